Source: an optimization exercise on an open RTL-to-GDS flow (aim: small area, a short achievable clock period and few clock cycles). Production flows keep margins and buffers that such runs may drop.
At most, simulation tests tie the RTL to the original design; equivalence was not proved.
The runs stand in the order in which they began. Some may have run side by side, so a run need not build on the results above it, and the first need not be the original design.
Not every run is shown, and edits may drop behaviour that the tests do not exercise.
For runs 2 to 10, 12, 14, 15, 17, 18, 24 to 26, 34, 38 to 40, 44 and 46, only the layout was checked, not whether the RTL still works.

## flow/config.mk

```make
export PLATFORM = sky130hd
export DESIGN_NAME = top_module
export DESIGN_NICKNAME = top_module
export VERILOG_FILES = /design/flow/design.v
export SDC_FILE = /design/flow/constraint.sdc
export NUM_CORES = 4
export LEC_CHECK = 0
export CAP_MARGIN = 20
export CORE_MARGIN = 2
export CORE_UTILIZATION = 40
export PLACE_DENSITY = 0.6
export SLEW_MARGIN = 20
```

## flow/constraint.sdc

```tcl
create_clock -name core_clock -period 5.0 [get_ports {clk}]
set_input_delay 1.0000 -clock core_clock [delete_from_list [all_inputs] [get_ports {clk}]]
set_output_delay 1.0000 -clock core_clock [all_outputs]
set_load 0.01 [all_outputs]
```

## flow/design.v

```verilog
module halfadder(S,C,x,y);
    input x,y;
    output S,C;
    xor(S,x,y);
    and(C,x,y);
endmodule
module fulladder(S,C,x,y,z);
   input x,y,z;
   output S,C;
   wire S1,D1,D2;
   halfadder HA1(S1,D1,x,y),
            HA2(S,D2,S1,z);
   or(C,D1,D2);
endmodule
`timescale 1ns / 1ps
module EightBitAdder(s,x,y,c,ov);
    input [7:0] x,y;
    input c;
    output ov;
    output [8:0] s;
    wire c1,c2,c3,c4,c5,c6;
    fulladder   FA1 (s[0],c1,x[0],y[0],c),
                FA2 (s[1],c2,x[1],y[1],c1),
                FA3 (s[2],c3,x[2],y[2],c2),
                FA4 (s[3],c4,x[3],y[3],c3),
                FA5 (s[4],c5,x[4],y[4],c4),
                FA6 (s[5],c6,x[5],y[5],c5),
                FA7 (s[6],ov,x[6],y[6],c6),
                FA8 (s[7],s[8],x[7],y[7],ov);
endmodule
`timescale 1ns / 1ps
module index_adder(next_index,index);
    input [3:0] index;
    output [3:0] next_index;
    wire c0,c1,c2,c3;
    halfadder IA1 (next_index[0],c0,index[0],1'b1),
                IA2 (next_index[1],c1,index[1],c0),
                IA3 (next_index[2],c2,index[2],c1),
                IA4 (next_index[3],c3,index[3],c2);
endmodule
`timescale 1ns / 1ps
module signchanger(nega,a);
    input [7:0] a;
    output [7:0] nega;
    wire [7:0] b,c;
    not(b[0],a[0]);
    not(b[1],a[1]);
    not(b[2],a[2]);
    not(b[3],a[3]);
    not(b[4],a[4]);
    not(b[5],a[5]);
    not(b[6],a[6]);
    not(b[7],a[7]);
    halfadder IA1 (nega[0],c[0],b[0],1'b1),
                IA2 (nega[1],c[1],b[1],c[0]),
                IA3 (nega[2],c[2],b[2],c[1]),
                IA4 (nega[3],c[3],b[3],c[2]),
                IA5 (nega[4],c[4],b[4],c[3]),
                IA6 (nega[5],c[5],b[5],c[4]),
                IA7 (nega[6],c[6],b[6],c[5]),
                IA8 (nega[7],c[7],b[7],c[6]);
endmodule
`timescale 1ns / 1ps
module EightBitAND(r,a,b);
    input [7:0]a,b;
    output [7:0]r;
    and(r[0],a[0],b[0]);
    and(r[1],a[1],b[1]);
    and(r[2],a[2],b[2]);
    and(r[3],a[3],b[3]);
    and(r[4],a[4],b[4]);
    and(r[5],a[5],b[5]);
    and(r[6],a[6],b[6]);
    and(r[7],a[7],b[7]);
endmodule
`timescale 1ns / 1ps
module EightBitOR(r,a,b);
    input [7:0]a,b;
    output [7:0]r;
    or(r[0],a[0],b[0]);
    or(r[1],a[1],b[1]);
    or(r[2],a[2],b[2]);
    or(r[3],a[3],b[3]);
    or(r[4],a[4],b[4]);
    or(r[5],a[5],b[5]);
    or(r[6],a[6],b[6]);
    or(r[7],a[7],b[7]);
endmodule
`timescale 1ns / 1ps
module EightBitXOR(r,a,b);
    input [7:0]a,b;
    output [7:0]r;
    xor(r[0],a[0],b[0]);
    xor(r[1],a[1],b[1]);
    xor(r[2],a[2],b[2]);
    xor(r[3],a[3],b[3]);
    xor(r[4],a[4],b[4]);
    xor(r[5],a[5],b[5]);
    xor(r[6],a[6],b[6]);
    xor(r[7],a[7],b[7]);
endmodule
`timescale 1ns / 1ps
module EightBitNOT(b,a);
    input [7:0] a;
    output [7:0]b;
    not(b[0],a[0]);
    not(b[1],a[1]);
    not(b[2],a[2]);
    not(b[3],a[3]);
    not(b[4],a[4]);
    not(b[5],a[5]);
    not(b[6],a[6]);
    not(b[7],a[7]);
endmodule
`timescale 1ns / 1ps
module EightBitMultiplier(mu_res,comp,x,y,not_y,clk,en,res);
    input [7:0] x,y,not_y;
    input clk,en,res;
    output [15:0] mu_res;
    output reg comp;
    reg signed [16:0] pro;
    reg [3:0] index;
    reg [7:0] add_b;
    wire [8:0] sum;
    wire [3:0] next_index;
    wire cont2,interm,interm2;
    reg clk_con,carry,isaneg;
    reg signed [16:0] pro_w;
    reg [3:0] index_w;
    reg [7:0] add_b_w;
    reg comp_w,clk_con_w,carry_w,isaneg_w;
    assign mu_res = pro[16:1];
    EightBitAdder mult_adder (sum,pro[16:9],add_b,carry,);
    index_adder MIA (next_index,index);
    or(interm2,index[1],index[0]);
    or(interm,index[2],interm2);
    or(cont2,index[3],interm);
    always @(posedge clk)
    begin
        pro_w = pro;
        index_w = index;
        add_b_w = add_b;
        comp_w = comp;
        clk_con_w = clk_con;
        carry_w = carry;
        isaneg_w = isaneg;
        if(!res)
        begin
            if(en)
            begin
                if(!cont2)
                begin
                    pro_w[8:1] = x;
                    isaneg_w = x[7];
                end
                if(!index[3])
                begin
                    if(!clk_con)
                    begin
                        if(isaneg_w)
                        begin
                            if(pro_w[0])
                            begin
                                if(pro_w[1])
                                begin
                                    add_b_w = 8'b0;
                                    carry_w = 1'b0;
                                end
                                else
                                begin
                                    add_b_w = y;
                                    carry_w = 1'b0;
                                end
                            end
                            else
                            begin
                                if(pro_w[1])
                                begin
                                    add_b_w = not_y;
                                    carry_w = 1'b1;
                                end
                                else
                                begin
                                    add_b_w = 8'b0;
                                    carry_w = 1'b0;
                                end
                            end
                        end
                        else
                        begin
                            if(pro_w[1])
                            begin
                                add_b_w = y;
                                carry_w = 1'b0;
                            end
                            else
                            begin
                                add_b_w = 8'b0;
                                carry_w = 1'b0;
                            end
                        end
                        clk_con_w = ~clk_con;
                    end
                    else
                    begin
                        pro_w[16:9] = sum[7:0];
                        pro_w = pro_w >>> 1;
                        pro_w[16] = sum[8] ^ pro[16] ^ add_b[7];
                        index_w = next_index;
                        clk_con_w = ~clk_con_w;
                    end
                end
                else
                    comp_w = 1'b1;
            end
        end
        else
        begin 
            pro_w = 17'b0;
            index_w = 4'b0;
            comp_w = 1'b0;
            clk_con_w = 1'b0;
        end
        pro <= pro_w;
        index <= index_w;
        add_b <= add_b_w;
        comp <= comp_w;
        clk_con <= clk_con_w;
        carry <= carry_w;
        isaneg <= isaneg_w;
    end
endmodule
`timescale 1ns / 1ps
module EightBitDivisor(sol,comp,x,y,noty,clk,en,res);
    input [7:0] x,y,noty;
    input clk,en,res;
    output [15:0] sol;
    output reg comp;
    reg signed [15:0] sol;
    reg [3:0] index;
    reg [7:0] add_b;
    wire [8:0] sum;
    wire [3:0] next_index;
    wire cont2,interm,interm2,interm3,end_indi;
    reg clk_con,carry,sign,in_store;
    reg signed [15:0] sol_w;
    reg [3:0] index_w;
    reg [7:0] add_b_w;
    reg comp_w,clk_con_w,carry_w,sign_w,in_store_w;
    EightBitAdder div_adder (sum,sol[15:8],add_b,carry,);
    index_adder DIA (next_index,index);
    and(interm3,index[1],index[0]);
    and(end_indi,index[2],interm3);
    or(interm2,index[1],index[0]);
    or(interm,index[2],interm2);
    or(cont2,index[3],interm);
    always @(posedge clk)
    begin
        sol_w = sol;
        index_w = index;
        add_b_w = add_b;
        comp_w = comp;
        clk_con_w = clk_con;
        carry_w = carry;
        sign_w = sign;
        in_store_w = in_store;
        if(!res)
        begin
            if(en)
            begin
                if(!in_store)
                begin
                    sol_w[7:0] = x;
                    in_store_w = 1'b1;
                end
                if(!index[3])
                begin
                    if(!clk_con)
                    begin
                        sol_w = sol_w <<< 1;
                        if(!sign)
                        begin
                            add_b_w = noty;
                            carry_w = 1'b1;
                        end
                        else
                        begin
                            add_b_w = y;
                            carry_w = 1'b0;
                        end
                        clk_con_w = ~clk_con;
                    end
                    else
                    begin
                        if(!end_indi)
                        begin
                            sol_w[15:8] = sum[7:0];
                            sol_w[0] = ~sol_w[15];
                        end
                        else
                        begin
                            sol_w[15:8] = sum[7:0];
                            sol_w[0] = ~sum[7];
                        end
                        sign_w = sol_w[15];
                        index_w = next_index;
                        clk_con_w = ~clk_con;
                    end
                end
                else
                    comp_w = 1'b1;
            end
        end
        else
        begin
            sol_w = 16'b0;
            index_w = 4'b0;
            comp_w = 1'b0;
            clk_con_w = 1'b0;
            carry_w = 1'b0;
            sign_w = 1'b0;
            in_store_w = 1'b0;
        end
        sol <= sol_w;
        index <= index_w;
        add_b <= add_b_w;
        comp <= comp_w;
        clk_con <= clk_con_w;
        carry <= carry_w;
        sign <= sign_w;
        in_store <= in_store_w;
    end
endmodule
`timescale 1ns / 1ps
module top_module(ans,sign,overflow,car,done,a,b,con,start,clk,rst);
    input [7:0] a;
    input [7:0] b;
    input [2:0] con;
    input start;
    input clk;
    input rst;
    output reg sign,car,overflow,done;
    output [15:0] ans;
    wire [15:0] mult_res,div_res;
    wire [8:0] sum;
    wire [7:0] rfix,negr,rem,notb,not_negb,and_ans,or_ans,xor_ans,nega,negb,negqo,div_a,div_b,div_notb,y;
    wire [8:0] rsum;
    wire mult_com,div_com,ov,carry,mult_enab,mult_reset,div_enab,div_reset;
    reg [7:0] ra,rb;
    reg [2:0] op;
    reg [15:0] sol;
    reg [1:0] state;
    assign ans = sol;
    parameter ADD = 3'b000;
    parameter SUB = 3'b001;
    parameter MUL = 3'b010;
    parameter DIV = 3'b011;
    parameter AND = 3'b100;
    parameter OR = 3'b101;
    parameter NOT = 3'b110;
    parameter XOR = 3'b111;
    localparam IDLE = 2'd0;
    localparam RUN = 2'd1;
    localparam DIVFIX = 2'd2;
    assign y = (op == SUB) ? notb : rb;
    assign carry = (op == SUB);
    assign mult_enab = (state == RUN) && (op == MUL);
    assign mult_reset = !mult_enab;
    assign div_enab = (state == RUN) && (op == DIV);
    assign div_reset = !div_enab;
    EightBitAdder adder (sum,ra,y,carry,ov);
    EightBitMultiplier mult (mult_res,mult_com,ra,rb,notb,clk,mult_enab,mult_reset);
    EightBitDivisor div (div_res,div_com,div_a,div_b,div_notb,clk,div_enab,div_reset);
    EightBitAND and_gate (and_ans,ra,rb);
    EightBitOR or_gate (or_ans,ra,rb);
    EightBitNOT not_gate (notb,rb);
    EightBitXOR xor_gate (xor_ans,ra,rb);
    signchanger s1 (nega,ra);
    signchanger s2 (negb,rb);
    signchanger s3 (negqo,sol[7:0]);
    EightBitNOT not_gate2 (not_negb,negb);
    assign div_a = ra[7]?nega:ra;
    assign div_b = rb[7]?negb:rb;
    assign div_notb = rb[7]?not_negb:notb;
    EightBitAdder rem_adder (rsum,sol[15:8],div_b,1'b0,);
    assign rfix = sol[15]?rsum[7:0]:sol[15:8];
    signchanger s4 (negr,rfix);
    assign rem = ra[7]?negr:rfix;
    always @(posedge clk)
    begin
        done <= 1'b0;
        if(rst)
        begin
            state <= IDLE;
            sol <= 16'b0;
            sign <= 1'b0;
            car <= 1'b0;
            overflow <= 1'b0;
        end
        else
        begin
            case(state)
                IDLE :
                begin
                    if(start)
                    begin
                        ra <= a;
                        rb <= b;
                        op <= con;
                        state <= RUN;
                    end
                end
                RUN :
                begin
                    case(op)
                        ADD, SUB :
                        begin
                            sol <= {8'b00000000, sum[7:0]};
                            car <= sum[8];
                            sign <= sum[7];
                            overflow <= sum[8] ^ ov;
                            done <= 1'b1;
                            state <= IDLE;
                        end
                        MUL :
                        begin
                            if(mult_com)
                            begin
                                sol <= mult_res;
                                sign <= mult_res[15];
                                car <= 1'b0;
                                overflow <= 1'b0;
                                done <= 1'b1;
                                state <= IDLE;
                            end
                        end
                        DIV :
                        begin
                            if(div_com)
                            begin
                                sol <= div_res;
                                state <= DIVFIX;
                            end
                        end
                        AND :
                        begin
                            sol <= {8'b00000000, and_ans};
                            sign <= and_ans[7];
                            car <= 1'b0;
                            overflow <= 1'b0;
                            done <= 1'b1;
                            state <= IDLE;
                        end
                        OR :
                        begin
                            sol <= {8'b00000000, or_ans};
                            sign <= or_ans[7];
                            car <= 1'b0;
                            overflow <= 1'b0;
                            done <= 1'b1;
                            state <= IDLE;
                        end
                        NOT :
                        begin
                            sol <= {8'b00000000, notb};
                            sign <= notb[7];
                            car <= 1'b0;
                            overflow <= 1'b0;
                            done <= 1'b1;
                            state <= IDLE;
                        end
                        default :
                        begin
                            sol <= {8'b00000000, xor_ans};
                            sign <= xor_ans[7];
                            car <= 1'b0;
                            overflow <= 1'b0;
                            done <= 1'b1;
                            state <= IDLE;
                        end
                    endcase
                end
                default :
                begin
                    if(ra[7] ^ rb[7])
                    begin
                        sol[7:0] <= negqo;
                        sign <= negqo[7];
                    end
                    else
                        sign <= sol[7];
                    sol[15:8] <= rem;
                    car <= 1'b0;
                    overflow <= 1'b0;
                    done <= 1'b1;
                    state <= IDLE;
                end
            endcase
        end
    end
endmodule
```

## flow/run.sh

```bash
#!/bin/bash
# synth_recipe.tcl (not shown) runs the flow's synth.tcl, then flattens the netlist and writes it again
# the make line also repeats each setting of config.mk as NAME=value (left out here)
make -C /OpenROAD-flow-scripts/flow DESIGN_CONFIG=/design/flow/config.mk WORK_HOME=/design/flow/orfs CLKGATE_MAP_FILE= SYNTH_SCRIPT=/design/flow/synth_recipe.tcl finish
```

==> results of run 1 <==
## stage by stage
step / util / cells / area, um^2
6_report: 0.458 / 913 / 7510
5_1_grt: 0.458 / 913 / 7510
4_1_cts: 0.457 / 913 / 7500
3_5_place_dp: 0.441 / 897 / 7230
3_3_place_gp: 0.441 / 897 / 7230
2_1_floorplan: - / 670 / 6670
## cell type report
cell class / count / area, um^2
Multi-Input combinational cell: 470 / 3770
Timing Repair Buffer: 55 / 515
Inverter: 45 / 169
Tap cell: 220 / 275
Fill cell: 1571 / 8900
Clock inverter: 3 / 25.0
Sequential cell: 107 / 2510
Clock buffer: 13 / 244
## flip-flops by register name (all words and copies together) (netlist names), 2 cells and up
signal / cells
rb: 8
mult.pro: 17
mult.index: 4
op: 3
mult.add_b: 8
div.add_b: 8
ra: 8
div.index: 4
div.sol: 16
state: 2
sol: 16
## worst max-delay path: stages, from the launching register on
cell       delay, ps
edfxtp_1         430
nor3_4           250
xnor2_1          130
fa_1             420
fa_1             400
fa_1             420
fa_1             390
fa_1             410
fa_1             440
fa_1             530
a2bb2oi_1         60
o22ai_1          250
o221ai_1         190
a221oi_1         290
## kinds of logic after synthesis
group	after synthesis
mux	65
compound gates	119
simple gates	189
xor+xnor	22
buf+inv	93
flops	107
fa+ha+maj	75
## routing by layer
metal / vias up / routed length, um
li1: 2353 / -
met1: 2420 / 8160
met2: 108 / 7900
met3: 23 / 677
met4: 0 / 373
met5: - / 0
## worst max-delay path by stage
stage | from | to
floorplan | op[1] | sol[7]
detailed placement | rb[0] | sol[14]
global route | op[0] | sign
CTS | rb[0] | sol[7]
finish | op[1] | sign
global placement | rb[0] | sol[14]
## cells in the final DEF (no fill, tap or decap), types with 14 or more instances in the layout
| cell | Yosys | layout |
|---|---|---|
| nor2_1 | 79 | 79 |
| edfxtp_1 | 37 | 37 |
| a21oi_1 | 40 | 40 |
| o21ai_0 | 25 | 25 |
| clkdlybuf4s50_1 | 0 | 41 |
| mux2i_1 | 52 | 52 |
| nand2_1 | 55 | 55 |
| dfxtp_1 | 70 | 70 |
| inv_1 | 45 | 44 |
| xnor2_1 | 19 | 19 |
| fa_1 | 29 | 29 |
| buf_4 | 9 | 14 |
| ha_1 | 46 | 46 |
## repair_timing
action	in CTS	in global routing
gates resized for setup	0	2
hold buffers	0	0
setup endpoints to repair	0	2
==> impl_metrics.tcl, run 1 <==
set metrics [dict create \
    outcome "finished clean" \
    gp_congestion 0.895 \
    clock_path_buffers 2 \
    fin_tns_setup_ps 0 \
    synth_top_family_by_area "adder cells" \
    drt_iter0_markers 281 \
    grt_usage 0.206 \
    ys.warnings.count 3 \
    drtAntennaViolNets 0 \
    vias 4904 \
    synth-seq-cells 107 \
    cp-end-kind "register" \
    dp_slack_ps 323 \
    io_pins 42 \
    hpwlAfterDp_um 12900 \
    wl_um 17100 \
    cts.sink_count 107 \
    syn2layout_area_growth_pct 12.7 \
    grt_max_degree 30 \
    cp.arrival_ps 4980 \
    gr-usage-met3 0.0251 \
    yosysTopAreaCell "dfxtp_1" \
    yosys.area.top_type_share 0.210 \
    finalNetCount 785 \
    io_buffers 41 \
    grt_overflow 0 \
    syn-num-nets 767 \
    busiest_layer "met2" \
    vias_per_cell 5.37 \
    holdWs_ps 475 \
    crit_type "reg -> reg" \
    netlist_area_mm2 0.00667 \
    grt_pass1_vias 4973 \
    clk_pin_slew_ps 70 \
    initial_utilization 0.406 \
    synth_cells 670 \
    htree_levels 3 \
    synth-simple-area-share 0.132 \
    synth_adder_area_share 0.173 \
    rows 47 \
    drt_pass1_iterations 4 \
    yosysUniqueCellTypes 57 \
    fmax_mhz 212 \
    yosysMostFrequentCell "nor2_1" \
    fin_ws_ps 284 \
    finalMaxSlewViolations 0 \
    setup_violations 0 \
    hold_viol 0 \
    r2r-start "op[1]" \
    synth_xor_area_frac 0.0289 \
    cts_setup_buffers 0 \
    gr-usage-met1 0.292 \
    drive_gt1_frac 0.0779 \
    synth.avg_cell_area_um2 9.95 \
    cts_tree "yes" \
    cp_max_fo 3 \
    period_needed_ps 4720 \
    detail_route.wl_per_cell_um 18.7 \
    r2r_setup_slack_ps 280 \
    cap_violations 0 \
    post-route-period-util 0.943 \
    synth-seq-area-share 0.377 \
    min_path_cells 2 \
    die-area_mm2 0.0177 \
    reg2reg_depth 13 \
    fp.dieW_um 133 \
    coreArea_mm2 0.0164 \
    synth-compound-area-share 0.119 \
    synth.area.mux_share 0.110 \
    synth-async-reset-ratio 0 \
    antenna_found_initial 0 \
    n_antenna_cell 0 \
    min-delay-start "sol[5]" \
    clock_latency_ps 360 \
    synthTopCellsByCount "nor2_1 (79), dfxtp_1 (70), nand2_1 (55), mux2i_1 (52), ha_1 (46)" \
    start_kind "register" \
    cts_root_buf "clkbuf_16" \
    worst_slew_pin_slew_ps 775 \
    numCtsBuffers 9 \
    hold_path.class "reg -> reg" \
    fin_skew_ps 8.77 \
    rsz0062_at_grt "no" \
    grt_pass1_wl_um 28100 \
    maxSlewHeadroom 0.483 \
    whs_endpoint "sol[5]" \
    r2r_end "sign" \
    required_ps 5270 \
    drc 0 \
    ys.flop_type "dfxtp_1" \
    grtUsageMet2 0.326 \
    die_h_um 133 \
    synth_edf_count 37 \
    netlist_top_cells_area "dfxtp_1 (21%), edfxtp_1 (17%), fa_1 (8.7%)" \
]
Testbench counts, summed over its fixed seeds: cycles 20,044.
Power of run 1 is not shown: the default activity estimate is doubtful for this run.
==> run 2, diff against run 1 <==
==> flow/design.v (replaced) <==
`timescale 1ns / 1ps
module top_module(ans,sign,overflow,car,done,a,b,con,start,clk,rst);
    input [7:0] a;
    input [7:0] b;
    input [2:0] con;
    input start;
    input clk;
    input rst;
    output reg sign,car,overflow,done;
    output [15:0] ans;
    localparam S_IDLE = 3'd0;
    localparam S_M1   = 3'd1;
    localparam S_M2   = 3'd2;
    localparam S_DA   = 3'd3;
    localparam S_DS   = 3'd4;
    localparam S_DF   = 3'd5;
    reg [15:0] R;       
    reg [7:0] A, B;     
    reg [2:0] st;
    reg [2:0] cnt;
    reg qneg;
    assign ans = R;
    wire        sub = (con == 3'b001);
    wire [7:0]  bx  = sub ? ~b : b;
    wire [8:0]  sum = {1'b0, a} + {1'b0, bx} + {8'd0, sub};
    wire        ov  = (a[7] == bx[7]) && (sum[7] != a[7]);
    reg  [7:0]  lres;
    always @* begin
        case (con)
            3'b000, 3'b001: lres = sum[7:0];
            3'b100: lres = a & b;
            3'b101: lres = a | b;
            3'b110: lres = ~b;
            default: lres = a ^ b;
        endcase
    end
    wire arith = (con[2:1] == 2'b00);
    function [9:0] booth_pp;      
        input [7:0] x;
        input [2:0] bits;         
        reg one, two, neg;
        reg [9:0] m;
        begin
            one = bits[1] ^ bits[0];
            two = (bits[2] & ~bits[1] & ~bits[0]) | (~bits[2] & bits[1] & bits[0]);
            neg = bits[2];
            m = one ? {{2{x[7]}}, x} : (two ? {x[7], x, 1'b0} : 10'd0);
            booth_pp = neg ? ~m : m;
        end
    endfunction
    wire [9:0] pp0 = booth_pp(A, {B[1:0], 1'b0});
    wire [9:0] pp1 = booth_pp(A, B[3:1]);
    wire [9:0] pp2 = booth_pp(A, B[5:3]);
    wire [9:0] pp3 = booth_pp(A, B[7:5]);
    wire [15:0] m1 = {{6{pp0[9]}}, pp0} + {{4{pp1[9]}}, pp1, 2'b00}
                   + {13'd0, B[3], 1'b0, B[1]};
    wire [15:0] m2 = R + {{2{pp2[9]}}, pp2, 4'b0000} + {pp3, 6'b000000}
                   + {9'd0, B[7], 1'b0, B[5], 4'b0000};
    wire [7:0] aa = A[7] ? (~A + 8'd1) : A;
    wire [7:0] bb = B[7] ? (~B + 8'd1) : B;
    function [3:0] blen;
        input [7:0] x;
        begin
            casez (x)
                8'b1???????: blen = 4'd8;
                8'b01??????: blen = 4'd7;
                8'b001?????: blen = 4'd6;
                8'b0001????: blen = 4'd5;
                8'b00001???: blen = 4'd4;
                8'b000001??: blen = 4'd3;
                8'b0000001?: blen = 4'd2;
                8'b00000001: blen = 4'd1;
                default:     blen = 4'd0;
            endcase
        end
    endfunction
    wire [3:0] la = blen(aa);
    wire [3:0] lb = blen(bb);
    wire [3:0] sh = la - lb;
    wire       qzero = (la < lb);
    wire       bzero = (B == 8'd0);
    wire [7:0] dal = bb << sh[2:0];
    wire [8:0] dt  = {1'b0, R[15:8]} - {1'b0, B};
    wire       qb  = ~dt[8];
    wire [7:0] qf  = qneg ? (~R[7:0] + 8'd1) : R[7:0];
    wire [7:0] rf  = A[7] ? (~R[15:8] + 8'd1) : R[15:8];
    always @(posedge clk) begin
        done <= 1'b0;
        if (rst) begin
            st <= S_IDLE;
        end else begin
            case (st)
                S_M1: begin
                    R <= m1;
                    st <= S_M2;
                end
                S_M2: begin
                    R <= m2;
                    sign <= m2[15];
                    car <= 1'b0;
                    overflow <= 1'b0;
                    done <= 1'b1;
                    st <= S_IDLE;
                end
                S_DA: begin
                    qneg <= A[7] ^ B[7];
                    car <= 1'b0;
                    overflow <= 1'b0;
                    if (bzero) begin
                        R <= {A, A[7] ? ((A == 8'h80) ? 8'h02 : 8'h01) : 8'hff};
                        sign <= ~A[7];
                        done <= 1'b1;
                        st <= S_IDLE;
                    end else if (qzero) begin
                        R <= {A, 8'h00};
                        sign <= 1'b0;
                        done <= 1'b1;
                        st <= S_IDLE;
                    end else begin
                        R <= {aa, 8'h00};
                        B <= dal;
                        cnt <= sh[2:0];
                        st <= S_DS;
                    end
                end
                S_DS: begin
                    R <= {qb ? dt[7:0] : R[15:8], R[6:0], qb};
                    B <= {1'b0, B[7:1]};
                    cnt <= cnt - 3'd1;
                    if (cnt == 3'd0)
                        st <= S_DF;
                end
                S_DF: begin
                    R <= {rf, qf};
                    sign <= qf[7];
                    done <= 1'b1;
                    st <= S_IDLE;
                end
                default: begin
                    if (start) begin
                        A <= a;
                        B <= b;
                        R <= {8'h00, lres};
                        sign <= lres[7];
                        car <= arith & sum[8];
                        overflow <= arith & ov;
                        if (con == 3'b010)
                            st <= S_M1;
                        else if (con == 3'b011)
                            st <= S_DA;
                        else
                            done <= 1'b1;
                    end
                end
            endcase
        end
    end
endmodule
==> impl_metrics.tcl, run 2 <==
set metrics [dict create \
    yosysUniqueCellTypes 82 \
    r2r_end "R[12]" \
    period_needed_ps 4550 \
    final_core_util 0.456 \
    netlist_area_mm2 0.00733 \
    initial_utilization 0.408 \
    vias 7146 \
    crit_type "reg -> reg" \
    cp.arrival_ps 4550 \
    critPathLaunch "A[2]" \
    clock_latency_ps 310 \
    coreArea_mm2 0.0180 \
    syn2layout_area_growth_pct 11.8 \
    fin_ws_ps 452 \
    yosys.area.top_type_share 0.160 \
    clk_pin_slew_ps 70 \
    r2r_setup_slack_ps 450 \
    detail_route.wl_per_cell_um 20.1 \
    die-area_mm2 0.0194 \
    worstPathCellList "xor2_1 -> nand2_1 -> o31ai_1 -> fa_1 -> inv_1 -> fa_1 -> inv_1 -> ha_1 -> fa_1 -> a211o_1 -> a21o_1 -> a21oi_1 -> xnor2_1 -> a211oi_1 -> o32ai_1" \
    synth.avg_cell_area_um2 7.78 \
    yosysTopAreaCell "edfxtp_1" \
    crit_buf_inv 2 \
    vias_per_cell 6.01 \
    fin_tns_setup_ps 0 \
    hpwlAfterDp_um 18700 \
    grt_overflow 0 \
    final_cells 1190 \
    layout_common_cells "a21oi_1 (124), ha_1 (85), nor2_1 (83), nand2_1 (76), inv_1 (63)" \
    ctsHoldBuffers 0 \
    cts.sink_count 43 \
    maxSlewHeadroom 0.300 \
    synth-seq-cells 43 \
    drtAntennaViolNets 0 \
    finalNetCount 1081 \
    hold_viol 0 \
    gp_congestion 0.911 \
    rows 49 \
    post-route-period-util 0.910 \
    grt_pass1_wl_um 37000 \
    largest_register_ff_count 16 \
    ys.flop_type "edfxtp_1" \
    setup_violations 0 \
    numCtsBuffers 5 \
    start_kind "register" \
    cts_root_buf "clkbuf_16" \
    yosysMostFrequentCell "a21oi_1" \
    io_buffers 41 \
    reg2reg_depth 15 \
    grt_usage 0.241 \
    drc 0 \
    cp-endpoint "R[12]" \
    dpl.cell_count 1182 \
    crit_family "adder cells" \
    grt_pass1_vias 6686 \
    fp.dieW_um 139 \
    drt_pass1_iterations 5 \
    met3WireLength_um 1490 \
    met1_length_um 10400 \
    top_register "R" \
    final_common_cell "a21oi_1" \
    path_common_cell "fa_1" \
    dp_slack_ps 476 \
    hold_path.class "reg -> reg" \
    die_h_um 139 \
    finalMaxSlewViolations 0 \
    ys.warnings.count 1 \
    cts_setup_buffers 0 \
    netlist_top_cells_area "edfxtp_1 (16%), ha_1 (15%), a21oi_1 (8.5%)" \
    cp_num_cells 15 \
    min-delay-start "cnt[0]" \
    synth_edf_count 39 \
    required_ps 5000 \
    fmax_mhz 220 \
    ctsResizeCount 0 \
    outcome "finished clean" \
    r2r-start "A[2]" \
    grt_max_degree 31 \
    htree_levels 2 \
    clock_path_buffers 2 \
    antenna_found_initial 0 \
    synthTopCellsByCount "a21oi_1 (124), ha_1 (85), nor2_1 (83), nand2_1 (76), inv_1 (63)" \
    fin_skew_ps 7.59 \
    rsz0062_at_grt "no" \
    cpPeakStageDelay_ps 890 \
    io_pins 42 \
    slowest_stage "edfxtp_1" \
    cp-end-kind "register" \
    drive_gt1_frac 0.0739 \
    synth_cells 943 \
    synth-async-reset-ratio 0 \
    wl_um 24000 \
    reg.largest.list "R: 16 flops, A: 8 flops, B: 8 flops" \
    worst_slew_pin_slew_ps 1050 \
    syn-num-nets 1064 \
    highest_layer "met4" \
    cts_tree "yes" \
    n_antenna_cell 0 \
    cap_violations 0 \
    cp_max_fo 21 \
    route.met2.wl_um 11400 \
    drt_iter0_markers 695 \
    synth-seq-area-share 0.171 \
    min_path_cells 1 \
]
-- run 2: cell families (layout without fill, tap and decap cells) --
| kind of cell | after synthesis | count (layout) | share of synthesized area |
|---|---|---|---|
| AOI/OAI and AO/OA | 304 | 304 | 0.263 |
| xor gates and xnor gates | 97 | 97 | 0.118 |
| adders and majority gates | 99 | 99 | 0.183 |
| buffers and inverters | 126 | 144 | 0.0667 |
| DFF | 43 | 43 | 0.171 |
| muxes | 14 | 14 | 0.0230 |
| and+or+nand+nor | 260 | 260 | 0.176 |
-- run 2: worst min path at each step --
stage / to / slack (ps)
after floorplan: cnt[0] / 550
after global placement: cnt[0] / 570
after detailed placement: cnt[0] / 600
after CTS: cnt[0] / 610
after global routing: cnt[0] / 620
final: cnt[0] / 620
-- run 2: through the flow --
stage | hold slack, ps | area (um^2)
4_1_cts | 609 | 8200
5_1_grt | 621 | 8200
3_5_place_dp | 598 | 8020
2_1_floorplan | 549 | 7340
6_report | 623 | 8200
3_3_place_gp | 572 | 8020
-- run 2: cell type report --
type / instances / area, um^2
clock inverter: 2 / 38.8
clock buffer: 6 / 139
fill: 1791 / 9760
multi-input combinational: 774 / 5600
sequential: 43 / 1250
inverter: 65 / 244
timing repair buffer: 71 / 636
tap: 229 / 287
-- run 2: per-layer routing --
layer,GRT usage,up-vias
met1,0.328,3416
li1,-,3426
met3,0.0317,45
met5,0,-
met4,0.0824,0
met2,0.393,259
Power of run 2 is not shown: the default activity estimate is doubtful for this run.
==> run 3, diff against run 2 <==
--- a/flow/config.mk
+++ b/flow/config.mk
@@ -7,6 +7,7 @@
 export LEC_CHECK = 0
+export ABC_AREA = 1
 export CAP_MARGIN = 20
 export CORE_MARGIN = 2
-export CORE_UTILIZATION = 40
-export PLACE_DENSITY = 0.6
+export CORE_UTILIZATION = 65
+export PLACE_DENSITY = 0.75
 export SLEW_MARGIN = 20
==> impl_metrics.tcl, run 3 <==
set metrics [dict create \
    cts_setup_buffers 0 \
    path_common_cell "nand2_1" \
    fp.dieW_um 110 \
    worst_slew_pin_slew_ps 792 \
    hpwlAfterDp_um 17600 \
    required_ps 5050 \
    yosys.area.top_type_share 0.160 \
    ctsResizeCount 0 \
    clk_pin_slew_ps 70 \
    wl_um 22200 \
    synth-seq-cells 43 \
    reg2reg_depth 22 \
    fin_ws_ps 426 \
    clock_path_buffers 2 \
    coreArea_mm2 0.0109 \
    netlist_area_mm2 0.00733 \
    min-delay-start "st[0]" \
    nFillCells 958 \
    cp_max_fo 16 \
    cts_root_buf "clkbuf_16" \
    numCtsBuffers 5 \
    crit_family "adder cells" \
    syn-num-nets 1225 \
    vias 7651 \
    cap_violations 0 \
    drtAntennaViolNets 0 \
    hold_path.class "reg -> reg" \
    finalMaxSlewViolations 0 \
    synth_cells 1104 \
    yosysTopAreaCell "edfxtp_1" \
    synthTopCellsByCount "nand2_1 (277), inv_1 (171), ha_1 (85), o21ai_0 (82), nand3_1 (76)" \
    met3WireLength_um 1950 \
    io_pins 42 \
    setup_violations 0 \
    synth_edf_count 39 \
    ctsHoldBuffers 0 \
    final_common_cell "nand2_1" \
    grt_overflow 0 \
    ys.flop_type "edfxtp_1" \
    critPathLaunch "B[4]" \
    r2r-start "B[4]" \
    cpPeakStageDelay_ps 590 \
    crit_buf_inv 4 \
    cts_tree "yes" \
    fin_tns_setup_ps 0 \
    grt_pass1_wl_um 35000 \
    finalInstanceArea_mm2 0.00802 \
    reg.largest.list "R: 16 flops, A: 8 flops, B: 8 flops" \
    initial_utilization 0.670 \
    cts.sink_count 43 \
    yosysUniqueCellTypes 53 \
    rows 38 \
    ys.warnings.count 1 \
    grt_pass1_vias 7131 \
    drt_iter0_markers 743 \
    period_needed_ps 4570 \
    maxSlewHeadroom 0.472 \
    worstPathCellList "inv_1 -> ha_1 -> inv_1 -> nand3_4 -> nand2_1 -> xor2_1 -> fa_1 -> inv_1 -> fa_1 -> inv_1 -> ha_1 -> fa_1 -> nand3_1 -> nand2_1 -> nand2_1 -> nand2_1 -> nand2_1 -> nand2_1 -> o21ai_0 -> nand3_1 -> nand2_1 -> nand2_1" \
    dp_slack_ps 473 \
    netlist_top_cells_area "edfxtp_1 (16%), ha_1 (15%), nand2_1 (14%)" \
    yosysMostFrequentCell "nand2_1" \
    grt_max_degree 25 \
    clock_latency_ps 300 \
    io_buffers 41 \
    drt_pass1_iterations 6 \
    outcome "finished clean" \
    cp.arrival_ps 4620 \
    synth.avg_cell_area_um2 6.64 \
    die_h_um 110 \
    start_kind "register" \
    crit_type "reg -> reg" \
    cp-end-kind "register" \
    drive_gt1_frac 0.0718 \
    gp_congestion 0.974 \
    largest_register_ff_count 16 \
    min_path_cells 2 \
    rsz0062_at_grt "no" \
    placedInstanceArea_mm2 0.00787 \
    n_antenna_cell 0 \
    fmax_mhz 219 \
    layout_common_cells "nand2_1 (277), inv_1 (171), ha_1 (85), o21ai_0 (82), nand3_1 (76)" \
    vias_per_cell 5.97 \
    grt_usage 0.376 \
    htree_levels 2 \
    detail_route.wl_per_cell_um 17.3 \
    hold_viol 0 \
    antenna_found_initial 0 \
    cp_num_cells 22 \
    syn2layout_area_growth_pct 9.44 \
    die-area_mm2 0.0121 \
    met1_length_um 9480 \
    fin_skew_ps 8.27 \
    post-route-period-util 0.915 \
    highest_layer "met4" \
    slowest_stage "ha_1" \
    synth-async-reset-ratio 0 \
    top_register "R" \
    route.met2.wl_um 9800 \
    finalNetCount 1262 \
    drc 0 \
    synth-seq-area-share 0.171 \
]
## run 3: cell types whose count changed after synthesis, sizes merged, moves of 13 or more
cell	delta
inv	+122
a21oi	-67
nand3	+75
o31ai	-18
nand2	+212
o21ai	+46
clkbuf	-36
nand4	+13
xnor2	-45
## run 3: kinds of logic (layout without fill, tap and decap cells)
family / after synthesis / after routing / share of synthesized area
simple gates: 494 / 494 / 0.304
buf+inv: 207 / 245 / 0.112
flops: 43 / 43 / 0.171
xor+xnor: 51 / 51 / 0.0620
fa+ha+maj: 99 / 99 / 0.183
compound gates: 210 / 210 / 0.168
## run 3: through the flow
| step | util | std cells | hold slack (ps) |
|---|---|---|---|
| finish | 0.734 | 1282 | 609 |
| global route | 0.734 | 1282 | 639 |
| CTS | 0.733 | 1282 | 604 |
| detailed placement | 0.720 | 1274 | 589 |
| global placement | 0.720 | 1274 | 580 |
| floorplan | - | 1104 | 552 |
## run 3: worst paths after layout
path / slack (ps) / to
setup / recovery: 430 / R[12]
hold / removal: 610 / st[0]
setup reg to reg: 430 / R[12]
hold reg to reg: 610 / st[0]
## run 3: area by class of cell
cell class / count / area (um^2) / area share
inverter: 186 / 701 / 0.0873
sequential: 43 / 1250 / 0.156
timing repair buffer: 51 / 485 / 0.0605
clock buffer: 5 / 125 / 0.0156
multi-input combinational: 854 / 5260 / 0.656
tap: 140 / 175 / 0.0218
clock inverter: 3 / 20.0 / 0.00250
## run 3: worst min-delay path, stage by stage, from the launching register on
cell	delay, ps
dfxtp_1	340
inv_2	130
a211oi_1	80
## run 3: layer usage
layer,track usage,up-vias
li1,-,3749
met4,0.170,0
met5,0,-
met3,0.0705,80
met2,0.595,361
met1,0.500,3461
Power of run 3 is not shown: the default activity estimate is doubtful for this run.
==> run 4, diff against run 3 <==
--- a/flow/config.mk
+++ b/flow/config.mk
@@ -7,3 +7,3 @@
 export LEC_CHECK = 0
-export ABC_AREA = 1
+export ABC_CLOCK_PERIOD_IN_PS = 2500
 export CAP_MARGIN = 20
@@ -12,2 +12,3 @@
 export PLACE_DENSITY = 0.75
+export SETUP_SLACK_MARGIN = 2.2
 export SLEW_MARGIN = 20
==> impl_metrics.tcl, run 4 <==
set metrics [dict create \
    netlist_top_cells_area "edfxtp_1 (16%), ha_1 (15%), a21oi_1 (8.5%)" \
    io_pins 42 \
    crit_endpoint "sign$_DFFE_PP_/DE" \
    synth_cells 943 \
    yosysMostFrequentCell "a21oi_1" \
    numCtsBuffers 5 \
    yosys.area.top_type_share 0.160 \
    grt_usage 0.716 \
    ys.flop_type "edfxtp_1" \
    yosysUniqueCellTypes 82 \
    endpoint_type "sequential cell input" \
    io_buffers 41 \
    clock_path_buffers 2 \
    synth_edf_count 39 \
    die_h_um 110 \
    cts.sink_count 43 \
    synth-seq-cells 43 \
    initial_utilization 0.671 \
    netlist_area_mm2 0.00733 \
    error_line "[ERROR GRT-0232] Routing congestion too high. Check the congestion heatmap in the GUI." \
    htree_levels 2 \
    synthTopCellsByCount "a21oi_1 (124), ha_1 (85), nor2_1 (83), nand2_1 (76), inv_1 (63)" \
    lastStage "global routing" \
    hpwlAfterDp_um 17900 \
    synth.avg_cell_area_um2 7.78 \
    outcome "did not finish" \
    fp.dieW_um 110 \
    gp_congestion 1.04 \
    ys.warnings.count 1 \
    cts_root_buf "clkbuf_16" \
    rows 38 \
    grt_max_degree 33 \
    yosysTopAreaCell "edfxtp_1" \
    syn-num-nets 1064 \
    synth-async-reset-ratio 0 \
    synth-seq-area-share 0.171 \
    grt_overflow 42 \
]
[run 4: cell count changes after synthesis, sizes merged, moves of 13 or more]
cell / delta
xnor2: +45
inv: -122
nand3: -75
clkbuf: +36
o21ai: -46
a21oi: +67
nand4: -13
nand2: -212
o31ai: +18
[run 4: kinds of logic after synthesis]
group           synth area share
mux                       0.0230
flops                      0.171
simple gates               0.176
buf+inv                   0.0667
xor+xnor                   0.118
compound gates             0.263
fa+ha+maj                  0.183
[run 4: per-layer routing]
layer  track usage  GRT overflow
met2         0.908            22
met4         0.729            18
met3         0.526             0
met5         0.161             0
met1         0.713             2
[run 4: metrics by stage]
| stage | instance area, um^2 | setup slack [ps] | util | std cells |
|---|---|---|---|---|
| after global placement | 8070 | 688 | 0.738 | 1086 |
| after CTS | 9260 | 894 | 0.847 | 1149 |
| after floorplan | 7680 | 772 | - | 943 |
| after detailed placement | 8070 | 492 | 0.738 | 1086 |
[run 4: how the worst min path moves through the flow]
stage               startpoint  endpoint  cells after the start
global placement        cnt[0]    cnt[0]                      1
CTS                     cnt[0]    cnt[0]                      1
floorplan               cnt[0]    cnt[0]                      1
detailed placement      cnt[0]    cnt[0]                      1
[run 4: what timing repair did]
action	CTS
gates resized for setup	128
gates cloned	4
setup endpoints to repair	52
setup buffers	51
endpoints found under the hold margin	0
hold buffers	0
pin swaps	46
==> run 5, diff against run 4 <==
--- a/flow/design.v
+++ b/flow/design.v
@@ -15,3 +15,2 @@
     localparam S_DS   = 3'd4;
-    localparam S_DF   = 3'd5;
     reg [15:0] R;       
@@ -20,3 +19,3 @@
     reg [2:0] cnt;
-    reg qneg;
+    reg D8;             
     assign ans = R;
@@ -58,4 +57,2 @@
                    + {9'd0, B[7], 1'b0, B[5], 4'b0000};
-    wire [7:0] aa = A[7] ? (~A + 8'd1) : A;
-    wire [7:0] bb = B[7] ? (~B + 8'd1) : B;
     function [3:0] blen;
@@ -76,4 +73,12 @@
     endfunction
-    wire [3:0] la = blen(aa);
-    wire [3:0] lb = blen(bb);
+    function [3:0] mlen;
+        input [7:0] x;
+        reg pw;
+        begin
+            pw = x[7] & (&(x[7:1] | ~x[6:0]));    
+            mlen = blen(x ^ {8{x[7]}}) + {3'd0, pw};
+        end
+    endfunction
+    wire [3:0] la = mlen(A);
+    wire [3:0] lb = mlen(B);
     wire [3:0] sh = la - lb;
@@ -81,7 +86,11 @@
     wire       bzero = (B == 8'd0);
-    wire [7:0] dal = bb << sh[2:0];
-    wire [8:0] dt  = {1'b0, R[15:8]} - {1'b0, B};
-    wire       qb  = ~dt[8];
-    wire [7:0] qf  = qneg ? (~R[7:0] + 8'd1) : R[7:0];
-    wire [7:0] rf  = A[7] ? (~R[15:8] + 8'd1) : R[15:8];
+    wire [8:0] dal = {B[7], B} << sh[2:0];
+    wire       dsub = (A[7] == D8);               
+    wire [9:0] dx   = {D8, D8, B} ^ {10{dsub}};
+    wire [9:0] dt   = {{2{R[15]}}, R[15:8]} + dx + {9'd0, dsub};
+    wire       dz   = (dt == 10'd0);
+    wire       qb   = A[7] ? (dt[9] | dz) : ~dt[9];
+    wire [7:0] qm1  = R[7:0] - 8'd1;
+    wire [7:0] qn   = qb ? {(dsub ? R[6:0] : qm1[6:0]), 1'b1} : {R[6:0], 1'b0};
+    wire [7:0] rn   = qb ? dt[7:0] : R[15:8];
     always @(posedge clk) begin
@@ -105,3 +114,2 @@
                 S_DA: begin
-                    qneg <= A[7] ^ B[7];
                     car <= 1'b0;
@@ -119,4 +127,4 @@
                     end else begin
-                        R <= {aa, 8'h00};
-                        B <= dal;
+                        R <= {A, 8'h00};
+                        {D8, B} <= dal;
                         cnt <= sh[2:0];
@@ -126,13 +134,10 @@
                 S_DS: begin
-                    R <= {qb ? dt[7:0] : R[15:8], R[6:0], qb};
-                    B <= {1'b0, B[7:1]};
+                    R <= {rn, qn};
+                    {D8, B} <= {D8, D8, B[7:1]};
                     cnt <= cnt - 3'd1;
-                    if (cnt == 3'd0)
-                        st <= S_DF;
-                end
-                S_DF: begin
-                    R <= {rf, qf};
-                    sign <= qf[7];
-                    done <= 1'b1;
-                    st <= S_IDLE;
+                    if (cnt == 3'd0) begin
+                        sign <= qn[7];
+                        done <= 1'b1;
+                        st <= S_IDLE;
+                    end
                 end
--- a/flow/config.mk
+++ b/flow/config.mk
@@ -10,5 +10,5 @@
 export CORE_MARGIN = 2
-export CORE_UTILIZATION = 65
-export PLACE_DENSITY = 0.75
-export SETUP_SLACK_MARGIN = 2.2
+export CORE_UTILIZATION = 50
+export PLACE_DENSITY = 0.65
+export SETUP_SLACK_MARGIN = 2.0
 export SLEW_MARGIN = 20
==> impl_metrics.tcl, run 5 <==
set metrics [dict create \
    crit_family "compound AO/OA/AOI/OAI gates" \
    hold_viol 0 \
    rows 43 \
    cts.sink_count 43 \
    crit_buf_inv 3 \
    maxSlewHeadroom 0.282 \
    clock_path_buffers 2 \
    period_needed_ps 4320 \
    synth-seq-area-share 0.175 \
    path_common_cell "inv_2" \
    finalMaxSlewViolations 0 \
    drt_iter0_markers 760 \
    drive_gt1_frac 0.291 \
    fmax_mhz 231 \
    finalNetCount 1133 \
    final_common_cell "buf_4" \
    final_cells 1193 \
    drt_pass1_iterations 5 \
    io_pins 42 \
    htree_levels 2 \
    cp.arrival_ps 4380 \
    numCtsBuffers 5 \
    detail_route.wl_per_cell_um 21.4 \
    synthTopCellsByCount "nor2_1 (97), ha_1 (85), nand2_1 (67), o21ai_0 (63), a21oi_1 (61)" \
    grt_max_degree 29 \
    layout_common_cells "buf_4 (94), nor2_1 (88), ha_1 (66), nand2_1 (59), a21oi_1 (50)" \
    initial_utilization 0.512 \
    worstPathCellList "and2_4 -> a211oi_2 -> nor2_1 -> a221oi_2 -> fa_1 -> inv_2 -> fa_2 -> inv_2 -> ha_4 -> inv_2 -> fa_2 -> nor2b_2 -> o21ai_2 -> a21boi_2 -> o21a_1 -> nor2_2 -> o2111ai_1 -> o211ai_1 -> a221o_1" \
    post-route-period-util 0.864 \
    grt_overflow 0 \
    r2r_setup_slack_ps 680 \
    rsz0062_at_grt "yes" \
    ys.warnings.count 1 \
    fin_skew_ps 11.1 \
    gp_congestion 0.944 \
    holdWs_ps 593 \
    multi_input_area_mm2 0.00634 \
    wl_um 25500 \
    critPathLaunch "B[3]" \
    syn-num-nets 1024 \
    synth_cells 903 \
    clock_latency_ps 310 \
    die_h_um 123 \
    min-delay-start "cnt[0]" \
    hpwlAfterDp_um 17900 \
    synth-async-reset-ratio 0 \
    r2r-start "B[3]" \
    slowest_stage "edfxtp_1" \
    yosysUniqueCellTypes 82 \
    cap_violations 0 \
    synth_edf_count 39 \
    largest_register_ff_count 16 \
    grt_pass1_vias 7362 \
    yosysMostFrequentCell "nor2_1" \
    ys.flop_type "edfxtp_1" \
    ctsHoldBuffers 0 \
    cp_max_fo 4 \
    setup_violations 0 \
    vias_per_cell 6.47 \
    fp.dieW_um 123 \
    register_area_mm2 0.00125 \
    worst_slew_pin_slew_ps 1070 \
    drtAntennaViolNets 0 \
    top_register "R" \
    hold_path.class "reg -> reg" \
    io_buffers 41 \
    syn2layout_area_growth_pct 36.1 \
    n_antenna_cell 0 \
    synth-seq-cells 43 \
    coreArea_mm2 0.0139 \
    dpl.cell_count 1091 \
    netlist_area_mm2 0.00713 \
    start_kind "register" \
    yosys.area.top_type_share 0.164 \
    netlist_top_cells_area "edfxtp_1 (16%), ha_1 (15%), xnor2_1 (5.4%)" \
    drc 0 \
    required_ps 5060 \
    antenna_found_initial 0 \
    outcome "finished clean" \
    cpPeakStageDelay_ps 480 \
    yosysTopAreaCell "edfxtp_1" \
    cts_tree "yes" \
    nFillCells 1074 \
    clk_pin_slew_ps 70 \
    vias 7719 \
    synth.avg_cell_area_um2 7.90 \
    crit_type "reg -> reg" \
    die-area_mm2 0.0152 \
    cp-end-kind "register" \
    grt_pass1_wl_um 39000 \
    fin_tns_setup_ps 0 \
    reg.largest.list "R: 16 flops, A: 8 flops, B: 8 flops" \
    grt_usage 0.334 \
    cts_root_buf "clkbuf_16" \
]
## run 5: cell types whose count changed after synthesis, sizes merged, moves of 7 or more
cell,delta
a21oi,-63
inv,-8
buf,-7
and3,-8
a22oi,+13
o21ai,+15
clkbuf,+8
nand2,-9
xor2,-24
o31ai,-18
mux2i,+11
a221oi,+15
nor2,+14
## run 5: metrics by stage
step / worst slack [ps] / utilization / cell area (um^2)
detailed placement: 418 / 0.568 / 7910
global route: 545 / 0.697 / 9710
floorplan: 857 / - / 7420
CTS: 863 / 0.661 / 9210
finish: 679 / 0.697 / 9710
global placement: 532 / 0.568 / 7910
## run 5: layer usage
metal,track usage,routed length (um),vias to the layer above
met4,0.155,1310,0
met1,0.411,10000,3705
li1,-,-,3525
met5,0,0,-
met2,0.576,12500,390
met3,0.0480,1750,99
## run 5: cells by family after synthesis
logic type | synth area share
AO/OA/AOI/OAI | 0.263
XOR/XNOR | 0.0849
adder cells (fa/ha/maj) | 0.190
buffers and inverters | 0.0633
flip-flops | 0.175
multiplexers | 0.0491
AND/OR/NAND/NOR | 0.175
## run 5: final timing paths
| path | to | depth (start not counted) |
|---|---|---|
| worst max-delay path | R[14] | 19 |
| worst min-delay path | cnt[0] | 1 |
| worst max register to register | R[14] | 19 |
| worst min register to register | cnt[0] | 1 |
## run 5: repair_timing
action	in CTS	in global routing
pin swaps	65	65
endpoints found under the setup margin	54	53
gates cloned	2	0
setup buffers	66	26
gates resized for setup	140	70
## run 5: cell type report
cell class                      instances  share of cell area
Timing Repair Buffer                  164               0.155
Clock buffer                            5              0.0129
Tap cell                              180              0.0232
Clock inverter                          3             0.00451
Inverter                               57              0.0226
Sequential cell                        43               0.129
Multi-Input combinational cell        741               0.653
Power of run 5 is not shown: the default activity estimate is doubtful for this run.
==> run 6, diff against run 5 <==
==> flow/design.v (replaced) <==
`timescale 1ns / 1ps
module top_module(ans,sign,overflow,car,done,a,b,con,start,clk,rst);
    input [7:0] a;
    input [7:0] b;
    input [2:0] con;
    input start;
    input clk;
    input rst;
    output reg sign,car,overflow,done;
    output [15:0] ans;
    reg [15:0] R;       
    reg [8:0]  X;       
    reg [2:0]  cnt;     
    reg        bm1;     
    reg        sa;      
    reg        mbusy, dbusy;
    assign ans = R;
    wire        sub = (con == 3'b001);
    wire [7:0]  bx  = sub ? ~b : b;
    wire [8:0]  sum = {1'b0, a} + {1'b0, bx} + {8'd0, sub};
    wire        ov  = (a[7] == bx[7]) && (sum[7] != a[7]);
    reg  [7:0]  lres;
    always @* begin
        case (con)
            3'b000, 3'b001: lres = sum[7:0];
            3'b100: lres = a & b;
            3'b101: lres = a | b;
            3'b110: lres = ~b;
            default: lres = a ^ b;
        endcase
    end
    wire arith = (con[2:1] == 2'b00);
    wire is_mul = (con == 3'b010);
    wire is_div = (con == 3'b011);
    function [3:0] blen;
        input [7:0] x;
        begin
            casez (x)
                8'b1???????: blen = 4'd8;
                8'b01??????: blen = 4'd7;
                8'b001?????: blen = 4'd6;
                8'b0001????: blen = 4'd5;
                8'b00001???: blen = 4'd4;
                8'b000001??: blen = 4'd3;
                8'b0000001?: blen = 4'd2;
                8'b00000001: blen = 4'd1;
                default:     blen = 4'd0;
            endcase
        end
    endfunction
    function [3:0] mlen;
        input [7:0] x;
        reg pw;
        begin
            pw = x[7] & (&(x[7:1] | ~x[6:0]));    
            mlen = blen(x ^ {8{x[7]}}) + {3'd0, pw};
        end
    endfunction
    wire [3:0] la = mlen(a);
    wire [3:0] lb = mlen(b);
    wire [3:0] sh = la - lb;
    wire       qzero = (la < lb);
    wire       bzero = (b == 8'd0);
    wire [8:0] dal = {b[7], b} << sh[2:0];
    wire       dsub = (sa == X[8]);              
    wire       bone = R[0] ^ bm1;
    wire       btwo = (R[1] & ~R[0] & ~bm1) | (~R[1] & R[0] & bm1);
    wire       one  = dbusy | bone;
    wire       two  = ~dbusy & btwo;
    wire       neg  = dbusy ? dsub : R[1];
    wire [9:0] mv   = one ? {X[8], X} : (two ? {X, 1'b0} : 10'd0);
    wire [9:0] p    = {{2{R[15]}}, R[15:8]};
    wire [9:0] q    = mv ^ {10{neg}};
    wire [9:0] y    = p + q + {9'd0, neg};
    wire       yz   = neg ? (p == mv) : ((p ^ mv) == {p[8:0] | mv[8:0], 1'b0});
    wire       qb   = sa ? (y[9] | yz) : ~y[9];
    wire [7:0] qm1  = R[7:0] - 8'd1;
    wire [7:0] qn   = qb ? {(dsub ? R[6:0] : qm1[6:0]), 1'b1} : {R[6:0], 1'b0};
    wire [7:0] rn   = qb ? y[7:0] : R[15:8];
    always @(posedge clk) begin
        done <= 1'b0;
        if (rst) begin
            mbusy <= 1'b0;
            dbusy <= 1'b0;
        end else if (mbusy) begin
            R <= {y, R[7:2]};
            bm1 <= R[1];
            cnt <= cnt - 3'd1;
            if (cnt == 3'd0) begin
                mbusy <= 1'b0;
                sign <= y[9];
                done <= 1'b1;
            end
        end else if (dbusy) begin
            R <= {rn, qn};
            X <= {X[8], X[8:1]};
            cnt <= cnt - 3'd1;
            if (cnt == 3'd0) begin
                dbusy <= 1'b0;
                sign <= qn[7];
                done <= 1'b1;
            end
        end else if (start) begin
            car <= arith & sum[8];
            overflow <= arith & ov;
            sa <= a[7];
            bm1 <= 1'b0;
            X <= is_mul ? {a[7], a} : dal;
            cnt <= is_mul ? 3'd3 : sh[2:0];
            if (is_mul) begin
                R <= {8'h00, b};
                mbusy <= 1'b1;
            end else if (is_div) begin
                if (bzero) begin
                    R <= {a, a[7] ? ((a == 8'h80) ? 8'h02 : 8'h01) : 8'hff};
                    sign <= ~a[7];
                    done <= 1'b1;
                end else begin
                    R <= {a, 8'h00};
                    sign <= 1'b0;
                    if (qzero)
                        done <= 1'b1;
                    else
                        dbusy <= 1'b1;
                end
            end else begin
                R <= {8'h00, lres};
                sign <= lres[7];
                done <= 1'b1;
            end
        end
    end
endmodule
--- a/flow/config.mk
+++ b/flow/config.mk
@@ -7,3 +7,2 @@
 export LEC_CHECK = 0
-export ABC_CLOCK_PERIOD_IN_PS = 2500
 export CAP_MARGIN = 20
@@ -12,3 +11,2 @@
 export PLACE_DENSITY = 0.65
-export SETUP_SLACK_MARGIN = 2.0
 export SLEW_MARGIN = 20
==> impl_metrics.tcl, run 6 <==
set metrics [dict create \
    required_ps 5060 \
    dpl.cell_count 782 \
    holdWs_ps 585 \
    gp_congestion 1.02 \
    drc 0 \
    fp.dieW_um 103 \
    yosysMostFrequentCell "ha_1" \
    vias_per_cell 6.11 \
    post-route-period-util 0.904 \
    layout_common_cells "ha_1 (56), nand2_1 (54), a21oi_1 (48), nor2_1 (46), o21ai_0 (43)" \
    placedInstanceArea_mm2 0.00554 \
    rows 36 \
    drive_gt1_frac 0.0837 \
    rsz0062_at_grt "no" \
    slowest_stage "fa_1" \
    io_pins 42 \
    cts.sink_count 36 \
    finalInstanceArea_mm2 0.00564 \
    worst_slew_pin_slew_ps 924 \
    yosysUniqueCellTypes 68 \
    coreArea_mm2 0.00964 \
    hold_path.class "reg -> reg" \
    outcome "finished clean" \
    hold_viol 0 \
    clock_latency_ps 300 \
    drtAntennaViolNets 0 \
    start_kind "input pin" \
    nFillCells 929 \
    n_antenna_cell 0 \
    period_needed_ps 4520 \
    clk_pin_slew_ps 80 \
    fin_tns_setup_ps 0 \
    grt_usage 0.292 \
    synth-seq-cells 36 \
    finalNetCount 737 \
    cp.arrival_ps 4580 \
    worstPathCellList "clkdlybuf4s50_1 -> nor4_1 -> a31oi_1 -> nor4_1 -> ha_1 -> ha_1 -> fa_1 -> buf_4 -> mux2i_1 -> a21oi_1 -> mux2i_1 -> a211oi_1 -> a21o_1" \
    wl_um 14800 \
    htree_levels 2 \
    reg.largest.list "R: 16 flops, X: 9 flops, cnt: 3 flops" \
    cts_setup_buffers 0 \
    numCtsBuffers 5 \
    netlist_top_cells_area "edfxtp_1 (20%), ha_1 (14%), a21oi_1 (4.9%)" \
    die-area_mm2 0.0106 \
    grt_overflow 0 \
    cp_max_fo 10 \
    ctsHoldBuffers 0 \
    grt_pass1_vias 4612 \
    clock_path_buffers 2 \
    die_h_um 103 \
    synth-seq-area-share 0.215 \
    syn-num-nets 696 \
    vias 4823 \
    initial_utilization 0.506 \
    detail_route.wl_per_cell_um 18.8 \
    grt_pass1_wl_um 23900 \
    synth-async-reset-ratio 0 \
    hpwlAfterDp_um 11800 \
    synth_edf_count 33 \
    drt_pass1_iterations 5 \
    crit_type "in -> reg" \
    final_cells 790 \
    io_buffers 41 \
    synth.avg_cell_area_um2 7.93 \
    maxSlewHeadroom 0.382 \
    yosys.area.top_type_share 0.203 \
    finalMaxSlewViolations 0 \
    drt_iter0_markers 462 \
    ctsResizeCount 0 \
    ys.flop_type "edfxtp_1" \
    cts_tree "yes" \
    fmax_mhz 221 \
    antenna_found_initial 0 \
    cpPeakStageDelay_ps 650 \
    fin_skew_ps 7.82 \
    largest_register_ff_count 16 \
    final_common_cell "ha_1" \
    synth_cells 615 \
    cap_violations 0 \
    synthTopCellsByCount "ha_1 (56), nand2_1 (54), a21oi_1 (48), nor2_1 (46), o21ai_0 (43)" \
    yosysTopAreaCell "edfxtp_1" \
    cts_root_buf "clkbuf_8" \
    netlist_area_mm2 0.00488 \
    ys.warnings.count 1 \
    cp-end-kind "register" \
    setup_violations 0 \
    top_register "R" \
    grt_max_degree 38 \
    syn2layout_area_growth_pct 15.6 \
]
==> run 6: cells by family (layout without fill, tap and decap cells) <==
| group | count (synthesis) | count (layout) | synth area share |
|---|---|---|---|
| AND/OR/NAND/NOR | 198 | 198 | 0.200 |
| AO/OA/AOI/OAI | 185 | 185 | 0.247 |
| buffers and inverters | 80 | 122 | 0.0649 |
| adder cells (fa/ha/maj) | 59 | 59 | 0.156 |
| XOR/XNOR | 45 | 45 | 0.0808 |
| flip-flops | 36 | 36 | 0.215 |
| multiplexers | 12 | 12 | 0.0362 |
==> run 6: worst paths after layout <==
path | from | end | slack [ps] | cells after the start
hold reg to reg | cnt[0] | cnt[0] | 590 | 1
hold / removal | cnt[0] | cnt[0] | 590 | 1
setup reg to reg | dbusy | R[6] | 770 | 13
setup / recovery | b[1] | X[7] | 480 | 13
==> run 6: cell type report <==
class                      count  area, um^2  share of cell area
multi-input combinational    499        3520               0.624
clock buffer                   8         100              0.0178
inverter                      41         154              0.0273
tap                          133         166              0.0295
sequential                    36        1050               0.186
timing repair buffer          73         651               0.115
==> run 6: per-stage QoR <==
| stage | setup WS (ps) | utilization |
|---|---|---|
| final | 478 | 0.585 |
| after global routing | 200 | 0.585 |
| after CTS | 523 | 0.585 |
| after detailed placement | 205 | 0.575 |
| after global placement | 314 | 0.574 |
| after floorplan | 536 | - |
==> run 6: critical path, delay by kind of cell <==
family,cells,cell delay [ps]
adders and majority gates,3,1110
and+or+nand+nor,2,860
muxes,2,380
AOI/OAI and AO/OA,4,450
buffers and inverters,2,760
==> run 6: layer usage <==
| layer | routed length, um | GRT usage | vias up | share of wire |
|---|---|---|---|---|
| met4 | 412 | 0.103 | 0 | 0.028 |
| met1 | 6450 | 0.391 | 2250 | 0.43 |
| met5 | 0 | 0 | - | 0 |
| met2 | 7020 | 0.486 | 188 | 0.47 |
| met3 | 959 | 0.0373 | 36 | 0.065 |
| li1 | - | - | 2349 | - |
Power of run 6 is not shown: the default activity estimate is doubtful for this run.
==> run 7, diff against run 6 <==
--- a/flow/config.mk
+++ b/flow/config.mk
@@ -7,2 +7,3 @@
 export LEC_CHECK = 0
+export ABC_CLOCK_PERIOD_IN_PS = 3000
 export CAP_MARGIN = 20
@@ -11,2 +12,3 @@
 export PLACE_DENSITY = 0.65
+export SETUP_SLACK_MARGIN = 1.5
 export SLEW_MARGIN = 20
==> impl_metrics.tcl, run 7 <==
set metrics [dict create \
    finalNetCount 794 \
    outcome "finished clean" \
    crit_type "reg -> reg" \
    finalMaxSlewViolations 0 \
    ys.warnings.count 1 \
    fin_tns_setup_ps 0 \
    cp_num_cells 16 \
    grt_pass1_vias 4948 \
    fin_skew_ps 7.70 \
    r2r_end "R[1]" \
    die_h_um 103 \
    r2r-start "R[0]" \
    final_common_cell "buf_4" \
    min_path_cells 1 \
    yosysTopAreaCell "edfxtp_1" \
    cts_root_buf "clkbuf_8" \
    largest_register_ff_count 16 \
    placedInstanceArea_mm2 0.00560 \
    clk_pin_slew_ps 80 \
    worstPathCellList "inv_2 -> ha_4 -> nand2_4 -> a21oi_4 -> buf_6 -> a22oi_2 -> xor2_1 -> ha_1 -> a21oi_2 -> o21ai_2 -> o21a_1 -> or3_4 -> nand3_4 -> a2bb2oi_4 -> xnor2_1 -> a221o_1" \
    ys.flop_type "edfxtp_1" \
    detail_route.wl_per_cell_um 20.2 \
    synth_cells 615 \
    slowest_stage "edfxtp_1" \
    fp.dieW_um 103 \
    fmax_mhz 264 \
    layout_common_cells "buf_4 (73), nand2_1 (49), ha_1 (44), a21oi_1 (40), nor2_1 (39)" \
    netlist_area_mm2 0.00488 \
    coreArea_mm2 0.00964 \
    yosysUniqueCellTypes 68 \
    drive_gt1_frac 0.324 \
    die-area_mm2 0.0106 \
    cp.arrival_ps 3850 \
    gp_congestion 1.10 \
    multi_input_area_mm2 0.00407 \
    reg.largest.list "R: 16 flops, X: 9 flops, cnt: 3 flops" \
    crit_buf_inv 2 \
    required_ps 5060 \
    worst_slew_pin_slew_ps 1010 \
    cts_tree "yes" \
    yosysMostFrequentCell "ha_1" \
    setup_violations 0 \
    io_pins 42 \
    cp-end-kind "register" \
    synthTopCellsByCount "ha_1 (56), nand2_1 (54), a21oi_1 (48), nor2_1 (46), o21ai_0 (43)" \
    clock_path_buffers 2 \
    dpl.cell_count 778 \
    synth-seq-cells 36 \
    initial_utilization 0.506 \
    drt_iter0_markers 349 \
    io_buffers 41 \
    n_antenna_cell 0 \
    nFillCells 795 \
    period_needed_ps 3790 \
    synth.avg_cell_area_um2 7.93 \
    vias 5223 \
    crit_family "compound AO/OA/AOI/OAI gates" \
    drc 0 \
    ctsHoldBuffers 0 \
    syn2layout_area_growth_pct 37.1 \
    top_register "R" \
    grt_overflow 0 \
    post-route-period-util 0.758 \
    numCtsBuffers 5 \
    cap_violations 0 \
    syn-num-nets 696 \
    cp_max_fo 7 \
    reg2reg_depth 16 \
    htree_levels 2 \
    final_cells 847 \
    cpPeakStageDelay_ps 510 \
    rsz0062_at_grt "yes" \
    drtAntennaViolNets 0 \
    antenna_found_initial 0 \
    clock_latency_ps 300 \
    grt_pass1_wl_um 26100 \
    yosys.area.top_type_share 0.203 \
    wl_um 17100 \
    cts.sink_count 36 \
    hpwlAfterDp_um 12000 \
    grt_usage 0.324 \
    start_kind "register" \
    min-delay-start "cnt[0]" \
    hold_viol 0 \
    whs_endpoint "cnt[0]" \
    hold_path.class "reg -> reg" \
    grt_max_degree 34 \
    synth-async-reset-ratio 0 \
    vias_per_cell 6.17 \
    drt_pass1_iterations 5 \
    maxSlewHeadroom 0.323 \
    finalInstanceArea_mm2 0.00669 \
    register_area_mm2 0.00105 \
    r2r_setup_slack_ps 1210 \
    synth_edf_count 33 \
    rows 36 \
    netlist_top_cells_area "edfxtp_1 (20%), ha_1 (14%), a21oi_1 (4.9%)" \
    synth-seq-area-share 0.215 \
]
[run 7: cell counts after synthesis]
Identical to the previous run, type by type.
[run 7: layer usage]
metal,wire [um],global-route usage,vias to the layer above,share of wire
li1,-,-,2476,-
met2,8110,0.550,240,0.48
met4,1080,0.179,0,0.063
met1,6890,0.405,2443,0.40
met5,0,0,-,0
met3,994,0.0325,64,0.058
[run 7: kinds of logic after synthesis]
| group | Yosys count | synth area share |
|---|---|---|
| AND/OR/NAND/NOR | 198 | 0.200 |
| buffers and inverters | 80 | 0.0649 |
| XOR/XNOR | 45 | 0.0808 |
| flip-flops | 36 | 0.215 |
| AO/OA/AOI/OAI | 185 | 0.247 |
| adder cells (fa/ha/maj) | 59 | 0.156 |
| multiplexers | 12 | 0.0362 |
[run 7: final cells by class]
| cell class | count | share of cell area |
|---|---|---|
| multi-input cells | 499 | 0.608 |
| repair buffers | 130 | 0.166 |
| flip-flops and latches | 36 | 0.158 |
| inverters | 41 | 0.0266 |
| well taps | 133 | 0.0249 |
| clock buffers | 5 | 0.0103 |
| clock inverters | 3 | 0.00636 |
[run 7: per-stage QoR]
| step | util | hold WS, ps | setup WS, ps |
|---|---|---|---|
| floorplan | - | 542 | 1010 |
| global placement | 0.580 | 563 | 283 |
| detailed placement | 0.580 | 571 | 236 |
| CTS | 0.662 | 583 | 1250 |
| global route | 0.694 | 593 | 1080 |
| finish | 0.694 | 578 | 1210 |
[run 7: what timing repair did]
item,CTS,global route
pin swaps,53,51
endpoints found under the setup margin,35,32
hold endpoints to repair,0,0
resized for setup,153,75
setup buffers,42,19
[run 7: how the worst max path moves through the flow]
stage / from / endpoint / slack, ps
after floorplan: b[3] / X[7] / 1010
after global placement: b[0] / X[7] / 280
after detailed placement: b[0] / X[7] / 240
after CTS: b[3] / X[7] / 1250
after global routing: R[0] / sign / 1080
final: R[0] / R[1] / 1210
Power of run 7 is not shown: the default activity estimate is doubtful for this run.
==> run 8, diff against run 7 <==
==> flow/flow/run.sh (new file) <==
#!/bin/bash
# Standard layout, with fast input/output buffers and sizing not tied to the cell footprint.
set -euo pipefail
bash standard.sh MATCH_CELL_FOOTPRINT=0 "BUFFER_PORTS_ARGS=-buffer_cell sky130_fd_sc_hd__buf_2" finish > standard_flow.log 2>&1
==> flow/standard.sh (new file) <==
#!/bin/bash
# synth_recipe.tcl (not shown) runs the flow's synth.tcl, then flattens the netlist and writes it again
# the make line also repeats each setting of config.mk as NAME=value (left out here)
make -C /OpenROAD-flow-scripts/flow DESIGN_CONFIG=/design/flow/config.mk WORK_HOME=/design/flow/orfs CLKGATE_MAP_FILE= SYNTH_SCRIPT=/design/flow/synth_recipe.tcl "${@:-finish}"
removed: flow/run.sh
==> impl_metrics.tcl, run 8 <==
set metrics [dict create \
    outcome "finished clean" \
    clock_latency_ps 310 \
    cap_violations 0 \
    post-route-period-util 0.774 \
    wl_um 16500 \
    gp_congestion 0.971 \
    hold_viol 0 \
    path_common_cell "ha_4" \
    antenna_found_initial 0 \
    syn2layout_area_growth_pct 33.2 \
    syn-num-nets 696 \
    busiest_layer "met2" \
    clk_pin_slew_ps 80 \
    worstPathCellList "buf_12 -> clkinv_8 -> ha_4 -> nor3_4 -> o311ai_2 -> ha_1 -> ha_4 -> fa_2 -> buf_8 -> mux4_2 -> mux2i_1 -> a211oi_1 -> a21o_1" \
    fp.dieW_um 103 \
    synth-compound-area-share 0.247 \
    cts_root_buf "clkbuf_8" \
    synth.area.mux_share 0.0362 \
    fin_tns_setup_ps 0 \
    nFillCells 792 \
    final_common_cell "buf_4" \
    cts.sink_count 36 \
    top_register "R" \
    setup_violations 0 \
    drc 0 \
    hold_path.class "reg -> reg" \
    gr-usage-met3 0.0339 \
    initial_utilization 0.506 \
    yosysMostFrequentCell "ha_1" \
    drive_gt1_frac 0.338 \
    grt_usage 0.311 \
    cts_tree "yes" \
    grt_max_degree 38 \
    synth_top_family_by_area "compound AO/OA/AOI/OAI gates" \
    grt_pass1_vias 4818 \
    synth_edf_count 33 \
    slowest_stage "fa_2" \
    netlist_top_cells_area "edfxtp_1 (20%), ha_1 (14%), a21oi_1 (4.9%)" \
    gr-usage-met1 0.403 \
    synth.avg_cell_area_um2 7.93 \
    required_ps 5070 \
    netlist_area_mm2 0.00488 \
    cpPeakStageDelay_ps 580 \
    n_antenna_cell 0 \
    r2r_end "R[6]" \
    detail_route.wl_per_cell_um 19.9 \
    crit_type "in -> reg" \
    grt_overflow 0 \
    die-area_mm2 0.0106 \
    clock_path_buffers 2 \
    synth_xor_area_frac 0.0808 \
    vias 5132 \
    fin_skew_ps 12.6 \
    finalNetCount 776 \
    synth_adder_area_share 0.156 \
    reg2reg_depth 14 \
    die_h_um 103 \
    hpwlAfterDp_um 11300 \
    r2r_setup_slack_ps 1150 \
    ys.flop_type "edfxtp_1" \
    cp_max_fo 10 \
    layout_common_cells "buf_4 (60), ha_1 (49), nand2_1 (48), nor2_1 (39), a21oi_1 (37)" \
    grtUsageMet2 0.516 \
    cp.arrival_ps 3940 \
    synth-simple-area-share 0.200 \
    synth-seq-area-share 0.215 \
    coreArea_mm2 0.00964 \
    start_kind "input pin" \
    yosysUniqueCellTypes 68 \
    fmax_mhz 258 \
    drtAntennaViolNets 0 \
    synth-async-reset-ratio 0 \
    drt_iter0_markers 365 \
    io_buffers 41 \
    cp-endpoint "X[7]" \
    vias_per_cell 6.19 \
    period_needed_ps 3870 \
    finalMaxSlewViolations 0 \
    rsz0062_at_grt "yes" \
    io_pins 42 \
    yosysTopAreaCell "edfxtp_1" \
    ys.warnings.count 1 \
    maxSlewHeadroom 0.344 \
    reg.largest.list "R: 16 flops, X: 9 flops, cnt: 3 flops" \
    synthTopCellsByCount "ha_1 (56), nand2_1 (54), a21oi_1 (48), nor2_1 (46), o21ai_0 (43)" \
    numCtsBuffers 5 \
    grt_pass1_wl_um 25200 \
    yosys.area.top_type_share 0.203 \
    ctsHoldBuffers 0 \
    largest_register_ff_count 16 \
    htree_levels 2 \
    r2r-start "R[0]" \
    synth_cells 615 \
    worst_slew_pin_slew_ps 980 \
    synth-seq-cells 36 \
    critPathLaunch "b[7]" \
    cp-end-kind "register" \
    drt_pass1_iterations 5 \
    rows 36 \
]
==> run 8: cell counts after synthesis <==
Identical to the previous run, type by type.
==> run 8: routing by layer <==
metal / routed length, um / share of wire
met1: 6730 / 0.41
met2: 8070 / 0.49
met3: 999 / 0.061
met4: 674 / 0.041
met5: 0 / 0
==> run 8: final cells by class <==
class / instances / area [um^2] / area share
Multi-Input combinational cell: 499 / 4010 / 0.617
Sequential cell: 36 / 1050 / 0.162
Timing Repair Buffer: 112 / 966 / 0.149
Inverter: 41 / 195 / 0.0300
Tap cell: 133 / 166 / 0.0256
Clock buffer: 6 / 72.6 / 0.0112
Clock inverter: 2 / 35.0 / 0.00539
==> run 8: how the worst min path moves through the flow <==
stage / to / slack (ps) / from / cells after the start
after detailed placement: cnt[0] / 560 / cnt[0] / 1
after floorplan: cnt[0] / 540 / cnt[0] / 1
after global placement: cnt[0] / 560 / cnt[0] / 1
after global routing: cnt[0] / 600 / cnt[0] / 1
final: cnt[0] / 570 / cnt[0] / 1
after CTS: cnt[0] / 570 / cnt[0] / 1
==> run 8: cell families (layout without fill, tap and decap cells) <==
family	count (synthesis)	in the layout
flops	36	36
mux	12	12
buf+inv	80	161
simple gates	198	198
compound gates	185	185
xor+xnor	45	45
fa+ha+maj	59	59
==> run 8: critical path, delay by kind of cell <==
kind	cells	cell delay [ps]
fa+ha+maj	4	1340
mux	2	670
compound gates	3	400
simple gates	1	180
buf+inv	3	340
==> run 8: what timing repair did <==
| item | in CTS | in global routing |
|---|---|---|
| pin swaps | 26 | 47 |
| cloned | 0 | 0 |
| gates resized for setup | 126 | 70 |
| endpoints found under the setup margin | 31 | 29 |
| buffers inserted | 42 | 21 |
==> run 8: per-stage QoR <==
step                utilization  worst slack [ps]  instances  hold slack [ps]  instance area (um^2)
floorplan                     -              1100        615              542                  5040
global placement          0.542               687        758              561                  5230
detailed placement        0.542               650        758              563                  5230
CTS                       0.626              1260        808              575                  6040
global route              0.674               934        829              602                  6500
finish                    0.674              1130        829              574                  6500
Power of run 8 is not shown: the default activity estimate is doubtful for this run.
==> run 9, diff against run 8 <==
==> flow/design.v (replaced) <==
`timescale 1ns / 1ps
module top_module(ans,sign,overflow,car,done,a,b,con,start,clk,rst);
    input [7:0] a;
    input [7:0] b;
    input [2:0] con;
    input start;
    input clk;
    input rst;
    output reg sign,car,overflow,done;
    output [15:0] ans;
    reg [15:0] R;       
    reg [8:0]  X;       
    reg [2:0]  cnt;     
    reg        c_one, c_two, c_neg;    
    reg        sa;      
    reg        mbusy, dbusy;
    assign ans = R;
    wire idle = ~mbusy & ~dbusy;
    wire is_add = (con == 3'b000);
    wire is_sub = (con == 3'b001);
    wire is_mul = (con == 3'b010);
    wire is_div = (con == 3'b011);
    wire is_and = (con == 3'b100);
    wire is_or  = (con == 3'b101);
    wire is_not = (con == 3'b110);
    wire is_xor = (con == 3'b111);
    wire arith  = is_add | is_sub;
    wire [7:0]  bx  = b ^ {8{is_sub}};
    wire [8:0]  sum = {1'b0, a} + {1'b0, bx} + {8'd0, is_sub};
    wire        ov  = (a[7] == bx[7]) && (sum[7] != a[7]);
    function [3:0] blen;
        input [7:0] x;
        begin
            casez (x)
                8'b1???????: blen = 4'd8;
                8'b01??????: blen = 4'd7;
                8'b001?????: blen = 4'd6;
                8'b0001????: blen = 4'd5;
                8'b00001???: blen = 4'd4;
                8'b000001??: blen = 4'd3;
                8'b0000001?: blen = 4'd2;
                8'b00000001: blen = 4'd1;
                default:     blen = 4'd0;
            endcase
        end
    endfunction
    function [3:0] mlen;
        input [7:0] x;
        reg pw;
        begin
            pw = x[7] & (&(x[7:1] | ~x[6:0]));    
            mlen = blen(x ^ {8{x[7]}}) + {3'd0, pw};
        end
    endfunction
    wire [3:0] la = mlen(a);
    wire [3:0] lb = mlen(b);
    wire [3:0] sh = la - lb;
    wire       qzero = (la < lb);
    wire       bzero = (b == 8'd0);
    wire [8:0] dal = {b[7], b} << sh[2:0];
    wire [7:0] dz_lo = a[7] ? ((a == 8'h80) ? 8'h02 : 8'h01) : 8'hff;
    wire [7:0] cap_lo = ({8{arith}}  & sum[7:0])
                      | ({8{is_and}} & (a & b))
                      | ({8{is_or}}  & (a | b))
                      | ({8{is_not}} & ~b)
                      | ({8{is_xor}} & (a ^ b))
                      | ({8{is_mul}} & b)
                      | ({8{is_div & bzero}} & dz_lo);
    wire [7:0] cap_hi = {8{is_div}} & a;
    wire       cap_sign = is_div ? (bzero & ~a[7]) : cap_lo[7];
    wire [9:0] mv   = ({10{c_one}} & {X[8], X}) | ({10{c_two}} & {X, 1'b0});
    wire [9:0] p    = {{2{R[15]}}, R[15:8]};
    wire [9:0] q    = mv ^ {10{c_neg}};
    wire [9:0] y    = p + q + {9'd0, c_neg};
    wire       yz   = c_neg ? (p == mv) : ((p ^ mv) == {p[8:0] | mv[8:0], 1'b0});
    wire       qb   = sa ? (y[9] | yz) : ~y[9];
    reg  [7:0] qm1;
    reg        nz;
    integer    i;
    always @* begin
        nz = 1'b0;
        for (i = 0; i < 8; i = i + 1) begin
            qm1[i] = R[i] ^ ~nz;
            nz = nz | R[i];
        end
    end
    wire [7:0] qn   = qb ? {(c_neg ? R[6:0] : qm1[6:0]), 1'b1} : {R[6:0], 1'b0};
    wire [7:0] rn   = qb ? y[7:0] : R[15:8];
    wire [15:0] mulv = {y, R[7:2]};
    wire [15:0] divv = {rn, qn};
    wire        last = (cnt == 3'd0);
    always @(posedge clk) begin
        R <= ({16{mbusy}} & mulv) | ({16{dbusy}} & divv) | ({16{idle}} & {cap_hi, cap_lo});
        sign <= (mbusy & y[9]) | (dbusy & qn[7]) | (idle & cap_sign);
        car <= idle & arith & sum[8];
        overflow <= idle & arith & ov;
        cnt <= idle ? (is_mul ? 3'd3 : sh[2:0]) : cnt - 3'd1;
        if (mbusy) begin
            c_one <= R[2] ^ R[1];
            c_two <= (R[3] & ~R[2] & ~R[1]) | (~R[3] & R[2] & R[1]);
            c_neg <= R[3];
        end else if (idle) begin
            c_one <= ~is_mul | b[0];
            c_two <= is_mul & b[1] & ~b[0];
            c_neg <= is_mul ? b[1] : (a[7] == b[7]);
        end
        if (idle) begin
            X <= is_mul ? {a[7], a} : dal;
            sa <= a[7];
        end else if (dbusy) begin
            X <= {X[8], X[8:1]};
        end
        done <= ~rst & ((idle & start & ~is_mul & ~(is_div & ~bzero & ~qzero))
                        | (~idle & last));
        if (rst) begin
            mbusy <= 1'b0;
            dbusy <= 1'b0;
        end else if (idle) begin
            mbusy <= start & is_mul;
            dbusy <= start & is_div & ~bzero & ~qzero;
        end else if (last) begin
            mbusy <= 1'b0;
            dbusy <= 1'b0;
        end
    end
endmodule
==> impl_metrics.tcl, run 9 <==
set metrics [dict create \
    drc 0 \
    crit_family "adder cells" \
    netlist_area_mm2 0.00481 \
    fin_tns_setup_ps 0 \
    clock_latency_ps 300 \
    drtAntennaViolNets 0 \
    finalMaxSlewViolations 0 \
    ys.warnings.count 1 \
    crit_type "in -> reg" \
    worstPathCellList "buf_12 -> inv_8 -> ha_4 -> nand2b_4 -> a2111oi_4 -> ha_4 -> ha_4 -> fa_2 -> mux2i_2 -> mux2i_1 -> nand2_1 -> a21oi_1 -> a21oi_1 -> o21ai_0" \
    layout_common_cells "nand2_1 (56), ha_1 (52), nor2_1 (46), inv_1 (35), a21oi_1 (33)" \
    cts_root_buf "clkbuf_8" \
    io_buffers 41 \
    register_area_um2 891 \
    crit_buf_inv 2 \
    multi_input_area_mm2 0.00382 \
    synth_cells 613 \
    clk_pin_slew_ps 70 \
    grt_usage 0.276 \
    largest_register_ff_count 16 \
    synth.avg_cell_area_um2 7.85 \
    antenna_found_initial 0 \
    yosysMostFrequentCell "ha_1" \
    rsz0062_at_grt "yes" \
    vias_per_cell 6.09 \
    rows 35 \
    cap_violations 0 \
    nFillCells 843 \
    fmax_mhz 271 \
    syn-num-nets 697 \
    final_common_cell "nand2_1" \
    yosysUniqueCellTypes 75 \
    maxSlewHeadroom 0.556 \
    setup_violations 0 \
    netlist_top_cells_area "ha_1 (15%), dfxtp_1 (10%), edfxtp_1 (8.1%)" \
    yosysTopAreaCell "ha_1" \
    holdWs_ps 428 \
    synth-seq-cells 38 \
    syn2layout_area_growth_pct 19.2 \
    numCtsBuffers 5 \
    cp-end-kind "register" \
    finalNetCount 736 \
    wl_um 14400 \
    drt_pass1_iterations 5 \
    grt_overflow 0 \
    hold_viol 0 \
    die-area_mm2 0.0104 \
    yosys.area.top_type_share 0.153 \
    hold_path.class "reg -> reg" \
    detail_route.wl_per_cell_um 18.4 \
    ys.flop_type "dfxtp_1" \
    cpPeakStageDelay_ps 680 \
    synthTopCellsByCount "ha_1 (59), nand2_1 (56), nor2_1 (49), inv_1 (45), a21oi_1 (38)" \
    gp_congestion 0.905 \
    io_pins 42 \
    ctsHoldBuffers 0 \
    fin_skew_ps 11.8 \
    drt_iter0_markers 282 \
    path_common_cell "ha_4" \
    reg.largest.list "R: 16 flops, X: 9 flops, cnt: 3 flops" \
    cts_tree "yes" \
    n_antenna_cell 0 \
    outcome "finished clean" \
    synth-seq-area-share 0.185 \
    die_h_um 102 \
    post-route-period-util 0.739 \
    drive_gt1_frac 0.225 \
    synth_edf_count 13 \
    start_kind "input pin" \
    cp_max_fo 7 \
    hpwlAfterDp_um 10600 \
    slowest_stage "fa_2" \
    period_needed_ps 3700 \
    htree_levels 2 \
    required_ps 5010 \
    synth-async-reset-ratio 0 \
    initial_utilization 0.518 \
    grt_pass1_vias 4508 \
    cp.arrival_ps 3710 \
    top_register "R" \
    coreArea_mm2 0.00928 \
    fp.dieW_um 102 \
    grt_max_degree 30 \
    vias 4765 \
    grt_pass1_wl_um 22700 \
    clock_path_buffers 2 \
    worst_slew_pin_slew_ps 665 \
    cts.sink_count 38 \
]
==> run 9: cell count changes in the layout (fill, tap and decap cells not counted), moves of 8 or more <==
| cell | delta |
|---|---|
| dfxtp_1 | +23 |
| edfxtp_1 | -20 |
| buf_4 | -32 |
| o21ai_1 | -10 |
| nand2_1 | +8 |
| a22oi_1 | +14 |
| nand2b_1 | -9 |
| buf_6 | -8 |
| nand4_1 | +14 |
| nor4_1 | -9 |
==> run 9: worst register-to-register path, cell delays in order, from the launching register on <==
cell and delay, ps:
edfxtp_1 510, clkbuf_2 200, a22oi_1 270, xnor2_1 230
ha_1 310, and4_1 240, o211ai_4 140, nand2_2 120
a221o_1 370, a21o_4 320, and2_2 280, a221o_1 300
==> run 9: timing repair <==
action,in CTS,in global routing
cloned,0,0
pin swaps,14,23
setup endpoints to repair,28,26
setup buffers,12,14
hold endpoints to repair,0,0
resized for setup,50,48
==> run 9: metal layers <==
layer | GRT usage | vias up | part of all wire
li1 | - | 2322 | -
met1 | 0.362 | 2263 | 0.44
met2 | 0.478 | 159 | 0.50
met3 | 0.0321 | 21 | 0.045
met4 | 0.0821 | 0 | 0.021
met5 | 0 | - | 0
==> run 9: cells by family (layout without fill, tap and decap cells) <==
group,count (synthesis),in the layout,synth area share
xor gates and xnor gates,46,46,0.0876
adders and majority gates,62,62,0.166
DFF,38,38,0.185
muxes,15,15,0.0317
buffers and inverters,85,125,0.0733
AOI/OAI and AO/OA,181,181,0.270
and+or+nand+nor,186,186,0.186
==> run 9: metrics by stage <==
stage	instance area (um^2)	util	setup WS [ps]	cells
2_1_floorplan	4960	-	1200	613
3_3_place_gp	5140	0.553	774	748
3_5_place_dp	5140	0.553	695	748
4_1_cts	5480	0.590	1270	768
5_1_grt	5730	0.618	1180	782
6_report	5730	0.618	1300	782
==> run 9: area by class of cell <==
type                       count  area share
sequential                    38       0.155
timing repair buffer          71       0.100
inverter                      46      0.0327
multi-input combinational    490       0.666
clock buffer                   8      0.0177
tap                          129      0.0282
==> run 9: path summary, 6_finish.rpt <==
| check | depth (start not counted) | end | startpoint | slack [ps] |
|---|---|---|---|---|
| worst max-delay path | 14 | X[4] | b[7] | 1300 |
| worst min-delay path | 1 | cnt[0] | cnt[0] | 430 |
| worst max register to register | 11 | R[0] | c_one | 1610 |
| worst min register to register | 1 | cnt[0] | cnt[0] | 430 |
Power of run 9 is not shown: the default activity estimate is doubtful for this run.
==> run 10, diff against run 9 <==
--- a/flow/config.mk
+++ b/flow/config.mk
@@ -7,3 +7,2 @@
 export LEC_CHECK = 0
-export ABC_CLOCK_PERIOD_IN_PS = 3000
 export CAP_MARGIN = 20
@@ -12,3 +11,2 @@
 export PLACE_DENSITY = 0.65
-export SETUP_SLACK_MARGIN = 1.5
 export SLEW_MARGIN = 20
==> impl_metrics.tcl, run 10 <==
set metrics [dict create \
    outcome "finished clean" \
    fin_tns_setup_ps 0 \
    grt_overflow 0 \
    yosysTopAreaCell "ha_1" \
    syn-num-nets 697 \
    drtAntennaViolNets 0 \
    start_kind "input pin" \
    finalMaxSlewViolations 0 \
    grt_pass1_wl_um 22500 \
    synth-seq-cells 38 \
    hold_viol 0 \
    cp-end-kind "register" \
    layout_common_cells "ha_1 (59), nand2_1 (56), nor2_1 (49), inv_1 (45), buf_2 (41)" \
    ys.flop_type "dfxtp_1" \
    synth-seq-area-share 0.185 \
    numCtsBuffers 5 \
    rows 35 \
    rsz0062_at_grt "no" \
    die-area_mm2 0.0104 \
    largest_register_ff_count 16 \
    top_register "R" \
    n_antenna_cell 0 \
    worst_slew_pin_slew_ps 798 \
    yosys.area.top_type_share 0.153 \
    fp.dieW_um 102 \
    cap_violations 0 \
    hold_path.class "reg -> reg" \
    io_pins 42 \
    ys.warnings.count 1 \
    ctsResizeCount 0 \
    netlist_top_cells_area "ha_1 (15%), dfxtp_1 (10%), edfxtp_1 (8.1%)" \
    cts_root_buf "clkbuf_8" \
    yosysUniqueCellTypes 75 \
    period_needed_ps 4110 \
    cp.arrival_ps 4160 \
    drive_gt1_frac 0.127 \
    vias_per_cell 6.13 \
    drt_iter0_markers 347 \
    reg.largest.list "R: 16 flops, X: 9 flops, cnt: 3 flops" \
    wl_um 13700 \
    cts_setup_buffers 0 \
    grt_usage 0.274 \
    synth.avg_cell_area_um2 7.85 \
    setup_violations 0 \
    synthTopCellsByCount "ha_1 (59), nand2_1 (56), nor2_1 (49), inv_1 (45), a21oi_1 (38)" \
    yosysMostFrequentCell "ha_1" \
    grt_pass1_vias 4346 \
    cp_max_fo 11 \
    htree_levels 2 \
    detail_route.wl_per_cell_um 18.1 \
    min_path_cells 1 \
    clock_latency_ps 300 \
    synth_cells 613 \
    final_common_cell "ha_1" \
    vias 4661 \
    synth-async-reset-ratio 0 \
    cts.sink_count 38 \
    grt_max_degree 30 \
    gp_congestion 0.929 \
    io_buffers 41 \
    synth_edf_count 13 \
    fmax_mhz 243 \
    reg2reg_depth 9 \
    ctsHoldBuffers 0 \
    finalNetCount 714 \
    crit_type "in -> reg" \
    coreArea_mm2 0.00928 \
    initial_utilization 0.518 \
    die_h_um 102 \
    maxSlewHeadroom 0.468 \
    drt_pass1_iterations 6 \
    post-route-period-util 0.822 \
    clock_path_buffers 2 \
    required_ps 5050 \
    hpwlAfterDp_um 10600 \
    fin_skew_ps 8.91 \
    syn2layout_area_growth_pct 7.98 \
    netlist_area_mm2 0.00481 \
    cts_tree "yes" \
    drc 0 \
    clk_pin_slew_ps 80 \
    antenna_found_initial 0 \
]
run 10: cell counts after synthesis:
No cell type changed its count.
run 10: worst paths after layout:
check / from / end / slack, ps
setup / recovery: b[3] / X[4] / 890
hold / removal: cnt[0] / cnt[0] / 430
hold reg to reg: cnt[0] / cnt[0] / 430
setup reg to reg: c_neg / R[0] / 1070
run 10: area by class of cell:
| type | count | area, um^2 |
|---|---|---|
| Clock buffer | 7 | 108 |
| Clock inverter | 1 | 30.0 |
| Fill cell | 936 | 4090 |
| Inverter | 46 | 173 |
| Multi-Input combinational cell | 490 | 3570 |
| Sequential cell | 38 | 891 |
| Tap cell | 129 | 161 |
| Timing Repair Buffer | 49 | 265 |
run 10: per-layer routing:
metal / global-route usage / part of all wire
met1: 0.382 / 0.47
met2: 0.465 / 0.47
met3: 0.0164 / 0.048
met4: 0.0708 / 0.018
met5: 0 / 0
run 10: cell families after synthesis:
family	synth area share
simple gates	0.186
flops	0.185
buf+inv	0.0733
mux	0.0317
compound gates	0.270
xor+xnor	0.0876
fa+ha+maj	0.166
run 10: critical path, cell delays in order:
cell and delay, ps:
buf_2 180, nor2_1 160, a21oi_1 60, nor3_1 150, a41oi_1 60, a2111oi_0 450
ha_1 250, ha_1 250, fa_1 620, buf_4 210, mux2i_1 250, mux2i_1 130
nand2_1 100, a21oi_1 70, a21oi_1 130, o21ai_0 90
run 10: stage by stage:
step	util	hold slack [ps]	setup WS, ps	instance area, um^2	std cells
6_report	0.560	428	891	5190	760
5_1_grt	0.560	451	490	5190	760
4_1_cts	0.560	433	895	5190	760
3_5_place_dp	0.545	422	590	5060	752
3_3_place_gp	0.545	419	701	5060	752
2_1_floorplan	-	404	700	4810	613
Power of run 10 is not shown: the default activity estimate is doubtful for this run.
==> run 11, diff against run 10 <==
--- a/flow/design.v
+++ b/flow/design.v
@@ -28,35 +28,38 @@
     wire [7:0]  bx  = b ^ {8{is_sub}};
-    wire [8:0]  sum = {1'b0, a} + {1'b0, bx} + {8'd0, is_sub};
+    wire [9:0]  ain = is_mul ? {{2{a[7]}}, a} : {2'b00, a};
+    wire [9:0]  bin = is_mul ? {a[7], a, 1'b0} : {2'b00, bx};
+    wire [9:0]  sum = ain + bin + {9'd0, is_sub};
     wire        ov  = (a[7] == bx[7]) && (sum[7] != a[7]);
-    function [3:0] blen;
+    function [7:0] mthermo;
         input [7:0] x;
+        integer k;
         begin
-            casez (x)
-                8'b1???????: blen = 4'd8;
-                8'b01??????: blen = 4'd7;
-                8'b001?????: blen = 4'd6;
-                8'b0001????: blen = 4'd5;
-                8'b00001???: blen = 4'd4;
-                8'b000001??: blen = 4'd3;
-                8'b0000001?: blen = 4'd2;
-                8'b00000001: blen = 4'd1;
-                default:     blen = 4'd0;
-            endcase
+            for (k = 0; k < 8; k = k + 1)
+                mthermo[k] = x[7] ? ~((&((x >> k) | (8'hff << (8 - k)))) & (|(x << (8 - k))))
+                                  : |(x >> k);
         end
     endfunction
-    function [3:0] mlen;
-        input [7:0] x;
-        reg pw;
-        begin
-            pw = x[7] & (&(x[7:1] | ~x[6:0]));    
-            mlen = blen(x ^ {8{x[7]}}) + {3'd0, pw};
+    wire [7:0] ta = mthermo(a);
+    wire [7:0] tb = mthermo(b);
+    wire [7:0] u  = ta & ~tb;
+    wire       qzero = |(tb & ~ta);
+    wire       bzero = (b == 8'd0);
+    wire [7:1] ge;
+    genvar g;
+    generate
+        for (g = 1; g < 8; g = g + 1) begin : run
+            assign ge[g] = |(u & (u >> (g - 1)));
         end
-    endfunction
-    wire [3:0] la = mlen(a);
-    wire [3:0] lb = mlen(b);
-    wire [3:0] sh = la - lb;
-    wire       qzero = (la < lb);
-    wire       bzero = (b == 8'd0);
-    wire [8:0] dal = {b[7], b} << sh[2:0];
+    endgenerate
+    wire [2:0] sh;
+    assign sh[2] = ge[4];
+    assign sh[1] = (ge[2] & ~ge[4]) | ge[6];
+    assign sh[0] = (ge[1] & ~ge[2]) | (ge[3] & ~ge[4]) | (ge[5] & ~ge[6]) | ge[7];
+    wire [8:0] d1  = sh[2] ? {b[4:0], 4'd0} : {b[7], b};
+    wire [8:0] d2  = sh[1] ? {d1[6:0], 2'd0} : d1;
+    wire [8:0] dal = sh[0] ? {d2[7:0], 1'b0} : d2;
     wire [7:0] dz_lo = a[7] ? ((a == 8'h80) ? 8'h02 : 8'h01) : 8'hff;
+    wire [9:0] a1  = {{2{a[7]}}, a};
+    wire [9:0] a2  = {a[7], a, 1'b0};
+    wire [9:0] m0  = b[1] ? (b[0] ? sum : a2) : (b[0] ? a1 : 10'd0);
     wire [7:0] cap_lo = ({8{arith}}  & sum[7:0])
@@ -66,5 +69,5 @@
                       | ({8{is_xor}} & (a ^ b))
-                      | ({8{is_mul}} & b)
+                      | ({8{is_mul}} & {m0[1:0], b[7:2]})
                       | ({8{is_div & bzero}} & dz_lo);
-    wire [7:0] cap_hi = {8{is_div}} & a;
+    wire [7:0] cap_hi = ({8{is_div}} & a) | ({8{is_mul}} & m0[9:2]);
     wire       cap_sign = is_div ? (bzero & ~a[7]) : cap_lo[7];
@@ -96,3 +99,3 @@
         overflow <= idle & arith & ov;
-        cnt <= idle ? (is_mul ? 3'd3 : sh[2:0]) : cnt - 3'd1;
+        cnt <= idle ? (is_mul ? 3'd2 : sh[2:0]) : cnt - 3'd1;
         if (mbusy) begin
@@ -102,5 +105,5 @@
         end else if (idle) begin
-            c_one <= ~is_mul | b[0];
-            c_two <= is_mul & b[1] & ~b[0];
-            c_neg <= is_mul ? b[1] : (a[7] == b[7]);
+            c_one <= ~is_mul | b[2];
+            c_two <= is_mul & b[3] & ~b[2];
+            c_neg <= is_mul ? b[3] : (a[7] == b[7]);
         end
--- a/flow/config.mk
+++ b/flow/config.mk
@@ -7,2 +7,3 @@
 export LEC_CHECK = 0
+export ABC_CLOCK_PERIOD_IN_PS = 3000
 export CAP_MARGIN = 20
@@ -11,2 +12,3 @@
 export PLACE_DENSITY = 0.65
+export SETUP_SLACK_MARGIN = 1.5
 export SLEW_MARGIN = 20
==> impl_metrics.tcl, run 11 <==
set metrics [dict create \
    synth-seq-area-share 0.171 \
    yosys.area.top_type_share 0.113 \
    grt_max_degree 30 \
    netlist_area_mm2 0.00520 \
    reg.largest.list "R: 16 flops, X: 9 flops, cnt: 3 flops" \
    maxSlewHeadroom 0.401 \
    finalNetCount 824 \
    largest_register_ff_count 16 \
    rsz0062_at_grt "yes" \
    syn-num-nets 741 \
    fin_skew_ps 11.6 \
    cpPeakStageDelay_ps 520 \
    dp_slack_ps 709 \
    n_antenna_cell 0 \
    grt_pass1_vias 5024 \
    clock_latency_ps 290 \
    gp_congestion 0.959 \
    min_path_cells 1 \
    cap_violations 0 \
    yosysTopAreaCell "ha_1" \
    layout_common_cells "buf_4 (69), nand2_1 (60), a21oi_1 (50), ha_1 (46), nor2_1 (45)" \
    synthTopCellsByCount "nand2_1 (64), a21oi_1 (60), nor2_1 (50), ha_1 (47)" \
    wl_um 18000 \
    cts.sink_count 38 \
    vias 5616 \
    netlist_top_cells_area "ha_1 (11%), dfxtp_1 (9.6%), edfxtp_1 (7.5%)" \
    r2r-start "c_one" \
    initial_utilization 0.509 \
    ys.flop_type "dfxtp_1" \
    io_pins 42 \
    nFillCells 893 \
    whs_endpoint "cnt[0]" \
    fin_tns_setup_ps 0 \
    period_needed_ps 3530 \
    synth-seq-cells 38 \
    yosysMostFrequentCell "nand2_1" \
    numCtsBuffers 5 \
    synth-async-reset-ratio 0 \
    reg2reg_depth 12 \
    slowest_stage "or4_4" \
    fp.dieW_um 106 \
    finalMaxSlewViolations 0 \
    grt_pass1_wl_um 26500 \
    syn2layout_area_growth_pct 26.5 \
    yosysUniqueCellTypes 75 \
    clock_path_buffers 2 \
    cp_max_fo 17 \
    min-delay-start "cnt[0]" \
    hold_path.class "reg -> reg" \
    vias_per_cell 6.32 \
    drtAntennaViolNets 0 \
    r2r_setup_slack_ps 1550 \
    hold_viol 0 \
    cts_tree "yes" \
    post-route-period-util 0.706 \
    rows 37 \
    start_kind "input pin" \
    die_h_um 106 \
    r2r_end "R[7]" \
    critPathLaunch "a[7]" \
    htree_levels 2 \
    outcome "finished clean" \
    grt_usage 0.298 \
    clk_pin_slew_ps 90 \
    cp.arrival_ps 3570 \
    required_ps 5040 \
    final_common_cell "buf_4" \
    placedInstanceArea_mm2 0.00540 \
    grt_overflow 0 \
    synth.avg_cell_area_um2 7.78 \
    holdWs_ps 461 \
    worstPathCellList "clkbuf_4 -> nand4_4 -> or4_4 -> o211ai_1 -> buf_4 -> a21oi_1 -> a211oi_2 -> a21oi_2 -> a211oi_4 -> buf_6 -> mux2i_2 -> o221ai_1" \
    coreArea_mm2 0.0102 \
    crit_type "in -> reg" \
    ctsHoldBuffers 0 \
    hpwlAfterDp_um 12200 \
    synth_cells 669 \
    drc 0 \
    ys.warnings.count 1 \
    io_buffers 41 \
    die-area_mm2 0.0112 \
    cts_root_buf "clkbuf_8" \
    fin_ws_ps 1470 \
    drt_pass1_iterations 6 \
    synth_edf_count 13 \
    setup_violations 0 \
    top_register "R" \
    detail_route.wl_per_cell_um 20.3 \
    cp-end-kind "register" \
    finalInstanceArea_mm2 0.00658 \
    worst_slew_pin_slew_ps 897 \
    fmax_mhz 283 \
    drt_iter0_markers 483 \
    drive_gt1_frac 0.316 \
    antenna_found_initial 0 \
]
## run 11: changes by cell type in the layout (fill, tap and decap cells not counted), sizes merged, moves of 9 or more
cell,previous run,this run
buf,49,115
a21oi,38,60
o21ai,30,48
xnor2,25,42
xor2,21,6
ha,59,47
nor4,1,11
a221o,2,11
nand4,18,9
## run 11: cells by family after synthesis
group | share of synthesized area
muxes | 0.0654
AOI/OAI and AO/OA | 0.258
xor gates and xnor gates | 0.0808
and+or+nand+nor | 0.201
DFF | 0.171
adders and majority gates | 0.126
buffers and inverters | 0.0967
## run 11: worst max path at each step
| stage | end | slack (ps) |
|---|---|---|
| after detailed placement | sign | 710 |
| after floorplan | R[13] | 1240 |
| after global placement | R[14] | 740 |
| final | X[7] | 1470 |
| after CTS | X[7] | 1500 |
| after global routing | sign | 1340 |
## run 11: cell type report
type                    count  area (um^2)  share of cell area
well taps                 136          170              0.0259
multi-input cells         540         4270               0.648
inverters                  45          180              0.0274
clock buffers               6         72.6              0.0110
flip-flops and latches     38          891               0.135
clock inverters             2         13.8             0.00209
repair buffers            122          987               0.150
## run 11: per-layer routing
layer / wire length [um] / global-route usage / up-vias
met5: 0 / 0 / -
met4: 620 / 0.102 / 0
met3: 1210 / 0.0331 / 51
met2: 8880 / 0.524 / 270
met1: 7310 / 0.378 / 2684
li1: - / - / 2611
## run 11: worst max-delay path: cells and delay by family
family          cells  cell delay (ps)
buf+inv             3              640
compound gates      6             1040
simple gates        2              650
mux                 1              220
## run 11: stage by stage
stage / cells / util
CTS: 841 / 0.569
global route: 889 / 0.643
detailed placement: 810 / 0.527
global placement: 810 / 0.527
floorplan: 669 / -
finish: 889 / 0.643
## run 11: what timing repair did
action / CTS / global route
hold endpoints to repair: 0 / 0
setup buffers: 22 / 48
pin swaps: 10 / 47
gates cloned: 1 / 0
gates resized for setup: 42 / 94
endpoints found under the setup margin: 27 / 21
Testbench counts for the RTL of run 11, summed over its fixed seeds: cycles 4,866.
Power of run 11 is not shown: the default activity estimate is doubtful for this run.
==> run 12, diff against run 11 <==
--- a/flow/design.v
+++ b/flow/design.v
@@ -32,30 +32,32 @@
     wire        ov  = (a[7] == bx[7]) && (sum[7] != a[7]);
-    function [7:0] mthermo;
+    function [3:0] blen;
         input [7:0] x;
-        integer k;
         begin
-            for (k = 0; k < 8; k = k + 1)
-                mthermo[k] = x[7] ? ~((&((x >> k) | (8'hff << (8 - k)))) & (|(x << (8 - k))))
-                                  : |(x >> k);
+            casez (x)
+                8'b1???????: blen = 4'd8;
+                8'b01??????: blen = 4'd7;
+                8'b001?????: blen = 4'd6;
+                8'b0001????: blen = 4'd5;
+                8'b00001???: blen = 4'd4;
+                8'b000001??: blen = 4'd3;
+                8'b0000001?: blen = 4'd2;
+                8'b00000001: blen = 4'd1;
+                default:     blen = 4'd0;
+            endcase
         end
     endfunction
-    wire [7:0] ta = mthermo(a);
-    wire [7:0] tb = mthermo(b);
-    wire [7:0] u  = ta & ~tb;
-    wire       qzero = |(tb & ~ta);
+    function [3:0] mlen;
+        input [7:0] x;
+        reg pw;
+        begin
+            pw = x[7] & (&(x[7:1] | ~x[6:0]));    
+            mlen = blen(x ^ {8{x[7]}}) + {3'd0, pw};
+        end
+    endfunction
+    wire [3:0] la = mlen(a);
+    wire [3:0] lb = mlen(b);
+    wire [3:0] sh = la - lb;
+    wire       qzero = (la < lb);
     wire       bzero = (b == 8'd0);
-    wire [7:1] ge;
-    genvar g;
-    generate
-        for (g = 1; g < 8; g = g + 1) begin : run
-            assign ge[g] = |(u & (u >> (g - 1)));
-        end
-    endgenerate
-    wire [2:0] sh;
-    assign sh[2] = ge[4];
-    assign sh[1] = (ge[2] & ~ge[4]) | ge[6];
-    assign sh[0] = (ge[1] & ~ge[2]) | (ge[3] & ~ge[4]) | (ge[5] & ~ge[6]) | ge[7];
-    wire [8:0] d1  = sh[2] ? {b[4:0], 4'd0} : {b[7], b};
-    wire [8:0] d2  = sh[1] ? {d1[6:0], 2'd0} : d1;
-    wire [8:0] dal = sh[0] ? {d2[7:0], 1'b0} : d2;
+    wire [8:0] dal = {b[7], b} << sh[2:0];
     wire [7:0] dz_lo = a[7] ? ((a == 8'h80) ? 8'h02 : 8'h01) : 8'hff;
==> impl_metrics.tcl, run 12 <==
set metrics [dict create \
    largest_register_ff_count 16 \
    reg.largest.list "R: 16 flops, X: 9 flops, cnt: 3 flops" \
    die_h_um 103 \
    finalInstanceArea_mm2 0.00641 \
    cts_tree "yes" \
    io_pins 42 \
    placedInstanceArea_mm2 0.00528 \
    yosysMostFrequentCell "nor2_1" \
    final_core_util 0.665 \
    drtAntennaViolNets 0 \
    synth-seq-area-share 0.182 \
    synth_cells 634 \
    hold_viol 0 \
    crit_type "in -> reg" \
    rows 36 \
    clk_pin_slew_ps 80 \
    fin_tns_setup_ps 0 \
    nFillCells 838 \
    grt_pass1_vias 5053 \
    synthTopCellsByCount "nor2_1 (61), nand2_1 (60), ha_1 (58), a21oi_1 (44), inv_1 (41)" \
    finalMaxSlewViolations 0 \
    period_needed_ps 3760 \
    fp.dieW_um 103 \
    wl_um 16700 \
    cp_max_fo 7 \
    detail_route.wl_per_cell_um 20.2 \
    vias_per_cell 6.35 \
    layout_common_cells "nor2_1 (56), nand2_1 (55), ha_1 (49), buf_4 (44), a21oi_1 (37)" \
    yosys.area.top_type_share 0.148 \
    drt_pass1_iterations 8 \
    synth_edf_count 13 \
    n_antenna_cell 0 \
    ys.flop_type "dfxtp_1" \
    syn2layout_area_growth_pct 30.8 \
    numCtsBuffers 5 \
    drive_gt1_frac 0.304 \
    coreArea_mm2 0.00964 \
    cap_violations 0 \
    io_buffers 41 \
    grt_usage 0.315 \
    netlist_top_cells_area "ha_1 (15%), dfxtp_1 (10%), edfxtp_1 (8.0%)" \
    register_area_um2 891 \
    synth-async-reset-ratio 0 \
    yosysTopAreaCell "ha_1" \
    cp-end-kind "register" \
    holdWs_ps 468 \
    gp_congestion 1.05 \
    start_kind "input pin" \
    final_common_cell "nor2_1" \
    grt_pass1_wl_um 25900 \
    drt_iter0_markers 398 \
    hold_path.class "reg -> reg" \
    synth-seq-cells 38 \
    synth.avg_cell_area_um2 7.73 \
    post-route-period-util 0.752 \
    outcome "finished clean" \
    ys.warnings.count 1 \
    top_register "R" \
    syn-num-nets 718 \
    multi_input_area_mm2 0.00414 \
    maxSlewHeadroom 0.312 \
    die-area_mm2 0.0106 \
    hpwlAfterDp_um 11500 \
    required_ps 5170 \
    fmax_mhz 266 \
    drc 0 \
    cts_root_buf "clkbuf_8" \
    fin_skew_ps 11.5 \
    cp.arrival_ps 3930 \
    rsz0062_at_grt "yes" \
    yosysUniqueCellTypes 75 \
    initial_utilization 0.509 \
    worst_slew_pin_slew_ps 1030 \
    netlist_area_mm2 0.00490 \
    grt_overflow 0 \
    antenna_found_initial 0 \
    cts.sink_count 38 \
    grt_max_degree 27 \
    setup_violations 0 \
    clock_path_buffers 2 \
    vias 5258 \
    htree_levels 2 \
    clock_latency_ps 300 \
    finalNetCount 778 \
]
-- run 12: final timing paths --
kind	startpoint	endpoint	slack [ps]	depth (start not counted)
max	a[7]	X[4]	1240	16
min	cnt[0]	cnt[0]	470	1
max reg2reg	c_neg	R[14]	1580	11
min reg2reg	cnt[0]	cnt[0]	470	1
-- run 12: worst max-delay path, stage by stage --
cell,delay (ps)
buf_12,90
inv_8,30
ha_4,130
or3_1,350
a221oi_2,190
ha_2,320
inv_2,70
ha_4,130
fa_2,520
buf_6,160
buf_6,110
mux2i_2,150
mux2i_1,170
nand2_1,100
a311oi_2,290
a21o_1,110
-- run 12: cell type report --
cell class,count,share of cell area
clock buffer,8,0.0207
inverter,45,0.0318
multi-input combinational,508,0.645
sequential,38,0.139
tap,133,0.0260
timing repair buffer,96,0.138
-- run 12: logic make-up after synthesis --
kind of cell    after synthesis  synth area share
simple gates                193             0.183
compound gates              180             0.260
buf+inv                      88            0.0694
fa+ha+maj                    62             0.164
xor+xnor                     47            0.0855
flops                        38             0.182
mux                          26            0.0564
-- run 12: what timing repair did --
item                       CTS  global route
setup endpoints to repair   26            26
gates resized for setup    119            51
pin swaps                   28            27
gates cloned                 1             0
buffers inserted            27            17
hold buffers                 0             0
-- run 12: through the flow --
step	setup WS, ps	instances
after floorplan	1170	634
after global placement	677	775
after detailed placement	603	775
after CTS	1360	811
after global routing	1130	828
final	1240	828
-- run 12: per-layer routing --
layer  wire, um  up-vias  global-route usage
met5          0        -                   0
met4        733        0               0.135
met3        978       63              0.0380
met2       8100      265               0.547
met1       6880     2497               0.392
li1           -     2433                   -
Power of run 12 is not shown: the default activity estimate is doubtful for this run.
==> run 13, diff against run 12 <==
--- a/flow/design.v
+++ b/flow/design.v
@@ -32,32 +32,30 @@
     wire        ov  = (a[7] == bx[7]) && (sum[7] != a[7]);
-    function [3:0] blen;
+    function [7:0] mthermo;
         input [7:0] x;
+        integer k;
         begin
-            casez (x)
-                8'b1???????: blen = 4'd8;
-                8'b01??????: blen = 4'd7;
-                8'b001?????: blen = 4'd6;
-                8'b0001????: blen = 4'd5;
-                8'b00001???: blen = 4'd4;
-                8'b000001??: blen = 4'd3;
-                8'b0000001?: blen = 4'd2;
-                8'b00000001: blen = 4'd1;
-                default:     blen = 4'd0;
-            endcase
+            for (k = 0; k < 8; k = k + 1)
+                mthermo[k] = x[7] ? ~((&((x >> k) | (8'hff << (8 - k)))) & (|(x << (8 - k))))
+                                  : |(x >> k);
         end
     endfunction
-    function [3:0] mlen;
-        input [7:0] x;
-        reg pw;
-        begin
-            pw = x[7] & (&(x[7:1] | ~x[6:0]));    
-            mlen = blen(x ^ {8{x[7]}}) + {3'd0, pw};
+    wire [7:0] ta = mthermo(a);
+    wire [7:0] tb = mthermo(b);
+    wire [7:0] u  = ta & ~tb;
+    wire       qzero = |(tb & ~ta);
+    wire       bzero = (b == 8'd0);
+    wire [7:1] ge;
+    genvar g;
+    generate
+        for (g = 1; g < 8; g = g + 1) begin : run
+            assign ge[g] = |(u & (u >> (g - 1)));
         end
-    endfunction
-    wire [3:0] la = mlen(a);
-    wire [3:0] lb = mlen(b);
-    wire [3:0] sh = la - lb;
-    wire       qzero = (la < lb);
-    wire       bzero = (b == 8'd0);
-    wire [8:0] dal = {b[7], b} << sh[2:0];
+    endgenerate
+    wire [2:0] sh;
+    assign sh[2] = ge[4];
+    assign sh[1] = (ge[2] & ~ge[4]) | ge[6];
+    assign sh[0] = (ge[1] & ~ge[2]) | (ge[3] & ~ge[4]) | (ge[5] & ~ge[6]) | ge[7];
+    wire [8:0] d1  = sh[2] ? {b[4:0], 4'd0} : {b[7], b};
+    wire [8:0] d2  = sh[1] ? {d1[6:0], 2'd0} : d1;
+    wire [8:0] dal = sh[0] ? {d2[7:0], 1'b0} : d2;
     wire [7:0] dz_lo = a[7] ? ((a == 8'h80) ? 8'h02 : 8'h01) : 8'hff;
--- a/flow/config.mk
+++ b/flow/config.mk
@@ -7,3 +7,2 @@
 export LEC_CHECK = 0
-export ABC_CLOCK_PERIOD_IN_PS = 3000
 export CAP_MARGIN = 20
@@ -12,3 +11,2 @@
 export PLACE_DENSITY = 0.65
-export SETUP_SLACK_MARGIN = 1.5
 export SLEW_MARGIN = 20
==> impl_metrics.tcl, run 13 <==
set metrics [dict create \
    drt_pass1_iterations 5 \
    clock_path_buffers 2 \
    cts.sink_count 38 \
    gp_congestion 1.01 \
    grt_overflow 0 \
    die_h_um 106 \
    setup_violations 0 \
    maxSlewHeadroom 0.401 \
    dp_slack_ps 463 \
    synthTopCellsByCount "nand2_1 (64), a21oi_1 (60), nor2_1 (50), ha_1 (47)" \
    syn-num-nets 741 \
    rows 37 \
    drt_iter0_markers 442 \
    initial_utilization 0.509 \
    start_kind "input pin" \
    required_ps 5190 \
    layout_common_cells "nand2_1 (64), a21oi_1 (60), nor2_1 (50), ha_1 (47)" \
    netlist_top_cells_area "ha_1 (11%), dfxtp_1 (9.6%), edfxtp_1 (7.5%)" \
    cts_root_buf "clkbuf_8" \
    holdWs_ps 469 \
    htree_levels 2 \
    detail_route.wl_per_cell_um 19.9 \
    hpwlAfterDp_um 12200 \
    clk_pin_slew_ps 90 \
    cp-endpoint "sign" \
    finalNetCount 752 \
    cap_violations 0 \
    r2r-start "c_one" \
    grt_usage 0.286 \
    synth-seq-cells 38 \
    coreArea_mm2 0.0102 \
    numCtsBuffers 5 \
    grt_max_degree 30 \
    drc 0 \
    drtAntennaViolNets 0 \
    fp.dieW_um 106 \
    ctsHoldBuffers 0 \
    hold_viol 0 \
    vias 5158 \
    ctsResizeCount 0 \
    die-area_mm2 0.0112 \
    io_pins 42 \
    n_antenna_cell 0 \
    fin_tns_setup_ps 0 \
    cp-end-kind "register" \
    hold_path.class "reg -> reg" \
    post-route-period-util 0.858 \
    final_common_cell "nand2_1" \
    io_buffers 41 \
    yosysMostFrequentCell "nand2_1" \
    worst_slew_pin_slew_ps 898 \
    clock_latency_ps 290 \
    drive_gt1_frac 0.134 \
    synth_edf_count 13 \
    cp.arrival_ps 4480 \
    fmax_mhz 233 \
    period_needed_ps 4290 \
    top_register "R" \
    yosysUniqueCellTypes 75 \
    reg.largest.list "R: 16 flops, X: 9 flops, cnt: 3 flops" \
    antenna_found_initial 0 \
    rsz0062_at_grt "no" \
    fin_skew_ps 8.12 \
    syn2layout_area_growth_pct 4.98 \
    cts_tree "yes" \
    yosys.area.top_type_share 0.113 \
    fin_ws_ps 709 \
    vias_per_cell 6.31 \
    critPathLaunch "con[1]" \
    cp_max_fo 29 \
    synth_cells 669 \
    netlist_area_mm2 0.00520 \
    ys.flop_type "dfxtp_1" \
    crit_type "in -> reg" \
    grt_pass1_wl_um 25500 \
    min-delay-start "cnt[0]" \
    yosysTopAreaCell "ha_1" \
    ys.warnings.count 1 \
    outcome "finished clean" \
    synth.avg_cell_area_um2 7.78 \
    cts_setup_buffers 0 \
    finalMaxSlewViolations 0 \
    largest_register_ff_count 16 \
    grt_pass1_vias 4842 \
    r2r_end "R[3]" \
    reg2reg_depth 12 \
    wl_um 16200 \
    synth-async-reset-ratio 0 \
    r2r_setup_slack_ps 1030 \
    nFillCells 1026 \
    synth-seq-area-share 0.171 \
]
[run 13: changes by cell type in the layout (fill, tap and decap cells not counted), sizes merged, moves of 5 or more]
cell	previous run	this run
nor2	62	50
o21ai	35	48
mux2i	22	16
a221o	6	11
a31oi	6	11
o311ai	8	0
buf	94	51
a21oi	45	60
nor4	4	11
ha	58	47
a22oi	15	20
o31ai	5	0
[run 13: cells by family (layout without fill, tap and decap cells)]
family,after synthesis,after routing,share of synthesized area
XOR/XNOR,48,48,0.0808
buffers and inverters,92,104,0.0967
AO/OA/AOI/OAI,204,204,0.258
AND/OR/NAND/NOR,209,209,0.201
adder cells (fa/ha/maj),51,51,0.126
flip-flops,38,38,0.171
multiplexers,27,27,0.0654
[run 13: cell type report]
cell class              count  area [um^2]  area share
clock inverters             2         60.1      0.0110
clock buffers               6         82.6      0.0151
well taps                 136          170      0.0311
inverters                  45          169      0.0309
flip-flops and latches     38          891       0.163
repair buffers             51          280      0.0513
multi-input cells         539         3810       0.697
[run 13: metrics by stage]
step / std cells / util / cell area, um^2
after detailed placement: 809 / 0.520 / 5320
after global placement: 809 / 0.520 / 5320
after global routing: 817 / 0.534 / 5460
final: 817 / 0.534 / 5460
after CTS: 817 / 0.534 / 5460
after floorplan: 669 / - / 5200
[run 13: critical path: stages]
cell and delay (ps):
buf_2 400, nor3_1 90, buf_4 200, xnor2_1 120
o21ai_0 320, ha_1 300, nor2b_1 130, o21ai_0 210
a21oi_1 140, o41ai_1 550, mux2i_1 250, a31oi_1 170
or2_2 370, nor3_1 140, nor3_1 70
[run 13: worst min-delay path by stage]
stage | end | slack, ps | depth (start not counted)
floorplan | cnt[0] | 430 | 1
global placement | cnt[0] | 450 | 1
detailed placement | cnt[0] | 460 | 1
CTS | cnt[0] | 470 | 1
global route | cnt[0] | 500 | 1
finish | cnt[0] | 470 | 1
[run 13: layer usage]
| layer | GRT usage | vias to the layer above | wire length, um |
|---|---|---|---|
| li1 | - | 2463 | - |
| met1 | 0.387 | 2441 | 7130 |
| met2 | 0.488 | 221 | 7800 |
| met3 | 0.0251 | 33 | 890 |
| met4 | 0.0808 | 0 | 423 |
| met5 | 0 | - | 0 |
Testbench counts for the RTL of run 13, summed over its fixed seeds: cycles 4,866.
Power of run 13 is not shown: the default activity estimate is doubtful for this run.
==> run 14, diff against run 13 <==
--- a/flow/design.v
+++ b/flow/design.v
@@ -11,5 +11,6 @@
     reg [15:0] R;       
-    reg [8:0]  X;       
+    reg [7:0]  X;       
+    reg [9:0]  Z;       
     reg [2:0]  cnt;     
-    reg        c_one, c_two, c_neg;    
+    reg        c_neg;   
     reg        sa;      
@@ -60,2 +61,3 @@
     wire [8:0] dal = sh[0] ? {d2[7:0], 1'b0} : d2;
+    wire       dsign = a[7] ^ b[7];    
     wire [7:0] dz_lo = a[7] ? ((a == 8'h80) ? 8'h02 : 8'h01) : 8'hff;
@@ -73,7 +75,16 @@
     wire       cap_sign = is_div ? (bzero & ~a[7]) : cap_lo[7];
-    wire [9:0] mv   = ({10{c_one}} & {X[8], X}) | ({10{c_two}} & {X, 1'b0});
+    function [9:0] booth;
+        input [7:0] m;
+        input [2:0] d;
+        reg one, two;
+        begin
+            one = d[1] ^ d[0];
+            two = (d[2] & ~d[1] & ~d[0]) | (~d[2] & d[1] & d[0]);
+            booth = (({10{one}} & {{2{m[7]}}, m}) | ({10{two}} & {m[7], m, 1'b0}))
+                  ^ {10{d[2]}};
+        end
+    endfunction
     wire [9:0] p    = {{2{R[15]}}, R[15:8]};
-    wire [9:0] q    = mv ^ {10{c_neg}};
-    wire [9:0] y    = p + q + {9'd0, c_neg};
-    wire       yz   = c_neg ? (p == mv) : ((p ^ mv) == {p[8:0] | mv[8:0], 1'b0});
+    wire [9:0] y    = p + Z + {9'd0, c_neg};
+    wire       yz   = c_neg ? (&(p ^ Z)) : ((p ^ Z) == {p[8:0] | Z[8:0], 1'b0});
     wire       qb   = sa ? (y[9] | yz) : ~y[9];
@@ -91,2 +102,5 @@
     wire [7:0] rn   = qb ? y[7:0] : R[15:8];
+    wire [7:0] xn   = idle ? a : X;
+    wire [2:0] dn   = idle ? {b[3:2], 1'b0} : R[3:1];
+    wire [9:0] zmul = booth(xn, dn);
     wire [15:0] mulv = {y, R[7:2]};
@@ -100,17 +114,14 @@
         cnt <= idle ? (is_mul ? 3'd2 : sh[2:0]) : cnt - 3'd1;
-        if (mbusy) begin
-            c_one <= R[2] ^ R[1];
-            c_two <= (R[3] & ~R[2] & ~R[1]) | (~R[3] & R[2] & R[1]);
-            c_neg <= R[3];
-        end else if (idle) begin
-            c_one <= ~is_mul | b[2];
-            c_two <= is_mul & b[3] & ~b[2];
-            c_neg <= is_mul ? b[3] : (a[7] == b[7]);
+        X <= xn;
+        if (dbusy) begin
+            Z <= {Z[9], Z[9:1]};
+        end else if (mbusy | is_mul) begin
+            Z <= zmul;
+            c_neg <= dn[2];
+        end else begin
+            Z <= {dal[8], dal} ^ {10{~dsign}};
+            c_neg <= ~dsign;
         end
-        if (idle) begin
-            X <= is_mul ? {a[7], a} : dal;
+        if (idle)
             sa <= a[7];
-        end else if (dbusy) begin
-            X <= {X[8], X[8:1]};
-        end
         done <= ~rst & ((idle & start & ~is_mul & ~(is_div & ~bzero & ~qzero))
--- a/flow/config.mk
+++ b/flow/config.mk
@@ -7,2 +7,3 @@
 export LEC_CHECK = 0
+export ABC_CLOCK_PERIOD_IN_PS = 2500
 export CAP_MARGIN = 20
@@ -11,2 +12,3 @@
 export PLACE_DENSITY = 0.65
+export SETUP_SLACK_MARGIN = 1.1
 export SLEW_MARGIN = 20
==> impl_metrics.tcl, run 14 <==
set metrics [dict create \
    period_needed_ps 3770 \
    hold_viol 0 \
    synth.avg_cell_area_um2 7.82 \
    r2r_end "R[7]" \
    die_h_um 106 \
    initial_utilization 0.511 \
    netlist_area_mm2 0.00523 \
    drt_iter0_markers 375 \
    io_pins 42 \
    final_common_cell "inv_1" \
    fmax_mhz 266 \
    coreArea_mm2 0.0102 \
    cp-end-kind "register" \
    wl_um 15800 \
    rows 37 \
    post-route-period-util 0.753 \
    start_kind "input pin" \
    grt_overflow 0 \
    ys.warnings.count 1 \
    maxSlewHeadroom 0.451 \
    synthTopCellsByCount "inv_1 (67), nand2_1 (50), nor2_1 (49), ha_1 (47), o21ai_0 (47)" \
    n_antenna_cell 0 \
    numCtsBuffers 5 \
    synth-seq-cells 45 \
    top_register "R" \
    finalNetCount 758 \
    ys.flop_type "dfxtp_1" \
    grtUsageMet2 0.457 \
    ctsHoldBuffers 0 \
    vias_per_cell 6.28 \
    grt_usage 0.287 \
    grt_pass1_vias 4861 \
    worst_slew_pin_slew_ps 823 \
    hold_path.class "reg -> reg" \
    clock_latency_ps 310 \
    synth_cells 669 \
    gr-usage-met3 0.0417 \
    fp.dieW_um 106 \
    syn2layout_area_growth_pct 8.68 \
    layout_common_cells "inv_1 (67), nand2_1 (49), nor2_1 (47), ha_1 (47), o21ai_0 (46)" \
    busiest_layer "met2" \
    clock_path_buffers 2 \
    r2r_setup_slack_ps 1370 \
    io_buffers 41 \
    cp.arrival_ps 3940 \
    die-area_mm2 0.0113 \
    drtAntennaViolNets 0 \
    gp_congestion 0.987 \
    reg.largest.list "R: 16 flops, Z: 10 flops, X: 8 flops" \
    netlist_top_cells_area "dfxtp_1 (16%), ha_1 (11%), mux2i_1 (7.8%)" \
    outcome "finished clean" \
    fin_skew_ps 10.0 \
    fin_tns_setup_ps 0 \
    finalMaxSlewViolations 0 \
    yosysTopAreaCell "dfxtp_1" \
    yosys.area.top_type_share 0.161 \
    hpwlAfterDp_um 11800 \
    r2r-start "c_neg" \
    drc 0 \
    min-delay-start "X[1]" \
    setup_violations 0 \
    syn-num-nets 742 \
    rsz0062_at_grt "yes" \
    cap_violations 0 \
    vias 5159 \
    grt_max_degree 29 \
    min_path_cells 2 \
    drt_pass1_iterations 7 \
    synth-async-reset-ratio 0 \
    required_ps 5180 \
    gr-usage-met1 0.402 \
    htree_levels 2 \
    cp_max_fo 14 \
    synth_edf_count 3 \
    cts_tree "yes" \
    yosysMostFrequentCell "inv_1" \
    drive_gt1_frac 0.149 \
    antenna_found_initial 0 \
    largest_register_ff_count 16 \
    synth-seq-area-share 0.178 \
    grt_pass1_wl_um 25700 \
    crit_type "in -> reg" \
    whs_endpoint "X[1]" \
    cts.sink_count 45 \
    clk_pin_slew_ps 100 \
    reg2reg_depth 12 \
    yosysUniqueCellTypes 77 \
    detail_route.wl_per_cell_um 19.3 \
    critPathLaunch "a[7]" \
    cts_root_buf "clkbuf_8" \
]
==> run 14: worst max-delay path, stage by stage <==
cell	delay (ps)
buf_2	220
or3_1	520
nor4b_2	390
nor2_1	160
a221o_1	390
a221oi_2	390
and2_2	330
mux2i_1	240
mux2i_1	220
a221oi_1	60
==> run 14: worst max-delay path by stage <==
stage          endpoint  slack (ps)  cells after the start
4_1_cts            R[7]        1120                     14
2_1_floorplan     R[14]        1110                     19
3_5_place_dp       R[7]         630                     17
6_report           Z[1]        1230                     10
3_3_place_gp       R[7]         710                     17
5_1_grt           R[14]         990                     17
==> run 14: timing repair <==
item | CTS | global route
pin swaps | 0 | 3
gates resized for setup | 4 | 26
cloned | 0 | 0
setup buffers | 0 | 1
endpoints found under the setup margin | 7 | 21
==> run 14: through the flow <==
step	util	worst slack [ps]	hold WS [ps]	std cells	cell area [um^2]
finish	0.556	1230	491	822	5690
global route	0.556	990	517	822	5690
detailed placement	0.532	634	464	813	5440
global placement	0.532	708	465	813	5440
floorplan	-	1110	434	669	5230
CTS	0.544	1120	487	821	5570
==> run 14: routing by layer <==
| layer | vias up | wire length (um) |
|---|---|---|
| met5 | - | 0 |
| met4 | 0 | 405 |
| met3 | 34 | 1290 |
| met2 | 258 | 7160 |
| met1 | 2434 | 6970 |
| li1 | 2433 | - |
==> run 14: logic make-up (layout without fill, tap and decap cells) <==
logic type	Yosys count	in the layout	synth area share
adders and majority gates	52	52	0.130
DFF	45	45	0.178
and+or+nand+nor	187	187	0.188
AOI/OAI and AO/OA	179	179	0.230
xor gates and xnor gates	47	47	0.0787
buffers and inverters	110	127	0.0916
muxes	49	49	0.104
==> run 14: area by class of cell <==
cell class / instances / area [um^2]
Tap cell: 136 / 170
Sequential cell: 45 / 931
Timing Repair Buffer: 49 / 285
Multi-Input combinational cell: 514 / 3920
Inverter: 70 / 263
Clock buffer: 5 / 68.8
Fill cell: 978 / 4550
Clock inverter: 3 / 46.3
Power of run 14 is not shown: the default activity estimate is doubtful for this run.
==> run 15, diff against run 14 <==
--- a/flow/config.mk
+++ b/flow/config.mk
@@ -7,3 +7,3 @@
 export LEC_CHECK = 0
-export ABC_CLOCK_PERIOD_IN_PS = 2500
+export ABC_CLOCK_PERIOD_IN_PS = 3000
 export CAP_MARGIN = 20
@@ -12,3 +12,3 @@
 export PLACE_DENSITY = 0.65
-export SETUP_SLACK_MARGIN = 1.1
+export SETUP_SLACK_MARGIN = 0.8
 export SLEW_MARGIN = 20
==> impl_metrics.tcl, run 15 <==
set metrics [dict create \
    clock_latency_ps 310 \
    htree_levels 2 \
    hold_viol 0 \
    syn-num-nets 742 \
    cts_setup_buffers 0 \
    synth-simple-area-share 0.188 \
    yosysTopAreaCell "dfxtp_1" \
    multi_input_area_mm2 0.00384 \
    drive_gt1_frac 0.131 \
    coreArea_mm2 0.0102 \
    n_antenna_cell 0 \
    fin_ws_ps 1050 \
    fin_tns_setup_ps 0 \
    r2r_end "R[3]" \
    synth.avg_cell_area_um2 7.82 \
    fin_skew_ps 11.4 \
    post-route-period-util 0.791 \
    whs_endpoint "cnt[0]" \
    largest_register_ff_count 16 \
    yosys.area.top_type_share 0.161 \
    netlist_top_cells_area "dfxtp_1 (16%), ha_1 (11%), mux2i_1 (7.8%)" \
    finalNetCount 757 \
    gp_congestion 1.02 \
    syn2layout_area_growth_pct 6.77 \
    die-area_mm2 0.0113 \
    r2r-start "c_neg" \
    worst_slew_pin_slew_ps 772 \
    detail_route.wl_per_cell_um 19.0 \
    cts.sink_count 45 \
    antenna_found_initial 0 \
    vias 5125 \
    hold_path.class "reg -> reg" \
    cts_root_buf "clkbuf_8" \
    drt_iter0_markers 389 \
    register_area_um2 931 \
    synth-compound-area-share 0.230 \
    final_common_cell "inv_1" \
    io_buffers 41 \
    finalMaxSlewViolations 0 \
    synth-seq-cells 45 \
    grt_pass1_wl_um 25700 \
    min_path_cells 1 \
    drc 0 \
    vias_per_cell 6.24 \
    grt_max_degree 29 \
    outcome "finished clean" \
    numCtsBuffers 5 \
    maxSlewHeadroom 0.475 \
    cts_tree "yes" \
    io_pins 42 \
    required_ps 5210 \
    yosysMostFrequentCell "inv_1" \
    synth_xor_area_frac 0.0787 \
    synth_adder_area_share 0.130 \
    min-delay-start "cnt[0]" \
    crit_type "in -> reg" \
    dp_slack_ps 646 \
    grt_overflow 0 \
    synth-async-reset-ratio 0 \
    reg.largest.list "R: 16 flops, Z: 10 flops, X: 8 flops" \
    drt_pass1_iterations 5 \
    fmax_mhz 253 \
    grt_pass1_vias 4918 \
    netlist_area_mm2 0.00523 \
    synth_cells 669 \
    reg2reg_depth 11 \
    layout_common_cells "inv_1 (67), nand2_1 (49), nor2_1 (49), o21ai_0 (47), ha_1 (47)" \
    ys.flop_type "dfxtp_1" \
    period_needed_ps 3950 \
    synth-seq-area-share 0.178 \
    rows 37 \
    nFillCells 993 \
    die_h_um 106 \
    fp.dieW_um 106 \
    setup_violations 0 \
    hpwlAfterDp_um 11900 \
    clock_path_buffers 2 \
    synth_top_family_by_area "compound AO/OA/AOI/OAI gates" \
    cp.arrival_ps 4160 \
    grt_usage 0.287 \
    cp_max_fo 12 \
    r2r_setup_slack_ps 1330 \
    synthTopCellsByCount "inv_1 (67), nand2_1 (50), nor2_1 (49), ha_1 (47), o21ai_0 (47)" \
    synth.area.mux_share 0.104 \
    initial_utilization 0.511 \
    cap_violations 0 \
    top_register "R" \
    start_kind "input pin" \
    cp-end-kind "register" \
    critPathLaunch "a[5]" \
    clk_pin_slew_ps 90 \
    yosysUniqueCellTypes 77 \
    synth_edf_count 3 \
    wl_um 15600 \
    drtAntennaViolNets 0 \
    rsz0062_at_grt "yes" \
    ys.warnings.count 1 \
]
==> run 15: stage by stage <==
| step | area, um^2 | util | cells | hold WS (ps) |
|---|---|---|---|---|
| final | 5590 | 0.546 | 821 | 476 |
| after global routing | 5590 | 0.546 | 821 | 521 |
| after CTS | 5560 | 0.544 | 821 | 477 |
| after detailed placement | 5440 | 0.532 | 813 | 456 |
| after global placement | 5440 | 0.532 | 813 | 463 |
| after floorplan | 5230 | - | 669 | 434 |
==> run 15: what timing repair did <==
action                                  4_1_cts  5_1_grt
resized for setup                             0        6
endpoints found under the setup margin        0       11
hold buffers                                  0        0
==> run 15: kinds of logic (layout without fill, tap and decap cells) <==
kind of cell | count (synthesis) | count (layout)
buffers and inverters | 110 | 126
adder cells (fa/ha/maj) | 52 | 52
AO/OA/AOI/OAI | 179 | 179
multiplexers | 49 | 49
XOR/XNOR | 47 | 47
flip-flops | 45 | 45
AND/OR/NAND/NOR | 187 | 187
==> run 15: cell type report <==
type / count / share of cell area
Multi-Input combinational cell: 514 / 0.687
Sequential cell: 45 / 0.167
Timing Repair Buffer: 48 / 0.0470
Inverter: 70 / 0.0470
Tap cell: 136 / 0.0305
Clock buffer: 6 / 0.0148
Clock inverter: 2 / 0.00672
==> run 15: worst max-delay path by stage <==
| stage | to | slack [ps] | depth (start not counted) |
|---|---|---|---|
| 2_1_floorplan | R[14] | 900 | 19 |
| 6_report | Z[1] | 1050 | 11 |
| 3_5_place_dp | R[7] | 650 | 17 |
| 4_1_cts | R[7] | 950 | 17 |
| 5_1_grt | R[14] | 740 | 17 |
| 3_3_place_gp | R[7] | 720 | 17 |
==> run 15: routing by layer <==
metal,up-vias,track usage,wire [um]
li1,2434,-,-
met1,2410,0.393,6820
met2,231,0.464,7020
met3,50,0.0380,1190
met4,0,0.102,571
met5,-,0,0
==> run 15: worst max-delay path, stage by stage <==
cell      delay, ps
buf_2           330
or3_1           310
a22oi_1         220
a31oi_1         390
a22oi_1         190
a221o_1         330
a221oi_2        370
and2_1          410
mux2i_1         270
mux2i_1         100
a221oi_1        220
Power of run 15 is not shown: the default activity estimate is doubtful for this run.
==> run 16, diff against run 15 <==
==> flow/design.v: back to that of run 11 <==
==> impl_metrics.tcl, run 16 <==
set metrics [dict create \
    drt_pass1_iterations 5 \
    coreArea_mm2 0.0102 \
    worst_slew_pin_slew_ps 836 \
    hold_path.class "reg -> reg" \
    met1_length_um 7030 \
    synth-seq-cells 38 \
    n_antenna_cell 0 \
    grt_pass1_wl_um 25800 \
    met3WireLength_um 984 \
    cp-end-kind "register" \
    reg.largest.list "R: 16 flops, X: 9 flops, cnt: 3 flops" \
    final_common_cell "nand2_1" \
    yosysMostFrequentCell "nand2_1" \
    setup_violations 0 \
    path_common_cell "nor3_1" \
    fin_skew_ps 13.4 \
    yosysTopAreaCell "ha_1" \
    clock_path_buffers 2 \
    layout_common_cells "nand2_1 (64), a21oi_1 (59), nor2_1 (50), ha_1 (47), inv_1 (43)" \
    dpl.cell_count 810 \
    rsz0062_at_grt "yes" \
    grt_overflow 0 \
    finalMaxSlewViolations 0 \
    syn-num-nets 741 \
    drc 0 \
    synth-seq-area-share 0.171 \
    yosys.area.top_type_share 0.113 \
    drt_iter0_markers 433 \
    cts_root_buf "clkbuf_8" \
    drive_gt1_frac 0.143 \
    crit_type "in -> reg" \
    htree_levels 2 \
    route.met2.wl_um 7670 \
    grt_pass1_vias 4865 \
    numCtsBuffers 5 \
    syn2layout_area_growth_pct 6.01 \
    hold_viol 0 \
    vias 5049 \
    grt_max_degree 28 \
    cp.arrival_ps 4190 \
    final_cells 820 \
    yosysUniqueCellTypes 75 \
    clk_pin_slew_ps 90 \
    cts.sink_count 38 \
    highest_layer "met4" \
    ys.flop_type "dfxtp_1" \
    slowest_stage "fa_1" \
    ys.warnings.count 1 \
    synthTopCellsByCount "nand2_1 (64), a21oi_1 (60), nor2_1 (50), ha_1 (47)" \
    top_register "R" \
    cts_tree "yes" \
    fmax_mhz 250 \
    netlist_area_mm2 0.00520 \
    outcome "finished clean" \
    synth_edf_count 13 \
    detail_route.wl_per_cell_um 19.6 \
    fp.dieW_um 106 \
    initial_utilization 0.509 \
    synth.avg_cell_area_um2 7.78 \
    rows 37 \
    required_ps 5200 \
    die_h_um 106 \
    vias_per_cell 6.16 \
    fin_tns_setup_ps 0 \
    period_needed_ps 4000 \
    gp_congestion 0.949 \
    io_buffers 41 \
    cpPeakStageDelay_ps 440 \
    clock_latency_ps 300 \
    worstPathCellList "buf_4 -> inv_1 -> nor3_1 -> buf_4 -> xnor2_1 -> nand2_1 -> fa_1 -> inv_1 -> fa_1 -> mux2i_1 -> nor2_1 -> a21oi_1 -> nor2_1 -> a21oi_1 -> a31oi_2 -> or2_2 -> nor3_1 -> nor3_1" \
    wl_um 16100 \
    largest_register_ff_count 16 \
    io_pins 42 \
    maxSlewHeadroom 0.442 \
    finalNetCount 755 \
    cp_max_fo 16 \
    synth_cells 669 \
    post-route-period-util 0.799 \
    cap_violations 0 \
    hpwlAfterDp_um 12300 \
    synth-async-reset-ratio 0 \
    start_kind "input pin" \
    netlist_top_cells_area "ha_1 (11%), dfxtp_1 (9.6%), edfxtp_1 (7.5%)" \
    drtAntennaViolNets 0 \
    die-area_mm2 0.0112 \
    grt_usage 0.291 \
    antenna_found_initial 0 \
]
==> run 16: cell count changes after synthesis, moves of 8 or more <==
cell      delta
xnor2_1      +8
dfxtp_1     -17
edfxtp_1    +10
clkbuf_8    +11
mux2i_1     -25
a31oi_1      +8
inv_1       -24
a21oi_1     +22
a22oi_1     +11
nor3_1      +12
nand2_1     +14
==> run 16: cell families after synthesis <==
logic type | count (synthesis) | synth area share
and+or+nand+nor | 209 | 0.201
adders and majority gates | 51 | 0.126
AOI/OAI and AO/OA | 204 | 0.258
DFF | 38 | 0.171
buffers and inverters | 92 | 0.0967
xor gates and xnor gates | 48 | 0.0808
muxes | 27 | 0.0654
==> run 16: repair_timing <==
| action | 4_1_cts | 5_1_grt |
|---|---|---|
| resized for setup | 0 | 7 |
| setup buffers | 0 | 2 |
| endpoints found under the setup margin | 0 | 15 |
| endpoints found under the hold margin | 0 | 0 |
| hold buffers | 0 | 0 |
==> run 16: metrics by stage <==
stage | hold WS (ps) | setup slack (ps) | utilization | area (um^2)
detailed placement | 450 | 522 | 0.522 | 5340
global route | 488 | 755 | 0.539 | 5520
finish | 458 | 1000 | 0.539 | 5520
floorplan | 434 | 820 | - | 5220
CTS | 462 | 855 | 0.535 | 5470
global placement | 453 | 613 | 0.522 | 5340
==> run 16: final timing paths <==
path         startpoint      to  slack [ps]  cells after the start
min              cnt[0]  cnt[0]         460                      1
max              con[0]    sign        1000                     18
max reg2reg       c_one    R[2]        1180                     12
min reg2reg      cnt[0]  cnt[0]         460                      1
==> run 16: layout make-up <==
class	instances	area [um^2]
repair buffers	54	318
clock inverters	1	8.76
fillers	1025	4710
multi-input cells	539	3840
well taps	136	170
flip-flops and latches	38	891
clock buffers	7	119
inverters	45	169
==> run 16: metal layers <==
metal / vias up / global-route usage
met2: 213 / 0.491
met5: - / 0
met4: 0 / 0.102
met3: 29 / 0.0343
met1: 2341 / 0.386
li1: 2466 / -
==> run 16: critical path, delay by kind of cell <==
family | cells | cell delay [ps]
AOI/OAI and AO/OA | 3 | 440
muxes | 1 | 140
xor gates and xnor gates | 1 | 130
buffers and inverters | 4 | 670
adders and majority gates | 2 | 860
and+or+nand+nor | 7 | 960
Testbench counts for the RTL of run 16, summed over its fixed seeds: cycles 4,866.
Power of run 16 is not shown: the default activity estimate is doubtful for this run.
==> run 17, diff against run 16 <==
--- a/flow/design.v
+++ b/flow/design.v
@@ -10,6 +10,33 @@
     output [15:0] ans;
+    function [10:0] add10;
+        input [9:0] x;
+        input [9:0] y;
+        input       ci;
+        reg   [9:0] g, p, gg, pp, gn, pn;
+        integer k, l;
+        begin
+            g = x & y;
+            p = x ^ y;
+            g[0] = g[0] | (p[0] & ci);
+            gg = g;
+            pp = p;
+            for (l = 1; l < 16; l = l * 2) begin
+                gn = gg;
+                pn = pp;
+                for (k = 0; k < 10; k = k + 1)
+                    if ((k / l) % 2 == 1) begin
+                        gn[k] = gg[k] | (pp[k] & gg[(k / l) * l - 1]);
+                        pn[k] = pp[k] & pp[(k / l) * l - 1];
+                    end
+                gg = gn;
+                pp = pn;
+            end
+            add10 = {gg[9], p ^ {gg[8:0], ci}};
+        end
+    endfunction
     reg [15:0] R;       
-    reg [8:0]  X;       
+    reg [7:0]  X;       
+    reg [9:0]  Z;       
     reg [2:0]  cnt;     
-    reg        c_one, c_two, c_neg;    
+    reg        c_neg;   
     reg        sa;      
@@ -30,3 +57,4 @@
     wire [9:0]  bin = is_mul ? {a[7], a, 1'b0} : {2'b00, bx};
-    wire [9:0]  sum = ain + bin + {9'd0, is_sub};
+    wire [10:0] sumc = add10(ain, bin, is_sub);
+    wire [9:0]  sum = sumc[9:0];
     wire        ov  = (a[7] == bx[7]) && (sum[7] != a[7]);
@@ -57,5 +85,8 @@
     assign sh[0] = (ge[1] & ~ge[2]) | (ge[3] & ~ge[4]) | (ge[5] & ~ge[6]) | ge[7];
-    wire [8:0] d1  = sh[2] ? {b[4:0], 4'd0} : {b[7], b};
-    wire [8:0] d2  = sh[1] ? {d1[6:0], 2'd0} : d1;
-    wire [8:0] dal = sh[0] ? {d2[7:0], 1'b0} : d2;
+    wire       dsign = a[7] ^ b[7];    
+    wire       dfill = ~dsign;
+    wire [7:0] bq  = b ^ {8{dfill}};
+    wire [8:0] d1  = sh[2] ? {bq[4:0], {4{dfill}}} : {bq[7], bq};
+    wire [8:0] d2  = sh[1] ? {d1[6:0], {2{dfill}}} : d1;
+    wire [8:0] dal = sh[0] ? {d2[7:0], dfill} : d2;
     wire [7:0] dz_lo = a[7] ? ((a == 8'h80) ? 8'h02 : 8'h01) : 8'hff;
@@ -73,7 +104,17 @@
     wire       cap_sign = is_div ? (bzero & ~a[7]) : cap_lo[7];
-    wire [9:0] mv   = ({10{c_one}} & {X[8], X}) | ({10{c_two}} & {X, 1'b0});
+    function [9:0] booth;
+        input [7:0] m;
+        input [2:0] d;
+        reg one, two;
+        begin
+            one = d[1] ^ d[0];
+            two = (d[2] & ~d[1] & ~d[0]) | (~d[2] & d[1] & d[0]);
+            booth = (({10{one}} & {{2{m[7]}}, m}) | ({10{two}} & {m[7], m, 1'b0}))
+                  ^ {10{d[2]}};
+        end
+    endfunction
     wire [9:0] p    = {{2{R[15]}}, R[15:8]};
-    wire [9:0] q    = mv ^ {10{c_neg}};
-    wire [9:0] y    = p + q + {9'd0, c_neg};
-    wire       yz   = c_neg ? (p == mv) : ((p ^ mv) == {p[8:0] | mv[8:0], 1'b0});
+    wire [10:0] yc  = add10(p, Z, c_neg);
+    wire [9:0] y    = yc[9:0];
+    wire       yz   = c_neg ? (&(p ^ Z)) : ((p ^ Z) == {p[8:0] | Z[8:0], 1'b0});
     wire       qb   = sa ? (y[9] | yz) : ~y[9];
@@ -91,2 +132,5 @@
     wire [7:0] rn   = qb ? y[7:0] : R[15:8];
+    wire [7:0] xn   = idle ? a : X;
+    wire [2:0] dn   = idle ? {b[3:2], 1'b0} : R[3:1];
+    wire [9:0] zmul = booth(xn, dn);
     wire [15:0] mulv = {y, R[7:2]};
@@ -100,17 +144,14 @@
         cnt <= idle ? (is_mul ? 3'd2 : sh[2:0]) : cnt - 3'd1;
-        if (mbusy) begin
-            c_one <= R[2] ^ R[1];
-            c_two <= (R[3] & ~R[2] & ~R[1]) | (~R[3] & R[2] & R[1]);
-            c_neg <= R[3];
-        end else if (idle) begin
-            c_one <= ~is_mul | b[2];
-            c_two <= is_mul & b[3] & ~b[2];
-            c_neg <= is_mul ? b[3] : (a[7] == b[7]);
+        X <= xn;
+        if (dbusy) begin
+            Z <= {Z[9], Z[9:1]};
+        end else if (mbusy | is_mul) begin
+            Z <= zmul;
+            c_neg <= dn[2];
+        end else begin
+            Z <= {dal[8], dal};
+            c_neg <= ~dsign;
         end
-        if (idle) begin
-            X <= is_mul ? {a[7], a} : dal;
+        if (idle)
             sa <= a[7];
-        end else if (dbusy) begin
-            X <= {X[8], X[8:1]};
-        end
         done <= ~rst & ((idle & start & ~is_mul & ~(is_div & ~bzero & ~qzero))
--- a/flow/config.mk
+++ b/flow/config.mk
@@ -7,3 +7,3 @@
 export LEC_CHECK = 0
-export ABC_CLOCK_PERIOD_IN_PS = 3000
+export ABC_CLOCK_PERIOD_IN_PS = 2500
 export CAP_MARGIN = 20
==> impl_metrics.tcl, run 17 <==
set metrics [dict create \
    cp-end-kind "register" \
    cts.sink_count 45 \
    clk_pin_slew_ps 80 \
    antenna_found_initial 0 \
    yosysTopAreaCell "dfxtp_1" \
    drt_pass1_iterations 5 \
    grt_pass1_vias 4552 \
    grt_pass1_wl_um 24100 \
    finalNetCount 728 \
    cts_tree "yes" \
    yosysMostFrequentCell "inv_1" \
    detail_route.wl_per_cell_um 19.0 \
    grt_max_degree 28 \
    die_h_um 105 \
    start_kind "input pin" \
    drc 0 \
    cp_max_fo 17 \
    gp_congestion 0.929 \
    syn2layout_area_growth_pct 7.99 \
    final_common_cell "inv_1" \
    crit_type "in -> reg" \
    numCtsBuffers 5 \
    post-route-period-util 0.801 \
    die-area_mm2 0.0110 \
    synth-seq-area-share 0.183 \
    synthTopCellsByCount "inv_1 (73), nand2_1 (47), nor2_1 (46), ha_1 (44), dfxtp_1 (42)" \
    drive_gt1_frac 0.157 \
    synth.avg_cell_area_um2 8.07 \
    coreArea_mm2 0.00982 \
    maxSlewHeadroom 0.434 \
    hold_path.class "reg -> reg" \
    layout_common_cells "inv_1 (72), nand2_1 (47), nor2_1 (46), ha_1 (44), dfxtp_1 (42)" \
    vias 4765 \
    worst_slew_pin_slew_ps 841 \
    yosysUniqueCellTypes 79 \
    grt_usage 0.274 \
    rsz0062_at_grt "no" \
    n_antenna_cell 0 \
    top_register "R" \
    hold_viol 0 \
    netlist_top_cells_area "dfxtp_1 (17%), ha_1 (11%), mux2i_1 (5.9%)" \
    drtAntennaViolNets 0 \
    ys.warnings.count 1 \
    reg.largest.list "R: 16 flops, Z: 10 flops, X: 8 flops" \
    cts_root_buf "clkbuf_8" \
    drt_iter0_markers 302 \
    hpwlAfterDp_um 11300 \
    outcome "finished clean" \
    syn-num-nets 706 \
    nFillCells 977 \
    cp.arrival_ps 4170 \
    finalMaxSlewViolations 0 \
    fin_skew_ps 8.65 \
    clock_latency_ps 310 \
    fin_tns_setup_ps 0 \
    synth-async-reset-ratio 0 \
    cap_violations 0 \
    synth-seq-cells 45 \
    grt_overflow 0 \
    yosys.area.top_type_share 0.165 \
    synth_cells 631 \
    htree_levels 2 \
    ys.flop_type "dfxtp_1" \
    period_needed_ps 4010 \
    fp.dieW_um 105 \
    setup_violations 0 \
    io_buffers 41 \
    synth_edf_count 3 \
    required_ps 5170 \
    initial_utilization 0.519 \
    rows 36 \
    vias_per_cell 6.05 \
    io_pins 42 \
    largest_register_ff_count 16 \
    wl_um 14900 \
    fmax_mhz 250 \
    netlist_area_mm2 0.00509 \
    clock_path_buffers 2 \
]
==> run 17: changes by cell type after synthesis, moves of 7 or more <==
cell,previous run,this run
a31oi_1,11,4
o21ai_0,43,29
xnor2_1,42,28
nor3_1,21,13
a21oi_1,60,36
inv_1,43,73
o22ai_1,5,12
clkbuf_8,11,0
mux2i_1,16,30
edfxtp_1,13,3
dfxtp_1,25,42
xor2_1,6,20
nand2_1,64,47
a22oi_1,20,9
==> run 17: path summary, 6_finish.rpt <==
path           from      to  slack [ps]  cells after the start
max            b[0]    Z[6]         990                     11
min          cnt[0]  cnt[0]         470                      1
max reg2reg   c_neg    sign        1050                     21
min reg2reg  cnt[0]  cnt[0]         470                      1
==> run 17: routing by layer <==
| layer | GRT usage | routed length [um] | share of wire |
|---|---|---|---|
| met1 | 0.374 | 6460 | 0.43 |
| met2 | 0.462 | 7180 | 0.48 |
| met3 | 0.0299 | 1050 | 0.070 |
| met4 | 0.0705 | 251 | 0.017 |
| met5 | 0 | 0 | 0 |
==> run 17: cells by family after synthesis <==
logic type	synth area share
multiplexers	0.0995
AO/OA/AOI/OAI	0.225
adder cells (fa/ha/maj)	0.143
buffers and inverters	0.0963
XOR/XNOR	0.0826
AND/OR/NAND/NOR	0.170
flip-flops	0.183
==> run 17: stage by stage <==
stage / util / setup slack (ps) / instances / cell area [um^2] / hold WS (ps)
6_report: 0.560 / 993 / 787 / 5500 / 471
2_1_floorplan: - / 808 / 631 / 5100 / 434
3_5_place_dp: 0.543 / 410 / 774 / 5330 / 454
3_3_place_gp: 0.543 / 502 / 774 / 5330 / 452
4_1_cts: 0.551 / 803 / 782 / 5410 / 466
5_1_grt: 0.560 / 794 / 787 / 5500 / 492
==> run 17: critical path: stages <==
cell and delay [ps]:
buf_2 220, or4_1 640, nor4_1 360, a21oi_1 260, nor2_1 240, o221ai_4 230
nor2b_1 230, a221o_1 390, mux2i_1 210, mux2i_1 270, o311ai_1 130
==> run 17: cell type report <==
cell class                 count  area (um^2)  area share
timing repair buffer          55          313      0.0569
inverter                      75          285      0.0519
clock buffer                   7         76.3      0.0139
multi-input combinational    471         3720       0.677
sequential                    45          931       0.169
tap                          133          166      0.0303
clock inverter                 1         5.00    0.000910
==> run 17: timing repair <==
item | CTS | global route
buffers inserted | 0 | 5
hold buffers | 0 | 0
gates resized for setup | 1 | 9
setup endpoints to repair | 4 | 13
pin swaps | 0 | 4
Power of run 17 is not shown: the default activity estimate is doubtful for this run.
==> run 18, diff against run 17 <==
--- a/flow/config.mk
+++ b/flow/config.mk
@@ -12,3 +12,3 @@
 export PLACE_DENSITY = 0.65
-export SETUP_SLACK_MARGIN = 0.8
+export SETUP_SLACK_MARGIN = 1.1
 export SLEW_MARGIN = 20
==> impl_metrics.tcl, run 18 <==
set metrics [dict create \
    fp.dieW_um 105 \
    io_buffers 41 \
    outcome "finished clean" \
    ys.flop_type "dfxtp_1" \
    netlist_area_mm2 0.00509 \
    drc 0 \
    fin_skew_ps 11.6 \
    final_core_util 0.585 \
    finalNetCount 743 \
    coreArea_mm2 0.00982 \
    crit_type "reg -> reg" \
    grt_usage 0.273 \
    grt_pass1_vias 4585 \
    syn-num-nets 706 \
    cpPeakStageDelay_ps 470 \
    crit_family "compound AO/OA/AOI/OAI gates" \
    yosysUniqueCellTypes 79 \
    fmax_mhz 262 \
    worstPathCellList "fa_2 -> inv_2 -> fa_2 -> inv_2 -> a21o_1 -> a21o_1 -> a21oi_2 -> o21bai_1 -> and2_4 -> o21a_1 -> nor2_2 -> fa_2 -> inv_2 -> o21ai_2 -> o32ai_4 -> nor2b_4 -> buf_6 -> buf_4 -> buf_4 -> xnor2_1 -> o221ai_1" \
    synth-seq-area-share 0.183 \
    ctsHoldBuffers 0 \
    r2r_setup_slack_ps 1180 \
    vias 4812 \
    r2r-start "c_neg" \
    setup_violations 0 \
    crit_buf_inv 6 \
    period_needed_ps 3820 \
    detail_route.wl_per_cell_um 19.1 \
    numCtsBuffers 5 \
    fin_tns_setup_ps 0 \
    reg2reg_depth 21 \
    final_common_cell "inv_1" \
    clk_pin_slew_ps 90 \
    io_pins 42 \
    clock_path_buffers 2 \
    wl_um 15300 \
    clock_latency_ps 320 \
    post-route-period-util 0.765 \
    dpl.cell_count 774 \
    cp-endpoint "R[1]" \
    syn2layout_area_growth_pct 12.7 \
    drive_gt1_frac 0.212 \
    hold_viol 0 \
    n_antenna_cell 0 \
    grt_overflow 0 \
    start_kind "register" \
    synthTopCellsByCount "inv_1 (73), nand2_1 (47), nor2_1 (46), ha_1 (44), dfxtp_1 (42)" \
    finalMaxSlewViolations 0 \
    cts_tree "yes" \
    slowest_stage "edfxtp_1" \
    gp_congestion 0.900 \
    cp_max_fo 5 \
    htree_levels 2 \
    worst_slew_pin_slew_ps 892 \
    yosys.area.top_type_share 0.165 \
    maxSlewHeadroom 0.400 \
    cts_root_buf "clkbuf_8" \
    cts.sink_count 45 \
    r2r_end "R[1]" \
    cp_num_cells 21 \
    grt_pass1_wl_um 23900 \
    drtAntennaViolNets 0 \
    synth_cells 631 \
    die_h_um 105 \
    layout_common_cells "inv_1 (69), nand2_1 (46), nor2_1 (44), ha_1 (44), dfxtp_1 (42)" \
    drt_iter0_markers 338 \
    die-area_mm2 0.0110 \
    reg.largest.list "R: 16 flops, Z: 10 flops, X: 8 flops" \
    cp.arrival_ps 4000 \
    synth_edf_count 3 \
    grt_max_degree 28 \
    required_ps 5180 \
    hpwlAfterDp_um 11300 \
    hold_path.class "reg -> reg" \
    vias_per_cell 6.00 \
    ys.warnings.count 1 \
    largest_register_ff_count 16 \
    synth.avg_cell_area_um2 8.07 \
    synth-async-reset-ratio 0 \
    critPathLaunch "c_neg" \
    synth-seq-cells 45 \
    antenna_found_initial 0 \
    cp-end-kind "register" \
    yosysMostFrequentCell "inv_1" \
    rows 36 \
    cap_violations 0 \
    rsz0062_at_grt "yes" \
    yosysTopAreaCell "dfxtp_1" \
    initial_utilization 0.519 \
    netlist_top_cells_area "dfxtp_1 (17%), ha_1 (11%), mux2i_1 (5.9%)" \
    final_cells 802 \
    top_register "R" \
    drt_pass1_iterations 5 \
]
-- run 18: cell counts after synthesis --
Identical to the previous run, type by type.
-- run 18: logic make-up after synthesis --
logic type      share of synthesized area
buf+inv                            0.0963
xor+xnor                           0.0826
flops                               0.183
simple gates                        0.170
fa+ha+maj                           0.143
mux                                0.0995
compound gates                      0.225
-- run 18: stage by stage --
step / worst slack [ps] / instance area [um^2] / hold slack, ps
after floorplan: 1100 / 5140 / 434
after global placement: 736 / 5350 / 454
after detailed placement: 664 / 5350 / 454
after CTS: 1110 / 5490 / 467
after global routing: 1010 / 5740 / 492
final: 1180 / 5740 / 470
-- run 18: cell type report --
| class | instances | area (um^2) |
|---|---|---|
| Clock buffer | 5 | 68.8 |
| Clock inverter | 3 | 16.3 |
| Fill cell | 973 | 4080 |
| Inverter | 75 | 285 |
| Multi-Input combinational cell | 471 | 3830 |
| Sequential cell | 45 | 931 |
| Tap cell | 133 | 166 |
| Timing Repair Buffer | 70 | 447 |
-- run 18: timing repair --
action	in CTS	in global routing
endpoints found under the setup margin	8	17
gates resized for setup	7	35
buffers inserted	4	16
pin swaps	2	19
-- run 18: worst min-delay path by stage --
stage,end,slack [ps],from,cells past startpoint
final,cnt[0],470,cnt[0],1
after global routing,cnt[0],490,cnt[0],1
after CTS,cnt[0],470,cnt[0],1
after detailed placement,cnt[0],450,cnt[0],1
after global placement,cnt[0],450,cnt[0],1
after floorplan,cnt[0],430,cnt[0],1
-- run 18: layer usage --
layer	global-route usage	routed length, um	up-vias
met5	0	0	-
met4	0.111	410	0
met3	0.0287	1060	27
met2	0.440	7330	200
met1	0.372	6480	2272
li1	-	-	2313
Power of run 18 is not shown: the default activity estimate is doubtful for this run.
==> run 19, diff against run 18 <==
--- a/flow/design.v
+++ b/flow/design.v
@@ -8,3 +8,4 @@
     input rst;
-    output reg sign,car,overflow,done;
+    output sign;
+    output reg car,overflow,done;
     output [15:0] ans;
@@ -43,3 +44,5 @@
     reg        mbusy, dbusy;
+    reg        mflag;   
     assign ans = R;
+    assign sign = mflag ? R[15] : R[7];
     wire idle = ~mbusy & ~dbusy;
@@ -103,3 +106,2 @@
     wire [7:0] cap_hi = ({8{is_div}} & a) | ({8{is_mul}} & m0[9:2]);
-    wire       cap_sign = is_div ? (bzero & ~a[7]) : cap_lo[7];
     function [9:0] booth;
@@ -140,3 +142,4 @@
         R <= ({16{mbusy}} & mulv) | ({16{dbusy}} & divv) | ({16{idle}} & {cap_hi, cap_lo});
-        sign <= (mbusy & y[9]) | (dbusy & qn[7]) | (idle & cap_sign);
+        if (idle)
+            mflag <= is_mul;
         car <= idle & arith & sum[8];
==> impl_metrics.tcl, run 19 <==
set metrics [dict create \
    dpl.cell_count 789 \
    cts.sink_count 45 \
    top_register "R" \
    fmax_mhz 264 \
    yosysMostFrequentCell "inv_1" \
    yosysTopAreaCell "dfxtp_1" \
    synthTopCellsByCount "inv_1 (70), nand2_1 (60), nor2_1 (59), ha_1 (44), dfxtp_1 (41)" \
    synth_edf_count 4 \
    vias_per_cell 6.12 \
    register_area_um2 942 \
    clock_path_buffers 2 \
    grt_overflow 0 \
    n_antenna_cell 0 \
    cts_root_buf "clkbuf_8" \
    syn-num-nets 723 \
    setup_violations 0 \
    synth.avg_cell_area_um2 7.87 \
    cp_max_fo 11 \
    netlist_area_mm2 0.00510 \
    netlist_top_cells_area "dfxtp_1 (16%), ha_1 (11%), mux2i_1 (5.3%)" \
    worst_slew_pin_slew_ps 814 \
    grt_pass1_vias 4604 \
    fp.dieW_um 105 \
    rows 36 \
    final_common_cell "inv_1" \
    final_core_util 0.569 \
    clk_pin_slew_ps 90 \
    maxSlewHeadroom 0.455 \
    grt_pass1_wl_um 24500 \
    die_h_um 105 \
    outcome "finished clean" \
    yosys.area.top_type_share 0.161 \
    yosysUniqueCellTypes 70 \
    synth-async-reset-ratio 0 \
    vias 4935 \
    worstPathCellList "buf_2 -> nor4_4 -> nand4_1 -> a21oi_2 -> nand2_1 -> and2_1 -> a222oi_1 -> o221a_2 -> mux2i_1 -> mux2_1 -> nand2_1" \
    htree_levels 2 \
    ys.warnings.count 1 \
    start_kind "input pin" \
    min_path_cells 2 \
    io_buffers 41 \
    drtAntennaViolNets 0 \
    io_pins 42 \
    hpwlAfterDp_um 11500 \
    multi_input_area_mm2 0.00374 \
    nFillCells 956 \
    numCtsBuffers 5 \
    antenna_found_initial 0 \
    detail_route.wl_per_cell_um 19.2 \
    gp_congestion 0.924 \
    drive_gt1_frac 0.174 \
    fin_skew_ps 9.21 \
    drc 0 \
    post-route-period-util 0.758 \
    crit_type "in -> reg" \
    rsz0062_at_grt "yes" \
    reg.largest.list "R: 16 flops, Z: 10 flops, X: 8 flops" \
    synth_cells 648 \
    initial_utilization 0.519 \
    grt_usage 0.281 \
    grt_max_degree 23 \
    cp.arrival_ps 4060 \
    layout_common_cells "inv_1 (66), nand2_1 (59), nor2_1 (56), ha_1 (44), dfxtp_1 (40)" \
    holdWs_ps 496 \
    synth-seq-area-share 0.185 \
    syn2layout_area_growth_pct 9.52 \
    finalMaxSlewViolations 0 \
    ys.flop_type "dfxtp_1" \
    reg2reg_depth 21 \
    wl_um 15500 \
    r2r-start "c_neg" \
    hold_path.class "reg -> reg" \
    required_ps 5260 \
    coreArea_mm2 0.00982 \
    critPathLaunch "a[1]" \
    die-area_mm2 0.0110 \
    r2r_end "R[5]" \
    synth-seq-cells 45 \
    clock_latency_ps 320 \
    path_common_cell "nand2_1" \
    cpPeakStageDelay_ps 480 \
    largest_register_ff_count 16 \
    cp-end-kind "register" \
    period_needed_ps 3790 \
    r2r_setup_slack_ps 1230 \
    cts_tree "yes" \
    drt_iter0_markers 556 \
    final_cells 807 \
    finalNetCount 748 \
    cp-endpoint "Z[1]" \
    fin_tns_setup_ps 0 \
    cap_violations 0 \
    slowest_stage "nor4_4" \
    min-delay-start "X[0]" \
    drt_pass1_iterations 5 \
    hold_viol 0 \
]
## run 19: changes by cell type after synthesis, moves of 5 or more
cell,delta
clkbuf_1,-7
and3_1,+7
o21ai_0,+5
nor2_1,+13
a222oi_1,+5
nor3_1,-7
nand2_1,+13
a211oi_1,-5
buf_2,+9
nor4_1,-5
## run 19: logic make-up after synthesis
group / after synthesis / share of synthesized area
AND/OR/NAND/NOR: 184 / 0.176
AO/OA/AOI/OAI: 166 / 0.224
buffers and inverters: 113 / 0.0955
adder cells (fa/ha/maj): 53 / 0.143
XOR/XNOR: 50 / 0.0859
flip-flops: 45 / 0.185
multiplexers: 37 / 0.0906
## run 19: final cells by class
cell class,instances,area share
repair buffers,59,0.0645
flip-flops and latches,45,0.169
well taps,133,0.0298
multi-input cells,490,0.670
clock inverters,1,0.00112
repair inverters,1,0.000896
clock buffers,7,0.0155
inverters,71,0.0493
## run 19: critical path: cells and delay by family
family / cells / cell delay [ps]
muxes: 2 / 610
and+or+nand+nor: 5 / 1160
AOI/OAI and AO/OA: 3 / 1060
buffers and inverters: 1 / 220
## run 19: worst min path at each step
stage                 to  slack [ps]
floorplan           X[7]         450
global placement    X[0]         470
detailed placement  X[0]         480
CTS                 X[0]         500
global route        X[5]         530
finish              X[0]         500
## run 19: timing repair
| action | CTS | global route |
|---|---|---|
| hold endpoints to repair | 0 | 0 |
| gates cloned | 0 | 1 |
| hold buffers | 0 | 0 |
| setup endpoints to repair | 8 | 23 |
| pin swaps | 0 | 12 |
| resized for setup | 6 | 29 |
| setup buffers | 0 | 9 |
## run 19: metrics by stage
stage | worst slack (ps) | cell area (um^2)
after global routing | 994 | 5580
after detailed placement | 668 | 5330
after CTS | 1100 | 5430
final | 1210 | 5580
after global placement | 740 | 5330
after floorplan | 1110 | 5120
## run 19: metal layers
metal  up-vias  GRT usage  wire (um)
li1       2341          -          -
met1      2334      0.371       6640
met2       237      0.463       7390
met3        23     0.0362       1180
met4         0      0.113        323
met5         -          0          0
Testbench counts for the RTL of run 19, summed over its fixed seeds: cycles 4,866.
Power of run 19 is not shown: the default activity estimate is doubtful for this run.
==> run 20, diff against run 19 <==
==> flow/flow/run.sh (replaced) <==
#!/bin/bash
# Standard layout, with fast input/output buffers, sizing not tied to the cell
# footprint, and adders left to ABC (no full/half-adder cell extraction).
set -euo pipefail
bash standard.sh MATCH_CELL_FOOTPRINT=0 "BUFFER_PORTS_ARGS=-buffer_cell sky130_fd_sc_hd__buf_2" ADDER_MAP_FILE= finish > standard_flow.log 2>&1
==> impl_metrics.tcl, run 20 <==
set metrics [dict create \
    cp-end-kind "register" \
    top_register "R" \
    synth_edf_count 4 \
    cts_tree "yes" \
    synth-seq-cells 45 \
    synthTopCellsByCount "nand2_1 (64), nor2_1 (54), xnor2_1 (45), dfxtp_1 (41)" \
    numCtsBuffers 5 \
    cap_violations 0 \
    coreArea_mm2 0.0104 \
    drc 0 \
    drt_iter0_markers 538 \
    die_h_um 108 \
    yosysTopAreaCell "dfxtp_1" \
    min-delay-start "X[3]" \
    fp.dieW_um 108 \
    hpwlAfterDp_um 12500 \
    clock_latency_ps 320 \
    cp_max_fo 18 \
    final_common_cell "nand2_1" \
    ys.flop_type "dfxtp_1" \
    synth-async-reset-ratio 0 \
    netlist_top_cells_area "dfxtp_1 (15%), xnor2_1 (7.3%), xor2_1 (4.6%)" \
    crit_type "in -> reg" \
    crit_family "simple AND/OR/NAND/NOR gates" \
    fmax_mhz 268 \
    hold_viol 0 \
    io_pins 42 \
    post-route-period-util 0.745 \
    grt_overflow 0 \
    required_ps 5220 \
    yosys.area.top_type_share 0.153 \
    r2r-start "mbusy" \
    synth.avg_cell_area_um2 7.57 \
    largest_register_ff_count 16 \
    start_kind "input pin" \
    ys.warnings.count 1 \
    finalMaxSlewViolations 0 \
    worstPathCellList "buf_2 -> or4_1 -> nor4b_4 -> nand2_1 -> o221a_2 -> a21oi_1 -> o22ai_1 -> or2_1 -> o211ai_1 -> a2bb2oi_1" \
    ctsHoldBuffers 0 \
    clock_path_buffers 2 \
    fin_skew_ps 5.25 \
    fin_tns_setup_ps 0 \
    reg.largest.list "R: 16 flops, Z: 10 flops, X: 8 flops" \
    synth-seq-area-share 0.175 \
    reg2reg_depth 9 \
    yosysMostFrequentCell "nand2_1" \
    cts.sink_count 45 \
    htree_levels 2 \
    n_antenna_cell 0 \
    detail_route.wl_per_cell_um 21.1 \
    grt_pass1_wl_um 28100 \
    netlist_area_mm2 0.00538 \
    drt_pass1_iterations 6 \
    io_buffers 41 \
    grt_max_degree 27 \
    vias 5722 \
    clk_pin_slew_ps 90 \
    r2r_setup_slack_ps 1490 \
    whs_endpoint "X[3]" \
    rows 37 \
    synth_cells 710 \
    hold_path.class "reg -> reg" \
    slowest_stage "or4_1" \
    die-area_mm2 0.0116 \
    crit_buf_inv 1 \
    wl_um 17600 \
    period_needed_ps 3730 \
    maxSlewHeadroom 0.377 \
    layout_common_cells "nand2_1 (64), nor2_1 (53), xnor2_1 (45), dfxtp_1 (41), buf_2 (40)" \
    final_core_util 0.536 \
    drive_gt1_frac 0.154 \
    grt_pass1_vias 5339 \
    cp.arrival_ps 3950 \
    finalNetCount 721 \
    syn2layout_area_growth_pct 3.44 \
    syn-num-nets 732 \
    yosysUniqueCellTypes 99 \
    cpPeakStageDelay_ps 730 \
    antenna_found_initial 0 \
    initial_utilization 0.518 \
    gp_congestion 1.02 \
    outcome "finished clean" \
    worst_slew_pin_slew_ps 927 \
    vias_per_cell 6.84 \
    drtAntennaViolNets 0 \
    cts_setup_buffers 0 \
    cts_root_buf "clkbuf_8" \
    min_path_cells 2 \
    rsz0062_at_grt "no" \
    setup_violations 0 \
    r2r_end "Z[7]" \
    grt_usage 0.308 \
]
-- run 20: area by class of cell --
class                   count  area [um^2]
flip-flops and latches     45          941
repair buffers             48          260
fillers                  1033         4810
well taps                 136          170
inverters                  26         97.6
multi-input cells         573         4000
clock inverters             3         21.3
clock buffers               5         68.8
-- run 20: layer usage --
metal | global-route usage | up-vias | wire length (um)
met5 | 0 | - | 0
met4 | 0.109 | 0 | 553
met3 | 0.0454 | 47 | 1520
met2 | 0.502 | 306 | 8110
met1 | 0.412 | 2715 | 7420
li1 | - | 2654 | -
-- run 20: cells by family (layout without fill, tap and decap cells) --
kind of cell             count (synthesis)  count (layout)  share of synthesized area
AND/OR/NAND/NOR                        232             232                      0.232
AO/OA/AOI/OAI                          238             238                      0.329
flip-flops                              45              45                      0.175
buffers and inverters                   92              82                     0.0868
XOR/XNOR                                74              74                      0.122
adder cells (fa/ha/maj)                  6               6                     0.0114
multiplexers                            23              23                     0.0442
-- run 20: worst register-to-register path, stage by stage (launching register included) --
cell and delay (ps):
dfxtp_1 900, or2_2 240, buf_4 340, inv_1 370, a21oi_2 560, o22ai_1 160
xnor2_1 170, a221o_1 360, a211oi_2 200, a22oi_1 100
-- run 20: metrics by stage --
| step | instance area [um^2] | hold WS [ps] | cells | worst slack (ps) |
|---|---|---|---|---|
| final | 5560 | 500 | 836 | 1270 |
| after global routing | 5560 | 543 | 836 | 1110 |
| after CTS | 5530 | 494 | 836 | 1170 |
| after detailed placement | 5440 | 471 | 828 | 683 |
| after global placement | 5440 | 466 | 828 | 744 |
| after floorplan | 5380 | 449 | 710 | 1420 |
-- run 20: what timing repair did --
action / CTS / global route
setup endpoints to repair: 3 / 15
cloned: 0 / 0
pin swaps: 0 / 1
resized for setup: 1 / 9
-- run 20: how the worst max path moves through the flow --
| stage | from | end | cells past startpoint |
|---|---|---|---|
| floorplan | a[1] | Z[2] | 12 |
| detailed placement | con[0] | R[7] | 11 |
| global route | a[7] | Z[5] | 10 |
| finish | a[1] | Z[2] | 10 |
| CTS | a[7] | Z[5] | 10 |
| global placement | con[0] | R[7] | 11 |
Power of run 20 is not shown: the default activity estimate is doubtful for this run.
==> run 21, diff against run 20 <==
--- a/flow/config.mk
+++ b/flow/config.mk
@@ -12,3 +12,3 @@
 export PLACE_DENSITY = 0.65
-export SETUP_SLACK_MARGIN = 1.1
+export SETUP_SLACK_MARGIN = 1.4
 export SLEW_MARGIN = 20
==> impl_metrics.tcl, run 21 <==
set metrics [dict create \
    outcome "finished clean" \
    finalNetCount 727 \
    cp_max_fo 18 \
    hold_viol 0 \
    period_needed_ps 3630 \
    fin_tns_setup_ps 0 \
    yosysUniqueCellTypes 99 \
    fin_skew_ps 6.29 \
    reg2reg_depth 9 \
    synth.avg_cell_area_um2 7.57 \
    cts.sink_count 45 \
    grt_usage 0.308 \
    critPathLaunch "a[1]" \
    finalMaxSlewViolations 0 \
    maxSlewHeadroom 0.310 \
    grt_pass1_wl_um 28100 \
    post-route-period-util 0.727 \
    holdWs_ps 498 \
    yosys.area.top_type_share 0.153 \
    grt_overflow 0 \
    hold_path.class "reg -> reg" \
    fmax_mhz 275 \
    drtAntennaViolNets 0 \
    cap_violations 0 \
    crit_type "in -> reg" \
    netlist_area_mm2 0.00538 \
    cpPeakStageDelay_ps 650 \
    clock_path_buffers 2 \
    top_register "R" \
    rsz0062_at_grt "yes" \
    cp-end-kind "register" \
    synth-async-reset-ratio 0 \
    reg.largest.list "R: 16 flops, Z: 10 flops, X: 8 flops" \
    clock_latency_ps 320 \
    drive_gt1_frac 0.194 \
    cp.arrival_ps 3850 \
    wl_um 17900 \
    cp_num_cells 10 \
    gp_congestion 1.02 \
    required_ps 5220 \
    slowest_stage "or4_4" \
    drt_iter0_markers 525 \
    r2r_end "Z[7]" \
    worstPathCellList "buf_2 -> or4_4 -> nor4b_4 -> nand2_2 -> o221a_2 -> a21oi_1 -> o22ai_2 -> or2_4 -> o211ai_1 -> a2bb2oi_1" \
    netlist_top_cells_area "dfxtp_1 (15%), xnor2_1 (7.3%), xor2_1 (4.6%)" \
    clk_pin_slew_ps 100 \
    min_path_cells 2 \
    worst_slew_pin_slew_ps 1030 \
    drc 0 \
    n_antenna_cell 0 \
    die-area_mm2 0.0116 \
    synth-seq-area-share 0.175 \
    io_buffers 41 \
    grt_max_degree 27 \
    htree_levels 2 \
    setup_violations 0 \
    rows 37 \
    ys.flop_type "dfxtp_1" \
    synth_cells 710 \
    final_core_util 0.557 \
    layout_common_cells "nand2_1 (63), nor2_1 (52), xnor2_1 (44), dfxtp_1 (41), o21ai_0 (37)" \
    crit_buf_inv 1 \
    syn2layout_area_growth_pct 7.47 \
    cp-endpoint "Z[2]" \
    final_common_cell "nand2_1" \
    drt_pass1_iterations 5 \
    r2r-start "mbusy" \
    start_kind "input pin" \
    vias 5827 \
    cts_root_buf "clkbuf_8" \
    hpwlAfterDp_um 12500 \
    initial_utilization 0.518 \
    largest_register_ff_count 16 \
    die_h_um 108 \
    yosysTopAreaCell "dfxtp_1" \
    synthTopCellsByCount "nand2_1 (64), nor2_1 (54), xnor2_1 (45), dfxtp_1 (41)" \
    antenna_found_initial 0 \
    synth-seq-cells 45 \
    r2r_setup_slack_ps 1480 \
    cts_tree "yes" \
    io_pins 42 \
    synth_edf_count 4 \
    yosysMostFrequentCell "nand2_1" \
    ctsHoldBuffers 0 \
    fp.dieW_um 108 \
    coreArea_mm2 0.0104 \
    detail_route.wl_per_cell_um 21.3 \
    crit_family "simple AND/OR/NAND/NOR gates" \
    grt_pass1_vias 5384 \
    numCtsBuffers 5 \
    vias_per_cell 6.92 \
    syn-num-nets 732 \
    ys.warnings.count 1 \
]
-- run 21: worst min-delay path by stage --
| stage | startpoint | end |
|---|---|---|
| 3_3_place_gp | X[6] | X[6] |
| 4_1_cts | X[3] | X[3] |
| 2_1_floorplan | X[4] | X[4] |
| 6_report | X[6] | X[6] |
| 3_5_place_dp | X[3] | X[3] |
| 5_1_grt | X[6] | X[6] |
-- run 21: cell families (layout without fill, tap and decap cells) --
logic type / after synthesis / count (layout) / share of synthesized area
AO/OA/AOI/OAI: 238 / 238 / 0.329
AND/OR/NAND/NOR: 232 / 232 / 0.232
buffers and inverters: 92 / 88 / 0.0868
XOR/XNOR: 74 / 74 / 0.122
flip-flops: 45 / 45 / 0.175
multiplexers: 23 / 23 / 0.0442
adder cells (fa/ha/maj): 6 / 6 / 0.0114
-- run 21: repair_timing --
action,in CTS,in global routing
buffers inserted,0,6
gates resized for setup,14,34
endpoints found under the setup margin,17,17
pin swaps,0,4
hold endpoints to repair,0,0
-- run 21: final cells by class --
type	instances	area [um^2]
Sequential cell	45	941
Clock inverter	3	21.3
Timing Repair Buffer	54	318
Multi-Input combinational cell	573	4160
Inverter	26	97.6
Clock buffer	5	68.8
Tap cell	136	170
Fill cell	1006	4590
-- run 21: per-layer routing --
layer	global-route usage	part of all wire	vias to the layer above
met1	0.411	0.41	2724
li1	-	-	2674
met3	0.0484	0.10	63
met4	0.110	0.033	0
met5	0	0	-
met2	0.503	0.46	366
-- run 21: metrics by stage --
| step | instances | setup slack [ps] | cell area [um^2] |
|---|---|---|---|
| after global placement | 828 | 744 | 5440 |
| after CTS | 836 | 1370 | 5570 |
| after global routing | 842 | 1240 | 5780 |
| final | 842 | 1370 | 5780 |
| after floorplan | 710 | 1420 | 5380 |
| after detailed placement | 828 | 683 | 5440 |
-- run 21: worst register-to-register path, delay by kind of cell, from the launching register on --
family                    cells  cell delay [ps]
AOI/OAI and AO/OA             5             1370
and+or+nand+nor               1              240
xor gates and xnor gates      1              170
buffers and inverters         2              710
DFF                           1              910
Power of run 21 is not shown: the default activity estimate is doubtful for this run.
==> run 22, diff against run 21 <==
--- a/flow/config.mk
+++ b/flow/config.mk
@@ -7,3 +7,3 @@
 export LEC_CHECK = 0
-export ABC_CLOCK_PERIOD_IN_PS = 2500
+export ABC_CLOCK_PERIOD_IN_PS = 2000
 export CAP_MARGIN = 20
@@ -12,3 +12,3 @@
 export PLACE_DENSITY = 0.65
-export SETUP_SLACK_MARGIN = 1.4
+export SETUP_SLACK_MARGIN = 1.1
 export SLEW_MARGIN = 20
==> impl_metrics.tcl, run 22 <==
set metrics [dict create \
    outcome "finished clean" \
    period_needed_ps 3730 \
    cts_root_buf "clkbuf_8" \
    yosysTopAreaCell "dfxtp_1" \
    n_antenna_cell 0 \
    cp_max_fo 18 \
    post-route-period-util 0.745 \
    drive_gt1_frac 0.154 \
    drtAntennaViolNets 0 \
    fp.dieW_um 108 \
    synth_edf_count 4 \
    fmax_mhz 268 \
    synth.avg_cell_area_um2 7.57 \
    hold_viol 0 \
    finalNetCount 721 \
    cts.sink_count 45 \
    cts_tree "yes" \
    fin_skew_ps 5.25 \
    hold_path.class "reg -> reg" \
    drt_pass1_iterations 6 \
    finalMaxSlewViolations 0 \
    grt_overflow 0 \
    synth_cells 710 \
    synth.area.mux_share 0.0442 \
    rsz0062_at_grt "no" \
    synth_top_family_by_area "compound AO/OA/AOI/OAI gates" \
    cts_setup_buffers 0 \
    yosys.area.top_type_share 0.153 \
    netlist_area_mm2 0.00538 \
    synthTopCellsByCount "nand2_1 (64), nor2_1 (54), xnor2_1 (45), dfxtp_1 (41)" \
    largest_register_ff_count 16 \
    clock_path_buffers 2 \
    gp_congestion 1.02 \
    hpwlAfterDp_um 12500 \
    worst_slew_pin_slew_ps 927 \
    synth-simple-area-share 0.232 \
    crit_type "in -> reg" \
    drt_iter0_markers 538 \
    synth-seq-area-share 0.175 \
    grt_pass1_vias 5339 \
    clk_pin_slew_ps 90 \
    yosysUniqueCellTypes 99 \
    grt_pass1_wl_um 28100 \
    synth-async-reset-ratio 0 \
    drc 0 \
    holdWs_ps 500 \
    syn2layout_area_growth_pct 3.44 \
    reg.largest.list "R: 16 flops, Z: 10 flops, X: 8 flops" \
    synth_xor_area_frac 0.122 \
    synth-compound-area-share 0.329 \
    io_buffers 41 \
    rows 37 \
    final_common_cell "nand2_1" \
    ctsHoldBuffers 0 \
    start_kind "input pin" \
    numCtsBuffers 5 \
    initial_utilization 0.518 \
    setup_violations 0 \
    netlist_top_cells_area "dfxtp_1 (15%), xnor2_1 (7.3%), xor2_1 (4.6%)" \
    clock_latency_ps 320 \
    io_pins 42 \
    fin_tns_setup_ps 0 \
    die-area_mm2 0.0116 \
    vias 5722 \
    synth-seq-cells 45 \
    ys.flop_type "dfxtp_1" \
    required_ps 5220 \
    coreArea_mm2 0.0104 \
    cap_violations 0 \
    die_h_um 108 \
    cp.arrival_ps 3950 \
    wl_um 17600 \
    top_register "R" \
    syn-num-nets 732 \
    vias_per_cell 6.84 \
    cp-end-kind "register" \
    ys.warnings.count 1 \
    yosysMostFrequentCell "nand2_1" \
    maxSlewHeadroom 0.377 \
    grt_usage 0.308 \
    antenna_found_initial 0 \
    detail_route.wl_per_cell_um 21.1 \
    grt_max_degree 27 \
    synth_adder_area_share 0.0114 \
    layout_common_cells "nand2_1 (64), nor2_1 (53), xnor2_1 (45), dfxtp_1 (41), buf_2 (40)" \
    htree_levels 2 \
]
## run 22: path summary, 6_finish.rpt
kind	slack, ps	cells past startpoint	from	end
max reg2reg	1490	9	mbusy	Z[7]
min	500	2	X[3]	X[3]
max	1270	10	a[1]	Z[2]
min reg2reg	500	2	X[3]	X[3]
## run 22: critical path, cell delays in order
cell       delay, ps
buf_2            230
or4_1            730
nor4b_4          360
nand2_1          200
o221a_2          400
a21oi_1          200
o22ai_1          160
or2_1            360
o211ai_1         230
a2bb2oi_1         80
## run 22: cell type report
type / instances / area, um^2
fillers: 1033 / 4810
multi-input cells: 573 / 4000
flip-flops and latches: 45 / 941
repair buffers: 48 / 260
well taps: 136 / 170
inverters: 26 / 97.6
clock buffers: 5 / 68.8
clock inverters: 3 / 21.3
## run 22: what timing repair did
action / 4_1_cts / 5_1_grt
endpoints found under the setup margin: 3 / 15
pin swaps: 0 / 1
resized for setup: 1 / 9
## run 22: kinds of logic after synthesis
family          Yosys count
xor+xnor                 74
buf+inv                  92
flops                    45
mux                      23
simple gates            232
fa+ha+maj                 6
compound gates          238
## run 22: through the flow
step           cells   util  area, um^2  worst slack, ps
2_1_floorplan    710      -        5380             1420
3_3_place_gp     828  0.524        5440              744
3_5_place_dp     828  0.524        5440              683
4_1_cts          836  0.533        5530             1170
5_1_grt          836  0.536        5560             1110
6_report         836  0.536        5560             1270
## run 22: metal layers
metal / GRT usage / part of all wire / routed length, um / up-vias
met5: 0 / 0 / 0 / -
met4: 0.109 / 0.031 / 553 / 0
met3: 0.0454 / 0.086 / 1520 / 47
met2: 0.502 / 0.46 / 8110 / 306
met1: 0.412 / 0.42 / 7420 / 2715
li1: - / - / - / 2654
Power of run 22 is not shown: the default activity estimate is doubtful for this run.
==> run 23, diff against run 22 <==
--- a/flow/config.mk
+++ b/flow/config.mk
@@ -7,7 +7,7 @@
 export LEC_CHECK = 0
-export ABC_CLOCK_PERIOD_IN_PS = 2000
+export ABC_CLOCK_PERIOD_IN_PS = 2500
 export CAP_MARGIN = 20
 export CORE_MARGIN = 2
-export CORE_UTILIZATION = 50
-export PLACE_DENSITY = 0.65
+export CORE_UTILIZATION = 65
+export PLACE_DENSITY = 0.75
 export SETUP_SLACK_MARGIN = 1.1
==> impl_metrics.tcl, run 23 <==
set metrics [dict create \
    outcome "finished clean" \
    syn2layout_area_growth_pct 3.21 \
    fin_skew_ps 5.96 \
    drt_iter0_markers 734 \
    grt_max_degree 26 \
    cap_violations 0 \
    synth-async-reset-ratio 0 \
    drtAntennaViolNets 0 \
    cp-end-kind "register" \
    grt_pass1_vias 5180 \
    post-route-period-util 0.755 \
    hold_path.class "reg -> reg" \
    worst_slew_pin_slew_ps 959 \
    cp.arrival_ps 4000 \
    htree_levels 2 \
    detail_route.wl_per_cell_um 21.2 \
    initial_utilization 0.661 \
    hpwlAfterDp_um 12300 \
    coreArea_mm2 0.00813 \
    die_h_um 94.9 \
    cpPeakStageDelay_ps 660 \
    vias_per_cell 7.17 \
    yosysTopAreaCell "dfxtp_1" \
    grt_overflow 0 \
    setup_violations 0 \
    io_buffers 41 \
    cts.sink_count 45 \
    final_common_cell "nand2_1" \
    cp_max_fo 15 \
    vias 5775 \
    netlist_area_mm2 0.00538 \
    finalNetCount 722 \
    reg.largest.list "R: 16 flops, Z: 10 flops, X: 8 flops" \
    drive_gt1_frac 0.154 \
    required_ps 5220 \
    antenna_found_initial 0 \
    fmax_mhz 265 \
    period_needed_ps 3770 \
    io_pins 42 \
    clk_pin_slew_ps 100 \
    n_antenna_cell 0 \
    drt_pass1_iterations 8 \
    yosys.area.top_type_share 0.153 \
    wl_um 17100 \
    grt_usage 0.383 \
    ys.flop_type "dfxtp_1" \
    grt_pass1_wl_um 26800 \
    drc 0 \
    slowest_stage "or4_1" \
    top_register "R" \
    die-area_mm2 0.00901 \
    hold_viol 0 \
    clock_path_buffers 2 \
    maxSlewHeadroom 0.356 \
    synth-seq-area-share 0.175 \
    synth_edf_count 4 \
    synth_cells 710 \
    rsz0062_at_grt "yes" \
    crit_type "in -> reg" \
    fp.dieW_um 94.9 \
    layout_common_cells "nand2_1 (64), nor2_1 (54), xnor2_1 (45), dfxtp_1 (41), buf_2 (40)" \
    path_common_cell "nor3_1" \
    clock_latency_ps 310 \
    fin_tns_setup_ps 0 \
    cts_tree "yes" \
    ys.warnings.count 1 \
    synthTopCellsByCount "nand2_1 (64), nor2_1 (54), xnor2_1 (45), dfxtp_1 (41)" \
    ctsHoldBuffers 0 \
    yosysMostFrequentCell "nand2_1" \
    start_kind "input pin" \
    crit_buf_inv 1 \
    cts_setup_buffers 0 \
    rows 33 \
    syn-num-nets 732 \
    netlist_top_cells_area "dfxtp_1 (15%), xnor2_1 (7.3%), xor2_1 (4.6%)" \
    crit_family "compound AO/OA/AOI/OAI gates" \
    synth.avg_cell_area_um2 7.57 \
    synth-seq-cells 45 \
    numCtsBuffers 5 \
    cts_root_buf "clkbuf_8" \
    gp_congestion 0.973 \
    worstPathCellList "buf_2 -> or4_1 -> nor3_1 -> o221ai_1 -> o21ai_1 -> a211o_1 -> o22ai_1 -> nor2_2 -> nor3_1 -> o41ai_2" \
    finalMaxSlewViolations 0 \
    largest_register_ff_count 16 \
    yosysUniqueCellTypes 99 \
]
-- run 23: metrics by stage --
step / cell area [um^2] / hold slack, ps / setup WS, ps / util / cells
2_1_floorplan: 5380 / 449 / 1420 / - / 710
3_3_place_gp: 5400 / 468 / 820 / 0.664 / 798
3_5_place_dp: 5400 / 478 / 709 / 0.664 / 798
4_1_cts: 5520 / 500 / 1190 / 0.679 / 806
5_1_grt: 5550 / 520 / 1060 / 0.682 / 806
6_report: 5550 / 500 / 1230 / 0.682 / 806
-- run 23: worst paths after layout --
path	end	depth (start not counted)	slack, ps	from
max	Z[1]	10	1230	b[4]
min	X[2]	2	500	X[2]
max reg2reg	R[7]	9	1570	Z[4]
min reg2reg	X[2]	2	500	X[2]
-- run 23: per-layer routing --
| layer | part of all wire | vias up | global-route usage | wire length, um |
|---|---|---|---|---|
| met5 | 0 | - | 0 | 0 |
| met2 | 0.46 | 336 | 0.605 | 7860 |
| met3 | 0.097 | 53 | 0.0615 | 1670 |
| met4 | 0.032 | 0 | 0.188 | 556 |
| met1 | 0.41 | 2721 | 0.506 | 7030 |
| li1 | - | 2665 | - | - |
-- run 23: final cells by class --
class | count | area [um^2]
fill | 733 | 2580
inverter | 26 | 97.6
clock inverter | 3 | 43.8
timing repair buffer | 49 | 268
tap | 105 | 131
multi-input combinational | 573 | 4000
sequential | 45 | 941
clock buffer | 5 | 68.8
-- run 23: cells by family after synthesis --
logic type | count (synthesis) | share of synthesized area
multiplexers | 23 | 0.0442
adder cells (fa/ha/maj) | 6 | 0.0114
AO/OA/AOI/OAI | 238 | 0.329
buffers and inverters | 92 | 0.0868
flip-flops | 45 | 0.175
XOR/XNOR | 74 | 0.122
AND/OR/NAND/NOR | 232 | 0.232
-- run 23: worst reg2reg max path, stage by stage, from the launching register on --
cell      delay (ps)
dfxtp_1          560
xnor2_1          210
or4_4            590
nor3_4           290
nor4_1           110
o21ai_1          410
a211o_1          430
nand4b_1         220
or4_1            450
nand3_1          100
-- run 23: what timing repair did --
action                                  CTS  global route
endpoints found under the setup margin    5            15
endpoints found under the hold margin     0             0
resized for setup                         1             8
Power of run 23 is not shown: the default activity estimate is doubtful for this run.
==> run 24, diff against run 23 <==
--- a/flow/design.v
+++ b/flow/design.v
@@ -74,10 +74,11 @@
     wire [7:0] tb = mthermo(b);
-    wire [7:0] u  = ta & ~tb;
     wire       qzero = |(tb & ~ta);
     wire       bzero = (b == 8'd0);
-    wire [7:1] ge;
+    wire [8:0] oa = {ta, 1'b1} & ~{1'b0, ta};
+    wire [8:0] ob = {tb, 1'b1} & ~{1'b0, tb};
+    wire [7:0] ssel;
     genvar g;
     generate
-        for (g = 1; g < 8; g = g + 1) begin : run
-            assign ge[g] = |(u & (u >> (g - 1)));
+        for (g = 0; g < 8; g = g + 1) begin : shs
+            assign ssel[g] = |(ob[8:1] & (oa[8:1] >> g));
         end
@@ -85,5 +86,5 @@
     wire [2:0] sh;
-    assign sh[2] = ge[4];
-    assign sh[1] = (ge[2] & ~ge[4]) | ge[6];
-    assign sh[0] = (ge[1] & ~ge[2]) | (ge[3] & ~ge[4]) | (ge[5] & ~ge[6]) | ge[7];
+    assign sh[2] = |ssel[7:4];
+    assign sh[1] = |{ssel[7:6], ssel[3:2]};
+    assign sh[0] = |{ssel[7], ssel[5], ssel[3], ssel[1]};
     wire       dsign = a[7] ^ b[7];    
@@ -91,5 +92,10 @@
     wire [7:0] bq  = b ^ {8{dfill}};
-    wire [8:0] d1  = sh[2] ? {bq[4:0], {4{dfill}}} : {bq[7], bq};
-    wire [8:0] d2  = sh[1] ? {d1[6:0], {2{dfill}}} : d1;
-    wire [8:0] dal = sh[0] ? {d2[7:0], dfill} : d2;
+    wire [16:0] bqx = {bq[7], bq, {8{dfill}}};
+    reg  [8:0]  dal;
+    integer     j;
+    always @* begin
+        dal = 9'd0;
+        for (j = 0; j < 8; j = j + 1)
+            dal = dal | ({9{ssel[j]}} & bqx[16 - j -: 9]);
+    end
     wire [7:0] dz_lo = a[7] ? ((a == 8'h80) ? 8'h02 : 8'h01) : 8'hff;
--- a/flow/config.mk
+++ b/flow/config.mk
@@ -10,4 +10,4 @@
 export CORE_MARGIN = 2
-export CORE_UTILIZATION = 65
-export PLACE_DENSITY = 0.75
+export CORE_UTILIZATION = 50
+export PLACE_DENSITY = 0.65
 export SETUP_SLACK_MARGIN = 1.1
==> impl_metrics.tcl, run 24 <==
set metrics [dict create \
    cpPeakStageDelay_ps 630 \
    register_area_um2 941 \
    netlist_top_cells_area "dfxtp_1 (14%), xnor2_1 (6.1%), a21oi_1 (5.6%)" \
    ys.flop_type "dfxtp_1" \
    final_common_cell "a21oi_1" \
    reg.largest.list "R: 16 flops, Z: 10 flops, X: 8 flops" \
    largest_register_ff_count 16 \
    drtAntennaViolNets 0 \
    detail_route.wl_per_cell_um 21.3 \
    ys.warnings.count 1 \
    die_h_um 111 \
    drc 0 \
    n_antenna_cell 0 \
    layout_common_cells "a21oi_1 (65), nor2_1 (60), nand2_1 (58), o21ai_0 (56), dfxtp_1 (41)" \
    syn-num-nets 832 \
    hpwlAfterDp_um 14200 \
    antenna_found_initial 0 \
    synth-seq-cells 45 \
    crit_family "compound AO/OA/AOI/OAI gates" \
    die-area_mm2 0.0124 \
    ctsHoldBuffers 0 \
    wl_um 19800 \
    drt_iter0_markers 844 \
    synth_edf_count 4 \
    numCtsBuffers 5 \
    multi_input_area_mm2 0.00437 \
    gp_congestion 0.983 \
    start_kind "input pin" \
    yosysTopAreaCell "dfxtp_1" \
    synth_cells 810 \
    synth-seq-area-share 0.163 \
    post-route-period-util 0.769 \
    fmax_mhz 260 \
    yosysMostFrequentCell "a21oi_1" \
    cts_root_buf "clkbuf_16" \
    io_pins 42 \
    clock_path_buffers 2 \
    finalInstanceArea_mm2 0.00608 \
    crit_buf_inv 1 \
    clk_pin_slew_ps 60 \
    vias 6496 \
    synthTopCellsByCount "a21oi_1 (65), nand2_1 (60), nor2_1 (60), o21ai_0 (57), clkbuf_1 (56)" \
    slowest_stage "or4_4" \
    outcome "finished clean" \
    top_register "R" \
    drt_pass1_iterations 6 \
    maxSlewHeadroom 0.398 \
    initial_utilization 0.510 \
    grt_overflow 0 \
    clock_latency_ps 290 \
    synth.avg_cell_area_um2 7.12 \
    cts_tree "yes" \
    cp-end-kind "register" \
    worst_slew_pin_slew_ps 904 \
    dp_slack_ps 733 \
    worstPathCellList "buf_2 -> or4_4 -> o31ai_4 -> nand2_2 -> a221o_1 -> a221o_1 -> a21oi_1 -> o2111ai_1 -> a22oi_1 -> a21oi_1" \
    cap_violations 0 \
    required_ps 5020 \
    rows 39 \
    htree_levels 2 \
    cp_max_fo 26 \
    hold_viol 0 \
    grt_pass1_vias 5856 \
    setup_violations 0 \
    placedInstanceArea_mm2 0.00586 \
    crit_type "in -> reg" \
    cp.arrival_ps 3860 \
    nFillCells 1125 \
    yosysUniqueCellTypes 90 \
    coreArea_mm2 0.0113 \
    netlist_area_mm2 0.00577 \
    vias_per_cell 6.98 \
    grt_pass1_wl_um 31400 \
    fp.dieW_um 111 \
    cts.sink_count 45 \
    period_needed_ps 3840 \
    fin_tns_setup_ps 0 \
    finalMaxSlewViolations 0 \
    syn2layout_area_growth_pct 5.31 \
    io_buffers 41 \
    fin_ws_ps 1160 \
    synth-async-reset-ratio 0 \
    rsz0062_at_grt "no" \
    grt_max_degree 28 \
    drive_gt1_frac 0.127 \
    fin_skew_ps 4.83 \
    yosys.area.top_type_share 0.142 \
    grt_usage 0.308 \
    hold_path.class "reg -> reg" \
    finalNetCount 808 \
]
==> run 24: cell count changes after synthesis, sizes merged, moves of 5 or more <==
| cell | change |
|---|---|
| o221ai | -7 |
| o21ai | +16 |
| a31oi | +7 |
| a211oi | +5 |
| a21oi | +27 |
| a22oi | +13 |
| nor2 | +5 |
| nor2b | +6 |
| clkbuf | +25 |
| xnor2 | -6 |
| nand3 | +6 |
| inv | +5 |
==> run 24: cell families after synthesis <==
| family | share of synthesized area |
|---|---|
| xor gates and xnor gates | 0.109 |
| DFF | 0.163 |
| and+or+nand+nor | 0.217 |
| adders and majority gates | 0.0108 |
| muxes | 0.0334 |
| AOI/OAI and AO/OA | 0.379 |
| buffers and inverters | 0.0882 |
==> run 24: tightest hold or removal path, stage by stage, from the launching register on <==
cell	delay, ps
dfxtp_1	310
mux2i_1	100
inv_1	60
==> run 24: worst paths after layout <==
check / to / from / slack (ps) / cells past startpoint
max: Z[9] / a[0] / 1160 / 10
min: X[6] / X[6] / 500 / 2
max reg2reg: R[1] / Z[4] / 1510 / 9
min reg2reg: X[6] / X[6] / 500 / 2
==> run 24: layout make-up <==
| class | instances | share of cell area |
|---|---|---|
| multi-input cells | 647 | 0.720 |
| flip-flops and latches | 45 | 0.155 |
| inverters | 32 | 0.0202 |
| well taps | 143 | 0.0294 |
| repair buffers | 55 | 0.0519 |
| clock buffers | 8 | 0.0241 |
==> run 24: through the flow <==
step,utilization,hold WS (ps),std cells
after CTS,0.530,497,928
after floorplan,-,449,810
after global routing,0.537,538,930
final,0.537,501,930
after global placement,0.517,474,920
after detailed placement,0.517,480,920
==> run 24: timing repair <==
| item | CTS | global route |
|---|---|---|
| resized for setup | 1 | 17 |
| pin swaps | 0 | 3 |
| endpoints found under the setup margin | 1 | 16 |
| setup buffers | 0 | 2 |
==> run 24: metal layers <==
layer | up-vias | GRT usage | share of wire
met4 | 0 | 0.0798 | 0.021
met5 | - | 0 | 0
met2 | 409 | 0.491 | 0.46
met3 | 42 | 0.0463 | 0.092
li1 | 3017 | - | -
met1 | 3028 | 0.436 | 0.43
Power of run 24 is not shown: the default activity estimate is doubtful for this run.
==> run 25, diff against run 24 <==
--- a/flow/design.v
+++ b/flow/design.v
@@ -43,5 +43,6 @@
     reg        sa;      
+    reg        Rx;      
     reg        mbusy, dbusy;
     reg        mflag;   
-    assign ans = R;
+    assign ans = {R[15:8] + {7'd0, sa}, R[7:0]};
     assign sign = mflag ? R[15] : R[7];
@@ -74,11 +75,10 @@
     wire [7:0] tb = mthermo(b);
+    wire [7:0] u  = ta & ~tb;
     wire       qzero = |(tb & ~ta);
     wire       bzero = (b == 8'd0);
-    wire [8:0] oa = {ta, 1'b1} & ~{1'b0, ta};
-    wire [8:0] ob = {tb, 1'b1} & ~{1'b0, tb};
-    wire [7:0] ssel;
+    wire [7:1] ge;
     genvar g;
     generate
-        for (g = 0; g < 8; g = g + 1) begin : shs
-            assign ssel[g] = |(ob[8:1] & (oa[8:1] >> g));
+        for (g = 1; g < 8; g = g + 1) begin : run
+            assign ge[g] = |(u & (u >> (g - 1)));
         end
@@ -86,5 +86,5 @@
     wire [2:0] sh;
-    assign sh[2] = |ssel[7:4];
-    assign sh[1] = |{ssel[7:6], ssel[3:2]};
-    assign sh[0] = |{ssel[7], ssel[5], ssel[3], ssel[1]};
+    assign sh[2] = ge[4];
+    assign sh[1] = (ge[2] & ~ge[4]) | ge[6];
+    assign sh[0] = (ge[1] & ~ge[2]) | (ge[3] & ~ge[4]) | (ge[5] & ~ge[6]) | ge[7];
     wire       dsign = a[7] ^ b[7];    
@@ -92,10 +92,5 @@
     wire [7:0] bq  = b ^ {8{dfill}};
-    wire [16:0] bqx = {bq[7], bq, {8{dfill}}};
-    reg  [8:0]  dal;
-    integer     j;
-    always @* begin
-        dal = 9'd0;
-        for (j = 0; j < 8; j = j + 1)
-            dal = dal | ({9{ssel[j]}} & bqx[16 - j -: 9]);
-    end
+    wire [8:0] d1  = sh[2] ? {bq[4:0], {4{dfill}}} : {bq[7], bq};
+    wire [8:0] d2  = sh[1] ? {d1[6:0], {2{dfill}}} : d1;
+    wire [8:0] dal = sh[0] ? {d2[7:0], dfill} : d2;
     wire [7:0] dz_lo = a[7] ? ((a == 8'h80) ? 8'h02 : 8'h01) : 8'hff;
@@ -111,3 +106,16 @@
                       | ({8{is_div & bzero}} & dz_lo);
-    wire [7:0] cap_hi = ({8{is_div}} & a) | ({8{is_mul}} & m0[9:2]);
+    reg  [8:0] am1;
+    reg        az;
+    integer    t;
+    always @* begin
+        az = 1'b1;
+        for (t = 0; t < 8; t = t + 1) begin
+            am1[t] = a[t] ^ az;
+            az = az & ~a[t];
+        end
+        am1[8] = a[7] & ~az;
+    end
+    wire [8:0] ad = a[7] ? am1 : {1'b0, a};
+    wire [7:0] cap_hi = ({8{is_div}} & ad[7:0]) | ({8{is_mul}} & m0[9:2]);
+    wire       cap_x  = (is_div & ad[8]) | (is_mul & m0[9]);
     function [9:0] booth;
@@ -123,7 +131,6 @@
     endfunction
-    wire [9:0] p    = {{2{R[15]}}, R[15:8]};
+    wire [9:0] p    = {Rx, Rx, R[15:8]};
     wire [10:0] yc  = add10(p, Z, c_neg);
     wire [9:0] y    = yc[9:0];
-    wire       yz   = c_neg ? (&(p ^ Z)) : ((p ^ Z) == {p[8:0] | Z[8:0], 1'b0});
-    wire       qb   = sa ? (y[9] | yz) : ~y[9];
+    wire       qb   = ~(y[9] ^ sa);
     reg  [7:0] qm1;
@@ -139,3 +146,3 @@
     wire [7:0] qn   = qb ? {(c_neg ? R[6:0] : qm1[6:0]), 1'b1} : {R[6:0], 1'b0};
-    wire [7:0] rn   = qb ? y[7:0] : R[15:8];
+    wire [8:0] rn   = qb ? y[8:0] : {Rx, R[15:8]};
     wire [7:0] xn   = idle ? a : X;
@@ -144,3 +151,3 @@
     wire [15:0] mulv = {y, R[7:2]};
-    wire [15:0] divv = {rn, qn};
+    wire [15:0] divv = {rn[7:0], qn};
     wire        last = (cnt == 3'd0);
@@ -148,2 +155,3 @@
         R <= ({16{mbusy}} & mulv) | ({16{dbusy}} & divv) | ({16{idle}} & {cap_hi, cap_lo});
+        Rx <= (mbusy & y[9]) | (dbusy & rn[8]) | (idle & cap_x);
         if (idle)
@@ -164,3 +172,3 @@
         if (idle)
-            sa <= a[7];
+            sa <= is_div & a[7];
         done <= ~rst & ((idle & start & ~is_mul & ~(is_div & ~bzero & ~qzero))
--- a/flow/config.mk
+++ b/flow/config.mk
@@ -12,3 +12,3 @@
 export PLACE_DENSITY = 0.65
-export SETUP_SLACK_MARGIN = 1.1
+export SETUP_SLACK_MARGIN = 1.4
 export SLEW_MARGIN = 20
==> impl_metrics.tcl, run 25 <==
set metrics [dict create \
    cap_violations 0 \
    io_pins 42 \
    cp.arrival_ps 3750 \
    antenna_found_initial 0 \
    synth.avg_cell_area_um2 7.48 \
    die-area_mm2 0.0118 \
    synth_cells 731 \
    synthTopCellsByCount "nand2_1 (68), nor2_1 (64), xnor2_1 (57), dfxtp_1 (42)" \
    crit_buf_inv 1 \
    die_h_um 109 \
    initial_utilization 0.509 \
    clk_pin_slew_ps 90 \
    maxSlewHeadroom 0.354 \
    largest_register_ff_count 16 \
    synth_edf_count 4 \
    critPathLaunch "a[1]" \
    vias_per_cell 6.57 \
    outcome "finished clean" \
    hpwlAfterDp_um 12300 \
    clock_path_buffers 2 \
    finalInstanceArea_mm2 0.00608 \
    netlist_top_cells_area "dfxtp_1 (15%), xnor2_1 (9.1%), nand2_1 (4.7%)" \
    hold_path.class "reg -> reg" \
    fin_ws_ps 1460 \
    period_needed_ps 3540 \
    min-delay-start "X[6]" \
    required_ps 5210 \
    rows 38 \
    cts_root_buf "clkbuf_8" \
    fin_skew_ps 6.47 \
    reg.largest.list "R: 16 flops, Z: 10 flops, X: 8 flops" \
    start_kind "input pin" \
    ys.warnings.count 1 \
    final_cells 873 \
    synth-async-reset-ratio 0 \
    dp_slack_ps 730 \
    vias 5734 \
    detail_route.wl_per_cell_um 20.2 \
    ys.flop_type "dfxtp_1" \
    ctsHoldBuffers 0 \
    cts_tree "yes" \
    clock_latency_ps 320 \
    finalMaxSlewViolations 0 \
    syn-num-nets 753 \
    syn2layout_area_growth_pct 11.2 \
    finalNetCount 754 \
    drc 0 \
    drt_iter0_markers 613 \
    crit_type "in -> reg" \
    crit_family "simple AND/OR/NAND/NOR gates" \
    htree_levels 2 \
    slowest_stage "or4b_4" \
    cts.sink_count 46 \
    drt_pass1_iterations 6 \
    cp_max_fo 16 \
    io_buffers 41 \
    fin_tns_setup_ps 0 \
    fp.dieW_um 109 \
    rsz0062_at_grt "yes" \
    fmax_mhz 283 \
    synth-seq-cells 46 \
    worst_slew_pin_slew_ps 961 \
    drive_gt1_frac 0.198 \
    synth-seq-area-share 0.176 \
    numCtsBuffers 5 \
    drtAntennaViolNets 0 \
    grt_pass1_vias 5252 \
    grt_max_degree 30 \
    hold_viol 0 \
    n_antenna_cell 0 \
    layout_common_cells "nand2_1 (68), nor2_1 (64), xnor2_1 (57), dfxtp_1 (42)" \
    grt_overflow 0 \
    coreArea_mm2 0.0107 \
    dpl.cell_count 841 \
    netlist_area_mm2 0.00547 \
    yosysMostFrequentCell "nand2_1" \
    yosysUniqueCellTypes 87 \
    cpPeakStageDelay_ps 590 \
    post-route-period-util 0.708 \
    wl_um 17600 \
    r2r-start "c_neg" \
    grt_pass1_wl_um 27700 \
    worstPathCellList "buf_4 -> or4b_4 -> nor4b_4 -> and2_4 -> a22o_1 -> a21oi_2 -> and3_1 -> a221o_1 -> or4_1 -> a21oi_1 -> o31ai_1" \
    top_register "R" \
    grt_usage 0.299 \
    yosysTopAreaCell "dfxtp_1" \
    gp_congestion 0.921 \
    yosys.area.top_type_share 0.154 \
    final_common_cell "nand2_1" \
    cp-end-kind "register" \
    setup_violations 0 \
    placedInstanceArea_mm2 0.00551 \
]
-- run 25: worst paths after layout --
check,to,slack (ps),cells past startpoint
min,X[6],510,2
min reg2reg,X[6],510,2
max,Z[5],1460,11
max reg2reg,R[13],1560,9
-- run 25: layer usage --
metal | vias to the layer above | GRT usage | wire length [um]
met5 | - | 0 | 0
met3 | 37 | 0.0392 | 1320
li1 | 2701 | - | -
met4 | 0 | 0.102 | 478
met1 | 2717 | 0.400 | 7450
met2 | 279 | 0.494 | 8380
-- run 25: kinds of logic after synthesis --
logic type / Yosys count / synth area share
AO/OA/AOI/OAI: 237 / 0.325
AND/OR/NAND/NOR: 236 / 0.225
XOR/XNOR: 81 / 0.132
multiplexers: 21 / 0.0391
flip-flops: 46 / 0.176
adder cells (fa/ha/maj): 6 / 0.0110
buffers and inverters: 104 / 0.0926
-- run 25: cell type report --
class | instances | area [um^2]
fillers | 1043 | 4660
multi-input cells | 581 | 4210
flip-flops and latches | 46 | 961
repair buffers | 74 | 542
well taps | 140 | 175
clock buffers | 7 | 96.3
inverters | 24 | 91.3
clock inverters | 1 | 8.76
-- run 25: worst min-delay path: cells and delay by family, from the launching register on --
| kind | cells | cell delay (ps) |
|---|---|---|
| flip-flops | 1 | 320 |
| multiplexers | 1 | 100 |
| buffers and inverters | 1 | 60 |
-- run 25: repair_timing --
action	in CTS	in global routing
pin swaps	10	22
gates resized for setup	31	48
setup buffers	13	11
endpoints found under the setup margin	17	13
-- run 25: metrics by stage --
step	hold slack [ps]	util
after floorplan	449	-
after global placement	468	0.513
after detailed placement	475	0.513
after CTS	496	0.540
after global routing	532	0.566
final	506	0.566
Power of run 25 is not shown: the default activity estimate is doubtful for this run.
==> run 26, diff against run 25 <==
--- a/flow/config.mk
+++ b/flow/config.mk
@@ -12,3 +12,3 @@
 export PLACE_DENSITY = 0.65
-export SETUP_SLACK_MARGIN = 1.4
+export SETUP_SLACK_MARGIN = 1.1
 export SLEW_MARGIN = 20
==> impl_metrics.tcl, run 26 <==
set metrics [dict create \
    ctsHoldBuffers 0 \
    fin_tns_setup_ps 0 \
    yosysTopAreaCell "dfxtp_1" \
    drt_pass1_iterations 5 \
    drive_gt1_frac 0.156 \
    crit_type "in -> reg" \
    clk_pin_slew_ps 90 \
    grt_usage 0.292 \
    required_ps 5210 \
    slowest_stage "nor4_4" \
    gp_congestion 0.888 \
    grt_overflow 0 \
    multi_input_area_mm2 0.00405 \
    min_path_cells 2 \
    n_antenna_cell 0 \
    drc 0 \
    detail_route.wl_per_cell_um 19.8 \
    drt_iter0_markers 636 \
    start_kind "input pin" \
    die-area_mm2 0.0118 \
    worst_slew_pin_slew_ps 903 \
    cp-end-kind "register" \
    nFillCells 1085 \
    htree_levels 2 \
    synth_cells 731 \
    r2r-start "c_neg" \
    synth-simple-area-share 0.225 \
    ys.flop_type "dfxtp_1" \
    initial_utilization 0.509 \
    hold_path.class "reg -> reg" \
    numCtsBuffers 5 \
    synth.area.mux_share 0.0391 \
    synth-seq-area-share 0.176 \
    yosysUniqueCellTypes 87 \
    synth_adder_area_share 0.0110 \
    setup_violations 0 \
    synth-seq-cells 46 \
    whs_endpoint "X[0]" \
    critPathLaunch "b[5]" \
    grt_max_degree 30 \
    layout_common_cells "nand2_1 (68), nor2_1 (64), xnor2_1 (57), dfxtp_1 (42)" \
    synth_xor_area_frac 0.132 \
    drtAntennaViolNets 0 \
    vias_per_cell 6.53 \
    io_pins 42 \
    reg.largest.list "R: 16 flops, Z: 10 flops, X: 8 flops" \
    netlist_top_cells_area "dfxtp_1 (15%), xnor2_1 (9.1%), nand2_1 (4.7%)" \
    grt_pass1_wl_um 27000 \
    synth_edf_count 4 \
    clock_latency_ps 310 \
    cts_tree "yes" \
    fmax_mhz 265 \
    final_common_cell "nand2_1" \
    r2r_end "R[13]" \
    hold_viol 0 \
    maxSlewHeadroom 0.394 \
    synth-async-reset-ratio 0 \
    die_h_um 109 \
    finalNetCount 739 \
    wl_um 17000 \
    clock_path_buffers 2 \
    synth.avg_cell_area_um2 7.48 \
    io_buffers 41 \
    worstPathCellList "buf_2 -> nor4_4 -> nand3_2 -> a211oi_4 -> a21o_1 -> o21ai_1 -> and2_1 -> a221o_1 -> or4_1 -> a21oi_1 -> o31ai_1" \
    fp.dieW_um 109 \
    hpwlAfterDp_um 12100 \
    synth-compound-area-share 0.325 \
    period_needed_ps 3780 \
    syn2layout_area_growth_pct 5.12 \
    cts.sink_count 46 \
    yosys.area.top_type_share 0.154 \
    synth_top_family_by_area "compound AO/OA/AOI/OAI gates" \
    synthTopCellsByCount "nand2_1 (68), nor2_1 (64), xnor2_1 (57), dfxtp_1 (42)" \
    cts_root_buf "clkbuf_8" \
    r2r_setup_slack_ps 1560 \
    cpPeakStageDelay_ps 520 \
    fin_skew_ps 15.5 \
    outcome "finished clean" \
    yosysMostFrequentCell "nand2_1" \
    cp_max_fo 14 \
    top_register "R" \
    post-route-period-util 0.756 \
    coreArea_mm2 0.0107 \
    netlist_area_mm2 0.00547 \
    antenna_found_initial 0 \
    ys.warnings.count 1 \
    rows 38 \
    min-delay-start "X[0]" \
    register_area_um2 961 \
    reg2reg_depth 9 \
    rsz0062_at_grt "no" \
    cap_violations 0 \
    vias 5601 \
    grt_pass1_vias 5244 \
    largest_register_ff_count 16 \
    syn-num-nets 753 \
    cp.arrival_ps 3990 \
    finalMaxSlewViolations 0 \
]
==> run 26: cell counts after synthesis <==
No cell type changed its count.
==> run 26: how the worst max path moves through the flow <==
| stage | endpoint | slack (ps) | cells past startpoint |
|---|---|---|---|
| final | Z[5] | 1220 | 11 |
| after floorplan | R[13] | 1110 | 12 |
| after CTS | Z[4] | 1100 | 11 |
| after global placement | R[13] | 770 | 11 |
| after detailed placement | R[13] | 650 | 11 |
| after global routing | Z[5] | 1090 | 11 |
==> run 26: per-stage QoR <==
| step | worst slack, ps | instances | instance area (um^2) | hold WS (ps) | utilization |
|---|---|---|---|---|---|
| 2_1_floorplan | 1110 | 731 | 5480 | 449 | - |
| 3_3_place_gp | 766 | 843 | 5530 | 465 | 0.514 |
| 3_5_place_dp | 655 | 843 | 5530 | 478 | 0.514 |
| 4_1_cts | 1100 | 851 | 5640 | 499 | 0.525 |
| 5_1_grt | 1090 | 858 | 5750 | 526 | 0.535 |
| 6_report | 1220 | 858 | 5750 | 504 | 0.535 |
==> run 26: final cells by class <==
| cell class | count | share of cell area |
|---|---|---|
| multi-input cells | 581 | 0.704 |
| clock buffers | 5 | 0.0120 |
| clock inverters | 3 | 0.00696 |
| flip-flops and latches | 46 | 0.167 |
| repair buffers | 59 | 0.0633 |
| well taps | 140 | 0.0305 |
| inverters | 24 | 0.0159 |
==> run 26: what timing repair did <==
item	4_1_cts	5_1_grt
pin swaps	0	6
resized for setup	1	17
setup buffers	0	7
setup endpoints to repair	1	7
==> run 26: kinds of logic after synthesis <==
group	after synthesis
adders and majority gates	6
xor gates and xnor gates	81
and+or+nand+nor	236
buffers and inverters	104
DFF	46
muxes	21
AOI/OAI and AO/OA	237
==> run 26: worst max-delay path, delay by kind of cell <==
kind                   cells  cell delay [ps]
AO/OA/AOI/OAI              6             1400
AND/OR/NAND/NOR            4             1360
buffers and inverters      1              210
==> run 26: metal layers <==
layer / routed length, um / track usage / vias up / part of all wire
li1: - / - / 2661 / -
met5: 0 / 0 / - / 0
met4: 447 / 0.104 / 0 / 0.026
met1: 7450 / 0.396 / 2687 / 0.44
met2: 8020 / 0.475 / 219 / 0.47
met3: 1090 / 0.0386 / 34 / 0.064
Power of run 26 is not shown: the default activity estimate is doubtful for this run.
==> run 27, diff against run 26 <==
--- a/flow/design.v
+++ b/flow/design.v
@@ -43,6 +43,5 @@
     reg        sa;      
-    reg        Rx;      
     reg        mbusy, dbusy;
     reg        mflag;   
-    assign ans = {R[15:8] + {7'd0, sa}, R[7:0]};
+    assign ans = R;
     assign sign = mflag ? R[15] : R[7];
@@ -106,16 +105,3 @@
                       | ({8{is_div & bzero}} & dz_lo);
-    reg  [8:0] am1;
-    reg        az;
-    integer    t;
-    always @* begin
-        az = 1'b1;
-        for (t = 0; t < 8; t = t + 1) begin
-            am1[t] = a[t] ^ az;
-            az = az & ~a[t];
-        end
-        am1[8] = a[7] & ~az;
-    end
-    wire [8:0] ad = a[7] ? am1 : {1'b0, a};
-    wire [7:0] cap_hi = ({8{is_div}} & ad[7:0]) | ({8{is_mul}} & m0[9:2]);
-    wire       cap_x  = (is_div & ad[8]) | (is_mul & m0[9]);
+    wire [7:0] cap_hi = ({8{is_div}} & a) | ({8{is_mul}} & m0[9:2]);
     function [9:0] booth;
@@ -131,6 +117,7 @@
     endfunction
-    wire [9:0] p    = {Rx, Rx, R[15:8]};
+    wire [9:0] p    = {{2{R[15]}}, R[15:8]};
     wire [10:0] yc  = add10(p, Z, c_neg);
     wire [9:0] y    = yc[9:0];
-    wire       qb   = ~(y[9] ^ sa);
+    wire       yz   = c_neg ? (&(p ^ Z)) : ((p ^ Z) == {p[8:0] | Z[8:0], 1'b0});
+    wire       qb   = sa ? (y[9] | yz) : ~y[9];
     reg  [7:0] qm1;
@@ -146,3 +133,3 @@
     wire [7:0] qn   = qb ? {(c_neg ? R[6:0] : qm1[6:0]), 1'b1} : {R[6:0], 1'b0};
-    wire [8:0] rn   = qb ? y[8:0] : {Rx, R[15:8]};
+    wire [7:0] rn   = qb ? y[7:0] : R[15:8];
     wire [7:0] xn   = idle ? a : X;
@@ -151,3 +138,3 @@
     wire [15:0] mulv = {y, R[7:2]};
-    wire [15:0] divv = {rn[7:0], qn};
+    wire [15:0] divv = {rn, qn};
     wire        last = (cnt == 3'd0);
@@ -155,3 +142,2 @@
         R <= ({16{mbusy}} & mulv) | ({16{dbusy}} & divv) | ({16{idle}} & {cap_hi, cap_lo});
-        Rx <= (mbusy & y[9]) | (dbusy & rn[8]) | (idle & cap_x);
         if (idle)
@@ -172,3 +158,3 @@
         if (idle)
-            sa <= is_div & a[7];
+            sa <= a[7];
         done <= ~rst & ((idle & start & ~is_mul & ~(is_div & ~bzero & ~qzero))
--- a/flow/config.mk
+++ b/flow/config.mk
@@ -7,3 +7,3 @@
 export LEC_CHECK = 0
-export ABC_CLOCK_PERIOD_IN_PS = 2500
+export ABC_CLOCK_PERIOD_IN_PS = 4000
 export CAP_MARGIN = 20
==> impl_metrics.tcl, run 27 <==
set metrics [dict create \
    synth-seq-cells 45 \
    antenna_found_initial 0 \
    cts_setup_buffers 0 \
    drt_iter0_markers 538 \
    largest_register_ff_count 16 \
    period_needed_ps 3730 \
    detail_route.wl_per_cell_um 21.1 \
    yosys.area.top_type_share 0.153 \
    io_buffers 41 \
    cts.sink_count 45 \
    post-route-period-util 0.745 \
    final_common_cell "nand2_1" \
    ys.flop_type "dfxtp_1" \
    synth.avg_cell_area_um2 7.57 \
    crit_type "in -> reg" \
    outcome "finished clean" \
    cp_num_cells 10 \
    worst_slew_pin_slew_ps 927 \
    die-area_mm2 0.0116 \
    cap_violations 0 \
    start_kind "input pin" \
    clock_latency_ps 320 \
    cpPeakStageDelay_ps 730 \
    cts_root_buf "clkbuf_8" \
    reg.largest.list "R: 16 flops, Z: 10 flops, X: 8 flops" \
    numCtsBuffers 5 \
    drt_pass1_iterations 6 \
    die_h_um 108 \
    cts_tree "yes" \
    top_register "R" \
    n_antenna_cell 0 \
    synthTopCellsByCount "nand2_1 (64), nor2_1 (54), xnor2_1 (45), dfxtp_1 (41)" \
    synth-seq-area-share 0.175 \
    holdWs_ps 500 \
    syn2layout_area_growth_pct 3.44 \
    yosysTopAreaCell "dfxtp_1" \
    setup_violations 0 \
    syn-num-nets 732 \
    ctsHoldBuffers 0 \
    finalMaxSlewViolations 0 \
    grt_pass1_vias 5339 \
    vias_per_cell 6.84 \
    io_pins 42 \
    vias 5722 \
    fp.dieW_um 108 \
    synth-async-reset-ratio 0 \
    worstPathCellList "buf_2 -> or4_1 -> nor4b_4 -> nand2_1 -> o221a_2 -> a21oi_1 -> o22ai_1 -> or2_1 -> o211ai_1 -> a2bb2oi_1" \
    grt_overflow 0 \
    clock_path_buffers 2 \
    synth_edf_count 4 \
    grt_max_degree 27 \
    hpwlAfterDp_um 12500 \
    cp_max_fo 18 \
    hold_path.class "reg -> reg" \
    gp_congestion 1.02 \
    rsz0062_at_grt "no" \
    min_path_cells 2 \
    clk_pin_slew_ps 90 \
    drtAntennaViolNets 0 \
    crit_buf_inv 1 \
    coreArea_mm2 0.0104 \
    initial_utilization 0.518 \
    fin_tns_setup_ps 0 \
    slowest_stage "or4_1" \
    ys.warnings.count 1 \
    grt_pass1_wl_um 28100 \
    wl_um 17600 \
    cp-end-kind "register" \
    netlist_area_mm2 0.00538 \
    netlist_top_cells_area "dfxtp_1 (15%), xnor2_1 (7.3%), xor2_1 (4.6%)" \
    crit_family "simple AND/OR/NAND/NOR gates" \
    htree_levels 2 \
    required_ps 5220 \
    layout_common_cells "nand2_1 (64), nor2_1 (53), xnor2_1 (45), dfxtp_1 (41), buf_2 (40)" \
    fin_skew_ps 5.25 \
    fmax_mhz 268 \
    maxSlewHeadroom 0.377 \
    drc 0 \
    hold_viol 0 \
    yosysMostFrequentCell "nand2_1" \
    grt_usage 0.308 \
    rows 37 \
    drive_gt1_frac 0.154 \
    finalNetCount 721 \
    cp.arrival_ps 3950 \
    yosysUniqueCellTypes 99 \
    reg2reg_depth 9 \
    synth_cells 710 \
]
run 27: worst min-delay path, delay by kind of cell, from the launching register on:
| family | cells | cell delay (ps) |
|---|---|---|
| muxes | 1 | 100 |
| buffers and inverters | 1 | 60 |
| DFF | 1 | 320 |
run 27: what timing repair did:
item                       CTS  global route
pin swaps                    0             1
resized for setup            1             9
setup endpoints to repair    3            15
run 27: stage by stage:
step	util	instances	setup WS, ps	cell area [um^2]
2_1_floorplan	-	710	1420	5380
3_3_place_gp	0.524	828	744	5440
3_5_place_dp	0.524	828	683	5440
4_1_cts	0.533	836	1170	5530
5_1_grt	0.536	836	1110	5560
6_report	0.536	836	1270	5560
run 27: cells by family (layout without fill, tap and decap cells):
group,after synthesis,count (layout),synth area share
compound gates,238,238,0.329
simple gates,232,232,0.232
buf+inv,92,82,0.0868
xor+xnor,74,74,0.122
flops,45,45,0.175
mux,23,23,0.0442
fa+ha+maj,6,6,0.0114
run 27: layout make-up:
| class | count | area, um^2 |
|---|---|---|
| clock buffer | 5 | 68.8 |
| fill | 1033 | 4810 |
| clock inverter | 3 | 21.3 |
| multi-input combinational | 573 | 4000 |
| tap | 136 | 170 |
| timing repair buffer | 48 | 260 |
| sequential | 45 | 941 |
| inverter | 26 | 97.6 |
run 27: routing by layer:
| metal | up-vias | wire (um) | GRT usage |
|---|---|---|---|
| met5 | - | 0 | 0 |
| met1 | 2715 | 7420 | 0.412 |
| met2 | 306 | 8110 | 0.502 |
| met4 | 0 | 553 | 0.109 |
| li1 | 2654 | - | - |
| met3 | 47 | 1520 | 0.0454 |
run 27: path summary, 6_finish.rpt:
kind / startpoint / to / slack (ps)
setup / recovery: a[1] / Z[2] / 1270
setup reg to reg: mbusy / Z[7] / 1490
hold / removal: X[3] / X[3] / 500
hold reg to reg: X[3] / X[3] / 500
Testbench counts for the RTL of run 27, summed over its fixed seeds: cycles 4,866.
Power of run 27 is not shown: the default activity estimate is doubtful for this run.
==> run 28, diff against run 27 <==
--- a/flow/config.mk
+++ b/flow/config.mk
@@ -7,3 +7,3 @@
 export LEC_CHECK = 0
-export ABC_CLOCK_PERIOD_IN_PS = 4000
+export ABC_AREA = 1
 export CAP_MARGIN = 20
==> impl_metrics.tcl, run 28 <==
set metrics [dict create \
    outcome "finished clean" \
    fmax_mhz 322 \
    dpl.cell_count 1087 \
    min_path_cells 2 \
    hpwlAfterDp_um 14200 \
    vias 6323 \
    grt_usage 0.321 \
    cts_tree "yes" \
    die-area_mm2 0.0115 \
    n_antenna_cell 0 \
    ys.warnings.count 1 \
    fp.dieW_um 107 \
    worst_slew_pin_slew_ps 891 \
    layout_common_cells "nand2_1 (305), inv_1 (105), nor2_1 (85), nand3_1 (79), o21ai_0 (45)" \
    detail_route.wl_per_cell_um 16.6 \
    synth-seq-cells 45 \
    cts_setup_buffers 0 \
    reg.largest.list "R: 16 flops, Z: 10 flops, X: 8 flops" \
    final_cells 1095 \
    hold_viol 0 \
    min-delay-start "X[3]" \
    cp_max_fo 15 \
    syn-num-nets 959 \
    finalMaxSlewViolations 0 \
    cap_violations 0 \
    whs_endpoint "X[3]" \
    synth-seq-area-share 0.177 \
    gp_congestion 1.03 \
    vias_per_cell 5.77 \
    synth_edf_count 4 \
    grt_overflow 0 \
    ys.flop_type "dfxtp_1" \
    drive_gt1_frac 0.129 \
    synth-async-reset-ratio 0 \
    synth.avg_cell_area_um2 5.69 \
    fin_tns_setup_ps 0 \
    cp-end-kind "register" \
    yosysTopAreaCell "nand2_1" \
    numCtsBuffers 5 \
    r2r_setup_slack_ps 2340 \
    rsz0062_at_grt "no" \
    clock_latency_ps 310 \
    setup_violations 0 \
    drt_iter0_markers 577 \
    drt_pass1_iterations 5 \
    hold_path.class "reg -> reg" \
    antenna_found_initial 0 \
    synth_cells 937 \
    yosys.area.top_type_share 0.215 \
    crit_type "in -> reg" \
    clock_path_buffers 2 \
    fin_skew_ps 8.48 \
    initial_utilization 0.516 \
    grt_max_degree 27 \
    clk_pin_slew_ps 90 \
    r2r-start "c_neg" \
    r2r_end "R[4]" \
    reg2reg_depth 17 \
    coreArea_mm2 0.0103 \
    dp_slack_ps 1630 \
    grt_pass1_vias 5745 \
    maxSlewHeadroom 0.391 \
    largest_register_ff_count 16 \
    synthTopCellsByCount "nand2_1 (305), inv_1 (105), nor2_1 (85), nand3_1 (79), o21ai_0 (45)" \
    yosysMostFrequentCell "nand2_1" \
    cts.sink_count 45 \
    die_h_um 107 \
    post-route-period-util 0.620 \
    drc 0 \
    critPathLaunch "b[0]" \
    drtAntennaViolNets 0 \
    final_common_cell "nand2_1" \
    required_ps 5230 \
    wl_um 18200 \
    finalNetCount 980 \
    syn2layout_area_growth_pct 5.47 \
    io_pins 42 \
    htree_levels 2 \
    holdWs_ps 494 \
    cp.arrival_ps 3340 \
    period_needed_ps 3100 \
    top_register "R" \
    netlist_area_mm2 0.00533 \
    grt_pass1_wl_um 29300 \
    ctsResizeCount 0 \
    yosysUniqueCellTypes 52 \
    cts_root_buf "clkbuf_8" \
    start_kind "input pin" \
    netlist_top_cells_area "nand2_1 (21%), dfxtp_1 (15%), nand3_1 (7.4%)" \
    io_buffers 41 \
    rows 37 \
    ctsHoldBuffers 0 \
    fin_ws_ps 1900 \
]
-- run 28: cell types whose count changed after synthesis, moves of 11 or more --
cell,previous run,this run
nand2_1,64,305
inv_1,25,105
nand3_1,15,79
xnor2_1,45,2
nor2_1,54,85
clkbuf_1,32,8
nand2_2,0,19
mux2i_1,17,0
o221ai_1,17,2
nor3_1,22,11
o211ai_1,17,6
-- run 28: metrics by stage --
step	cell area (um^2)	util
finish	5620	0.545
global route	5620	0.545
CTS	5620	0.545
detailed placement	5530	0.536
global placement	5530	0.536
floorplan	5330	-
-- run 28: critical path, stage by stage --
cell and delay [ps]:
buf_2 220, inv_1 440, nand2_1 100, nand4_1 110, nand2_1 100, inv_1 90
nor2_1 50, nand2_1 90, nand2_2 70, nor2_4 280, nand2_2 190, nand2_4 140
nand2_1 110, nand3_1 100, nand3_1 80, a21oi_1 150
-- run 28: per-layer routing --
metal	up-vias	routed length, um	global-route usage
met5	-	0	0
met2	319	8400	0.538
met3	45	1490	0.0375
met4	0	544	0.0918
li1	3099	-	-
met1	2860	7780	0.434
-- run 28: worst max path at each step --
stage / endpoint / depth (start not counted)
3_3_place_gp: R[11] / 19
5_1_grt: R[11] / 19
6_report: Z[2] / 16
3_5_place_dp: Z[2] / 16
4_1_cts: Z[2] / 16
2_1_floorplan: Z[1] / 18
-- run 28: logic make-up after synthesis --
| logic type | synth area share |
|---|---|
| AO/OA/AOI/OAI | 0.189 |
| buffers and inverters | 0.118 |
| AND/OR/NAND/NOR | 0.479 |
| XOR/XNOR | 0.0376 |
| flip-flops | 0.177 |
-- run 28: area by class of cell --
| class | instances | area, um^2 |
|---|---|---|
| fillers | 1094 | 4700 |
| multi-input cells | 746 | 3760 |
| flip-flops and latches | 45 | 941 |
| inverters | 117 | 442 |
| repair buffers | 43 | 220 |
| well taps | 136 | 170 |
| clock buffers | 5 | 68.8 |
| clock inverters | 3 | 21.3 |
Power of run 28 is not shown: the default activity estimate is doubtful for this run.
==> run 29, diff against run 28 <==
--- a/flow/design.v
+++ b/flow/design.v
@@ -74,16 +74,15 @@
     wire [7:0] tb = mthermo(b);
-    wire [7:0] u  = ta & ~tb;
     wire       qzero = |(tb & ~ta);
     wire       bzero = (b == 8'd0);
-    wire [7:1] ge;
-    genvar g;
-    generate
-        for (g = 1; g < 8; g = g + 1) begin : run
-            assign ge[g] = |(u & (u >> (g - 1)));
+    function [2:0] t2b;
+        input [7:0] t;
+        begin
+            t2b[0] = (t[0] & ~t[1]) | (t[2] & ~t[3]) | (t[4] & ~t[5]) | (t[6] & ~t[7]);
+            t2b[1] = (t[1] & ~t[3]) | (t[5] & ~t[7]);
+            t2b[2] = t[3] & ~t[7];
         end
-    endgenerate
-    wire [2:0] sh;
-    assign sh[2] = ge[4];
-    assign sh[1] = (ge[2] & ~ge[4]) | ge[6];
-    assign sh[0] = (ge[1] & ~ge[2]) | (ge[3] & ~ge[4]) | (ge[5] & ~ge[6]) | ge[7];
+    endfunction
+    wire [2:0] la = t2b(ta);
+    wire [2:0] lb = t2b(tb);
+    wire [2:0] sh = la - lb;
     wire       dsign = a[7] ^ b[7];    
@@ -91,5 +90,5 @@
     wire [7:0] bq  = b ^ {8{dfill}};
-    wire [8:0] d1  = sh[2] ? {bq[4:0], {4{dfill}}} : {bq[7], bq};
+    wire [8:0] d1  = sh[0] ? {bq, dfill} : {bq[7], bq};
     wire [8:0] d2  = sh[1] ? {d1[6:0], {2{dfill}}} : d1;
-    wire [8:0] dal = sh[0] ? {d2[7:0], dfill} : d2;
+    wire [8:0] dal = sh[2] ? {d2[4:0], {4{dfill}}} : d2;
     wire [7:0] dz_lo = a[7] ? ((a == 8'h80) ? 8'h02 : 8'h01) : 8'hff;
==> impl_metrics.tcl, run 29 <==
set metrics [dict create \
    outcome "finished clean" \
    grt_usage 0.309 \
    io_pins 42 \
    drt_pass1_iterations 6 \
    drive_gt1_frac 0.145 \
    hpwlAfterDp_um 13600 \
    syn2layout_area_growth_pct 5.00 \
    ys.warnings.count 1 \
    yosysTopAreaCell "nand2_1" \
    yosysUniqueCellTypes 52 \
    grt_pass1_vias 5555 \
    met1_length_um 7830 \
    drt_iter0_markers 574 \
    cts_tree "yes" \
    synth-async-reset-ratio 0 \
    crit_type "reg -> reg" \
    crit_family "simple AND/OR/NAND/NOR gates" \
    synth_edf_count 4 \
    ctsHoldBuffers 0 \
    numCtsBuffers 5 \
    placedInstanceArea_mm2 0.00548 \
    synth_cells 912 \
    maxSlewHeadroom 0.304 \
    layout_common_cells "nand2_1 (280), inv_1 (99), nor2_1 (84), nand3_1 (77), a21oi_1 (44)" \
    finalInstanceArea_mm2 0.00557 \
    synth-seq-area-share 0.178 \
    finalMaxSlewViolations 0 \
    required_ps 5060 \
    cp_max_fo 25 \
    fin_tns_setup_ps 0 \
    route.met2.wl_um 7870 \
    post-route-period-util 0.677 \
    hold_path.class "reg -> reg" \
    slowest_stage "nor2_2" \
    finalNetCount 953 \
    fmax_mhz 295 \
    antenna_found_initial 0 \
    netlist_area_mm2 0.00530 \
    ctsResizeCount 0 \
    drc 0 \
    synthTopCellsByCount "nand2_1 (280), inv_1 (99), nor2_1 (84), nand3_1 (77), a21oi_1 (44)" \
    largest_register_ff_count 16 \
    syn-num-nets 934 \
    yosys.area.top_type_share 0.198 \
    dpl.cell_count 1060 \
    detail_route.wl_per_cell_um 16.4 \
    synth.avg_cell_area_um2 5.81 \
    met3WireLength_um 1230 \
    fp.dieW_um 107 \
    path_common_cell "nand2_1" \
    highest_layer "met4" \
    cpPeakStageDelay_ps 740 \
    netlist_top_cells_area "nand2_1 (20%), dfxtp_1 (15%), nand3_1 (7.3%)" \
    cp.arrival_ps 3450 \
    die_h_um 107 \
    yosysMostFrequentCell "nand2_1" \
    vias_per_cell 5.71 \
    htree_levels 2 \
    period_needed_ps 3390 \
    crit_buf_inv 1 \
    clk_pin_slew_ps 100 \
    setup_violations 0 \
    grt_max_degree 28 \
    initial_utilization 0.513 \
    final_common_cell "nand2_1" \
    grt_overflow 0 \
    die-area_mm2 0.0114 \
    ys.flop_type "dfxtp_1" \
    cts_setup_buffers 0 \
    drtAntennaViolNets 0 \
    rsz0062_at_grt "no" \
    cts_root_buf "clkbuf_8" \
    n_antenna_cell 0 \
    cp-end-kind "register" \
    top_register "R" \
    clock_path_buffers 2 \
    reg.largest.list "R: 16 flops, Z: 10 flops, X: 8 flops" \
    final_cells 1068 \
    io_buffers 41 \
    fin_skew_ps 9.24 \
    worst_slew_pin_slew_ps 1020 \
    final_core_util 0.539 \
    synth-seq-cells 45 \
    coreArea_mm2 0.0103 \
    worstPathCellList "nor2_2 -> inv_1 -> o21ai_0 -> nand2_1 -> nand2_1 -> o21ai_1 -> xor2_1 -> nor2_1 -> a31oi_1" \
    reg2reg_depth 9 \
    hold_viol 0 \
    rows 37 \
    clock_latency_ps 310 \
    cp_num_cells 9 \
    vias 6101 \
    wl_um 17500 \
    grt_pass1_wl_um 28100 \
    min_path_cells 2 \
    gp_congestion 0.968 \
    cap_violations 0 \
    start_kind "register" \
    cts.sink_count 45 \
]
-- run 29: through the flow --
step / setup WS (ps) / hold slack (ps)
4_1_cts: 1730 / 478
3_3_place_gp: 1620 / 464
3_5_place_dp: 1710 / 457
5_1_grt: 1350 / 506
6_report: 1610 / 483
2_1_floorplan: 2340 / 434
-- run 29: cell type report --
| type | instances | area [um^2] |
|---|---|---|
| flip-flops and latches | 45 | 941 |
| well taps | 136 | 170 |
| multi-input cells | 723 | 3720 |
| clock inverters | 3 | 21.3 |
| repair buffers | 42 | 213 |
| clock buffers | 5 | 68.8 |
| fillers | 1084 | 4760 |
| inverters | 114 | 432 |
-- run 29: kinds of logic (layout without fill, tap and decap cells) --
group / after synthesis / in the layout / synth area share
xor+xnor: 26 / 26 / 0.0430
compound gates: 162 / 162 / 0.189
buf+inv: 144 / 164 / 0.121
flops: 45 / 45 / 0.178
simple gates: 535 / 535 / 0.470
-- run 29: path summary, 6_finish.rpt --
check / slack (ps) / startpoint / endpoint
min reg2reg: 480 / X[7] / X[7]
min: 480 / X[7] / X[7]
max: 1610 / dbusy / Z[9]
max reg2reg: 1610 / dbusy / Z[9]
-- run 29: worst min-delay path, stage by stage, from the launching register on --
cell and delay, ps:
dfxtp_1 310, a21oi_1 50, inv_1 80
-- run 29: metal layers --
metal  global-route usage  up-vias
met1                0.429     2755
met3               0.0292       44
met2                0.500      261
met5                    0        -
li1                     -     3041
met4                0.109        0
Testbench counts for the RTL of run 29, summed over its fixed seeds: cycles 4,866.
Power of run 29 is not shown: the default activity estimate is doubtful for this run.
==> run 30, diff against run 29 <==
--- a/flow/design.v
+++ b/flow/design.v
@@ -74,15 +74,16 @@
     wire [7:0] tb = mthermo(b);
+    wire [7:0] u  = ta & ~tb;
     wire       qzero = |(tb & ~ta);
     wire       bzero = (b == 8'd0);
-    function [2:0] t2b;
-        input [7:0] t;
-        begin
-            t2b[0] = (t[0] & ~t[1]) | (t[2] & ~t[3]) | (t[4] & ~t[5]) | (t[6] & ~t[7]);
-            t2b[1] = (t[1] & ~t[3]) | (t[5] & ~t[7]);
-            t2b[2] = t[3] & ~t[7];
+    wire [7:1] ge;
+    genvar g;
+    generate
+        for (g = 1; g < 8; g = g + 1) begin : run
+            assign ge[g] = |(u & (u >> (g - 1)));
         end
-    endfunction
-    wire [2:0] la = t2b(ta);
-    wire [2:0] lb = t2b(tb);
-    wire [2:0] sh = la - lb;
+    endgenerate
+    wire [2:0] sh;
+    assign sh[2] = ge[4];
+    assign sh[1] = (ge[2] & ~ge[4]) | ge[6];
+    assign sh[0] = (ge[1] & ~ge[2]) | (ge[3] & ~ge[4]) | (ge[5] & ~ge[6]) | ge[7];
     wire       dsign = a[7] ^ b[7];    
@@ -90,5 +91,5 @@
     wire [7:0] bq  = b ^ {8{dfill}};
-    wire [8:0] d1  = sh[0] ? {bq, dfill} : {bq[7], bq};
+    wire [8:0] d1  = sh[2] ? {bq[4:0], {4{dfill}}} : {bq[7], bq};
     wire [8:0] d2  = sh[1] ? {d1[6:0], {2{dfill}}} : d1;
-    wire [8:0] dal = sh[2] ? {d2[4:0], {4{dfill}}} : d2;
+    wire [8:0] dal = sh[0] ? {d2[7:0], dfill} : d2;
     wire [7:0] dz_lo = a[7] ? ((a == 8'h80) ? 8'h02 : 8'h01) : 8'hff;
--- a/flow/config.mk
+++ b/flow/config.mk
@@ -12,3 +12,3 @@
 export PLACE_DENSITY = 0.65
-export SETUP_SLACK_MARGIN = 1.1
+export SETUP_SLACK_MARGIN = 2.0
 export SLEW_MARGIN = 20
==> impl_metrics.tcl, run 30 <==
set metrics [dict create \
    slowest_stage "clkinvlp_4" \
    numCtsBuffers 5 \
    path_common_cell "nand2_1" \
    gp_congestion 1.03 \
    finalNetCount 998 \
    cts_root_buf "clkbuf_8" \
    grt_usage 0.322 \
    finalMaxSlewViolations 0 \
    antenna_found_initial 0 \
    crit_type "in -> reg" \
    layout_common_cells "nand2_1 (304), inv_1 (102), nor2_1 (83), nand3_1 (76), o21ai_0 (45)" \
    holdWs_ps 489 \
    synth_cells 937 \
    synthTopCellsByCount "nand2_1 (305), inv_1 (105), nor2_1 (85), nand3_1 (79), o21ai_0 (45)" \
    outcome "finished clean" \
    dp_slack_ps 1630 \
    synth_edf_count 4 \
    detail_route.wl_per_cell_um 16.6 \
    crit_buf_inv 3 \
    worst_slew_pin_slew_ps 845 \
    crit_family "simple AND/OR/NAND/NOR gates" \
    cap_violations 0 \
    netlist_area_mm2 0.00533 \
    hpwlAfterDp_um 14200 \
    cts.sink_count 45 \
    vias 6410 \
    yosysUniqueCellTypes 52 \
    fp.dieW_um 107 \
    cpPeakStageDelay_ps 200 \
    largest_register_ff_count 16 \
    syn2layout_area_growth_pct 10.3 \
    ys.flop_type "dfxtp_1" \
    fin_skew_ps 7.75 \
    reg.largest.list "R: 16 flops, Z: 10 flops, X: 8 flops" \
    io_pins 42 \
    clk_pin_slew_ps 90 \
    rsz0062_at_grt "yes" \
    n_antenna_cell 0 \
    die_h_um 107 \
    fin_ws_ps 2150 \
    synth-seq-cells 45 \
    final_common_cell "nand2_1" \
    io_buffers 41 \
    fin_tns_setup_ps 0 \
    top_register "R" \
    clock_latency_ps 310 \
    cp.arrival_ps 3060 \
    clock_path_buffers 2 \
    synth.avg_cell_area_um2 5.69 \
    netlist_top_cells_area "nand2_1 (21%), dfxtp_1 (15%), nand3_1 (7.4%)" \
    final_core_util 0.570 \
    rows 37 \
    die-area_mm2 0.0115 \
    initial_utilization 0.516 \
    grt_overflow 0 \
    vias_per_cell 5.76 \
    required_ps 5210 \
    worstPathCellList "buf_2 -> inv_2 -> nor2_4 -> nand2_8 -> clkinvlp_4 -> nand2_1 -> nand3_1 -> nand2_1 -> nor2_1 -> nor2_1 -> nand2_2 -> nand2_1 -> nand2_1 -> nand2_1 -> nand3_1 -> nand2_1 -> nand2_1 -> nand2_1 -> nand2_1" \
    drt_iter0_markers 592 \
    syn-num-nets 959 \
    fmax_mhz 351 \
    yosysTopAreaCell "nand2_1" \
    hold_path.class "reg -> reg" \
    setup_violations 0 \
    start_kind "input pin" \
    drc 0 \
    coreArea_mm2 0.0103 \
    yosysMostFrequentCell "nand2_1" \
    htree_levels 2 \
    ctsHoldBuffers 0 \
    grt_max_degree 27 \
    cts_tree "yes" \
    synth-seq-area-share 0.177 \
    grt_pass1_wl_um 29400 \
    ys.warnings.count 1 \
    maxSlewHeadroom 0.422 \
    drt_pass1_iterations 7 \
    cp_max_fo 26 \
    period_needed_ps 2850 \
    synth-async-reset-ratio 0 \
    post-route-period-util 0.570 \
    drtAntennaViolNets 0 \
    grt_pass1_vias 5779 \
    wl_um 18500 \
    cp-end-kind "register" \
    hold_viol 0 \
    yosys.area.top_type_share 0.215 \
    drive_gt1_frac 0.158 \
]
==> run 30: cell types whose count changed in the layout (fill, tap and decap cells not counted), sizes merged, moves of 4 or more <==
cell and delta:
buf +14, clkbuf +5, o21ai +10, o22ai +5, o211ai -8, a31oi -5, nor2 +6, a22oi +4
nor3 +4, nand2 +14, a21oi -4
==> run 30: worst reg2reg max path: cells and delay by family, from the launching register on <==
family                 cells  cell delay (ps)
DFF                        1              580
buffers and inverters      2              330
and+or+nand+nor           12             1070
AOI/OAI and AO/OA          3              550
==> run 30: path summary, 6_finish.rpt <==
| path | startpoint | end | slack, ps | cells after the start |
|---|---|---|---|---|
| setup / recovery | con[1] | R[11] | 2150 | 19 |
| hold / removal | X[6] | X[6] | 490 | 2 |
| setup reg to reg | c_neg | R[4] | 2350 | 17 |
| hold reg to reg | X[6] | X[6] | 490 | 2 |
==> run 30: per-stage QoR <==
step,std cells,cell area (um^2)
final,1113,5880
after global routing,1113,5880
after CTS,1098,5650
after detailed placement,1087,5530
after global placement,1087,5530
after floorplan,937,5330
==> run 30: final cells by class <==
cell class | count | area (um^2)
multi-input cells | 746 | 3850
fillers | 1080 | 4440
inverters | 117 | 454
repair buffers | 61 | 374
clock buffers | 5 | 68.8
clock inverters | 3 | 21.3
flip-flops and latches | 45 | 941
well taps | 136 | 170
==> run 30: timing repair <==
item | in CTS | in global routing
pin swaps | 1 | 3
buffers inserted | 3 | 15
gates resized for setup | 2 | 33
endpoints found under the setup margin | 8 | 23
cloned | 0 | 0
==> run 30: logic make-up after synthesis <==
group,Yosys count,share of synthesized area
flops,45,0.177
buf+inv,146,0.118
simple gates,558,0.479
compound gates,166,0.189
xor+xnor,22,0.0376
==> run 30: routing by layer <==
layer | wire length, um | GRT usage | part of all wire | up-vias
met2 | 8620 | 0.538 | 0.47 | 307
met3 | 1510 | 0.0381 | 0.082 | 50
met1 | 7790 | 0.434 | 0.42 | 2921
li1 | - | - | - | 3132
met5 | 0 | 0 | 0 | -
met4 | 600 | 0.101 | 0.032 | 0
Testbench counts for the RTL of run 30, summed over its fixed seeds: cycles 4,866.
Power of run 30 is not shown: the default activity estimate is doubtful for this run.
==> run 31, diff against run 30 <==
--- a/flow/design.v
+++ b/flow/design.v
@@ -74,16 +74,15 @@
     wire [7:0] tb = mthermo(b);
-    wire [7:0] u  = ta & ~tb;
     wire       qzero = |(tb & ~ta);
     wire       bzero = (b == 8'd0);
-    wire [7:1] ge;
-    genvar g;
-    generate
-        for (g = 1; g < 8; g = g + 1) begin : run
-            assign ge[g] = |(u & (u >> (g - 1)));
+    function [2:0] t2b;
+        input [7:0] t;
+        begin
+            t2b[0] = (t[0] & ~t[1]) | (t[2] & ~t[3]) | (t[4] & ~t[5]) | (t[6] & ~t[7]);
+            t2b[1] = (t[1] & ~t[3]) | (t[5] & ~t[7]);
+            t2b[2] = t[3] & ~t[7];
         end
-    endgenerate
-    wire [2:0] sh;
-    assign sh[2] = ge[4];
-    assign sh[1] = (ge[2] & ~ge[4]) | ge[6];
-    assign sh[0] = (ge[1] & ~ge[2]) | (ge[3] & ~ge[4]) | (ge[5] & ~ge[6]) | ge[7];
+    endfunction
+    wire [2:0] la = t2b(ta);
+    wire [2:0] lb = t2b(tb);
+    wire [2:0] sh = la - lb;
     wire       dsign = a[7] ^ b[7];    
@@ -91,5 +90,5 @@
     wire [7:0] bq  = b ^ {8{dfill}};
-    wire [8:0] d1  = sh[2] ? {bq[4:0], {4{dfill}}} : {bq[7], bq};
+    wire [8:0] d1  = sh[0] ? {bq, dfill} : {bq[7], bq};
     wire [8:0] d2  = sh[1] ? {d1[6:0], {2{dfill}}} : d1;
-    wire [8:0] dal = sh[0] ? {d2[7:0], dfill} : d2;
+    wire [8:0] dal = sh[2] ? {d2[4:0], {4{dfill}}} : d2;
     wire [7:0] dz_lo = a[7] ? ((a == 8'h80) ? 8'h02 : 8'h01) : 8'hff;
--- a/flow/config.mk
+++ b/flow/config.mk
@@ -12,3 +12,3 @@
 export PLACE_DENSITY = 0.65
-export SETUP_SLACK_MARGIN = 2.0
+export SETUP_SLACK_MARGIN = 2.4
 export SLEW_MARGIN = 20
==> impl_metrics.tcl, run 31 <==
set metrics [dict create \
    worst_slew_pin_slew_ps 701 \
    htree_levels 2 \
    layout_common_cells "nand2_1 (223), inv_1 (88), nor2_1 (75), buf_4 (62), nand2_2 (60)" \
    cp.arrival_ps 2670 \
    initial_utilization 0.513 \
    io_buffers 41 \
    final_cells 1148 \
    ys.flop_type "dfxtp_1" \
    synth_cells 912 \
    vias_per_cell 5.86 \
    r2r_setup_slack_ps 2570 \
    clock_path_buffers 2 \
    reg.largest.list "R: 16 flops, Z: 10 flops, X: 8 flops" \
    top_register "R" \
    wl_um 20500 \
    cts_tree "yes" \
    syn-num-nets 934 \
    ctsHoldBuffers 0 \
    netlist_top_cells_area "nand2_1 (20%), dfxtp_1 (15%), nand3_1 (7.3%)" \
    antenna_found_initial 0 \
    gp_congestion 0.989 \
    synth.avg_cell_area_um2 5.81 \
    start_kind "input pin" \
    final_core_util 0.709 \
    io_pins 42 \
    maxSlewHeadroom 0.531 \
    nFillCells 844 \
    fp.dieW_um 107 \
    ys.warnings.count 1 \
    min_path_cells 2 \
    synth-simple-area-share 0.470 \
    r2r_end "Z[9]" \
    crit_type "in -> reg" \
    post-route-period-util 0.521 \
    clk_pin_slew_ps 100 \
    period_needed_ps 2610 \
    n_antenna_cell 0 \
    cap_violations 0 \
    hpwlAfterDp_um 13700 \
    whs_endpoint "X[2]" \
    drc 0 \
    yosysMostFrequentCell "nand2_1" \
    grt_pass1_vias 5808 \
    yosysTopAreaCell "nand2_1" \
    coreArea_mm2 0.0103 \
    finalMaxSlewViolations 0 \
    largest_register_ff_count 16 \
    synth-seq-cells 45 \
    synth_adder_area_share 0 \
    final_common_cell "nand2_1" \
    numCtsBuffers 5 \
    drt_iter0_markers 846 \
    vias 6731 \
    hold_path.class "reg -> reg" \
    synthTopCellsByCount "nand2_1 (280), inv_1 (99), nor2_1 (84), nand3_1 (77), a21oi_1 (44)" \
    netlist_area_mm2 0.00530 \
    cp_max_fo 8 \
    hold_viol 0 \
    drt_pass1_iterations 9 \
    rows 37 \
    detail_route.wl_per_cell_um 17.8 \
    yosysUniqueCellTypes 52 \
    grt_max_degree 28 \
    synth-compound-area-share 0.189 \
    reg2reg_depth 9 \
    cp-end-kind "register" \
    r2r-start "dbusy" \
    rsz0062_at_grt "yes" \
    synth_edf_count 4 \
    clock_latency_ps 310 \
    dpl.cell_count 1059 \
    cts.sink_count 45 \
    synth-seq-area-share 0.178 \
    die-area_mm2 0.0114 \
    fin_tns_setup_ps 0 \
    required_ps 5060 \
    min-delay-start "X[2]" \
    grt_usage 0.326 \
    cts_root_buf "clkbuf_8" \
    syn2layout_area_growth_pct 38.0 \
    grt_overflow 0 \
    synth_xor_area_frac 0.0430 \
    synth_top_family_by_area "simple AND/OR/NAND/NOR gates" \
    grt_pass1_wl_um 29600 \
    die_h_um 107 \
    drive_gt1_frac 0.342 \
    synth-async-reset-ratio 0 \
    outcome "finished clean" \
    finalNetCount 1033 \
    synth.area.mux_share 0 \
    drtAntennaViolNets 0 \
    yosys.area.top_type_share 0.198 \
    setup_violations 0 \
    fin_skew_ps 17.7 \
    fmax_mhz 384 \
]
-- run 31: changes by cell type in the layout (fill, tap and decap cells not counted), moves of 26 or more --
cell     change
nand3_1     -33
nand2_4     +26
nand2_1     -81
nand3_2     +27
nand2_2     +41
buf_4       +41
-- run 31: layer usage --
layer,share of wire,up-vias,global-route usage
li1,-,3216,-
met1,0.41,3092,0.445
met2,0.48,355,0.535
met3,0.084,68,0.0389
met4,0.032,0,0.101
met5,0,-,0
-- run 31: logic make-up after synthesis --
family | after synthesis
flops | 45
compound gates | 162
xor+xnor | 26
buf+inv | 144
simple gates | 535
-- run 31: area by class of cell --
class                           instances  area [um^2]  area share
Tap cell                              136          170      0.0233
Clock buffer                            5         68.8     0.00941
Timing Repair Buffer                  115         1060       0.145
Clock inverter                          3         25.0     0.00342
Inverter                              114          509      0.0696
Sequential cell                        45          947       0.129
Multi-Input combinational cell        730         4530       0.620
-- run 31: worst max path at each step --
stage,start,end,cells after the start
6_report,b[6],Z[9],14
3_5_place_dp,dbusy,Z[9],9
3_3_place_gp,dbusy,Z[9],9
2_1_floorplan,a[2],Z[9],15
4_1_cts,con[1],R[11],19
5_1_grt,b[7],Z[3],17
-- run 31: timing repair --
action,in CTS,in global routing
gates cloned,6,1
endpoints found under the setup margin,31,27
pin swaps,22,92
resized for setup,72,230
buffers inserted,20,54
-- run 31: stage by stage --
stage	setup slack [ps]	area [um^2]	hold slack [ps]
after floorplan	2350	5350	434
after global placement	1510	5510	463
after detailed placement	1470	5510	468
after CTS	2330	6060	492
after global routing	2280	7310	519
final	2390	7310	486
-- run 31: critical path: stages --
cell and delay (ps):
buf_12 120, nand2_4 60, nor2_4 230, nand3_2 120, nand2_2 110, inv_2 50, nand2_4 70, nand4_4 160
nand2_8 170, nand2_4 90, nand2_4 70, nand4_1 190, nand3_2 150, a31oi_1 80
Testbench counts for the RTL of run 31, summed over its fixed seeds: cycles 4,866.
Power of run 31 is not shown: the default activity estimate is doubtful for this run.
==> run 32, diff against run 31 <==
--- a/flow/config.mk
+++ b/flow/config.mk
@@ -12,3 +12,3 @@
 export PLACE_DENSITY = 0.65
-export SETUP_SLACK_MARGIN = 2.4
+export SETUP_SLACK_MARGIN = 2.0
 export SLEW_MARGIN = 20
==> impl_metrics.tcl, run 32 <==
set metrics [dict create \
    layout_common_cells "nand2_1 (280), inv_1 (97), nor2_1 (84), nand3_1 (77), a21oi_1 (44)" \
    netlist_top_cells_area "nand2_1 (20%), dfxtp_1 (15%), nand3_1 (7.3%)" \
    drt_pass1_iterations 5 \
    fmax_mhz 356 \
    setup_violations 0 \
    rows 37 \
    n_antenna_cell 0 \
    yosysUniqueCellTypes 52 \
    clock_path_buffers 2 \
    ctsHoldBuffers 0 \
    yosys.area.top_type_share 0.198 \
    finalNetCount 956 \
    fin_skew_ps 8.92 \
    synth_edf_count 4 \
    busiest_layer "met2" \
    top_register "R" \
    post-route-period-util 0.561 \
    initial_utilization 0.513 \
    hpwlAfterDp_um 13600 \
    largest_register_ff_count 16 \
    antenna_found_initial 0 \
    synth-compound-area-share 0.189 \
    required_ps 5260 \
    die-area_mm2 0.0114 \
    grt_pass1_vias 5554 \
    io_pins 42 \
    synth-seq-cells 45 \
    r2r_end "Z[9]" \
    maxSlewHeadroom 0.341 \
    min-delay-start "X[7]" \
    drive_gt1_frac 0.151 \
    cp.arrival_ps 3060 \
    drc 0 \
    hold_viol 0 \
    worst_slew_pin_slew_ps 964 \
    final_common_cell "nand2_1" \
    ys.warnings.count 1 \
    synth_xor_area_frac 0.0430 \
    synth-async-reset-ratio 0 \
    cp-end-kind "register" \
    syn2layout_area_growth_pct 6.26 \
    crit_type "in -> reg" \
    yosysTopAreaCell "nand2_1" \
    cts_root_buf "clkbuf_8" \
    yosysMostFrequentCell "nand2_1" \
    synthTopCellsByCount "nand2_1 (280), inv_1 (99), nor2_1 (84), nand3_1 (77), a21oi_1 (44)" \
    synth_adder_area_share 0 \
    fp.dieW_um 107 \
    rsz0062_at_grt "yes" \
    synth.area.mux_share 0 \
    grt_overflow 0 \
    cts.sink_count 45 \
    clock_latency_ps 310 \
    min_path_cells 2 \
    synth-seq-area-share 0.178 \
    hold_path.class "reg -> reg" \
    start_kind "input pin" \
    reg2reg_depth 9 \
    synth.avg_cell_area_um2 5.81 \
    ys.flop_type "dfxtp_1" \
    period_needed_ps 2810 \
    r2r-start "mbusy" \
    die_h_um 107 \
    vias_per_cell 5.69 \
    gp_congestion 0.968 \
    vias 6094 \
    grt_usage 0.309 \
    r2r_setup_slack_ps 2260 \
    numCtsBuffers 5 \
    clk_pin_slew_ps 100 \
    syn-num-nets 934 \
    reg.largest.list "R: 16 flops, Z: 10 flops, X: 8 flops" \
    netlist_area_mm2 0.00530 \
    drtAntennaViolNets 0 \
    drt_iter0_markers 569 \
    grt_max_degree 28 \
    fin_tns_setup_ps 0 \
    gr-usage-met3 0.0292 \
    cts_tree "yes" \
    coreArea_mm2 0.0103 \
    whs_endpoint "X[7]" \
    htree_levels 2 \
    grt_pass1_wl_um 28000 \
    cap_violations 0 \
    grtUsageMet2 0.500 \
    synth_cells 912 \
    synth-simple-area-share 0.470 \
    io_buffers 41 \
    wl_um 17500 \
    outcome "finished clean" \
    detail_route.wl_per_cell_um 16.3 \
    synth_top_family_by_area "simple AND/OR/NAND/NOR gates" \
    finalMaxSlewViolations 0 \
    cp_max_fo 14 \
    gr-usage-met1 0.429 \
]
## run 32: cell counts after synthesis
No cell type changed its count.
## run 32: stage by stage
step           hold WS, ps  setup WS, ps  utilization  cell area, um^2  instances
6_report               487          2190        0.546             5630       1071
5_1_grt                506          1980        0.546             5630       1071
4_1_cts                478          2030        0.540             5570       1068
3_5_place_dp           457          1710        0.530             5480       1060
3_3_place_gp           464          1620        0.530             5480       1060
2_1_floorplan          434          2340            -             5300        912
## run 32: timing repair
item,4_1_cts,5_1_grt
setup buffers,0,2
cloned,0,1
setup endpoints to repair,12,22
hold endpoints to repair,0,0
resized for setup,2,10
## run 32: worst max path at each step
stage / start / endpoint / slack [ps] / cells after the start
2_1_floorplan: a[2] / Z[9] / 2340 / 15
3_3_place_gp: con[1] / R[2] / 1620 / 9
3_5_place_dp: con[1] / R[12] / 1710 / 17
4_1_cts: con[1] / R[12] / 2030 / 17
5_1_grt: con[2] / R[13] / 1980 / 16
6_report: b[0] / Z[0] / 2190 / 19
## run 32: cells by family after synthesis
| family | Yosys count |
|---|---|
| AOI/OAI and AO/OA | 162 |
| xor gates and xnor gates | 26 |
| buffers and inverters | 144 |
| DFF | 45 |
| and+or+nand+nor | 535 |
## run 32: layer usage
| layer | part of all wire | vias up |
|---|---|---|
| met3 | 0.065 | 36 |
| met4 | 0.029 | 0 |
| li1 | - | 3037 |
| met2 | 0.45 | 251 |
| met5 | 0 | - |
| met1 | 0.45 | 2770 |
## run 32: area by class of cell
class,count,area [um^2]
clock buffer,5,68.8
clock inverter,3,21.3
fill,1079,4690
inverter,114,445
multi-input combinational,723,3750
sequential,45,942
tap,136,170
timing repair buffer,44,230
timing repair inverter,1,5.00
## run 32: worst max-delay path, cell delays in order
cell     delay, ps
buf_2          300
inv_2          230
nor2_1         150
nand3_1        100
nand2_2        100
inv_1           80
nand2_4         80
nand2_2         50
nand3_1         70
nand2_1         50
nand3_1        120
nand2_4        140
inv_4          120
nand2_2         70
nand2_1         70
nand2_1         60
nand2_1         60
nand2_1         70
a21oi_2        120
Power of run 32 is not shown: the default activity estimate is doubtful for this run.
==> run 33, diff against run 32 <==
--- a/flow/config.mk
+++ b/flow/config.mk
@@ -12,3 +12,3 @@
 export PLACE_DENSITY = 0.65
-export SETUP_SLACK_MARGIN = 2.0
+export SETUP_SLACK_MARGIN = 2.2
 export SLEW_MARGIN = 20
==> impl_metrics.tcl, run 33 <==
set metrics [dict create \
    die-area_mm2 0.0114 \
    vias_per_cell 5.72 \
    largest_register_ff_count 16 \
    synth-seq-cells 45 \
    finalInstanceArea_mm2 0.00594 \
    yosysUniqueCellTypes 52 \
    setup_violations 0 \
    synth.avg_cell_area_um2 5.81 \
    yosys.area.top_type_share 0.198 \
    fin_tns_setup_ps 0 \
    worst_slew_pin_slew_ps 936 \
    netlist_area_mm2 0.00530 \
    clock_latency_ps 310 \
    cap_violations 0 \
    dp_slack_ps 1710 \
    finalNetCount 975 \
    yosysTopAreaCell "nand2_1" \
    initial_utilization 0.513 \
    start_kind "input pin" \
    nFillCells 1050 \
    cts.sink_count 45 \
    top_register "R" \
    coreArea_mm2 0.0103 \
    r2r_setup_slack_ps 2460 \
    finalMaxSlewViolations 0 \
    n_antenna_cell 0 \
    ys.warnings.count 1 \
    gp_congestion 0.968 \
    synth-seq-area-share 0.178 \
    fin_skew_ps 14.2 \
    rsz0062_at_grt "yes" \
    hold_path.class "reg -> reg" \
    grt_overflow 0 \
    synthTopCellsByCount "nand2_1 (280), inv_1 (99), nor2_1 (84), nand3_1 (77), a21oi_1 (44)" \
    drt_iter0_markers 684 \
    cp_num_cells 17 \
    syn-num-nets 934 \
    synth_cells 912 \
    holdWs_ps 478 \
    cts_root_buf "clkbuf_8" \
    cts_tree "yes" \
    outcome "finished clean" \
    period_needed_ps 2700 \
    required_ps 5260 \
    crit_family "simple AND/OR/NAND/NOR gates" \
    layout_common_cells "nand2_1 (275), inv_1 (95), nor2_1 (82), nand3_1 (73), o21ai_0 (42)" \
    crit_buf_inv 3 \
    synth_edf_count 4 \
    ctsHoldBuffers 0 \
    post-route-period-util 0.540 \
    htree_levels 2 \
    cp_max_fo 9 \
    cp-end-kind "register" \
    rows 37 \
    fin_ws_ps 2300 \
    placedInstanceArea_mm2 0.00548 \
    fmax_mhz 370 \
    grt_max_degree 28 \
    drive_gt1_frac 0.186 \
    clock_path_buffers 2 \
    syn2layout_area_growth_pct 12.1 \
    crit_type "in -> reg" \
    grt_usage 0.310 \
    hold_viol 0 \
    cp.arrival_ps 2960 \
    detail_route.wl_per_cell_um 16.8 \
    min_path_cells 2 \
    reg.largest.list "R: 16 flops, Z: 10 flops, X: 8 flops" \
    io_pins 42 \
    reg2reg_depth 19 \
    drt_pass1_iterations 5 \
    drtAntennaViolNets 0 \
    cpPeakStageDelay_ps 190 \
    grt_pass1_wl_um 28200 \
    io_buffers 41 \
    worstPathCellList "clkbuf_4 -> nor2_4 -> inv_2 -> nor2_4 -> nand3_2 -> nand2_2 -> nand4_4 -> nand2_4 -> buf_12 -> nand2_8 -> nand2_1 -> nand2_1 -> nand2_1 -> nand3_1 -> nand2_1 -> nand2_1 -> a21oi_2" \
    maxSlewHeadroom 0.360 \
    ys.flop_type "dfxtp_1" \
    synth-async-reset-ratio 0 \
    final_common_cell "nand2_1" \
    hpwlAfterDp_um 13600 \
    clk_pin_slew_ps 100 \
    drc 0 \
    antenna_found_initial 0 \
    netlist_top_cells_area "nand2_1 (20%), dfxtp_1 (15%), nand3_1 (7.3%)" \
    grt_pass1_vias 5558 \
    path_common_cell "nand2_1" \
    fp.dieW_um 107 \
    yosysMostFrequentCell "nand2_1" \
    die_h_um 107 \
    vias 6237 \
    slowest_stage "clkbuf_4" \
    numCtsBuffers 5 \
    wl_um 18400 \
]
run 33: cell type report:
cell class                 instances  area, um^2  share of cell area
clock inverter                     3        21.3             0.00358
clock buffer                       5        68.8              0.0116
timing repair inverter             1        5.00            0.000842
tap                              136         170              0.0286
sequential                        45         942               0.159
multi-input combinational        727        3880               0.653
timing repair buffer              59         383              0.0644
inverter                         114         470              0.0792
run 33: worst register-to-register path: cells and delay by family, from the launching register on:
family | cells | cell delay (ps)
compound gates | 1 | 210
simple gates | 16 | 1410
flops | 1 | 530
buf+inv | 2 | 280
run 33: final timing paths:
check,end,start
worst max-delay path,Z[2],b[6]
worst max register to register,R[12],c_neg
worst min-delay path,X[7],X[7]
worst min register to register,X[7],X[7]
run 33: through the flow:
stage | util | instances
floorplan | - | 912
global placement | 0.530 | 1060
detailed placement | 0.530 | 1060
CTS | 0.542 | 1069
global route | 0.575 | 1090
finish | 0.575 | 1090
run 33: layer usage:
layer / part of all wire / track usage / up-vias / routed length (um)
li1: - / - / 3090 / -
met1: 0.43 / 0.433 / 2815 / 7980
met2: 0.45 / 0.500 / 291 / 8320
met3: 0.084 / 0.0298 / 41 / 1540
met4: 0.028 / 0.107 / 0 / 508
met5: 0 / 0 / - / 0
run 33: cell families after synthesis:
logic type	share of synthesized area
and+or+nand+nor	0.470
AOI/OAI and AO/OA	0.189
buffers and inverters	0.121
DFF	0.178
xor gates and xnor gates	0.0430
run 33: timing repair:
item	CTS	global route
pin swaps	0	15
endpoints found under the setup margin	21	26
resized for setup	9	53
setup buffers	1	16
cloned	0	5
Power of run 33 is not shown: the default activity estimate is doubtful for this run.
==> run 34, diff against run 33 <==
--- a/flow/design.v
+++ b/flow/design.v
@@ -43,5 +43,6 @@
     reg        sa;      
+    reg        Rx;      
     reg        mbusy, dbusy;
     reg        mflag;   
-    assign ans = R;
+    assign ans = {R[15:8] + {7'd0, sa}, R[7:0]};
     assign sign = mflag ? R[15] : R[7];
@@ -104,3 +105,16 @@
                       | ({8{is_div & bzero}} & dz_lo);
-    wire [7:0] cap_hi = ({8{is_div}} & a) | ({8{is_mul}} & m0[9:2]);
+    reg  [8:0] am1;
+    reg        az;
+    integer    t;
+    always @* begin
+        az = 1'b1;
+        for (t = 0; t < 8; t = t + 1) begin
+            am1[t] = a[t] ^ az;
+            az = az & ~a[t];
+        end
+        am1[8] = a[7] & ~az;
+    end
+    wire [8:0] ad = a[7] ? am1 : {1'b0, a};
+    wire [7:0] cap_hi = ({8{is_div}} & ad[7:0]) | ({8{is_mul}} & m0[9:2]);
+    wire       cap_x  = (is_div & ad[8]) | (is_mul & m0[9]);
     function [9:0] booth;
@@ -116,7 +130,6 @@
     endfunction
-    wire [9:0] p    = {{2{R[15]}}, R[15:8]};
+    wire [9:0] p    = {Rx, Rx, R[15:8]};
     wire [10:0] yc  = add10(p, Z, c_neg);
     wire [9:0] y    = yc[9:0];
-    wire       yz   = c_neg ? (&(p ^ Z)) : ((p ^ Z) == {p[8:0] | Z[8:0], 1'b0});
-    wire       qb   = sa ? (y[9] | yz) : ~y[9];
+    wire       qb   = ~(y[9] ^ sa);
     reg  [7:0] qm1;
@@ -132,3 +145,3 @@
     wire [7:0] qn   = qb ? {(c_neg ? R[6:0] : qm1[6:0]), 1'b1} : {R[6:0], 1'b0};
-    wire [7:0] rn   = qb ? y[7:0] : R[15:8];
+    wire [8:0] rn   = qb ? y[8:0] : {Rx, R[15:8]};
     wire [7:0] xn   = idle ? a : X;
@@ -137,3 +150,3 @@
     wire [15:0] mulv = {y, R[7:2]};
-    wire [15:0] divv = {rn, qn};
+    wire [15:0] divv = {rn[7:0], qn};
     wire        last = (cnt == 3'd0);
@@ -141,2 +154,3 @@
         R <= ({16{mbusy}} & mulv) | ({16{dbusy}} & divv) | ({16{idle}} & {cap_hi, cap_lo});
+        Rx <= (mbusy & y[9]) | (dbusy & rn[8]) | (idle & cap_x);
         if (idle)
@@ -157,3 +171,3 @@
         if (idle)
-            sa <= a[7];
+            sa <= is_div & a[7];
         done <= ~rst & ((idle & start & ~is_mul & ~(is_div & ~bzero & ~qzero))
--- a/flow/config.mk
+++ b/flow/config.mk
@@ -12,3 +12,3 @@
 export PLACE_DENSITY = 0.65
-export SETUP_SLACK_MARGIN = 2.2
+export SETUP_SLACK_MARGIN = 2.0
 export SLEW_MARGIN = 20
==> impl_metrics.tcl, run 34 <==
set metrics [dict create \
    fin_tns_setup_ps 0 \
    cp_max_fo 11 \
    synth-seq-area-share 0.180 \
    synth_cells 922 \
    final_common_cell "nand2_1" \
    cts_tree "yes" \
    rows 37 \
    die-area_mm2 0.0115 \
    reg.largest.list "R: 16 flops, Z: 10 flops, X: 8 flops" \
    largest_register_ff_count 16 \
    htree_levels 2 \
    die_h_um 107 \
    yosys.area.top_type_share 0.183 \
    drc 0 \
    hold_viol 0 \
    clock_path_buffers 2 \
    cap_violations 0 \
    syn-num-nets 944 \
    worstPathCellList "buf_2 -> clkinvlp_4 -> nor2_4 -> buf_4 -> nand2_2 -> o211ai_1 -> nand2_1 -> nor2_1 -> nand3_1 -> nand2_1 -> nand2_1 -> nand2_1 -> nand2_1 -> nand2_1 -> nand2_1 -> nand3_1" \
    required_ps 5260 \
    clk_pin_slew_ps 100 \
    multi_input_area_mm2 0.00383 \
    cpPeakStageDelay_ps 260 \
    slowest_stage "o211ai_1" \
    detail_route.wl_per_cell_um 16.9 \
    ys.warnings.count 1 \
    grt_pass1_vias 5419 \
    numCtsBuffers 5 \
    grt_pass1_wl_um 28500 \
    synth-async-reset-ratio 0 \
    vias_per_cell 5.80 \
    placedInstanceArea_mm2 0.00544 \
    synth_edf_count 4 \
    netlist_top_cells_area "nand2_1 (18%), dfxtp_1 (16%), nand3_1 (9.5%)" \
    cts.sink_count 46 \
    worst_slew_pin_slew_ps 1000 \
    cts_root_buf "clkbuf_8" \
    io_buffers 41 \
    hold_path.class "reg -> reg" \
    crit_type "in -> reg" \
    drt_iter0_markers 712 \
    finalMaxSlewViolations 0 \
    drt_pass1_iterations 6 \
    setup_violations 0 \
    start_kind "input pin" \
    r2r_setup_slack_ps 2270 \
    grt_overflow 0 \
    cp.arrival_ps 3190 \
    gp_congestion 0.937 \
    grt_max_degree 27 \
    yosysMostFrequentCell "nand2_1" \
    maxSlewHeadroom 0.316 \
    grt_usage 0.315 \
    finalInstanceArea_mm2 0.00595 \
    initial_utilization 0.516 \
    layout_common_cells "nand2_1 (253), nand3_1 (100), inv_1 (91), nor2_1 (89), o21ai_0 (49)" \
    yosysUniqueCellTypes 47 \
    synth-seq-cells 46 \
    netlist_area_mm2 0.00533 \
    coreArea_mm2 0.0103 \
    synth.avg_cell_area_um2 5.78 \
    hpwlAfterDp_um 13900 \
    vias 6353 \
    outcome "finished clean" \
    drtAntennaViolNets 0 \
    cp-end-kind "register" \
    io_pins 42 \
    fmax_mhz 341 \
    ys.flop_type "dfxtp_1" \
    ctsHoldBuffers 0 \
    n_antenna_cell 0 \
    post-route-period-util 0.586 \
    fp.dieW_um 107 \
    drive_gt1_frac 0.176 \
    syn2layout_area_growth_pct 11.7 \
    clock_latency_ps 310 \
    register_area_um2 961 \
    synthTopCellsByCount "nand2_1 (260), nand3_1 (101), inv_1 (100), nor2_1 (93), o21ai_0 (51)" \
    finalNetCount 981 \
    nFillCells 1089 \
    period_needed_ps 2930 \
    path_common_cell "nand2_1" \
    top_register "R" \
    yosysTopAreaCell "nand2_1" \
    wl_um 18600 \
    rsz0062_at_grt "yes" \
    antenna_found_initial 0 \
    fin_skew_ps 6.48 \
]
run 34: cell count changes in the layout (fill, tap and decap cells not counted), sizes merged, moves of 10 or more:
cell / change
inv: -10
o21ai: +14
nand3: +21
nand2: -37
buf: +15
run 34: final cells by class:
type / instances / area share
clock buffers: 5 / 0.0116
clock inverters: 3 / 0.00736
inverters: 108 / 0.0738
multi-input cells: 728 / 0.643
flip-flops and latches: 46 / 0.161
well taps: 136 / 0.0286
repair buffers: 69 / 0.0738
repair inverters: 1 / 0.000841
run 34: what timing repair did:
item / CTS / global route
gates cloned: 1 / 2
pin swaps: 0 / 9
buffers inserted: 5 / 21
gates resized for setup: 7 / 48
endpoints found under the setup margin: 25 / 30
run 34: final timing paths:
kind,start,to,cells past startpoint
worst max-delay path,con[1],R[14],16
worst min-delay path,cnt[0],cnt[0],1
worst max register to register,mbusy,Z[9],11
worst min register to register,cnt[0],cnt[0],1
run 34: cell families after synthesis:
group / Yosys count / share of synthesized area
flip-flops: 46 / 0.180
AO/OA/AOI/OAI: 166 / 0.186
buffers and inverters: 150 / 0.129
AND/OR/NAND/NOR: 525 / 0.446
XOR/XNOR: 34 / 0.0559
multiplexers: 1 / 0.00211
run 34: through the flow:
| stage | hold slack (ps) | worst slack, ps | cells | utilization |
|---|---|---|---|---|
| detailed placement | 479 | 1230 | 1059 | 0.527 |
| global route | 522 | 1930 | 1096 | 0.577 |
| CTS | 492 | 2050 | 1073 | 0.544 |
| finish | 493 | 2070 | 1096 | 0.577 |
| global placement | 472 | 1230 | 1059 | 0.527 |
| floorplan | 454 | 2230 | 922 | - |
run 34: worst max-delay path: cells and delay by family:
kind                   cells  cell delay, ps
and+or+nand+nor           12            1440
buffers and inverters      3             480
AOI/OAI and AO/OA          1             260
run 34: per-layer routing:
layer  track usage  up-vias  share of wire
met5             0        -              0
met2         0.509      319           0.45
met3        0.0365       61          0.078
met4        0.0983        0          0.030
li1              -     3099              -
met1         0.438     2874           0.44
Power of run 34 is not shown: the default activity estimate is doubtful for this run.
==> run 35, diff against run 34 <==
--- a/flow/design.v
+++ b/flow/design.v
@@ -43,6 +43,5 @@
     reg        sa;      
-    reg        Rx;      
     reg        mbusy, dbusy;
     reg        mflag;   
-    assign ans = {R[15:8] + {7'd0, sa}, R[7:0]};
+    assign ans = R;
     assign sign = mflag ? R[15] : R[7];
@@ -105,16 +104,3 @@
                       | ({8{is_div & bzero}} & dz_lo);
-    reg  [8:0] am1;
-    reg        az;
-    integer    t;
-    always @* begin
-        az = 1'b1;
-        for (t = 0; t < 8; t = t + 1) begin
-            am1[t] = a[t] ^ az;
-            az = az & ~a[t];
-        end
-        am1[8] = a[7] & ~az;
-    end
-    wire [8:0] ad = a[7] ? am1 : {1'b0, a};
-    wire [7:0] cap_hi = ({8{is_div}} & ad[7:0]) | ({8{is_mul}} & m0[9:2]);
-    wire       cap_x  = (is_div & ad[8]) | (is_mul & m0[9]);
+    wire [7:0] cap_hi = ({8{is_div}} & a) | ({8{is_mul}} & m0[9:2]);
     function [9:0] booth;
@@ -130,6 +116,7 @@
     endfunction
-    wire [9:0] p    = {Rx, Rx, R[15:8]};
+    wire [9:0] p    = {{2{R[15]}}, R[15:8]};
     wire [10:0] yc  = add10(p, Z, c_neg);
     wire [9:0] y    = yc[9:0];
-    wire       qb   = ~(y[9] ^ sa);
+    wire       yz   = c_neg ? (&(p ^ Z)) : ((p ^ Z) == {p[8:0] | Z[8:0], 1'b0});
+    wire       qb   = sa ? (y[9] | yz) : ~y[9];
     reg  [7:0] qm1;
@@ -145,3 +132,3 @@
     wire [7:0] qn   = qb ? {(c_neg ? R[6:0] : qm1[6:0]), 1'b1} : {R[6:0], 1'b0};
-    wire [8:0] rn   = qb ? y[8:0] : {Rx, R[15:8]};
+    wire [7:0] rn   = qb ? y[7:0] : R[15:8];
     wire [7:0] xn   = idle ? a : X;
@@ -150,3 +137,3 @@
     wire [15:0] mulv = {y, R[7:2]};
-    wire [15:0] divv = {rn[7:0], qn};
+    wire [15:0] divv = {rn, qn};
     wire        last = (cnt == 3'd0);
@@ -154,3 +141,2 @@
         R <= ({16{mbusy}} & mulv) | ({16{dbusy}} & divv) | ({16{idle}} & {cap_hi, cap_lo});
-        Rx <= (mbusy & y[9]) | (dbusy & rn[8]) | (idle & cap_x);
         if (idle)
@@ -171,3 +157,3 @@
         if (idle)
-            sa <= is_div & a[7];
+            sa <= a[7];
         done <= ~rst & ((idle & start & ~is_mul & ~(is_div & ~bzero & ~qzero))
--- a/flow/config.mk
+++ b/flow/config.mk
@@ -12,3 +12,3 @@
 export PLACE_DENSITY = 0.65
-export SETUP_SLACK_MARGIN = 2.0
+export SETUP_SLACK_MARGIN = 1.8
 export SLEW_MARGIN = 20
==> impl_metrics.tcl, run 35 <==
set metrics [dict create \
    synth.area.mux_share 0 \
    synth-simple-area-share 0.470 \
    die_h_um 107 \
    fp.dieW_um 107 \
    dp_slack_ps 1710 \
    ys.flop_type "dfxtp_1" \
    fin_skew_ps 9.30 \
    syn-num-nets 934 \
    die-area_mm2 0.0114 \
    netlist_top_cells_area "nand2_1 (20%), dfxtp_1 (15%), nand3_1 (7.3%)" \
    finalNetCount 953 \
    synth_cells 912 \
    rows 37 \
    yosys.area.top_type_share 0.198 \
    grt_pass1_vias 5554 \
    top_register "R" \
    layout_common_cells "nand2_1 (280), inv_1 (99), nor2_1 (84), nand3_1 (77), a21oi_1 (44)" \
    hold_path.class "reg -> reg" \
    synth-seq-area-share 0.178 \
    fin_tns_setup_ps 0 \
    start_kind "input pin" \
    cts_setup_buffers 0 \
    grt_overflow 0 \
    grt_pass1_wl_um 28000 \
    ys.warnings.count 1 \
    synth_top_family_by_area "simple AND/OR/NAND/NOR gates" \
    synth.avg_cell_area_um2 5.81 \
    final_common_cell "nand2_1" \
    antenna_found_initial 0 \
    numCtsBuffers 5 \
    yosysTopAreaCell "nand2_1" \
    cpPeakStageDelay_ps 300 \
    synth-async-reset-ratio 0 \
    synth_adder_area_share 0 \
    synthTopCellsByCount "nand2_1 (280), inv_1 (99), nor2_1 (84), nand3_1 (77), a21oi_1 (44)" \
    finalMaxSlewViolations 0 \
    clock_latency_ps 310 \
    cap_violations 0 \
    slowest_stage "buf_2" \
    maxSlewHeadroom 0.332 \
    initial_utilization 0.513 \
    largest_register_ff_count 16 \
    final_core_util 0.540 \
    synth_xor_area_frac 0.0430 \
    cp.arrival_ps 3210 \
    drc 0 \
    grt_max_degree 28 \
    vias 6102 \
    grt_usage 0.309 \
    outcome "finished clean" \
    dpl.cell_count 1060 \
    vias_per_cell 5.71 \
    drtAntennaViolNets 0 \
    cp-end-kind "register" \
    gp_congestion 0.968 \
    yosysUniqueCellTypes 52 \
    worstPathCellList "buf_2 -> nand2_1 -> nor2_2 -> inv_1 -> nand3_1 -> inv_1 -> nand2_1 -> nand2_2 -> nand3_4 -> nand2_1 -> nand3_1 -> nand2_2 -> inv_2 -> nand2_2 -> nand2_1 -> nand2_1 -> nand2_1 -> nand2_1 -> a21oi_2" \
    wl_um 17400 \
    crit_family "simple AND/OR/NAND/NOR gates" \
    hold_viol 0 \
    synth-compound-area-share 0.189 \
    drt_iter0_markers 584 \
    n_antenna_cell 0 \
    syn2layout_area_growth_pct 5.22 \
    synth_edf_count 4 \
    cts.sink_count 45 \
    netlist_area_mm2 0.00530 \
    post-route-period-util 0.592 \
    fmax_mhz 338 \
    htree_levels 2 \
    clock_path_buffers 2 \
    drive_gt1_frac 0.146 \
    setup_violations 0 \
    worst_slew_pin_slew_ps 976 \
    crit_type "in -> reg" \
    final_cells 1068 \
    path_common_cell "nand2_1" \
    io_pins 42 \
    hpwlAfterDp_um 13600 \
    crit_buf_inv 4 \
    fin_ws_ps 2040 \
    cts_tree "yes" \
    cp_max_fo 13 \
    yosysMostFrequentCell "nand2_1" \
    cts_root_buf "clkbuf_8" \
    period_needed_ps 2960 \
    rsz0062_at_grt "no" \
    clk_pin_slew_ps 100 \
    drt_pass1_iterations 7 \
    coreArea_mm2 0.0103 \
    detail_route.wl_per_cell_um 16.3 \
    synth-seq-cells 45 \
    reg.largest.list "R: 16 flops, Z: 10 flops, X: 8 flops" \
    io_buffers 41 \
    required_ps 5250 \
]
run 35: cell count changes after synthesis, moves of 9 or more:
cell	previous run	this run
buf_4	14	3
nand2_1	260	280
nand2_2	9	26
nand3_1	101	77
nor2_1	93	84
o21ai_0	51	42
run 35: what timing repair did:
item | CTS | global route
gates cloned | 0 | 0
resized for setup | 1 | 2
setup endpoints to repair | 6 | 13
hold buffers | 0 | 0
run 35: logic make-up after synthesis:
logic type,after synthesis
XOR/XNOR,26
buffers and inverters,144
AO/OA/AOI/OAI,162
AND/OR/NAND/NOR,535
flip-flops,45
run 35: worst min-delay path, delay by kind of cell, from the launching register on:
| kind | cells | cell delay (ps) |
|---|---|---|
| AOI/OAI and AO/OA | 1 | 50 |
| buffers and inverters | 1 | 90 |
| DFF | 1 | 310 |
run 35: metal layers:
metal,GRT usage,wire [um],vias up
met5,0,0,-
met4,0.109,496,0
met3,0.0292,1250,39
met2,0.500,7900,250
met1,0.429,7790,2780
li1,-,-,3033
run 35: area by class of cell:
type	count	area, um^2
multi-input combinational	723	3730
tap	136	170
clock buffer	5	68.8
fill	1086	4750
sequential	45	942
inverter	114	432
clock inverter	3	21.3
timing repair buffer	42	213
run 35: path summary, 6_finish.rpt:
| path | from | cells after the start | endpoint | slack [ps] |
|---|---|---|---|---|
| worst max-delay path | a[7] | 19 | Z[0] | 2040 |
| worst min-delay path | X[7] | 2 | X[7] | 490 |
| worst max register to register | mbusy | 9 | Z[9] | 2210 |
| worst min register to register | X[7] | 2 | X[7] | 490 |
run 35: per-stage QoR:
step / hold slack (ps) / instance area (um^2)
2_1_floorplan: 434 / 5300
6_report: 486 / 5580
5_1_grt: 506 / 5580
3_5_place_dp: 457 / 5480
3_3_place_gp: 464 / 5480
4_1_cts: 478 / 5570
Testbench counts for the RTL of run 35, summed over its fixed seeds: cycles 4,866.
Power of run 35 is not shown: the default activity estimate is doubtful for this run.
==> run 36, diff against run 35 <==
--- a/flow/config.mk
+++ b/flow/config.mk
@@ -10,5 +10,5 @@
 export CORE_MARGIN = 2
-export CORE_UTILIZATION = 50
-export PLACE_DENSITY = 0.65
-export SETUP_SLACK_MARGIN = 1.8
+export CORE_UTILIZATION = 60
+export PLACE_DENSITY = 0.72
+export SETUP_SLACK_MARGIN = 2.0
 export SLEW_MARGIN = 20
==> impl_metrics.tcl, run 36 <==
set metrics [dict create \
    outcome "finished clean" \
    fp.dieW_um 98.0 \
    drive_gt1_frac 0.152 \
    r2r-start "mbusy" \
    cp_max_fo 25 \
    dp_slack_ps 1770 \
    finalNetCount 958 \
    required_ps 5180 \
    synth-seq-area-share 0.178 \
    grt_pass1_vias 5699 \
    syn2layout_area_growth_pct 5.78 \
    post-route-period-util 0.572 \
    grt_usage 0.354 \
    clk_pin_slew_ps 100 \
    layout_common_cells "nand2_1 (280), inv_1 (97), nor2_1 (84), nand3_1 (77), a21oi_1 (44)" \
    detail_route.wl_per_cell_um 16.3 \
    htree_levels 2 \
    cp-end-kind "register" \
    yosysTopAreaCell "nand2_1" \
    cts.sink_count 45 \
    synthTopCellsByCount "nand2_1 (280), inv_1 (99), nor2_1 (84), nand3_1 (77), a21oi_1 (44)" \
    wl_um 17000 \
    period_needed_ps 2860 \
    largest_register_ff_count 16 \
    top_register "R" \
    die_h_um 98.0 \
    gp_congestion 1.01 \
    holdWs_ps 510 \
    setup_violations 0 \
    nFillCells 871 \
    die-area_mm2 0.00960 \
    crit_type "in -> reg" \
    hpwlAfterDp_um 13400 \
    synth.area.mux_share 0 \
    synth_edf_count 4 \
    hold_viol 0 \
    drtAntennaViolNets 0 \
    yosysUniqueCellTypes 52 \
    io_pins 42 \
    synth_adder_area_share 0 \
    cpPeakStageDelay_ps 860 \
    drc 0 \
    worstPathCellList "buf_2 -> inv_2 -> nor2_2 -> nand2_4 -> inv_4 -> a2111oi_0 -> a21oi_1 -> a21oi_1 -> nand3_1" \
    synth.avg_cell_area_um2 5.81 \
    synth-async-reset-ratio 0 \
    rows 34 \
    rsz0062_at_grt "no" \
    numCtsBuffers 5 \
    ys.flop_type "dfxtp_1" \
    drt_pass1_iterations 7 \
    grt_pass1_wl_um 28100 \
    antenna_found_initial 0 \
    coreArea_mm2 0.00864 \
    fmax_mhz 350 \
    synth_xor_area_frac 0.0430 \
    cp.arrival_ps 3040 \
    vias 6162 \
    slowest_stage "a2111oi_0" \
    n_antenna_cell 0 \
    fin_tns_setup_ps 0 \
    netlist_area_mm2 0.00530 \
    drt_iter0_markers 566 \
    initial_utilization 0.614 \
    start_kind "input pin" \
    min-delay-start "X[2]" \
    final_common_cell "nand2_1" \
    worst_slew_pin_slew_ps 958 \
    finalMaxSlewViolations 0 \
    reg.largest.list "R: 16 flops, Z: 10 flops, X: 8 flops" \
    maxSlewHeadroom 0.345 \
    netlist_top_cells_area "nand2_1 (20%), dfxtp_1 (15%), nand3_1 (7.3%)" \
    fin_ws_ps 2140 \
    clock_latency_ps 300 \
    critPathLaunch "con[1]" \
    vias_per_cell 5.90 \
    syn-num-nets 934 \
    hold_path.class "reg -> reg" \
    yosys.area.top_type_share 0.198 \
    fin_skew_ps 11.9 \
    grt_overflow 0 \
    path_common_cell "a21oi_1" \
    synth-simple-area-share 0.470 \
    cts_root_buf "clkbuf_8" \
    cap_violations 0 \
    synth_top_family_by_area "simple AND/OR/NAND/NOR gates" \
    synth_cells 912 \
    io_buffers 41 \
    synth-compound-area-share 0.189 \
    yosysMostFrequentCell "nand2_1" \
    synth-seq-cells 45 \
    cts_tree "yes" \
    final_core_util 0.649 \
    clock_path_buffers 2 \
    grt_max_degree 28 \
    ys.warnings.count 1 \
]
-- run 36: cell counts after synthesis --
Identical to the previous run, type by type.
-- run 36: repair_timing --
item	CTS	global route
setup buffers	0	3
hold buffers	0	0
gates resized for setup	0	13
setup endpoints to repair	0	21
-- run 36: cells by family after synthesis --
| kind of cell | count (synthesis) |
|---|---|
| AO/OA/AOI/OAI | 162 |
| AND/OR/NAND/NOR | 535 |
| buffers and inverters | 144 |
| XOR/XNOR | 26 |
| flip-flops | 45 |
-- run 36: worst paths after layout --
check / endpoint / slack [ps] / cells past startpoint
hold / removal: X[2] / 510 / 2
setup reg to reg: Z[9] / 2290 / 9
hold reg to reg: X[2] / 510 / 2
setup / recovery: R[2] / 2140 / 9
-- run 36: through the flow --
stage          area, um^2  instances
6_report             5610       1045
5_1_grt              5610       1045
4_1_cts              5540       1041
3_5_place_dp         5450       1033
3_3_place_gp         5450       1033
2_1_floorplan        5300        912
-- run 36: critical path, delay by kind of cell --
family          cells  cell delay, ps
buf+inv             3             340
compound gates      3            1310
simple gates        3             390
-- run 36: per-layer routing --
metal	track usage	up-vias	routed length (um)
li1	-	3044	-
met1	0.490	2770	7270
met2	0.574	306	7690
met3	0.0480	42	1500
met4	0.113	0	519
met5	0	-	0
-- run 36: layout make-up --
type	instances	area, um^2	share of cell area
multi-input combinational	723	3740	0.666
sequential	45	941	0.168
inverter	114	443	0.0790
timing repair buffer	46	253	0.0451
tap	108	135	0.0241
clock buffer	5	68.8	0.0123
clock inverter	3	25.0	0.00446
timing repair inverter	1	5.00	0.000893
Power of run 36 is not shown: the default activity estimate is doubtful for this run.
==> run 37, diff against run 36 <==
==> flow/run.sh (new file) <==
#!/bin/bash
# synth_recipe.tcl (not shown) runs the flow's synth.tcl, then flattens the netlist and writes it again
# the make line also repeats each setting of config.mk as NAME=value (left out here)
make -C /OpenROAD-flow-scripts/flow DESIGN_CONFIG=/design/flow/config.mk WORK_HOME=/design/flow/orfs CLKGATE_MAP_FILE= SYNTH_SCRIPT=/design/flow/synth_recipe.tcl finish
--- a/flow/config.mk
+++ b/flow/config.mk
@@ -10,4 +10,4 @@
 export CORE_MARGIN = 2
-export CORE_UTILIZATION = 60
-export PLACE_DENSITY = 0.72
+export CORE_UTILIZATION = 50
+export PLACE_DENSITY = 0.65
 export SETUP_SLACK_MARGIN = 2.0
removed: flow/flow/run.sh
removed: flow/standard.sh
==> impl_metrics.tcl, run 37 <==
set metrics [dict create \
    detail_route.wl_per_cell_um 18.7 \
    finalNetCount 1003 \
    rows 37 \
    n_antenna_cell 0 \
    grt_max_degree 26 \
    crit_buf_inv 4 \
    grt_pass1_vias 5759 \
    min_path_cells 1 \
    start_kind "input pin" \
    hpwlAfterDp_um 13800 \
    htree_levels 2 \
    fin_skew_ps 12.2 \
    min-delay-start "cnt[0]" \
    fp.dieW_um 106 \
    io_pins 42 \
    gr-usage-met3 0.0429 \
    cp_num_cells 15 \
    reg.largest.list "R: 16 flops, Z: 10 flops, X: 8 flops" \
    drtAntennaViolNets 0 \
    final_core_util 0.711 \
    vias 6285 \
    synth_edf_count 4 \
    die_h_um 106 \
    cts.sink_count 45 \
    cp-end-kind "register" \
    vias_per_cell 5.91 \
    antenna_found_initial 0 \
    whs_endpoint "cnt[0]" \
    hold_viol 0 \
    initial_utilization 0.511 \
    grtUsageMet2 0.549 \
    drive_gt1_frac 0.318 \
    top_register "R" \
    maxSlewHeadroom 0.583 \
    die-area_mm2 0.0113 \
    drt_pass1_iterations 5 \
    synth-seq-area-share 0.179 \
    ctsHoldBuffers 0 \
    r2r-start "c_neg" \
    coreArea_mm2 0.0103 \
    period_needed_ps 3330 \
    yosysTopAreaCell "dfxtp_1" \
    slowest_stage "fa_2" \
    finalMaxSlewViolations 0 \
    yosysUniqueCellTypes 52 \
    ys.warnings.count 1 \
    reg2reg_depth 17 \
    drt_iter0_markers 597 \
    rsz0062_at_grt "yes" \
    syn-num-nets 891 \
    synth-seq-cells 45 \
    netlist_top_cells_area "dfxtp_1 (16%), nand2_1 (15%), ha_1 (11%)" \
    r2r_setup_slack_ps 1930 \
    gr-usage-met1 0.437 \
    synth_cells 814 \
    crit_type "in -> reg" \
    layout_common_cells "nand2_1 (176), inv_1 (70), buf_4 (66), nand3_1 (57), nor2_1 (56)" \
    grt_pass1_wl_um 30100 \
    r2r_end "R[4]" \
    hold_path.class "reg -> reg" \
    cp_max_fo 4 \
    ys.flop_type "dfxtp_1" \
    netlist_area_mm2 0.00525 \
    setup_violations 0 \
    io_buffers 41 \
    synth.avg_cell_area_um2 6.45 \
    path_common_cell "fa_2" \
    clock_latency_ps 310 \
    required_ps 5230 \
    largest_register_ff_count 16 \
    cts_root_buf "clkbuf_8" \
    cp.arrival_ps 3570 \
    fmax_mhz 300 \
    cpPeakStageDelay_ps 440 \
    wl_um 19900 \
    syn2layout_area_growth_pct 39.3 \
    yosysMostFrequentCell "nand2_1" \
    final_common_cell "nand2_1" \
    grt_overflow 0 \
    crit_family "adder cells" \
    drc 0 \
    worst_slew_pin_slew_ps 625 \
    clock_path_buffers 2 \
    outcome "finished clean" \
    cap_violations 0 \
    post-route-period-util 0.667 \
    clk_pin_slew_ps 90 \
    busiest_layer "met2" \
    numCtsBuffers 5 \
    synthTopCellsByCount "nand2_1 (205), inv_1 (88), nand3_1 (78), nor2_1 (67)" \
    gp_congestion 0.945 \
    worstPathCellList "buf_8 -> clkinvlp_4 -> nand3_4 -> clkinv_4 -> o21ai_2 -> a21oi_2 -> fa_2 -> fa_2 -> nand3_2 -> nand3_2 -> inv_2 -> fa_2 -> a221oi_2 -> a221oi_2 -> o21ai_1" \
    grt_usage 0.339 \
    synth-async-reset-ratio 0 \
    yosys.area.top_type_share 0.156 \
    cts_tree "yes" \
    fin_tns_setup_ps 0 \
]
[run 37: changes by cell type after synthesis, moves of 10 or more]
cell | previous run | this run
nand2_1 | 280 | 205
ha_1 | 0 | 45
nand2_2 | 26 | 7
nor2_1 | 84 | 67
xor2_1 | 22 | 10
inv_1 | 99 | 88
fa_1 | 0 | 10
[run 37: how the worst max path moves through the flow]
stage	start	endpoint	slack, ps
5_1_grt	con[2]	R[10]	1560
4_1_cts	con[2]	R[10]	1680
2_1_floorplan	con[2]	R[4]	1630
6_report	con[2]	R[10]	1670
3_3_place_gp	a[6]	Z[9]	580
3_5_place_dp	a[4]	Z[9]	520
[run 37: area by class of cell]
class / count / area (um^2)
clock buffers: 6 / 72.6
clock inverters: 2 / 15.0
fillers: 845 / 2970
inverters: 104 / 438
multi-input cells: 642 / 4450
flip-flops and latches: 45 / 943
well taps: 136 / 170
repair buffers: 128 / 1220
[run 37: metal layers]
layer	wire length [um]	vias to the layer above
met4	1110	0
met2	9180	357
met1	7970	2888
met3	1620	89
met5	0	-
li1	-	2951
[run 37: cells by family (layout without fill, tap and decap cells)]
group / after synthesis / after routing / synth area share
AND/OR/NAND/NOR: 407 / 408 / 0.364
AO/OA/AOI/OAI: 161 / 161 / 0.181
flip-flops: 45 / 45 / 0.179
XOR/XNOR: 18 / 18 / 0.0300
adder cells (fa/ha/maj): 55 / 55 / 0.145
buffers and inverters: 128 / 240 / 0.100
[run 37: stage by stage]
step / std cells / cell area, um^2 / setup slack [ps] / hold slack (ps)
3_5_place_dp: 979 / 5930 / 516 / 448
3_3_place_gp: 979 / 5930 / 576 / 442
6_report: 1063 / 7310 / 1670 / 465
5_1_grt: 1063 / 7310 / 1560 / 479
2_1_floorplan: 814 / 5440 / 1630 / 431
4_1_cts: 1046 / 6840 / 1680 / 461
[run 37: worst reg2reg max path, delay by kind of cell (launching register included)]
| family | cells | cell delay, ps |
|---|---|---|
| adders and majority gates | 3 | 900 |
| and+or+nand+nor | 9 | 830 |
| DFF | 1 | 470 |
| AOI/OAI and AO/OA | 1 | 320 |
| buffers and inverters | 3 | 260 |
| xor gates and xnor gates | 1 | 140 |
[run 37: timing repair]
action	CTS	global route
setup endpoints to repair	31	30
cloned	1	0
resized for setup	222	89
pin swaps	55	59
setup buffers	58	17
Power of run 37 is not shown: the default activity estimate is doubtful for this run.
==> run 38, diff against run 37 <==
--- a/flow/design.v
+++ b/flow/design.v
@@ -45,4 +45,6 @@
     reg        mflag;   
-    assign ans = R;
-    assign sign = mflag ? R[15] : R[7];
+    reg        qneg;    
+    wire [7:0] qout = (R[7:0] ^ {8{qneg}}) + {7'd0, qneg};
+    assign ans = {R[15:8], qout};
+    assign sign = mflag ? R[15] : qout[7];
     wire idle = ~mbusy & ~dbusy;
@@ -119,15 +121,5 @@
     wire [9:0] y    = yc[9:0];
-    wire       yz   = c_neg ? (&(p ^ Z)) : ((p ^ Z) == {p[8:0] | Z[8:0], 1'b0});
+    wire       yz   = (y == 10'd0);
     wire       qb   = sa ? (y[9] | yz) : ~y[9];
-    reg  [7:0] qm1;
-    reg        nz;
-    integer    i;
-    always @* begin
-        nz = 1'b0;
-        for (i = 0; i < 8; i = i + 1) begin
-            qm1[i] = R[i] ^ ~nz;
-            nz = nz | R[i];
-        end
-    end
-    wire [7:0] qn   = qb ? {(c_neg ? R[6:0] : qm1[6:0]), 1'b1} : {R[6:0], 1'b0};
+    wire [7:0] qn   = {R[6:0], qb};
     wire [7:0] rn   = qb ? y[7:0] : R[15:8];
@@ -141,4 +133,6 @@
         R <= ({16{mbusy}} & mulv) | ({16{dbusy}} & divv) | ({16{idle}} & {cap_hi, cap_lo});
-        if (idle)
+        if (idle) begin
             mflag <= is_mul;
+            qneg <= is_div & dsign & ~bzero;
+        end
         car <= idle & arith & sum[8];
==> flow/flow/run.sh (new file) <==
#!/bin/bash
# Standard layout, with fast input/output buffers, sizing not tied to the cell
# footprint, and adders left to ABC (no full/half-adder cell extraction).
set -euo pipefail
bash standard.sh MATCH_CELL_FOOTPRINT=0 "BUFFER_PORTS_ARGS=-buffer_cell sky130_fd_sc_hd__buf_2" ADDER_MAP_FILE= finish > standard_flow.log 2>&1
==> flow/standard.sh (new file) <==
#!/bin/bash
# synth_recipe.tcl (not shown) runs the flow's synth.tcl, then flattens the netlist and writes it again
# the make line also repeats each setting of config.mk as NAME=value (left out here)
make -C /OpenROAD-flow-scripts/flow DESIGN_CONFIG=/design/flow/config.mk WORK_HOME=/design/flow/orfs CLKGATE_MAP_FILE= SYNTH_SCRIPT=/design/flow/synth_recipe.tcl "${@:-finish}"
removed: flow/run.sh
==> impl_metrics.tcl, run 38 <==
set metrics [dict create \
    dp_slack_ps 1470 \
    maxSlewHeadroom 0.505 \
    yosys.area.top_type_share 0.209 \
    clk_pin_slew_ps 90 \
    detail_route.wl_per_cell_um 17.0 \
    cp_max_fo 2 \
    rsz0062_at_grt "yes" \
    setup_violations 0 \
    slowest_stage "edfxtp_1" \
    crit_buf_inv 6 \
    drc 0 \
    cts_root_buf "clkbuf_8" \
    reg2reg_depth 7 \
    hold_viol 0 \
    grt_max_degree 26 \
    layout_common_cells "nand2_1 (273), inv_1 (91), nand3_1 (82), nor2_1 (79), a21oi_1 (47)" \
    whs_endpoint "cnt[0]" \
    drtAntennaViolNets 0 \
    synth-async-reset-ratio 0 \
    nFillCells 988 \
    htree_levels 2 \
    clock_path_buffers 2 \
    initial_utilization 0.513 \
    crit_type "reg -> out" \
    r2r_setup_slack_ps 2300 \
    synth-seq-area-share 0.196 \
    hpwlAfterDp_um 13400 \
    n_antenna_cell 0 \
    yosysTopAreaCell "nand2_1" \
    grt_pass1_vias 5390 \
    cts.sink_count 46 \
    required_ps 4000 \
    period_needed_ps 3210 \
    path_common_cell "buf_4" \
    cpPeakStageDelay_ps 430 \
    synth_cells 877 \
    ys.flop_type "dfxtp_1" \
    cp-end-kind "output pin" \
    cap_violations 0 \
    yosysMostFrequentCell "nand2_1" \
    antenna_found_initial 0 \
    min-delay-start "cnt[0]" \
    rows 36 \
    syn2layout_area_growth_pct 16.1 \
    post-route-period-util 0.641 \
    synth-seq-cells 46 \
    drive_gt1_frac 0.178 \
    fin_ws_ps 1790 \
    synth_edf_count 5 \
    crit_family "buffers and inverters" \
    hold_path.class "reg -> reg" \
    r2r-start "mbusy" \
    vias 5971 \
    worst_slew_pin_slew_ps 737 \
    worstPathCellList "inv_2 -> nor2_4 -> inv_2 -> nor3_4 -> nand2_2 -> nor3_4 -> buf_4 -> a21oi_4 -> xor2_2 -> buf_4 -> buf_4 -> buf_6" \
    drt_iter0_markers 594 \
    start_kind "register" \
    grt_overflow 0 \
    finalNetCount 948 \
    synth.avg_cell_area_um2 5.66 \
    wl_um 18000 \
    yosysUniqueCellTypes 54 \
    outcome "finished clean" \
    fin_skew_ps 7.92 \
    reg.largest.list "R: 16 flops, Z: 10 flops, X: 8 flops" \
    clock_latency_ps 310 \
    fp.dieW_um 104 \
    finalMaxSlewViolations 0 \
    largest_register_ff_count 16 \
    ys.warnings.count 1 \
    io_buffers 41 \
    io_pins 42 \
    numCtsBuffers 5 \
    synthTopCellsByCount "nand2_1 (277), inv_1 (98), nor2_1 (86), nand3_1 (84), a21oi_1 (48)" \
    cts_tree "yes" \
    drt_pass1_iterations 5 \
    grt_pass1_wl_um 27600 \
    final_core_util 0.595 \
    r2r_end "Z[9]" \
    die-area_mm2 0.0107 \
    fmax_mhz 312 \
    syn-num-nets 899 \
    vias_per_cell 5.63 \
    gp_congestion 1.02 \
    netlist_top_cells_area "nand2_1 (21%), dfxtp_1 (17%), nand3_1 (8.5%)" \
    coreArea_mm2 0.00968 \
    grt_usage 0.321 \
    top_register "R" \
    final_common_cell "nand2_1" \
    netlist_area_mm2 0.00496 \
    cp.arrival_ps 2210 \
    min_path_cells 1 \
    fin_tns_setup_ps 0 \
    die_h_um 104 \
]
[run 38: changes by cell type after synthesis, sizes merged, moves of 9 or more]
| cell | previous run | this run |
|---|---|---|
| nand2 | 217 | 294 |
| nor2 | 74 | 97 |
| fa | 10 | 0 |
| o21ai | 56 | 47 |
| ha | 45 | 0 |
[run 38: area by class of cell]
type	count	area (um^2)	share of cell area
clock buffer	6	72.6	0.0126
clock inverter	2	37.5	0.00651
inverter	109	440	0.0764
multi-input combinational	692	3600	0.625
sequential	46	971	0.169
tap	133	166	0.0289
timing repair buffer	72	472	0.0819
[run 38: timing repair]
item | CTS | global route
resized for setup | 21 | 43
hold buffers | 0 | 0
hold endpoints to repair | 0 | 0
cloned | 1 | 2
endpoints found under the setup margin | 22 | 24
buffers inserted | 9 | 21
pin swaps | 6 | 11
[run 38: how the worst max path moves through the flow]
stage,from,cells past startpoint,slack [ps],to
finish,qneg,12,1790,ans[7]
global route,qneg,12,1660,sign
CTS,qneg,12,1840,sign
detailed placement,con[1],15,1470,R[14]
global placement,con[2],17,1460,overflow
floorplan,qneg,12,2010,sign
[run 38: cell families (layout without fill, tap and decap cells)]
family	Yosys count	after routing	share of synthesized area
muxes	1	1	0.00227
and+or+nand+nor	509	512	0.444
DFF	46	46	0.196
buffers and inverters	142	189	0.124
AOI/OAI and AO/OA	153	153	0.187
xor gates and xnor gates	26	26	0.0474
[run 38: per-layer routing]
metal | share of wire | vias to the layer above | wire (um) | GRT usage
met1 | 0.43 | 2718 | 7810 | 0.421
met2 | 0.46 | 256 | 8330 | 0.535
met5 | 0 | - | 0 | 0
met4 | 0.023 | 0 | 406 | 0.0907
met3 | 0.080 | 35 | 1450 | 0.0673
li1 | - | 2962 | - | -
[run 38: worst reg2reg max path, cell delays in order, from the launching register on]
cell     delay [ps]
dfxtp_1         440
nor2_4          360
nor2_1           80
a21oi_1         560
o21ai_2         260
o21ai_0         240
mux2_2          380
and2_1          160
[run 38: stage by stage]
step / instances / hold slack [ps] / area, um^2
2_1_floorplan: 877 / 436 / 4970
3_3_place_gp: 1019 / 448 / 5140
3_5_place_dp: 1019 / 460 / 5140
4_1_cts: 1037 / 480 / 5410
5_1_grt: 1060 / 505 / 5760
6_report: 1060 / 489 / 5760
Power of run 38 is not shown: the default activity estimate is doubtful for this run.
==> run 39, diff against run 38 <==
--- a/flow/design.v
+++ b/flow/design.v
@@ -121,3 +121,3 @@
     wire [9:0] y    = yc[9:0];
-    wire       yz   = (y == 10'd0);
+    wire       yz   = c_neg ? (&(p ^ Z)) : ((p ^ Z) == {p[8:0] | Z[8:0], 1'b0});
     wire       qb   = sa ? (y[9] | yz) : ~y[9];
==> impl_metrics.tcl, run 39 <==
set metrics [dict create \
    die_h_um 106 \
    cap_violations 0 \
    nFillCells 1080 \
    initial_utilization 0.508 \
    worst_slew_pin_slew_ps 861 \
    fin_ws_ps 1980 \
    grt_pass1_vias 5485 \
    vias 5999 \
    cpPeakStageDelay_ps 450 \
    grt_overflow 0 \
    layout_common_cells "nand2_1 (277), nor2_1 (91), inv_1 (88), nand3_1 (75), a21oi_1 (48)" \
    antenna_found_initial 0 \
    wl_um 17700 \
    top_register "R" \
    worstPathCellList "nand2_2 -> nor2_4 -> nand2_2 -> nor2_4 -> inv_2 -> nor3_2 -> inv_1 -> o21ai_2 -> xor2_2 -> nor2_1 -> a21oi_1 -> buf_2" \
    reg.largest.list "R: 16 flops, Z: 10 flops, X: 8 flops" \
    dpl.cell_count 1040 \
    ys.flop_type "dfxtp_1" \
    drt_iter0_markers 550 \
    fmax_mhz 331 \
    finalNetCount 953 \
    cp.arrival_ps 2020 \
    required_ps 4000 \
    final_cells 1068 \
    detail_route.wl_per_cell_um 16.6 \
    maxSlewHeadroom 0.411 \
    crit_family "simple AND/OR/NAND/NOR gates" \
    hold_viol 0 \
    htree_levels 2 \
    fin_skew_ps 7.65 \
    grt_pass1_wl_um 27800 \
    outcome "finished clean" \
    ys.warnings.count 1 \
    ctsHoldBuffers 0 \
    post-route-period-util 0.604 \
    yosysUniqueCellTypes 52 \
    yosysTopAreaCell "nand2_1" \
    yosys.area.top_type_share 0.204 \
    n_antenna_cell 0 \
    cts_tree "yes" \
    netlist_top_cells_area "nand2_1 (20%), dfxtp_1 (16%), nand3_1 (7.3%)" \
    io_pins 42 \
    synth.avg_cell_area_um2 5.73 \
    crit_buf_inv 3 \
    grt_usage 0.314 \
    hold_path.class "reg -> reg" \
    start_kind "register" \
    min-delay-start "Z[3]" \
    clock_path_buffers 2 \
    drtAntennaViolNets 0 \
    drc 0 \
    vias_per_cell 5.62 \
    fp.dieW_um 106 \
    synth-async-reset-ratio 0 \
    rsz0062_at_grt "yes" \
    synth_edf_count 5 \
    syn-num-nets 926 \
    drive_gt1_frac 0.166 \
    cts_root_buf "clkbuf_8" \
    clock_latency_ps 300 \
    critPathLaunch "qneg" \
    met1_length_um 7760 \
    drt_pass1_iterations 5 \
    r2r_setup_slack_ps 2180 \
    r2r_end "Z[9]" \
    coreArea_mm2 0.0102 \
    setup_violations 0 \
    io_buffers 41 \
    met3WireLength_um 1520 \
    period_needed_ps 3020 \
    syn2layout_area_growth_pct 9.91 \
    grt_max_degree 28 \
    highest_layer "met4" \
    yosysMostFrequentCell "nand2_1" \
    synth-seq-cells 46 \
    synth_cells 904 \
    cp_max_fo 4 \
    hpwlAfterDp_um 13600 \
    gp_congestion 0.989 \
    rows 37 \
    min_path_cells 2 \
    numCtsBuffers 5 \
    die-area_mm2 0.0112 \
    cp-end-kind "output pin" \
    fin_tns_setup_ps 0 \
    route.met2.wl_um 7940 \
    crit_type "reg -> out" \
    slowest_stage "edfxtp_1" \
    dp_slack_ps 1490 \
    largest_register_ff_count 16 \
    final_common_cell "nand2_1" \
    clk_pin_slew_ps 100 \
    synth-seq-area-share 0.188 \
    cts.sink_count 46 \
    netlist_area_mm2 0.00518 \
    r2r-start "dbusy" \
    whs_endpoint "Z[2]" \
    reg2reg_depth 8 \
    finalMaxSlewViolations 0 \
    synthTopCellsByCount "nand2_1 (281), nor2_1 (94), inv_1 (92), nand3_1 (76), a21oi_1 (49)" \
]
## run 39: area by class of cell
class / instances / area (um^2) / share of cell area
Tap cell: 136 / 170 / 0.0299
Clock inverter: 3 / 22.5 / 0.00396
Sequential cell: 46 / 975 / 0.171
Clock buffer: 5 / 68.8 / 0.0121
Timing Repair Buffer: 60 / 384 / 0.0675
Inverter: 108 / 422 / 0.0741
Multi-Input combinational cell: 710 / 3650 / 0.641
## run 39: stage by stage
step	hold WS, ps	utilization	instance area [um^2]
5_1_grt	509	0.559	5690
3_3_place_gp	459	0.520	5290
2_1_floorplan	436	-	5180
3_5_place_dp	461	0.520	5290
4_1_cts	478	0.533	5430
6_report	474	0.559	5690
## run 39: worst max path at each step
| stage | endpoint | slack, ps | cells past startpoint |
|---|---|---|---|
| 2_1_floorplan | Z[9] | 2140 | 19 |
| 3_3_place_gp | overflow | 1580 | 18 |
| 3_5_place_dp | overflow | 1490 | 18 |
| 4_1_cts | sign | 1880 | 12 |
| 5_1_grt | sign | 1820 | 12 |
| 6_report | sign | 1980 | 12 |
## run 39: logic make-up after synthesis
| kind of cell | Yosys count | share of synthesized area |
|---|---|---|
| and+or+nand+nor | 522 | 0.451 |
| AOI/OAI and AO/OA | 157 | 0.182 |
| xor gates and xnor gates | 29 | 0.0491 |
| DFF | 46 | 0.188 |
| buffers and inverters | 150 | 0.130 |
## run 39: per-layer routing
metal | vias up | GRT usage
met3 | 34 | 0.0625
met2 | 256 | 0.511
met1 | 2720 | 0.422
met5 | - | 0
li1 | 2989 | -
met4 | 0 | 0.0855
## run 39: worst register-to-register path, stage by stage (launching register included)
cell     delay, ps
dfxtp_1        870
nor2_4         190
a21oi_2        440
nand3_1        140
o21ai_1        360
o21ai_1        180
or2_2          300
nand3_1         90
and2_1         140
## run 39: timing repair
action / 4_1_cts / 5_1_grt
endpoints found under the hold margin: 0 / 0
setup buffers: 5 / 13
gates cloned: 0 / 2
pin swaps: 4 / 11
gates resized for setup: 8 / 39
setup endpoints to repair: 13 / 25
Power of run 39 is not shown: the default activity estimate is doubtful for this run.
==> run 40, diff against run 39 <==
--- a/flow/design.v
+++ b/flow/design.v
@@ -46,3 +46,12 @@
     reg        qneg;    
-    wire [7:0] qout = (R[7:0] ^ {8{qneg}}) + {7'd0, qneg};
+    wire [7:0] qlo;                  
+    assign qlo[0] = 1'b0;
+    assign qlo[1] = R[0];
+    assign qlo[2] = R[0] | R[1];
+    assign qlo[3] = qlo[2] | R[2];
+    assign qlo[4] = qlo[2] | (R[2] | R[3]);
+    assign qlo[5] = qlo[4] | R[4];
+    assign qlo[6] = qlo[4] | (R[4] | R[5]);
+    assign qlo[7] = qlo[4] | (R[4] | R[5] | R[6]);
+    wire [7:0] qout = R[7:0] ^ ({8{qneg}} & qlo);
     assign ans = {R[15:8], qout};
==> impl_metrics.tcl, run 40 <==
set metrics [dict create \
    ys.warnings.count 1 \
    io_buffers 41 \
    fp.dieW_um 104 \
    fin_tns_setup_ps 0 \
    synth-async-reset-ratio 0 \
    setup_violations 0 \
    synth-compound-area-share 0.192 \
    fin_ws_ps 2110 \
    synthTopCellsByCount "nand2_1 (279), inv_1 (101), nor2_1 (82), nand3_1 (80), a21oi_1 (48)" \
    clock_path_buffers 2 \
    yosysUniqueCellTypes 49 \
    finalMaxSlewViolations 0 \
    vias_per_cell 5.69 \
    die-area_mm2 0.0109 \
    coreArea_mm2 0.00977 \
    drt_pass1_iterations 7 \
    syn-num-nets 902 \
    maxSlewHeadroom 0.485 \
    rows 36 \
    io_pins 42 \
    syn2layout_area_growth_pct 12.5 \
    htree_levels 2 \
    synth_xor_area_frac 0.0452 \
    final_common_cell "nand2_1" \
    drive_gt1_frac 0.175 \
    r2r_setup_slack_ps 2110 \
    hpwlAfterDp_um 13600 \
    yosys.area.top_type_share 0.208 \
    netlist_top_cells_area "nand2_1 (21%), dfxtp_1 (16%), nand3_1 (7.9%)" \
    placedInstanceArea_mm2 0.00522 \
    cts_tree "yes" \
    layout_common_cells "nand2_1 (271), inv_1 (95), nand3_1 (79), nor2_1 (72), a21oi_1 (47)" \
    hold_path.class "reg -> reg" \
    cp-endpoint "Z[9]" \
    finalInstanceArea_mm2 0.00567 \
    synth-seq-cells 46 \
    cap_violations 0 \
    outcome "finished clean" \
    cts.sink_count 46 \
    start_kind "register" \
    synth.avg_cell_area_um2 5.73 \
    top_register "R" \
    grt_pass1_wl_um 27700 \
    period_needed_ps 2890 \
    initial_utilization 0.516 \
    clk_pin_slew_ps 100 \
    rsz0062_at_grt "yes" \
    drc 0 \
    r2r_end "Z[9]" \
    wl_um 17500 \
    synth-simple-area-share 0.445 \
    detail_route.wl_per_cell_um 16.6 \
    fmax_mhz 346 \
    required_ps 5050 \
    largest_register_ff_count 16 \
    grt_overflow 0 \
    netlist_area_mm2 0.00504 \
    yosysTopAreaCell "nand2_1" \
    synth_adder_area_share 0 \
    dp_slack_ps 1530 \
    vias 6003 \
    critPathLaunch "mbusy" \
    grt_max_degree 23 \
    antenna_found_initial 0 \
    grt_pass1_vias 5420 \
    synth_edf_count 5 \
    reg.largest.list "R: 16 flops, Z: 10 flops, X: 8 flops" \
    numCtsBuffers 5 \
    holdWs_ps 476 \
    worst_slew_pin_slew_ps 771 \
    finalNetCount 943 \
    cts_root_buf "clkbuf_8" \
    grt_usage 0.316 \
    n_antenna_cell 0 \
    cp.arrival_ps 2950 \
    synth.area.mux_share 0 \
    reg2reg_depth 9 \
    crit_type "reg -> reg" \
    gp_congestion 1.02 \
    synth-seq-area-share 0.193 \
    drtAntennaViolNets 0 \
    fin_skew_ps 10.3 \
    die_h_um 104 \
    ctsHoldBuffers 0 \
    post-route-period-util 0.578 \
    drt_iter0_markers 455 \
    hold_viol 0 \
    cp_max_fo 18 \
    yosysMostFrequentCell "nand2_1" \
    synth_cells 880 \
    r2r-start "mbusy" \
    ys.flop_type "dfxtp_1" \
    clock_latency_ps 310 \
    synth_top_family_by_area "simple AND/OR/NAND/NOR gates" \
    cp-end-kind "register" \
]
[run 40: cell count changes after synthesis, moves of 5 or more]
cell       change
o21ai_0        -5
a22oi_1        +6
a31oi_1        -5
inv_1          +9
o21ai_1        +6
nor2_1        -12
a211oi_1       +5
a22o_1         -5
o2111ai_1      +7
inv_2          -6
nand2_2       -10
[run 40: metrics by stage]
step | utilization | cells
5_1_grt | 0.580 | 1055
3_5_place_dp | 0.534 | 1024
2_1_floorplan | - | 880
4_1_cts | 0.547 | 1033
3_3_place_gp | 0.534 | 1024
6_report | 0.580 | 1055
[run 40: what timing repair did]
item / CTS / global route
pin swaps: 1 / 8
gates resized for setup: 5 / 51
setup endpoints to repair: 11 / 24
buffers inserted: 1 / 22
[run 40: critical path, stage by stage, from the launching register on]
cell     delay (ps)
dfxtp_1         490
nor2_2          680
o21ai_0         210
nand2_1         130
inv_1            50
nor2_1          400
o21ai_0         210
or2_2           310
nand3_1          70
nand2_1          80
[run 40: kinds of logic after synthesis]
kind of cell,after synthesis
AOI/OAI and AO/OA,159
xor gates and xnor gates,26
buffers and inverters,145
and+or+nand+nor,504
DFF,46
[run 40: worst min-delay path by stage]
stage / startpoint / end / depth (start not counted)
2_1_floorplan: X[7] / X[7] / 2
3_3_place_gp: X[7] / X[7] / 2
3_5_place_dp: X[7] / X[7] / 2
4_1_cts: Z[3] / Z[2] / 2
5_1_grt: X[1] / X[1] / 2
6_report: Z[3] / Z[2] / 2
[run 40: routing by layer]
layer	routed length, um	share of wire	GRT usage	vias up
li1	-	-	-	2954
met1	7550	0.43	0.419	2744
met2	8090	0.46	0.514	258
met3	1340	0.076	0.0551	47
met4	557	0.032	0.115	0
met5	0	0	0	-
[run 40: cell type report]
class                           count  area [um^2]
Fill cell                        1065         4100
Multi-Input combinational cell    689         3560
Sequential cell                    46          973
Inverter                          113          457
Timing Repair Buffer               66          408
Tap cell                          133          166
Clock buffer                        6         93.8
Clock inverter                      2         15.0
Power of run 40 is not shown: the default activity estimate is doubtful for this run.
==> run 41, diff against run 40 <==
--- a/flow/design.v
+++ b/flow/design.v
@@ -45,15 +45,4 @@
     reg        mflag;   
-    reg        qneg;    
-    wire [7:0] qlo;                  
-    assign qlo[0] = 1'b0;
-    assign qlo[1] = R[0];
-    assign qlo[2] = R[0] | R[1];
-    assign qlo[3] = qlo[2] | R[2];
-    assign qlo[4] = qlo[2] | (R[2] | R[3]);
-    assign qlo[5] = qlo[4] | R[4];
-    assign qlo[6] = qlo[4] | (R[4] | R[5]);
-    assign qlo[7] = qlo[4] | (R[4] | R[5] | R[6]);
-    wire [7:0] qout = R[7:0] ^ ({8{qneg}} & qlo);
-    assign ans = {R[15:8], qout};
-    assign sign = mflag ? R[15] : qout[7];
+    assign ans = R;
+    assign sign = mflag ? R[15] : R[7];
     wire idle = ~mbusy & ~dbusy;
@@ -132,3 +121,13 @@
     wire       qb   = sa ? (y[9] | yz) : ~y[9];
-    wire [7:0] qn   = {R[6:0], qb};
+    reg  [7:0] qm1;
+    reg        nz;
+    integer    i;
+    always @* begin
+        nz = 1'b0;
+        for (i = 0; i < 8; i = i + 1) begin
+            qm1[i] = R[i] ^ ~nz;
+            nz = nz | R[i];
+        end
+    end
+    wire [7:0] qn   = qb ? {(c_neg ? R[6:0] : qm1[6:0]), 1'b1} : {R[6:0], 1'b0};
     wire [7:0] rn   = qb ? y[7:0] : R[15:8];
@@ -142,6 +141,4 @@
         R <= ({16{mbusy}} & mulv) | ({16{dbusy}} & divv) | ({16{idle}} & {cap_hi, cap_lo});
-        if (idle) begin
+        if (idle)
             mflag <= is_mul;
-            qneg <= is_div & dsign & ~bzero;
-        end
         car <= idle & arith & sum[8];
--- a/flow/config.mk
+++ b/flow/config.mk
@@ -12,3 +12,3 @@
 export PLACE_DENSITY = 0.65
-export SETUP_SLACK_MARGIN = 2.0
+export SETUP_SLACK_MARGIN = 2.1
 export SLEW_MARGIN = 20
==> impl_metrics.tcl, run 41 <==
set metrics [dict create \
    drc 0 \
    io_pins 42 \
    post-route-period-util 0.553 \
    cts_root_buf "clkbuf_8" \
    cap_violations 0 \
    final_cells 1080 \
    synth-async-reset-ratio 0 \
    yosys.area.top_type_share 0.198 \
    reg.largest.list "R: 16 flops, Z: 10 flops, X: 8 flops" \
    antenna_found_initial 0 \
    hpwlAfterDp_um 13600 \
    vias_per_cell 5.67 \
    grt_pass1_wl_um 28100 \
    vias 6126 \
    setup_violations 0 \
    placedInstanceArea_mm2 0.00548 \
    grtUsageMet2 0.500 \
    finalMaxSlewViolations 0 \
    fp.dieW_um 107 \
    synthTopCellsByCount "nand2_1 (280), inv_1 (99), nor2_1 (84), nand3_1 (77), a21oi_1 (44)" \
    worst_slew_pin_slew_ps 813 \
    cp_max_fo 20 \
    die_h_um 107 \
    required_ps 5070 \
    syn-num-nets 934 \
    ys.warnings.count 1 \
    cts_tree "yes" \
    die-area_mm2 0.0114 \
    yosysTopAreaCell "nand2_1" \
    drt_iter0_markers 633 \
    fin_tns_setup_ps 0 \
    maxSlewHeadroom 0.444 \
    hold_path.class "reg -> reg" \
    io_buffers 41 \
    period_needed_ps 2770 \
    grt_pass1_vias 5563 \
    netlist_area_mm2 0.00530 \
    busiest_layer "met2" \
    grt_overflow 0 \
    drtAntennaViolNets 0 \
    gp_congestion 0.968 \
    outcome "finished clean" \
    hold_viol 0 \
    finalNetCount 965 \
    fin_skew_ps 11.7 \
    grt_max_degree 28 \
    wl_um 17800 \
    cts.sink_count 45 \
    top_register "R" \
    drive_gt1_frac 0.168 \
    synth_cells 912 \
    dpl.cell_count 1060 \
    htree_levels 2 \
    synth-seq-area-share 0.178 \
    ctsHoldBuffers 0 \
    coreArea_mm2 0.0103 \
    initial_utilization 0.513 \
    yosysUniqueCellTypes 52 \
    layout_common_cells "nand2_1 (277), inv_1 (95), nor2_1 (84), nand3_1 (74), a21oi_1 (43)" \
    ys.flop_type "dfxtp_1" \
    drt_pass1_iterations 6 \
    syn2layout_area_growth_pct 9.28 \
    clock_path_buffers 2 \
    detail_route.wl_per_cell_um 16.5 \
    rows 37 \
    yosysMostFrequentCell "nand2_1" \
    gr-usage-met3 0.0292 \
    clock_latency_ps 310 \
    synth_edf_count 4 \
    grt_usage 0.309 \
    cp.arrival_ps 2840 \
    clk_pin_slew_ps 100 \
    netlist_top_cells_area "nand2_1 (20%), dfxtp_1 (15%), nand3_1 (7.3%)" \
    fmax_mhz 362 \
    largest_register_ff_count 16 \
    start_kind "register" \
    cp-end-kind "register" \
    finalInstanceArea_mm2 0.00579 \
    n_antenna_cell 0 \
    rsz0062_at_grt "yes" \
    crit_type "reg -> reg" \
    final_common_cell "nand2_1" \
    gr-usage-met1 0.429 \
    numCtsBuffers 5 \
    synth-seq-cells 45 \
    synth.avg_cell_area_um2 5.81 \
]
## run 41: cell count changes after synthesis, moves of 8 or more
cell,delta
buf_4,-9
o2111ai_1,-8
nand2_2,+16
o21ai_1,-9
o21ai_0,+10
o22ai_1,-10
o211ai_1,+10
## run 41: area by class of cell
| cell class | instances | area, um^2 |
|---|---|---|
| Clock buffer | 5 | 68.8 |
| Tap cell | 136 | 170 |
| Inverter | 114 | 465 |
| Timing Repair Buffer | 51 | 295 |
| Fill cell | 1067 | 4530 |
| Sequential cell | 45 | 942 |
| Timing Repair inverter | 1 | 5.00 |
| Multi-Input combinational cell | 725 | 3820 |
| Clock inverter | 3 | 21.3 |
## run 41: metal layers
layer / up-vias / share of wire
met3: 39 / 0.076
met4: 0 / 0.030
met2: 253 / 0.45
met5: - / 0
met1: 2764 / 0.45
li1: 3070 / -
## run 41: cells by family (layout without fill, tap and decap cells)
group	after synthesis	after routing	share of synthesized area
xor gates and xnor gates	26	26	0.0430
AOI/OAI and AO/OA	162	162	0.189
buffers and inverters	144	174	0.121
and+or+nand+nor	535	537	0.470
DFF	45	45	0.178
## run 41: worst paths after layout
check                           start   end  slack (ps)  cells after the start
worst min register to register   X[7]  X[7]         490                      2
worst max register to register  mbusy  Z[9]        2230                      9
worst min-delay path             X[7]  X[7]         490                      2
worst max-delay path            mbusy  Z[9]        2230                      9
## run 41: per-stage QoR
step	setup slack [ps]	hold WS [ps]	util
4_1_cts	2100	478	0.540
3_3_place_gp	1620	464	0.530
2_1_floorplan	2340	434	-
3_5_place_dp	1710	457	0.530
6_report	2230	485	0.561
5_1_grt	2010	506	0.561
## run 41: repair_timing
action                     CTS  global route
pin swaps                    0             5
setup endpoints to repair   17            18
setup buffers                0             9
gates cloned                 0             3
gates resized for setup      3            37
## run 41: worst max-delay path: stages, from the launching register on
cell	delay (ps)
dfxtp_1	510
nor2_4	510
clkinvlp_4	360
o21ai_0	360
nand2_1	100
nand2_1	230
o21ai_1	110
xor2_1	160
nor2_1	130
a31oi_1	50
Testbench counts for the RTL of run 41, summed over its fixed seeds: cycles 4,866.
Power of run 41 is not shown: the default activity estimate is doubtful for this run.
==> run 42, diff against run 41 <==
--- a/flow/config.mk
+++ b/flow/config.mk
@@ -11,4 +11,4 @@
 export CORE_UTILIZATION = 50
-export PLACE_DENSITY = 0.65
-export SETUP_SLACK_MARGIN = 2.1
+export PLACE_DENSITY = 0.55
+export SETUP_SLACK_MARGIN = 2.0
 export SLEW_MARGIN = 20
==> impl_metrics.tcl, run 42 <==
set metrics [dict create \
    outcome "finished clean" \
    hold_path.class "reg -> reg" \
    cts_root_buf "clkbuf_8" \
    r2r_end "Z[9]" \
    reg2reg_depth 9 \
    finalNetCount 963 \
    syn2layout_area_growth_pct 7.37 \
    drc 0 \
    whs_endpoint "X[4]" \
    worstPathCellList "buf_2 -> clkinv_2 -> nand2_2 -> nor2_1 -> nand2_1 -> nand3_1 -> nand2_1 -> nor2_4 -> nand2_4 -> nand2_4 -> nand2_4 -> buf_2 -> nand3_2 -> nand2_2 -> nand2_1 -> nand2_1 -> nand2_1 -> a21oi_2" \
    grt_usage 0.311 \
    finalMaxSlewViolations 0 \
    final_cells 1078 \
    ys.warnings.count 1 \
    setup_violations 0 \
    final_core_util 0.551 \
    post-route-period-util 0.564 \
    vias 6108 \
    start_kind "input pin" \
    layout_common_cells "nand2_1 (280), inv_1 (97), nor2_1 (84), nand3_1 (76), a21oi_1 (44)" \
    drive_gt1_frac 0.158 \
    grt_pass1_vias 5494 \
    clk_pin_slew_ps 90 \
    io_buffers 41 \
    yosysUniqueCellTypes 52 \
    rows 37 \
    yosysMostFrequentCell "nand2_1" \
    synth_edf_count 4 \
    fin_skew_ps 7.30 \
    cap_violations 0 \
    rsz0062_at_grt "yes" \
    yosys.area.top_type_share 0.198 \
    vias_per_cell 5.67 \
    gp_congestion 0.924 \
    die-area_mm2 0.0114 \
    fp.dieW_um 107 \
    clock_latency_ps 310 \
    fmax_mhz 355 \
    clock_path_buffers 2 \
    htree_levels 2 \
    dpl.cell_count 1060 \
    synth_cells 912 \
    io_pins 42 \
    reg.largest.list "R: 16 flops, Z: 10 flops, X: 8 flops" \
    crit_family "simple AND/OR/NAND/NOR gates" \
    synth-seq-area-share 0.178 \
    path_common_cell "nand2_1" \
    cp.arrival_ps 3070 \
    wl_um 17600 \
    top_register "R" \
    hpwlAfterDp_um 13700 \
    ys.flop_type "dfxtp_1" \
    grt_overflow 0 \
    min_path_cells 2 \
    netlist_area_mm2 0.00530 \
    largest_register_ff_count 16 \
    antenna_found_initial 0 \
    holdWs_ps 492 \
    period_needed_ps 2820 \
    drt_iter0_markers 597 \
    crit_type "in -> reg" \
    synth.avg_cell_area_um2 5.81 \
    fin_tns_setup_ps 0 \
    ctsHoldBuffers 0 \
    cp_max_fo 10 \
    cts.sink_count 45 \
    synth-seq-cells 45 \
    r2r_setup_slack_ps 2320 \
    r2r-start "mbusy" \
    coreArea_mm2 0.0103 \
    drtAntennaViolNets 0 \
    n_antenna_cell 0 \
    worst_slew_pin_slew_ps 974 \
    yosysTopAreaCell "nand2_1" \
    syn-num-nets 934 \
    grt_max_degree 28 \
    min-delay-start "X[4]" \
    drt_pass1_iterations 6 \
    synthTopCellsByCount "nand2_1 (280), inv_1 (99), nor2_1 (84), nand3_1 (77), a21oi_1 (44)" \
    grt_pass1_wl_um 27900 \
    required_ps 5250 \
    final_common_cell "nand2_1" \
    detail_route.wl_per_cell_um 16.3 \
    die_h_um 107 \
    initial_utilization 0.513 \
    hold_viol 0 \
    crit_buf_inv 3 \
    cts_tree "yes" \
    cpPeakStageDelay_ps 220 \
    cp-end-kind "register" \
    maxSlewHeadroom 0.334 \
    synth-async-reset-ratio 0 \
    numCtsBuffers 5 \
    netlist_top_cells_area "nand2_1 (20%), dfxtp_1 (15%), nand3_1 (7.3%)" \
    slowest_stage "buf_2" \
]
==> run 42: what timing repair did <==
item | 4_1_cts | 5_1_grt
pin swaps | 0 | 3
resized for setup | 2 | 16
cloned | 0 | 1
buffers inserted | 0 | 9
setup endpoints to repair | 12 | 21
==> run 42: metrics by stage <==
step	area, um^2	setup slack, ps
finish	5690	2180
global route	5690	1980
CTS	5570	2010
detailed placement	5480	1700
global placement	5480	1750
floorplan	5300	2340
==> run 42: metal layers <==
| layer | vias to the layer above | global-route usage | routed length [um] |
|---|---|---|---|
| li1 | 3057 | - | - |
| met1 | 2794 | 0.415 | 7940 |
| met2 | 225 | 0.511 | 8000 |
| met3 | 32 | 0.0632 | 1230 |
| met4 | 0 | 0.0844 | 390 |
| met5 | - | 0 | 0 |
==> run 42: layout make-up <==
class / instances / area (um^2)
Sequential cell: 45 / 942
Fill cell: 1126 / 4630
Timing Repair inverter: 1 / 5.00
Multi-Input combinational cell: 723 / 3750
Tap cell: 136 / 170
Inverter: 114 / 447
Clock inverter: 3 / 21.3
Clock buffer: 5 / 68.8
Timing Repair Buffer: 51 / 285
==> run 42: how the worst max path moves through the flow <==
stage | from | endpoint | slack, ps | cells past startpoint
2_1_floorplan | a[2] | Z[9] | 2340 | 15
3_3_place_gp | a[7] | Z[5] | 1750 | 19
3_5_place_dp | a[7] | Z[0] | 1700 | 19
4_1_cts | a[7] | Z[0] | 2010 | 19
5_1_grt | con[1] | R[12] | 1980 | 17
6_report | a[5] | Z[5] | 2180 | 18
==> run 42: kinds of logic after synthesis <==
kind of cell / synth area share
AOI/OAI and AO/OA: 0.189
buffers and inverters: 0.121
xor gates and xnor gates: 0.0430
and+or+nand+nor: 0.470
DFF: 0.178
==> run 42: tightest hold or removal path: stages (launching register included) <==
cell,delay (ps)
dfxtp_1,320
nand2_1,40
nand2_1,90
Power of run 42 is not shown: the default activity estimate is doubtful for this run.
==> run 43, diff against run 42 <==
--- a/flow/config.mk
+++ b/flow/config.mk
@@ -11,3 +11,3 @@
 export CORE_UTILIZATION = 50
-export PLACE_DENSITY = 0.55
+export PLACE_DENSITY = 0.85
 export SETUP_SLACK_MARGIN = 2.0
==> impl_metrics.tcl, run 43 <==
set metrics [dict create \
    synth-seq-area-share 0.178 \
    initial_utilization 0.513 \
    fin_ws_ps 2170 \
    period_needed_ps 2830 \
    layout_common_cells "nand2_1 (280), inv_1 (98), nor2_1 (84), nand3_1 (77), a21oi_1 (44)" \
    clock_path_buffers 2 \
    hpwlAfterDp_um 12700 \
    grt_pass1_wl_um 26100 \
    cts_root_buf "clkbuf_8" \
    netlist_top_cells_area "nand2_1 (20%), dfxtp_1 (15%), nand3_1 (7.3%)" \
    wl_um 16500 \
    final_common_cell "nand2_1" \
    fp.dieW_um 107 \
    ys.warnings.count 1 \
    worst_slew_pin_slew_ps 905 \
    dpl.cell_count 1061 \
    dp_slack_ps 1800 \
    hold_path.class "reg -> reg" \
    min_path_cells 1 \
    io_pins 42 \
    hold_viol 0 \
    finalNetCount 955 \
    htree_levels 2 \
    synth-async-reset-ratio 0 \
    crit_type "in -> reg" \
    drive_gt1_frac 0.147 \
    coreArea_mm2 0.0103 \
    drt_pass1_iterations 6 \
    final_cells 1070 \
    maxSlewHeadroom 0.381 \
    start_kind "input pin" \
    cts_tree "yes" \
    largest_register_ff_count 16 \
    syn-num-nets 934 \
    synthTopCellsByCount "nand2_1 (280), inv_1 (99), nor2_1 (84), nand3_1 (77), a21oi_1 (44)" \
    cp_max_fo 25 \
    setup_violations 0 \
    reg2reg_depth 8 \
    vias 6168 \
    die_h_um 107 \
    synth_edf_count 4 \
    netlist_area_mm2 0.00530 \
    synth-seq-cells 45 \
    yosysUniqueCellTypes 52 \
    synth.avg_cell_area_um2 5.81 \
    yosys.area.top_type_share 0.198 \
    grt_usage 0.286 \
    clock_latency_ps 310 \
    io_buffers 41 \
    fin_skew_ps 10.4 \
    outcome "finished clean" \
    yosysTopAreaCell "nand2_1" \
    detail_route.wl_per_cell_um 15.4 \
    cts_setup_buffers 0 \
    yosysMostFrequentCell "nand2_1" \
    drc 0 \
    drtAntennaViolNets 0 \
    grt_max_degree 28 \
    ys.flop_type "dfxtp_1" \
    fmax_mhz 353 \
    required_ps 5200 \
    grt_pass1_vias 5355 \
    numCtsBuffers 5 \
    reg.largest.list "R: 16 flops, Z: 10 flops, X: 8 flops" \
    vias_per_cell 5.76 \
    grt_overflow 0 \
    post-route-period-util 0.566 \
    clk_pin_slew_ps 90 \
    gp_congestion 1.00 \
    fin_tns_setup_ps 0 \
    cap_violations 0 \
    antenna_found_initial 0 \
    cp-end-kind "register" \
    top_register "R" \
    synth_cells 912 \
    cp.arrival_ps 3030 \
    cts.sink_count 45 \
    rows 37 \
    drt_iter0_markers 715 \
    rsz0062_at_grt "no" \
    final_core_util 0.542 \
    die-area_mm2 0.0114 \
    n_antenna_cell 0 \
    syn2layout_area_growth_pct 5.64 \
    finalMaxSlewViolations 0 \
]
[run 43: changes by cell type in the layout (fill, tap and decap cells not counted), sizes merged]
cell	delta
inv	+1
clkinv	-1
buf	-6
clkinvlp	-2
[run 43: layout make-up]
type                       instances  area, um^2
timing repair inverter             1        5.00
clock inverter                     1        6.26
sequential                        45         941
fill                            1103        4720
multi-input combinational        723        3740
timing repair buffer              43         223
inverter                         114         435
tap                              136         170
clock buffer                       7        76.3
[run 43: per-layer routing]
layer  wire (um)  track usage
met1        7000        0.391
met2        7310        0.465
met3        1600       0.0353
met4         557       0.0965
met5           0            0
[run 43: worst paths after layout]
check | slack, ps | to | startpoint
worst max register to register | 2260 | Z[5] | mbusy
worst min-delay path | 490 | cnt[0] | cnt[0]
worst min register to register | 490 | cnt[0] | cnt[0]
worst max-delay path | 2170 | R[2] | con[1]
[run 43: repair_timing]
action                                  4_1_cts  5_1_grt
gates resized for setup                       1        6
cloned                                        0        1
endpoints found under the setup margin        4       20
hold buffers                                  0        0
[run 43: cells by family (layout without fill, tap and decap cells)]
logic type	Yosys count	count (layout)	synth area share
xor gates and xnor gates	26	26	0.0430
AOI/OAI and AO/OA	162	162	0.189
and+or+nand+nor	535	535	0.470
buffers and inverters	144	166	0.121
DFF	45	45	0.178
[run 43: critical path, cell delays in order]
cell       delay, ps
buf_2            120
inv_2            110
nor2_2            70
nand2_4          240
inv_2            160
a2111oi_0        810
a21oi_1          260
a21oi_1          180
nand3_1           80
[run 43: stage by stage]
step | hold WS (ps) | cell area [um^2]
after floorplan | 434 | 5300
after global placement | 452 | 5480
after detailed placement | 459 | 5480
after CTS | 483 | 5570
after global routing | 518 | 5600
final | 489 | 5600
Power of run 43 is not shown: the default activity estimate is doubtful for this run.
==> run 44, diff against run 43 <==
--- a/flow/design.v
+++ b/flow/design.v
@@ -119,3 +119,3 @@
     wire [9:0] y    = yc[9:0];
-    wire       yz   = c_neg ? (&(p ^ Z)) : ((p ^ Z) == {p[8:0] | Z[8:0], 1'b0});
+    wire       yz   = (y == 10'd0);
     wire       qb   = sa ? (y[9] | yz) : ~y[9];
--- a/flow/config.mk
+++ b/flow/config.mk
@@ -11,3 +11,3 @@
 export CORE_UTILIZATION = 50
-export PLACE_DENSITY = 0.85
+export PLACE_DENSITY = 0.75
 export SETUP_SLACK_MARGIN = 2.0
==> impl_metrics.tcl, run 44 <==
set metrics [dict create \
    outcome "finished clean" \
    maxSlewHeadroom 0.391 \
    clk_pin_slew_ps 100 \
    finalMaxSlewViolations 0 \
    antenna_found_initial 0 \
    cts_tree "yes" \
    ctsHoldBuffers 0 \
    reg2reg_depth 8 \
    post-route-period-util 0.584 \
    synth-async-reset-ratio 0 \
    synth.avg_cell_area_um2 5.75 \
    top_register "R" \
    synth_cells 890 \
    cts.sink_count 45 \
    r2r_end "Z[9]" \
    hold_viol 0 \
    clock_path_buffers 2 \
    r2r_setup_slack_ps 2150 \
    cp-endpoint "R[3]" \
    cp_max_fo 7 \
    gp_congestion 1.04 \
    io_pins 42 \
    io_buffers 41 \
    netlist_top_cells_area "nand2_1 (22%), dfxtp_1 (16%), nand3_1 (8.3%)" \
    period_needed_ps 2920 \
    numCtsBuffers 5 \
    worst_slew_pin_slew_ps 891 \
    clock_latency_ps 310 \
    r2r-start "mbusy" \
    yosysMostFrequentCell "nand2_1" \
    netlist_area_mm2 0.00512 \
    synth_xor_area_frac 0.0428 \
    drc 0 \
    finalNetCount 936 \
    final_cells 1048 \
    crit_type "in -> reg" \
    min_path_cells 2 \
    multi_input_area_mm2 0.00359 \
    yosys.area.top_type_share 0.217 \
    n_antenna_cell 0 \
    synth-compound-area-share 0.177 \
    cp-end-kind "register" \
    fin_ws_ps 2080 \
    initial_utilization 0.519 \
    drtAntennaViolNets 0 \
    drt_iter0_markers 733 \
    vias 5867 \
    synth-seq-area-share 0.184 \
    synth.area.mux_share 0 \
    yosysUniqueCellTypes 55 \
    final_common_cell "nand2_1" \
    largest_register_ff_count 16 \
    synthTopCellsByCount "nand2_1 (296), inv_1 (87), nand3_1 (85), nor2_1 (74), dfxtp_1 (41)" \
    layout_common_cells "nand2_1 (295), nand3_1 (85), inv_1 (84), nor2_1 (71), dfxtp_1 (41)" \
    fmax_mhz 343 \
    register_area_um2 941 \
    rows 36 \
    finalInstanceArea_mm2 0.00547 \
    dpl.cell_count 1034 \
    vias_per_cell 5.60 \
    fin_tns_setup_ps 0 \
    fp.dieW_um 105 \
    critPathLaunch "con[0]" \
    grt_usage 0.277 \
    syn-num-nets 912 \
    fin_skew_ps 7.77 \
    rsz0062_at_grt "yes" \
    die_h_um 105 \
    synth_adder_area_share 0 \
    cp.arrival_ps 3170 \
    yosysTopAreaCell "nand2_1" \
    detail_route.wl_per_cell_um 14.6 \
    drt_pass1_iterations 6 \
    hpwlAfterDp_um 11800 \
    grt_max_degree 29 \
    start_kind "input pin" \
    synth-seq-cells 45 \
    ys.flop_type "dfxtp_1" \
    nFillCells 1009 \
    required_ps 5250 \
    synth-simple-area-share 0.477 \
    ys.warnings.count 1 \
    drive_gt1_frac 0.163 \
    cts_root_buf "clkbuf_8" \
    placedInstanceArea_mm2 0.00527 \
    dp_slack_ps 1670 \
    htree_levels 2 \
    reg.largest.list "R: 16 flops, Z: 10 flops, X: 8 flops" \
    grt_pass1_wl_um 25100 \
    setup_violations 0 \
    grt_pass1_vias 5163 \
    synth_edf_count 4 \
    die-area_mm2 0.0111 \
    hold_path.class "reg -> reg" \
    cap_violations 0 \
    wl_um 15300 \
    synth_top_family_by_area "simple AND/OR/NAND/NOR gates" \
    syn2layout_area_growth_pct 6.90 \
    grt_overflow 0 \
    coreArea_mm2 0.00986 \
]
[run 44: cell count changes after synthesis, moves of 5 or more]
| cell | previous run | this run |
|---|---|---|
| nand2_1 | 280 | 296 |
| inv_1 | 99 | 87 |
| o21ai_0 | 42 | 31 |
| a21oi_1 | 44 | 34 |
| nor2_1 | 84 | 74 |
| o211ai_1 | 13 | 4 |
| nand3_1 | 77 | 85 |
| nor2_2 | 8 | 14 |
| buf_2 | 6 | 11 |
| clkbuf_1 | 10 | 5 |
[run 44: critical path, cell delays in order]
cell       delay (ps)
buf_2             160
inv_1              90
nor3_1            680
inv_1             280
nor2_1            250
nand2_1           190
o2111ai_1         200
a22oi_1           110
nand2_1           100
inv_1              40
nand2_1            50
[run 44: logic make-up after synthesis]
logic type,count (synthesis)
AND/OR/NAND/NOR,543
AO/OA/AOI/OAI,143
buffers and inverters,134
flip-flops,45
XOR/XNOR,25
[run 44: layout make-up]
cell class              instances  area share
inverters                     103      0.0734
multi-input cells             711       0.657
repair buffers                 48      0.0503
well taps                     133      0.0304
clock buffers                   5      0.0126
flip-flops and latches         45       0.172
clock inverters                 3     0.00458
[run 44: timing repair]
item | 4_1_cts | 5_1_grt
pin swaps | 0 | 3
buffers inserted | 0 | 6
gates resized for setup | 1 | 21
setup endpoints to repair | 12 | 24
[run 44: layer usage]
layer / share of wire / routed length, um / track usage
met1: 0.44 / 6770 / 0.389
met2: 0.44 / 6750 / 0.438
met3: 0.093 / 1430 / 0.0443
met4: 0.023 / 354 / 0.0781
met5: 0 / 0 / 0
[run 44: worst min path at each step]
stage | start | slack, ps | end
final | X[0] | 480 | X[0]
after global routing | cnt[0] | 510 | cnt[0]
after CTS | X[0] | 490 | X[0]
after detailed placement | X[0] | 460 | X[0]
after global placement | X[0] | 460 | X[0]
after floorplan | X[1] | 440 | X[1]
[run 44: metrics by stage]
step | hold WS [ps] | utilization
global route | 510 | 0.554
floorplan | 437 | -
CTS | 487 | 0.544
detailed placement | 459 | 0.534
global placement | 457 | 0.534
finish | 485 | 0.554
Power of run 44 is not shown: the default activity estimate is doubtful for this run.
==> run 45, diff against run 44 <==
--- a/flow/design.v
+++ b/flow/design.v
@@ -119,3 +119,3 @@
     wire [9:0] y    = yc[9:0];
-    wire       yz   = (y == 10'd0);
+    wire       yz   = c_neg ? (&(p ^ Z)) : ((p ^ Z) == {p[8:0] | Z[8:0], 1'b0});
     wire       qb   = sa ? (y[9] | yz) : ~y[9];
==> impl_metrics.tcl, run 45 <==
set metrics [dict create \
    cts_root_buf "clkbuf_8" \
    r2r_setup_slack_ps 2390 \
    drt_iter0_markers 572 \
    outcome "finished clean" \
    die-area_mm2 0.0114 \
    largest_register_ff_count 16 \
    cts.sink_count 45 \
    synthTopCellsByCount "nand2_1 (280), inv_1 (99), nor2_1 (84), nand3_1 (77), a21oi_1 (44)" \
    register_area_um2 942 \
    fin_tns_setup_ps 0 \
    grt_usage 0.283 \
    hpwlAfterDp_um 12600 \
    grt_max_degree 28 \
    fp.dieW_um 107 \
    start_kind "input pin" \
    reg2reg_depth 7 \
    syn2layout_area_growth_pct 5.83 \
    synth-seq-cells 45 \
    wl_um 16300 \
    gp_congestion 0.980 \
    route.met2.wl_um 7230 \
    layout_common_cells "nand2_1 (280), inv_1 (99), nor2_1 (84), nand3_1 (77), a21oi_1 (44)" \
    ys.warnings.count 1 \
    required_ps 5250 \
    whs_endpoint "X[4]" \
    syn-num-nets 934 \
    clock_latency_ps 310 \
    cap_violations 0 \
    drtAntennaViolNets 0 \
    min-delay-start "X[4]" \
    period_needed_ps 2810 \
    hold_path.class "reg -> reg" \
    initial_utilization 0.513 \
    met3WireLength_um 1550 \
    synth_cells 912 \
    min_path_cells 2 \
    grt_pass1_wl_um 26000 \
    cp-end-kind "register" \
    synth_edf_count 4 \
    nFillCells 1096 \
    detail_route.wl_per_cell_um 15.2 \
    drt_pass1_iterations 9 \
    rsz0062_at_grt "no" \
    cts_tree "yes" \
    ctsHoldBuffers 0 \
    setup_violations 0 \
    clock_path_buffers 2 \
    worstPathCellList "buf_2 -> nand2_1 -> nor2_2 -> inv_1 -> nand3_1 -> inv_1 -> nand2_1 -> nand2_2 -> nand3_4 -> nand2_1 -> nand3_1 -> nand2_4 -> inv_4 -> nand2_2 -> nand2_2 -> nand2_1 -> nand2_1 -> nand2_1 -> a21oi_2" \
    synth-async-reset-ratio 0 \
    crit_type "in -> reg" \
    finalNetCount 955 \
    multi_input_area_mm2 0.00373 \
    met1_length_um 6970 \
    yosysTopAreaCell "nand2_1" \
    fmax_mhz 355 \
    slowest_stage "buf_2" \
    clk_pin_slew_ps 100 \
    ys.flop_type "dfxtp_1" \
    worst_slew_pin_slew_ps 911 \
    r2r-start "mbusy" \
    cpPeakStageDelay_ps 260 \
    coreArea_mm2 0.0103 \
    antenna_found_initial 0 \
    highest_layer "met4" \
    grt_overflow 0 \
    synth.avg_cell_area_um2 5.81 \
    yosysUniqueCellTypes 52 \
    io_pins 42 \
    drive_gt1_frac 0.148 \
    htree_levels 2 \
    maxSlewHeadroom 0.377 \
    rows 37 \
    numCtsBuffers 5 \
    reg.largest.list "R: 16 flops, Z: 10 flops, X: 8 flops" \
    cp_max_fo 11 \
    vias 6098 \
    io_buffers 41 \
    synth-seq-area-share 0.178 \
    post-route-period-util 0.563 \
    vias_per_cell 5.70 \
    netlist_area_mm2 0.00530 \
    top_register "R" \
    path_common_cell "nand2_1" \
    drc 0 \
    cp.arrival_ps 3070 \
    grt_pass1_vias 5262 \
    fin_skew_ps 10.5 \
    die_h_um 107 \
    n_antenna_cell 0 \
    yosys.area.top_type_share 0.198 \
    final_common_cell "nand2_1" \
    hold_viol 0 \
    netlist_top_cells_area "nand2_1 (20%), dfxtp_1 (15%), nand3_1 (7.3%)" \
    yosysMostFrequentCell "nand2_1" \
    finalMaxSlewViolations 0 \
    r2r_end "Z[5]" \
]
-- run 45: changes by cell type after synthesis, moves of 9 or more --
cell / delta
nand2_1: -16
inv_1: +12
o211ai_1: +9
a21oi_1: +10
o21ai_0: +11
nor2_1: +10
-- run 45: worst max path at each step --
| stage | startpoint | to | depth (start not counted) |
|---|---|---|---|
| 4_1_cts | a[7] | Z[1] | 19 |
| 3_5_place_dp | dbusy | Z[5] | 8 |
| 6_report | a[6] | Z[1] | 19 |
| 5_1_grt | c_neg | R[12] | 19 |
| 2_1_floorplan | a[2] | Z[9] | 15 |
| 3_3_place_gp | dbusy | Z[5] | 8 |
-- run 45: per-stage QoR --
stage | std cells | worst slack (ps) | utilization | instance area (um^2) | hold slack (ps)
floorplan | 912 | 2340 | - | 5300 | 434
finish | 1070 | 2190 | 0.543 | 5610 | 487
CTS | 1068 | 2110 | 0.540 | 5580 | 484
global route | 1070 | 2010 | 0.543 | 5610 | 507
detailed placement | 1060 | 1710 | 0.530 | 5480 | 459
global placement | 1060 | 1700 | 0.530 | 5480 | 456
-- run 45: layout make-up --
| cell class | count | share of cell area |
|---|---|---|
| repair buffers | 44 | 0.0410 |
| clock inverters | 3 | 0.00513 |
| multi-input cells | 723 | 0.666 |
| flip-flops and latches | 45 | 0.168 |
| clock buffers | 5 | 0.0123 |
| well taps | 136 | 0.0303 |
| inverters | 114 | 0.0774 |
-- run 45: cells by family (layout without fill, tap and decap cells) --
kind of cell | Yosys count | in the layout | synth area share
buffers and inverters | 144 | 166 | 0.121
AOI/OAI and AO/OA | 162 | 162 | 0.189
DFF | 45 | 45 | 0.178
xor gates and xnor gates | 26 | 26 | 0.0430
and+or+nand+nor | 535 | 535 | 0.470
-- run 45: timing repair --
item | CTS | global route
gates cloned | 0 | 0
endpoints found under the setup margin | 11 | 14
endpoints found under the hold margin | 0 | 0
pin swaps | 0 | 1
gates resized for setup | 2 | 4
buffers inserted | 0 | 2
-- run 45: layer usage --
metal,global-route usage,up-vias
met5,0,-
met4,0.0955,0
met3,0.0426,48
met2,0.449,291
met1,0.391,2726
li1,-,3033
-- run 45: worst max-delay path, delay by kind of cell --
kind                   cells  cell delay (ps)
AND/OR/NAND/NOR           14             1440
buffers and inverters      4              500
AO/OA/AOI/OAI              1              120
Testbench counts for the RTL of run 45, summed over its fixed seeds: cycles 4,866.
Power of run 45 is not shown: the default activity estimate is doubtful for this run.
==> run 46, diff against run 45 <==
--- a/flow/design.v
+++ b/flow/design.v
@@ -119,3 +119,3 @@
     wire [9:0] y    = yc[9:0];
-    wire       yz   = c_neg ? (&(p ^ Z)) : ((p ^ Z) == {p[8:0] | Z[8:0], 1'b0});
+    wire       yz   = (y == 10'd0);
     wire       qb   = sa ? (y[9] | yz) : ~y[9];
--- a/flow/config.mk
+++ b/flow/config.mk
@@ -12,3 +12,3 @@
 export PLACE_DENSITY = 0.75
-export SETUP_SLACK_MARGIN = 2.0
+export SETUP_SLACK_MARGIN = 2.2
 export SLEW_MARGIN = 20
==> impl_metrics.tcl, run 46 <==
set metrics [dict create \
    coreArea_mm2 0.00986 \
    rows 36 \
    die-area_mm2 0.0111 \
    io_buffers 41 \
    clk_pin_slew_ps 100 \
    slowest_stage "nand4_1" \
    cp_num_cells 15 \
    ctsHoldBuffers 0 \
    cp-end-kind "register" \
    gr-usage-met1 0.391 \
    htree_levels 2 \
    cap_violations 0 \
    io_pins 42 \
    grt_pass1_wl_um 25200 \
    detail_route.wl_per_cell_um 15.4 \
    cts_root_buf "clkbuf_8" \
    yosysUniqueCellTypes 55 \
    largest_register_ff_count 16 \
    finalInstanceArea_mm2 0.00597 \
    ys.warnings.count 1 \
    fin_skew_ps 8.01 \
    finalNetCount 958 \
    r2r-start "mbusy" \
    syn-num-nets 912 \
    final_common_cell "nand2_1" \
    cts.sink_count 45 \
    antenna_found_initial 0 \
    hpwlAfterDp_um 11800 \
    wl_um 16400 \
    fmax_mhz 367 \
    drt_pass1_iterations 8 \
    cp_max_fo 7 \
    synth_cells 890 \
    syn2layout_area_growth_pct 16.7 \
    fin_tns_setup_ps 0 \
    finalMaxSlewViolations 0 \
    drt_iter0_markers 727 \
    path_common_cell "nand2_1" \
    synth.avg_cell_area_um2 5.75 \
    yosys.area.top_type_share 0.217 \
    drive_gt1_frac 0.211 \
    gp_congestion 1.04 \
    top_register "R" \
    start_kind "input pin" \
    synth-seq-area-share 0.184 \
    crit_type "in -> reg" \
    period_needed_ps 2730 \
    synthTopCellsByCount "nand2_1 (296), inv_1 (87), nand3_1 (85), nor2_1 (74), dfxtp_1 (41)" \
    maxSlewHeadroom 0.423 \
    gr-usage-met3 0.0443 \
    r2r_setup_slack_ps 2420 \
    required_ps 5060 \
    drc 0 \
    numCtsBuffers 5 \
    reg.largest.list "R: 16 flops, Z: 10 flops, X: 8 flops" \
    critPathLaunch "a[5]" \
    yosysTopAreaCell "nand2_1" \
    vias 6181 \
    grt_max_degree 29 \
    vias_per_cell 5.78 \
    clock_latency_ps 310 \
    holdWs_ps 485 \
    worst_slew_pin_slew_ps 844 \
    n_antenna_cell 0 \
    cpPeakStageDelay_ps 210 \
    hold_viol 0 \
    rsz0062_at_grt "yes" \
    busiest_layer "met2" \
    cts_tree "yes" \
    hold_path.class "reg -> reg" \
    synth-seq-cells 45 \
    post-route-period-util 0.545 \
    synth_edf_count 4 \
    cp.arrival_ps 2790 \
    ys.flop_type "dfxtp_1" \
    crit_family "simple AND/OR/NAND/NOR gates" \
    clock_path_buffers 2 \
    fp.dieW_um 105 \
    grtUsageMet2 0.439 \
    netlist_top_cells_area "nand2_1 (22%), dfxtp_1 (16%), nand3_1 (8.3%)" \
    crit_buf_inv 3 \
    grt_usage 0.279 \
    initial_utilization 0.519 \
    netlist_area_mm2 0.00512 \
    setup_violations 0 \
    drtAntennaViolNets 0 \
    fin_ws_ps 2270 \
    worstPathCellList "buf_4 -> inv_6 -> nor2_4 -> nand2_4 -> nor2_4 -> nand2_1 -> nand3_2 -> nand4_1 -> buf_4 -> nand2_2 -> nand3_1 -> nand2_1 -> nand2_1 -> nand3_1 -> a31oi_1" \
    outcome "finished clean" \
    die_h_um 105 \
    placedInstanceArea_mm2 0.00527 \
    yosysMostFrequentCell "nand2_1" \
    grt_pass1_vias 5190 \
    r2r_end "Z[9]" \
    layout_common_cells "nand2_1 (284), inv_1 (81), nand3_1 (79), nor2_1 (70), dfxtp_1 (41)" \
    grt_overflow 0 \
    synth-async-reset-ratio 0 \
    dp_slack_ps 1670 \
    cp-endpoint "Z[9]" \
    reg2reg_depth 8 \
]
-- run 46: how the worst min path moves through the flow --
stage                 from  endpoint  cells past startpoint
global placement      X[0]      X[0]                      2
CTS                   X[0]      X[0]                      2
detailed placement    X[0]      X[0]                      2
finish                X[0]      X[0]                      2
floorplan             X[1]      X[1]                      2
global route        cnt[0]    cnt[0]                      1
-- run 46: logic make-up (layout without fill, tap and decap cells) --
logic type / after synthesis / in the layout / synth area share
AO/OA/AOI/OAI: 143 / 143 / 0.177
XOR/XNOR: 25 / 25 / 0.0428
buffers and inverters: 134 / 175 / 0.120
flip-flops: 45 / 45 / 0.184
AND/OR/NAND/NOR: 543 / 549 / 0.477
-- run 46: routing by layer --
| layer | wire length (um) | vias to the layer above |
|---|---|---|
| li1 | - | 3020 |
| met1 | 6940 | 2748 |
| met2 | 7330 | 354 |
| met3 | 1630 | 59 |
| met4 | 527 | 0 |
| met5 | 0 | - |
-- run 46: area by class of cell --
type | instances | area [um^2]
sequential | 45 | 941
tap | 133 | 166
fill | 942 | 3890
clock buffer | 5 | 68.8
inverter | 103 | 435
clock inverter | 3 | 25.0
multi-input combinational | 717 | 3870
timing repair buffer | 64 | 459
-- run 46: timing repair --
action                     4_1_cts  5_1_grt
setup endpoints to repair       24       26
gates resized for setup         14      105
pin swaps                        1       26
gates cloned                     0        6
buffers inserted                 1       21
-- run 46: tightest hold or removal path: cells and delay by family (launching register included) --
family	cells	cell delay [ps]
buffers and inverters	1	80
AOI/OAI and AO/OA	1	50
DFF	1	320
-- run 46: per-stage QoR --
| stage | cells | utilization |
|---|---|---|
| 3_5_place_dp | 1034 | 0.534 |
| 6_report | 1070 | 0.605 |
| 3_3_place_gp | 1034 | 0.534 |
| 2_1_floorplan | 890 | - |
| 5_1_grt | 1070 | 0.605 |
| 4_1_cts | 1043 | 0.548 |
Power of run 46 is not shown: the default activity estimate is doubtful for this run.

-- what the ideal ports hide --
The flow's constraints put no driver on any port. The routed layouts listed below were extracted and timed again, unchanged, in two steps.
Step 1: set_driving_cell puts a clkbuf_16 on clk and a buf_2 on each other input, an assumption about the parent block.
Step 2 also shifts input and output timing later by t, the mid clock arrival at the registers, as if the neighbouring blocks saw the same clock.
a / b / c = ideal / step 1 / step 2; a / b = the first two.
run | shift t [ns] | setup slack, ns | worst register clock-pin slew, ns
run 1 | 0.401 | 0.284 / 0.284 / 0.284 | 0.07 / 0.07
run 2 | 0.344 | 0.452 / 0.452 / 0.452 | 0.07 / 0.07
run 3 | 0.332 | 0.426 / 0.426 / 0.426 | 0.07 / 0.07
run 5 | 0.346 | 0.679 / 0.679 / 0.679 | 0.07 / 0.07
run 6 | 0.326 | 0.478 / 0.482 / 0.156 | 0.08 / 0.08
run 7 | 0.324 | 1.208 / 1.208 / 0.906 | 0.08 / 0.08
run 8 | 0.330 | 1.129 / 1.098 / 0.768 | 0.08 / 0.08
run 9 | 0.322 | 1.304 / 1.269 / 0.948 | 0.09 / 0.09
run 10 | 0.328 | 0.891 / 0.902 / 0.574 | 0.09 / 0.09
run 11 | 0.319 | 1.469 / 1.448 / 1.129 | 0.09 / 0.09
run 12 | 0.322 | 1.238 / 1.188 / 0.866 | 0.08 / 0.08
run 13 | 0.322 | 0.709 / 0.721 / 0.399 | 0.09 / 0.09
run 14 | 0.335 | 1.235 / 1.249 / 0.914 | 0.10 / 0.10
run 15 | 0.329 | 1.045 / 1.052 / 0.723 | 0.09 / 0.09
run 16 | 0.328 | 1.003 / 1.000 / 0.673 | 0.09 / 0.09
run 17 | 0.336 | 0.993 / 1.005 / 0.669 | 0.09 / 0.09
run 18 | 0.347 | 1.176 / 1.176 / 0.898 | 0.09 / 0.09
run 19 | 0.343 | 1.209 / 1.220 / 0.877 | 0.09 / 0.09
run 20 | 0.357 | 1.273 / 1.287 / 0.930 | 0.10 / 0.10
run 21 | 0.354 | 1.367 / 1.381 / 1.026 | 0.10 / 0.10
run 22 | 0.357 | 1.273 / 1.287 / 0.930 | 0.10 / 0.10
run 23 | 0.339 | 1.227 / 1.239 / 0.900 | 0.10 / 0.10
run 24 | 0.324 | 1.156 / 1.170 / 0.847 | 0.06 / 0.06
run 25 | 0.347 | 1.462 / 1.432 / 1.085 | 0.09 / 0.09
run 26 | 0.339 | 1.221 / 1.234 / 0.895 | 0.10 / 0.10
run 27 | 0.357 | 1.273 / 1.287 / 0.930 | 0.10 / 0.10
run 28 | 0.332 | 1.899 / 1.905 / 1.573 | 0.10 / 0.10
run 29 | 0.336 | 1.613 / 1.613 / 1.605 | 0.10 / 0.10
run 30 | 0.337 | 2.150 / 2.151 / 1.814 | 0.10 / 0.10
run 31 | 0.340 | 2.393 / 2.364 / 2.024 | 0.10 / 0.10
run 32 | 0.341 | 2.194 / 2.209 / 1.868 | 0.10 / 0.10
run 33 | 0.341 | 2.299 / 2.303 / 1.962 | 0.10 / 0.10
run 34 | 0.340 | 2.070 / 2.081 / 1.741 | 0.10 / 0.10
run 35 | 0.338 | 2.039 / 2.044 / 1.706 | 0.10 / 0.10
run 36 | 0.326 | 2.140 / 2.152 / 1.826 | 0.10 / 0.10
run 37 | 0.335 | 1.666 / 1.648 / 1.313 | 0.09 / 0.09
run 38 | 0.337 | 1.794 / 1.762 / 1.729 | 0.09 / 0.09
run 39 | 0.335 | 1.979 / 1.944 / 1.835 | 0.10 / 0.10
run 40 | 0.340 | 2.108 / 2.080 / 1.831 | 0.10 / 0.10
run 41 | 0.343 | 2.235 / 2.235 / 1.925 | 0.10 / 0.10
run 42 | 0.338 | 2.180 / 2.193 / 1.855 | 0.10 / 0.10
run 43 | 0.338 | 2.169 / 2.183 / 1.845 | 0.09 / 0.09
run 44 | 0.335 | 2.081 / 2.094 / 1.759 | 0.10 / 0.10
run 45 | 0.338 | 2.187 / 2.196 / 1.858 | 0.10 / 0.10
run 46 | 0.337 | 2.275 / 2.249 / 1.912 | 0.10 / 0.10
After both steps every run listed still meets setup and hold. The setup slack of run 25, which loses most, moves by -0.030 ns with the drivers and by -0.377 ns with both steps.
